Context: an optimization exercise on an open-source flow, tuned for small area. The choices shown serve that exercise and are no tape-out recipe.
Function was checked by simulation only, so behaviour that the tests miss may differ from the original.
Runs are listed by start time; runs that overlapped did not see each other's results, and the first one shown may already differ from the original design.
The series may have gaps, and a smaller design here may also do less where the tests do not look.

### design/flow/config.mk
export PLATFORM = sky130hd
export DESIGN_NAME = dkong_audio
export DESIGN_NICKNAME = dkong_audio
export VERILOG_FILES = /design/flow/design.v
export SDC_FILE = /design/flow/constraint.sdc
export NUM_CORES = 4
export LEC_CHECK = 0
export CAP_MARGIN = 20
export CORE_MARGIN = 2
export CORE_UTILIZATION = 40
export SLEW_MARGIN = 20
### design/flow/constraint.sdc
create_clock -name core_clock -period 40.0 [get_ports {clk}]
set_input_delay 8.0000 -clock core_clock [delete_from_list [all_inputs] [get_ports {clk}]]
set_output_delay 8.0000 -clock core_clock [all_outputs]
set_load 0.01 [all_outputs]
### design/flow/design.v
module LFSR(
  input clk,
  input audio_clk_en,
  input I_RSTn,
  output reg [7:0] LFSR   
);
wire feedback = LFSR[7];
always @(posedge clk) begin
  if(!I_RSTn)begin
    LFSR <= 255;
  end else if(audio_clk_en) begin
    LFSR[0] <= feedback;
    LFSR[1] <= LFSR[0];
    LFSR[2] <= LFSR[1] ^ feedback;
    LFSR[3] <= LFSR[2] ^ feedback;
    LFSR[4] <= LFSR[3] ^ feedback;
    LFSR[5] <= LFSR[4];
    LFSR[6] <= LFSR[5];
    LFSR[7] <= LFSR[6];
  end
end
endmodule
module Log2highacc
(
	input [23:0]	DIN_8_shifted,
	input			clk,
	output	[11:0]	DOUT_8_shifted
);
reg	[3:0]	priencout1;
reg	[3:0]	priencout2;
reg	[3:0]	priencout3;
reg	[5:0]	barrelout;
reg	[20:0]	barrelin;
reg	[7:0]	LUTout;
assign	DOUT_8_shifted	=	{priencout3, LUTout};	 
always @(posedge clk) 					
begin
	priencout2	<=	priencout1;
	priencout3	<=	priencout2;
	barrelin	<=	DIN_8_shifted[22:2];
end
wire [20:0] tmp1 =	(barrelin << ~priencout1);	 
always @(posedge clk)
begin
	barrelout	<=	tmp1[20:15];
end
wire	[15:0]	priencin = DIN_8_shifted[23:8];
always @(posedge clk)						 
casex (priencin)
	16'b1xxxxxxxxxxxxxxx:	priencout1	<=	15;
	16'b01xxxxxxxxxxxxxx:	priencout1	<=	14;
	16'b001xxxxxxxxxxxxx:	priencout1	<=	13;	
	16'b0001xxxxxxxxxxxx:	priencout1	<=	12;	
	16'b00001xxxxxxxxxxx:	priencout1	<=	11;	
	16'b000001xxxxxxxxxx:	priencout1	<=	10;	
	16'b0000001xxxxxxxxx:	priencout1	<=	9;	
	16'b00000001xxxxxxxx:	priencout1	<=	8;	
	16'b000000001xxxxxxx:	priencout1	<=	7;	
	16'b0000000001xxxxxx:	priencout1	<=	6;	
	16'b00000000001xxxxx:	priencout1	<=	5;	
	16'b000000000001xxxx:	priencout1	<=	4;	
	16'b0000000000001xxx:	priencout1	<=	3;	
	16'b00000000000001xx:	priencout1	<=	2;	
	16'b000000000000001x:	priencout1	<=	1;	
	16'b000000000000000x:	priencout1	<=	0;
endcase
always @(posedge clk)
case (barrelout)
	0:	LUTout	<=	0;
	1:	LUTout	<=	6;
	2:	LUTout	<=	11;
	3:	LUTout	<=	17;
	4:	LUTout	<=	22;
	5:	LUTout	<=	28;
	6:	LUTout	<=	33;
	7:	LUTout	<=	38;
	8:	LUTout	<=	44;
	9:	LUTout	<=	49;
	10:	LUTout	<=	54;
	11:	LUTout	<=	59;
	12:	LUTout	<=	63;
	13:	LUTout	<=	68;
	14:	LUTout	<=	73;
	15:	LUTout	<=	78;
	16:	LUTout	<=	82;
	17:	LUTout	<=	87;
	18:	LUTout	<=	92;
	19:	LUTout	<=	96;
	20:	LUTout	<=	100;
	21:	LUTout	<=	105;
	22:	LUTout	<=	109;
	23:	LUTout	<=	113;
	24:	LUTout	<=	118;
	25:	LUTout	<=	122;
	26:	LUTout	<=	126;
	27:	LUTout	<=	130;
	28:	LUTout	<=	134;
	29:	LUTout	<=	138;
	30:	LUTout	<=	142;
	31:	LUTout	<=	146;
	32:	LUTout	<=	150;
	33:	LUTout	<=	154;
	34:	LUTout	<=	157;
	35:	LUTout	<=	161;
	36:	LUTout	<=	165;
	37:	LUTout	<=	169;
	38:	LUTout	<=	172;
	39:	LUTout	<=	176;
	40:	LUTout	<=	179;
	41:	LUTout	<=	183;
	42:	LUTout	<=	186;
	43:	LUTout	<=	190;
	44:	LUTout	<=	193;
	45:	LUTout	<=	197;
	46:	LUTout	<=	200;
	47:	LUTout	<=	203;
	48:	LUTout	<=	207;
	49:	LUTout	<=	210;
	50:	LUTout	<=	213;
	51:	LUTout	<=	216;
	52:	LUTout	<=	220;
	53:	LUTout	<=	223;
	54:	LUTout	<=	226;
	55:	LUTout	<=	229;
	56:	LUTout	<=	232;
	57:	LUTout	<=	235;
	58:	LUTout	<=	238;
	59:	LUTout	<=	241;
	60:	LUTout	<=	244;
	61:	LUTout	<=	247;
	62:	LUTout	<=	250;
	63:	LUTout	<=	253;
endcase
endmodule
module rate_of_change_limiter #(
    parameter VCC = 12,
    parameter SAMPLE_RATE = 48000,
    parameter MAX_CHANGE_RATE = 1000  
) (
    input clk,
    input I_RSTn,
    input audio_clk_en,
    input signed[15:0] in,
    output reg signed[15:0] out
);
    localparam longint MAX_CHANGE_PER_SAMPLE = (MAX_CHANGE_RATE << 14) / VCC / SAMPLE_RATE;
    wire signed[16:0] difference;
    assign difference = in - out;
    always@(posedge clk, negedge I_RSTn) begin
        if(!I_RSTn)begin
            out <= 0;
        end else if(audio_clk_en) begin
            if(difference < -MAX_CHANGE_PER_SAMPLE)begin
                out <= out - MAX_CHANGE_PER_SAMPLE;
            end else if(difference > MAX_CHANGE_PER_SAMPLE) begin
                out <= out + MAX_CHANGE_PER_SAMPLE;
            end else begin
                out <= in; 
            end
        end
    end
endmodule
module natural_log(input clk, input[23:0] in_8_shifted, input I_RSTn, output reg[11:0] out_8_shifted);
    localparam RATIO_16_SHIFTED = 45426;  
    wire[11:0] log2_x;
    Log2highacc log2(
        .DIN_8_shifted(in_8_shifted < 24'h104 ? 24'h104 : in_8_shifted),  
        .clk(clk),
        .DOUT_8_shifted(log2_x)
    );
    always_ff @( posedge clk, negedge I_RSTn ) begin : blockName
        if(!I_RSTn)begin
            out_8_shifted <= 0;
        end else if(log2_x)begin
            out_8_shifted <= RATIO_16_SHIFTED * log2_x >> 16; 
        end
    end
endmodule
module astable_555_vco#(
    parameter CLOCK_RATE = 50000000,
    parameter longint SAMPLE_RATE = 48000,
    parameter R1 = 47000,
    parameter R2 = 27000,
    parameter C_35_SHIFTED = 1134  
) (
    input clk,
    input I_RSTn,
    input audio_clk_en,
    input signed[15:0] v_control,
    output signed[15:0] out
);
    localparam VCC = 16384;
    localparam ln2_16_SHIFTED = 45426;
    localparam[63:0] C_R2_ln2_27_SHIFTED = C_35_SHIFTED * R2 * ln2_16_SHIFTED >> 24;
    localparam[63:0] C_R1_R2_35_SHIFTED = C_35_SHIFTED * (R1 + R2);
    localparam[31:0] CYCLES_LOW = C_R2_ln2_27_SHIFTED * CLOCK_RATE >> 27;
    localparam[31:0] CLOCK_RATE_C_R1_R2 = C_R1_R2_35_SHIFTED * CLOCK_RATE >> 35;
    wire signed[15:0] v_control_safe;
    reg[15:0] v_control_divided_two_vcc_minus_vcontrol;
    reg[15:0] two_vcc_minus_vcontrol;
    wire [11:0] ln_vc_vcc_vc_8_shifted;
    reg[23:0] to_log_8_shifted;
    natural_log natlog(
        .in_8_shifted(to_log_8_shifted),
        .I_RSTn(I_RSTn),
        .clk(clk),
        .out_8_shifted(ln_vc_vcc_vc_8_shifted)
    );
    wire[32:0] WAVE_LENGTH;
    reg[31:0] CYCLES_HIGH;
    assign v_control_safe = v_control < 32767 ? v_control : 32766;
    assign WAVE_LENGTH = CYCLES_HIGH + CYCLES_LOW;
    reg[63:0] wave_length_counter;
    reg signed[15:0] unfiltered_out;
    rate_of_change_limiter #(
        .SAMPLE_RATE(SAMPLE_RATE),
        .MAX_CHANGE_RATE(200000)
    ) slew_rate (
        clk,
        I_RSTn,
        audio_clk_en,
        unfiltered_out,
        out
    );
    always @(posedge clk, negedge I_RSTn) begin
        if(!I_RSTn)begin
            unfiltered_out <= 0;
            to_log_8_shifted <= 0;
            wave_length_counter <= 0;
            CYCLES_HIGH <= 1000;
        end else begin
            v_control_divided_two_vcc_minus_vcontrol <= v_control_safe / (two_vcc_minus_vcontrol >> 8);
            two_vcc_minus_vcontrol <= (VCC << 1) - (v_control_safe << 1);
            to_log_8_shifted <= (1 << 8) + v_control_divided_two_vcc_minus_vcontrol;
            CYCLES_HIGH <= ((CLOCK_RATE_C_R1_R2 >> 4) * ln_vc_vcc_vc_8_shifted) >> 4;  
            if(wave_length_counter < WAVE_LENGTH)begin
            wave_length_counter <= wave_length_counter + 1;
            end else begin 
                wave_length_counter <= 0;
            end
            if(audio_clk_en)begin
                unfiltered_out <= wave_length_counter < CYCLES_HIGH ? 16384 : 0;
            end
        end
    end
endmodule
module invertor_square_wave_oscilator#(
    parameter longint CLOCK_RATE = 50000000,
    parameter SAMPLE_RATE = 48000,
    parameter R1 = 4300,
    parameter C_MICROFARADS_16_SHIFTED = 655360  
) (
    input clk,
    input I_RSTn,
    input audio_clk_en,
    output signed[15:0] out
);
    localparam longint R1_K_OHM_16_SHIFTED = R1 * 16777 >> 8;  
    localparam CONSTANT_RATIO_16_SHIFTED = 14895;  
    localparam longint FREQUENCY_16_SHIFTED = CONSTANT_RATIO_16_SHIFTED * (R1_K_OHM_16_SHIFTED * C_MICROFARADS_16_SHIFTED) >> 32;
    localparam longint WAVE_LENGTH = (CLOCK_RATE <<< 16) / FREQUENCY_16_SHIFTED;
    localparam HALF_WAVE_LENGTH = WAVE_LENGTH >> 1;
    reg [63:0] wave_length_counter;
    reg signed[15:0] unfiltered_out;
    rate_of_change_limiter #(
        .SAMPLE_RATE(SAMPLE_RATE)
    ) slew_rate (
        .clk(clk),
        .I_RSTn(I_RSTn),
        .audio_clk_en(audio_clk_en),
        .in(unfiltered_out),
        .out(out)
    );
    always@(posedge clk, negedge I_RSTn) begin
        if(!I_RSTn)begin
            wave_length_counter <= 0;
            unfiltered_out <= 0;
        end else begin
            if(wave_length_counter < WAVE_LENGTH)begin
                wave_length_counter <= wave_length_counter + 1;
            end else begin 
                wave_length_counter <= 0;
            end
            if (audio_clk_en) begin
                unfiltered_out <=  wave_length_counter < HALF_WAVE_LENGTH ? 16384 : 0;
            end
        end
    end
endmodule
module resistive_two_way_mixer #(
    parameter longint R0 = 10000,
    parameter longint R1 = 10000
) ( 
    input clk,
    input I_RSTn,
    input audio_clk_en,
    input signed[15:0] inputs_0,
    input signed[15:0] inputs_1,
    output reg[15:0] out
);
    localparam integer R0_RATIO_16_SHIFTED = ((R1 <<< 16) / R0);
    localparam integer R1_RATIO_16_SHIFTED = ((R0 <<< 16) / R1);
    localparam longint NORMALIZATION_RATIO_16_SHIFTED = (1 <<< 32)/(R0_RATIO_16_SHIFTED+R1_RATIO_16_SHIFTED);
    always@(posedge clk, negedge I_RSTn) begin
        if(!I_RSTn)begin
            out <= 0;
        end else if(audio_clk_en)begin
            out <= (R0_RATIO_16_SHIFTED * inputs_0 + R1_RATIO_16_SHIFTED * inputs_1) * NORMALIZATION_RATIO_16_SHIFTED >>> 32;
        end
    end
endmodule
module resistor_capacitor_high_pass_filter #(
    parameter SAMPLE_RATE = 48000,
    parameter R = 47000,
    parameter C_35_SHIFTED = 1615  
) ( 
    input clk,
    input I_RSTn,
    input audio_clk_en,
    input signed[15:0] in,
    output reg signed[15:0] out
);
    localparam longint DELTA_T_32_SHIFTED = (1 <<< 32) / SAMPLE_RATE;
    localparam longint R_C_32_SHIFTED = R * C_35_SHIFTED >>> 3;
    localparam longint SMOOTHING_FACTOR_ALPHA_16_SHIFTED = (R_C_32_SHIFTED <<< 16) / (R_C_32_SHIFTED + DELTA_T_32_SHIFTED);
    wire[7:0] random_number;
    LFSR lfsr(
        .clk(clk),
        .audio_clk_en(audio_clk_en),
        .I_RSTn(I_RSTn),
        .LFSR(random_number)
    );
    reg signed[15:0] last_in;
    always@(posedge clk, negedge I_RSTn) begin
        if(!I_RSTn)begin
            out <= 0;
            last_in <= 0;
        end else if(audio_clk_en)begin
            out <= SMOOTHING_FACTOR_ALPHA_16_SHIFTED * (out + in - last_in) >> 16;
            last_in <= in + ((random_number >>> 6) - 2);  
        end
    end
endmodule
module resistor_capacitor_low_pass_filter #(
    parameter SAMPLE_RATE = 48000,
    parameter R = 47000,
    parameter C_35_SHIFTED = 1615  
) ( 
    input clk,
    input I_RSTn,
    input audio_clk_en,
    input signed[15:0] in,
    output reg signed[15:0] out
);
    localparam longint DELTA_T_32_SHIFTED = (1 <<< 32) / SAMPLE_RATE;
    localparam longint R_C_32_SHIFTED = R * C_35_SHIFTED >>> 3;
    localparam longint SMOOTHING_FACTOR_ALPHA_16_SHIFTED = (DELTA_T_32_SHIFTED <<< 16) / (R_C_32_SHIFTED + DELTA_T_32_SHIFTED);
    always@(posedge clk, negedge I_RSTn) begin
        if(!I_RSTn)begin
            out <= 0;
        end else if(audio_clk_en)begin
            out <= out + (SMOOTHING_FACTOR_ALPHA_16_SHIFTED * (in - out) >>> 16);
        end
    end
endmodule
module dk_walk #(
    parameter CLOCK_RATE = 1000000,
    parameter SAMPLE_RATE = 48000
)(
    input clk,
    input I_RSTn,
    input audio_clk_en,
    input walk_en,
    output reg signed[15:0] out
);
    wire signed[15:0] square_osc_out;
    wire signed[15:0] v_control;
    wire signed[15:0] mixer_input_0;
    wire signed[15:0] mixer_input_1;
    wire signed[15:0] walk_en_5volts;
    wire signed[15:0] walk_en_5volts_filtered;
    assign walk_en_5volts =  walk_en ? 0 : 'd6826;  
    rate_of_change_limiter #(
        .SAMPLE_RATE(SAMPLE_RATE),
        .MAX_CHANGE_RATE(950)
    ) slew_rate (
        .clk(clk),
        .I_RSTn(I_RSTn),
        .audio_clk_en(audio_clk_en),
        .in(walk_en_5volts),
        .out(walk_en_5volts_filtered)
    );
    assign mixer_input_0 = walk_en_5volts_filtered; 
    assign mixer_input_1 = square_osc_out;
    localparam SAMPLE_RATE_SHIFT = 3;
    localparam INTEGRATOR_SAMPLE_RATE = SAMPLE_RATE >> SAMPLE_RATE_SHIFT;
    wire signed[15:0] walk_en_filtered;
    wire signed[15:0] astable_555_out;
    invertor_square_wave_oscilator#(
        .CLOCK_RATE(CLOCK_RATE),
        .SAMPLE_RATE(SAMPLE_RATE),
        .R1(4100), 
        .C_MICROFARADS_16_SHIFTED(655360)
    ) square (
        .clk(clk),
        .I_RSTn(I_RSTn),
        .audio_clk_en(audio_clk_en),
        .out(square_osc_out)
    );
    resistive_two_way_mixer #(
        .R0(10000),
        .R1(12000)
    ) mixer (
        .clk(clk),
        .I_RSTn(I_RSTn),
        .audio_clk_en(audio_clk_en),
        .inputs_0(mixer_input_0),
        .inputs_1(mixer_input_1),
        .out(v_control)
    );
    wire signed[15:0] v_control_filtered;
    resistor_capacitor_low_pass_filter #(
        .SAMPLE_RATE(SAMPLE_RATE),
        .R(3700),  
        .C_35_SHIFTED(113387)
    ) filter4 (
        .clk(clk),
        .I_RSTn(I_RSTn),
        .audio_clk_en(audio_clk_en),
        .in(v_control),
        .out(v_control_filtered)
    );
    astable_555_vco #(
        .CLOCK_RATE(CLOCK_RATE),
        .SAMPLE_RATE(SAMPLE_RATE),
        .R1(47000),
        .R2(27000),
        .C_35_SHIFTED(1134)
    ) vco (
        .clk(clk),
        .I_RSTn(I_RSTn),
        .audio_clk_en(audio_clk_en),
        .v_control((v_control_filtered >>> 1) + 16'd5900),
        .out(astable_555_out)
    );
    resistor_capacitor_high_pass_filter #(
        .SAMPLE_RATE(SAMPLE_RATE),
        .R(9200),  
        .C_35_SHIFTED(113387)
    ) filter1 (
        .clk(clk),
        .I_RSTn(I_RSTn),
        .audio_clk_en(audio_clk_en),
        .in(walk_en_5volts_filtered),
        .out(walk_en_filtered)
    );
    wire signed[15:0] walk_enveloped;
    assign walk_enveloped = astable_555_out > 1000 ? walk_en_filtered : 0;
    wire signed[15:0] walk_enveloped_high_passed;
    resistor_capacitor_high_pass_filter #(
        .SAMPLE_RATE(SAMPLE_RATE),
        .R(2000),
        .C_35_SHIFTED(161491)
    ) filter2 (
        .clk(clk),
        .I_RSTn(I_RSTn),
        .audio_clk_en(audio_clk_en),
        .in(walk_enveloped),
        .out(walk_enveloped_high_passed)
    );
    wire signed[15:0] walk_enveloped_band_passed;
    resistor_capacitor_low_pass_filter #(
        .SAMPLE_RATE(SAMPLE_RATE),
        .R(3000),  
        .C_35_SHIFTED(1614)
    ) filter3 (
        .clk(clk),
        .I_RSTn(I_RSTn),
        .audio_clk_en(audio_clk_en),
        .in(walk_enveloped_high_passed),
        .out(walk_enveloped_band_passed)
    );
    always @(posedge clk, negedge I_RSTn) begin
        if(!I_RSTn)begin
            out <= 0;
        end else if(audio_clk_en)begin
            if(walk_enveloped_band_passed > 0) begin  
                out <= walk_enveloped_band_passed + (walk_enveloped_band_passed >>> 1);
            end else begin
                out <= walk_enveloped_band_passed >>> 1 + (walk_enveloped_band_passed >>> 2);
            end
        end
    end
endmodule
module dkongjr_dac
(
	input		I_CLK,
	input		I_DECAY_EN,
	input  	I_RESET_n,
	input		signed [15:0]I_SND_DAT,
	output	signed [15:0]O_SND_DAT
);
function [14:0] exp_lut;
	input [7:0] idx;
	begin
		case (idx)
			8'd0: exp_lut = 15'h000A;
			8'd1: exp_lut = 15'h001D;
			8'd2: exp_lut = 15'h0030;
			8'd3: exp_lut = 15'h0043;
			8'd4: exp_lut = 15'h0056;
			8'd5: exp_lut = 15'h0069;
			8'd6: exp_lut = 15'h007C;
			8'd7: exp_lut = 15'h0090;
			8'd8: exp_lut = 15'h00A3;
			8'd9: exp_lut = 15'h00B7;
			8'd10: exp_lut = 15'h00CA;
			8'd11: exp_lut = 15'h00DE;
			8'd12: exp_lut = 15'h00F2;
			8'd13: exp_lut = 15'h0106;
			8'd14: exp_lut = 15'h011A;
			8'd15: exp_lut = 15'h012E;
			8'd16: exp_lut = 15'h0142;
			8'd17: exp_lut = 15'h0156;
			8'd18: exp_lut = 15'h016A;
			8'd19: exp_lut = 15'h017E;
			8'd20: exp_lut = 15'h0193;
			8'd21: exp_lut = 15'h01A7;
			8'd22: exp_lut = 15'h01BC;
			8'd23: exp_lut = 15'h01D1;
			8'd24: exp_lut = 15'h01E5;
			8'd25: exp_lut = 15'h01FA;
			8'd26: exp_lut = 15'h020F;
			8'd27: exp_lut = 15'h0224;
			8'd28: exp_lut = 15'h0239;
			8'd29: exp_lut = 15'h024F;
			8'd30: exp_lut = 15'h0264;
			8'd31: exp_lut = 15'h0279;
			8'd32: exp_lut = 15'h028F;
			8'd33: exp_lut = 15'h02A5;
			8'd34: exp_lut = 15'h02BA;
			8'd35: exp_lut = 15'h02D0;
			8'd36: exp_lut = 15'h02E6;
			8'd37: exp_lut = 15'h02FC;
			8'd38: exp_lut = 15'h0312;
			8'd39: exp_lut = 15'h0328;
			8'd40: exp_lut = 15'h033F;
			8'd41: exp_lut = 15'h0355;
			8'd42: exp_lut = 15'h036C;
			8'd43: exp_lut = 15'h0382;
			8'd44: exp_lut = 15'h0399;
			8'd45: exp_lut = 15'h03B0;
			8'd46: exp_lut = 15'h03C7;
			8'd47: exp_lut = 15'h03DE;
			8'd48: exp_lut = 15'h03F5;
			8'd49: exp_lut = 15'h040C;
			8'd50: exp_lut = 15'h0424;
			8'd51: exp_lut = 15'h043B;
			8'd52: exp_lut = 15'h0453;
			8'd53: exp_lut = 15'h046B;
			8'd54: exp_lut = 15'h0483;
			8'd55: exp_lut = 15'h049B;
			8'd56: exp_lut = 15'h04B3;
			8'd57: exp_lut = 15'h04CB;
			8'd58: exp_lut = 15'h04E3;
			8'd59: exp_lut = 15'h04FC;
			8'd60: exp_lut = 15'h0514;
			8'd61: exp_lut = 15'h052D;
			8'd62: exp_lut = 15'h0546;
			8'd63: exp_lut = 15'h055F;
			8'd64: exp_lut = 15'h0578;
			8'd65: exp_lut = 15'h0591;
			8'd66: exp_lut = 15'h05AB;
			8'd67: exp_lut = 15'h05C4;
			8'd68: exp_lut = 15'h05DE;
			8'd69: exp_lut = 15'h05F8;
			8'd70: exp_lut = 15'h0612;
			8'd71: exp_lut = 15'h062C;
			8'd72: exp_lut = 15'h0646;
			8'd73: exp_lut = 15'h0661;
			8'd74: exp_lut = 15'h067B;
			8'd75: exp_lut = 15'h0696;
			8'd76: exp_lut = 15'h06B1;
			8'd77: exp_lut = 15'h06CC;
			8'd78: exp_lut = 15'h06E7;
			8'd79: exp_lut = 15'h0702;
			8'd80: exp_lut = 15'h071D;
			8'd81: exp_lut = 15'h0739;
			8'd82: exp_lut = 15'h0755;
			8'd83: exp_lut = 15'h0771;
			8'd84: exp_lut = 15'h078D;
			8'd85: exp_lut = 15'h07A9;
			8'd86: exp_lut = 15'h07C5;
			8'd87: exp_lut = 15'h07E2;
			8'd88: exp_lut = 15'h07FF;
			8'd89: exp_lut = 15'h081C;
			8'd90: exp_lut = 15'h0839;
			8'd91: exp_lut = 15'h0856;
			8'd92: exp_lut = 15'h0873;
			8'd93: exp_lut = 15'h0891;
			8'd94: exp_lut = 15'h08AF;
			8'd95: exp_lut = 15'h08CD;
			8'd96: exp_lut = 15'h08EB;
			8'd97: exp_lut = 15'h0909;
			8'd98: exp_lut = 15'h0928;
			8'd99: exp_lut = 15'h0947;
			8'd100: exp_lut = 15'h0966;
			8'd101: exp_lut = 15'h0985;
			8'd102: exp_lut = 15'h09A4;
			8'd103: exp_lut = 15'h09C4;
			8'd104: exp_lut = 15'h09E4;
			8'd105: exp_lut = 15'h0A04;
			8'd106: exp_lut = 15'h0A24;
			8'd107: exp_lut = 15'h0A44;
			8'd108: exp_lut = 15'h0A65;
			8'd109: exp_lut = 15'h0A86;
			8'd110: exp_lut = 15'h0AA7;
			8'd111: exp_lut = 15'h0AC8;
			8'd112: exp_lut = 15'h0AEA;
			8'd113: exp_lut = 15'h0B0C;
			8'd114: exp_lut = 15'h0B2E;
			8'd115: exp_lut = 15'h0B50;
			8'd116: exp_lut = 15'h0B72;
			8'd117: exp_lut = 15'h0B95;
			8'd118: exp_lut = 15'h0BB8;
			8'd119: exp_lut = 15'h0BDC;
			8'd120: exp_lut = 15'h0BFF;
			8'd121: exp_lut = 15'h0C23;
			8'd122: exp_lut = 15'h0C47;
			8'd123: exp_lut = 15'h0C6B;
			8'd124: exp_lut = 15'h0C90;
			8'd125: exp_lut = 15'h0CB5;
			8'd126: exp_lut = 15'h0CDA;
			8'd127: exp_lut = 15'h0D00;
			8'd128: exp_lut = 15'h0D25;
			8'd129: exp_lut = 15'h0D4B;
			8'd130: exp_lut = 15'h0D72;
			8'd131: exp_lut = 15'h0D99;
			8'd132: exp_lut = 15'h0DC0;
			8'd133: exp_lut = 15'h0DE7;
			8'd134: exp_lut = 15'h0E0F;
			8'd135: exp_lut = 15'h0E37;
			8'd136: exp_lut = 15'h0E5F;
			8'd137: exp_lut = 15'h0E88;
			8'd138: exp_lut = 15'h0EB1;
			8'd139: exp_lut = 15'h0EDA;
			8'd140: exp_lut = 15'h0F04;
			8'd141: exp_lut = 15'h0F2E;
			8'd142: exp_lut = 15'h0F58;
			8'd143: exp_lut = 15'h0F83;
			8'd144: exp_lut = 15'h0FAE;
			8'd145: exp_lut = 15'h0FDA;
			8'd146: exp_lut = 15'h1006;
			8'd147: exp_lut = 15'h1033;
			8'd148: exp_lut = 15'h105F;
			8'd149: exp_lut = 15'h108D;
			8'd150: exp_lut = 15'h10BA;
			8'd151: exp_lut = 15'h10E9;
			8'd152: exp_lut = 15'h1117;
			8'd153: exp_lut = 15'h1146;
			8'd154: exp_lut = 15'h1176;
			8'd155: exp_lut = 15'h11A6;
			8'd156: exp_lut = 15'h11D6;
			8'd157: exp_lut = 15'h1207;
			8'd158: exp_lut = 15'h1239;
			8'd159: exp_lut = 15'h126B;
			8'd160: exp_lut = 15'h129D;
			8'd161: exp_lut = 15'h12D0;
			8'd162: exp_lut = 15'h1304;
			8'd163: exp_lut = 15'h1338;
			8'd164: exp_lut = 15'h136D;
			8'd165: exp_lut = 15'h13A2;
			8'd166: exp_lut = 15'h13D8;
			8'd167: exp_lut = 15'h140F;
			8'd168: exp_lut = 15'h1446;
			8'd169: exp_lut = 15'h147E;
			8'd170: exp_lut = 15'h14B6;
			8'd171: exp_lut = 15'h14EF;
			8'd172: exp_lut = 15'h1529;
			8'd173: exp_lut = 15'h1564;
			8'd174: exp_lut = 15'h159F;
			8'd175: exp_lut = 15'h15DB;
			8'd176: exp_lut = 15'h1618;
			8'd177: exp_lut = 15'h1655;
			8'd178: exp_lut = 15'h1694;
			8'd179: exp_lut = 15'h16D3;
			8'd180: exp_lut = 15'h1713;
			8'd181: exp_lut = 15'h1754;
			8'd182: exp_lut = 15'h1795;
			8'd183: exp_lut = 15'h17D8;
			8'd184: exp_lut = 15'h181C;
			8'd185: exp_lut = 15'h1860;
			8'd186: exp_lut = 15'h18A6;
			8'd187: exp_lut = 15'h18EC;
			8'd188: exp_lut = 15'h1934;
			8'd189: exp_lut = 15'h197D;
			8'd190: exp_lut = 15'h19C7;
			8'd191: exp_lut = 15'h1A12;
			8'd192: exp_lut = 15'h1A5E;
			8'd193: exp_lut = 15'h1AAB;
			8'd194: exp_lut = 15'h1AFA;
			8'd195: exp_lut = 15'h1B4A;
			8'd196: exp_lut = 15'h1B9B;
			8'd197: exp_lut = 15'h1BEE;
			8'd198: exp_lut = 15'h1C42;
			8'd199: exp_lut = 15'h1C98;
			8'd200: exp_lut = 15'h1CEF;
			8'd201: exp_lut = 15'h1D48;
			8'd202: exp_lut = 15'h1DA3;
			8'd203: exp_lut = 15'h1DFF;
			8'd204: exp_lut = 15'h1E5D;
			8'd205: exp_lut = 15'h1EBD;
			8'd206: exp_lut = 15'h1F1F;
			8'd207: exp_lut = 15'h1F83;
			8'd208: exp_lut = 15'h1FE9;
			8'd209: exp_lut = 15'h2052;
			8'd210: exp_lut = 15'h20BC;
			8'd211: exp_lut = 15'h2129;
			8'd212: exp_lut = 15'h2199;
			8'd213: exp_lut = 15'h220B;
			8'd214: exp_lut = 15'h2280;
			8'd215: exp_lut = 15'h22F8;
			8'd216: exp_lut = 15'h2373;
			8'd217: exp_lut = 15'h23F2;
			8'd218: exp_lut = 15'h2473;
			8'd219: exp_lut = 15'h24F9;
			8'd220: exp_lut = 15'h2582;
			8'd221: exp_lut = 15'h260F;
			8'd222: exp_lut = 15'h26A1;
			8'd223: exp_lut = 15'h2737;
			8'd224: exp_lut = 15'h27D1;
			8'd225: exp_lut = 15'h2871;
			8'd226: exp_lut = 15'h2917;
			8'd227: exp_lut = 15'h29C2;
			8'd228: exp_lut = 15'h2A74;
			8'd229: exp_lut = 15'h2B2D;
			8'd230: exp_lut = 15'h2BED;
			8'd231: exp_lut = 15'h2CB5;
			8'd232: exp_lut = 15'h2D86;
			8'd233: exp_lut = 15'h2E60;
			8'd234: exp_lut = 15'h2F45;
			8'd235: exp_lut = 15'h3035;
			8'd236: exp_lut = 15'h3131;
			8'd237: exp_lut = 15'h323C;
			8'd238: exp_lut = 15'h3356;
			8'd239: exp_lut = 15'h3483;
			8'd240: exp_lut = 15'h35C3;
			8'd241: exp_lut = 15'h371A;
			8'd242: exp_lut = 15'h388B;
			8'd243: exp_lut = 15'h3A1B;
			8'd244: exp_lut = 15'h3BD0;
			8'd245: exp_lut = 15'h3DB0;
			8'd246: exp_lut = 15'h3FC6;
			8'd247: exp_lut = 15'h421F;
			8'd248: exp_lut = 15'h44CE;
			8'd249: exp_lut = 15'h47F0;
			8'd250: exp_lut = 15'h4BB3;
			8'd251: exp_lut = 15'h5069;
			8'd252: exp_lut = 15'h56B8;
			8'd253: exp_lut = 15'h604C;
			8'd254: exp_lut = 15'h74E6;
			8'd255: exp_lut = 15'h7FFF;
			default: exp_lut = 15'h0000;
		endcase
	end
endfunction
parameter div = 512;  
reg   [11:0]sample;
reg   sample_pls;
always@(posedge I_CLK or negedge I_RESET_n)
begin
  if(! I_RESET_n) begin
    sample <= 0;
    sample_pls <= 0;
  end else begin
    sample <= (sample == div-1) ? 1'b0 : sample + 1'b1;
    sample_pls <= (sample == div-1)? 1'b1 : 1'b0 ;
  end
end
reg	signed [8:0]expval;
reg	[7:0]index;
reg	[14:0]count;
reg 	signed [23:0]snd_out;
always@(posedge I_CLK or negedge I_RESET_n)
begin
	if(!I_RESET_n) begin
		expval <= 9'sd255;
		count <= 0;
		index <= 0;
		snd_out <= 0;
	end
	else begin
		if (sample_pls) begin
			if (I_DECAY_EN) begin
				count <= (count == 15'h7FF0) ? 15'h7FF0 : count + 1'b1;
				if (count == exp_lut(index)) begin
					index <= (index == 8'd255) ? 8'd255 : index + 1'b1;
					expval <= (expval == 0) ? 1'b0 : expval - 1'b1;
				end
			end
			else begin
				expval <= (expval == 9'sd255) ? 9'sd255 : expval + 1'b1;
				count <= 0;
				index <= 0;
			end
			snd_out <= I_SND_DAT * expval;
		end
	end
end
assign O_SND_DAT = snd_out[23:8];
endmodule
module iir_1st_order
#(
	parameter COEFF_WIDTH = 18,
	parameter COEFF_SCALE = 15,
	parameter DATA_WIDTH  = 8,
	parameter COUNT_BITS  = 11
)
(
	input clk,
	input reset,
	input [COUNT_BITS - 1 : 0] div,
	input signed [COEFF_WIDTH - 1 : 0] A2, B1, B2,
   input signed [DATA_WIDTH - 1 :0] in,
   output signed [DATA_WIDTH - 1:0] out
);
	reg signed [DATA_WIDTH-1:0] x0,x1,y0;
	reg signed [DATA_WIDTH + COEFF_WIDTH - 1 : 0] out32;
	reg [COUNT_BITS - 1:0] count;
	assign out = y0;
	always @ (*) begin
		out32 <= (B1*x0 + B2*x1) - A2*y0;  
	end
	always @ (posedge clk) begin
		if(reset) begin
			count <= 0;
			x0 <= 0;
			x1 <= 0;
			y0 <= 0;
		end
		else begin
			count <= count + 1'd1;
			if (count == div - 1) begin
					count <= 0;
					y0 <= {out32[DATA_WIDTH + COEFF_WIDTH - 1] , out32[COEFF_SCALE + DATA_WIDTH - 2 : COEFF_SCALE]};
					x1 <= x0;
					x0 <= in;
			end
		end
	end
endmodule  
module iir_2nd_order
#(
	parameter COEFF_WIDTH = 18,
	parameter COEFF_SCALE = 14,
	parameter DATA_WIDTH  = 16,
	parameter COUNT_BITS  = 10
)
(
	input clk,
	input reset,
	input [COUNT_BITS - 1 : 0] div,
	input signed [COEFF_WIDTH - 1 : 0] A2, A3, B1, B2, B3,
   input signed [DATA_WIDTH - 1 : 0] in,
   output [DATA_WIDTH - 1 : 0] out
);
	reg signed [DATA_WIDTH-1 : 0] x0,x1,x2;
	reg signed [DATA_WIDTH-1 : 0] y0,y1;
	reg signed [(DATA_WIDTH + COEFF_WIDTH - 1) : 0] out32;
	reg [COUNT_BITS : 0] count;
   assign out = y0;
	always @ (*) begin
		out32 <= (B1*x0 + B2*x1 + B3*x2) - (A2*y0 + A3*y1);  
	end
	always @ (posedge clk) begin
		if(reset) begin
			count <=  0;
			x0 <= 0;
			x1 <= 0;
			x2 <= 0;
			y0 <= 0;
			y1 <= 0; 
		end
		else begin
			count <= count + 1'd1;
			if (count == div - 1) begin
					count <= 0;
					y1 <= y0;
					y0 <= {out32[DATA_WIDTH + COEFF_WIDTH - 1] , out32[(DATA_WIDTH + COEFF_SCALE - 2) : COEFF_SCALE]};
					x2 <= x1;
					x1 <= x0;
					x0 <= in;
			end
		end
	end
endmodule  
module dkong_wav_sound #(
  parameter CLOCK_RATE = 24000000
)(
  input I_CLK,
  input I_RSTn,
  input [2:1]I_SW,
  output [18:0] O_ROM_AB
);
localparam WAV_SAMPLE_RATE = 11025;  
localparam Sample_cnt = CLOCK_RATE / WAV_SAMPLE_RATE;
localparam Wlk1_adr = 16'h0000;  
localparam Wlk1_cnt = 16'h07d0;  
localparam Wlk2_adr = 16'h0800;  
localparam Wlk2_cnt = 16'h07d0;  
localparam Jump_adr = 16'h1000;  
localparam Jump_cnt = 16'h1e20;  
localparam Foot_adr = 16'h3000;  
localparam Foot_cnt = 16'h1750;  
localparam Wlk3_adr = 16'h4800;  
localparam Wlk3_cnt = 16'h07d0;  
reg   [11:0]sample;
reg   sample_pls;
always@(posedge I_CLK or negedge I_RSTn)
begin
  if(! I_RSTn)begin
    sample <= 0;
    sample_pls <= 0;
  end else begin
    sample <= (sample == Sample_cnt - 1'b1) ? 12'b0 : sample+1'b1;
    sample_pls <= (sample == Sample_cnt - 1'b1)? 1'b1 : 1'b0 ;
  end
end
reg    status0_1;
reg    status0_2;
reg    [2:0]status1;
reg    [15:0]ad_cnt;
reg    [15:0]end_cnt;
reg    [1:0]steps_cnt;
reg    old_foot_rq;
reg    old_jump_rq;
wire   foot_rq = I_SW[2];
wire   jump_rq = I_SW[1];
wire   [2:0]status0 = {status0_2, status0_1, ~old_foot_rq & foot_rq};
always@(posedge I_CLK)
begin
  if(I_RSTn)begin
    old_foot_rq <= foot_rq;
    old_jump_rq <= jump_rq;
  end
end
always@(posedge I_CLK or negedge I_RSTn)
begin
  if(! I_RSTn)begin
    status0_1 <= 0;
    status0_2 <= 0;
    status1 <= 0;
    end_cnt <= Foot_cnt;
    ad_cnt  <= 0;
    steps_cnt <= 2'b01;
  end else begin
    status0_2 <= ~old_jump_rq & jump_rq;
    if(status0 > status1)begin
      if(status0[2])begin
        status1 <= 3'b111;
        ad_cnt <= Jump_adr;
        end_cnt <= Jump_cnt;
        steps_cnt <= 2'b01;
      end else if(status0[1])begin
        status1 <= 3'b011;
        case (steps_cnt)
            2'b01: begin
                ad_cnt <= Wlk1_adr;
                end_cnt <= Wlk1_cnt;
                steps_cnt <= 2'b10;
                end
            2'b10: begin
                ad_cnt <= Wlk2_adr;
                end_cnt <= Wlk2_cnt;
                steps_cnt <= 2'b11;
                end
            2'b11: begin
                ad_cnt <= Wlk3_adr;
                end_cnt <= Wlk3_cnt;
                steps_cnt <= 2'b01;
                end
        endcase
      end else begin
        status1 <= 3'b001;
        ad_cnt <= Foot_adr;
        end_cnt <= Foot_cnt;
        steps_cnt <= 2'b01;
      end
    end else begin
      if(sample_pls)begin
        if(!end_cnt)begin
          status1 <= 3'b000;
        end else begin
          end_cnt <= end_cnt-1;
          ad_cnt <= ad_cnt+1;
        end
      end
    end
  end
end
assign O_ROM_AB  = {3'b001,ad_cnt};
endmodule
module dkong_audio (
	input         clk,           
	input         rst_n,
	input         dkjr,          
	input   [7:0] snd_dat,       
	input         decay_n,       
	input   [2:0] sw,            
	input   [7:0] wav_rom_do,    
	output reg [15:0] sound,
	output [18:0] wav_rom_a
);
localparam W_CLK_24576M_RATE = 24576000;
localparam SAMPLE_RATE = 48000;
localparam [8:0] clocks_per_sample = 24000000 / 48000;
wire signed[15:0] W_D_S_DATB;
dkongjr_dac dac08
(
	.I_CLK(clk),
	.I_DECAY_EN(~decay_n),
	.I_RESET_n(rst_n),
	.I_SND_DAT({2{~snd_dat[7],snd_dat[6:0]}}),  
	.O_SND_DAT(W_D_S_DATB)
);
wire signed[15:0] W_D_S_DATC;
iir_2nd_order filter
(
	.clk(clk),
	.reset(~rst_n),
	.div({1'b0, clocks_per_sample}),
	.A2(-18'sd26649),
	.A3(18'sd11453),
	.B1(18'sd215),
	.B2(18'sd430),
	.B3(18'sd215),
	.in(W_D_S_DATB),
	.out(W_D_S_DATC)
);
dkong_wav_sound #(
	.CLOCK_RATE(W_CLK_24576M_RATE)
) Analog_sound (
	.I_CLK(clk),
	.I_RSTn(rst_n),
	.I_SW(dkjr ? 2'b00 : sw[2:1]),
	.O_ROM_AB(wav_rom_a)
);
reg[8:0] audio_clk_counter;
reg audio_clk_en;
always@(posedge clk, negedge rst_n) begin
	if(!rst_n)begin
		audio_clk_en <= 0;
		audio_clk_counter <= 0;
	end else begin
		if(audio_clk_counter != (clocks_per_sample - 9'd1))begin
			audio_clk_en <= 0;
			audio_clk_counter <= audio_clk_counter + 9'd1;
		end else begin
			audio_clk_en <= 1;
			audio_clk_counter <= 0;
		end
	end
end
wire signed[15:0] walk_out;
dk_walk #(.CLOCK_RATE(W_CLK_24576M_RATE),.SAMPLE_RATE(SAMPLE_RATE)) walk (
	.clk(clk),
	.I_RSTn(rst_n),
	.audio_clk_en(audio_clk_en),
	.walk_en(~sw[0]),
	.out(walk_out)
);
wire signed[15:0] sound_mix =
	(dkjr ? 16'd0 : {{3{~wav_rom_do[7]}}, wav_rom_do[6:0],6'b0}) +
	{{3{W_D_S_DATC[15]}},W_D_S_DATC[14:2]} + {{5{W_D_S_DATC[15]}},W_D_S_DATC[14:4]} +
	walk_out;
always@(posedge clk) begin
	if (audio_clk_en) begin
		sound <= sound_mix;
	end
end
endmodule
### design/flow/run.sh
#!/bin/bash
# synth_recipe.tcl (not shown) runs the flow's synth.tcl, then flattens the netlist and writes it again
# the make line also repeats each setting of config.mk as NAME=value (left out here)
make -C /OpenROAD-flow-scripts/flow DESIGN_CONFIG=/design/flow/config.mk WORK_HOME=/design/flow/orfs CLKGATE_MAP_FILE= SYNTH_SCRIPT=/design/flow/synth_recipe.tcl finish
==> results.json, run 1 <==
{
  "drc_errors": 0,
  "fin_nets": 15400,
  "cp_common_cell": "o21a_1",
  "io_buffers": 54,
  "fmax_mhz": 36.6,
  "cp_data_required_time_ns": 40.48,
  "cpPeakStageDelay_ns": 0.61,
  "synth.avg_cell_area_um2": 9.44,
  "slew_violations": 0,
  "first_pass_iters": 8,
  "rows": 195,
  "cts_hold_buffers": 0,
  "cts-root-buf": "clkbuf_16",
  "timing.final.crit_share": 0.682,
  "drive_gt1_frac": 0.0364,
  "crit_cells": 119,
  "critPathMaxFanout": 13,
  "min_period_ns": 27.29,
  "rsz0062_at_grt": "false",
  "via_per_inst": 4.95,
  "cts_sinks": 655,
  "grt_antenna_before_repair": 5,
  "status": "timing/DRC/antenna clean",
  "grt_first_pass_wirelength_mm": 431,
  "synth_warnings": 18,
  "start_util": 0.401,
  "critPathArrivalTime_ns": 27.77,
  "fin_tns_setup_ns": 0,
  "slowest_stage": "a31oi_2",
  "area_delta_synth_final_pct": 7.27,
  "cts_buffer_depth": 3,
  "clk_latency_ns": 0.77,
  "first_iter_violations": 4199,
  "hold_violations": 0,
  "wl_per_cell_um": 16.0,
  "startpoint_type": "register",
  "setup.worst_path.end_class": "register",
  "synth-edff-count": 40,
  "critPathBufInv": 7,
  "cts_tree": "yes",
  "synth_area_mm2": 0.113,
  "setup_viol": 0,
  "path_class": "reg -> reg",
  "synthFlopType": "dfrtp_1",
  "fillers": 27700,
  "regArea_mm2": 0.0159,
  "yosysSeqAreaShare": 0.141,
  "overflow": 0,
  "hold_ws_ns": 0.326,
  "hp-class": "reg -> reg",
  "numCtsBuffers": 87,
  "dieArea_mm2": 0.287,
  "fp.dieH_um": 535,
  "largest_registers": "walk.square.wave_length_counter x64, walk.vco.wave_length_counter x64, walk.vco.CYCLES_HIGH x20",
  "wirelength_mm": 253,
  "place_hpwl_mm": 211,
  "gp_congestion": 0.915,
  "path_clk_slew_ns": 0.06,
  "hold_path_depth": 0,
  "track_usage": 0.184,
  "die_w_um": 535,
  "core_mm2": 0.282,
  "rr_worst_depth": 119,
  "boundaryPins": 58,
  "ant_nets": 0,
  "vias": 78300,
  "async_flop_share": 0.713,
  "yosysUniqueCellTypes": 98,
  "relSlewSlack": 0.298,
  "first_global_vias": 81600,
  "htreeDepth": 3,
  "grt_max_degree": 146,
  "cpLargestDelayFamily": "compound AO/OA/AOI/OAI gates",
  "cts_setup_buffers": 0,
  "multi_input_area_mm2": 0.0867,
  "maxCapViolCount": 0,
  "synth_cells": 12000,
  "worst_clock_skew_ns": 0.0706,
  "ys_ff_latch": 655,
  "tightestPinTransition_ns": 1.05,
  "cts-resized-gates": 0
}
==> metrics by stage <==
step | utilization | setup slack [ns] | std cells | cell area, um^2
6_report | 0.430 | 12.71 | 15800 | 121000
5_1_grt | 0.430 | 10.20 | 15800 | 121000
4_1_cts | 0.430 | 12.78 | 15800 | 121000
3_5_place_dp | 0.419 | 12.85 | 15700 | 118000
3_3_place_gp | 0.419 | 13.16 | 15700 | 118000
2_1_floorplan | - | 16.56 | 12100 | 113000
==> cell usage in the layout (no fill, tap or decap), drive strengths merged, types with 115 or more instances in the layout <==
cell type and count:
clkbuf 115, dfrtp 447, nor2b 119, nand2 683, dfxtp 148, ha 1672
nand3 181, a21oi 512, inv 2595, nor2 602, fa 1730, o21ai 500
xnor2 481, xor2 167, nor3 205
==> routing by layer <==
metal  track usage  part of all wire  routed length [um]
met1         0.262              0.48              121000
met2         0.302              0.47              118000
met3        0.0207             0.038                9630
met4        0.0351             0.018                4600
met5             0                 0                   0
==> cell type report <==
cell class	count	share of cell area
clock inverter	49	0.00494
sequential	655	0.131
antenna	1	0.0000207
clock buffer	115	0.0206
inverter	2592	0.0803
timing repair buffer	120	0.00870
tap	3743	0.0387
multi-input combinational	8544	0.716
==> final timing paths <==
kind	startpoint	end	slack, ns
max	walk.filter4.out[3]$_DFFE_PN0P_	register	12.71
min	walk.vco.natlog.log2.priencout2[3]$_DFF_P_	walk.vco.natlog.log2.priencout3[3]$_DFF_P_	0.33
max reg2reg	walk.filter4.out[3]$_DFFE_PN0P_	register	12.71
min reg2reg	walk.vco.natlog.log2.priencout2[3]$_DFF_P_	walk.vco.natlog.log2.priencout3[3]$_DFF_P_	0.33
max in group asynchronous	rst_n	walk.mixer.out[10]$_DFFE_PN0P_	30.19
min in group asynchronous	rst_n	walk.filter3.out[2]$_DFFE_PN0P_	7.12
==> worst register-to-register path, delay by kind of cell (launching register included) <==
kind | cells | cell delay (ns)
simple gates | 33 | 6.39
flops | 1 | 0.50
fa+ha+maj | 14 | 4.22
mux | 6 | 1.98
compound gates | 58 | 12.37
xor+xnor | 1 | 0.50
buf+inv | 7 | 1.14
==> kinds of logic (layout without fill, tap and decap cells) <==
group | after synthesis | after routing | share of synthesized area
muxes | 162 | 162 | 0.0176
buffers and inverters | 2872 | 2876 | 0.0957
adders and majority gates | 3403 | 3403 | 0.492
AOI/OAI and AO/OA | 1937 | 1937 | 0.109
and+or+nand+nor | 2290 | 2290 | 0.0952
xor gates and xnor gates | 648 | 648 | 0.0503
DFF | 655 | 655 | 0.141
other | 2 | 105 | 0.0000665
==> synth_stat cells (all sizes together) (65+ instances only) <==
| cell type | count | area, um^2 |
|---|---|---|
| o21bai | 93 | 698 |
| dfxtp | 148 | 2960 |
| xor2 | 167 | 1460 |
| a31oi | 65 | 413 |
| nand2 | 683 | 2560 |
| ha | 1672 | 20900 |
| fa | 1730 | 34600 |
| clkbuf | 244 | 916 |
| inv | 2587 | 9710 |
| dfrtp | 447 | 11200 |
| a21o | 105 | 788 |
| nor3 | 205 | 1030 |
| nand3 | 181 | 906 |
| o21ai | 500 | 2500 |
| xnor2 | 481 | 4220 |
| nand2b | 75 | 469 |
| a21boi | 108 | 815 |
| o21a | 107 | 803 |
| nor2b | 119 | 744 |
| a21oi | 512 | 2560 |
| and3 | 75 | 470 |
| mux2 | 98 | 1120 |
| and2 | 87 | 544 |
| nor2 | 602 | 2260 |
Power of run 1 is not shown: the default activity estimate is doubtful for this run.
==> run 2, diff against run 1 <==
==> design/flow/design.v (replaced) <==
module dkong_audio (
	input         clk,
	input         rst_n,
	input         dkjr,
	input   [7:0] snd_dat,
	input         decay_n,
	input   [2:0] sw,
	input   [7:0] wav_rom_do,
	output reg [15:0] sound,
	output [18:0] wav_rom_a
);
reg [8:0] cnt;
reg       en;
always @(posedge clk or negedge rst_n) begin
	if (!rst_n) begin
		cnt <= 9'd0;
		en  <= 1'b0;
	end else begin
		en  <= (cnt == 9'd499);
		cnt <= (cnt == 9'd499) ? 9'd0 : cnt + 9'd1;
	end
end
wire last = (cnt == 9'd499);    
function [14:0] exp_lut;
	input [7:0] idx;
	begin
		case (idx)
      8'd0: exp_lut = 15'h000A;
      8'd1: exp_lut = 15'h001D;
      8'd2: exp_lut = 15'h0030;
      8'd3: exp_lut = 15'h0043;
      8'd4: exp_lut = 15'h0056;
      8'd5: exp_lut = 15'h0069;
      8'd6: exp_lut = 15'h007C;
      8'd7: exp_lut = 15'h0090;
      8'd8: exp_lut = 15'h00A3;
      8'd9: exp_lut = 15'h00B7;
      8'd10: exp_lut = 15'h00CA;
      8'd11: exp_lut = 15'h00DE;
      8'd12: exp_lut = 15'h00F2;
      8'd13: exp_lut = 15'h0106;
      8'd14: exp_lut = 15'h011A;
      8'd15: exp_lut = 15'h012E;
      8'd16: exp_lut = 15'h0142;
      8'd17: exp_lut = 15'h0156;
      8'd18: exp_lut = 15'h016A;
      8'd19: exp_lut = 15'h017E;
      8'd20: exp_lut = 15'h0193;
      8'd21: exp_lut = 15'h01A7;
      8'd22: exp_lut = 15'h01BC;
      8'd23: exp_lut = 15'h01D1;
      8'd24: exp_lut = 15'h01E5;
      8'd25: exp_lut = 15'h01FA;
      8'd26: exp_lut = 15'h020F;
      8'd27: exp_lut = 15'h0224;
      8'd28: exp_lut = 15'h0239;
      8'd29: exp_lut = 15'h024F;
      8'd30: exp_lut = 15'h0264;
      8'd31: exp_lut = 15'h0279;
      8'd32: exp_lut = 15'h028F;
      8'd33: exp_lut = 15'h02A5;
      8'd34: exp_lut = 15'h02BA;
      8'd35: exp_lut = 15'h02D0;
      8'd36: exp_lut = 15'h02E6;
      8'd37: exp_lut = 15'h02FC;
      8'd38: exp_lut = 15'h0312;
      8'd39: exp_lut = 15'h0328;
      8'd40: exp_lut = 15'h033F;
      8'd41: exp_lut = 15'h0355;
      8'd42: exp_lut = 15'h036C;
      8'd43: exp_lut = 15'h0382;
      8'd44: exp_lut = 15'h0399;
      8'd45: exp_lut = 15'h03B0;
      8'd46: exp_lut = 15'h03C7;
      8'd47: exp_lut = 15'h03DE;
      8'd48: exp_lut = 15'h03F5;
      8'd49: exp_lut = 15'h040C;
      8'd50: exp_lut = 15'h0424;
      8'd51: exp_lut = 15'h043B;
      8'd52: exp_lut = 15'h0453;
      8'd53: exp_lut = 15'h046B;
      8'd54: exp_lut = 15'h0483;
      8'd55: exp_lut = 15'h049B;
      8'd56: exp_lut = 15'h04B3;
      8'd57: exp_lut = 15'h04CB;
      8'd58: exp_lut = 15'h04E3;
      8'd59: exp_lut = 15'h04FC;
      8'd60: exp_lut = 15'h0514;
      8'd61: exp_lut = 15'h052D;
      8'd62: exp_lut = 15'h0546;
      8'd63: exp_lut = 15'h055F;
      8'd64: exp_lut = 15'h0578;
      8'd65: exp_lut = 15'h0591;
      8'd66: exp_lut = 15'h05AB;
      8'd67: exp_lut = 15'h05C4;
      8'd68: exp_lut = 15'h05DE;
      8'd69: exp_lut = 15'h05F8;
      8'd70: exp_lut = 15'h0612;
      8'd71: exp_lut = 15'h062C;
      8'd72: exp_lut = 15'h0646;
      8'd73: exp_lut = 15'h0661;
      8'd74: exp_lut = 15'h067B;
      8'd75: exp_lut = 15'h0696;
      8'd76: exp_lut = 15'h06B1;
      8'd77: exp_lut = 15'h06CC;
      8'd78: exp_lut = 15'h06E7;
      8'd79: exp_lut = 15'h0702;
      8'd80: exp_lut = 15'h071D;
      8'd81: exp_lut = 15'h0739;
      8'd82: exp_lut = 15'h0755;
      8'd83: exp_lut = 15'h0771;
      8'd84: exp_lut = 15'h078D;
      8'd85: exp_lut = 15'h07A9;
      8'd86: exp_lut = 15'h07C5;
      8'd87: exp_lut = 15'h07E2;
      8'd88: exp_lut = 15'h07FF;
      8'd89: exp_lut = 15'h081C;
      8'd90: exp_lut = 15'h0839;
      8'd91: exp_lut = 15'h0856;
      8'd92: exp_lut = 15'h0873;
      8'd93: exp_lut = 15'h0891;
      8'd94: exp_lut = 15'h08AF;
      8'd95: exp_lut = 15'h08CD;
      8'd96: exp_lut = 15'h08EB;
      8'd97: exp_lut = 15'h0909;
      8'd98: exp_lut = 15'h0928;
      8'd99: exp_lut = 15'h0947;
      8'd100: exp_lut = 15'h0966;
      8'd101: exp_lut = 15'h0985;
      8'd102: exp_lut = 15'h09A4;
      8'd103: exp_lut = 15'h09C4;
      8'd104: exp_lut = 15'h09E4;
      8'd105: exp_lut = 15'h0A04;
      8'd106: exp_lut = 15'h0A24;
      8'd107: exp_lut = 15'h0A44;
      8'd108: exp_lut = 15'h0A65;
      8'd109: exp_lut = 15'h0A86;
      8'd110: exp_lut = 15'h0AA7;
      8'd111: exp_lut = 15'h0AC8;
      8'd112: exp_lut = 15'h0AEA;
      8'd113: exp_lut = 15'h0B0C;
      8'd114: exp_lut = 15'h0B2E;
      8'd115: exp_lut = 15'h0B50;
      8'd116: exp_lut = 15'h0B72;
      8'd117: exp_lut = 15'h0B95;
      8'd118: exp_lut = 15'h0BB8;
      8'd119: exp_lut = 15'h0BDC;
      8'd120: exp_lut = 15'h0BFF;
      8'd121: exp_lut = 15'h0C23;
      8'd122: exp_lut = 15'h0C47;
      8'd123: exp_lut = 15'h0C6B;
      8'd124: exp_lut = 15'h0C90;
      8'd125: exp_lut = 15'h0CB5;
      8'd126: exp_lut = 15'h0CDA;
      8'd127: exp_lut = 15'h0D00;
      8'd128: exp_lut = 15'h0D25;
      8'd129: exp_lut = 15'h0D4B;
      8'd130: exp_lut = 15'h0D72;
      8'd131: exp_lut = 15'h0D99;
      8'd132: exp_lut = 15'h0DC0;
      8'd133: exp_lut = 15'h0DE7;
      8'd134: exp_lut = 15'h0E0F;
      8'd135: exp_lut = 15'h0E37;
      8'd136: exp_lut = 15'h0E5F;
      8'd137: exp_lut = 15'h0E88;
      8'd138: exp_lut = 15'h0EB1;
      8'd139: exp_lut = 15'h0EDA;
      8'd140: exp_lut = 15'h0F04;
      8'd141: exp_lut = 15'h0F2E;
      8'd142: exp_lut = 15'h0F58;
      8'd143: exp_lut = 15'h0F83;
      8'd144: exp_lut = 15'h0FAE;
      8'd145: exp_lut = 15'h0FDA;
      8'd146: exp_lut = 15'h1006;
      8'd147: exp_lut = 15'h1033;
      8'd148: exp_lut = 15'h105F;
      8'd149: exp_lut = 15'h108D;
      8'd150: exp_lut = 15'h10BA;
      8'd151: exp_lut = 15'h10E9;
      8'd152: exp_lut = 15'h1117;
      8'd153: exp_lut = 15'h1146;
      8'd154: exp_lut = 15'h1176;
      8'd155: exp_lut = 15'h11A6;
      8'd156: exp_lut = 15'h11D6;
      8'd157: exp_lut = 15'h1207;
      8'd158: exp_lut = 15'h1239;
      8'd159: exp_lut = 15'h126B;
      8'd160: exp_lut = 15'h129D;
      8'd161: exp_lut = 15'h12D0;
      8'd162: exp_lut = 15'h1304;
      8'd163: exp_lut = 15'h1338;
      8'd164: exp_lut = 15'h136D;
      8'd165: exp_lut = 15'h13A2;
      8'd166: exp_lut = 15'h13D8;
      8'd167: exp_lut = 15'h140F;
      8'd168: exp_lut = 15'h1446;
      8'd169: exp_lut = 15'h147E;
      8'd170: exp_lut = 15'h14B6;
      8'd171: exp_lut = 15'h14EF;
      8'd172: exp_lut = 15'h1529;
      8'd173: exp_lut = 15'h1564;
      8'd174: exp_lut = 15'h159F;
      8'd175: exp_lut = 15'h15DB;
      8'd176: exp_lut = 15'h1618;
      8'd177: exp_lut = 15'h1655;
      8'd178: exp_lut = 15'h1694;
      8'd179: exp_lut = 15'h16D3;
      8'd180: exp_lut = 15'h1713;
      8'd181: exp_lut = 15'h1754;
      8'd182: exp_lut = 15'h1795;
      8'd183: exp_lut = 15'h17D8;
      8'd184: exp_lut = 15'h181C;
      8'd185: exp_lut = 15'h1860;
      8'd186: exp_lut = 15'h18A6;
      8'd187: exp_lut = 15'h18EC;
      8'd188: exp_lut = 15'h1934;
      8'd189: exp_lut = 15'h197D;
      8'd190: exp_lut = 15'h19C7;
      8'd191: exp_lut = 15'h1A12;
      8'd192: exp_lut = 15'h1A5E;
      8'd193: exp_lut = 15'h1AAB;
      8'd194: exp_lut = 15'h1AFA;
      8'd195: exp_lut = 15'h1B4A;
      8'd196: exp_lut = 15'h1B9B;
      8'd197: exp_lut = 15'h1BEE;
      8'd198: exp_lut = 15'h1C42;
      8'd199: exp_lut = 15'h1C98;
      8'd200: exp_lut = 15'h1CEF;
      8'd201: exp_lut = 15'h1D48;
      8'd202: exp_lut = 15'h1DA3;
      8'd203: exp_lut = 15'h1DFF;
      8'd204: exp_lut = 15'h1E5D;
      8'd205: exp_lut = 15'h1EBD;
      8'd206: exp_lut = 15'h1F1F;
      8'd207: exp_lut = 15'h1F83;
      8'd208: exp_lut = 15'h1FE9;
      8'd209: exp_lut = 15'h2052;
      8'd210: exp_lut = 15'h20BC;
      8'd211: exp_lut = 15'h2129;
      8'd212: exp_lut = 15'h2199;
      8'd213: exp_lut = 15'h220B;
      8'd214: exp_lut = 15'h2280;
      8'd215: exp_lut = 15'h22F8;
      8'd216: exp_lut = 15'h2373;
      8'd217: exp_lut = 15'h23F2;
      8'd218: exp_lut = 15'h2473;
      8'd219: exp_lut = 15'h24F9;
      8'd220: exp_lut = 15'h2582;
      8'd221: exp_lut = 15'h260F;
      8'd222: exp_lut = 15'h26A1;
      8'd223: exp_lut = 15'h2737;
      8'd224: exp_lut = 15'h27D1;
      8'd225: exp_lut = 15'h2871;
      8'd226: exp_lut = 15'h2917;
      8'd227: exp_lut = 15'h29C2;
      8'd228: exp_lut = 15'h2A74;
      8'd229: exp_lut = 15'h2B2D;
      8'd230: exp_lut = 15'h2BED;
      8'd231: exp_lut = 15'h2CB5;
      8'd232: exp_lut = 15'h2D86;
      8'd233: exp_lut = 15'h2E60;
      8'd234: exp_lut = 15'h2F45;
      8'd235: exp_lut = 15'h3035;
      8'd236: exp_lut = 15'h3131;
      8'd237: exp_lut = 15'h323C;
      8'd238: exp_lut = 15'h3356;
      8'd239: exp_lut = 15'h3483;
      8'd240: exp_lut = 15'h35C3;
      8'd241: exp_lut = 15'h371A;
      8'd242: exp_lut = 15'h388B;
      8'd243: exp_lut = 15'h3A1B;
      8'd244: exp_lut = 15'h3BD0;
      8'd245: exp_lut = 15'h3DB0;
      8'd246: exp_lut = 15'h3FC6;
      8'd247: exp_lut = 15'h421F;
      8'd248: exp_lut = 15'h44CE;
      8'd249: exp_lut = 15'h47F0;
      8'd250: exp_lut = 15'h4BB3;
      8'd251: exp_lut = 15'h5069;
      8'd252: exp_lut = 15'h56B8;
      8'd253: exp_lut = 15'h604C;
      8'd254: exp_lut = 15'h74E6;
      8'd255: exp_lut = 15'h7FFF;
			default: exp_lut = 15'h0000;
		endcase
	end
endfunction
reg [8:0]  dsample;
reg        dpls;
reg [7:0]  expval;
reg [7:0]  index;
reg [14:0] count;
reg [15:0] dlat;       
always @(posedge clk or negedge rst_n) begin
	if (!rst_n) begin
		dsample <= 9'd0;
		dpls <= 1'b0;
		expval <= 8'd255;
		count <= 15'd0;
		index <= 8'd0;
		dlat <= 16'd0;
	end else begin
		dsample <= dsample + 9'd1;
		dpls <= (dsample == 9'd511);
		if (dpls) begin
			if (!decay_n) begin
				count <= (count == 15'h7FF0) ? 15'h7FF0 : count + 15'd1;
				if (count == exp_lut(index)) begin
					index <= (index == 8'd255) ? 8'd255 : index + 8'd1;
					expval <= (expval == 8'd0) ? 8'd0 : expval - 8'd1;
				end
			end else begin
				expval <= (expval == 8'd255) ? 8'd255 : expval + 8'd1;
				count <= 15'd0;
				index <= 8'd0;
			end
			dlat <= {~snd_dat[7], snd_dat[6:0], expval};
		end
	end
end
reg [11:0] wsample;
reg        wpls;
always @(posedge clk or negedge rst_n) begin
	if (!rst_n) begin
		wsample <= 12'd0;
		wpls <= 1'b0;
	end else begin
		wsample <= (wsample == 12'd2228) ? 12'd0 : wsample + 12'd1;
		wpls <= (wsample == 12'd2228);
	end
end
wire foot_rq = sw[2] & ~dkjr;
wire jump_rq = sw[1] & ~dkjr;
reg old_foot, old_jump, jedge;
reg busy, mj, mf;
reg [14:0] ad;
wire fedge = ~old_foot & foot_rq;
wire trig = (~busy & (jedge | fedge)) | (busy & mf & jedge);
wire [14:0] ad_end = mj ? 15'h2E20 : mf ? 15'h4750 : 15'h1750;
always @(posedge clk or negedge rst_n) begin
	if (!rst_n) begin
		old_foot <= 1'b0;
		old_jump <= 1'b0;
		jedge <= 1'b0;
		busy <= 1'b0;
		mj <= 1'b0;
		mf <= 1'b0;
		ad <= 15'd0;
	end else begin
		old_foot <= foot_rq;
		old_jump <= jump_rq;
		jedge <= ~old_jump & jump_rq;
		if (trig) begin
			busy <= 1'b1;
			mj <= jedge;
			mf <= ~jedge;
			ad <= jedge ? 15'h1000 : 15'h3000;
		end else if (wpls) begin
			if (ad == ad_end)
				busy <= 1'b0;
			else
				ad <= ad + 15'd1;
		end
	end
end
assign wav_rom_a = {4'b0010, ad};
reg [21:0] sqc;
reg        sq_uf;
reg [14:0] s1;
always @(posedge clk or negedge rst_n) begin
	if (!rst_n) begin
		sqc <= 22'd0;
		sq_uf <= 1'b0;
		s1 <= 15'd0;
	end else begin
		sqc <= (sqc < 22'd2637382) ? sqc + 22'd1 : 22'd0;
		if (en) begin
			sq_uf <= (sqc < 22'd1318691);
			if (sq_uf)
				s1 <= (s1 < 15'd16356) ? s1 + 15'd28 : 15'd16384;
			else
				s1 <= (s1 > 15'd28) ? s1 - 15'd28 : 15'd0;
		end
	end
end
reg [12:0] ws;
always @(posedge clk or negedge rst_n) begin
	if (!rst_n)
		ws <= 13'd0;
	else if (en) begin
		if (sw[0])
			ws <= (ws < 13'd6799) ? ws + 13'd27 : 13'd6826;
		else
			ws <= (ws > 13'd27) ? ws - 13'd27 : 13'd0;
	end
end
reg [15:0] c5;
reg [15:0] CH, CG, CF;
reg        uf5;
reg [2:0]  a5;        
wire [16:0] wl5 = {1'b0, CH} + 17'd15179;
always @(posedge clk or negedge rst_n) begin
	if (!rst_n) begin
		c5 <= 16'd0;
		uf5 <= 1'b0;
		a5 <= 3'd0;
		CH <= 16'd14769;
	end else begin
		c5 <= ({1'b0, c5} < wl5) ? c5 + 16'd1 : 16'd0;
		if (cnt == 9'd7) CH <= CG;
		if (cnt == 9'd8) CH <= CF;
		if (en) begin
			uf5 <= (c5 < CH);
			case (a5)
				3'd0: a5 <= uf5 ? 3'd1 : 3'd0;
				3'd1: a5 <= uf5 ? 3'd2 : 3'd0;
				3'd2: a5 <= uf5 ? 3'd3 : 3'd1;
				3'd3: a5 <= uf5 ? 3'd3 : 3'd4;
				3'd4: a5 <= uf5 ? 3'd3 : 3'd5;
				3'd5: a5 <= uf5 ? 3'd4 : 3'd0;
				default: a5 <= 3'd0;
			endcase
		end
	end
end
reg [13:0] vsh;
reg [6:0]  rr;
reg [6:0]  dcur;
wire [7:0] dt = {rr, vsh[13]};
wire       dge = dt >= {1'b0, dcur};
wire [7:0] dsub = dt - {1'b0, dcur};
wire [9:0] tl = 10'd256 + vsh[9:0];
wire [6:0] nla = tl[9] ? {1'b1, tl[8:3]} : {1'b0, tl[7:2]};
reg  [8:0] nl;
always @* begin
	case (nla)
      7'd0: nl = 9'd0;
      7'd1: nl = 9'd4;
      7'd2: nl = 9'd7;
      7'd3: nl = 9'd11;
      7'd4: nl = 9'd15;
      7'd5: nl = 9'd19;
      7'd6: nl = 9'd22;
      7'd7: nl = 9'd26;
      7'd8: nl = 9'd30;
      7'd9: nl = 9'd33;
      7'd10: nl = 9'd37;
      7'd11: nl = 9'd40;
      7'd12: nl = 9'd43;
      7'd13: nl = 9'd47;
      7'd14: nl = 9'd50;
      7'd15: nl = 9'd54;
      7'd16: nl = 9'd56;
      7'd17: nl = 9'd60;
      7'd18: nl = 9'd63;
      7'd19: nl = 9'd66;
      7'd20: nl = 9'd69;
      7'd21: nl = 9'd72;
      7'd22: nl = 9'd75;
      7'd23: nl = 9'd78;
      7'd24: nl = 9'd81;
      7'd25: nl = 9'd84;
      7'd26: nl = 9'd87;
      7'd27: nl = 9'd90;
      7'd28: nl = 9'd92;
      7'd29: nl = 9'd95;
      7'd30: nl = 9'd98;
      7'd31: nl = 9'd101;
      7'd32: nl = 9'd103;
      7'd33: nl = 9'd106;
      7'd34: nl = 9'd108;
      7'd35: nl = 9'd111;
      7'd36: nl = 9'd114;
      7'd37: nl = 9'd117;
      7'd38: nl = 9'd119;
      7'd39: nl = 9'd121;
      7'd40: nl = 9'd124;
      7'd41: nl = 9'd126;
      7'd42: nl = 9'd128;
      7'd43: nl = 9'd131;
      7'd44: nl = 9'd133;
      7'd45: nl = 9'd136;
      7'd46: nl = 9'd138;
      7'd47: nl = 9'd140;
      7'd48: nl = 9'd143;
      7'd49: nl = 9'd145;
      7'd50: nl = 9'd147;
      7'd51: nl = 9'd149;
      7'd52: nl = 9'd152;
      7'd53: nl = 9'd154;
      7'd54: nl = 9'd156;
      7'd55: nl = 9'd158;
      7'd56: nl = 9'd160;
      7'd57: nl = 9'd162;
      7'd58: nl = 9'd164;
      7'd59: nl = 9'd167;
      7'd60: nl = 9'd169;
      7'd61: nl = 9'd171;
      7'd62: nl = 9'd173;
      7'd63: nl = 9'd175;
      7'd64: nl = 9'd177;
      7'd65: nl = 9'd181;
      7'd66: nl = 9'd185;
      7'd67: nl = 9'd189;
      7'd68: nl = 9'd192;
      7'd69: nl = 9'd196;
      7'd70: nl = 9'd200;
      7'd71: nl = 9'd203;
      7'd72: nl = 9'd207;
      7'd73: nl = 9'd211;
      7'd74: nl = 9'd214;
      7'd75: nl = 9'd218;
      7'd76: nl = 9'd221;
      7'd77: nl = 9'd224;
      7'd78: nl = 9'd228;
      7'd79: nl = 9'd231;
      7'd80: nl = 9'd234;
      7'd81: nl = 9'd237;
      7'd82: nl = 9'd241;
      7'd83: nl = 9'd243;
      7'd84: nl = 9'd246;
      7'd85: nl = 9'd250;
      7'd86: nl = 9'd252;
      7'd87: nl = 9'd255;
      7'd88: nl = 9'd259;
      7'd89: nl = 9'd262;
      7'd90: nl = 9'd264;
      7'd91: nl = 9'd267;
      7'd92: nl = 9'd270;
      7'd93: nl = 9'd273;
      7'd94: nl = 9'd275;
      7'd95: nl = 9'd278;
      7'd96: nl = 9'd281;
      7'd97: nl = 9'd284;
      7'd98: nl = 9'd286;
      7'd99: nl = 9'd289;
      7'd100: nl = 9'd291;
      7'd101: nl = 9'd294;
      7'd102: nl = 9'd296;
      7'd103: nl = 9'd299;
      7'd104: nl = 9'd301;
      7'd105: nl = 9'd304;
      7'd106: nl = 9'd306;
      7'd107: nl = 9'd309;
      7'd108: nl = 9'd311;
      7'd109: nl = 9'd313;
      7'd110: nl = 9'd316;
      7'd111: nl = 9'd318;
      7'd112: nl = 9'd320;
      7'd113: nl = 9'd323;
      7'd114: nl = 9'd325;
      7'd115: nl = 9'd327;
      7'd116: nl = 9'd329;
      7'd117: nl = 9'd332;
      7'd118: nl = 9'd334;
      7'd119: nl = 9'd336;
      7'd120: nl = 9'd338;
      7'd121: nl = 9'd340;
      7'd122: nl = 9'd342;
      7'd123: nl = 9'd344;
      7'd124: nl = 9'd346;
      7'd125: nl = 9'd348;
      7'd126: nl = 9'd350;
      7'd127: nl = 9'd352;
		default: nl = 9'd0;
	endcase
end
reg signed [23:0] A;
reg [15:0] xr0, xr1, xr2, y0, y1, P, wo, l3, h2, lw2, h1;
reg [13:0] lw1, m, l4;
reg [7:0]  rnd;
wire [15:0] env = (a5 != 3'd0) ? h1 : 16'd0;
wire l3_pos = ~l3[15] & (l3 != 16'd0);
wire l3_ltm4 = l3[15] & (l3 < 16'hFFFC);
reg clr, neg, sh;
reg [4:0] src;
reg wr_x0, wr_y0, wr_y1, wr_P, wr_wo, wr_l3, wr_h2, wr_lw2, wr_h1, wr_lw1, wr_l4, wr_m, wr_CG, wr_CF;
reg lfsr, vload, dload, dstep;
always @* begin
	clr = 0; neg = 0; sh = 0; src = 0;
	wr_x0 = 0; wr_y0 = 0; wr_y1 = 0; wr_P = 0; wr_wo = 0; wr_l3 = 0; wr_h2 = 0; wr_lw2 = 0; wr_h1 = 0; wr_lw1 = 0; wr_l4 = 0; wr_m = 0; wr_CG = 0; wr_CF = 0;
	lfsr = 0; vload = 0; dload = 0; dstep = 0;
	case (cnt)
      9'd1: begin clr = 1; sh = 1; src = xr0[0] ? 5'd6 : 5'd0; end
      9'd2: begin sh = 1; src = xr0[1] ? 5'd6 : 5'd0; end
      9'd3: begin sh = 1; src = xr0[2] ? 5'd6 : 5'd0; end
      9'd4: begin sh = 1; src = xr0[3] ? 5'd6 : 5'd0; end
      9'd5: begin sh = 1; src = xr0[4] ? 5'd6 : 5'd0; end
      9'd6: begin sh = 1; src = xr0[5] ? 5'd6 : 5'd0; end
      9'd7: begin sh = 1; src = xr0[6] ? 5'd6 : 5'd0; end
      9'd8: begin sh = 1; src = xr0[7] ? 5'd6 : 5'd0; end
      9'd9: begin wr_x0 = 1; end
      9'd10: begin clr = 1; neg = 1; src = 5'd7; end
      9'd11: begin neg = 1; src = 5'd9; end
      9'd12: begin src = 5'd10; end
      9'd13: begin neg = 1; sh = 1; src = 5'd11; end
      9'd14: begin neg = 1; sh = 1; src = 5'd8; end
      9'd15: begin sh = 1; src = 5'd11; end
      9'd16: begin neg = 1; src = 5'd7; end
      9'd17: begin neg = 1; src = 5'd9; end
      9'd18: begin sh = 1; src = 5'd10; end
      9'd19: begin neg = 1; src = 5'd8; end
      9'd20: begin sh = 1; src = 5'd10; end
      9'd21: begin neg = 1; src = 5'd7; end
      9'd22: begin neg = 1; sh = 1; src = 5'd9; end
      9'd23: begin neg = 1; src = 5'd8; end
      9'd24: begin sh = 1; src = 5'd11; end
      9'd25: begin sh = 1; end
      9'd26: begin src = 5'd7; end
      9'd27: begin src = 5'd9; end
      9'd28: begin neg = 1; sh = 1; src = 5'd11; end
      9'd29: begin sh = 1; src = 5'd8; end
      9'd30: begin sh = 1; src = 5'd11; end
      9'd31: begin sh = 1; src = 5'd10; end
      9'd32: begin sh = 1; src = 5'd11; end
      9'd33: begin sh = 1; src = 5'd10; end
      9'd34: begin src = 5'd10; end
      9'd35: begin neg = 1; src = 5'd11; end
      9'd36: begin wr_y0 = 1; wr_y1 = 1; end
      9'd37: begin clr = 1; sh = 1; src = 5'd10; end
      9'd38: begin sh = 1; end
      9'd39: begin src = 5'd12; end
      9'd40: begin src = 5'd13; end
      9'd41: begin wr_P = 1; end
      9'd42: begin clr = 1; src = l3_ltm4 ? 5'd1 : 5'd14; end
      9'd43: begin src = l3_pos ? 5'd15 : 5'd0; end
      9'd44: begin wr_wo = 1; end
      9'd45: begin clr = 1; neg = 1; src = 5'd16; end
      9'd46: begin sh = 1; src = 5'd14; end
      9'd47: begin sh = 1; end
      9'd48: begin sh = 1; end
      9'd49: begin sh = 1; end
      9'd50: begin sh = 1; end
      9'd51: begin src = 5'd16; end
      9'd52: begin neg = 1; sh = 1; src = 5'd14; end
      9'd53: begin sh = 1; end
      9'd54: begin sh = 1; end
      9'd55: begin sh = 1; end
      9'd56: begin sh = 1; end
      9'd57: begin src = 5'd16; end
      9'd58: begin neg = 1; sh = 1; src = 5'd14; end
      9'd59: begin sh = 1; end
      9'd60: begin sh = 1; end
      9'd61: begin src = 5'd14; end
      9'd62: begin wr_l3 = 1; end
      9'd63: begin clr = 1; neg = 1; src = 5'd16; end
      9'd64: begin neg = 1; src = 5'd18; end
      9'd65: begin sh = 1; src = 5'd17; end
      9'd66: begin sh = 1; end
      9'd67: begin sh = 1; end
      9'd68: begin sh = 1; end
      9'd69: begin neg = 1; src = 5'd16; end
      9'd70: begin neg = 1; src = 5'd18; end
      9'd71: begin sh = 1; src = 5'd17; end
      9'd72: begin sh = 1; end
      9'd73: begin sh = 1; end
      9'd74: begin neg = 1; src = 5'd16; end
      9'd75: begin neg = 1; src = 5'd18; end
      9'd76: begin sh = 1; src = 5'd17; end
      9'd77: begin sh = 1; end
      9'd78: begin sh = 1; end
      9'd79: begin sh = 1; end
      9'd80: begin sh = 1; end
      9'd81: begin sh = 1; end
      9'd82: begin sh = 1; end
      9'd83: begin sh = 1; end
      9'd84: begin sh = 1; end
      9'd85: begin src = 5'd16; end
      9'd86: begin src = 5'd18; end
      9'd87: begin neg = 1; src = 5'd17; end
      9'd88: begin wr_h2 = 1; end
      9'd89: begin clr = 1; src = 5'd18; end
      9'd90: begin src = 5'd25; end
      9'd91: begin wr_lw2 = 1; end
      9'd92: begin clr = 1; neg = 1; src = 5'd19; end
      9'd93: begin neg = 1; src = 5'd21; end
      9'd94: begin sh = 1; src = 5'd20; end
      9'd95: begin sh = 1; end
      9'd96: begin src = 5'd19; end
      9'd97: begin src = 5'd21; end
      9'd98: begin neg = 1; sh = 1; src = 5'd20; end
      9'd99: begin sh = 1; end
      9'd100: begin src = 5'd19; end
      9'd101: begin src = 5'd21; end
      9'd102: begin neg = 1; sh = 1; src = 5'd20; end
      9'd103: begin sh = 1; end
      9'd104: begin neg = 1; src = 5'd19; end
      9'd105: begin neg = 1; src = 5'd21; end
      9'd106: begin sh = 1; src = 5'd20; end
      9'd107: begin sh = 1; end
      9'd108: begin sh = 1; end
      9'd109: begin sh = 1; end
      9'd110: begin sh = 1; end
      9'd111: begin sh = 1; end
      9'd112: begin sh = 1; end
      9'd113: begin sh = 1; end
      9'd114: begin sh = 1; end
      9'd115: begin sh = 1; end
      9'd116: begin src = 5'd19; end
      9'd117: begin src = 5'd21; end
      9'd118: begin neg = 1; src = 5'd20; end
      9'd119: begin wr_h1 = 1; end
      9'd120: begin clr = 1; src = 5'd21; end
      9'd121: begin src = 5'd25; end
      9'd122: begin wr_lw1 = 1; lfsr = 1; end
      9'd123: begin clr = 1; neg = 1; src = 5'd23; end
      9'd124: begin sh = 1; src = 5'd24; end
      9'd125: begin sh = 1; end
      9'd126: begin sh = 1; end
      9'd127: begin sh = 1; end
      9'd128: begin neg = 1; src = 5'd23; end
      9'd129: begin sh = 1; src = 5'd24; end
      9'd130: begin sh = 1; end
      9'd131: begin sh = 1; end
      9'd132: begin src = 5'd23; end
      9'd133: begin neg = 1; sh = 1; src = 5'd24; end
      9'd134: begin sh = 1; end
      9'd135: begin sh = 1; end
      9'd136: begin sh = 1; end
      9'd137: begin sh = 1; end
      9'd138: begin sh = 1; end
      9'd139: begin sh = 1; end
      9'd140: begin sh = 1; end
      9'd141: begin sh = 1; end
      9'd142: begin src = 5'd24; end
      9'd143: begin wr_l4 = 1; end
      9'd144: begin clr = 1; src = 5'd21; end
      9'd145: begin neg = 1; sh = 1; src = 5'd22; end
      9'd146: begin sh = 1; end
      9'd147: begin sh = 1; end
      9'd148: begin sh = 1; src = 5'd21; end
      9'd149: begin neg = 1; sh = 1; src = 5'd22; end
      9'd150: begin neg = 1; sh = 1; src = 5'd21; end
      9'd151: begin neg = 1; sh = 1; src = 5'd22; end
      9'd152: begin neg = 1; sh = 1; src = 5'd21; end
      9'd153: begin sh = 1; end
      9'd154: begin neg = 1; sh = 1; src = 5'd22; end
      9'd155: begin sh = 1; src = 5'd21; end
      9'd156: begin neg = 1; sh = 1; src = 5'd22; end
      9'd157: begin neg = 1; sh = 1; src = 5'd21; end
      9'd158: begin sh = 1; src = 5'd22; end
      9'd159: begin sh = 1; end
      9'd160: begin sh = 1; end
      9'd161: begin sh = 1; src = 5'd22; end
      9'd162: begin sh = 1; src = 5'd21; end
      9'd163: begin sh = 1; src = 5'd22; end
      9'd164: begin sh = 1; src = 5'd21; end
      9'd165: begin neg = 1; sh = 1; src = 5'd22; end
      9'd166: begin sh = 1; end
      9'd167: begin sh = 1; end
      9'd168: begin neg = 1; src = 5'd21; end
      9'd169: begin sh = 1; src = 5'd22; end
      9'd170: begin sh = 1; end
      9'd171: begin sh = 1; end
      9'd172: begin neg = 1; src = 5'd21; end
      9'd173: begin sh = 1; src = 5'd22; end
      9'd174: begin sh = 1; end
      9'd175: begin src = 5'd21; end
      9'd176: begin neg = 1; sh = 1; src = 5'd22; end
      9'd177: begin sh = 1; end
      9'd178: begin src = 5'd21; end
      9'd179: begin sh = 1; src = 5'd22; end
      9'd180: begin wr_m = 1; end
      9'd181: begin clr = 1; sh = 1; src = 5'd24; end
      9'd182: begin src = 5'd3; end
      9'd183: begin vload = 1; end
      9'd184: begin dstep = 1; end
      9'd185: begin dstep = 1; end
      9'd186: begin dstep = 1; end
      9'd187: begin dstep = 1; end
      9'd188: begin dstep = 1; end
      9'd189: begin dstep = 1; end
      9'd190: begin dstep = 1; end
      9'd191: begin dstep = 1; end
      9'd192: begin dstep = 1; end
      9'd193: begin dstep = 1; end
      9'd194: begin dstep = 1; end
      9'd195: begin dstep = 1; end
      9'd196: begin dstep = 1; end
      9'd197: begin dstep = 1; end
      9'd198: begin clr = 1; neg = 1; sh = 1; src = 5'd26; end
      9'd199: begin sh = 1; end
      9'd200: begin sh = 1; end
      9'd201: begin sh = 1; src = 5'd26; end
      9'd202: begin sh = 1; end
      9'd203: begin sh = 1; src = 5'd26; end
      9'd204: begin sh = 1; end
      9'd205: begin sh = 1; src = 5'd26; end
      9'd206: begin sh = 1; end
      9'd207: begin neg = 1; sh = 1; src = 5'd26; end
      9'd208: begin sh = 1; end
      9'd209: begin sh = 1; end
      9'd210: begin sh = 1; src = 5'd26; end
      9'd211: begin sh = 1; end
      9'd212: begin sh = 1; end
      9'd213: begin sh = 1; end
      9'd214: begin wr_CG = 1; end
      9'd215: begin clr = 1; src = 5'd2; end
      9'd216: begin neg = 1; sh = 1; src = 5'd24; end
      9'd217: begin src = 5'd4; end
      9'd218: begin sh = 1; end
      9'd219: begin sh = 1; end
      9'd220: begin sh = 1; end
      9'd221: begin sh = 1; end
      9'd222: begin sh = 1; end
      9'd223: begin sh = 1; end
      9'd224: begin sh = 1; end
      9'd225: begin dload = 1; end
      9'd226: begin clr = 1; sh = 1; src = 5'd24; end
      9'd227: begin src = 5'd3; end
      9'd228: begin vload = 1; end
      9'd229: begin dstep = 1; end
      9'd230: begin dstep = 1; end
      9'd231: begin dstep = 1; end
      9'd232: begin dstep = 1; end
      9'd233: begin dstep = 1; end
      9'd234: begin dstep = 1; end
      9'd235: begin dstep = 1; end
      9'd236: begin dstep = 1; end
      9'd237: begin dstep = 1; end
      9'd238: begin dstep = 1; end
      9'd239: begin dstep = 1; end
      9'd240: begin dstep = 1; end
      9'd241: begin dstep = 1; end
      9'd242: begin dstep = 1; end
      9'd243: begin clr = 1; neg = 1; sh = 1; src = 5'd26; end
      9'd244: begin sh = 1; end
      9'd245: begin sh = 1; end
      9'd246: begin sh = 1; src = 5'd26; end
      9'd247: begin sh = 1; end
      9'd248: begin sh = 1; src = 5'd26; end
      9'd249: begin sh = 1; end
      9'd250: begin sh = 1; src = 5'd26; end
      9'd251: begin sh = 1; end
      9'd252: begin neg = 1; sh = 1; src = 5'd26; end
      9'd253: begin sh = 1; end
      9'd254: begin sh = 1; end
      9'd255: begin sh = 1; src = 5'd26; end
      9'd256: begin sh = 1; end
      9'd257: begin sh = 1; end
      9'd258: begin sh = 1; end
      9'd259: begin wr_CF = 1; end
		default: ;
	endcase
end
wire [12:0] t_K5900 = 13'd5900;
wire [13:0] t_K10484 = 14'd10484;
wire [13:0] t_K15179 = 14'd15179;
wire [15:0] t_BB = {xr0[15:8], xr0[15:8]};
wire [15:0] t_X0 = xr0;
wire [15:0] t_X1 = xr1;
wire [15:0] t_X2 = xr2;
wire [15:0] t_Y0 = y0;
wire [15:0] t_Y1 = y1;
wire [11:0] t_Y0S4 = y0[15:4];
wire [15:0] t_O = wo;
wire [15:0] t_L3 = l3;
wire [14:0] t_L3S1 = l3[15:1];
wire [15:0] t_H2 = h2;
wire [15:0] t_LW2 = lw2;
wire [15:0] t_E = env;
wire [15:0] t_H1 = h1;
wire [13:0] t_LW1 = lw1;
wire [12:0] t_W = ws;
wire [14:0] t_S1 = s1;
wire [13:0] t_M = m;
wire [13:0] t_L4 = l4;
wire [2:0] t_NOISE = {1'b0, rnd[7:6]} - 3'd2;
wire [20:0] t_NLS = {nl, 12'd0};
reg [23:0] opv;
always @* begin
	case (src)
		5'd0: opv = {23'd0, 1'b0};
		5'd1: opv = {24{1'b1}};
		5'd2: opv = {23'd0, 1'b1};
		5'd3: opv = {11'd0, t_K5900};
		5'd4: opv = {10'd0, t_K10484};
		5'd5: opv = {10'd0, t_K15179};
		5'd6: opv = {{8{t_BB[15]}}, t_BB};
		5'd7: opv = {{8{t_X0[15]}}, t_X0};
		5'd8: opv = {{8{t_X1[15]}}, t_X1};
		5'd9: opv = {{8{t_X2[15]}}, t_X2};
		5'd10: opv = {{8{t_Y0[15]}}, t_Y0};
		5'd11: opv = {{8{t_Y1[15]}}, t_Y1};
		5'd12: opv = {{12{t_Y0S4[11]}}, t_Y0S4};
		5'd13: opv = {{8{t_O[15]}}, t_O};
		5'd14: opv = {{8{t_L3[15]}}, t_L3};
		5'd15: opv = {{9{t_L3S1[14]}}, t_L3S1};
		5'd16: opv = {{8{t_H2[15]}}, t_H2};
		5'd17: opv = {{8{t_LW2[15]}}, t_LW2};
		5'd18: opv = {{8{t_E[15]}}, t_E};
		5'd19: opv = {{8{t_H1[15]}}, t_H1};
		5'd20: opv = {{10{t_LW1[13]}}, t_LW1};
		5'd21: opv = {11'd0, t_W};
		5'd22: opv = {9'd0, t_S1};
		5'd23: opv = {10'd0, t_M};
		5'd24: opv = {10'd0, t_L4};
		5'd25: opv = {{21{t_NOISE[2]}}, t_NOISE};
		5'd26: opv = {3'd0, t_NLS};
		default: opv = 24'd0;
	endcase
end
wire [23:0] base = clr ? 24'd0 : A;
wire [23:0] sum = base + (opv ^ {24{neg}}) + {23'd0, neg};
always @(posedge clk)
	A <= sh ? {sum[23], sum[23:1]} : sum;
always @(posedge clk or negedge rst_n) begin
	if (!rst_n) begin
		xr0 <= 16'd0; xr1 <= 16'd0; xr2 <= 16'd0;
		y0 <= 16'd0; y1 <= 16'd0;
		wo <= 16'd0; l3 <= 16'd0; h2 <= 16'd0; lw2 <= 16'd0; h1 <= 16'd0;
		lw1 <= 14'd0; m <= 14'd0; l4 <= 14'd0;
		rnd <= 8'd255;
		CG <= 16'd14769; CF <= 16'd14769;
		dcur <= 7'd81;
	end else begin
		if (last) begin
			xr2 <= xr1;
			xr1 <= xr0;
			xr0 <= dlat;
		end
		if (wr_x0) xr0 <= A[15:0];
		if (wr_y0) begin y0 <= {A[23], A[14:0]}; y1 <= y0; end
		if (wr_wo) wo <= A[15:0];
		if (wr_l3) l3 <= A[15:0];
		if (wr_h2) h2 <= A[15:0];
		if (wr_lw2) lw2 <= A[15:0];
		if (wr_h1) h1 <= A[15:0];
		if (wr_lw1) lw1 <= A[13:0];
		if (wr_l4) l4 <= A[13:0];
		if (wr_m) m <= A[13:0];
		if (wr_CG) CG <= A[15:0];
		if (wr_CF) CF <= A[15:0];
		if (dload) dcur <= A[6:0];
		if (lfsr) rnd <= {rnd[6:5], rnd[4], rnd[3] ^ rnd[7], rnd[2] ^ rnd[7], rnd[1] ^ rnd[7], rnd[0], rnd[7]};
	end
end
always @(posedge clk) begin
	if (wr_P) P <= A[15:0];
	if (vload) begin
		vsh <= A[13:0];
		rr <= 7'd0;
	end else if (dstep) begin
		vsh <= {vsh[12:0], dge};
		rr <= dge ? dsub[6:0] : dt[6:0];
	end
end
wire [15:0] wav_term = dkjr ? 16'd0 : {{3{~wav_rom_do[7]}}, wav_rom_do[6:0], 6'b0};
always @(posedge clk)
	if (en)
		sound <= wav_term + P;
endmodule
==> run 2 against run 1 <==
  * Setup slack improved by 17 ns
  * Final area decreased by 69%
  * Synthesized cell count decreased by 67%
  * Via count decreased by 60%
  * Register-to-register slack improved by 18 ns
  * Maximum frequency increased to 2.6 times the previous value
  * Largest cell class unchanged
  * Highest routed layer unchanged
==> results.json, run 2 <==
{
  "status": "timing/DRC/antenna clean",
  "wirelength_mm": 110,
  "cts_tree": "yes",
  "core_mm2": 0.0855,
  "yosysUniqueCellTypes": 107,
  "rr_worst_depth": 30,
  "ant_nets": 0,
  "grt_first_pass_wirelength_mm": 173,
  "hold_violations": 0,
  "synth_adder_area_share": 0.0448,
  "min_period_ns": 10.39,
  "ys_ff_latch": 512,
  "hp-class": "reg -> reg",
  "relSlewSlack": 0.237,
  "area_delta_synth_final_pct": 9.90,
  "design_area_mm2": 0.0381,
  "start_util": 0.405,
  "cts-root-buf": "clkbuf_16",
  "fin_nets": 4007,
  "synth.avg_cell_area_um2": 8.73,
  "startpoint_type": "input port",
  "setup_viol": 0,
  "largest_registers": "A x24, sqc x22",
  "synth_top_cell_by_area": "dfrtp_1",
  "tightestPinTransition_ns": 1.14,
  "placed_cell_area_mm2": 0.0362,
  "htreeDepth": 2,
  "grt_max_degree": 161,
  "worst_clock_skew_ns": 0.0197,
  "slew_violations": 0,
  "vias": 31100,
  "numCtsBuffers": 56,
  "boundaryPins": 58,
  "setup.worst_path.end_class": "register",
  "rsz0062_at_grt": "false",
  "first_pass_iters": 8,
  "synth_cells": 3972,
  "fin_tns_setup_ns": 0,
  "first_iter_violations": 3992,
  "synthMuxAreaShare": 0.0951,
  "synth.most_common_cell": "nand2_1",
  "final_util": 0.445,
  "place_ws_ns": 28.91,
  "overflow": 0,
  "cts_buffer_depth": 3,
  "critPathArrivalTime_ns": 10.88,
  "cts_hold_buffers": 0,
  "hold_path_depth": 1,
  "cts-resized-gates": 0,
  "final_cell_mix": "480 x nand2_1, 386 x dfrtp_1, 327 x nor2_1, 269 x o21ai_0, 242 x a21oi_1",
  "cp_data_required_time_ns": 40.49,
  "layout_commonest_cell": "nand2_1",
  "setup_ws_ns": 29.61,
  "synth_warnings": 1,
  "synth_xor_area_frac": 0.0412,
  "synth_common_cells": "480 x nand2_1, 392 x dfrtp_1, 328 x nor2_1",
  "drive_gt1_frac": 0.132,
  "synth_compound_area_frac": 0.201,
  "synth_top_family_by_area": "compound AO/OA/AOI/OAI gates",
  "cts_setup_buffers": 0,
  "grt_antenna_before_repair": 1,
  "wl_per_cell_um": 21.8,
  "place_hpwl_mm": 74.5,
  "drc_errors": 0,
  "dieArea_mm2": 0.0891,
  "fmax_mhz": 96.3,
  "via_per_inst": 6.16,
  "synth_top_area_frac": 0.283,
  "synth-edff-count": 46,
  "path_clk_slew_ns": 0.06,
  "path_class": "in -> reg",
  "synth_area_mm2": 0.0347,
  "top_register": "A",
  "cts_sinks": 512,
  "timing.final.crit_share": 0.260,
  "yosysSeqAreaShare": 0.373,
  "fp.dieH_um": 298,
  "clk_latency_ns": 0.62,
  "insertedDiodeCount": 0,
  "maxCapViolCount": 0,
  "async_flop_share": 0.850,
  "die_w_um": 298,
  "rows": 107,
  "synthSimpleGateAreaFrac": 0.197,
  "critPathMaxFanout": 16,
  "io_buffers": 53,
  "first_global_vias": 29100,
  "synthTopCellsByArea": "dfrtp_1 28%, mux2_2 7.3%, nand2_1 5.2%",
  "synthFlopType": "dfrtp_1",
  "gp_congestion": 0.960,
  "largest_reg_flops": 24,
  "track_usage": 0.241
}
run 2: final timing paths:
check,to,slack [ns],from
min in group asynchronous,ad[0]$_DFFE_PN0P_,7.41,rst_n
max in group asynchronous,y1[8]$_DFFE_PN0N_,30.41,rst_n
worst min register to register,jedge$_DFF_PN0_,0.40,old_jump$_DFF_PN0_
worst max register to register,A[22]$_DFF_P_,30.66,cnt[3]$_DFF_PN0_
worst max-delay path,ad[12]$_DFFE_PN0P_,29.61,dkjr
worst min-delay path,jedge$_DFF_PN0_,0.40,old_jump$_DFF_PN0_
run 2: layer usage:
layer	up-vias	global-route usage	wire (um)
met4	0	0.0828	3750
met2	1436	0.356	46700
met1	15200	0.355	50700
met3	255	0.0398	9230
li1	14300	-	-
met5	-	0	0
run 2: kinds of logic (layout without fill, tap and decap cells):
family / after synthesis / in the layout
mux: 285 / 285
flops: 512 / 512
compound gates: 1059 / 1059
simple gates: 1408 / 1408
fa+ha+maj: 123 / 123
xor+xnor: 163 / 163
buf+inv: 420 / 357
other cells: 2 / 4
run 2: per-stage QoR:
step                      cells  hold WS (ns)
after floorplan            3974         0.378
after global placement     4949         0.390
after detailed placement   4950         0.404
after CTS                  5055         0.409
after global routing       5055         0.422
final                      5055         0.402
run 2: layout make-up:
cell class | count | area (um^2)
Clock buffer | 81 | 1610
Clock inverter | 24 | 344
Fill cell | 8360 | 47400
Inverter | 117 | 439
Multi-Input combinational cell | 3042 | 20200
Sequential cell | 512 | 13000
Tap cell | 1144 | 1430
Timing Repair Buffer | 135 | 1170
run 2: critical path: stages:
cell and delay (ns):
clkdlybuf4s50_1 0.68, nor2b_1 0.24, nor3b_1 0.42, o21a_1 0.53, nand2b_1 0.20, nand4_1 0.22, nor2_1 0.23, nand4_1 0.13
xor2_1 0.15, nand2b_1 0.06
Power of run 2 is not shown: the default activity estimate is doubtful for this run.
==> run 3, diff against run 2 <==
==> design/flow/design.v (replaced) <==
module dkong_audio (
	input         clk,
	input         rst_n,
	input         dkjr,
	input   [7:0] snd_dat,
	input         decay_n,
	input   [2:0] sw,
	input   [7:0] wav_rom_do,
	output reg [15:0] sound,
	output [18:0] wav_rom_a
);
reg [8:0] cnt;
reg       en;
always @(posedge clk or negedge rst_n) begin
	if (!rst_n) begin
		cnt <= 9'd0;
		en  <= 1'b0;
	end else begin
		en  <= (cnt == 9'd499);
		cnt <= (cnt == 9'd499) ? 9'd0 : cnt + 9'd1;
	end
end
wire last = (cnt == 9'd499);    
reg exp_hit;
always @* begin
	case (count)
      15'd10: exp_hit = 1'b1;
      15'd29: exp_hit = 1'b1;
      15'd48: exp_hit = 1'b1;
      15'd67: exp_hit = 1'b1;
      15'd86: exp_hit = 1'b1;
      15'd105: exp_hit = 1'b1;
      15'd124: exp_hit = 1'b1;
      15'd144: exp_hit = 1'b1;
      15'd163: exp_hit = 1'b1;
      15'd183: exp_hit = 1'b1;
      15'd202: exp_hit = 1'b1;
      15'd222: exp_hit = 1'b1;
      15'd242: exp_hit = 1'b1;
      15'd262: exp_hit = 1'b1;
      15'd282: exp_hit = 1'b1;
      15'd302: exp_hit = 1'b1;
      15'd322: exp_hit = 1'b1;
      15'd342: exp_hit = 1'b1;
      15'd362: exp_hit = 1'b1;
      15'd382: exp_hit = 1'b1;
      15'd403: exp_hit = 1'b1;
      15'd423: exp_hit = 1'b1;
      15'd444: exp_hit = 1'b1;
      15'd465: exp_hit = 1'b1;
      15'd485: exp_hit = 1'b1;
      15'd506: exp_hit = 1'b1;
      15'd527: exp_hit = 1'b1;
      15'd548: exp_hit = 1'b1;
      15'd569: exp_hit = 1'b1;
      15'd591: exp_hit = 1'b1;
      15'd612: exp_hit = 1'b1;
      15'd633: exp_hit = 1'b1;
      15'd655: exp_hit = 1'b1;
      15'd677: exp_hit = 1'b1;
      15'd698: exp_hit = 1'b1;
      15'd720: exp_hit = 1'b1;
      15'd742: exp_hit = 1'b1;
      15'd764: exp_hit = 1'b1;
      15'd786: exp_hit = 1'b1;
      15'd808: exp_hit = 1'b1;
      15'd831: exp_hit = 1'b1;
      15'd853: exp_hit = 1'b1;
      15'd876: exp_hit = 1'b1;
      15'd898: exp_hit = 1'b1;
      15'd921: exp_hit = 1'b1;
      15'd944: exp_hit = 1'b1;
      15'd967: exp_hit = 1'b1;
      15'd990: exp_hit = 1'b1;
      15'd1013: exp_hit = 1'b1;
      15'd1036: exp_hit = 1'b1;
      15'd1060: exp_hit = 1'b1;
      15'd1083: exp_hit = 1'b1;
      15'd1107: exp_hit = 1'b1;
      15'd1131: exp_hit = 1'b1;
      15'd1155: exp_hit = 1'b1;
      15'd1179: exp_hit = 1'b1;
      15'd1203: exp_hit = 1'b1;
      15'd1227: exp_hit = 1'b1;
      15'd1251: exp_hit = 1'b1;
      15'd1276: exp_hit = 1'b1;
      15'd1300: exp_hit = 1'b1;
      15'd1325: exp_hit = 1'b1;
      15'd1350: exp_hit = 1'b1;
      15'd1375: exp_hit = 1'b1;
      15'd1400: exp_hit = 1'b1;
      15'd1425: exp_hit = 1'b1;
      15'd1451: exp_hit = 1'b1;
      15'd1476: exp_hit = 1'b1;
      15'd1502: exp_hit = 1'b1;
      15'd1528: exp_hit = 1'b1;
      15'd1554: exp_hit = 1'b1;
      15'd1580: exp_hit = 1'b1;
      15'd1606: exp_hit = 1'b1;
      15'd1633: exp_hit = 1'b1;
      15'd1659: exp_hit = 1'b1;
      15'd1686: exp_hit = 1'b1;
      15'd1713: exp_hit = 1'b1;
      15'd1740: exp_hit = 1'b1;
      15'd1767: exp_hit = 1'b1;
      15'd1794: exp_hit = 1'b1;
      15'd1821: exp_hit = 1'b1;
      15'd1849: exp_hit = 1'b1;
      15'd1877: exp_hit = 1'b1;
      15'd1905: exp_hit = 1'b1;
      15'd1933: exp_hit = 1'b1;
      15'd1961: exp_hit = 1'b1;
      15'd1989: exp_hit = 1'b1;
      15'd2018: exp_hit = 1'b1;
      15'd2047: exp_hit = 1'b1;
      15'd2076: exp_hit = 1'b1;
      15'd2105: exp_hit = 1'b1;
      15'd2134: exp_hit = 1'b1;
      15'd2163: exp_hit = 1'b1;
      15'd2193: exp_hit = 1'b1;
      15'd2223: exp_hit = 1'b1;
      15'd2253: exp_hit = 1'b1;
      15'd2283: exp_hit = 1'b1;
      15'd2313: exp_hit = 1'b1;
      15'd2344: exp_hit = 1'b1;
      15'd2375: exp_hit = 1'b1;
      15'd2406: exp_hit = 1'b1;
      15'd2437: exp_hit = 1'b1;
      15'd2468: exp_hit = 1'b1;
      15'd2500: exp_hit = 1'b1;
      15'd2532: exp_hit = 1'b1;
      15'd2564: exp_hit = 1'b1;
      15'd2596: exp_hit = 1'b1;
      15'd2628: exp_hit = 1'b1;
      15'd2661: exp_hit = 1'b1;
      15'd2694: exp_hit = 1'b1;
      15'd2727: exp_hit = 1'b1;
      15'd2760: exp_hit = 1'b1;
      15'd2794: exp_hit = 1'b1;
      15'd2828: exp_hit = 1'b1;
      15'd2862: exp_hit = 1'b1;
      15'd2896: exp_hit = 1'b1;
      15'd2930: exp_hit = 1'b1;
      15'd2965: exp_hit = 1'b1;
      15'd3000: exp_hit = 1'b1;
      15'd3036: exp_hit = 1'b1;
      15'd3071: exp_hit = 1'b1;
      15'd3107: exp_hit = 1'b1;
      15'd3143: exp_hit = 1'b1;
      15'd3179: exp_hit = 1'b1;
      15'd3216: exp_hit = 1'b1;
      15'd3253: exp_hit = 1'b1;
      15'd3290: exp_hit = 1'b1;
      15'd3328: exp_hit = 1'b1;
      15'd3365: exp_hit = 1'b1;
      15'd3403: exp_hit = 1'b1;
      15'd3442: exp_hit = 1'b1;
      15'd3481: exp_hit = 1'b1;
      15'd3520: exp_hit = 1'b1;
      15'd3559: exp_hit = 1'b1;
      15'd3599: exp_hit = 1'b1;
      15'd3639: exp_hit = 1'b1;
      15'd3679: exp_hit = 1'b1;
      15'd3720: exp_hit = 1'b1;
      15'd3761: exp_hit = 1'b1;
      15'd3802: exp_hit = 1'b1;
      15'd3844: exp_hit = 1'b1;
      15'd3886: exp_hit = 1'b1;
      15'd3928: exp_hit = 1'b1;
      15'd3971: exp_hit = 1'b1;
      15'd4014: exp_hit = 1'b1;
      15'd4058: exp_hit = 1'b1;
      15'd4102: exp_hit = 1'b1;
      15'd4147: exp_hit = 1'b1;
      15'd4191: exp_hit = 1'b1;
      15'd4237: exp_hit = 1'b1;
      15'd4282: exp_hit = 1'b1;
      15'd4329: exp_hit = 1'b1;
      15'd4375: exp_hit = 1'b1;
      15'd4422: exp_hit = 1'b1;
      15'd4470: exp_hit = 1'b1;
      15'd4518: exp_hit = 1'b1;
      15'd4566: exp_hit = 1'b1;
      15'd4615: exp_hit = 1'b1;
      15'd4665: exp_hit = 1'b1;
      15'd4715: exp_hit = 1'b1;
      15'd4765: exp_hit = 1'b1;
      15'd4816: exp_hit = 1'b1;
      15'd4868: exp_hit = 1'b1;
      15'd4920: exp_hit = 1'b1;
      15'd4973: exp_hit = 1'b1;
      15'd5026: exp_hit = 1'b1;
      15'd5080: exp_hit = 1'b1;
      15'd5135: exp_hit = 1'b1;
      15'd5190: exp_hit = 1'b1;
      15'd5246: exp_hit = 1'b1;
      15'd5302: exp_hit = 1'b1;
      15'd5359: exp_hit = 1'b1;
      15'd5417: exp_hit = 1'b1;
      15'd5476: exp_hit = 1'b1;
      15'd5535: exp_hit = 1'b1;
      15'd5595: exp_hit = 1'b1;
      15'd5656: exp_hit = 1'b1;
      15'd5717: exp_hit = 1'b1;
      15'd5780: exp_hit = 1'b1;
      15'd5843: exp_hit = 1'b1;
      15'd5907: exp_hit = 1'b1;
      15'd5972: exp_hit = 1'b1;
      15'd6037: exp_hit = 1'b1;
      15'd6104: exp_hit = 1'b1;
      15'd6172: exp_hit = 1'b1;
      15'd6240: exp_hit = 1'b1;
      15'd6310: exp_hit = 1'b1;
      15'd6380: exp_hit = 1'b1;
      15'd6452: exp_hit = 1'b1;
      15'd6525: exp_hit = 1'b1;
      15'd6599: exp_hit = 1'b1;
      15'd6674: exp_hit = 1'b1;
      15'd6750: exp_hit = 1'b1;
      15'd6827: exp_hit = 1'b1;
      15'd6906: exp_hit = 1'b1;
      15'd6986: exp_hit = 1'b1;
      15'd7067: exp_hit = 1'b1;
      15'd7150: exp_hit = 1'b1;
      15'd7234: exp_hit = 1'b1;
      15'd7320: exp_hit = 1'b1;
      15'd7407: exp_hit = 1'b1;
      15'd7496: exp_hit = 1'b1;
      15'd7587: exp_hit = 1'b1;
      15'd7679: exp_hit = 1'b1;
      15'd7773: exp_hit = 1'b1;
      15'd7869: exp_hit = 1'b1;
      15'd7967: exp_hit = 1'b1;
      15'd8067: exp_hit = 1'b1;
      15'd8169: exp_hit = 1'b1;
      15'd8274: exp_hit = 1'b1;
      15'd8380: exp_hit = 1'b1;
      15'd8489: exp_hit = 1'b1;
      15'd8601: exp_hit = 1'b1;
      15'd8715: exp_hit = 1'b1;
      15'd8832: exp_hit = 1'b1;
      15'd8952: exp_hit = 1'b1;
      15'd9075: exp_hit = 1'b1;
      15'd9202: exp_hit = 1'b1;
      15'd9331: exp_hit = 1'b1;
      15'd9465: exp_hit = 1'b1;
      15'd9602: exp_hit = 1'b1;
      15'd9743: exp_hit = 1'b1;
      15'd9889: exp_hit = 1'b1;
      15'd10039: exp_hit = 1'b1;
      15'd10193: exp_hit = 1'b1;
      15'd10353: exp_hit = 1'b1;
      15'd10519: exp_hit = 1'b1;
      15'd10690: exp_hit = 1'b1;
      15'd10868: exp_hit = 1'b1;
      15'd11053: exp_hit = 1'b1;
      15'd11245: exp_hit = 1'b1;
      15'd11445: exp_hit = 1'b1;
      15'd11654: exp_hit = 1'b1;
      15'd11872: exp_hit = 1'b1;
      15'd12101: exp_hit = 1'b1;
      15'd12341: exp_hit = 1'b1;
      15'd12593: exp_hit = 1'b1;
      15'd12860: exp_hit = 1'b1;
      15'd13142: exp_hit = 1'b1;
      15'd13443: exp_hit = 1'b1;
      15'd13763: exp_hit = 1'b1;
      15'd14106: exp_hit = 1'b1;
      15'd14475: exp_hit = 1'b1;
      15'd14875: exp_hit = 1'b1;
      15'd15312: exp_hit = 1'b1;
      15'd15792: exp_hit = 1'b1;
      15'd16326: exp_hit = 1'b1;
      15'd16927: exp_hit = 1'b1;
      15'd17614: exp_hit = 1'b1;
      15'd18416: exp_hit = 1'b1;
      15'd19379: exp_hit = 1'b1;
      15'd20585: exp_hit = 1'b1;
      15'd22200: exp_hit = 1'b1;
      15'd24652: exp_hit = 1'b1;
      15'd29926: exp_hit = 1'b1;
      15'd32767: exp_hit = 1'b1;
		default: exp_hit = 1'b0;
	endcase
end
reg [8:0]  dsample;
reg        dpls;
reg [7:0]  expval;
reg [14:0] count;
reg [15:0] dlat;       
always @(posedge clk or negedge rst_n) begin
	if (!rst_n) begin
		dsample <= 9'd0;
		dpls <= 1'b0;
		expval <= 8'd255;
		count <= 15'd0;
		dlat[7:0] <= 8'd0;
	end else begin
		dsample <= dsample + 9'd1;
		dpls <= (dsample == 9'd511);
		if (dpls) begin
			if (!decay_n) begin
				count <= (count == 15'h7FF0) ? 15'h7FF0 : count + 15'd1;
				if (exp_hit)
					expval <= (expval == 8'd0) ? 8'd0 : expval - 8'd1;
			end else begin
				expval <= (expval == 8'd255) ? 8'd255 : expval + 8'd1;
				count <= 15'd0;
			end
			dlat[7:0] <= expval;
		end
	end
end
always @(posedge clk) begin
	if (dpls)
		dlat[15:8] <= {~snd_dat[7], snd_dat[6:0]};
end
reg [11:0] wsample;
reg        wpls;
always @(posedge clk or negedge rst_n) begin
	if (!rst_n) begin
		wsample <= 12'd0;
		wpls <= 1'b0;
	end else begin
		wsample <= (wsample == 12'd2228) ? 12'd0 : wsample + 12'd1;
		wpls <= (wsample == 12'd2228);
	end
end
wire foot_rq = sw[2] & ~dkjr;
wire jump_rq = sw[1] & ~dkjr;
reg old_foot, old_jump, jedge;
reg busy, mj, mf;
reg [14:0] ad;
wire fedge = ~old_foot & foot_rq;
wire trig = (~busy & (jedge | fedge)) | (busy & mf & jedge);
wire [14:0] ad_end = mj ? 15'h2E20 : mf ? 15'h4750 : 15'h1750;
always @(posedge clk or negedge rst_n) begin
	if (!rst_n) begin
		old_foot <= 1'b0;
		old_jump <= 1'b0;
		jedge <= 1'b0;
		busy <= 1'b0;
		mj <= 1'b0;
		mf <= 1'b0;
		ad <= 15'd0;
	end else begin
		old_foot <= foot_rq;
		old_jump <= jump_rq;
		jedge <= ~old_jump & jump_rq;
		if (trig) begin
			busy <= 1'b1;
			mj <= jedge;
			mf <= ~jedge;
			ad <= jedge ? 15'h1000 : 15'h3000;
		end else if (wpls) begin
			if (ad == ad_end)
				busy <= 1'b0;
			else
				ad <= ad + 15'd1;
		end
	end
end
assign wav_rom_a = {4'b0010, ad};
reg [21:0] sqc;
reg        sq_uf;
reg [14:0] s1;
always @(posedge clk or negedge rst_n) begin
	if (!rst_n) begin
		sqc <= 22'd0;
		sq_uf <= 1'b0;
		s1 <= 15'd0;
	end else begin
		sqc <= (sqc < 22'd2637382) ? sqc + 22'd1 : 22'd0;
		if (en) begin
			sq_uf <= (sqc < 22'd1318691);
			if (sq_uf)
				s1 <= (s1 < 15'd16356) ? s1 + 15'd28 : 15'd16384;
			else
				s1 <= (s1 > 15'd28) ? s1 - 15'd28 : 15'd0;
		end
	end
end
reg [12:0] ws;
always @(posedge clk or negedge rst_n) begin
	if (!rst_n)
		ws <= 13'd0;
	else if (en) begin
		if (sw[0])
			ws <= (ws < 13'd6799) ? ws + 13'd27 : 13'd6826;
		else
			ws <= (ws > 13'd27) ? ws - 13'd27 : 13'd0;
	end
end
reg [15:0] c5;
reg [15:0] CH, CG, CF;
reg        first;
reg        uf5;
reg [2:0]  a5;        
wire [16:0] wl5 = {1'b0, CH} + 17'd15179;
always @(posedge clk or negedge rst_n) begin
	if (!rst_n) begin
		c5 <= 16'd0;
		uf5 <= 1'b0;
		a5 <= 3'd0;
		CH <= 16'd14769;
	end else begin
		c5 <= ({1'b0, c5} < wl5) ? c5 + 16'd1 : 16'd0;
		if (cnt == 9'd7 && !first) CH <= CG;
		if (cnt == 9'd8 && !first) CH <= CF;
		if (en) begin
			uf5 <= (c5 < CH);
			case (a5)
				3'd0: a5 <= uf5 ? 3'd1 : 3'd0;
				3'd1: a5 <= uf5 ? 3'd2 : 3'd0;
				3'd2: a5 <= uf5 ? 3'd3 : 3'd1;
				3'd3: a5 <= uf5 ? 3'd3 : 3'd4;
				3'd4: a5 <= uf5 ? 3'd3 : 3'd5;
				3'd5: a5 <= uf5 ? 3'd4 : 3'd0;
				default: a5 <= 3'd0;
			endcase
		end
	end
end
reg [13:0] vsh;
reg [6:0]  rr;
reg [6:0]  dcur;
wire [7:0] dt = {rr, vsh[13]};
wire       dge = dt >= {1'b0, dcur};
wire [7:0] dsub = dt - {1'b0, dcur};
wire [9:0] tl = 10'd256 + vsh[9:0];
wire [6:0] nla = tl[9] ? {1'b1, tl[8:3]} : {1'b0, tl[7:2]};
reg  [8:0] nl;
always @* begin
	case (nla)
      7'd0: nl = 9'd0;
      7'd1: nl = 9'd4;
      7'd2: nl = 9'd7;
      7'd3: nl = 9'd11;
      7'd4: nl = 9'd15;
      7'd5: nl = 9'd19;
      7'd6: nl = 9'd22;
      7'd7: nl = 9'd26;
      7'd8: nl = 9'd30;
      7'd9: nl = 9'd33;
      7'd10: nl = 9'd37;
      7'd11: nl = 9'd40;
      7'd12: nl = 9'd43;
      7'd13: nl = 9'd47;
      7'd14: nl = 9'd50;
      7'd15: nl = 9'd54;
      7'd16: nl = 9'd56;
      7'd17: nl = 9'd60;
      7'd18: nl = 9'd63;
      7'd19: nl = 9'd66;
      7'd20: nl = 9'd69;
      7'd21: nl = 9'd72;
      7'd22: nl = 9'd75;
      7'd23: nl = 9'd78;
      7'd24: nl = 9'd81;
      7'd25: nl = 9'd84;
      7'd26: nl = 9'd87;
      7'd27: nl = 9'd90;
      7'd28: nl = 9'd92;
      7'd29: nl = 9'd95;
      7'd30: nl = 9'd98;
      7'd31: nl = 9'd101;
      7'd32: nl = 9'd103;
      7'd33: nl = 9'd106;
      7'd34: nl = 9'd108;
      7'd35: nl = 9'd111;
      7'd36: nl = 9'd114;
      7'd37: nl = 9'd117;
      7'd38: nl = 9'd119;
      7'd39: nl = 9'd121;
      7'd40: nl = 9'd124;
      7'd41: nl = 9'd126;
      7'd42: nl = 9'd128;
      7'd43: nl = 9'd131;
      7'd44: nl = 9'd133;
      7'd45: nl = 9'd136;
      7'd46: nl = 9'd138;
      7'd47: nl = 9'd140;
      7'd48: nl = 9'd143;
      7'd49: nl = 9'd145;
      7'd50: nl = 9'd147;
      7'd51: nl = 9'd149;
      7'd52: nl = 9'd152;
      7'd53: nl = 9'd154;
      7'd54: nl = 9'd156;
      7'd55: nl = 9'd158;
      7'd56: nl = 9'd160;
      7'd57: nl = 9'd162;
      7'd58: nl = 9'd164;
      7'd59: nl = 9'd167;
      7'd60: nl = 9'd169;
      7'd61: nl = 9'd171;
      7'd62: nl = 9'd173;
      7'd63: nl = 9'd175;
      7'd64: nl = 9'd177;
      7'd65: nl = 9'd181;
      7'd66: nl = 9'd185;
      7'd67: nl = 9'd189;
      7'd68: nl = 9'd192;
      7'd69: nl = 9'd196;
      7'd70: nl = 9'd200;
      7'd71: nl = 9'd203;
      7'd72: nl = 9'd207;
      7'd73: nl = 9'd211;
      7'd74: nl = 9'd214;
      7'd75: nl = 9'd218;
      7'd76: nl = 9'd221;
      7'd77: nl = 9'd224;
      7'd78: nl = 9'd228;
      7'd79: nl = 9'd231;
      7'd80: nl = 9'd234;
      7'd81: nl = 9'd237;
      7'd82: nl = 9'd241;
      7'd83: nl = 9'd243;
      7'd84: nl = 9'd246;
      7'd85: nl = 9'd250;
      7'd86: nl = 9'd252;
      7'd87: nl = 9'd255;
      7'd88: nl = 9'd259;
      7'd89: nl = 9'd262;
      7'd90: nl = 9'd264;
      7'd91: nl = 9'd267;
      7'd92: nl = 9'd270;
      7'd93: nl = 9'd273;
      7'd94: nl = 9'd275;
      7'd95: nl = 9'd278;
      7'd96: nl = 9'd281;
      7'd97: nl = 9'd284;
      7'd98: nl = 9'd286;
      7'd99: nl = 9'd289;
      7'd100: nl = 9'd291;
      7'd101: nl = 9'd294;
      7'd102: nl = 9'd296;
      7'd103: nl = 9'd299;
      7'd104: nl = 9'd301;
      7'd105: nl = 9'd304;
      7'd106: nl = 9'd306;
      7'd107: nl = 9'd309;
      7'd108: nl = 9'd311;
      7'd109: nl = 9'd313;
      7'd110: nl = 9'd316;
      7'd111: nl = 9'd318;
      7'd112: nl = 9'd320;
      7'd113: nl = 9'd323;
      7'd114: nl = 9'd325;
      7'd115: nl = 9'd327;
      7'd116: nl = 9'd329;
      7'd117: nl = 9'd332;
      7'd118: nl = 9'd334;
      7'd119: nl = 9'd336;
      7'd120: nl = 9'd338;
      7'd121: nl = 9'd340;
      7'd122: nl = 9'd342;
      7'd123: nl = 9'd344;
      7'd124: nl = 9'd346;
      7'd125: nl = 9'd348;
      7'd126: nl = 9'd350;
      7'd127: nl = 9'd352;
		default: nl = 9'd0;
	endcase
end
reg signed [20:0] A;
reg [15:0] xr0, xr1, xr2, y0, y1, P, wo, l3, h2, lw2, h1;
reg [13:0] lw1, m, l4;
reg [7:0]  rnd;
wire a5nz = (a5 != 3'd0);
wire l3_pos = ~l3[15] & (l3 != 16'd0);
wire l3_ltm4 = l3[15] & (l3 < 16'hFFFC) & ~first;
reg clr, neg, sh;
reg [4:0] src;
reg wr_x0, wr_y0, wr_y1, wr_P, wr_wo, wr_l3, wr_h2, wr_lw2, wr_h1, wr_lw1, wr_l4, wr_m, wr_CG, wr_CF;
reg lfsr, vload, dload, dstep;
always @* begin
	clr = 0; neg = 0; sh = 0; src = 0;
	wr_x0 = 0; wr_y0 = 0; wr_y1 = 0; wr_P = 0; wr_wo = 0; wr_l3 = 0; wr_h2 = 0; wr_lw2 = 0; wr_h1 = 0; wr_lw1 = 0; wr_l4 = 0; wr_m = 0; wr_CG = 0; wr_CF = 0;
	lfsr = 0; vload = 0; dload = 0; dstep = 0;
	case (cnt)
      9'd1: begin clr = 1; sh = 1; src = xr0[0] ? 5'd9 : 5'd0; end
      9'd2: begin sh = 1; src = xr0[1] ? 5'd9 : 5'd0; end
      9'd3: begin sh = 1; src = xr0[2] ? 5'd9 : 5'd0; end
      9'd4: begin sh = 1; src = xr0[3] ? 5'd9 : 5'd0; end
      9'd5: begin sh = 1; src = xr0[4] ? 5'd9 : 5'd0; end
      9'd6: begin sh = 1; src = xr0[5] ? 5'd9 : 5'd0; end
      9'd7: begin sh = 1; src = xr0[6] ? 5'd9 : 5'd0; end
      9'd8: begin sh = 1; src = xr0[7] ? 5'd9 : 5'd0; end
      9'd9: begin wr_x0 = 1; end
      9'd10: begin clr = 1; neg = 1; src = 5'd10; end
      9'd11: begin neg = 1; src = 5'd12; end
      9'd12: begin src = 5'd13; end
      9'd13: begin neg = 1; sh = 1; src = 5'd14; end
      9'd14: begin neg = 1; sh = 1; src = 5'd11; end
      9'd15: begin sh = 1; src = 5'd14; end
      9'd16: begin neg = 1; src = 5'd10; end
      9'd17: begin neg = 1; src = 5'd12; end
      9'd18: begin sh = 1; src = 5'd13; end
      9'd19: begin neg = 1; src = 5'd11; end
      9'd20: begin sh = 1; src = 5'd13; end
      9'd21: begin neg = 1; src = 5'd10; end
      9'd22: begin neg = 1; sh = 1; src = 5'd12; end
      9'd23: begin neg = 1; src = 5'd11; end
      9'd24: begin sh = 1; src = 5'd14; end
      9'd25: begin sh = 1; end
      9'd26: begin src = 5'd10; end
      9'd27: begin src = 5'd12; end
      9'd28: begin neg = 1; sh = 1; src = 5'd14; end
      9'd29: begin sh = 1; src = 5'd11; end
      9'd30: begin sh = 1; src = 5'd14; end
      9'd31: begin sh = 1; src = 5'd13; end
      9'd32: begin sh = 1; src = 5'd14; end
      9'd33: begin sh = 1; src = 5'd13; end
      9'd34: begin src = 5'd13; end
      9'd35: begin neg = 1; src = 5'd14; end
      9'd36: begin wr_y0 = 1; wr_y1 = 1; end
      9'd37: begin clr = 1; sh = 1; src = 5'd13; end
      9'd38: begin sh = 1; end
      9'd39: begin src = 5'd15; end
      9'd40: begin src = 5'd16; end
      9'd41: begin wr_P = 1; end
      9'd42: begin clr = 1; src = l3_ltm4 ? 5'd1 : 5'd17; end
      9'd43: begin src = l3_ltm4 ? 5'd1 : 5'd17; end
      9'd44: begin sh = 1; src = l3_pos ? 5'd17 : 5'd0; end
      9'd45: begin wr_wo = 1; end
      9'd46: begin clr = 1; neg = 1; src = 5'd18; end
      9'd47: begin sh = 1; src = 5'd17; end
      9'd48: begin sh = 1; end
      9'd49: begin sh = 1; end
      9'd50: begin sh = 1; end
      9'd51: begin sh = 1; end
      9'd52: begin src = 5'd18; end
      9'd53: begin neg = 1; sh = 1; src = 5'd17; end
      9'd54: begin sh = 1; end
      9'd55: begin sh = 1; end
      9'd56: begin sh = 1; end
      9'd57: begin sh = 1; end
      9'd58: begin src = 5'd18; end
      9'd59: begin neg = 1; sh = 1; src = 5'd17; end
      9'd60: begin sh = 1; end
      9'd61: begin sh = 1; end
      9'd62: begin src = 5'd17; end
      9'd63: begin wr_l3 = 1; end
      9'd64: begin clr = 1; neg = 1; src = 5'd18; end
      9'd65: begin neg = 1; src = a5nz ? 5'd20 : 5'd0; end
      9'd66: begin sh = 1; src = 5'd19; end
      9'd67: begin sh = 1; end
      9'd68: begin sh = 1; end
      9'd69: begin sh = 1; end
      9'd70: begin neg = 1; src = 5'd18; end
      9'd71: begin neg = 1; src = a5nz ? 5'd20 : 5'd0; end
      9'd72: begin sh = 1; src = 5'd19; end
      9'd73: begin sh = 1; end
      9'd74: begin sh = 1; end
      9'd75: begin neg = 1; src = 5'd18; end
      9'd76: begin neg = 1; src = a5nz ? 5'd20 : 5'd0; end
      9'd77: begin sh = 1; src = 5'd19; end
      9'd78: begin sh = 1; end
      9'd79: begin sh = 1; end
      9'd80: begin sh = 1; end
      9'd81: begin sh = 1; end
      9'd82: begin sh = 1; end
      9'd83: begin sh = 1; end
      9'd84: begin sh = 1; end
      9'd85: begin sh = 1; end
      9'd86: begin src = 5'd18; end
      9'd87: begin src = a5nz ? 5'd20 : 5'd0; end
      9'd88: begin neg = 1; src = 5'd19; end
      9'd89: begin wr_h2 = 1; end
      9'd90: begin clr = 1; src = a5nz ? 5'd20 : 5'd0; end
      9'd91: begin src = 5'd5; end
      9'd92: begin wr_lw2 = 1; end
      9'd93: begin clr = 1; neg = 1; src = 5'd20; end
      9'd94: begin neg = 1; src = 5'd7; end
      9'd95: begin sh = 1; src = 5'd21; end
      9'd96: begin sh = 1; end
      9'd97: begin src = 5'd20; end
      9'd98: begin src = 5'd7; end
      9'd99: begin neg = 1; sh = 1; src = 5'd21; end
      9'd100: begin sh = 1; end
      9'd101: begin src = 5'd20; end
      9'd102: begin src = 5'd7; end
      9'd103: begin neg = 1; sh = 1; src = 5'd21; end
      9'd104: begin sh = 1; end
      9'd105: begin neg = 1; src = 5'd20; end
      9'd106: begin neg = 1; src = 5'd7; end
      9'd107: begin sh = 1; src = 5'd21; end
      9'd108: begin sh = 1; end
      9'd109: begin sh = 1; end
      9'd110: begin sh = 1; end
      9'd111: begin sh = 1; end
      9'd112: begin sh = 1; end
      9'd113: begin sh = 1; end
      9'd114: begin sh = 1; end
      9'd115: begin sh = 1; end
      9'd116: begin sh = 1; end
      9'd117: begin src = 5'd20; end
      9'd118: begin src = 5'd7; end
      9'd119: begin neg = 1; src = 5'd21; end
      9'd120: begin wr_h1 = 1; end
      9'd121: begin clr = 1; src = 5'd7; end
      9'd122: begin src = 5'd5; end
      9'd123: begin wr_lw1 = 1; lfsr = 1; end
      9'd124: begin clr = 1; neg = 1; src = 5'd22; end
      9'd125: begin sh = 1; src = 5'd23; end
      9'd126: begin sh = 1; end
      9'd127: begin sh = 1; end
      9'd128: begin sh = 1; end
      9'd129: begin neg = 1; src = 5'd22; end
      9'd130: begin sh = 1; src = 5'd23; end
      9'd131: begin sh = 1; end
      9'd132: begin sh = 1; end
      9'd133: begin src = 5'd22; end
      9'd134: begin neg = 1; sh = 1; src = 5'd23; end
      9'd135: begin sh = 1; end
      9'd136: begin sh = 1; end
      9'd137: begin sh = 1; end
      9'd138: begin sh = 1; end
      9'd139: begin sh = 1; end
      9'd140: begin sh = 1; end
      9'd141: begin sh = 1; end
      9'd142: begin sh = 1; end
      9'd143: begin src = 5'd23; end
      9'd144: begin wr_l4 = 1; end
      9'd145: begin clr = 1; src = 5'd7; end
      9'd146: begin neg = 1; sh = 1; src = 5'd8; end
      9'd147: begin sh = 1; end
      9'd148: begin sh = 1; end
      9'd149: begin sh = 1; src = 5'd7; end
      9'd150: begin neg = 1; sh = 1; src = 5'd8; end
      9'd151: begin neg = 1; sh = 1; src = 5'd7; end
      9'd152: begin neg = 1; sh = 1; src = 5'd8; end
      9'd153: begin neg = 1; sh = 1; src = 5'd7; end
      9'd154: begin sh = 1; end
      9'd155: begin neg = 1; sh = 1; src = 5'd8; end
      9'd156: begin sh = 1; src = 5'd7; end
      9'd157: begin neg = 1; sh = 1; src = 5'd8; end
      9'd158: begin neg = 1; sh = 1; src = 5'd7; end
      9'd159: begin sh = 1; src = 5'd8; end
      9'd160: begin sh = 1; end
      9'd161: begin sh = 1; end
      9'd162: begin sh = 1; src = 5'd8; end
      9'd163: begin sh = 1; src = 5'd7; end
      9'd164: begin sh = 1; src = 5'd8; end
      9'd165: begin sh = 1; src = 5'd7; end
      9'd166: begin neg = 1; sh = 1; src = 5'd8; end
      9'd167: begin sh = 1; end
      9'd168: begin sh = 1; end
      9'd169: begin neg = 1; src = 5'd7; end
      9'd170: begin sh = 1; src = 5'd8; end
      9'd171: begin sh = 1; end
      9'd172: begin sh = 1; end
      9'd173: begin neg = 1; src = 5'd7; end
      9'd174: begin sh = 1; src = 5'd8; end
      9'd175: begin sh = 1; end
      9'd176: begin src = 5'd7; end
      9'd177: begin neg = 1; sh = 1; src = 5'd8; end
      9'd178: begin sh = 1; end
      9'd179: begin src = 5'd7; end
      9'd180: begin sh = 1; src = 5'd8; end
      9'd181: begin wr_m = 1; end
      9'd182: begin clr = 1; sh = 1; src = 5'd23; end
      9'd183: begin src = 5'd3; end
      9'd184: begin vload = 1; end
      9'd185: begin dstep = 1; end
      9'd186: begin dstep = 1; end
      9'd187: begin dstep = 1; end
      9'd188: begin dstep = 1; end
      9'd189: begin dstep = 1; end
      9'd190: begin dstep = 1; end
      9'd191: begin dstep = 1; end
      9'd192: begin dstep = 1; end
      9'd193: begin dstep = 1; end
      9'd194: begin dstep = 1; end
      9'd195: begin dstep = 1; end
      9'd196: begin dstep = 1; end
      9'd197: begin dstep = 1; end
      9'd198: begin dstep = 1; end
      9'd199: begin clr = 1; neg = 1; sh = 1; src = 5'd6; end
      9'd200: begin sh = 1; end
      9'd201: begin sh = 1; end
      9'd202: begin sh = 1; src = 5'd6; end
      9'd203: begin sh = 1; end
      9'd204: begin sh = 1; src = 5'd6; end
      9'd205: begin sh = 1; end
      9'd206: begin sh = 1; src = 5'd6; end
      9'd207: begin sh = 1; end
      9'd208: begin neg = 1; sh = 1; src = 5'd6; end
      9'd209: begin sh = 1; end
      9'd210: begin sh = 1; end
      9'd211: begin sh = 1; src = 5'd6; end
      9'd212: begin sh = 1; end
      9'd213: begin sh = 1; end
      9'd214: begin sh = 1; end
      9'd215: begin wr_CG = 1; end
      9'd216: begin clr = 1; src = 5'd2; end
      9'd217: begin neg = 1; sh = 1; src = 5'd23; end
      9'd218: begin src = 5'd4; end
      9'd219: begin sh = 1; end
      9'd220: begin sh = 1; end
      9'd221: begin sh = 1; end
      9'd222: begin sh = 1; end
      9'd223: begin sh = 1; end
      9'd224: begin sh = 1; end
      9'd225: begin sh = 1; end
      9'd226: begin dload = 1; end
      9'd227: begin clr = 1; sh = 1; src = 5'd23; end
      9'd228: begin src = 5'd3; end
      9'd229: begin vload = 1; end
      9'd230: begin dstep = 1; end
      9'd231: begin dstep = 1; end
      9'd232: begin dstep = 1; end
      9'd233: begin dstep = 1; end
      9'd234: begin dstep = 1; end
      9'd235: begin dstep = 1; end
      9'd236: begin dstep = 1; end
      9'd237: begin dstep = 1; end
      9'd238: begin dstep = 1; end
      9'd239: begin dstep = 1; end
      9'd240: begin dstep = 1; end
      9'd241: begin dstep = 1; end
      9'd242: begin dstep = 1; end
      9'd243: begin dstep = 1; end
      9'd244: begin clr = 1; neg = 1; sh = 1; src = 5'd6; end
      9'd245: begin sh = 1; end
      9'd246: begin sh = 1; end
      9'd247: begin sh = 1; src = 5'd6; end
      9'd248: begin sh = 1; end
      9'd249: begin sh = 1; src = 5'd6; end
      9'd250: begin sh = 1; end
      9'd251: begin sh = 1; src = 5'd6; end
      9'd252: begin sh = 1; end
      9'd253: begin neg = 1; sh = 1; src = 5'd6; end
      9'd254: begin sh = 1; end
      9'd255: begin sh = 1; end
      9'd256: begin sh = 1; src = 5'd6; end
      9'd257: begin sh = 1; end
      9'd258: begin sh = 1; end
      9'd259: begin sh = 1; end
      9'd260: begin wr_CF = 1; end
		default: ;
	endcase
end
wire [12:0] t_K5900 = 13'd5900;
wire [13:0] t_K10484 = 14'd10484;
wire [2:0] t_NOISE = {1'b0, rnd[7:6]} - 3'd2;
wire [20:0] t_NLS = {nl, 12'd0};
wire [12:0] t_W = ws;
wire [14:0] t_S1 = s1;
wire [15:0] t_BB = {xr0[15:8], xr0[15:8]};
wire [15:0] t_X0 = xr0;
wire [15:0] t_X1 = xr1;
wire [15:0] t_X2 = xr2;
wire [15:0] t_Y0 = y0;
wire [15:0] t_Y1 = y1;
wire [11:0] t_Y0S4 = y0[15:4];
wire [15:0] t_O = wo;
wire [15:0] t_L3 = l3;
wire [15:0] t_H2 = h2;
wire [15:0] t_LW2 = lw2;
wire [15:0] t_H1 = h1;
wire [13:0] t_LW1 = lw1;
wire [13:0] t_M = m;
wire [13:0] t_L4 = l4;
reg [20:0] opv;
wire [4:0] srcg = (first && src >= 5'd9) ? 5'd0 : src;
always @* begin
	case (srcg)
		5'd0: opv = {20'd0, 1'b0};
		5'd1: opv = {21{1'b1}};
		5'd2: opv = {20'd0, 1'b1};
		5'd3: opv = {8'd0, t_K5900};
		5'd4: opv = {7'd0, t_K10484};
		5'd5: opv = {{18{t_NOISE[2]}}, t_NOISE};
		5'd6: opv = {nl, 12'd0};
		5'd7: opv = {8'd0, t_W};
		5'd8: opv = {6'd0, t_S1};
		5'd9: opv = {{5{t_BB[15]}}, t_BB};
		5'd10: opv = {{5{t_X0[15]}}, t_X0};
		5'd11: opv = {{5{t_X1[15]}}, t_X1};
		5'd12: opv = {{5{t_X2[15]}}, t_X2};
		5'd13: opv = {{5{t_Y0[15]}}, t_Y0};
		5'd14: opv = {{5{t_Y1[15]}}, t_Y1};
		5'd15: opv = {{9{t_Y0S4[11]}}, t_Y0S4};
		5'd16: opv = {{5{t_O[15]}}, t_O};
		5'd17: opv = {{5{t_L3[15]}}, t_L3};
		5'd18: opv = {{5{t_H2[15]}}, t_H2};
		5'd19: opv = {{5{t_LW2[15]}}, t_LW2};
		5'd20: opv = {{5{t_H1[15]}}, t_H1};
		5'd21: opv = {{7{t_LW1[13]}}, t_LW1};
		5'd22: opv = {7'd0, t_M};
		5'd23: opv = {7'd0, t_L4};
		default: opv = 21'd0;
	endcase
end
wire [20:0] base = clr ? 21'd0 : A;
wire [20:0] sum = base + (opv ^ {21{neg}}) + {20'd0, neg};
always @(posedge clk)
	A <= sh ? {sum[20], sum[20:1]} : sum;
always @(posedge clk or negedge rst_n) begin
	if (!rst_n) begin
		first <= 1'b1;
		xr1 <= 16'd0;
		y0 <= 16'd0;
		rnd <= 8'd255;
		dcur <= 7'd81;
	end else begin
		if (last) begin
			first <= 1'b0;
			xr1 <= xr0;
		end
		if (wr_y0) y0 <= {A[20], A[14:0]};
		if (dload) dcur <= A[6:0];
		if (lfsr) rnd <= {rnd[6:5], rnd[4], rnd[3] ^ rnd[7], rnd[2] ^ rnd[7], rnd[1] ^ rnd[7], rnd[0], rnd[7]};
	end
end
always @(posedge clk) begin
	if (rst_n) begin
		if (last) begin
			xr2 <= xr1;
			xr0 <= dlat;
		end
		if (wr_x0) xr0 <= A[15:0];
		if (wr_y0) y1 <= y0;
		if (wr_wo) wo <= A[15:0];
		if (wr_l3) l3 <= A[15:0];
		if (wr_h2) h2 <= A[15:0];
		if (wr_lw2) lw2 <= A[15:0];
		if (wr_h1) h1 <= A[15:0];
		if (wr_lw1) lw1 <= A[13:0];
		if (wr_l4) l4 <= A[13:0];
		if (wr_m) m <= A[13:0];
		if (wr_CG) CG <= A[15:0];
		if (wr_CF) CF <= A[15:0];
	end
end
always @(posedge clk) begin
	if (wr_P) P <= A[15:0];
	if (vload) begin
		vsh <= A[13:0];
		rr <= 7'd0;
	end else if (dstep) begin
		vsh <= {vsh[12:0], dge};
		rr <= dge ? dsub[6:0] : dt[6:0];
	end
end
wire [15:0] wav_term = dkjr ? 16'd0 : {{3{~wav_rom_do[7]}}, wav_rom_do[6:0], 6'b0};
always @(posedge clk)
	if (en)
		sound <= wav_term + P;
endmodule
==> run 3 against run 2 <==
  * Still clean on timing, DRC and antenna
  * Synthesized cell count is 17% lower
  * Critical path depth is 2 lower
  * First-iteration DRC count is 11% lower
  * Cell count is 14% lower
  * Wire length is 11% lower
  * Utilization is 0.36 points higher
  * Flip-flop and latch count is 10 lower
  * Die area is 11% lower
  * Clock-buffer cell count is 11 lower
  * Sequential share of layout area is 6.2 points higher
  * Final area is 10% lower
  * Maximum frequency is 0.41% higher
  * Largest cell class unchanged
  * Highest routed layer is now met5
==> results.json, run 3 <==
{
  "status": "timing/DRC/antenna clean",
  "fin_nets": 3385,
  "drive_gt1_frac": 0.103,
  "crit_path_start": "dkjr",
  "async_flop_share": 0.434,
  "fp.dieH_um": 282,
  "worstHoldStart": "old_jump$_DFF_PN0_",
  "cts_tree": "yes",
  "path_clk_slew_ns": 0.07,
  "worstSetupEndpoint": "ad[12]$_DFFE_PN0P_",
  "r2r_setup_slack_ns": 31.14,
  "maxCapViolCount": 0,
  "area_delta_synth_final_pct": 10.8,
  "place_hpwl_mm": 65.9,
  "cts_buffer_depth": 3,
  "slew_violations": 0,
  "regArea_mm2": 0.0137,
  "synth-edff-count": 256,
  "numCtsBuffers": 53,
  "fillers": 7296,
  "track_usage": 0.243,
  "cpLargestDelayFamily": "simple AND/OR/NAND/NOR gates",
  "dieArea_mm2": 0.0795,
  "htreeDepth": 2,
  "setup.worst_path.end_class": "register",
  "yosysUniqueCellTypes": 117,
  "cp_cell_sequence": "clkdlybuf4s50_1 -> nor2b_1 -> nor3b_1 -> o21a_1 -> nand2b_1 -> nand4_1 -> o21ai_0 -> or3b_2",
  "startpoint_type": "input port",
  "slowest_stage": "clkdlybuf4s50_1",
  "insertedDiodeCount": 0,
  "cp_data_required_time_ns": 40.49,
  "rsz0062_at_grt": "false",
  "cpPeakStageDelay_ns": 0.57,
  "layout_commonest_cell": "nand2_1",
  "wl_per_cell_um": 22.6,
  "first_iter_violations": 3544,
  "synthTopCellsByArea": "edfxtp_1 25%, dfrtp_1 15%, nand2_1 4.5%",
  "grt_max_degree": 79,
  "setup_viol": 0,
  "hp-class": "reg -> reg",
  "fmax_mhz": 96.7,
  "start_util": 0.405,
  "first_global_vias": 24700,
  "critPathArrivalTime_ns": 10.83,
  "via_per_inst": 6.17,
  "min_period_ns": 10.35,
  "cts_setup_buffers": 0,
  "synth_top_area_frac": 0.249,
  "rows": 101,
  "synth_common_cells": "372 x nand2_1, 287 x nor2_1, 256 x edfxtp_1",
  "grt_antenna_before_repair": 1,
  "synth.most_common_cell": "nand2_1",
  "synth_area_mm2": 0.0309,
  "synth_cells": 3313,
  "largest_registers": "sqc x22, A x21",
  "tightestPinTransition_ns": 1.12,
  "timing.final.crit_share": 0.259,
  "final_cell_mix": "372 x nand2_1, 286 x nor2_1, 256 x edfxtp_1, 209 x o21ai_0, 189 x dfrtp_1",
  "multi_input_area_mm2": 0.0159,
  "fin_tns_setup_ns": 0,
  "hold_violations": 0,
  "core_mm2": 0.0762,
  "first_pass_iters": 8,
  "vias": 26700,
  "wirelength_mm": 97.8,
  "overflow": 0,
  "critPathMaxFanout": 16,
  "synthFlopType": "edfxtp_1",
  "cts-resized-gates": 0,
  "relSlewSlack": 0.255,
  "largest_reg_flops": 22,
  "clk_latency_ns": 0.62,
  "top_register": "sqc",
  "die_w_um": 282,
  "critPathBufInv": 1,
  "ant_nets": 0,
  "crit_cells": 8,
  "synth.avg_cell_area_um2": 9.32,
  "cts-root-buf": "clkbuf_16",
  "worst_clock_skew_ns": 0.0286,
  "gp_congestion": 0.993,
  "drc_errors": 0,
  "synth_top_cell_by_area": "edfxtp_1",
  "io_buffers": 53,
  "ys_ff_latch": 502,
  "timing.rr.start": "cnt[3]$_DFF_PN0_",
  "cts_sinks": 502,
  "path_class": "in -> reg",
  "boundaryPins": 58,
  "r2r-end": "A[19]$_DFF_P_",
  "rr_worst_depth": 29,
  "grt_first_pass_wirelength_mm": 151,
  "synth_warnings": 1,
  "cts_hold_buffers": 0,
  "yosysSeqAreaShare": 0.445
}
==> run 3: cells by family (layout without fill, tap and decap cells) <==
group / after synthesis / in the layout / synth area share
AO/OA/AOI/OAI: 896 / 896 / 0.194
XOR/XNOR: 142 / 142 / 0.0403
buffers and inverters: 332 / 320 / 0.0446
multiplexers: 113 / 113 / 0.0399
flip-flops: 502 / 502 / 0.445
other: 2 / 4 / 0.000243
adder cells (fa/ha/maj): 104 / 104 / 0.0428
AND/OR/NAND/NOR: 1222 / 1222 / 0.193
==> run 3: layout make-up <==
type,count,share of cell area
Clock buffer,70,0.0427
Clock inverter,29,0.0116
Inverter,98,0.0108
Multi-Input combinational cell,2481,0.465
Sequential cell,502,0.402
Tap cell,1030,0.0377
Timing Repair Buffer,123,0.0310
==> run 3: routing by layer <==
layer | part of all wire | track usage
met5 | 0.00016 | 0
met4 | 0.039 | 0.0863
met3 | 0.096 | 0.0484
met2 | 0.43 | 0.362
met1 | 0.43 | 0.348
==> run 3: worst min path at each step <==
stage,to,slack [ns],depth (start not counted)
4_1_cts,jedge$_DFF_PN0_,0.40,1
3_5_place_dp,jedge$_DFF_PN0_,0.39,1
3_3_place_gp,jedge$_DFF_PN0_,0.39,1
5_1_grt,jedge$_DFF_PN0_,0.43,1
6_report,jedge$_DFF_PN0_,0.39,1
2_1_floorplan,jedge$_DFF_PN0_,0.38,1
==> run 3: through the flow <==
step / setup WS, ns / utilization / cells / hold WS (ns) / area (um^2)
finish: 29.65 / 0.449 / 4333 / 0.392 / 34200
global route: 29.26 / 0.449 / 4333 / 0.426 / 34200
CTS: 29.62 / 0.449 / 4333 / 0.401 / 34200
detailed placement: 29.00 / 0.425 / 4234 / 0.392 / 32400
global placement: 29.04 / 0.424 / 4233 / 0.386 / 32300
floorplan: 29.91 / - / 3315 / 0.378 / 30900
Power of run 3 is not shown: the default activity estimate is doubtful for this run.
==> run 4, diff against run 3 <==
--- a/design/flow/config.mk
+++ b/design/flow/config.mk
@@ -5,7 +5,10 @@
 export SDC_FILE = /design/flow/constraint.sdc
 export NUM_CORES = 4
 export LEC_CHECK = 0
+export ABC_AREA = 1
 export CAP_MARGIN = 20
 export CORE_MARGIN = 2
-export CORE_UTILIZATION = 40
+export CORE_UTILIZATION = 65
+export CTS_BUF_LIST = sky130_fd_sc_hd__clkbuf_4 sky130_fd_sc_hd__clkbuf_8
+export CTS_CLUSTER_SIZE = 30
 export SLEW_MARGIN = 20
==> run 4 against run 3 <==
  * Critical path depth increased by 9
  * Maximum frequency decreased by 5.3%
  * Cell count increased by 2.9%
  * Via count increased by 13%
  * Clock skew increased by 0.023 ns
  * Final area decreased by 3.0%
  * Area after synthesis decreased by 1.9%
  * Flip-flop and latch count unchanged
  * Setup slack got worse by 0.58 ns
  * Register-to-register slack got worse by 0.10 ns
  * Highest routed layer is now met4
==> results.json, run 4 <==
{
  "status": "timing/DRC/antenna clean",
  "cts_hold_buffers": 0,
  "wl_per_cell_um": 23.5,
  "top_register": "sqc",
  "grt_antenna_before_repair": 3,
  "hold_violations": 0,
  "htreeDepth": 3,
  "path_class": "in -> reg",
  "cts_sinks": 502,
  "worst_clock_skew_ns": 0.0512,
  "cts_setup_buffers": 0,
  "met1_usage": 0.533,
  "cts_tree": "yes",
  "cp_cell_sequence": "clkdlybuf4s50_1 -> nor2_1 -> nand2_1 -> nand2_1 -> clkinv_1 -> nand2_1 -> nand3_1 -> nor2_1 -> inv_1 -> nor2_1 -> inv_1 -> nor2_1 -> inv_1 -> nor2_1 -> nand4_1 -> o21ai_0 -> a21oi_1",
  "via_per_inst": 6.75,
  "busiest_layer": "met2",
  "maxCapViolCount": 0,
  "path_clk_slew_ns": 0.05,
  "tightestPinTransition_ns": 1.24,
  "synth-edff-count": 256,
  "core_mm2": 0.0463,
  "final_cell_mix": "661 x nand2_1, 497 x nor2_1, 455 x inv_1, 286 x o21ai_0, 256 x edfxtp_1",
  "grt_first_pass_wirelength_mm": 160,
  "timing.final.crit_share": 0.273,
  "die_w_um": 220,
  "cts-resized-gates": 0,
  "synth_top_area_frac": 0.254,
  "start_util": 0.655,
  "hp-class": "reg -> reg",
  "gp_congestion": 1.13,
  "regArea_mm2": 0.0137,
  "synthFlopType": "edfxtp_1",
  "fillers": 3267,
  "grt_max_degree": 78,
  "fp.dieH_um": 220,
  "wirelength_mm": 105,
  "first_iter_violations": 5124,
  "numCtsBuffers": 80,
  "met3_usage": 0.127,
  "synth_cells": 3708,
  "rows": 79,
  "critPathMaxFanout": 11,
  "synthTopCellsByArea": "edfxtp_1 25%, dfrtp_1 16%, nand2_1 8.2%",
  "fmax_mhz": 91.6,
  "first_pass_iters": 10,
  "startpoint_type": "input port",
  "min_period_ns": 10.92,
  "boundaryPins": 58,
  "fin_nets": 3907,
  "fin_tns_setup_ns": 0,
  "drc_errors": 0,
  "synth.avg_cell_area_um2": 8.17,
  "cp_common_cell": "nor2_1",
  "overflow": 0,
  "io_buffers": 53,
  "critPathArrivalTime_ns": 11.46,
  "synth_common_cells": "661 x nand2_1, 500 x nor2_1, 455 x inv_1",
  "cp_data_required_time_ns": 40.54,
  "area_delta_synth_final_pct": 9.56,
  "multi_input_area_mm2": 0.0144,
  "track_usage": 0.430,
  "drive_gt1_frac": 0.0873,
  "setup.worst_path.end_class": "register",
  "setup_viol": 0,
  "use_met2": 0.670,
  "slew_violations": 0,
  "largest_reg_flops": 22,
  "place_hpwl_mm": 74.4,
  "async_flop_share": 0.434,
  "cts-root-buf": "clkbuf_8",
  "clk_latency_ns": 0.71,
  "yosysSeqAreaShare": 0.453,
  "yosysUniqueCellTypes": 72,
  "ant_nets": 0,
  "relSlewSlack": 0.150,
  "cpPeakStageDelay_ns": 0.66,
  "synth_warnings": 1,
  "synth.most_common_cell": "nand2_1",
  "dieArea_mm2": 0.0484,
  "slowest_stage": "clkdlybuf4s50_1",
  "synth_top_cell_by_area": "edfxtp_1",
  "layout_commonest_cell": "nand2_1",
  "synth_area_mm2": 0.0303,
  "rsz0062_at_grt": "false",
  "first_global_vias": 28600,
  "largest_registers": "sqc x22, A x21",
  "vias": 30100,
  "ys_ff_latch": 502,
  "cts_buffer_depth": 3
}
## run 4: cell types whose count changed after synthesis, sizes merged, moves of 35 or more
| cell | change |
|---|---|
| nand2 | +303 |
| nor2b | -36 |
| and2 | -35 |
| o21ai | +93 |
| nor2 | +245 |
| mux2 | -60 |
| clkbuf | -106 |
| buf | -36 |
| nand3 | +60 |
| inv | +384 |
| nand2b | -39 |
| mux2i | -37 |
| o22ai | -44 |
| xnor2 | -51 |
## run 4: cell families after synthesis
group | count (synthesis) | share of synthesized area
compound gates | 775 | 0.154
mux | 16 | 0.00595
simple gates | 1618 | 0.236
flops | 502 | 0.453
buf+inv | 584 | 0.0757
other cells | 2 | 0.000248
xor+xnor | 108 | 0.0312
fa+ha+maj | 103 | 0.0433
## run 4: per-layer routing
layer | vias up | share of wire
met5 | - | 0
met3 | 642 | 0.14
li1 | 12900 | -
met4 | 0 | 0.070
met2 | 2652 | 0.44
met1 | 13900 | 0.35
## run 4: final timing paths
kind                                    start  depth (start not counted)  slack [ns]                    end
setup / recovery                         dkjr                         17       29.08     ad[14]$_DFFE_PN0P_
hold / removal             old_jump$_DFF_PN0_                          1        0.41        jedge$_DFF_PN0_
setup reg to reg             cnt[3]$_DFF_PN0_                         43       31.04          A[19]$_DFF_P_
hold reg to reg            old_jump$_DFF_PN0_                          1        0.41        jedge$_DFF_PN0_
max in group asynchronous               rst_n                          4       30.71  expval[0]$_DFFE_PN1P_
min in group asynchronous               rst_n                          1        7.27       sqc[3]$_DFF_PN0_
## run 4: cell type report
type                       instances  share of cell area
inverter                         492              0.0558
timing repair buffer              81              0.0231
clock inverter                    26             0.00659
sequential                       502               0.414
tap                              607              0.0229
clock buffer                     122              0.0442
antenna                            6            0.000452
multi-input combinational       2624               0.433
## run 4: per-stage QoR
stage	util	instances	hold slack, ns	area [um^2]	setup slack (ns)
after floorplan	-	3710	0.383	30300	29.86
after global placement	0.679	4303	0.398	31400	28.70
after detailed placement	0.679	4303	0.405	31400	28.52
after CTS	0.716	4451	0.421	33100	29.15
after global routing	0.718	4456	0.428	33200	28.76
final	0.718	4460	0.414	33200	29.08
## run 4: worst max-delay path, delay by kind of cell
| family | cells | cell delay (ns) |
|---|---|---|
| simple gates | 10 | 2.02 |
| buf+inv | 5 | 1.21 |
| compound gates | 2 | 0.23 |
Power of run 4 is not shown: the default activity estimate is doubtful for this run.
==> run 5, diff against run 4 <==
==> design/flow/design.v (replaced) <==
module dkong_audio (
	input         clk,
	input         rst_n,
	input         dkjr,
	input   [7:0] snd_dat,
	input         decay_n,
	input   [2:0] sw,
	input   [7:0] wav_rom_do,
	output reg [15:0] sound,
	output [18:0] wav_rom_a
);
reg [8:0] cnt;
reg       en;
always @(posedge clk or negedge rst_n) begin
	if (!rst_n) begin
		cnt <= 9'd0;
		en  <= 1'b0;
	end else begin
		en  <= (cnt == 9'd499);
		cnt <= (cnt == 9'd499) ? 9'd0 : cnt + 9'd1;
	end
end
wire last = (cnt == 9'd499);    
reg exp_hit;
always @* begin
	case (count)
      15'd10: exp_hit = 1'b1;
      15'd29: exp_hit = 1'b1;
      15'd48: exp_hit = 1'b1;
      15'd67: exp_hit = 1'b1;
      15'd86: exp_hit = 1'b1;
      15'd105: exp_hit = 1'b1;
      15'd124: exp_hit = 1'b1;
      15'd144: exp_hit = 1'b1;
      15'd163: exp_hit = 1'b1;
      15'd183: exp_hit = 1'b1;
      15'd202: exp_hit = 1'b1;
      15'd222: exp_hit = 1'b1;
      15'd242: exp_hit = 1'b1;
      15'd262: exp_hit = 1'b1;
      15'd282: exp_hit = 1'b1;
      15'd302: exp_hit = 1'b1;
      15'd322: exp_hit = 1'b1;
      15'd342: exp_hit = 1'b1;
      15'd362: exp_hit = 1'b1;
      15'd382: exp_hit = 1'b1;
      15'd403: exp_hit = 1'b1;
      15'd423: exp_hit = 1'b1;
      15'd444: exp_hit = 1'b1;
      15'd465: exp_hit = 1'b1;
      15'd485: exp_hit = 1'b1;
      15'd506: exp_hit = 1'b1;
      15'd527: exp_hit = 1'b1;
      15'd548: exp_hit = 1'b1;
      15'd569: exp_hit = 1'b1;
      15'd591: exp_hit = 1'b1;
      15'd612: exp_hit = 1'b1;
      15'd633: exp_hit = 1'b1;
      15'd655: exp_hit = 1'b1;
      15'd677: exp_hit = 1'b1;
      15'd698: exp_hit = 1'b1;
      15'd720: exp_hit = 1'b1;
      15'd742: exp_hit = 1'b1;
      15'd764: exp_hit = 1'b1;
      15'd786: exp_hit = 1'b1;
      15'd808: exp_hit = 1'b1;
      15'd831: exp_hit = 1'b1;
      15'd853: exp_hit = 1'b1;
      15'd876: exp_hit = 1'b1;
      15'd898: exp_hit = 1'b1;
      15'd921: exp_hit = 1'b1;
      15'd944: exp_hit = 1'b1;
      15'd967: exp_hit = 1'b1;
      15'd990: exp_hit = 1'b1;
      15'd1013: exp_hit = 1'b1;
      15'd1036: exp_hit = 1'b1;
      15'd1060: exp_hit = 1'b1;
      15'd1083: exp_hit = 1'b1;
      15'd1107: exp_hit = 1'b1;
      15'd1131: exp_hit = 1'b1;
      15'd1155: exp_hit = 1'b1;
      15'd1179: exp_hit = 1'b1;
      15'd1203: exp_hit = 1'b1;
      15'd1227: exp_hit = 1'b1;
      15'd1251: exp_hit = 1'b1;
      15'd1276: exp_hit = 1'b1;
      15'd1300: exp_hit = 1'b1;
      15'd1325: exp_hit = 1'b1;
      15'd1350: exp_hit = 1'b1;
      15'd1375: exp_hit = 1'b1;
      15'd1400: exp_hit = 1'b1;
      15'd1425: exp_hit = 1'b1;
      15'd1451: exp_hit = 1'b1;
      15'd1476: exp_hit = 1'b1;
      15'd1502: exp_hit = 1'b1;
      15'd1528: exp_hit = 1'b1;
      15'd1554: exp_hit = 1'b1;
      15'd1580: exp_hit = 1'b1;
      15'd1606: exp_hit = 1'b1;
      15'd1633: exp_hit = 1'b1;
      15'd1659: exp_hit = 1'b1;
      15'd1686: exp_hit = 1'b1;
      15'd1713: exp_hit = 1'b1;
      15'd1740: exp_hit = 1'b1;
      15'd1767: exp_hit = 1'b1;
      15'd1794: exp_hit = 1'b1;
      15'd1821: exp_hit = 1'b1;
      15'd1849: exp_hit = 1'b1;
      15'd1877: exp_hit = 1'b1;
      15'd1905: exp_hit = 1'b1;
      15'd1933: exp_hit = 1'b1;
      15'd1961: exp_hit = 1'b1;
      15'd1989: exp_hit = 1'b1;
      15'd2018: exp_hit = 1'b1;
      15'd2047: exp_hit = 1'b1;
      15'd2076: exp_hit = 1'b1;
      15'd2105: exp_hit = 1'b1;
      15'd2134: exp_hit = 1'b1;
      15'd2163: exp_hit = 1'b1;
      15'd2193: exp_hit = 1'b1;
      15'd2223: exp_hit = 1'b1;
      15'd2253: exp_hit = 1'b1;
      15'd2283: exp_hit = 1'b1;
      15'd2313: exp_hit = 1'b1;
      15'd2344: exp_hit = 1'b1;
      15'd2375: exp_hit = 1'b1;
      15'd2406: exp_hit = 1'b1;
      15'd2437: exp_hit = 1'b1;
      15'd2468: exp_hit = 1'b1;
      15'd2500: exp_hit = 1'b1;
      15'd2532: exp_hit = 1'b1;
      15'd2564: exp_hit = 1'b1;
      15'd2596: exp_hit = 1'b1;
      15'd2628: exp_hit = 1'b1;
      15'd2661: exp_hit = 1'b1;
      15'd2694: exp_hit = 1'b1;
      15'd2727: exp_hit = 1'b1;
      15'd2760: exp_hit = 1'b1;
      15'd2794: exp_hit = 1'b1;
      15'd2828: exp_hit = 1'b1;
      15'd2862: exp_hit = 1'b1;
      15'd2896: exp_hit = 1'b1;
      15'd2930: exp_hit = 1'b1;
      15'd2965: exp_hit = 1'b1;
      15'd3000: exp_hit = 1'b1;
      15'd3036: exp_hit = 1'b1;
      15'd3071: exp_hit = 1'b1;
      15'd3107: exp_hit = 1'b1;
      15'd3143: exp_hit = 1'b1;
      15'd3179: exp_hit = 1'b1;
      15'd3216: exp_hit = 1'b1;
      15'd3253: exp_hit = 1'b1;
      15'd3290: exp_hit = 1'b1;
      15'd3328: exp_hit = 1'b1;
      15'd3365: exp_hit = 1'b1;
      15'd3403: exp_hit = 1'b1;
      15'd3442: exp_hit = 1'b1;
      15'd3481: exp_hit = 1'b1;
      15'd3520: exp_hit = 1'b1;
      15'd3559: exp_hit = 1'b1;
      15'd3599: exp_hit = 1'b1;
      15'd3639: exp_hit = 1'b1;
      15'd3679: exp_hit = 1'b1;
      15'd3720: exp_hit = 1'b1;
      15'd3761: exp_hit = 1'b1;
      15'd3802: exp_hit = 1'b1;
      15'd3844: exp_hit = 1'b1;
      15'd3886: exp_hit = 1'b1;
      15'd3928: exp_hit = 1'b1;
      15'd3971: exp_hit = 1'b1;
      15'd4014: exp_hit = 1'b1;
      15'd4058: exp_hit = 1'b1;
      15'd4102: exp_hit = 1'b1;
      15'd4147: exp_hit = 1'b1;
      15'd4191: exp_hit = 1'b1;
      15'd4237: exp_hit = 1'b1;
      15'd4282: exp_hit = 1'b1;
      15'd4329: exp_hit = 1'b1;
      15'd4375: exp_hit = 1'b1;
      15'd4422: exp_hit = 1'b1;
      15'd4470: exp_hit = 1'b1;
      15'd4518: exp_hit = 1'b1;
      15'd4566: exp_hit = 1'b1;
      15'd4615: exp_hit = 1'b1;
      15'd4665: exp_hit = 1'b1;
      15'd4715: exp_hit = 1'b1;
      15'd4765: exp_hit = 1'b1;
      15'd4816: exp_hit = 1'b1;
      15'd4868: exp_hit = 1'b1;
      15'd4920: exp_hit = 1'b1;
      15'd4973: exp_hit = 1'b1;
      15'd5026: exp_hit = 1'b1;
      15'd5080: exp_hit = 1'b1;
      15'd5135: exp_hit = 1'b1;
      15'd5190: exp_hit = 1'b1;
      15'd5246: exp_hit = 1'b1;
      15'd5302: exp_hit = 1'b1;
      15'd5359: exp_hit = 1'b1;
      15'd5417: exp_hit = 1'b1;
      15'd5476: exp_hit = 1'b1;
      15'd5535: exp_hit = 1'b1;
      15'd5595: exp_hit = 1'b1;
      15'd5656: exp_hit = 1'b1;
      15'd5717: exp_hit = 1'b1;
      15'd5780: exp_hit = 1'b1;
      15'd5843: exp_hit = 1'b1;
      15'd5907: exp_hit = 1'b1;
      15'd5972: exp_hit = 1'b1;
      15'd6037: exp_hit = 1'b1;
      15'd6104: exp_hit = 1'b1;
      15'd6172: exp_hit = 1'b1;
      15'd6240: exp_hit = 1'b1;
      15'd6310: exp_hit = 1'b1;
      15'd6380: exp_hit = 1'b1;
      15'd6452: exp_hit = 1'b1;
      15'd6525: exp_hit = 1'b1;
      15'd6599: exp_hit = 1'b1;
      15'd6674: exp_hit = 1'b1;
      15'd6750: exp_hit = 1'b1;
      15'd6827: exp_hit = 1'b1;
      15'd6906: exp_hit = 1'b1;
      15'd6986: exp_hit = 1'b1;
      15'd7067: exp_hit = 1'b1;
      15'd7150: exp_hit = 1'b1;
      15'd7234: exp_hit = 1'b1;
      15'd7320: exp_hit = 1'b1;
      15'd7407: exp_hit = 1'b1;
      15'd7496: exp_hit = 1'b1;
      15'd7587: exp_hit = 1'b1;
      15'd7679: exp_hit = 1'b1;
      15'd7773: exp_hit = 1'b1;
      15'd7869: exp_hit = 1'b1;
      15'd7967: exp_hit = 1'b1;
      15'd8067: exp_hit = 1'b1;
      15'd8169: exp_hit = 1'b1;
      15'd8274: exp_hit = 1'b1;
      15'd8380: exp_hit = 1'b1;
      15'd8489: exp_hit = 1'b1;
      15'd8601: exp_hit = 1'b1;
      15'd8715: exp_hit = 1'b1;
      15'd8832: exp_hit = 1'b1;
      15'd8952: exp_hit = 1'b1;
      15'd9075: exp_hit = 1'b1;
      15'd9202: exp_hit = 1'b1;
      15'd9331: exp_hit = 1'b1;
      15'd9465: exp_hit = 1'b1;
      15'd9602: exp_hit = 1'b1;
      15'd9743: exp_hit = 1'b1;
      15'd9889: exp_hit = 1'b1;
      15'd10039: exp_hit = 1'b1;
      15'd10193: exp_hit = 1'b1;
      15'd10353: exp_hit = 1'b1;
      15'd10519: exp_hit = 1'b1;
      15'd10690: exp_hit = 1'b1;
      15'd10868: exp_hit = 1'b1;
      15'd11053: exp_hit = 1'b1;
      15'd11245: exp_hit = 1'b1;
      15'd11445: exp_hit = 1'b1;
      15'd11654: exp_hit = 1'b1;
      15'd11872: exp_hit = 1'b1;
      15'd12101: exp_hit = 1'b1;
      15'd12341: exp_hit = 1'b1;
      15'd12593: exp_hit = 1'b1;
      15'd12860: exp_hit = 1'b1;
      15'd13142: exp_hit = 1'b1;
      15'd13443: exp_hit = 1'b1;
      15'd13763: exp_hit = 1'b1;
      15'd14106: exp_hit = 1'b1;
      15'd14475: exp_hit = 1'b1;
      15'd14875: exp_hit = 1'b1;
      15'd15312: exp_hit = 1'b1;
      15'd15792: exp_hit = 1'b1;
      15'd16326: exp_hit = 1'b1;
      15'd16927: exp_hit = 1'b1;
      15'd17614: exp_hit = 1'b1;
      15'd18416: exp_hit = 1'b1;
      15'd19379: exp_hit = 1'b1;
      15'd20585: exp_hit = 1'b1;
      15'd22200: exp_hit = 1'b1;
      15'd24652: exp_hit = 1'b1;
      15'd29926: exp_hit = 1'b1;
      15'd32767: exp_hit = 1'b1;
		default: exp_hit = 1'b0;
	endcase
end
reg [8:0]  dsample;
reg        dpls;
reg [7:0]  expval;
reg [14:0] count;
reg [15:0] dlat;       
always @(posedge clk or negedge rst_n) begin
	if (!rst_n) begin
		dsample <= 9'd0;
		dpls <= 1'b0;
		expval <= 8'd255;
		count <= 15'd0;
		dlat[7:0] <= 8'd0;
	end else begin
		dsample <= dsample + 9'd1;
		dpls <= (dsample == 9'd511);
		if (dpls) begin
			if (!decay_n) begin
				count <= (count == 15'h7FF0) ? 15'h7FF0 : count + 15'd1;
				if (exp_hit)
					expval <= (expval == 8'd0) ? 8'd0 : expval - 8'd1;
			end else begin
				expval <= (expval == 8'd255) ? 8'd255 : expval + 8'd1;
				count <= 15'd0;
			end
			dlat[7:0] <= expval;
		end
	end
end
always @(posedge clk) begin
	if (dpls)
		dlat[15:8] <= {~snd_dat[7], snd_dat[6:0]};
end
reg [11:0] wsample;
reg        wpls;
wire       wsend = (wsample == 12'd3915);
always @(posedge clk or negedge rst_n) begin
	if (!rst_n) begin
		wsample <= 12'd0;
		wpls <= 1'b0;
	end else begin
		wsample <= wsend ? 12'd0 : {wsample[10:0], ~(wsample[11] ^ wsample[10] ^ wsample[9] ^ wsample[3])};
		wpls <= wsend;
	end
end
wire foot_rq = sw[2] & ~dkjr;
wire jump_rq = sw[1] & ~dkjr;
reg old_foot, old_jump, jedge;
reg busy, mj, mf;
reg [14:0] ad;
wire fedge = ~old_foot & foot_rq;
wire trig = (~busy & (jedge | fedge)) | (busy & mf & jedge);
wire [14:0] ad_end = mj ? 15'h2E20 : mf ? 15'h4750 : 15'h1750;
always @(posedge clk or negedge rst_n) begin
	if (!rst_n) begin
		old_foot <= 1'b0;
		old_jump <= 1'b0;
		jedge <= 1'b0;
		busy <= 1'b0;
		mj <= 1'b0;
		mf <= 1'b0;
		ad <= 15'd0;
	end else begin
		old_foot <= foot_rq;
		old_jump <= jump_rq;
		jedge <= ~old_jump & jump_rq;
		if (trig) begin
			busy <= 1'b1;
			mj <= jedge;
			mf <= ~jedge;
			ad <= jedge ? 15'h1000 : 15'h3000;
		end else if (wpls) begin
			if (ad == ad_end)
				busy <= 1'b0;
			else
				ad <= ad + 15'd1;
		end
	end
end
assign wav_rom_a = {4'b0010, ad};
reg [21:0] sqc;
reg        sqh;
reg        sq_uf;
reg [14:0] s1;
wire       sqend = (sqc == 22'd2463828);
always @(posedge clk or negedge rst_n) begin
	if (!rst_n) begin
		sqc <= 22'd0;
		sqh <= 1'b1;
		sq_uf <= 1'b0;
	end else begin
		sqc <= sqend ? 22'd0 : {sqc[20:0], ~(sqc[21] ^ sqc[20])};
		if (sqend)
			sqh <= 1'b1;
		else if (sqc == 22'd2790992)
			sqh <= 1'b0;
		if (en)
			sq_uf <= sqh;
	end
end
wire s_keep = sq_uf ? (s1 < 15'd16356) : (s1 > 15'd28);
reg [12:0] ws;
reg        wl;            
always @(posedge clk)
	if (en)
		wl <= sw[0];
wire w_keep = wl ? (ws < 13'd6799) : (ws > 13'd27);
reg [15:0] c5;
reg [15:0] CH, CG, CF;
reg        first;
reg        uf5;
reg [2:0]  a5;        
wire [16:0] wl5 = {1'b0, CH} + 17'd15179;
always @(posedge clk or negedge rst_n) begin
	if (!rst_n) begin
		c5 <= 16'd0;
		uf5 <= 1'b0;
		a5 <= 3'd0;
		CH <= 16'd14769;
	end else begin
		c5 <= ({1'b0, c5} < wl5) ? c5 + 16'd1 : 16'd0;
		if (cnt == 9'd7 && !first) CH <= CG;
		if (cnt == 9'd8 && !first) CH <= CF;
		if (en) begin
			uf5 <= (c5 < CH);
			case (a5)
				3'd0: a5 <= uf5 ? 3'd1 : 3'd0;
				3'd1: a5 <= uf5 ? 3'd2 : 3'd0;
				3'd2: a5 <= uf5 ? 3'd3 : 3'd1;
				3'd3: a5 <= uf5 ? 3'd3 : 3'd4;
				3'd4: a5 <= uf5 ? 3'd3 : 3'd5;
				3'd5: a5 <= uf5 ? 3'd4 : 3'd0;
				default: a5 <= 3'd0;
			endcase
		end
	end
end
reg signed [18:0] A;
reg [15:0] xr0, xr1, xr2, y0, y1, P, wo, l3, h2, lw2, h1;
reg [13:0] lw1, m, l4;
reg [7:0]  rnd;
reg [6:0]  dcur;
wire a5nz = (a5 != 3'd0);
wire l3_pos = ~l3[15] & (l3 != 16'd0);
wire l3_ltm4 = l3[15] & (l3 < 16'hFFFC) & ~first;
wire [7:0] dt = {xr2[6:0], P[13]};
wire       dge = dt >= {1'b0, dcur};
wire [7:0] dsub = dt - {1'b0, dcur};
wire [9:0] tl = 10'd256 + P[9:0];
wire [6:0] nla = tl[9] ? {1'b1, tl[8:3]} : {1'b0, tl[7:2]};
reg  [8:0] nl;
always @* begin
	case (nla)
      7'd0: nl = 9'd63;
      7'd1: nl = 9'd63;
      7'd2: nl = 9'd63;
      7'd3: nl = 9'd63;
      7'd4: nl = 9'd63;
      7'd5: nl = 9'd63;
      7'd6: nl = 9'd63;
      7'd7: nl = 9'd63;
      7'd8: nl = 9'd63;
      7'd9: nl = 9'd63;
      7'd10: nl = 9'd63;
      7'd11: nl = 9'd63;
      7'd12: nl = 9'd63;
      7'd13: nl = 9'd63;
      7'd14: nl = 9'd63;
      7'd15: nl = 9'd63;
      7'd16: nl = 9'd63;
      7'd17: nl = 9'd63;
      7'd18: nl = 9'd63;
      7'd19: nl = 9'd66;
      7'd20: nl = 9'd69;
      7'd21: nl = 9'd72;
      7'd22: nl = 9'd75;
      7'd23: nl = 9'd78;
      7'd24: nl = 9'd81;
      7'd25: nl = 9'd84;
      7'd26: nl = 9'd87;
      7'd27: nl = 9'd90;
      7'd28: nl = 9'd92;
      7'd29: nl = 9'd95;
      7'd30: nl = 9'd98;
      7'd31: nl = 9'd101;
      7'd32: nl = 9'd103;
      7'd33: nl = 9'd106;
      7'd34: nl = 9'd108;
      7'd35: nl = 9'd111;
      7'd36: nl = 9'd114;
      7'd37: nl = 9'd117;
      7'd38: nl = 9'd119;
      7'd39: nl = 9'd121;
      7'd40: nl = 9'd124;
      7'd41: nl = 9'd126;
      7'd42: nl = 9'd128;
      7'd43: nl = 9'd131;
      7'd44: nl = 9'd133;
      7'd45: nl = 9'd136;
      7'd46: nl = 9'd138;
      7'd47: nl = 9'd140;
      7'd48: nl = 9'd143;
      7'd49: nl = 9'd145;
      7'd50: nl = 9'd147;
      7'd51: nl = 9'd149;
      7'd52: nl = 9'd152;
      7'd53: nl = 9'd154;
      7'd54: nl = 9'd156;
      7'd55: nl = 9'd158;
      7'd56: nl = 9'd160;
      7'd57: nl = 9'd162;
      7'd58: nl = 9'd164;
      7'd59: nl = 9'd167;
      7'd60: nl = 9'd169;
      7'd61: nl = 9'd171;
      7'd62: nl = 9'd173;
      7'd63: nl = 9'd175;
      7'd64: nl = 9'd177;
      7'd65: nl = 9'd181;
      7'd66: nl = 9'd185;
      7'd67: nl = 9'd189;
      7'd68: nl = 9'd192;
      7'd69: nl = 9'd192;
      7'd70: nl = 9'd192;
      7'd71: nl = 9'd192;
      7'd72: nl = 9'd192;
      7'd73: nl = 9'd192;
      7'd74: nl = 9'd192;
      7'd75: nl = 9'd192;
      7'd76: nl = 9'd192;
      7'd77: nl = 9'd192;
      7'd78: nl = 9'd192;
      7'd79: nl = 9'd192;
      7'd80: nl = 9'd192;
      7'd81: nl = 9'd192;
      7'd82: nl = 9'd192;
      7'd83: nl = 9'd192;
      7'd84: nl = 9'd192;
      7'd85: nl = 9'd192;
      7'd86: nl = 9'd192;
      7'd87: nl = 9'd192;
      7'd88: nl = 9'd192;
      7'd89: nl = 9'd192;
      7'd90: nl = 9'd192;
      7'd91: nl = 9'd192;
      7'd92: nl = 9'd192;
      7'd93: nl = 9'd192;
      7'd94: nl = 9'd192;
      7'd95: nl = 9'd192;
      7'd96: nl = 9'd192;
      7'd97: nl = 9'd192;
      7'd98: nl = 9'd192;
      7'd99: nl = 9'd192;
      7'd100: nl = 9'd192;
      7'd101: nl = 9'd192;
      7'd102: nl = 9'd192;
      7'd103: nl = 9'd192;
      7'd104: nl = 9'd192;
      7'd105: nl = 9'd192;
      7'd106: nl = 9'd192;
      7'd107: nl = 9'd192;
      7'd108: nl = 9'd192;
      7'd109: nl = 9'd192;
      7'd110: nl = 9'd192;
      7'd111: nl = 9'd192;
      7'd112: nl = 9'd192;
      7'd113: nl = 9'd192;
      7'd114: nl = 9'd192;
      7'd115: nl = 9'd192;
      7'd116: nl = 9'd192;
      7'd117: nl = 9'd192;
      7'd118: nl = 9'd192;
      7'd119: nl = 9'd192;
      7'd120: nl = 9'd192;
      7'd121: nl = 9'd192;
      7'd122: nl = 9'd192;
      7'd123: nl = 9'd192;
      7'd124: nl = 9'd192;
      7'd125: nl = 9'd192;
      7'd126: nl = 9'd192;
      7'd127: nl = 9'd192;
		default: nl = 9'd0;
	endcase
end
reg clr, neg, sh;
reg [4:0] src;
reg wr_ws, wr_x0, wr_y0, wr_P, wr_wo, wr_l3, wr_h2, wr_lw2, wr_h1, wr_lw1, wr_l4, wr_m, wr_s1, wr_CG, wr_CF;
reg lfsr, vload, dload, dstep;
always @* begin
	clr = 0; neg = 0; sh = 0; src = 0;
	wr_ws = 0; wr_x0 = 0; wr_y0 = 0; wr_P = 0; wr_wo = 0; wr_l3 = 0; wr_h2 = 0; wr_lw2 = 0; wr_h1 = 0; wr_lw1 = 0; wr_l4 = 0; wr_m = 0; wr_s1 = 0; wr_CG = 0; wr_CF = 0;
	lfsr = 0; vload = 0; dload = 0; dstep = 0;
	case (cnt)
      9'd1: begin clr = 1; src = (w_keep ? 5'd11 : (wl ? 5'd6 : 5'd0)); end
      9'd2: begin neg = (wl ? 1'b0 : 1'b1); src = (w_keep ? 5'd3 : 5'd0); end
      9'd3: begin wr_ws = 1; end
      9'd4: begin clr = 1; sh = 1; src = (xr0[0] ? 5'd13 : 5'd0); end
      9'd5: begin sh = 1; src = (xr0[1] ? 5'd13 : 5'd0); end
      9'd6: begin sh = 1; src = (xr0[2] ? 5'd13 : 5'd0); end
      9'd7: begin sh = 1; src = (xr0[3] ? 5'd13 : 5'd0); end
      9'd8: begin sh = 1; src = (xr0[4] ? 5'd13 : 5'd0); end
      9'd9: begin sh = 1; src = (xr0[5] ? 5'd13 : 5'd0); end
      9'd10: begin sh = 1; src = (xr0[6] ? 5'd13 : 5'd0); end
      9'd11: begin sh = 1; src = (xr0[7] ? 5'd13 : 5'd0); end
      9'd12: begin wr_x0 = 1; end
      9'd13: begin clr = 1; neg = 1'b1; src = 5'd14; end
      9'd14: begin neg = 1'b1; src = 5'd16; end
      9'd15: begin src = 5'd17; end
      9'd16: begin neg = 1'b1; sh = 1; src = 5'd18; end
      9'd17: begin neg = 1'b1; sh = 1; src = 5'd15; end
      9'd18: begin sh = 1; src = 5'd18; end
      9'd19: begin neg = 1'b1; src = 5'd14; end
      9'd20: begin neg = 1'b1; src = 5'd16; end
      9'd21: begin sh = 1; src = 5'd17; end
      9'd22: begin neg = 1'b1; src = 5'd15; end
      9'd23: begin sh = 1; src = 5'd17; end
      9'd24: begin neg = 1'b1; src = 5'd14; end
      9'd25: begin neg = 1'b1; sh = 1; src = 5'd16; end
      9'd26: begin neg = 1'b1; src = 5'd15; end
      9'd27: begin sh = 1; src = 5'd18; end
      9'd28: begin sh = 1; end
      9'd29: begin src = 5'd14; end
      9'd30: begin src = 5'd16; end
      9'd31: begin neg = 1'b1; sh = 1; src = 5'd18; end
      9'd32: begin sh = 1; src = 5'd15; end
      9'd33: begin sh = 1; src = 5'd18; end
      9'd34: begin sh = 1; src = 5'd17; end
      9'd35: begin sh = 1; src = 5'd18; end
      9'd36: begin sh = 1; src = 5'd17; end
      9'd37: begin src = 5'd17; end
      9'd38: begin neg = 1'b1; src = 5'd18; end
      9'd39: begin wr_y0 = 1; end
      9'd40: begin clr = 1; neg = 1'b1; src = 5'd26; end
      9'd41: begin sh = 1; src = 5'd27; end
      9'd42: begin sh = 1; end
      9'd43: begin sh = 1; end
      9'd44: begin sh = 1; end
      9'd45: begin neg = 1'b1; src = 5'd26; end
      9'd46: begin sh = 1; src = 5'd27; end
      9'd47: begin sh = 1; end
      9'd48: begin sh = 1; end
      9'd49: begin src = 5'd26; end
      9'd50: begin neg = 1'b1; sh = 1; src = 5'd27; end
      9'd51: begin sh = 1; end
      9'd52: begin sh = 1; end
      9'd53: begin sh = 1; end
      9'd54: begin sh = 1; end
      9'd55: begin sh = 1; end
      9'd56: begin sh = 1; end
      9'd57: begin sh = 1; end
      9'd58: begin sh = 1; end
      9'd59: begin src = 5'd27; end
      9'd60: begin wr_l4 = 1; end
      9'd61: begin clr = 1; sh = 1; src = 5'd27; end
      9'd62: begin src = 5'd5; end
      9'd63: begin vload = 1; end
      9'd64: begin dstep = 1; end
      9'd65: begin dstep = 1; end
      9'd66: begin dstep = 1; end
      9'd67: begin dstep = 1; end
      9'd68: begin dstep = 1; end
      9'd69: begin dstep = 1; end
      9'd70: begin dstep = 1; end
      9'd71: begin dstep = 1; end
      9'd72: begin dstep = 1; end
      9'd73: begin dstep = 1; end
      9'd74: begin dstep = 1; end
      9'd75: begin dstep = 1; end
      9'd76: begin dstep = 1; end
      9'd77: begin dstep = 1; end
      9'd78: begin clr = 1; neg = 1'b1; sh = 1; src = 5'd10; end
      9'd79: begin sh = 1; end
      9'd80: begin sh = 1; end
      9'd81: begin sh = 1; src = 5'd10; end
      9'd82: begin sh = 1; end
      9'd83: begin sh = 1; src = 5'd10; end
      9'd84: begin sh = 1; end
      9'd85: begin sh = 1; src = 5'd10; end
      9'd86: begin sh = 1; end
      9'd87: begin neg = 1'b1; sh = 1; src = 5'd10; end
      9'd88: begin sh = 1; end
      9'd89: begin sh = 1; end
      9'd90: begin src = 5'd10; end
      9'd91: begin wr_CG = 1; end
      9'd92: begin clr = 1; src = 5'd2; end
      9'd93: begin neg = 1'b1; sh = 1; src = 5'd27; end
      9'd94: begin src = 5'd7; end
      9'd95: begin sh = 1; end
      9'd96: begin sh = 1; end
      9'd97: begin sh = 1; end
      9'd98: begin sh = 1; end
      9'd99: begin sh = 1; end
      9'd100: begin sh = 1; end
      9'd101: begin sh = 1; end
      9'd102: begin dload = 1; end
      9'd103: begin clr = 1; sh = 1; src = 5'd27; end
      9'd104: begin src = 5'd5; end
      9'd105: begin vload = 1; end
      9'd106: begin dstep = 1; end
      9'd107: begin dstep = 1; end
      9'd108: begin dstep = 1; end
      9'd109: begin dstep = 1; end
      9'd110: begin dstep = 1; end
      9'd111: begin dstep = 1; end
      9'd112: begin dstep = 1; end
      9'd113: begin dstep = 1; end
      9'd114: begin dstep = 1; end
      9'd115: begin dstep = 1; end
      9'd116: begin dstep = 1; end
      9'd117: begin dstep = 1; end
      9'd118: begin dstep = 1; end
      9'd119: begin dstep = 1; end
      9'd120: begin clr = 1; neg = 1'b1; sh = 1; src = 5'd10; end
      9'd121: begin sh = 1; end
      9'd122: begin sh = 1; end
      9'd123: begin sh = 1; src = 5'd10; end
      9'd124: begin sh = 1; end
      9'd125: begin sh = 1; src = 5'd10; end
      9'd126: begin sh = 1; end
      9'd127: begin sh = 1; src = 5'd10; end
      9'd128: begin sh = 1; end
      9'd129: begin neg = 1'b1; sh = 1; src = 5'd10; end
      9'd130: begin sh = 1; end
      9'd131: begin sh = 1; end
      9'd132: begin src = 5'd10; end
      9'd133: begin wr_CF = 1; end
      9'd134: begin clr = 1; sh = 1; src = 5'd17; end
      9'd135: begin sh = 1; end
      9'd136: begin src = 5'd19; end
      9'd137: begin src = 5'd20; end
      9'd138: begin wr_P = 1; end
      9'd139: begin clr = 1; src = (l3_ltm4 ? 5'd1 : 5'd21); end
      9'd140: begin src = (l3_ltm4 ? 5'd1 : 5'd21); end
      9'd141: begin sh = 1; src = (l3_pos ? 5'd21 : 5'd0); end
      9'd142: begin wr_wo = 1; end
      9'd143: begin clr = 1; neg = 1'b1; src = 5'd22; end
      9'd144: begin sh = 1; src = 5'd21; end
      9'd145: begin sh = 1; end
      9'd146: begin sh = 1; end
      9'd147: begin sh = 1; end
      9'd148: begin sh = 1; end
      9'd149: begin src = 5'd22; end
      9'd150: begin neg = 1'b1; sh = 1; src = 5'd21; end
      9'd151: begin sh = 1; end
      9'd152: begin sh = 1; end
      9'd153: begin sh = 1; end
      9'd154: begin sh = 1; end
      9'd155: begin src = 5'd22; end
      9'd156: begin neg = 1'b1; sh = 1; src = 5'd21; end
      9'd157: begin sh = 1; end
      9'd158: begin sh = 1; end
      9'd159: begin src = 5'd21; end
      9'd160: begin wr_l3 = 1; end
      9'd161: begin clr = 1; neg = 1'b1; src = 5'd22; end
      9'd162: begin neg = 1'b1; src = (a5nz ? 5'd24 : 5'd0); end
      9'd163: begin sh = 1; src = 5'd23; end
      9'd164: begin sh = 1; end
      9'd165: begin sh = 1; end
      9'd166: begin sh = 1; end
      9'd167: begin neg = 1'b1; src = 5'd22; end
      9'd168: begin neg = 1'b1; src = (a5nz ? 5'd24 : 5'd0); end
      9'd169: begin sh = 1; src = 5'd23; end
      9'd170: begin sh = 1; end
      9'd171: begin sh = 1; end
      9'd172: begin neg = 1'b1; src = 5'd22; end
      9'd173: begin neg = 1'b1; src = (a5nz ? 5'd24 : 5'd0); end
      9'd174: begin sh = 1; src = 5'd23; end
      9'd175: begin sh = 1; end
      9'd176: begin sh = 1; end
      9'd177: begin sh = 1; end
      9'd178: begin sh = 1; end
      9'd179: begin sh = 1; end
      9'd180: begin sh = 1; end
      9'd181: begin sh = 1; end
      9'd182: begin sh = 1; end
      9'd183: begin src = 5'd22; end
      9'd184: begin src = (a5nz ? 5'd24 : 5'd0); end
      9'd185: begin neg = 1'b1; src = 5'd23; end
      9'd186: begin wr_h2 = 1; end
      9'd187: begin clr = 1; src = (a5nz ? 5'd24 : 5'd0); end
      9'd188: begin src = 5'd9; end
      9'd189: begin wr_lw2 = 1; end
      9'd190: begin clr = 1; neg = 1'b1; src = 5'd24; end
      9'd191: begin neg = 1'b1; src = 5'd11; end
      9'd192: begin sh = 1; src = 5'd25; end
      9'd193: begin sh = 1; end
      9'd194: begin src = 5'd24; end
      9'd195: begin src = 5'd11; end
      9'd196: begin neg = 1'b1; sh = 1; src = 5'd25; end
      9'd197: begin sh = 1; end
      9'd198: begin src = 5'd24; end
      9'd199: begin src = 5'd11; end
      9'd200: begin neg = 1'b1; sh = 1; src = 5'd25; end
      9'd201: begin sh = 1; end
      9'd202: begin neg = 1'b1; src = 5'd24; end
      9'd203: begin neg = 1'b1; src = 5'd11; end
      9'd204: begin sh = 1; src = 5'd25; end
      9'd205: begin sh = 1; end
      9'd206: begin sh = 1; end
      9'd207: begin sh = 1; end
      9'd208: begin sh = 1; end
      9'd209: begin sh = 1; end
      9'd210: begin sh = 1; end
      9'd211: begin sh = 1; end
      9'd212: begin sh = 1; end
      9'd213: begin sh = 1; end
      9'd214: begin src = 5'd24; end
      9'd215: begin src = 5'd11; end
      9'd216: begin neg = 1'b1; src = 5'd25; end
      9'd217: begin wr_h1 = 1; end
      9'd218: begin clr = 1; src = 5'd11; end
      9'd219: begin src = 5'd9; end
      9'd220: begin wr_lw1 = 1; lfsr = 1; end
      9'd221: begin clr = 1; src = 5'd11; end
      9'd222: begin neg = 1'b1; sh = 1; src = 5'd12; end
      9'd223: begin sh = 1; end
      9'd224: begin sh = 1; end
      9'd225: begin sh = 1; src = 5'd11; end
      9'd226: begin neg = 1'b1; sh = 1; src = 5'd12; end
      9'd227: begin neg = 1'b1; sh = 1; src = 5'd11; end
      9'd228: begin neg = 1'b1; sh = 1; src = 5'd12; end
      9'd229: begin neg = 1'b1; sh = 1; src = 5'd11; end
      9'd230: begin sh = 1; end
      9'd231: begin neg = 1'b1; sh = 1; src = 5'd12; end
      9'd232: begin sh = 1; src = 5'd11; end
      9'd233: begin neg = 1'b1; sh = 1; src = 5'd12; end
      9'd234: begin neg = 1'b1; sh = 1; src = 5'd11; end
      9'd235: begin sh = 1; src = 5'd12; end
      9'd236: begin sh = 1; end
      9'd237: begin sh = 1; end
      9'd238: begin sh = 1; src = 5'd12; end
      9'd239: begin sh = 1; src = 5'd11; end
      9'd240: begin sh = 1; src = 5'd12; end
      9'd241: begin sh = 1; src = 5'd11; end
      9'd242: begin neg = 1'b1; sh = 1; src = 5'd12; end
      9'd243: begin sh = 1; end
      9'd244: begin sh = 1; end
      9'd245: begin neg = 1'b1; src = 5'd11; end
      9'd246: begin sh = 1; src = 5'd12; end
      9'd247: begin sh = 1; end
      9'd248: begin sh = 1; end
      9'd249: begin neg = 1'b1; src = 5'd11; end
      9'd250: begin sh = 1; src = 5'd12; end
      9'd251: begin sh = 1; end
      9'd252: begin src = 5'd11; end
      9'd253: begin neg = 1'b1; sh = 1; src = 5'd12; end
      9'd254: begin sh = 1; end
      9'd255: begin src = 5'd11; end
      9'd256: begin sh = 1; src = 5'd12; end
      9'd257: begin wr_m = 1; end
      9'd258: begin clr = 1; src = (s_keep ? 5'd12 : (sq_uf ? 5'd8 : 5'd0)); end
      9'd259: begin neg = (sq_uf ? 1'b0 : 1'b1); src = (s_keep ? 5'd4 : 5'd0); end
      9'd260: begin wr_s1 = 1; end
		default: ;
	endcase
end
wire [4:0] t_K27 = 5'd27;
wire [4:0] t_K28 = 5'd28;
wire [12:0] t_K5900 = 13'd5900;
wire [12:0] t_K6826 = 13'd6826;
wire [13:0] t_K10484 = 14'd10484;
wire [14:0] t_K16384 = 15'd16384;
wire [2:0] t_NOISE = {1'b0, rnd[7:6]} - 3'd2;
wire [16:0] t_NLS = {nl, 8'd0};
wire [12:0] t_W = ws;
wire [14:0] t_S1 = s1;
wire [15:0] t_BB = {xr0[15:8], xr0[15:8]};
wire [15:0] t_X0 = xr0;
wire [15:0] t_X1 = xr1;
wire [15:0] t_X2 = xr2;
wire [15:0] t_Y0 = y0;
wire [15:0] t_Y1 = y1;
wire [11:0] t_Y0S4 = y0[15:4];
wire [15:0] t_O = wo;
wire [15:0] t_L3 = l3;
wire [15:0] t_H2 = h2;
wire [15:0] t_LW2 = lw2;
wire [15:0] t_H1 = h1;
wire [13:0] t_LW1 = lw1;
wire [13:0] t_M = m;
wire [13:0] t_L4 = l4;
reg [18:0] opv;
wire [4:0] srcg = (first && src >= 5'd13) ? 5'd0 : src;
always @* begin
	case (srcg)
		5'd0: opv = {18'd0, 1'b0};
		5'd1: opv = {19{1'b1}};
		5'd2: opv = {18'd0, 1'b1};
		5'd3: opv = {14'd0, t_K27};
		5'd4: opv = {14'd0, t_K28};
		5'd5: opv = {6'd0, t_K5900};
		5'd6: opv = {6'd0, t_K6826};
		5'd7: opv = {5'd0, t_K10484};
		5'd8: opv = {4'd0, t_K16384};
		5'd9: opv = {{16{t_NOISE[2]}}, t_NOISE};
		5'd10: opv = {2'd0, t_NLS};
		5'd11: opv = {6'd0, t_W};
		5'd12: opv = {4'd0, t_S1};
		5'd13: opv = {{3{t_BB[15]}}, t_BB};
		5'd14: opv = {{3{t_X0[15]}}, t_X0};
		5'd15: opv = {{3{t_X1[15]}}, t_X1};
		5'd16: opv = {{3{t_X2[15]}}, t_X2};
		5'd17: opv = {{3{t_Y0[15]}}, t_Y0};
		5'd18: opv = {{3{t_Y1[15]}}, t_Y1};
		5'd19: opv = {{7{t_Y0S4[11]}}, t_Y0S4};
		5'd20: opv = {{3{t_O[15]}}, t_O};
		5'd21: opv = {{3{t_L3[15]}}, t_L3};
		5'd22: opv = {{3{t_H2[15]}}, t_H2};
		5'd23: opv = {{3{t_LW2[15]}}, t_LW2};
		5'd24: opv = {{3{t_H1[15]}}, t_H1};
		5'd25: opv = {{5{t_LW1[13]}}, t_LW1};
		5'd26: opv = {5'd0, t_M};
		5'd27: opv = {5'd0, t_L4};
		default: opv = 19'd0;
	endcase
end
wire [18:0] base = clr ? 19'd0 : A;
wire [18:0] sum = base + (opv ^ {19{neg}}) + {18'd0, neg};
always @(posedge clk)
	A <= sh ? {sum[18], sum[18:1]} : sum;
always @(posedge clk or negedge rst_n) begin
	if (!rst_n) begin
		first <= 1'b1;
		xr1 <= 16'd0;
		y0 <= 16'd0;
		rnd <= 8'd255;
		dcur <= 7'd81;
		ws <= 13'd0;
		s1 <= 15'd0;
	end else begin
		if (last) begin
			first <= 1'b0;
			xr1 <= xr0;
		end
		if (wr_y0) y0 <= {A[18], A[14:0]};
		if (dload) dcur <= A[6:0];
		if (lfsr) rnd <= {rnd[6:5], rnd[4], rnd[3] ^ rnd[7], rnd[2] ^ rnd[7], rnd[1] ^ rnd[7], rnd[0], rnd[7]};
		if (wr_ws && !first) ws <= A[12:0];
		if (wr_s1) s1 <= A[14:0];
	end
end
always @(posedge clk) begin
	if (last)
		xr0 <= dlat;
	else if (wr_x0)
		xr0 <= A[15:0];
	if (last)
		xr2 <= xr1;
	else if (vload)
		xr2[6:0] <= 7'd0;
	else if (dstep)
		xr2[6:0] <= dge ? dsub[6:0] : dt[6:0];
	if (vload || wr_P)
		P <= A[15:0];
	else if (dstep)
		P <= {P[14:0], dge};
	if (wr_y0) y1 <= y0;
	if (wr_wo) wo <= A[15:0];
	if (wr_l3) l3 <= A[15:0];
	if (wr_h2) h2 <= A[15:0];
	if (wr_lw2) lw2 <= A[15:0];
	if (wr_h1) h1 <= A[15:0];
	if (wr_lw1) lw1 <= A[13:0];
	if (wr_l4) l4 <= A[13:0];
	if (wr_m) m <= A[13:0];
	if (wr_CG) CG <= A[15:0];
	if (wr_CF) CF <= A[15:0];
end
wire [15:0] wav_term = dkjr ? 16'd0 : {{3{~wav_rom_do[7]}}, wav_rom_do[6:0], 6'b0};
always @(posedge clk)
	if (en)
		sound <= wav_term + P;
endmodule
--- a/design/flow/config.mk
+++ b/design/flow/config.mk
@@ -8,7 +8,5 @@
 export ABC_AREA = 1
 export CAP_MARGIN = 20
 export CORE_MARGIN = 2
-export CORE_UTILIZATION = 65
-export CTS_BUF_LIST = sky130_fd_sc_hd__clkbuf_4 sky130_fd_sc_hd__clkbuf_8
-export CTS_CLUSTER_SIZE = 30
+export CORE_UTILIZATION = 40
 export SLEW_MARGIN = 20
==> run 5 against run 4 <==
  * Synthesized cell count decreased by 10%
  * Clock skew decreased by 0.025 ns
  * Cell count decreased by 3.3%
  * Non-clock buffer count increased by 5
  * Worst hold slack got worse by 0.038 ns
  * Flip-flop and latch count decreased by 19
  * Critical path type unchanged
  * Still clean
==> results.json, run 5 <==
{
  "slew_violations": 0,
  "synth_xor_area_frac": 0.0263,
  "start_util": 0.403,
  "async_flop_share": 0.458,
  "numCtsBuffers": 55,
  "fillers": 6777,
  "status": "timing/DRC/antenna clean",
  "io_buffers": 53,
  "wl_per_cell_um": 22.4,
  "rr_worst_depth": 38,
  "overflow": 0,
  "cts_tree": "yes",
  "synth_cells": 3330,
  "maxCapViolCount": 0,
  "critPathBufInv": 4,
  "first_iter_violations": 2981,
  "yosysUniqueCellTypes": 71,
  "cts-root-buf": "clkbuf_16",
  "cpPeakStageDelay_ns": 0.68,
  "fmax_mhz": 93.4,
  "r2r-end": "A[17]$_DFF_P_",
  "cpLargestDelayFamily": "simple AND/OR/NAND/NOR gates",
  "critPathMaxFanout": 13,
  "timing.final.crit_share": 0.268,
  "synth_top_cell_by_area": "edfxtp_1",
  "fin_tns_setup_ns": 0,
  "track_usage": 0.271,
  "worstHoldStart": "sqc[13]$_DFF_PN0_",
  "largest_registers": "sqc x22, A x19",
  "rsz0062_at_grt": "false",
  "place_hpwl_mm": 71.3,
  "synth_compound_area_frac": 0.143,
  "cts-resized-gates": 0,
  "startpoint_type": "input port",
  "cts_sinks": 483,
  "ant_nets": 0,
  "setup_ws_ns": 29.29,
  "min_period_ns": 10.71,
  "top_register": "sqc",
  "holdPathEnd": "sqc[14]$_DFF_PN0_",
  "synth.most_common_cell": "nand2_1",
  "cp_cell_sequence": "clkdlybuf4s50_1 -> nor2_1 -> nand2_1 -> nand2_1 -> inv_1 -> nand2_1 -> nand3_1 -> nor2_1 -> inv_1 -> nor4_1 -> inv_1 -> nor2_1 -> nand4_1 -> o21ai_0 -> a21oi_1",
  "vias": 24500,
  "synthTopCellsByArea": "edfxtp_1 26%, dfrtp_1 17%, nand2_1 8.9%",
  "synthMuxAreaShare": 0,
  "drc_errors": 0,
  "ys_ff_latch": 483,
  "layout_commonest_cell": "nand2_1",
  "cts_hold_buffers": 0,
  "area_delta_synth_final_pct": 12.0,
  "gp_congestion": 1.03,
  "wirelength_mm": 96.6,
  "final_cell_mix": "654 x nand2_1, 449 x nor2_1, 389 x inv_1, 273 x o21ai_0, 243 x edfxtp_1",
  "cts_setup_buffers": 0,
  "synth_common_cells": "654 x nand2_1, 454 x nor2_1, 389 x inv_1",
  "hold_violations": 0,
  "cp_data_required_time_ns": 40.52,
  "synth_top_area_frac": 0.265,
  "crit_path_start": "dkjr",
  "synth_adder_area_share": 0.0430,
  "fin_nets": 3501,
  "synthSimpleGateAreaFrac": 0.234,
  "largest_reg_flops": 22,
  "tightestPinTransition_ns": 1.09,
  "boundaryPins": 58,
  "yosysSeqAreaShare": 0.480,
  "hp-class": "reg -> reg",
  "grt_antenna_before_repair": 1,
  "multi_input_area_mm2": 0.0123,
  "path_clk_slew_ns": 0.06,
  "place_ws_ns": 28.63,
  "hold_path_depth": 0,
  "clk_latency_ns": 0.64,
  "synth-edff-count": 243,
  "first_global_vias": 23400,
  "first_pass_iters": 6,
  "core_mm2": 0.0685,
  "htreeDepth": 2,
  "rows": 96,
  "via_per_inst": 5.69,
  "slowest_stage": "clkdlybuf4s50_1",
  "setup_viol": 0,
  "fp.dieH_um": 267,
  "relSlewSlack": 0.269,
  "critPathArrivalTime_ns": 11.23,
  "grt_max_degree": 90,
  "dieArea_mm2": 0.0711,
  "synth.avg_cell_area_um2": 8.28,
  "r2r_setup_slack_ns": 31.40,
  "die_w_um": 267,
  "regArea_mm2": 0.0132,
  "timing.rr.start": "cnt[8]$_DFF_PN0_",
  "path_class": "in -> reg",
  "grt_first_pass_wirelength_mm": 146,
  "synth_warnings": 1,
  "cts_buffer_depth": 3,
  "final_util": 0.451,
  "setup.worst_path.end_class": "register",
  "synthFlopType": "edfxtp_1",
  "synth_area_mm2": 0.0276,
  "worst_clock_skew_ns": 0.0258,
  "drive_gt1_frac": 0.0732,
  "synth_top_family_by_area": "simple AND/OR/NAND/NOR gates"
}
## run 5: cell count changes in the layout (fill, tap and decap cells not counted), sizes merged, moves of 29 or more
cell,delta
a21oi,-46
clkbuf,-52
inv,-65
nand3,-29
nor2,-55
nor3,-36
## run 5: worst max path at each step
stage / end / slack (ns) / cells past startpoint
2_1_floorplan: sound[15]$_DFFE_PP_ / 29.96 / 13
3_3_place_gp: ad[14]$_DFFE_PN0P_ / 28.66 / 15
3_5_place_dp: ad[14]$_DFFE_PN0P_ / 28.63 / 15
4_1_cts: ad[14]$_DFFE_PN0P_ / 29.28 / 15
5_1_grt: ad[14]$_DFFE_PN0P_ / 28.82 / 15
6_report: ad[14]$_DFFE_PN0P_ / 29.29 / 15
## run 5: kinds of logic (layout without fill, tap and decap cells)
logic type / after synthesis / count (layout)
AND/OR/NAND/NOR: 1491 / 1491
AO/OA/AOI/OAI: 659 / 659
buffers and inverters: 520 / 619
flip-flops: 483 / 483
adder cells (fa/ha/maj): 93 / 93
XOR/XNOR: 82 / 82
other: 2 / 5
## run 5: cell type report
cell class | instances | area share
well taps | 882 | 0.0357
inverters | 430 | 0.0523
flip-flops and latches | 483 | 0.429
clock buffers | 70 | 0.0483
repair buffers | 86 | 0.0254
clock inverters | 33 | 0.00980
diodes | 1 | 0.0000810
multi-input cells | 2329 | 0.400
## run 5: stage by stage
stage	hold WS (ns)	cells	cell area, um^2
floorplan	0.383	3332	27600
global placement	0.357	4210	29100
detailed placement	0.361	4210	29100
CTS	0.377	4313	30900
global route	0.386	4313	30900
finish	0.377	4314	30900
## run 5: per-layer routing
layer / share of wire / track usage / routed length (um) / vias up
met2: 0.43 / 0.408 / 41600 / 1171
met4: 0.053 / 0.130 / 5130 / 0
li1: - / - / - / 11500
met3: 0.087 / 0.0500 / 8360 / 278
met1: 0.43 / 0.376 / 41500 / 11600
met5: 0 / 0 / 0 / -
Power of run 5 is not shown: the default activity estimate is doubtful for this run.
==> run 6, diff against run 5 <==
--- a/design/flow/design.v
+++ b/design/flow/design.v
@@ -421,7 +421,9 @@
 end
 reg signed [18:0] A;
 reg [15:0] xr0, xr1, xr2, y0, y1, P, wo, l3, h2, lw2, h1;
-reg [13:0] lw1, m, l4;
+reg [13:0] m, l4;
+reg [5:0]  dlt;       
+reg [1:0]  nu;        
 reg [7:0]  rnd;
 reg [6:0]  dcur;
 wire a5nz = (a5 != 3'd0);
@@ -568,79 +570,79 @@
 end
 reg clr, neg, sh;
 reg [4:0] src;
-reg wr_ws, wr_x0, wr_y0, wr_P, wr_wo, wr_l3, wr_h2, wr_lw2, wr_h1, wr_lw1, wr_l4, wr_m, wr_s1, wr_CG, wr_CF;
+reg wr_ws, wr_dlt, wr_x0, wr_y0, wr_P, wr_wo, wr_l3, wr_h2, wr_lw2, wr_h1, wr_l4, wr_m, wr_s1, wr_CG, wr_CF;
 reg lfsr, vload, dload, dstep;
 always @* begin
 	clr = 0; neg = 0; sh = 0; src = 0;
-	wr_ws = 0; wr_x0 = 0; wr_y0 = 0; wr_P = 0; wr_wo = 0; wr_l3 = 0; wr_h2 = 0; wr_lw2 = 0; wr_h1 = 0; wr_lw1 = 0; wr_l4 = 0; wr_m = 0; wr_s1 = 0; wr_CG = 0; wr_CF = 0;
+	wr_ws = 0; wr_dlt = 0; wr_x0 = 0; wr_y0 = 0; wr_P = 0; wr_wo = 0; wr_l3 = 0; wr_h2 = 0; wr_lw2 = 0; wr_h1 = 0; wr_l4 = 0; wr_m = 0; wr_s1 = 0; wr_CG = 0; wr_CF = 0;
 	lfsr = 0; vload = 0; dload = 0; dstep = 0;
 	case (cnt)
       9'd1: begin clr = 1; src = (w_keep ? 5'd11 : (wl ? 5'd6 : 5'd0)); end
       9'd2: begin neg = (wl ? 1'b0 : 1'b1); src = (w_keep ? 5'd3 : 5'd0); end
-      9'd3: begin wr_ws = 1; end
-      9'd4: begin clr = 1; sh = 1; src = (xr0[0] ? 5'd13 : 5'd0); end
-      9'd5: begin sh = 1; src = (xr0[1] ? 5'd13 : 5'd0); end
-      9'd6: begin sh = 1; src = (xr0[2] ? 5'd13 : 5'd0); end
-      9'd7: begin sh = 1; src = (xr0[3] ? 5'd13 : 5'd0); end
-      9'd8: begin sh = 1; src = (xr0[4] ? 5'd13 : 5'd0); end
-      9'd9: begin sh = 1; src = (xr0[5] ? 5'd13 : 5'd0); end
-      9'd10: begin sh = 1; src = (xr0[6] ? 5'd13 : 5'd0); end
-      9'd11: begin sh = 1; src = (xr0[7] ? 5'd13 : 5'd0); end
-      9'd12: begin wr_x0 = 1; end
-      9'd13: begin clr = 1; neg = 1'b1; src = 5'd14; end
-      9'd14: begin neg = 1'b1; src = 5'd16; end
-      9'd15: begin src = 5'd17; end
-      9'd16: begin neg = 1'b1; sh = 1; src = 5'd18; end
-      9'd17: begin neg = 1'b1; sh = 1; src = 5'd15; end
-      9'd18: begin sh = 1; src = 5'd18; end
-      9'd19: begin neg = 1'b1; src = 5'd14; end
-      9'd20: begin neg = 1'b1; src = 5'd16; end
-      9'd21: begin sh = 1; src = 5'd17; end
-      9'd22: begin neg = 1'b1; src = 5'd15; end
-      9'd23: begin sh = 1; src = 5'd17; end
-      9'd24: begin neg = 1'b1; src = 5'd14; end
-      9'd25: begin neg = 1'b1; sh = 1; src = 5'd16; end
-      9'd26: begin neg = 1'b1; src = 5'd15; end
-      9'd27: begin sh = 1; src = 5'd18; end
-      9'd28: begin sh = 1; end
-      9'd29: begin src = 5'd14; end
-      9'd30: begin src = 5'd16; end
-      9'd31: begin neg = 1'b1; sh = 1; src = 5'd18; end
-      9'd32: begin sh = 1; src = 5'd15; end
-      9'd33: begin sh = 1; src = 5'd18; end
-      9'd34: begin sh = 1; src = 5'd17; end
-      9'd35: begin sh = 1; src = 5'd18; end
-      9'd36: begin sh = 1; src = 5'd17; end
-      9'd37: begin src = 5'd17; end
-      9'd38: begin neg = 1'b1; src = 5'd18; end
-      9'd39: begin wr_y0 = 1; end
-      9'd40: begin clr = 1; neg = 1'b1; src = 5'd26; end
-      9'd41: begin sh = 1; src = 5'd27; end
-      9'd42: begin sh = 1; end
-      9'd43: begin sh = 1; end
-      9'd44: begin sh = 1; end
-      9'd45: begin neg = 1'b1; src = 5'd26; end
-      9'd46: begin sh = 1; src = 5'd27; end
+      9'd3: begin neg = 1'b1; src = 5'd11; end
+      9'd4: begin wr_dlt = 1; end
+      9'd5: begin src = 5'd11; end
+      9'd6: begin wr_ws = 1; end
+      9'd7: begin clr = 1; sh = 1; src = (xr0[0] ? 5'd13 : 5'd0); end
+      9'd8: begin sh = 1; src = (xr0[1] ? 5'd13 : 5'd0); end
+      9'd9: begin sh = 1; src = (xr0[2] ? 5'd13 : 5'd0); end
+      9'd10: begin sh = 1; src = (xr0[3] ? 5'd13 : 5'd0); end
+      9'd11: begin sh = 1; src = (xr0[4] ? 5'd13 : 5'd0); end
+      9'd12: begin sh = 1; src = (xr0[5] ? 5'd13 : 5'd0); end
+      9'd13: begin sh = 1; src = (xr0[6] ? 5'd13 : 5'd0); end
+      9'd14: begin sh = 1; src = (xr0[7] ? 5'd13 : 5'd0); end
+      9'd15: begin wr_x0 = 1; end
+      9'd16: begin clr = 1; neg = 1'b1; src = 5'd14; end
+      9'd17: begin neg = 1'b1; src = 5'd16; end
+      9'd18: begin src = 5'd17; end
+      9'd19: begin neg = 1'b1; sh = 1; src = 5'd18; end
+      9'd20: begin neg = 1'b1; sh = 1; src = 5'd15; end
+      9'd21: begin sh = 1; src = 5'd18; end
+      9'd22: begin neg = 1'b1; src = 5'd14; end
+      9'd23: begin neg = 1'b1; src = 5'd16; end
+      9'd24: begin sh = 1; src = 5'd17; end
+      9'd25: begin neg = 1'b1; src = 5'd15; end
+      9'd26: begin sh = 1; src = 5'd17; end
+      9'd27: begin neg = 1'b1; src = 5'd14; end
+      9'd28: begin neg = 1'b1; sh = 1; src = 5'd16; end
+      9'd29: begin neg = 1'b1; src = 5'd15; end
+      9'd30: begin sh = 1; src = 5'd18; end
+      9'd31: begin sh = 1; end
+      9'd32: begin src = 5'd14; end
+      9'd33: begin src = 5'd16; end
+      9'd34: begin neg = 1'b1; sh = 1; src = 5'd18; end
+      9'd35: begin sh = 1; src = 5'd15; end
+      9'd36: begin sh = 1; src = 5'd18; end
+      9'd37: begin sh = 1; src = 5'd17; end
+      9'd38: begin sh = 1; src = 5'd18; end
+      9'd39: begin sh = 1; src = 5'd17; end
+      9'd40: begin src = 5'd17; end
+      9'd41: begin neg = 1'b1; src = 5'd18; end
+      9'd42: begin wr_y0 = 1; end
+      9'd43: begin clr = 1; neg = 1'b1; src = 5'd27; end
+      9'd44: begin sh = 1; src = 5'd28; end
+      9'd45: begin sh = 1; end
+      9'd46: begin sh = 1; end
       9'd47: begin sh = 1; end
-      9'd48: begin sh = 1; end
-      9'd49: begin src = 5'd26; end
-      9'd50: begin neg = 1'b1; sh = 1; src = 5'd27; end
+      9'd48: begin neg = 1'b1; src = 5'd27; end
+      9'd49: begin sh = 1; src = 5'd28; end
+      9'd50: begin sh = 1; end
       9'd51: begin sh = 1; end
-      9'd52: begin sh = 1; end
-      9'd53: begin sh = 1; end
+      9'd52: begin src = 5'd27; end
+      9'd53: begin neg = 1'b1; sh = 1; src = 5'd28; end
       9'd54: begin sh = 1; end
       9'd55: begin sh = 1; end
       9'd56: begin sh = 1; end
       9'd57: begin sh = 1; end
       9'd58: begin sh = 1; end
-      9'd59: begin src = 5'd27; end
-      9'd60: begin wr_l4 = 1; end
-      9'd61: begin clr = 1; sh = 1; src = 5'd27; end
-      9'd62: begin src = 5'd5; end
-      9'd63: begin vload = 1; end
-      9'd64: begin dstep = 1; end
-      9'd65: begin dstep = 1; end
-      9'd66: begin dstep = 1; end
+      9'd59: begin sh = 1; end
+      9'd60: begin sh = 1; end
+      9'd61: begin sh = 1; end
+      9'd62: begin src = 5'd28; end
+      9'd63: begin wr_l4 = 1; end
+      9'd64: begin clr = 1; sh = 1; src = 5'd28; end
+      9'd65: begin src = 5'd5; end
+      9'd66: begin vload = 1; end
       9'd67: begin dstep = 1; end
       9'd68: begin dstep = 1; end
       9'd69: begin dstep = 1; end
@@ -652,34 +654,34 @@
       9'd75: begin dstep = 1; end
       9'd76: begin dstep = 1; end
       9'd77: begin dstep = 1; end
-      9'd78: begin clr = 1; neg = 1'b1; sh = 1; src = 5'd10; end
-      9'd79: begin sh = 1; end
-      9'd80: begin sh = 1; end
-      9'd81: begin sh = 1; src = 5'd10; end
+      9'd78: begin dstep = 1; end
+      9'd79: begin dstep = 1; end
+      9'd80: begin dstep = 1; end
+      9'd81: begin clr = 1; neg = 1'b1; sh = 1; src = 5'd10; end
       9'd82: begin sh = 1; end
-      9'd83: begin sh = 1; src = 5'd10; end
-      9'd84: begin sh = 1; end
-      9'd85: begin sh = 1; src = 5'd10; end
-      9'd86: begin sh = 1; end
-      9'd87: begin neg = 1'b1; sh = 1; src = 5'd10; end
-      9'd88: begin sh = 1; end
+      9'd83: begin sh = 1; end
+      9'd84: begin sh = 1; src = 5'd10; end
+      9'd85: begin sh = 1; end
+      9'd86: begin sh = 1; src = 5'd10; end
+      9'd87: begin sh = 1; end
+      9'd88: begin sh = 1; src = 5'd10; end
       9'd89: begin sh = 1; end
-      9'd90: begin src = 5'd10; end
-      9'd91: begin wr_CG = 1; end
-      9'd92: begin clr = 1; src = 5'd2; end
-      9'd93: begin neg = 1'b1; sh = 1; src = 5'd27; end
-      9'd94: begin src = 5'd7; end
-      9'd95: begin sh = 1; end
-      9'd96: begin sh = 1; end
-      9'd97: begin sh = 1; end
-      9'd98: begin sh = 1; end
-      9'd99: begin sh = 1; end
-      9'd100: begin sh = 1; end
-      9'd101: begin sh = 1; end
-      9'd102: begin dload = 1; end
-      9'd103: begin clr = 1; sh = 1; src = 5'd27; end
-      9'd104: begin src = 5'd5; end
-      9'd105: begin vload = 1; end
+      9'd90: begin neg = 1'b1; sh = 1; src = 5'd10; end
+      9'd91: begin sh = 1; end
+      9'd92: begin sh = 1; end
+      9'd93: begin src = 5'd10; end
+      9'd94: begin wr_CG = 1; end
+      9'd95: begin clr = 1; src = 5'd2; end
+      9'd96: begin neg = 1'b1; sh = 1; src = 5'd28; end
+      9'd97: begin src = 5'd7; end
+      9'd98: begin dload = 1; end
+      9'd99: begin clr = 1; sh = 1; src = 5'd28; end
+      9'd100: begin src = 5'd5; end
+      9'd101: begin vload = 1; end
+      9'd102: begin dstep = 1; end
+      9'd103: begin dstep = 1; end
+      9'd104: begin dstep = 1; end
+      9'd105: begin dstep = 1; end
       9'd106: begin dstep = 1; end
       9'd107: begin dstep = 1; end
       9'd108: begin dstep = 1; end
@@ -690,151 +692,144 @@
       9'd113: begin dstep = 1; end
       9'd114: begin dstep = 1; end
       9'd115: begin dstep = 1; end
-      9'd116: begin dstep = 1; end
-      9'd117: begin dstep = 1; end
-      9'd118: begin dstep = 1; end
-      9'd119: begin dstep = 1; end
-      9'd120: begin clr = 1; neg = 1'b1; sh = 1; src = 5'd10; end
-      9'd121: begin sh = 1; end
+      9'd116: begin clr = 1; neg = 1'b1; sh = 1; src = 5'd10; end
+      9'd117: begin sh = 1; end
+      9'd118: begin sh = 1; end
+      9'd119: begin sh = 1; src = 5'd10; end
+      9'd120: begin sh = 1; end
+      9'd121: begin sh = 1; src = 5'd10; end
       9'd122: begin sh = 1; end
       9'd123: begin sh = 1; src = 5'd10; end
       9'd124: begin sh = 1; end
-      9'd125: begin sh = 1; src = 5'd10; end
+      9'd125: begin neg = 1'b1; sh = 1; src = 5'd10; end
       9'd126: begin sh = 1; end
-      9'd127: begin sh = 1; src = 5'd10; end
-      9'd128: begin sh = 1; end
-      9'd129: begin neg = 1'b1; sh = 1; src = 5'd10; end
-      9'd130: begin sh = 1; end
+      9'd127: begin sh = 1; end
+      9'd128: begin src = 5'd10; end
+      9'd129: begin wr_CF = 1; end
+      9'd130: begin clr = 1; sh = 1; src = 5'd17; end
       9'd131: begin sh = 1; end
-      9'd132: begin src = 5'd10; end
-      9'd133: begin wr_CF = 1; end
-      9'd134: begin clr = 1; sh = 1; src = 5'd17; end
-      9'd135: begin sh = 1; end
-      9'd136: begin src = 5'd19; end
-      9'd137: begin src = 5'd20; end
-      9'd138: begin wr_P = 1; end
-      9'd139: begin clr = 1; src = (l3_ltm4 ? 5'd1 : 5'd21); end
-      9'd140: begin src = (l3_ltm4 ? 5'd1 : 5'd21); end
-      9'd141: begin sh = 1; src = (l3_pos ? 5'd21 : 5'd0); end
-      9'd142: begin wr_wo = 1; end
-      9'd143: begin clr = 1; neg = 1'b1; src = 5'd22; end
-      9'd144: begin sh = 1; src = 5'd21; end
-      9'd145: begin sh = 1; end
-      9'd146: begin sh = 1; end
+      9'd132: begin src = 5'd19; end
+      9'd133: begin src = 5'd20; end
+      9'd134: begin wr_P = 1; end
+      9'd135: begin clr = 1; src = (l3_ltm4 ? 5'd1 : 5'd21); end
+      9'd136: begin src = (l3_ltm4 ? 5'd1 : 5'd21); end
+      9'd137: begin sh = 1; src = (l3_pos ? 5'd21 : 5'd0); end
+      9'd138: begin wr_wo = 1; end
+      9'd139: begin clr = 1; neg = 1'b1; src = 5'd22; end
+      9'd140: begin sh = 1; src = 5'd21; end
+      9'd141: begin sh = 1; end
+      9'd142: begin sh = 1; end
+      9'd143: begin sh = 1; end
+      9'd144: begin sh = 1; end
+      9'd145: begin src = 5'd22; end
+      9'd146: begin neg = 1'b1; sh = 1; src = 5'd21; end
       9'd147: begin sh = 1; end
       9'd148: begin sh = 1; end
-      9'd149: begin src = 5'd22; end
-      9'd150: begin neg = 1'b1; sh = 1; src = 5'd21; end
-      9'd151: begin sh = 1; end
-      9'd152: begin sh = 1; end
+      9'd149: begin sh = 1; end
+      9'd150: begin sh = 1; end
+      9'd151: begin src = 5'd22; end
+      9'd152: begin neg = 1'b1; sh = 1; src = 5'd21; end
       9'd153: begin sh = 1; end
       9'd154: begin sh = 1; end
-      9'd155: begin src = 5'd22; end
-      9'd156: begin neg = 1'b1; sh = 1; src = 5'd21; end
-      9'd157: begin sh = 1; end
-      9'd158: begin sh = 1; end
-      9'd159: begin src = 5'd21; end
-      9'd160: begin wr_l3 = 1; end
-      9'd161: begin clr = 1; neg = 1'b1; src = 5'd22; end
-      9'd162: begin neg = 1'b1; src = (a5nz ? 5'd24 : 5'd0); end
-      9'd163: begin sh = 1; src = 5'd23; end
-      9'd164: begin sh = 1; end
-      9'd165: begin sh = 1; end
+      9'd155: begin src = 5'd21; end
+      9'd156: begin wr_l3 = 1; end
+      9'd157: begin clr = 1; neg = 1'b1; src = 5'd22; end
+      9'd158: begin neg = 1'b1; src = (a5nz ? 5'd24 : 5'd0); end
+      9'd159: begin sh = 1; src = 5'd23; end
+      9'd160: begin sh = 1; end
+      9'd161: begin sh = 1; end
+      9'd162: begin sh = 1; end
+      9'd163: begin neg = 1'b1; src = 5'd22; end
+      9'd164: begin neg = 1'b1; src = (a5nz ? 5'd24 : 5'd0); end
+      9'd165: begin sh = 1; src = 5'd23; end
       9'd166: begin sh = 1; end
-      9'd167: begin neg = 1'b1; src = 5'd22; end
-      9'd168: begin neg = 1'b1; src = (a5nz ? 5'd24 : 5'd0); end
-      9'd169: begin sh = 1; src = 5'd23; end
-      9'd170: begin sh = 1; end
+      9'd167: begin sh = 1; end
+      9'd168: begin neg = 1'b1; src = 5'd22; end
+      9'd169: begin neg = 1'b1; src = (a5nz ? 5'd24 : 5'd0); end
+      9'd170: begin sh = 1; src = 5'd23; end
       9'd171: begin sh = 1; end
-      9'd172: begin neg = 1'b1; src = 5'd22; end
-      9'd173: begin neg = 1'b1; src = (a5nz ? 5'd24 : 5'd0); end
-      9'd174: begin sh = 1; src = 5'd23; end
+      9'd172: begin sh = 1; end
+      9'd173: begin sh = 1; end
+      9'd174: begin sh = 1; end
       9'd175: begin sh = 1; end
       9'd176: begin sh = 1; end
       9'd177: begin sh = 1; end
       9'd178: begin sh = 1; end
-      9'd179: begin sh = 1; end
-      9'd180: begin sh = 1; end
-      9'd181: begin sh = 1; end
-      9'd182: begin sh = 1; end
-      9'd183: begin src = 5'd22; end
-      9'd184: begin src = (a5nz ? 5'd24 : 5'd0); end
-      9'd185: begin neg = 1'b1; src = 5'd23; end
-      9'd186: begin wr_h2 = 1; end
-      9'd187: begin clr = 1; src = (a5nz ? 5'd24 : 5'd0); end
-      9'd188: begin src = 5'd9; end
-      9'd189: begin wr_lw2 = 1; end
-      9'd190: begin clr = 1; neg = 1'b1; src = 5'd24; end
-      9'd191: begin neg = 1'b1; src = 5'd11; end
-      9'd192: begin sh = 1; src = 5'd25; end
+      9'd179: begin src = 5'd22; end
+      9'd180: begin src = (a5nz ? 5'd24 : 5'd0); end
+      9'd181: begin neg = 1'b1; src = 5'd23; end
+      9'd182: begin wr_h2 = 1; end
+      9'd183: begin clr = 1; src = (a5nz ? 5'd24 : 5'd0); end
+      9'd184: begin src = 5'd9; end
+      9'd185: begin wr_lw2 = 1; end
+      9'd186: begin clr = 1; neg = 1'b1; src = 5'd24; end
+      9'd187: begin neg = 1'b1; src = 5'd25; end
+      9'd188: begin sh = 1; src = 5'd26; end
+      9'd189: begin sh = 1; end
+      9'd190: begin src = 5'd24; end
+      9'd191: begin src = 5'd25; end
+      9'd192: begin neg = 1'b1; sh = 1; src = 5'd26; end
       9'd193: begin sh = 1; end
       9'd194: begin src = 5'd24; end
-      9'd195: begin src = 5'd11; end
-      9'd196: begin neg = 1'b1; sh = 1; src = 5'd25; end
+      9'd195: begin src = 5'd25; end
+      9'd196: begin neg = 1'b1; sh = 1; src = 5'd26; end
       9'd197: begin sh = 1; end
-      9'd198: begin src = 5'd24; end
-      9'd199: begin src = 5'd11; end
-      9'd200: begin neg = 1'b1; sh = 1; src = 5'd25; end
+      9'd198: begin neg = 1'b1; src = 5'd24; end
+      9'd199: begin neg = 1'b1; src = 5'd25; end
+      9'd200: begin sh = 1; src = 5'd26; end
       9'd201: begin sh = 1; end
-      9'd202: begin neg = 1'b1; src = 5'd24; end
-      9'd203: begin neg = 1'b1; src = 5'd11; end
-      9'd204: begin sh = 1; src = 5'd25; end
+      9'd202: begin sh = 1; end
+      9'd203: begin sh = 1; end
+      9'd204: begin sh = 1; end
       9'd205: begin sh = 1; end
       9'd206: begin sh = 1; end
       9'd207: begin sh = 1; end
       9'd208: begin sh = 1; end
       9'd209: begin sh = 1; end
-      9'd210: begin sh = 1; end
-      9'd211: begin sh = 1; end
-      9'd212: begin sh = 1; end
-      9'd213: begin sh = 1; end
-      9'd214: begin src = 5'd24; end
-      9'd215: begin src = 5'd11; end
-      9'd216: begin neg = 1'b1; src = 5'd25; end
-      9'd217: begin wr_h1 = 1; end
-      9'd218: begin clr = 1; src = 5'd11; end
-      9'd219: begin src = 5'd9; end
-      9'd220: begin wr_lw1 = 1; lfsr = 1; end
-      9'd221: begin clr = 1; src = 5'd11; end
-      9'd222: begin neg = 1'b1; sh = 1; src = 5'd12; end
+      9'd210: begin src = 5'd24; end
+      9'd211: begin src = 5'd25; end
+      9'd212: begin neg = 1'b1; src = 5'd26; end
+      9'd213: begin wr_h1 = 1; lfsr = 1; end
+      9'd214: begin clr = 1; src = 5'd11; end
+      9'd215: begin neg = 1'b1; sh = 1; src = 5'd12; end
+      9'd216: begin sh = 1; end
+      9'd217: begin sh = 1; end
+      9'd218: begin sh = 1; src = 5'd11; end
+      9'd219: begin neg = 1'b1; sh = 1; src = 5'd12; end
+      9'd220: begin neg = 1'b1; sh = 1; src = 5'd11; end
+      9'd221: begin neg = 1'b1; sh = 1; src = 5'd12; end
+      9'd222: begin neg = 1'b1; sh = 1; src = 5'd11; end
       9'd223: begin sh = 1; end
-      9'd224: begin sh = 1; end
+      9'd224: begin neg = 1'b1; sh = 1; src = 5'd12; end
       9'd225: begin sh = 1; src = 5'd11; end
       9'd226: begin neg = 1'b1; sh = 1; src = 5'd12; end
       9'd227: begin neg = 1'b1; sh = 1; src = 5'd11; end
-      9'd228: begin neg = 1'b1; sh = 1; src = 5'd12; end
-      9'd229: begin neg = 1'b1; sh = 1; src = 5'd11; end
+      9'd228: begin sh = 1; src = 5'd12; end
+      9'd229: begin sh = 1; end
       9'd230: begin sh = 1; end
-      9'd231: begin neg = 1'b1; sh = 1; src = 5'd12; end
+      9'd231: begin sh = 1; src = 5'd12; end
       9'd232: begin sh = 1; src = 5'd11; end
-      9'd233: begin neg = 1'b1; sh = 1; src = 5'd12; end
-      9'd234: begin neg = 1'b1; sh = 1; src = 5'd11; end
-      9'd235: begin sh = 1; src = 5'd12; end
+      9'd233: begin sh = 1; src = 5'd12; end
+      9'd234: begin sh = 1; src = 5'd11; end
+      9'd235: begin neg = 1'b1; sh = 1; src = 5'd12; end
       9'd236: begin sh = 1; end
       9'd237: begin sh = 1; end
-      9'd238: begin sh = 1; src = 5'd12; end
-      9'd239: begin sh = 1; src = 5'd11; end
-      9'd240: begin sh = 1; src = 5'd12; end
-      9'd241: begin sh = 1; src = 5'd11; end
-      9'd242: begin neg = 1'b1; sh = 1; src = 5'd12; end
-      9'd243: begin sh = 1; end
+      9'd238: begin neg = 1'b1; src = 5'd11; end
+      9'd239: begin sh = 1; src = 5'd12; end
+      9'd240: begin sh = 1; end
+      9'd241: begin sh = 1; end
+      9'd242: begin neg = 1'b1; src = 5'd11; end
+      9'd243: begin sh = 1; src = 5'd12; end
       9'd244: begin sh = 1; end
-      9'd245: begin neg = 1'b1; src = 5'd11; end
-      9'd246: begin sh = 1; src = 5'd12; end
+      9'd245: begin src = 5'd11; end
+      9'd246: begin neg = 1'b1; sh = 1; src = 5'd12; end
       9'd247: begin sh = 1; end
-      9'd248: begin sh = 1; end
-      9'd249: begin neg = 1'b1; src = 5'd11; end
-      9'd250: begin sh = 1; src = 5'd12; end
-      9'd251: begin sh = 1; end
-      9'd252: begin src = 5'd11; end
-      9'd253: begin neg = 1'b1; sh = 1; src = 5'd12; end
-      9'd254: begin sh = 1; end
-      9'd255: begin src = 5'd11; end
-      9'd256: begin sh = 1; src = 5'd12; end
-      9'd257: begin wr_m = 1; end
-      9'd258: begin clr = 1; src = (s_keep ? 5'd12 : (sq_uf ? 5'd8 : 5'd0)); end
-      9'd259: begin neg = (sq_uf ? 1'b0 : 1'b1); src = (s_keep ? 5'd4 : 5'd0); end
-      9'd260: begin wr_s1 = 1; end
+      9'd248: begin src = 5'd11; end
+      9'd249: begin sh = 1; src = 5'd12; end
+      9'd250: begin wr_m = 1; end
+      9'd251: begin clr = 1; src = (s_keep ? 5'd12 : (sq_uf ? 5'd8 : 5'd0)); end
+      9'd252: begin neg = (sq_uf ? 1'b0 : 1'b1); src = (s_keep ? 5'd4 : 5'd0); end
+      9'd253: begin wr_s1 = 1; end
 		default: ;
 	endcase
 end
@@ -860,7 +855,8 @@
 wire [15:0] t_H2 = h2;
 wire [15:0] t_LW2 = lw2;
 wire [15:0] t_H1 = h1;
-wire [13:0] t_LW1 = lw1;
+wire [5:0] t_DLT = dlt;
+wire [2:0] t_NU = {1'b0, nu} - 3'd2;
 wire [13:0] t_M = m;
 wire [13:0] t_L4 = l4;
 reg [18:0] opv;
@@ -892,9 +888,10 @@
 		5'd22: opv = {{3{t_H2[15]}}, t_H2};
 		5'd23: opv = {{3{t_LW2[15]}}, t_LW2};
 		5'd24: opv = {{3{t_H1[15]}}, t_H1};
-		5'd25: opv = {{5{t_LW1[13]}}, t_LW1};
-		5'd26: opv = {5'd0, t_M};
-		5'd27: opv = {5'd0, t_L4};
+		5'd25: opv = {{13{t_DLT[5]}}, t_DLT};
+		5'd26: opv = {{16{t_NU[2]}}, t_NU};
+		5'd27: opv = {5'd0, t_M};
+		5'd28: opv = {5'd0, t_L4};
 		default: opv = 19'd0;
 	endcase
 end
@@ -917,7 +914,7 @@
 			xr1 <= xr0;
 		end
 		if (wr_y0) y0 <= {A[18], A[14:0]};
-		if (dload) dcur <= A[6:0];
+		if (dload) dcur <= A[13:7];
 		if (lfsr) rnd <= {rnd[6:5], rnd[4], rnd[3] ^ rnd[7], rnd[2] ^ rnd[7], rnd[1] ^ rnd[7], rnd[0], rnd[7]};
 		if (wr_ws && !first) ws <= A[12:0];
 		if (wr_s1) s1 <= A[14:0];
@@ -944,7 +941,8 @@
 	if (wr_h2) h2 <= A[15:0];
 	if (wr_lw2) lw2 <= A[15:0];
 	if (wr_h1) h1 <= A[15:0];
-	if (wr_lw1) lw1 <= A[13:0];
+	if (wr_dlt) dlt <= A[5:0];
+	if (lfsr) nu <= rnd[7:6];
 	if (wr_l4) l4 <= A[13:0];
 	if (wr_m) m <= A[13:0];
 	if (wr_CG) CG <= A[15:0];
==> design/flow/flow/run.sh (new file) <==
#!/bin/bash
# Own flow: the standard layout (standard.sh) with two changes:
#  - synthesis maps logic with a different ABC area script (flow/abc_area.script);
#    everything else in synthesis, including the flip-flop mapping, is the standard one;
#  - the clock tree uses larger sink clusters and no dummy loads.
# Each tool's full output goes to a log file in this folder.
set -euo pipefail
rm -rf scripts
cp -r "$FLOW_HOME/scripts" scripts
cp flow/abc_area.script scripts/abc_area.script
bash standard.sh SCRIPTS_DIR="$PWD/scripts" \
  CTS_ARGS="-sink_clustering_enable -repair_clock_nets -sink_clustering_size 15 -sink_clustering_max_diameter 80 -dont_use_dummy_load" \
  finish > standard.log 2>&1
==> design/flow/flow/abc_area.script (new file) <==
strash
&get -n
&fraig -x
&put
scorr
dc2
strash
&get -n
&dch -f
&nf -R 1000
&put
strash
dc2
&get -n
&dch -f
&nf -R 1000
&put
topo
stime -c
upsize -c
dnsize -c
==> design/flow/standard.sh (new file) <==
#!/bin/bash
# synth_recipe.tcl (not shown) runs the flow's synth.tcl, then flattens the netlist and writes it again
# the make line also repeats each setting of config.mk as NAME=value (left out here)
make -C /OpenROAD-flow-scripts/flow DESIGN_CONFIG=/design/flow/config.mk WORK_HOME=/design/flow/orfs CLKGATE_MAP_FILE= SYNTH_SCRIPT=/design/flow/synth_recipe.tcl "${@:-finish}"
--- a/design/flow/config.mk
+++ b/design/flow/config.mk
@@ -6,7 +6,8 @@
 export NUM_CORES = 4
 export LEC_CHECK = 0
 export ABC_AREA = 1
-export CAP_MARGIN = 20
+export CAP_MARGIN = 0
 export CORE_MARGIN = 2
 export CORE_UTILIZATION = 40
-export SLEW_MARGIN = 20
+export GPL_TIMING_DRIVEN = 0
+export SLEW_MARGIN = 0
removed: design/flow/run.sh
==> run 6 against run 5 <==
  * The layout now fails its checks (max-capacitance violations, max-slew violations)
  * Worst hold slack gained 0.016 ns
  * Critical path depth shrank 2
  * Setup slack improved by 0.37 ns
  * Critical endpoint is now sound[15]$_DFFE_PP_
  * Largest cell class unchanged
==> results.json, run 6 <==
{
  "status": "finished with violations",
  "violations": "max-capacitance violations, max-slew violations",
  "vias": 21300,
  "numCtsBuffers": 39,
  "track_usage": 0.256,
  "startpoint_type": "input port",
  "tightestPinTransition_ns": 1.56,
  "clk_latency_ns": 0.58,
  "hold_path_depth": 1,
  "yosysSeqAreaShare": 0.512,
  "path_clk_slew_ns": 0.07,
  "fin_nets": 2681,
  "worst_clock_skew_ns": 0.0514,
  "fin_tns_setup_ns": 0,
  "multi_input_area_mm2": 0.0122,
  "min_period_ns": 10.34,
  "boundaryPins": 58,
  "synthTopCellsByArea": "edfxtp_1 28%, dfrtp_1 19%, ha_1 4.3%",
  "cp_data_required_time_ns": 40.33,
  "largest_registers": "sqc x22, A x19",
  "cts_setup_buffers": 0,
  "wirelength_mm": 85.7,
  "maxCapViolCount": 1,
  "regArea_mm2": 0.0131,
  "setup_viol": 0,
  "layout_commonest_cell": "nand2_1",
  "gp_congestion": 0.965,
  "hp-class": "reg -> reg",
  "rsz0062_at_grt": "false",
  "rows": 92,
  "cts_sinks": 477,
  "yosysUniqueCellTypes": 91,
  "core_mm2": 0.0631,
  "insertedDiodeCount": 0,
  "htreeDepth": 2,
  "cts_hold_buffers": 0,
  "setup.worst_path.end_class": "register",
  "slowest_stage": "clkdlybuf4s50_1",
  "cts-resized-gates": 0,
  "cts_tree": "yes",
  "io_buffers": 53,
  "die_w_um": 257,
  "dieArea_mm2": 0.0658,
  "start_util": 0.405,
  "wl_per_cell_um": 25.1,
  "timing.final.crit_share": 0.258,
  "final_cell_mix": "268 x nand2_1, 237 x edfxtp_1, 204 x nor2_1, 192 x dfrtp_1, 149 x a21oi_1",
  "path_class": "in -> reg",
  "first_global_vias": 20800,
  "cpPeakStageDelay_ns": 0.73,
  "cp_cell_sequence": "clkdlybuf4s50_1 -> nand2b_1 -> clkinv_1 -> ha_1 -> a21o_1 -> a21oi_1 -> o21bai_1 -> a21oi_1 -> o21bai_1 -> a21oi_1 -> o21bai_1 -> a21oi_1 -> xnor2_1",
  "fp.dieH_um": 257,
  "relSlewSlack": -0.0462,
  "ant_nets": 0,
  "grt_max_degree": 104,
  "top_register": "sqc",
  "largest_reg_flops": 22,
  "drive_gt1_frac": 0.0686,
  "synth-edff-count": 237,
  "synth.avg_cell_area_um2": 10.4,
  "slew_violations": 13,
  "cp_common_cell": "a21oi_1",
  "synth_area_mm2": 0.0255,
  "fmax_mhz": 96.7,
  "rr_worst_depth": 40,
  "cts_buffer_depth": 3,
  "area_delta_synth_final_pct": 11.8,
  "drc_errors": 0,
  "synth_warnings": 1,
  "synth_common_cells": "268 x nand2_1, 237 x edfxtp_1, 217 x nor2_1",
  "synth_top_cell_by_area": "edfxtp_1",
  "critPathArrivalTime_ns": 10.67,
  "place_hpwl_mm": 60.7,
  "hold_violations": 0,
  "via_per_inst": 6.24,
  "grt_first_pass_wirelength_mm": 130,
  "cts-root-buf": "clkbuf_16",
  "critPathMaxFanout": 10,
  "async_flop_share": 0.463,
  "synthFlopType": "edfxtp_1",
  "synth_top_area_frac": 0.279,
  "overflow": 0,
  "synth_cells": 2449,
  "grt_antenna_before_repair": 1,
  "fillers": 5940,
  "first_iter_violations": 2363,
  "ys_ff_latch": 477,
  "synth.most_common_cell": "nand2_1",
  "first_pass_iters": 6
}
## run 6: changes by cell type in the layout (fill, tap and decap cells not counted), moves of 81 or more
cell,before,now
nand2_1,654,268
mux2_1,0,87
nor2_1,449,204
nand3_1,151,70
o21ai_0,273,95
inv_1,389,0
## run 6: worst paths after layout
kind	start	slack, ns	endpoint
max	dkjr	29.66	sound[15]$_DFFE_PP_
min	old_jump$_DFF_PN0_	0.39	jedge$_DFF_PN0_
max reg2reg	cnt[0]$_DFF_PN0_	30.07	A[17]$_DFF_P_
min reg2reg	old_jump$_DFF_PN0_	0.39	jedge$_DFF_PN0_
max in group asynchronous	rst_n	31.83	mj$_DFFE_PN0N_
min in group asynchronous	rst_n	7.27	c5[8]$_DFF_PN0_
## run 6: per-stage QoR
stage / instances / util / hold slack (ns) / area [um^2] / setup slack [ns]
CTS: 3410 / 0.452 / 0.398 / 28500 / 29.64
global route: 3411 / 0.452 / 0.425 / 28500 / 29.38
finish: 3411 / 0.452 / 0.393 / 28500 / 29.66
detailed placement: 3371 / 0.437 / 0.389 / 27500 / 29.02
global placement: 3350 / 0.430 / 0.380 / 27100 / 21.08
floorplan: 2451 / - / 0.378 / 25500 / 30.09
## run 6: metal layers
metal  wire length [um]  global-route usage  up-vias  part of all wire
met5                 13                   0        -           0.00015
li1                   -                   -     9573                 -
met2              40800               0.428     1010              0.48
met4               3510              0.0993        2             0.041
met1              35300               0.337    10500              0.41
met3               6100              0.0349      181             0.071
## run 6: kinds of logic after synthesis
kind of cell | after synthesis | synth area share
AOI/OAI and AO/OA | 616 | 0.164
buffers and inverters | 89 | 0.0137
xor gates and xnor gates | 86 | 0.0295
other | 2 | 0.000294
DFF | 477 | 0.512
muxes | 93 | 0.0409
adders and majority gates | 91 | 0.0455
and+or+nand+nor | 995 | 0.195
## run 6: final cells by class
type                    count  area share
plain buffers              20     0.00316
clock buffers              39      0.0342
inverters                  69     0.00912
multi-input cells        1885       0.427
flip-flops and latches    477       0.458
well taps                 846      0.0371
repair buffers             75      0.0313
## run 6: worst max-delay path, delay by kind of cell
kind / cells / cell delay (ns)
AOI/OAI and AO/OA: 8 / 1.29
xor gates and xnor gates: 1 / 0.09
adders and majority gates: 1 / 0.26
buffers and inverters: 2 / 0.81
and+or+nand+nor: 1 / 0.22
Power of run 6 is not shown: the default activity estimate is doubtful for this run.
==> run 7, diff against run 6 <==
==> design/flow/flow/run.sh (replaced) <==
#!/bin/bash
# Own flow: the standard layout (standard.sh) with two changes:
#  - synthesis maps logic with a different ABC area script (flow/abc_area.script);
#    everything else in synthesis, including the flip-flop mapping, is the standard one;
#  - the clock tree uses larger sink clusters (25 sinks) and no dummy loads.
# Each tool's full output goes to a log file in this folder.
set -euo pipefail
rm -rf scripts
cp -r "$FLOW_HOME/scripts" scripts
cp flow/abc_area.script scripts/abc_area.script
bash standard.sh SCRIPTS_DIR="$PWD/scripts" \
  CTS_ARGS="-sink_clustering_enable -repair_clock_nets -sink_clustering_size 25 -sink_clustering_max_diameter 100 -dont_use_dummy_load" \
  finish > standard.log 2>&1
--- a/design/flow/config.mk
+++ b/design/flow/config.mk
@@ -6,8 +6,8 @@
 export NUM_CORES = 4
 export LEC_CHECK = 0
 export ABC_AREA = 1
-export CAP_MARGIN = 0
+export CAP_MARGIN = 20
 export CORE_MARGIN = 2
 export CORE_UTILIZATION = 40
 export GPL_TIMING_DRIVEN = 0
-export SLEW_MARGIN = 0
+export SLEW_MARGIN = 20
==> run 7 against run 6 <==
  * Now clean on timing, DRC and antenna
  * Non-clock buffer count fell by 4
  * Maximum frequency shrank 0.22%
  * Via count down 0.73%
==> results.json, run 7 <==
{
  "start_util": 0.405,
  "critPathArrivalTime_ns": 10.70,
  "timing.rr.start": "cnt[0]$_DFF_PN0_",
  "hp-class": "reg -> reg",
  "relSlewSlack": 0.303,
  "synth.avg_cell_area_um2": 10.4,
  "wl_per_cell_um": 25.1,
  "first_iter_violations": 2480,
  "cpPeakStageDelay_ns": 0.73,
  "cts-resized-gates": 0,
  "synth.most_common_cell": "nand2_1",
  "grt_antenna_before_repair": 1,
  "cpLargestDelayFamily": "compound AO/OA/AOI/OAI gates",
  "cts_hold_buffers": 0,
  "htreeDepth": 1,
  "synth_warnings": 1,
  "synthTopCellsByArea": "edfxtp_1 28%, dfrtp_1 19%, ha_1 4.3%",
  "dieArea_mm2": 0.0658,
  "drive_gt1_frac": 0.0652,
  "rows": 92,
  "r2r-end": "A[17]$_DFF_P_",
  "r2r_setup_slack_ns": 30.37,
  "overflow": 0,
  "synth_cells": 2449,
  "track_usage": 0.251,
  "worstHoldStart": "old_jump$_DFF_PN0_",
  "rr_worst_depth": 40,
  "area_delta_synth_final_pct": 10.1,
  "holdPathEnd": "jedge$_DFF_PN0_",
  "cts_sinks": 477,
  "async_flop_share": 0.463,
  "io_buffers": 53,
  "place_hpwl_mm": 60.8,
  "synth-edff-count": 237,
  "boundaryPins": 58,
  "vias": 21100,
  "cts-root-buf": "clkbuf_16",
  "grt_first_pass_wirelength_mm": 129,
  "first_global_vias": 20600,
  "via_per_inst": 6.23,
  "yosysSeqAreaShare": 0.512,
  "synth_common_cells": "268 x nand2_1, 237 x edfxtp_1, 217 x nor2_1",
  "cts_setup_buffers": 0,
  "fin_nets": 2661,
  "ant_nets": 0,
  "cts_tree": "yes",
  "critPathBufInv": 2,
  "synth_top_area_frac": 0.279,
  "numCtsBuffers": 23,
  "maxCapViolCount": 0,
  "first_pass_iters": 8,
  "grt_max_degree": 95,
  "layout_commonest_cell": "nand2_1",
  "clk_latency_ns": 0.59,
  "die_w_um": 257,
  "top_register": "sqc",
  "worst_clock_skew_ns": 0.0483,
  "crit_path_start": "dkjr",
  "hold_path_depth": 1,
  "yosysUniqueCellTypes": 91,
  "fp.dieH_um": 257,
  "final_cell_mix": "268 x nand2_1, 237 x edfxtp_1, 201 x nor2_1, 190 x dfrtp_1, 149 x a21oi_1",
  "slowest_stage": "clkdlybuf4s50_1",
  "drc_errors": 0,
  "cp_data_required_time_ns": 40.34,
  "ys_ff_latch": 477,
  "startpoint_type": "input port",
  "critPathMaxFanout": 10,
  "path_clk_slew_ns": 0.10,
  "setup_viol": 0,
  "insertedDiodeCount": 0,
  "synth_area_mm2": 0.0255,
  "synth_top_cell_by_area": "edfxtp_1",
  "fmax_mhz": 96.5,
  "rsz0062_at_grt": "false",
  "core_mm2": 0.0631,
  "tightestPinTransition_ns": 1.04,
  "largest_reg_flops": 22,
  "fin_tns_setup_ns": 0,
  "wirelength_mm": 85.0,
  "synthFlopType": "edfxtp_1",
  "setup.worst_path.end_class": "register",
  "gp_congestion": 0.965,
  "path_class": "in -> reg",
  "largest_registers": "sqc x22, A x19",
  "slew_violations": 0,
  "hold_violations": 0,
  "cp_cell_sequence": "clkdlybuf4s50_1 -> nand2b_1 -> clkinv_1 -> ha_1 -> a21o_1 -> a21oi_1 -> o21bai_1 -> a21oi_1 -> o21bai_1 -> a21oi_1 -> o21bai_1 -> a21oi_1 -> xnor2_1",
  "timing.final.crit_share": 0.259,
  "cp_common_cell": "a21oi_1",
  "status": "timing/DRC/antenna clean",
  "min_period_ns": 10.36,
  "cts_buffer_depth": 3,
  "fillers": 5978
}
run 7: cell counts after synthesis:
Identical to the previous run, type by type.
run 7: layout make-up:
| type | count | area, um^2 | share of cell area |
|---|---|---|---|
| Buffer | 20 | 90.1 | 0.00320 |
| Clock buffer | 23 | 576 | 0.0205 |
| Inverter | 69 | 260 | 0.00926 |
| Multi-Input combinational cell | 1885 | 12300 | 0.436 |
| Sequential cell | 477 | 13100 | 0.465 |
| Tap cell | 846 | 1060 | 0.0377 |
| Timing Repair Buffer | 71 | 805 | 0.0286 |
run 7: cell families (layout without fill, tap and decap cells):
group,count (synthesis),after routing,share of synthesized area
buffers and inverters,89,183,0.0137
and+or+nand+nor,995,995,0.195
DFF,477,477,0.512
xor gates and xnor gates,86,86,0.0295
muxes,93,93,0.0409
adders and majority gates,91,91,0.0455
other,2,4,0.000294
AOI/OAI and AO/OA,616,616,0.164
run 7: worst max path at each step:
stage | endpoint | cells past startpoint | slack [ns]
final | sound[15]$_DFFE_PP_ | 13 | 29.64
after global routing | sound[15]$_DFFE_PP_ | 13 | 29.40
after CTS | sound[15]$_DFFE_PP_ | 13 | 29.64
after detailed placement | sound[15]$_DFFE_PP_ | 13 | 29.04
after global placement | xr1[11]$_DFFE_PN0P_ | 1 | 21.08
after floorplan | sound[15]$_DFFE_PP_ | 12 | 30.09
run 7: per-layer routing:
metal  up-vias  global-route usage  share of wire
li1       9523                   -              -
met3       192              0.0318          0.073
met2       980               0.423           0.47
met5         -                   0        0.00015
met4         2              0.0969          0.043
met1     10400               0.330           0.41
run 7: through the flow:
stage | setup slack, ns | hold slack (ns) | cell area (um^2) | util | instances
global placement | 21.08 | 0.380 | 27100 | 0.430 | 3350
finish | 29.64 | 0.405 | 28100 | 0.446 | 3391
detailed placement | 29.04 | 0.389 | 27500 | 0.436 | 3368
global route | 29.40 | 0.435 | 28100 | 0.446 | 3391
floorplan | 30.09 | 0.378 | 25500 | - | 2451
CTS | 29.64 | 0.406 | 28100 | 0.446 | 3391
Power of run 7 is not shown: the default activity estimate is doubtful for this run.
==> run 8, diff against run 7 <==
==> design/flow/flow/run.sh (replaced) <==
#!/bin/bash
# Own flow: the standard layout (standard.sh) with two changes:
#  - synthesis maps logic with a different ABC area script (flow/abc_area.script);
#    everything else in synthesis, including the flip-flop mapping, is the standard one;
#  - the clock tree uses larger sink clusters (25 sinks) and no dummy loads;
#  - the port buffers (every input and output still gets one) are buf_1 cells.
# Each tool's full output goes to a log file in this folder.
set -euo pipefail
rm -rf scripts
cp -r "$FLOW_HOME/scripts" scripts
cp flow/abc_area.script scripts/abc_area.script
bash standard.sh SCRIPTS_DIR="$PWD/scripts" \
  CTS_ARGS="-sink_clustering_enable -repair_clock_nets -sink_clustering_size 25 -sink_clustering_max_diameter 100 -dont_use_dummy_load" \
  BUFFER_PORTS_ARGS="-buffer_cell sky130_fd_sc_hd__buf_1" \
  finish > standard.log 2>&1
--- a/design/flow/config.mk
+++ b/design/flow/config.mk
@@ -6,8 +6,8 @@
 export NUM_CORES = 4
 export LEC_CHECK = 0
 export ABC_AREA = 1
-export CAP_MARGIN = 20
+export CAP_MARGIN = 10
 export CORE_MARGIN = 2
 export CORE_UTILIZATION = 40
 export GPL_TIMING_DRIVEN = 0
-export SLEW_MARGIN = 20
+export SLEW_MARGIN = 10
==> run 8 against run 7 <==
  * Register-to-register slack got worse by 0.09 ns
  * Wire length rose by 0.27%
  * Maximum frequency rose by 3.1%
  * Die area did not move
  * Final area fell by 0.66%
  * Critical path type unchanged
  * Largest cell class unchanged
  * Non-clock buffer count rose by 8
  * Sequential share of layout area rose by 0.31 points
  * Worst hold slack got worse by 0.0058 ns
  * Clock-buffer cell count rose by 1
  * Area after synthesis did not move
  * Synthesized cell count did not move
==> results.json, run 8 <==
{
  "fin_nets": 2670,
  "synthFlopType": "edfxtp_1",
  "gp_congestion": 0.971,
  "setup.worst_path.end_class": "register",
  "wl_met3_mm": 6.37,
  "vias": 21600,
  "wirelength_mm": 85.2,
  "dieArea_mm2": 0.0658,
  "cts_tree": "yes",
  "drc_errors": 0,
  "fp.dieH_um": 257,
  "cp_data_required_time_ns": 40.35,
  "track_usage": 0.253,
  "cpLargestDelayFamily": "compound AO/OA/AOI/OAI gates",
  "synth_top_area_frac": 0.279,
  "cts-root-buf": "clkbuf_16",
  "place_hpwl_mm": 61.6,
  "rsz0062_at_grt": "false",
  "cp_common_cell": "a21oi_1",
  "crit_cells": 13,
  "slowest_stage": "buf_1",
  "hp-class": "reg -> reg",
  "grt_first_pass_wirelength_mm": 130,
  "area_delta_synth_final_pct": 9.41,
  "first_global_vias": 21000,
  "first_pass_iters": 7,
  "cts_hold_buffers": 0,
  "ant_nets": 0,
  "overflow": 0,
  "drive_gt1_frac": 0.0662,
  "wl_per_cell_um": 25.1,
  "largest_reg_flops": 22,
  "synthTopCellsByArea": "edfxtp_1 28%, dfrtp_1 19%, ha_1 4.3%",
  "synth-edff-count": 237,
  "final_util": 0.443,
  "io_buffers": 53,
  "tightestPinTransition_ns": 1.31,
  "cts_sinks": 477,
  "insertedDiodeCount": 0,
  "placed_cell_area_mm2": 0.0273,
  "critPathArrivalTime_ns": 10.40,
  "core_mm2": 0.0631,
  "path_class": "in -> reg",
  "cpPeakStageDelay_ns": 0.39,
  "fmax_mhz": 99.5,
  "die_w_um": 257,
  "design_area_mm2": 0.0279,
  "synth_cells": 2449,
  "startpoint_type": "input port",
  "grt_max_degree": 47,
  "cts_setup_buffers": 0,
  "maxCapViolCount": 0,
  "hold_path_depth": 1,
  "yosysSeqAreaShare": 0.512,
  "async_flop_share": 0.463,
  "route.met2.wl_mm": 40.0,
  "hold_violations": 0,
  "top_register": "sqc",
  "path_clk_slew_ns": 0.10,
  "grt_antenna_before_repair": 0,
  "synth.avg_cell_area_um2": 10.4,
  "slew_violations": 0,
  "first_iter_violations": 2650,
  "synth_area_mm2": 0.0255,
  "final_cell_mix": "268 x nand2_1, 237 x edfxtp_1, 202 x nor2_1, 191 x dfrtp_1, 149 x a21oi_1",
  "yosysUniqueCellTypes": 91,
  "relSlewSlack": 0.123,
  "cts-resized-gates": 0,
  "synth_warnings": 1,
  "min_period_ns": 10.05,
  "layout_commonest_cell": "nand2_1",
  "fin_tns_setup_ns": 0,
  "rows": 92,
  "multi_input_area_mm2": 0.0122,
  "via_per_inst": 6.34,
  "cp_cell_sequence": "buf_1 -> nand2b_1 -> clkinv_1 -> ha_1 -> a21o_1 -> a21oi_1 -> o21bai_1 -> a21oi_1 -> o21bai_1 -> a21oi_1 -> o21bai_1 -> a21oi_1 -> xnor2_1",
  "fillers": 5976,
  "timing.final.crit_share": 0.251,
  "synth.most_common_cell": "nand2_1",
  "htreeDepth": 1,
  "critPathMaxFanout": 10,
  "ys_ff_latch": 477,
  "rr_worst_depth": 40,
  "worst_clock_skew_ns": 0.0725,
  "setup_viol": 0,
  "boundaryPins": 58,
  "cts_buffer_depth": 3,
  "clk_latency_ns": 0.58,
  "numCtsBuffers": 24,
  "synth_common_cells": "268 x nand2_1, 237 x edfxtp_1, 217 x nor2_1",
  "wl_met1_mm": 34.7,
  "status": "timing/DRC/antenna clean",
  "synth_top_cell_by_area": "edfxtp_1",
  "largest_registers": "sqc x22, A x19",
  "regArea_mm2": 0.0131,
  "critPathBufInv": 2,
  "top_layer_used": "met4",
  "start_util": 0.405
}
-- run 8: final timing paths --
| check | start | endpoint | slack [ns] |
|---|---|---|---|
| worst max-delay path | dkjr | sound[15]$_DFFE_PP_ | 29.95 |
| worst min-delay path | old_jump$_DFF_PN0_ | jedge$_DFF_PN0_ | 0.40 |
| worst max register to register | cnt[0]$_DFF_PN0_ | A[17]$_DFF_P_ | 30.28 |
| worst min register to register | old_jump$_DFF_PN0_ | jedge$_DFF_PN0_ | 0.40 |
| max in group asynchronous | rst_n | dpls$_DFF_PN0_ | 31.25 |
| min in group asynchronous | rst_n | c5[4]$_DFF_PN0_ | 7.41 |
-- run 8: cells by family (layout without fill, tap and decap cells) --
family	Yosys count	in the layout	synth area share
buffers and inverters	89	192	0.0137
and+or+nand+nor	995	995	0.195
adders and majority gates	91	91	0.0455
AOI/OAI and AO/OA	616	616	0.164
DFF	477	477	0.512
xor gates and xnor gates	86	86	0.0295
muxes	93	93	0.0409
other	2	4	0.000294
-- run 8: stage by stage --
stage / hold WS (ns) / std cells / setup WS (ns)
after floorplan: 0.378 / 2451 / 30.09
after global placement: 0.385 / 3350 / 19.34
after detailed placement: 0.386 / 3376 / 29.32
after CTS: 0.400 / 3400 / 29.94
after global routing: 0.418 / 3400 / 29.71
final: 0.399 / 3400 / 29.95
-- run 8: cell type report --
cell class / instances / area share
Sequential cell: 477 / 0.468
Timing Repair Buffer: 79 / 0.0229
Inverter: 69 / 0.00932
Clock buffer: 24 / 0.0215
Tap cell: 846 / 0.0379
Multi-Input combinational cell: 1885 / 0.437
Buffer: 20 / 0.00323
-- run 8: per-layer routing --
layer	global-route usage	vias up
met5	0	-
met4	0.105	0
met3	0.0327	238
met2	0.424	1062
met1	0.332	10700
li1	-	9570
Power of run 8 is not shown: the default activity estimate is doubtful for this run.
==> run 9, diff against run 8 <==
--- a/design/flow/config.mk
+++ b/design/flow/config.mk
@@ -6,8 +6,8 @@
 export NUM_CORES = 4
 export LEC_CHECK = 0
 export ABC_AREA = 1
-export CAP_MARGIN = 10
+export CAP_MARGIN = 20
 export CORE_MARGIN = 2
 export CORE_UTILIZATION = 40
 export GPL_TIMING_DRIVEN = 0
-export SLEW_MARGIN = 10
+export SLEW_MARGIN = 20
==> run 9 against run 8 <==
  * Register-to-register slack improved by 0.15 ns
  * Wire length barely moved
  * Utilization barely moved
  * First-iteration DRC count rose by 2.9%
  * Synthesized cell count did not move
  * Highest routed layer unchanged
  * Clock skew barely moved
  * Area after synthesis did not move
  * Global-route usage rose by 0.083 points
  * Die area did not move
==> results.json, run 9 <==
{
  "first_global_vias": 21000,
  "maxCapViolCount": 0,
  "clk_latency_ns": 0.58,
  "final_util": 0.443,
  "async_flop_share": 0.463,
  "htreeDepth": 1,
  "via_per_inst": 6.37,
  "fin_tns_setup_ns": 0,
  "track_usage": 0.254,
  "boundaryPins": 58,
  "startpoint_type": "input port",
  "vias": 21700,
  "setup_viol": 0,
  "wl_per_cell_um": 25.1,
  "grt_antenna_before_repair": 0,
  "worst_clock_skew_ns": 0.0726,
  "cts-root-buf": "clkbuf_16",
  "cts_sinks": 477,
  "ant_nets": 0,
  "hp-class": "reg -> reg",
  "cts_tree": "yes",
  "cp_data_required_time_ns": 40.35,
  "synth_common_cells": "268 x nand2_1, 237 x edfxtp_1, 217 x nor2_1",
  "cts_buffer_depth": 3,
  "slew_violations": 0,
  "fp.dieH_um": 257,
  "synth.avg_cell_area_um2": 10.4,
  "synth_area_mm2": 0.0255,
  "synthFlopType": "edfxtp_1",
  "path_class": "in -> reg",
  "cts_setup_buffers": 0,
  "layout_commonest_cell": "nand2_1",
  "gp_congestion": 0.971,
  "overflow": 0,
  "grt_first_pass_wirelength_mm": 131,
  "final_cell_mix": "268 x nand2_1, 237 x edfxtp_1, 201 x nor2_1, 190 x dfrtp_1, 149 x a21oi_1",
  "wirelength_mm": 85.3,
  "drive_gt1_frac": 0.0678,
  "first_pass_iters": 7,
  "grt_max_degree": 36,
  "ys_ff_latch": 477,
  "rows": 92,
  "dieArea_mm2": 0.0658,
  "cts_hold_buffers": 0,
  "start_util": 0.405,
  "tightestPinTransition_ns": 1.21,
  "largest_reg_flops": 22,
  "synth-edff-count": 237,
  "rsz0062_at_grt": "false",
  "relSlewSlack": 0.194,
  "synth_top_area_frac": 0.279,
  "io_buffers": 53,
  "hold_violations": 0,
  "timing.final.crit_share": 0.250,
  "synth_cells": 2449,
  "core_mm2": 0.0631,
  "die_w_um": 257,
  "cts-resized-gates": 0,
  "fin_nets": 2669,
  "drc_errors": 0,
  "fmax_mhz": 100,
  "synth.most_common_cell": "nand2_1",
  "yosysUniqueCellTypes": 91,
  "setup.worst_path.end_class": "register",
  "synth_warnings": 1,
  "min_period_ns": 10.0,
  "status": "timing/DRC/antenna clean",
  "first_iter_violations": 2726,
  "yosysSeqAreaShare": 0.512,
  "numCtsBuffers": 24,
  "insertedDiodeCount": 0,
  "largest_registers": "sqc x22, A x19",
  "synth_top_cell_by_area": "edfxtp_1",
  "place_hpwl_mm": 61.7,
  "synthTopCellsByArea": "edfxtp_1 28%, dfrtp_1 19%, ha_1 4.3%",
  "top_register": "sqc",
  "path_clk_slew_ns": 0.10,
  "area_delta_synth_final_pct": 9.38,
  "critPathMaxFanout": 10,
  "critPathArrivalTime_ns": 10.35
}
[run 9: final cells by class]
| cell class | instances | area, um^2 |
|---|---|---|
| fill | 6012 | 35200 |
| sequential | 477 | 13100 |
| buffer | 20 | 90.1 |
| timing repair buffer | 78 | 606 |
| clock buffer | 24 | 601 |
| inverter | 69 | 260 |
| multi-input combinational | 1885 | 12200 |
| tap | 846 | 1060 |
[run 9: cell families after synthesis]
family	after synthesis	synth area share
xor gates and xnor gates	86	0.0295
AOI/OAI and AO/OA	616	0.164
buffers and inverters	89	0.0137
DFF	477	0.512
and+or+nand+nor	995	0.195
muxes	93	0.0409
adders and majority gates	91	0.0455
other	2	0.000294
[run 9: through the flow]
| stage | instance area (um^2) | instances | hold WS (ns) | setup slack, ns |
|---|---|---|---|---|
| after floorplan | 25500 | 2451 | 0.378 | 30.09 |
| after CTS | 27900 | 3399 | 0.405 | 29.99 |
| after global routing | 27900 | 3399 | 0.430 | 29.78 |
| final | 27900 | 3399 | 0.401 | 30.00 |
| after global placement | 26800 | 3350 | 0.385 | 19.34 |
| after detailed placement | 27300 | 3375 | 0.398 | 29.38 |
[run 9: layer usage]
layer	routed length, um	GRT usage	up-vias	part of all wire
met4	4070	0.108	0	0.048
met5	0	0	-	0
met3	6600	0.0334	253	0.077
met1	34600	0.333	10700	0.41
li1	-	-	9542	-
met2	40000	0.423	1158	0.47
[run 9: final timing paths]
check | depth (start not counted) | start | endpoint | slack, ns
max | 13 | dkjr | sound[15]$_DFFE_PP_ | 30.00
min | 1 | old_jump$_DFF_PN0_ | jedge$_DFF_PN0_ | 0.40
max reg2reg | 40 | cnt[0]$_DFF_PN0_ | A[17]$_DFF_P_ | 30.43
min reg2reg | 1 | old_jump$_DFF_PN0_ | jedge$_DFF_PN0_ | 0.40
max in group asynchronous | 5 | rst_n | sqh$_DFFE_PN1P_ | 31.28
min in group asynchronous | 1 | rst_n | c5[5]$_DFF_PN0_ | 7.40
[run 9: critical path, stage by stage]
cell and delay (ns):
buf_1 0.37, nand2b_1 0.22, clkinv_1 0.08, ha_1 0.28, a21o_1 0.17, a21oi_1 0.22
o21bai_1 0.09, a21oi_1 0.23, o21bai_1 0.09, a21oi_1 0.23, o21bai_1 0.09, a21oi_1 0.20
xnor2_1 0.09
Power of run 9 is not shown: the default activity estimate is doubtful for this run.
==> run 10, diff against run 9 <==
--- a/design/flow/design.v
+++ b/design/flow/design.v
@@ -390,7 +390,7 @@
 		wl <= sw[0];
 wire w_keep = wl ? (ws < 13'd6799) : (ws > 13'd27);
 reg [15:0] c5;
-reg [15:0] CH, CG, CF;
+reg [15:0] CH, CF;
 reg        first;
 reg        uf5;
 reg [2:0]  a5;        
@@ -403,7 +403,7 @@
 		CH <= 16'd14769;
 	end else begin
 		c5 <= ({1'b0, c5} < wl5) ? c5 + 16'd1 : 16'd0;
-		if (cnt == 9'd7 && !first) CH <= CG;
+		if (cnt == 9'd7 && !first) CH <= A[15:0];
 		if (cnt == 9'd8 && !first) CH <= CF;
 		if (en) begin
 			uf5 <= (c5 < CH);
@@ -429,10 +429,10 @@
 wire a5nz = (a5 != 3'd0);
 wire l3_pos = ~l3[15] & (l3 != 16'd0);
 wire l3_ltm4 = l3[15] & (l3 < 16'hFFFC) & ~first;
-wire [7:0] dt = {xr2[6:0], P[13]};
-wire       dge = dt >= {1'b0, dcur};
-wire [7:0] dsub = dt - {1'b0, dcur};
-wire [9:0] tl = 10'd256 + P[9:0];
+wire [7:0] dt = {xr2[15:9], xr2[8]};
+wire       dge = dt >= {1'b0, A[13:7]};
+wire [7:0] dsub = dt - {1'b0, A[13:7]};
+wire [9:0] tl = 10'd256 + {1'b0, xr2[8:0]};
 wire [6:0] nla = tl[9] ? {1'b1, tl[8:3]} : {1'b0, tl[7:2]};
 reg  [8:0] nl;
 always @* begin
@@ -570,266 +570,259 @@
 end
 reg clr, neg, sh;
 reg [4:0] src;
-reg wr_ws, wr_dlt, wr_x0, wr_y0, wr_P, wr_wo, wr_l3, wr_h2, wr_lw2, wr_h1, wr_l4, wr_m, wr_s1, wr_CG, wr_CF;
+reg wr_ws, wr_dlt, wr_x0, wr_y0, wr_P, wr_wo, wr_l3, wr_h2, wr_lw2, wr_h1, wr_l4, wr_m, wr_s1, wr_CF;
 reg lfsr, vload, dload, dstep;
 always @* begin
 	clr = 0; neg = 0; sh = 0; src = 0;
-	wr_ws = 0; wr_dlt = 0; wr_x0 = 0; wr_y0 = 0; wr_P = 0; wr_wo = 0; wr_l3 = 0; wr_h2 = 0; wr_lw2 = 0; wr_h1 = 0; wr_l4 = 0; wr_m = 0; wr_s1 = 0; wr_CG = 0; wr_CF = 0;
+	wr_ws = 0; wr_dlt = 0; wr_x0 = 0; wr_y0 = 0; wr_P = 0; wr_wo = 0; wr_l3 = 0; wr_h2 = 0; wr_lw2 = 0; wr_h1 = 0; wr_l4 = 0; wr_m = 0; wr_s1 = 0; wr_CF = 0;
 	lfsr = 0; vload = 0; dload = 0; dstep = 0;
 	case (cnt)
-      9'd1: begin clr = 1; src = (w_keep ? 5'd11 : (wl ? 5'd6 : 5'd0)); end
-      9'd2: begin neg = (wl ? 1'b0 : 1'b1); src = (w_keep ? 5'd3 : 5'd0); end
-      9'd3: begin neg = 1'b1; src = 5'd11; end
-      9'd4: begin wr_dlt = 1; end
-      9'd5: begin src = 5'd11; end
-      9'd6: begin wr_ws = 1; end
-      9'd7: begin clr = 1; sh = 1; src = (xr0[0] ? 5'd13 : 5'd0); end
-      9'd8: begin sh = 1; src = (xr0[1] ? 5'd13 : 5'd0); end
-      9'd9: begin sh = 1; src = (xr0[2] ? 5'd13 : 5'd0); end
-      9'd10: begin sh = 1; src = (xr0[3] ? 5'd13 : 5'd0); end
-      9'd11: begin sh = 1; src = (xr0[4] ? 5'd13 : 5'd0); end
-      9'd12: begin sh = 1; src = (xr0[5] ? 5'd13 : 5'd0); end
-      9'd13: begin sh = 1; src = (xr0[6] ? 5'd13 : 5'd0); end
-      9'd14: begin sh = 1; src = (xr0[7] ? 5'd13 : 5'd0); end
-      9'd15: begin wr_x0 = 1; end
-      9'd16: begin clr = 1; neg = 1'b1; src = 5'd14; end
-      9'd17: begin neg = 1'b1; src = 5'd16; end
-      9'd18: begin src = 5'd17; end
-      9'd19: begin neg = 1'b1; sh = 1; src = 5'd18; end
-      9'd20: begin neg = 1'b1; sh = 1; src = 5'd15; end
-      9'd21: begin sh = 1; src = 5'd18; end
-      9'd22: begin neg = 1'b1; src = 5'd14; end
-      9'd23: begin neg = 1'b1; src = 5'd16; end
-      9'd24: begin sh = 1; src = 5'd17; end
-      9'd25: begin neg = 1'b1; src = 5'd15; end
-      9'd26: begin sh = 1; src = 5'd17; end
-      9'd27: begin neg = 1'b1; src = 5'd14; end
+      9'd9: begin clr = 1; src = (w_keep ? 5'd12 : (wl ? 5'd6 : 5'd0)); end
+      9'd10: begin neg = (wl ? 1'b0 : 1'b1); src = (w_keep ? 5'd3 : 5'd0); end
+      9'd11: begin neg = 1'b1; src = 5'd12; end
+      9'd12: begin wr_dlt = 1; end
+      9'd13: begin src = 5'd12; end
+      9'd14: begin wr_ws = 1; end
+      9'd15: begin clr = 1; sh = 1; src = (xr0[0] ? 5'd14 : 5'd0); end
+      9'd16: begin sh = 1; src = (xr0[1] ? 5'd14 : 5'd0); end
+      9'd17: begin sh = 1; src = (xr0[2] ? 5'd14 : 5'd0); end
+      9'd18: begin sh = 1; src = (xr0[3] ? 5'd14 : 5'd0); end
+      9'd19: begin sh = 1; src = (xr0[4] ? 5'd14 : 5'd0); end
+      9'd20: begin sh = 1; src = (xr0[5] ? 5'd14 : 5'd0); end
+      9'd21: begin sh = 1; src = (xr0[6] ? 5'd14 : 5'd0); end
+      9'd22: begin sh = 1; src = (xr0[7] ? 5'd14 : 5'd0); end
+      9'd23: begin wr_x0 = 1; end
+      9'd24: begin clr = 1; neg = 1'b1; src = 5'd15; end
+      9'd25: begin neg = 1'b1; src = 5'd17; end
+      9'd26: begin src = 5'd18; end
+      9'd27: begin neg = 1'b1; sh = 1; src = 5'd19; end
       9'd28: begin neg = 1'b1; sh = 1; src = 5'd16; end
-      9'd29: begin neg = 1'b1; src = 5'd15; end
-      9'd30: begin sh = 1; src = 5'd18; end
-      9'd31: begin sh = 1; end
-      9'd32: begin src = 5'd14; end
-      9'd33: begin src = 5'd16; end
-      9'd34: begin neg = 1'b1; sh = 1; src = 5'd18; end
-      9'd35: begin sh = 1; src = 5'd15; end
-      9'd36: begin sh = 1; src = 5'd18; end
-      9'd37: begin sh = 1; src = 5'd17; end
-      9'd38: begin sh = 1; src = 5'd18; end
-      9'd39: begin sh = 1; src = 5'd17; end
-      9'd40: begin src = 5'd17; end
-      9'd41: begin neg = 1'b1; src = 5'd18; end
-      9'd42: begin wr_y0 = 1; end
-      9'd43: begin clr = 1; neg = 1'b1; src = 5'd27; end
-      9'd44: begin sh = 1; src = 5'd28; end
-      9'd45: begin sh = 1; end
-      9'd46: begin sh = 1; end
-      9'd47: begin sh = 1; end
-      9'd48: begin neg = 1'b1; src = 5'd27; end
-      9'd49: begin sh = 1; src = 5'd28; end
-      9'd50: begin sh = 1; end
-      9'd51: begin sh = 1; end
-      9'd52: begin src = 5'd27; end
-      9'd53: begin neg = 1'b1; sh = 1; src = 5'd28; end
+      9'd29: begin sh = 1; src = 5'd19; end
+      9'd30: begin neg = 1'b1; src = 5'd15; end
+      9'd31: begin neg = 1'b1; src = 5'd17; end
+      9'd32: begin sh = 1; src = 5'd18; end
+      9'd33: begin neg = 1'b1; src = 5'd16; end
+      9'd34: begin sh = 1; src = 5'd18; end
+      9'd35: begin neg = 1'b1; src = 5'd15; end
+      9'd36: begin neg = 1'b1; sh = 1; src = 5'd17; end
+      9'd37: begin neg = 1'b1; src = 5'd16; end
+      9'd38: begin sh = 1; src = 5'd19; end
+      9'd39: begin sh = 1; end
+      9'd40: begin src = 5'd15; end
+      9'd41: begin src = 5'd17; end
+      9'd42: begin neg = 1'b1; sh = 1; src = 5'd19; end
+      9'd43: begin sh = 1; src = 5'd16; end
+      9'd44: begin sh = 1; src = 5'd19; end
+      9'd45: begin sh = 1; src = 5'd18; end
+      9'd46: begin sh = 1; src = 5'd19; end
+      9'd47: begin sh = 1; src = 5'd18; end
+      9'd48: begin src = 5'd18; end
+      9'd49: begin neg = 1'b1; src = 5'd19; end
+      9'd50: begin wr_y0 = 1; end
+      9'd51: begin clr = 1; neg = 1'b1; src = 5'd28; end
+      9'd52: begin sh = 1; src = 5'd29; end
+      9'd53: begin sh = 1; end
       9'd54: begin sh = 1; end
       9'd55: begin sh = 1; end
-      9'd56: begin sh = 1; end
-      9'd57: begin sh = 1; end
+      9'd56: begin neg = 1'b1; src = 5'd28; end
+      9'd57: begin sh = 1; src = 5'd29; end
       9'd58: begin sh = 1; end
       9'd59: begin sh = 1; end
-      9'd60: begin sh = 1; end
-      9'd61: begin sh = 1; end
-      9'd62: begin src = 5'd28; end
-      9'd63: begin wr_l4 = 1; end
-      9'd64: begin clr = 1; sh = 1; src = 5'd28; end
-      9'd65: begin src = 5'd5; end
-      9'd66: begin vload = 1; end
-      9'd67: begin dstep = 1; end
-      9'd68: begin dstep = 1; end
-      9'd69: begin dstep = 1; end
-      9'd70: begin dstep = 1; end
-      9'd71: begin dstep = 1; end
-      9'd72: begin dstep = 1; end
-      9'd73: begin dstep = 1; end
-      9'd74: begin dstep = 1; end
-      9'd75: begin dstep = 1; end
-      9'd76: begin dstep = 1; end
-      9'd77: begin dstep = 1; end
-      9'd78: begin dstep = 1; end
-      9'd79: begin dstep = 1; end
-      9'd80: begin dstep = 1; end
-      9'd81: begin clr = 1; neg = 1'b1; sh = 1; src = 5'd10; end
-      9'd82: begin sh = 1; end
+      9'd60: begin src = 5'd28; end
+      9'd61: begin neg = 1'b1; sh = 1; src = 5'd29; end
+      9'd62: begin sh = 1; end
+      9'd63: begin sh = 1; end
+      9'd64: begin sh = 1; end
+      9'd65: begin sh = 1; end
+      9'd66: begin sh = 1; end
+      9'd67: begin sh = 1; end
+      9'd68: begin sh = 1; end
+      9'd69: begin sh = 1; end
+      9'd70: begin src = 5'd29; end
+      9'd71: begin wr_l4 = 1; end
+      9'd72: begin clr = 1; sh = 1; src = 5'd18; end
+      9'd73: begin sh = 1; end
+      9'd74: begin src = 5'd20; end
+      9'd75: begin src = 5'd21; end
+      9'd76: begin wr_P = 1; end
+      9'd77: begin clr = 1; src = (l3_ltm4 ? 5'd1 : 5'd22); end
+      9'd78: begin src = (l3_ltm4 ? 5'd1 : 5'd22); end
+      9'd79: begin sh = 1; src = (l3_pos ? 5'd22 : 5'd0); end
+      9'd80: begin wr_wo = 1; end
+      9'd81: begin clr = 1; neg = 1'b1; src = 5'd23; end
+      9'd82: begin sh = 1; src = 5'd22; end
       9'd83: begin sh = 1; end
-      9'd84: begin sh = 1; src = 5'd10; end
+      9'd84: begin sh = 1; end
       9'd85: begin sh = 1; end
-      9'd86: begin sh = 1; src = 5'd10; end
-      9'd87: begin sh = 1; end
-      9'd88: begin sh = 1; src = 5'd10; end
+      9'd86: begin sh = 1; end
+      9'd87: begin src = 5'd23; end
+      9'd88: begin neg = 1'b1; sh = 1; src = 5'd22; end
       9'd89: begin sh = 1; end
-      9'd90: begin neg = 1'b1; sh = 1; src = 5'd10; end
+      9'd90: begin sh = 1; end
       9'd91: begin sh = 1; end
       9'd92: begin sh = 1; end
-      9'd93: begin src = 5'd10; end
-      9'd94: begin wr_CG = 1; end
-      9'd95: begin clr = 1; src = 5'd2; end
-      9'd96: begin neg = 1'b1; sh = 1; src = 5'd28; end
-      9'd97: begin src = 5'd7; end
-      9'd98: begin dload = 1; end
-      9'd99: begin clr = 1; sh = 1; src = 5'd28; end
-      9'd100: begin src = 5'd5; end
-      9'd101: begin vload = 1; end
-      9'd102: begin dstep = 1; end
-      9'd103: begin dstep = 1; end
-      9'd104: begin dstep = 1; end
-      9'd105: begin dstep = 1; end
-      9'd106: begin dstep = 1; end
-      9'd107: begin dstep = 1; end
-      9'd108: begin dstep = 1; end
-      9'd109: begin dstep = 1; end
-      9'd110: begin dstep = 1; end
-      9'd111: begin dstep = 1; end
-      9'd112: begin dstep = 1; end
-      9'd113: begin dstep = 1; end
-      9'd114: begin dstep = 1; end
-      9'd115: begin dstep = 1; end
-      9'd116: begin clr = 1; neg = 1'b1; sh = 1; src = 5'd10; end
+      9'd93: begin src = 5'd23; end
+      9'd94: begin neg = 1'b1; sh = 1; src = 5'd22; end
+      9'd95: begin sh = 1; end
+      9'd96: begin sh = 1; end
+      9'd97: begin src = 5'd22; end
+      9'd98: begin wr_l3 = 1; end
+      9'd99: begin clr = 1; neg = 1'b1; src = 5'd23; end
+      9'd100: begin neg = 1'b1; src = (a5nz ? 5'd25 : 5'd0); end
+      9'd101: begin sh = 1; src = 5'd24; end
+      9'd102: begin sh = 1; end
+      9'd103: begin sh = 1; end
+      9'd104: begin sh = 1; end
+      9'd105: begin neg = 1'b1; src = 5'd23; end
+      9'd106: begin neg = 1'b1; src = (a5nz ? 5'd25 : 5'd0); end
+      9'd107: begin sh = 1; src = 5'd24; end
+      9'd108: begin sh = 1; end
+      9'd109: begin sh = 1; end
+      9'd110: begin neg = 1'b1; src = 5'd23; end
+      9'd111: begin neg = 1'b1; src = (a5nz ? 5'd25 : 5'd0); end
+      9'd112: begin sh = 1; src = 5'd24; end
+      9'd113: begin sh = 1; end
+      9'd114: begin sh = 1; end
+      9'd115: begin sh = 1; end
+      9'd116: begin sh = 1; end
       9'd117: begin sh = 1; end
       9'd118: begin sh = 1; end
-      9'd119: begin sh = 1; src = 5'd10; end
+      9'd119: begin sh = 1; end
       9'd120: begin sh = 1; end
-      9'd121: begin sh = 1; src = 5'd10; end
-      9'd122: begin sh = 1; end
-      9'd123: begin sh = 1; src = 5'd10; end
-      9'd124: begin sh = 1; end
-      9'd125: begin neg = 1'b1; sh = 1; src = 5'd10; end
-      9'd126: begin sh = 1; end
-      9'd127: begin sh = 1; end
-      9'd128: begin src = 5'd10; end
-      9'd129: begin wr_CF = 1; end
-      9'd130: begin clr = 1; sh = 1; src = 5'd17; end
+      9'd121: begin src = 5'd23; end
+      9'd122: begin src = (a5nz ? 5'd25 : 5'd0); end
+      9'd123: begin neg = 1'b1; src = 5'd24; end
+      9'd124: begin wr_h2 = 1; end
+      9'd125: begin clr = 1; src = (a5nz ? 5'd25 : 5'd0); end
+      9'd126: begin src = 5'd9; end
+      9'd127: begin wr_lw2 = 1; end
+      9'd128: begin clr = 1; neg = 1'b1; src = 5'd25; end
+      9'd129: begin neg = 1'b1; src = 5'd26; end
+      9'd130: begin sh = 1; src = 5'd27; end
       9'd131: begin sh = 1; end
-      9'd132: begin src = 5'd19; end
-      9'd133: begin src = 5'd20; end
-      9'd134: begin wr_P = 1; end
-      9'd135: begin clr = 1; src = (l3_ltm4 ? 5'd1 : 5'd21); end
-      9'd136: begin src = (l3_ltm4 ? 5'd1 : 5'd21); end
-      9'd137: begin sh = 1; src = (l3_pos ? 5'd21 : 5'd0); end
-      9'd138: begin wr_wo = 1; end
-      9'd139: begin clr = 1; neg = 1'b1; src = 5'd22; end
-      9'd140: begin sh = 1; src = 5'd21; end
-      9'd141: begin sh = 1; end
-      9'd142: begin sh = 1; end
+      9'd132: begin src = 5'd25; end
+      9'd133: begin src = 5'd26; end
+      9'd134: begin neg = 1'b1; sh = 1; src = 5'd27; end
+      9'd135: begin sh = 1; end
+      9'd136: begin src = 5'd25; end
+      9'd137: begin src = 5'd26; end
+      9'd138: begin neg = 1'b1; sh = 1; src = 5'd27; end
+      9'd139: begin sh = 1; end
+      9'd140: begin neg = 1'b1; src = 5'd25; end
+      9'd141: begin neg = 1'b1; src = 5'd26; end
+      9'd142: begin sh = 1; src = 5'd27; end
       9'd143: begin sh = 1; end
       9'd144: begin sh = 1; end
-      9'd145: begin src = 5'd22; end
-      9'd146: begin neg = 1'b1; sh = 1; src = 5'd21; end
+      9'd145: begin sh = 1; end
+      9'd146: begin sh = 1; end
       9'd147: begin sh = 1; end
       9'd148: begin sh = 1; end
       9'd149: begin sh = 1; end
       9'd150: begin sh = 1; end
-      9'd151: begin src = 5'd22; end
-      9'd152: begin neg = 1'b1; sh = 1; src = 5'd21; end
-      9'd153: begin sh = 1; end
-      9'd154: begin sh = 1; end
-      9'd155: begin src = 5'd21; end
-      9'd156: begin wr_l3 = 1; end
-      9'd157: begin clr = 1; neg = 1'b1; src = 5'd22; end
-      9'd158: begin neg = 1'b1; src = (a5nz ? 5'd24 : 5'd0); end
-      9'd159: begin sh = 1; src = 5'd23; end
-      9'd160: begin sh = 1; end
-      9'd161: begin sh = 1; end
-      9'd162: begin sh = 1; end
-      9'd163: begin neg = 1'b1; src = 5'd22; end
-      9'd164: begin neg = 1'b1; src = (a5nz ? 5'd24 : 5'd0); end
-      9'd165: begin sh = 1; src = 5'd23; end
-      9'd166: begin sh = 1; end
-      9'd167: begin sh = 1; end
-      9'd168: begin neg = 1'b1; src = 5'd22; end
-      9'd169: begin neg = 1'b1; src = (a5nz ? 5'd24 : 5'd0); end
-      9'd170: begin sh = 1; src = 5'd23; end
+      9'd151: begin sh = 1; end
+      9'd152: begin src = 5'd25; end
+      9'd153: begin src = 5'd26; end
+      9'd154: begin neg = 1'b1; src = 5'd27; end
+      9'd155: begin wr_h1 = 1; lfsr = 1; end
+      9'd156: begin clr = 1; src = 5'd12; end
+      9'd157: begin neg = 1'b1; sh = 1; src = 5'd13; end
+      9'd158: begin sh = 1; end
+      9'd159: begin sh = 1; end
+      9'd160: begin sh = 1; src = 5'd12; end
+      9'd161: begin neg = 1'b1; sh = 1; src = 5'd13; end
+      9'd162: begin neg = 1'b1; sh = 1; src = 5'd12; end
+      9'd163: begin neg = 1'b1; sh = 1; src = 5'd13; end
+      9'd164: begin neg = 1'b1; sh = 1; src = 5'd12; end
+      9'd165: begin sh = 1; end
+      9'd166: begin neg = 1'b1; sh = 1; src = 5'd13; end
+      9'd167: begin sh = 1; src = 5'd12; end
+      9'd168: begin neg = 1'b1; sh = 1; src = 5'd13; end
+      9'd169: begin neg = 1'b1; sh = 1; src = 5'd12; end
+      9'd170: begin sh = 1; src = 5'd13; end
       9'd171: begin sh = 1; end
       9'd172: begin sh = 1; end
-      9'd173: begin sh = 1; end
-      9'd174: begin sh = 1; end
-      9'd175: begin sh = 1; end
-      9'd176: begin sh = 1; end
-      9'd177: begin sh = 1; end
+      9'd173: begin sh = 1; src = 5'd13; end
+      9'd174: begin sh = 1; src = 5'd12; end
+      9'd175: begin sh = 1; src = 5'd13; end
+      9'd176: begin sh = 1; src = 5'd12; end
+      9'd177: begin neg = 1'b1; sh = 1; src = 5'd13; end
       9'd178: begin sh = 1; end
-      9'd179: begin src = 5'd22; end
-      9'd180: begin src = (a5nz ? 5'd24 : 5'd0); end
-      9'd181: begin neg = 1'b1; src = 5'd23; end
-      9'd182: begin wr_h2 = 1; end
-      9'd183: begin clr = 1; src = (a5nz ? 5'd24 : 5'd0); end
-      9'd184: begin src = 5'd9; end
-      9'd185: begin wr_lw2 = 1; end
-      9'd186: begin clr = 1; neg = 1'b1; src = 5'd24; end
-      9'd187: begin neg = 1'b1; src = 5'd25; end
-      9'd188: begin sh = 1; src = 5'd26; end
+      9'd179: begin sh = 1; end
+      9'd180: begin neg = 1'b1; src = 5'd12; end
+      9'd181: begin sh = 1; src = 5'd13; end
+      9'd182: begin sh = 1; end
+      9'd183: begin sh = 1; end
+      9'd184: begin neg = 1'b1; src = 5'd12; end
+      9'd185: begin sh = 1; src = 5'd13; end
+      9'd186: begin sh = 1; end
+      9'd187: begin src = 5'd12; end
+      9'd188: begin neg = 1'b1; sh = 1; src = 5'd13; end
       9'd189: begin sh = 1; end
-      9'd190: begin src = 5'd24; end
-      9'd191: begin src = 5'd25; end
-      9'd192: begin neg = 1'b1; sh = 1; src = 5'd26; end
-      9'd193: begin sh = 1; end
-      9'd194: begin src = 5'd24; end
-      9'd195: begin src = 5'd25; end
-      9'd196: begin neg = 1'b1; sh = 1; src = 5'd26; end
-      9'd197: begin sh = 1; end
-      9'd198: begin neg = 1'b1; src = 5'd24; end
-      9'd199: begin neg = 1'b1; src = 5'd25; end
-      9'd200: begin sh = 1; src = 5'd26; end
-      9'd201: begin sh = 1; end
-      9'd202: begin sh = 1; end
-      9'd203: begin sh = 1; end
-      9'd204: begin sh = 1; end
-      9'd205: begin sh = 1; end
-      9'd206: begin sh = 1; end
-      9'd207: begin sh = 1; end
-      9'd208: begin sh = 1; end
-      9'd209: begin sh = 1; end
-      9'd210: begin src = 5'd24; end
-      9'd211: begin src = 5'd25; end
-      9'd212: begin neg = 1'b1; src = 5'd26; end
-      9'd213: begin wr_h1 = 1; lfsr = 1; end
-      9'd214: begin clr = 1; src = 5'd11; end
-      9'd215: begin neg = 1'b1; sh = 1; src = 5'd12; end
-      9'd216: begin sh = 1; end
+      9'd190: begin src = 5'd12; end
+      9'd191: begin sh = 1; src = 5'd13; end
+      9'd192: begin wr_m = 1; end
+      9'd193: begin clr = 1; src = (s_keep ? 5'd13 : (sq_uf ? 5'd8 : 5'd0)); end
+      9'd194: begin neg = (sq_uf ? 1'b0 : 1'b1); src = (s_keep ? 5'd4 : 5'd0); end
+      9'd195: begin wr_s1 = 1; end
+      9'd196: begin clr = 1; sh = 1; src = 5'd29; end
+      9'd197: begin src = 5'd5; end
+      9'd198: begin vload = 1; end
+      9'd199: begin clr = 1; src = 5'd2; end
+      9'd200: begin neg = 1'b1; sh = 1; src = 5'd29; end
+      9'd201: begin src = 5'd7; end
+      9'd202: begin dstep = 1; end
+      9'd203: begin dstep = 1; end
+      9'd204: begin dstep = 1; end
+      9'd205: begin dstep = 1; end
+      9'd206: begin dstep = 1; end
+      9'd207: begin dstep = 1; end
+      9'd208: begin dstep = 1; end
+      9'd209: begin dstep = 1; end
+      9'd210: begin dstep = 1; end
+      9'd211: begin clr = 1; neg = 1'b1; sh = 1; src = 5'd10; end
+      9'd212: begin sh = 1; end
+      9'd213: begin sh = 1; end
+      9'd214: begin sh = 1; src = 5'd10; end
+      9'd215: begin sh = 1; end
+      9'd216: begin sh = 1; src = 5'd10; end
       9'd217: begin sh = 1; end
-      9'd218: begin sh = 1; src = 5'd11; end
-      9'd219: begin neg = 1'b1; sh = 1; src = 5'd12; end
-      9'd220: begin neg = 1'b1; sh = 1; src = 5'd11; end
-      9'd221: begin neg = 1'b1; sh = 1; src = 5'd12; end
-      9'd222: begin neg = 1'b1; sh = 1; src = 5'd11; end
-      9'd223: begin sh = 1; end
-      9'd224: begin neg = 1'b1; sh = 1; src = 5'd12; end
-      9'd225: begin sh = 1; src = 5'd11; end
-      9'd226: begin neg = 1'b1; sh = 1; src = 5'd12; end
-      9'd227: begin neg = 1'b1; sh = 1; src = 5'd11; end
-      9'd228: begin sh = 1; src = 5'd12; end
-      9'd229: begin sh = 1; end
-      9'd230: begin sh = 1; end
-      9'd231: begin sh = 1; src = 5'd12; end
-      9'd232: begin sh = 1; src = 5'd11; end
-      9'd233: begin sh = 1; src = 5'd12; end
-      9'd234: begin sh = 1; src = 5'd11; end
-      9'd235: begin neg = 1'b1; sh = 1; src = 5'd12; end
-      9'd236: begin sh = 1; end
-      9'd237: begin sh = 1; end
-      9'd238: begin neg = 1'b1; src = 5'd11; end
-      9'd239: begin sh = 1; src = 5'd12; end
-      9'd240: begin sh = 1; end
-      9'd241: begin sh = 1; end
-      9'd242: begin neg = 1'b1; src = 5'd11; end
-      9'd243: begin sh = 1; src = 5'd12; end
+      9'd218: begin sh = 1; src = 5'd10; end
+      9'd219: begin sh = 1; end
+      9'd220: begin neg = 1'b1; sh = 1; src = 5'd10; end
+      9'd221: begin sh = 1; end
+      9'd222: begin sh = 1; end
+      9'd223: begin src = 5'd10; end
+      9'd224: begin wr_CF = 1; end
+      9'd225: begin clr = 1; sh = 1; src = 5'd29; end
+      9'd226: begin src = 5'd5; end
+      9'd227: begin vload = 1; end
+      9'd228: begin clr = 1; src = 5'd11; end
+      9'd229: begin dstep = 1; end
+      9'd230: begin dstep = 1; end
+      9'd231: begin dstep = 1; end
+      9'd232: begin dstep = 1; end
+      9'd233: begin dstep = 1; end
+      9'd234: begin dstep = 1; end
+      9'd235: begin dstep = 1; end
+      9'd236: begin dstep = 1; end
+      9'd237: begin dstep = 1; end
+      9'd238: begin clr = 1; src = 5'd2; end
+      9'd239: begin neg = 1'b1; sh = 1; src = 5'd29; end
+      9'd240: begin src = 5'd7; end
+      9'd241: begin dload = 1; end
+      9'd242: begin clr = 1; neg = 1'b1; sh = 1; src = 5'd10; end
+      9'd243: begin sh = 1; end
       9'd244: begin sh = 1; end
-      9'd245: begin src = 5'd11; end
-      9'd246: begin neg = 1'b1; sh = 1; src = 5'd12; end
-      9'd247: begin sh = 1; end
-      9'd248: begin src = 5'd11; end
-      9'd249: begin sh = 1; src = 5'd12; end
-      9'd250: begin wr_m = 1; end
-      9'd251: begin clr = 1; src = (s_keep ? 5'd12 : (sq_uf ? 5'd8 : 5'd0)); end
-      9'd252: begin neg = (sq_uf ? 1'b0 : 1'b1); src = (s_keep ? 5'd4 : 5'd0); end
-      9'd253: begin wr_s1 = 1; end
+      9'd245: begin sh = 1; src = 5'd10; end
+      9'd246: begin sh = 1; end
+      9'd247: begin sh = 1; src = 5'd10; end
+      9'd248: begin sh = 1; end
+      9'd249: begin sh = 1; src = 5'd10; end
+      9'd250: begin sh = 1; end
+      9'd251: begin neg = 1'b1; sh = 1; src = 5'd10; end
+      9'd252: begin sh = 1; end
+      9'd253: begin sh = 1; end
+      9'd254: begin src = 5'd10; end
 		default: ;
 	endcase
 end
@@ -841,6 +834,7 @@
 wire [14:0] t_K16384 = 15'd16384;
 wire [2:0] t_NOISE = {1'b0, rnd[7:6]} - 3'd2;
 wire [16:0] t_NLS = {nl, 8'd0};
+wire [13:0] t_DCUR = {dcur, 7'd0};
 wire [12:0] t_W = ws;
 wire [14:0] t_S1 = s1;
 wire [15:0] t_BB = {xr0[15:8], xr0[15:8]};
@@ -860,7 +854,7 @@
 wire [13:0] t_M = m;
 wire [13:0] t_L4 = l4;
 reg [18:0] opv;
-wire [4:0] srcg = (first && src >= 5'd13) ? 5'd0 : src;
+wire [4:0] srcg = (first && src >= 5'd14) ? 5'd0 : src;
 always @* begin
 	case (srcg)
 		5'd0: opv = {18'd0, 1'b0};
@@ -874,24 +868,25 @@
 		5'd8: opv = {4'd0, t_K16384};
 		5'd9: opv = {{16{t_NOISE[2]}}, t_NOISE};
 		5'd10: opv = {2'd0, t_NLS};
-		5'd11: opv = {6'd0, t_W};
-		5'd12: opv = {4'd0, t_S1};
-		5'd13: opv = {{3{t_BB[15]}}, t_BB};
-		5'd14: opv = {{3{t_X0[15]}}, t_X0};
-		5'd15: opv = {{3{t_X1[15]}}, t_X1};
-		5'd16: opv = {{3{t_X2[15]}}, t_X2};
-		5'd17: opv = {{3{t_Y0[15]}}, t_Y0};
-		5'd18: opv = {{3{t_Y1[15]}}, t_Y1};
-		5'd19: opv = {{7{t_Y0S4[11]}}, t_Y0S4};
-		5'd20: opv = {{3{t_O[15]}}, t_O};
-		5'd21: opv = {{3{t_L3[15]}}, t_L3};
-		5'd22: opv = {{3{t_H2[15]}}, t_H2};
-		5'd23: opv = {{3{t_LW2[15]}}, t_LW2};
-		5'd24: opv = {{3{t_H1[15]}}, t_H1};
-		5'd25: opv = {{13{t_DLT[5]}}, t_DLT};
-		5'd26: opv = {{16{t_NU[2]}}, t_NU};
-		5'd27: opv = {5'd0, t_M};
-		5'd28: opv = {5'd0, t_L4};
+		5'd11: opv = {5'd0, t_DCUR};
+		5'd12: opv = {6'd0, t_W};
+		5'd13: opv = {4'd0, t_S1};
+		5'd14: opv = {{3{t_BB[15]}}, t_BB};
+		5'd15: opv = {{3{t_X0[15]}}, t_X0};
+		5'd16: opv = {{3{t_X1[15]}}, t_X1};
+		5'd17: opv = {{3{t_X2[15]}}, t_X2};
+		5'd18: opv = {{3{t_Y0[15]}}, t_Y0};
+		5'd19: opv = {{3{t_Y1[15]}}, t_Y1};
+		5'd20: opv = {{7{t_Y0S4[11]}}, t_Y0S4};
+		5'd21: opv = {{3{t_O[15]}}, t_O};
+		5'd22: opv = {{3{t_L3[15]}}, t_L3};
+		5'd23: opv = {{3{t_H2[15]}}, t_H2};
+		5'd24: opv = {{3{t_LW2[15]}}, t_LW2};
+		5'd25: opv = {{3{t_H1[15]}}, t_H1};
+		5'd26: opv = {{13{t_DLT[5]}}, t_DLT};
+		5'd27: opv = {{16{t_NU[2]}}, t_NU};
+		5'd28: opv = {5'd0, t_M};
+		5'd29: opv = {5'd0, t_L4};
 		default: opv = 19'd0;
 	endcase
 end
@@ -928,13 +923,11 @@
 	if (last)
 		xr2 <= xr1;
 	else if (vload)
-		xr2[6:0] <= 7'd0;
+		xr2 <= {2'b00, A[13:0]};
 	else if (dstep)
-		xr2[6:0] <= dge ? dsub[6:0] : dt[6:0];
-	if (vload || wr_P)
+		xr2 <= {dge ? dsub[6:0] : dt[6:0], xr2[7:0], dge};
+	if (wr_P)
 		P <= A[15:0];
-	else if (dstep)
-		P <= {P[14:0], dge};
 	if (wr_y0) y1 <= y0;
 	if (wr_wo) wo <= A[15:0];
 	if (wr_l3) l3 <= A[15:0];
@@ -945,7 +938,6 @@
 	if (lfsr) nu <= rnd[7:6];
 	if (wr_l4) l4 <= A[13:0];
 	if (wr_m) m <= A[13:0];
-	if (wr_CG) CG <= A[15:0];
 	if (wr_CF) CF <= A[15:0];
 end
 wire [15:0] wav_term = dkjr ? 16'd0 : {{3{~wav_rom_do[7]}}, wav_rom_do[6:0], 6'b0};
==> run 10 against run 9 <==
  * Still clean
  * Utilization increased by 0.084 points
  * Sequential share of layout area fell by 0.72 points
  * Clock-buffer cell count unchanged
  * Final area is 2.2% lower
  * Die area fell by 2.5%
  * Cell count is 0.41% higher
  * Via count decreased by 0.84%
  * Global-route usage up 0.81 points
  * Synthesized cell count increased by 0.82%
  * Critical path type unchanged
==> results.json, run 10 <==
{
  "maxCapViolCount": 0,
  "cts_hold_buffers": 0,
  "setup.worst_path.end_class": "register",
  "path_class": "in -> reg",
  "synth_warnings": 1,
  "via_per_inst": 6.29,
  "layout_commonest_cell": "nand2_1",
  "cts_sinks": 461,
  "start_util": 0.404,
  "synthFlopType": "edfxtp_1",
  "wl_met1_mm": 35.4,
  "clk_latency_ns": 0.58,
  "die_w_um": 253,
  "track_usage": 0.262,
  "htreeDepth": 1,
  "rows": 91,
  "wl_per_cell_um": 24.9,
  "grt_antenna_before_repair": 0,
  "yosysUniqueCellTypes": 95,
  "cp_data_required_time_ns": 40.34,
  "slew_violations": 0,
  "ant_nets": 0,
  "top_layer_used": "met4",
  "io_buffers": 53,
  "yosysSeqAreaShare": 0.506,
  "gp_congestion": 0.962,
  "hp-class": "reg -> reg",
  "fin_nets": 2692,
  "wl_met3_mm": 7.38,
  "fin_tns_setup_ns": 0,
  "path_clk_slew_ns": 0.09,
  "critPathArrivalTime_ns": 10.42,
  "status": "timing/DRC/antenna clean",
  "cts-resized-gates": 0,
  "rsz0062_at_grt": "false",
  "synth.avg_cell_area_um2": 10.1,
  "cts_tree": "yes",
  "final_cell_mix": "262 x nand2_1, 255 x nor2_1, 221 x edfxtp_1, 190 x dfrtp_1, 172 x a21oi_1",
  "synth_area_mm2": 0.0249,
  "numCtsBuffers": 24,
  "timing.final.crit_share": 0.252,
  "async_flop_share": 0.479,
  "synth_top_cell_by_area": "edfxtp_1",
  "core_mm2": 0.0616,
  "synth.most_common_cell": "nor2_1",
  "setup_viol": 0,
  "ys_ff_latch": 461,
  "vias": 21500,
  "place_hpwl_mm": 61.2,
  "synth-edff-count": 221,
  "fmax_mhz": 99.2,
  "first_pass_iters": 9,
  "first_iter_violations": 2810,
  "final_util": 0.443,
  "first_global_vias": 20600,
  "drc_errors": 0,
  "startpoint_type": "input port",
  "cts_buffer_depth": 3,
  "largest_registers": "sqc x22, A x19",
  "relSlewSlack": 0.236,
  "cts_setup_buffers": 0,
  "synth_cells": 2469,
  "min_period_ns": 10.08,
  "grt_first_pass_wirelength_mm": 129,
  "wirelength_mm": 85.1,
  "boundaryPins": 58,
  "grt_max_degree": 56,
  "insertedDiodeCount": 0,
  "drive_gt1_frac": 0.0613,
  "area_delta_synth_final_pct": 9.81,
  "top_register": "sqc",
  "tightestPinTransition_ns": 1.13,
  "synth_top_area_frac": 0.267,
  "dieArea_mm2": 0.0642,
  "largest_reg_flops": 22,
  "synth_common_cells": "270 x nor2_1, 262 x nand2_1, 221 x edfxtp_1",
  "cts-root-buf": "clkbuf_16",
  "fp.dieH_um": 253,
  "critPathMaxFanout": 10,
  "worst_clock_skew_ns": 0.0610,
  "route.met2.wl_mm": 38.9,
  "synthTopCellsByArea": "edfxtp_1 27%, dfrtp_1 19%, ha_1 4.4%",
  "overflow": 0,
  "hold_violations": 0
}
[run 10: through the flow]
| step | instances | hold WS [ns] | area [um^2] | setup slack [ns] |
|---|---|---|---|---|
| after global placement | 3361 | 0.383 | 26100 | 19.66 |
| final | 3413 | 0.400 | 27300 | 29.92 |
| after CTS | 3413 | 0.404 | 27300 | 29.97 |
| after detailed placement | 3389 | 0.391 | 26700 | 29.35 |
| after global routing | 3413 | 0.435 | 27300 | 29.57 |
| after floorplan | 2471 | 0.378 | 24900 | 30.08 |
[run 10: cells by family (layout without fill, tap and decap cells)]
| kind of cell | count (synthesis) | after routing | synth area share |
|---|---|---|---|
| flops | 461 | 461 | 0.506 |
| compound gates | 660 | 660 | 0.174 |
| buf+inv | 92 | 197 | 0.0145 |
| other cells | 2 | 4 | 0.000302 |
| simple gates | 1016 | 1016 | 0.201 |
| xor+xnor | 84 | 84 | 0.0296 |
| fa+ha+maj | 91 | 91 | 0.0467 |
| mux | 63 | 63 | 0.0283 |
[run 10: worst paths after layout]
path / start / end / slack [ns] / cells past startpoint
min: old_jump$_DFF_PN0_ / jedge$_DFF_PN0_ / 0.40 / 1
max in group asynchronous: rst_n / sqh$_DFFE_PN1P_ / 31.45 / 4
max: dkjr / sound[15]$_DFFE_PP_ / 29.92 / 13
max reg2reg: cnt[0]$_DFF_PN0_ / A[17]$_DFF_P_ / 30.24 / 42
min reg2reg: old_jump$_DFF_PN0_ / jedge$_DFF_PN0_ / 0.40 / 1
min in group asynchronous: rst_n / xr1[11]$_DFFE_PN0P_ / 7.39 / 1
[run 10: critical path, stage by stage]
cell      delay (ns)
buf_1           0.35
nand2b_1        0.21
clkinv_1        0.09
ha_1            0.27
a21o_1          0.15
a21oi_1         0.23
o21ai_0         0.15
a21oi_1         0.25
o21bai_1        0.11
a21oi_1         0.22
o21bai_1        0.09
a21oi_1         0.19
xnor2_1         0.10
[run 10: area by class of cell]
cell class / instances / area (um^2)
inverter: 72 / 272
buffer: 20 / 90.1
fill: 5900 / 34300
clock buffer: 24 / 601
sequential: 461 / 12600
multi-input combinational: 1918 / 12100
tap: 837 / 1050
timing repair buffer: 81 / 634
[run 10: layer usage]
layer	track usage	vias to the layer above
met3	0.0442	214
met4	0.0965	0
li1	-	9614
met5	0	-
met2	0.421	1117
met1	0.357	10500
Power of run 10 is not shown: the default activity estimate is doubtful for this run.
==> run 11, diff against run 10 <==
--- a/design/flow/flow/run.sh
+++ b/design/flow/flow/run.sh
@@ -1,7 +1,7 @@
 #!/bin/bash
 # Own flow: the standard layout (standard.sh) with two changes:
 #  - synthesis maps logic with a different ABC area script (flow/abc_area.script);
-#    everything else in synthesis, including the flip-flop mapping, is the standard one;
+#    (without gate upsizing); everything else in synthesis, including the flip-flop mapping, is the standard one;
 #  - the clock tree uses larger sink clusters (25 sinks) and no dummy loads;
 #  - the port buffers (every input and output still gets one) are buf_1 cells.
 # Each tool's full output goes to a log file in this folder.
--- a/design/flow/flow/abc_area.script
+++ b/design/flow/flow/abc_area.script
@@ -17,5 +17,4 @@
 &put
 topo
 stime -c
-upsize -c
 dnsize -c
==> run 11 against run 10 <==
  * Still clean on timing, DRC and antenna
  * Global-route usage rose by 0.12 points
  * First-iteration DRC count up 2.9%
  * Wire length fell by 0.19%
  * Cell count is 1.1% lower
  * Worst hold slack better by 0.0069 ns
  * Final area down 0.37%
  * Maximum frequency shrank 4.9%
  * Synthesized cell count unchanged
  * Critical path type is now reg -> reg
  * Highest routed layer unchanged
==> results.json, run 11 <==
{
  "cts-root-buf": "clkbuf_16",
  "first_global_vias": 20600,
  "die_w_um": 252,
  "cp_data_required_time_ns": 40.49,
  "tightestPinTransition_ns": 1.12,
  "first_iter_violations": 2891,
  "dieArea_mm2": 0.0637,
  "setup_viol": 0,
  "grt_first_pass_wirelength_mm": 129,
  "maxCapViolCount": 0,
  "synth_top_area_frac": 0.269,
  "rows": 91,
  "final_cell_mix": "267 x nand2_1, 258 x nor2_1, 221 x edfxtp_1, 190 x dfrtp_1, 175 x a21oi_1",
  "vias": 21600,
  "yosysUniqueCellTypes": 70,
  "place_hpwl_mm": 61.4,
  "critPathMaxFanout": 24,
  "fin_nets": 2701,
  "cts_setup_buffers": 0,
  "synthTopCellsByArea": "edfxtp_1 27%, dfrtp_1 19%, ha_1 4.5%",
  "cts_sinks": 461,
  "synth-edff-count": 221,
  "critPathArrivalTime_ns": 11.09,
  "worst_clock_skew_ns": 0.0713,
  "ant_nets": 0,
  "numCtsBuffers": 26,
  "fmax_mhz": 94.4,
  "via_per_inst": 6.41,
  "yosysSeqAreaShare": 0.510,
  "boundaryPins": 58,
  "layout_commonest_cell": "nand2_1",
  "status": "timing/DRC/antenna clean",
  "cts_tree": "yes",
  "min_period_ns": 10.59,
  "drive_gt1_frac": 0.0518,
  "io_buffers": 53,
  "cp_common_cell": "a21o_1",
  "cpPeakStageDelay_ns": 0.89,
  "overflow": 0,
  "ys_ff_latch": 461,
  "core_mm2": 0.0614,
  "wl_per_cell_um": 25.2,
  "cts_hold_buffers": 0,
  "async_flop_share": 0.479,
  "top_register": "sqc",
  "path_class": "reg -> reg",
  "cts-resized-gates": 0,
  "synth.most_common_cell": "nor2_1",
  "synthFlopType": "edfxtp_1",
  "timing.final.crit_share": 0.265,
  "critPathBufInv": 2,
  "gp_congestion": 0.961,
  "track_usage": 0.264,
  "synth_cells": 2469,
  "cts_buffer_depth": 3,
  "synth_top_cell_by_area": "edfxtp_1",
  "synth_warnings": 1,
  "slew_violations": 0,
  "synth.avg_cell_area_um2": 9.99,
  "first_pass_iters": 9,
  "grt_max_degree": 49,
  "hold_violations": 0,
  "fp.dieH_um": 252,
  "startpoint_type": "register",
  "hp-class": "reg -> reg",
  "setup.worst_path.end_class": "register",
  "slowest_stage": "dfrtp_1",
  "largest_reg_flops": 22,
  "largest_registers": "sqc x22, A x19",
  "clk_latency_ns": 0.60,
  "drc_errors": 0,
  "path_clk_slew_ns": 0.10,
  "fin_tns_setup_ns": 0,
  "setup_ws_ns": 29.41,
  "htreeDepth": 1,
  "fillers": 5856,
  "wirelength_mm": 85.0,
  "cpLargestDelayFamily": "simple AND/OR/NAND/NOR gates",
  "start_util": 0.402,
  "synth_area_mm2": 0.0247,
  "grt_antenna_before_repair": 0,
  "relSlewSlack": 0.250,
  "synth_common_cells": "282 x nor2_1, 267 x nand2_1, 221 x edfxtp_1",
  "area_delta_synth_final_pct": 10.3,
  "rsz0062_at_grt": "false",
  "place_ws_ns": 29.38
}
==> run 11: worst paths after layout <==
path / from / end / slack, ns / cells after the start
max in group asynchronous: rst_n / expval[3]$_DFFE_PN1P_ / 31.47 / 5
max reg2reg: cnt[8]$_DFF_PN0_ / A[17]$_DFF_P_ / 29.41 / 38
max: cnt[8]$_DFF_PN0_ / A[17]$_DFF_P_ / 29.41 / 38
min: old_jump$_DFF_PN0_ / jedge$_DFF_PN0_ / 0.41 / 1
min reg2reg: old_jump$_DFF_PN0_ / jedge$_DFF_PN0_ / 0.41 / 1
min in group asynchronous: rst_n / cnt[4]$_DFF_PN0_ / 7.34 / 1
==> run 11: metal layers <==
metal  vias up  wire length, um  track usage
met3       234             8040       0.0459
met2      1257            38300        0.411
met1     10500            34800        0.365
met4         0             3850        0.105
met5         -                0            0
li1       9609                -            -
==> run 11: logic make-up (layout without fill, tap and decap cells) <==
family	Yosys count	after routing	synth area share
DFF	461	461	0.510
other	2	5	0.000304
and+or+nand+nor	1016	1016	0.197
buffers and inverters	92	206	0.0146
adders and majority gates	91	91	0.0471
xor gates and xnor gates	84	84	0.0298
muxes	63	63	0.0284
AOI/OAI and AO/OA	660	660	0.173
==> run 11: metrics by stage <==
step / instance area, um^2 / instances / utilization / hold WS, ns
6_report: 27200 / 3376 / 0.443 / 0.407
3_5_place_dp: 26600 / 3349 / 0.433 / 0.388
3_3_place_gp: 25900 / 3314 / 0.421 / 0.383
2_1_floorplan: 24700 / 2471 / - / 0.378
4_1_cts: 27200 / 3375 / 0.443 / 0.410
5_1_grt: 27200 / 3375 / 0.443 / 0.411
==> run 11: area by class of cell <==
class	count	area (um^2)	share of cell area
Sequential cell	461	12600	0.462
Multi-Input combinational cell	1918	11900	0.437
Tap cell	790	988	0.0363
Timing Repair Buffer	88	726	0.0267
Clock buffer	26	651	0.0239
Inverter	72	272	0.00998
Buffer	20	90.1	0.00331
Antenna cell	1	2.50	0.0000920
Power of run 11 is not shown: the default activity estimate is doubtful for this run.
==> run 12, diff against run 11 <==
==> design/flow/flow/run.sh (replaced) <==
#!/bin/bash
# Own flow: the standard layout (standard.sh) with two changes:
#  - synthesis maps logic with a different ABC area script (flow/abc_area.script);
#    (without gate upsizing); everything else in synthesis, including the flip-flop mapping, is the standard one;
#  - the clock tree uses larger sink clusters (30 sinks) and no dummy loads;
#  - the port buffers (every input and output still gets one) are buf_1 cells.
# Each tool's full output goes to a log file in this folder.
set -euo pipefail
rm -rf scripts
cp -r "$FLOW_HOME/scripts" scripts
cp flow/abc_area.script scripts/abc_area.script
bash standard.sh SCRIPTS_DIR="$PWD/scripts" \
  CTS_ARGS="-sink_clustering_enable -repair_clock_nets -sink_clustering_size 30 -sink_clustering_max_diameter 100 -dont_use_dummy_load" \
  BUFFER_PORTS_ARGS="-buffer_cell sky130_fd_sc_hd__buf_1" \
  finish > standard.log 2>&1
==> run 12 against run 11 <==
  * Synthesized cell count stayed put
  * Clock-buffer cell count is 4 lower
  * Still clean on timing, DRC and antenna
  * Critical path depth is 1 lower
  * Largest cell class unchanged
  * Via count is 0.47% lower
  * Maximum frequency is 0.13% higher
  * First-iteration DRC count is 8.0% higher
  * Area after synthesis stayed put
  * Utilization is 0.17 points lower
  * Final area is 0.38% lower
  * Global-route usage hardly changed
  * Cell count is 0.15% lower
==> results.json, run 12 <==
{
  "wl_met3_mm": 7.84,
  "cts_setup_buffers": 0,
  "fmax_mhz": 94.5,
  "cts_tree": "yes",
  "min_period_ns": 10.58,
  "ant_nets": 0,
  "first_pass_iters": 9,
  "synth_top_area_frac": 0.269,
  "synth_area_mm2": 0.0247,
  "insertedDiodeCount": 0,
  "synth_common_cells": "282 x nor2_1, 267 x nand2_1, 221 x edfxtp_1",
  "relSlewSlack": 0.231,
  "synth_cells": 2469,
  "startpoint_type": "register",
  "status": "timing/DRC/antenna clean",
  "cts_sinks": 461,
  "hold_violations": 0,
  "grt_max_degree": 49,
  "fp.dieH_um": 252,
  "overflow": 0,
  "largest_registers": "sqc x22, A x19",
  "synth_top_cell_by_area": "edfxtp_1",
  "boundaryPins": 58,
  "r2r_setup_slack_ns": 29.42,
  "synth_warnings": 1,
  "rows": 91,
  "vias": 21500,
  "async_flop_share": 0.479,
  "cpPeakStageDelay_ns": 0.88,
  "core_mm2": 0.0614,
  "route.met2.wl_mm": 38.0,
  "crit_path_start": "cnt[8]$_DFF_PN0_",
  "top_register": "sqc",
  "cp_common_cell": "a21o_1",
  "synth.most_common_cell": "nor2_1",
  "dieArea_mm2": 0.0637,
  "place_hpwl_mm": 61.4,
  "fin_nets": 2697,
  "drive_gt1_frac": 0.0504,
  "hold_ws_ns": 0.403,
  "wirelength_mm": 84.7,
  "synthFlopType": "edfxtp_1",
  "wl_per_cell_um": 25.1,
  "critPathMaxFanout": 24,
  "worst_clock_skew_ns": 0.0763,
  "critPathBufInv": 2,
  "synth.avg_cell_area_um2": 9.99,
  "cts-resized-gates": 0,
  "setup_viol": 0,
  "cts_hold_buffers": 0,
  "slowest_stage": "dfrtp_1",
  "grt_antenna_before_repair": 1,
  "drc_errors": 0,
  "timing.final.crit_share": 0.265,
  "wl_met1_mm": 34.8,
  "path_clk_slew_ns": 0.11,
  "path_class": "reg -> reg",
  "cp_data_required_time_ns": 40.49,
  "track_usage": 0.263,
  "ys_ff_latch": 461,
  "cts-root-buf": "clkbuf_16",
  "top_layer_used": "met5",
  "largest_reg_flops": 22,
  "grt_first_pass_wirelength_mm": 129,
  "setup.worst_path.end_class": "register",
  "yosysUniqueCellTypes": 70,
  "numCtsBuffers": 22,
  "fillers": 5871,
  "worstHoldStart": "old_jump$_DFF_PN0_",
  "critPathArrivalTime_ns": 11.07,
  "first_global_vias": 20600,
  "hp-class": "reg -> reg",
  "place_ws_ns": 29.38,
  "io_buffers": 53,
  "cts_buffer_depth": 3,
  "via_per_inst": 6.39,
  "maxCapViolCount": 0,
  "slew_violations": 0,
  "synth-edff-count": 221,
  "yosysSeqAreaShare": 0.510,
  "area_delta_synth_final_pct": 9.91,
  "htreeDepth": 1,
  "synthTopCellsByArea": "edfxtp_1 27%, dfrtp_1 19%, ha_1 4.5%",
  "clk_latency_ns": 0.60,
  "die_w_um": 252,
  "first_iter_violations": 3121,
  "final_cell_mix": "267 x nand2_1, 258 x nor2_1, 221 x edfxtp_1, 190 x dfrtp_1, 175 x a21oi_1",
  "fin_tns_setup_ns": 0,
  "timing.rr.start": "cnt[8]$_DFF_PN0_",
  "gp_congestion": 0.961,
  "start_util": 0.402,
  "rsz0062_at_grt": "false",
  "layout_commonest_cell": "nand2_1",
  "setup_ws_ns": 29.42,
  "tightestPinTransition_ns": 1.15,
  "cpLargestDelayFamily": "simple AND/OR/NAND/NOR gates"
}
-- run 12: changes by cell type in the layout (fill, tap and decap cells not counted), sizes merged --
cell / change
clkbuf: -4
diode: -1
-- run 12: kinds of logic after synthesis --
kind of cell	after synthesis	synth area share
compound gates	660	0.173
xor+xnor	84	0.0298
fa+ha+maj	91	0.0471
buf+inv	92	0.0146
flops	461	0.510
mux	63	0.0284
other cells	2	0.000304
simple gates	1016	0.197
-- run 12: cell type report --
cell class                 instances  area [um^2]  share of cell area
buffer                            20         90.1             0.00332
timing repair buffer              88          726              0.0268
sequential                       461        12600               0.464
tap                              790          988              0.0365
clock buffer                      22          551              0.0203
multi-input combinational       1918        11900               0.439
inverter                          72          272              0.0100
-- run 12: per-stage QoR --
| step | cell area [um^2] | instances | utilization |
|---|---|---|---|
| 2_1_floorplan | 24700 | 2471 | - |
| 3_3_place_gp | 25900 | 3314 | 0.421 |
| 6_report | 27100 | 3371 | 0.442 |
| 4_1_cts | 27100 | 3371 | 0.442 |
| 5_1_grt | 27100 | 3371 | 0.442 |
| 3_5_place_dp | 26600 | 3349 | 0.433 |
-- run 12: routing by layer --
| metal | global-route usage | vias to the layer above |
|---|---|---|
| li1 | - | 9603 |
| met1 | 0.363 | 10500 |
| met2 | 0.411 | 1188 |
| met3 | 0.0463 | 237 |
| met4 | 0.105 | 2 |
| met5 | 0 | - |
-- run 12: path summary, 6_finish.rpt --
kind / endpoint / cells after the start
worst max-delay path: A[17]$_DFF_P_ / 37
worst min-delay path: jedge$_DFF_PN0_ / 1
worst max register to register: A[17]$_DFF_P_ / 37
worst min register to register: jedge$_DFF_PN0_ / 1
max in group asynchronous: expval[0]$_DFFE_PN1P_ / 5
min in group asynchronous: cnt[4]$_DFF_PN0_ / 1
-- run 12: worst register-to-register path, delay by kind of cell (launching register included) --
family / cells / cell delay, ns
AOI/OAI and AO/OA: 16 / 3.50
xor gates and xnor gates: 1 / 0.11
adders and majority gates: 1 / 0.24
buffers and inverters: 2 / 0.42
DFF: 1 / 0.88
muxes: 2 / 0.53
and+or+nand+nor: 15 / 4.85
Power of run 12 is not shown: the default activity estimate is doubtful for this run.

-- static timing again, ports no longer ideal --
The flow's constraints put no driver on any port. The routed layouts listed below were extracted and timed again, unchanged, in two steps. Step 1 assumes that a clkbuf_16 drives the clock port and a buf_2 every other input. Step 2 times the ports against the registers' clock, not the clock port: input delays grow and output delays shrink by t, the midpoint of the rising clock arrivals with the driver on. a / b / c = ideal ports / drivers / drivers and shift; a / b = the first two.
run | t, ns | setup WS [ns] | worst setup path after step 2
run 1 | 0.824 | 12.711 / 12.711 / 12.711 | register to register
run 2 | 0.672 | 29.611 / 29.655 / 28.983 | input to register
run 3 | 0.667 | 29.654 / 29.700 / 29.032 | input to register
run 4 | 0.745 | 29.077 / 29.117 / 28.372 | input to register
run 5 | 0.693 | 29.290 / 29.335 / 28.642 | input to register
run 6 | 0.617 | 29.663 / 29.692 / 29.076 | input to register
run 7 | 0.615 | 29.640 / 29.671 / 29.056 | input to register
run 8 | 0.613 | 29.947 / 29.988 / 29.374 | input to register
run 9 | 0.613 | 30.004 / 30.038 / 29.425 | input to register
run 10 | 0.614 | 29.923 / 29.953 / 29.339 | input to register
run 11 | 0.631 | 29.406 / 29.406 / 29.393 | input to register
run 12 | 0.626 | 29.419 / 29.419 / 29.401 | input to register
For run 4, which loses most, drivers alone change the setup slack by +0.040 ns; drivers and shift together by -0.705 ns.
